This design comes from an exercise in tuning for small area, a short achievable clock period and few clock cycles on the open sky130 flow, not from production work. Where RTL was checked, it was by simulation tests only, not by an equivalence proof against the original. Order is by start time. A run may have started before the one above it ended, and the first run may already hold edits. Not every run is shown, and edits may drop behaviour that the tests do not exercise. No functional check of the RTL was part of runs 2 to 22, 25, 29, 33 to 35, 43, 44, 55, 56, 59, 60, 62, 67, 69, 71 and 74. The flow treats the clock pin as an ideal source, which a real chip does not have.

`flow/config.mk`:
```
export PLATFORM = sky130hd
export DESIGN_NAME = LBP
export DESIGN_NICKNAME = LBP
export VERILOG_FILES = /design/flow/design.v
export SDC_FILE = /design/flow/constraint.sdc
export NUM_CORES = 4
export LEC_CHECK = 0
export CAP_MARGIN = 20
export CORE_MARGIN = 2
export CORE_UTILIZATION = 40
export SLEW_MARGIN = 20
```
`flow/constraint.sdc`:
```
create_clock -name core_clock -period 4.0 [get_ports {clk}]
set_input_delay 0.8000 -clock core_clock [delete_from_list [all_inputs] [get_ports {clk}]]
set_output_delay 0.8000 -clock core_clock [all_outputs]
set_load 0.01 [all_outputs]
```
`flow/design.v`:
```
`timescale 1ns/10ps
module LBP ( clk, reset, gray_addr, gray_req, gray_ready, gray_data, lbp_addr, lbp_valid, lbp_data, finish);
input   	clk;
input   	reset;
output reg  [13:0] 	gray_addr;
output reg         	gray_req;
input   	gray_ready;
input   [7:0] 	gray_data;
output reg  [13:0] 	lbp_addr;
output reg  	lbp_valid;
output reg  [7:0] 	lbp_data;
output reg  	finish;
reg [7:0] mem[0:8];
reg [2:0] current_state, next_state;
parameter idle = 3'd0, write = 3'd1, read = 3'd2, cal = 3'd3, done = 3'd4;
reg [6:0] row, col;
reg [7:0] result;
reg [3:0] count;
 always @(posedge clk or posedge reset) begin
    if(reset)begin
        current_state <= idle;
    end
    else begin
        current_state <= next_state;
    end
 end
 always @(*) begin
    case (current_state)
        idle:begin
            if(reset)begin
                next_state = idle;
            end
            else begin
                next_state = write;
            end
        end  
        write: begin
            if(row>7'd0 && row<7'd127 && col<7'd126) 
                next_state = read;
            else if(row == 7'd127 && col == 7'd127) 
                next_state = done;
            else
                next_state = write;
        end 
        read: begin
            if( count == 2'd0)
                next_state = cal;
            else
                next_state = read;
        end
        cal: begin
            next_state = write;
        end
        done:
            next_state = idle;
        default:
            next_state = idle;
    endcase
 end
 always @(posedge clk or posedge reset) begin
    if(reset)
    begin
        gray_addr <= 14'd0;
        gray_req <= 1'd0;
        lbp_addr <= 14'd0;
        lbp_data <= 8'd0;
        lbp_valid <= 1'd0;
        finish <= 1'd0;
        row <= 7'd0;
        col <= 7'd0;
        result <= 8'd0;
        count <= 4'd9;
    end
    else
    begin
        case (current_state)
            idle:begin
                gray_addr <= 14'd0;
                gray_req <= 1'd0;
                lbp_addr <= 14'd0;
                lbp_data <= 8'd0;
                lbp_valid <= 1'd0;
                finish <= 1'd0;
                row <= 7'd0;
                col <= 7'd0;
                result <= 8'd0;
                count <= 4'd9;
            end 
            write:begin
                lbp_valid <= 1'd1;
                lbp_addr <= {row, col};
                lbp_data <= result;
                result <= 8'd0;
                count <= 4'd9;
                if(col==127) begin
                    row <= row + 7'd1;
                    col <= 7'd0;
                end
                else begin
                    col <= col + 7'd1;
                end
            end
            read:begin
                case (count)
                    4'd9: begin
                        gray_req <= 1'd1;
                        gray_addr <= {(row-7'd1), (col-7'd1)};
                        count <= count - 4'd1;
                    end
                    4'd8: begin
                        gray_req <= 1'd1;
                        gray_addr <= {(row-7'd1), (col)};
                        mem[0] <= gray_data;
                        count <= count - 4'd1;
                    end
                    4'd7: begin
                        gray_req <= 1'd1;
                        gray_addr <= {(row-7'd1), (col+7'd1)};
                        mem[1] <= gray_data;
                        count <= count - 4'd1;
                    end
                    4'd6: begin
                        gray_req <= 1'd1;
                        gray_addr <= {(row), (col-7'd1)};
                        mem[2] <= gray_data;
                        count <= count - 4'd1;
                    end
                    4'd5: begin
                        gray_req <= 1'd1;
                        gray_addr <= {(row), (col)};
                        mem[3] <= gray_data;
                        count <= count - 4'd1;
                    end
                    4'd4: begin
                        gray_req <= 1'd1;
                        gray_addr <= {(row), (col+7'd1)};
                        mem[4] <= gray_data;
                        count <= count - 4'd1;
                    end
                    4'd3: begin
                        gray_req <= 1'd1;
                        gray_addr <= {(row+7'd1), (col-7'd1)};
                        mem[5] <= gray_data;
                        count <= count - 4'd1;
                    end
                    4'd2: begin
                        gray_req <= 1'd1;
                        gray_addr <= {(row+7'd1), (col)};
                        mem[6] <= gray_data;
                        count <= count - 4'd1;
                    end
                    4'd1: begin
                        gray_req <= 1'd1;
                        gray_addr <= {(row+7'd1), (col+7'd1)};
                        mem[7] <= gray_data;
                        count <= count - 4'd1;
                    end
                    4'd0: begin
                        gray_req <= 1'd0;
                        mem[8] <= gray_data;
                    end
                    default: begin
                        gray_addr <= 14'd0;
                        gray_req <= 1'd0;
                    end
                endcase
            end
            cal: begin
                result[7] <= !(mem[8] < mem[4]);
                result[6] <= !(mem[7] < mem[4]);
                result[5] <= !(mem[6] < mem[4]);
                result[4] <= !(mem[5] < mem[4]);
                result[3] <= !(mem[3] < mem[4]);
                result[2] <= !(mem[2] < mem[4]);
                result[1] <= !(mem[1] < mem[4]);
                result[0] <= !(mem[0] < mem[4]);
            end
            done: begin
                finish <= 1'd1;
            end
        endcase
    end
 end
endmodule
```
`flow/run.sh`:
```
#!/bin/bash
# synth_recipe.tcl (not shown) runs the flow's synth.tcl, then flattens the netlist and writes it again
# the make line also repeats each setting of config.mk as NAME=value (left out here)
make -C /OpenROAD-flow-scripts/flow DESIGN_CONFIG=/design/flow/config.mk WORK_HOME=/design/flow/orfs CLKGATE_MAP_FILE= SYNTH_SCRIPT=/design/flow/synth_recipe.tcl finish
```
==> impl_metrics.json, run 1 <==
{
  "synth_compound_area_frac": 0.181,
  "avgSynthCellArea_um2": 12.2,
  "multiInputGateArea_um2": 2880,
  "drt-pass1-iter-count": 4,
  "drt-initial-drc-count": 349,
  "vias": 4795,
  "cp_slowest_cell": "dfrtp_1",
  "fill_cells": 1523,
  "wl_per_cell_um": 18.4,
  "cp.required_ns": 4.35,
  "r2r_start": "current_state[0]$_DFF_PP0_",
  "end_kind": "flop",
  "synth_flop_cell": "edfxtp_1",
  "dp_hpwl_um": 10600,
  "die_y_um": 136,
  "rrSetupSlack_ns": 1.56,
  "track_usage": 0.183,
  "cts-hold-fix-buffers": 0,
  "min-delay-start": "lbp_valid$_DFFE_PP0P_",
  "routabilityCongestion": 0.844,
  "whs_ns": 0.476,
  "overflow": 0,
  "cts_made_buffers": 17,
  "reg2reg_depth": 7,
  "clock_path_buffers": 2,
  "postRouteAntennaNets": 0,
  "cts_root_buf": "clkbuf_16",
  "dpl_cell_area_um2": 7610,
  "htreeDepth": 4,
  "hold_path_depth": 2,
  "setup_viol": 0,
  "fin_skew_ns": 0.00800,
  "synth_top_family_by_area": "compound AO/OA/AOI/OAI gates",
  "grt_pass1_wl_um": 25700,
  "hold_viol": 0,
  "wl_um": 15600,
  "drc": 0,
  "synth_warnings": 2,
  "max_freq_mhz": 409,
  "worst-path-buf-inv": 2,
  "rows": 48,
  "netlist_area_um2": 6940,
  "hp-class": "flop to flop",
  "cp_common_cell": "buf_4",
  "startpoint_type": "flop",
  "relSlewSlack": 0.341,
  "die-area_um2": 18400,
  "layout-drive-gt1-share": 0.0767,
  "start_util": 0.406,
  "path_cells": "nor3b_4, buf_4, nor2_2, buf_4, nand3_1, o21ai_0, a41o_1",
  "grt_start_max_net_pins": 69,
  "nets": 689,
  "rsz0062_at_grt": "false",
  "numPortBuffers": 48,
  "maxCapViolations": 0,
  "post_cts_buffers": 0,
  "area_growth_pct": 17.9,
  "synth_xor_area_frac": 0.00252,
  "yosysSeqAreaShare": 0.557,
  "final_common_cell": "edfxtp_1",
  "core_area_um2": 17100,
  "synth.net_count": 645,
  "antenna_cells": 0,
  "via_per_inst": 5.63,
  "fin_area_um2": 8190,
  "final.period_utilization": 0.611,
  "tns_ns": 0,
  "clk_latency_ns": 0.42,
  "synth_edf_count": 72,
  "hold_end": "lbp_valid$_DFFE_PP0P_",
  "seqCellArea_um2": 3870,
  "synth_cells": 570,
  "cp_max_fo": 28,
  "status": "complete, no violations",
  "layout_common_cells": "72 x edfxtp_1, 66 x dfrtp_1, 64 x ha_1, 48 x clkdlybuf4s50_1, 44 x o21ai_0",
  "critPathMaxStageDelay_ns": 0.55,
  "die_w_um": 136,
  "numClockSinks": 140,
  "synthSimpleGateAreaFrac": 0.107,
  "grt_pass1_vias": 4820,
  "io_pins": 50,
  "worstPathArrival_ns": 2.79,
  "antenna_found_initial": 0,
  "ys_ff_latch": 140,
  "yosys.area_share.adder": 0.115,
  "clk_pin_slew_ns": 0.06,
  "synthMuxAreaShare": 0.00883,
  "cts_tree": "built",
  "cts_resized": 0,
  "worst_pin_slew_ns": 0.984,
  "yosysUniqueCellTypes": 64,
  "timing_worst_setup_path_type": "flop to flop",
  "crit_family": "simple AND/OR/NAND/NOR gates",
  "async_reset_ff_frac": 0.486,
  "r2r_end": "result[2]$_DFFE_PP0P_",
  "fin_crit_ns": 2.44,
  "finalMaxSlewViolations": 0
}
## metrics by stage
step	util	instances	setup WS [ns]
floorplan	-	570	0.672
global placement	0.445	820	1.44
detailed placement	0.445	820	1.37
CTS	0.478	851	1.55
global route	0.478	851	1.35
finish	0.478	851	1.56
## tightest hold or removal path, cell delays in order, from the launching register on
cell and delay [ns]:
dfrtp_1 0.34, nand2_1 0.05, nand2_1 0.05
## routing by layer
metal | global-route usage | vias up | wire (um)
li1 | - | 2292 | -
met1 | 0.260 | 2394 | 7510
met2 | 0.281 | 97 | 7390
met3 | 0.0434 | 12 | 544
met4 | 0.0538 | 0 | 172
met5 | 0 | - | 0
## logic make-up (layout without fill, tap and decap cells)
group | Yosys count | count (layout)
buffers and inverters | 46 | 102
flip-flops | 140 | 140
AND/OR/NAND/NOR | 137 | 137
adder cells (fa/ha/maj) | 64 | 64
AO/OA/AOI/OAI | 175 | 175
XOR/XNOR | 2 | 2
multiplexers | 6 | 6
## area by class of cell
cell class                 instances  share of cell area
clock buffer                      25              0.0633
clock inverter                     6             0.00703
inverter                          18             0.00825
multi-input combinational        384               0.352
sequential                       140               0.472
tap                              225              0.0344
timing repair buffer              53              0.0633
## synthesized netlist by cell type (3+ instances only)
library cell	count	area [um2]
and3_1	11	68.8
nand3b_1	3	22.5
clkbuf_1	11	41.3
a32o_1	9	90.1
edfxtp_1	72	2160
nor2_1	13	48.8
mux2i_1	5	50.1
and2_1	8	50.1
nand3_1	26	130
nor3_1	11	55.1
o21ai_0	44	220
nand2_1	32	120
a21o_1	16	120
a41o_1	8	80.1
nand2b_1	12	75.1
o211ai_1	4	30.0
or3_1	3	18.8
buf_2	13	65.1
o21a_1	3	22.5
inv_1	18	67.6
a221o_1	6	60.1
o31ai_1	4	30.0
o21ai_1	4	20.0
ha_1	64	801
a21oi_1	24	120
a31oi_1	9	56.3
dfrtp_1	66	1650
o2111ai_1	4	35.0
a22o_1	22	193
## worst max-delay path by stage
stage          depth (start not counted)                        from               endpoint
3_3_place_gp                           4                       reset    mem[0][4]$_DFFE_PP_
3_5_place_dp                           4                       reset    mem[0][5]$_DFFE_PP_
5_1_grt                                7  current_state[0]$_DFF_PP0_  result[2]$_DFFE_PP0P_
6_report                               7  current_state[0]$_DFF_PP0_  result[2]$_DFFE_PP0P_
2_1_floorplan                          4                       reset    mem[7][0]$_DFFE_PP_
4_1_cts                                7  current_state[0]$_DFF_PP0_  result[2]$_DFFE_PP0P_
## state kept, by name, summed over array words and instances (netlist names)
name,count
gray_addr,14
lbp_valid,1
lbp_addr,14
finish,1
current_state,3
result,8
row,7
lbp_data,8
col,7
count,4
mem,72
gray_req,1
Testbench counts, summed over its fixed seeds: cycles 3,438,414.
Power of run 1 is not shown: the default activity estimate is doubtful for this run.
==> inputs of run 2 (changes only) <==
==> flow/design.v (replaced) <==
`timescale 1ns/10ps
module LBP ( clk, reset, gray_addr, gray_req, gray_ready, gray_data, lbp_addr, lbp_valid, lbp_data, finish);
input   	clk;
input   	reset;
output  [13:0] 	gray_addr;
output reg         	gray_req;
input   	gray_ready;
input   [7:0] 	gray_data;
output reg  [13:0] 	lbp_addr;
output reg  	lbp_valid;
output reg  [7:0] 	lbp_data;
output reg  	finish;
parameter K = 4;               
localparam H = K + 2;          
localparam L = 2*H + 2;        
reg [6:0] r, x;                
reg [2:0] j;                   
reg [7:0] sr [0:L-1];
assign gray_addr = {r, x};
wire colend = (j == H-1);
wire [6:0] rdown = r - 7'd1;
wire [6:0] nb = (rdown > 7'd126 - K) ? 7'd126 - K : rdown;
always @(posedge clk or posedge reset) begin
    if (reset) begin
        r <= 7'd1;
        x <= 7'd127;
        j <= H-1;
        gray_req <= 1'b0;
        lbp_valid <= 1'b0;
        finish <= 1'b0;
    end else begin
        gray_req <= 1'b1;
        if (colend) begin
            j <= 3'd0;
            x <= x + 7'd1;
            r <= (&x) ? nb : r - (H-1);
        end else begin
            j <= j + 3'd1;
            r <= r + 7'd1;
        end
        lbp_valid <= (j >= 3'd2) | (r[6:1] == 6'd0);
        finish <= finish | (lbp_valid & (lbp_addr == {7'd126, 7'd126}));
    end
end
wire [7:0] c  = sr[H];
wire [7:0] code;
assign code[0] = sr[2*H+1] >= c;
assign code[1] = sr[H+1]   >= c;
assign code[2] = sr[1]     >= c;
assign code[3] = sr[2*H]   >= c;
assign code[4] = sr[0]     >= c;
assign code[5] = sr[2*H-1] >= c;
assign code[6] = sr[H-1]   >= c;
assign code[7] = gray_data >= c;
wire zero = (r[6:1] == 6'd0) | (x[6:1] == 6'd0);
integer i;
always @(posedge clk) begin
    sr[0] <= gray_data;
    for (i = 1; i < L; i = i + 1)
        sr[i] <= sr[i-1];
    lbp_addr <= {r - 7'd1, x - 7'd1};
    lbp_data <= zero ? 8'd0 : code;
end
endmodule
==> impl_metrics.json, run 2 <==
{
  "drt-initial-drc-count": 100,
  "synthDominantCellAreaShare": 0.497,
  "track_usage": 0.136,
  "start_util": 0.409,
  "placed_cells": 636,
  "htreeDepth": 4,
  "hp-class": "flop to flop",
  "clock_path_buffers": 2,
  "grtUsageMet1": 0.172,
  "rrSetupSlack_ns": 2.02,
  "async_reset_ff_frac": 0.130,
  "synthMuxAreaShare": 0.00371,
  "synth_xor_area_frac": 0.0371,
  "setup_viol": 0,
  "reg2reg_depth": 7,
  "cp_max_fo": 13,
  "buffer_area_frac": 0.0717,
  "startpoint_type": "flop",
  "path_cells": "clkdlybuf4s50_1",
  "numClockSinks": 154,
  "synth_common_cells": "134 x dfxtp_1, 68 x ha_1, 29 x inv_1",
  "seq_share": 0.477,
  "synth.net_count": 498,
  "grt_use_met3": 0.0356,
  "vias": 3162,
  "layout-drive-gt1-share": 0.112,
  "numPortBuffers": 48,
  "antenna_found_initial": 0,
  "maxCapViolations": 0,
  "n_tap_cell": 176,
  "inv_count": 30,
  "worstPathArrival_ns": 1.71,
  "area_growth_pct": 24.2,
  "n_all_buffers": 48,
  "hold_path_depth": 0,
  "worst-path-buf-inv": 1,
  "max_freq_mhz": 398,
  "status": "complete, no violations",
  "multi_input_area_share": 0.304,
  "overflow": 0,
  "avgSynthCellArea_um2": 12.9,
  "core_area_um2": 13200,
  "clkbuf_count": 20,
  "nMultiInputCombCells": 228,
  "antenna_cells": 0,
  "utilization": 0.508,
  "timing_worst_setup_path_type": "flop to output port",
  "yosysUniqueCellTypes": 48,
  "cts_root_buf": "clkbuf_16",
  "cts_tree": "built",
  "yosys.area_share.adder": 0.162,
  "worst_pin_slew_ns": 0.874,
  "synth_flop_cell": "dfxtp_1",
  "crit_family": "flip-flops",
  "critPathMaxStageDelay_ns": 0.67,
  "gr-usage-met2": 0.213,
  "routabilityCongestion": 0.814,
  "synth_edf_count": 0,
  "multiInputGateArea_um2": 2040,
  "clk_latency_ns": 0.41,
  "drt-pass1-iter-count": 4,
  "dominant_cells": "registers",
  "cp_slowest_cell": "dfrtp_1",
  "fill_cells": 1170,
  "io_pins": 50,
  "rows": 42,
  "synth_compound_area_frac": 0.104,
  "synth_most_common_cell": "dfxtp_1",
  "yosys-top-cells-area": "dfxtp_1 50%, ha_1 16%, dfstp_2 4.9%, dfrtp_1 4.6%, a211oi_1 2.4%",
  "final_common_cell": "dfxtp_1",
  "biggestRegsByFlops": "sr x112, lbp_addr x14, lbp_data x8"
}
-- run 2: cell types whose count changed after synthesis, sizes merged, moves of 16 or more --
cell	delta
o21ai	-36
dfrtp	-56
a21oi	-22
a211oi	+16
dfxtp	+134
nand2	-22
edfxtp	-72
a22o	-22
nand3	-21
-- run 2: final timing paths --
check / startpoint / end
worst max-delay path: r[2]$_DFF_PP0_ / gray_addr[9]
worst min-delay path: sr[9][7]$_DFF_P_ / sr[10][7]$_DFF_P_
worst max register to register: r[0]$_DFF_PP1_ / r[1]$_DFF_PP0_
worst min register to register: sr[9][7]$_DFF_P_ / sr[10][7]$_DFF_P_
max in group asynchronous: reset / r[6]$_DFF_PP0_
min in group asynchronous: reset / lbp_valid$_DFF_PP0_
-- run 2: logic make-up (layout without fill, tap and decap cells) --
group                    count (synthesis)  in the layout
other                                    1              1
XOR/XNOR                                22             22
buffers and inverters                   37            110
AND/OR/NAND/NOR                         58             58
flip-flops                             154            154
adder cells (fa/ha/maj)                 70             70
multiplexers                             2              2
AO/OA/AOI/OAI                           75             75
-- run 2: routing by layer --
metal | vias to the layer above | wire (um)
met5 | - | 0
met4 | 0 | 135
met3 | 13 | 281
met2 | 49 | 4160
met1 | 1501 | 4320
li1 | 1599 | -
-- run 2: through the flow --
step	hold WS [ns]	setup slack (ns)
detailed placement	0.312	1.46
CTS	0.324	1.46
global placement	0.310	1.46
floorplan	0.310	2.12
global route	0.326	1.41
finish	0.318	1.49
Power of run 2 is not shown: the default activity estimate is doubtful for this run.
==> inputs of run 3 (changes only) <==
--- a/flow/design.v
+++ b/flow/design.v
@@ -12,8 +12,8 @@
 output reg  	finish;
-parameter K = 4;               
+parameter K = 6;               
 localparam H = K + 2;          
-localparam L = 2*H + 2;        
+localparam JW = $clog2(H);
 reg [6:0] r, x;                
-reg [2:0] j;                   
-reg [7:0] sr [0:L-1];
+reg [JW-1:0] j;                  
+reg [7:0] sr [0:H];            
 assign gray_addr = {r, x};
@@ -33,3 +33,3 @@
         if (colend) begin
-            j <= 3'd0;
+            j <= 0;
             x <= x + 7'd1;
@@ -37,6 +37,6 @@
         end else begin
-            j <= j + 3'd1;
+            j <= j + 1;
             r <= r + 7'd1;
         end
-        lbp_valid <= (j >= 3'd2) | (r[6:1] == 6'd0);
+        lbp_valid <= (j >= 2) | (r[6:1] == 6'd0);
         finish <= finish | (lbp_valid & (lbp_addr == {7'd126, 7'd126}));
@@ -45,11 +45,19 @@
 wire [7:0] c  = sr[H];
+wire [7:0] dr = gray_data;
+wire [7:0] rt = sr[0];
+wire [7:0] ur = sr[1];
+wire [7:0] dn = sr[H-1];
+reg [H:0]   d0;    
+reg [H-1:0] d3;    
+reg [H-2:0] d5;    
+reg         d1;    
 wire [7:0] code;
-assign code[0] = sr[2*H+1] >= c;
-assign code[1] = sr[H+1]   >= c;
-assign code[2] = sr[1]     >= c;
-assign code[3] = sr[2*H]   >= c;
-assign code[4] = sr[0]     >= c;
-assign code[5] = sr[2*H-1] >= c;
-assign code[6] = sr[H-1]   >= c;
-assign code[7] = gray_data >= c;
+assign code[0] = d0[H];
+assign code[1] = d1;
+assign code[2] = ur >= c;
+assign code[3] = d3[H-1];
+assign code[4] = rt >= c;
+assign code[5] = d5[H-2];
+assign code[6] = dn >= c;
+assign code[7] = dr >= c;
 wire zero = (r[6:1] == 6'd0) | (x[6:1] == 6'd0);
@@ -58,4 +66,8 @@
     sr[0] <= gray_data;
-    for (i = 1; i < L; i = i + 1)
+    for (i = 1; i <= H; i = i + 1)
         sr[i] <= sr[i-1];
+    d0 <= {d0[H-1:0], c >= dr};
+    d3 <= {d3[H-2:0], c >= rt};
+    d5 <= {d5[H-3:0], c >= ur};
+    d1 <= c >= dn;
     lbp_addr <= {r - 7'd1, x - 7'd1};
==> impl_metrics.json, run 3 <==
{
  "dr.max_layer_used": "met4",
  "min-delay-start": "sr[4][6]$_DFF_P_",
  "clk_latency_ns": 0.40,
  "drt-met1-wl_um": 3510,
  "hold_viol": 0,
  "core_area_um2": 11300,
  "synth_common_cells": "119 x dfxtp_1, 40 x ha_1, 40 x inv_1",
  "layout_common_cells": "119 x dfxtp_1, 48 x clkdlybuf4s50_1, 40 x inv_1, 40 x ha_1",
  "postRouteAntennaNets": 0,
  "grt_start_max_net_pins": 21,
  "synth_flop_cell": "dfxtp_1",
  "fin_skew_ns": 0.00626,
  "cts_tree": "built",
  "finalMaxSlewViolations": 0,
  "die_y_um": 111,
  "cts_made_buffers": 17,
  "synth.net_count": 435,
  "worst-path-buf-inv": 1,
  "cp_slowest_cell": "dfrtp_1",
  "setup_viol": 0,
  "crit_family": "flip-flops",
  "utilization": 0.515,
  "grt_pass1_vias": 2628,
  "area_growth_pct": 26.7,
  "nets": 494,
  "final_cell_count_no_fill": 599,
  "dp_hpwl_um": 5300,
  "startpoint": "r[2]$_DFF_PP0_",
  "numClockSinks": 139,
  "largest_register": "sr",
  "antenna_cells": 0,
  "fin_crit_ns": 2.44,
  "yosysUniqueCellTypes": 51,
  "cts-hold-fix-buffers": 0,
  "maxCapViolations": 0,
  "rrSetupSlack_ns": 1.85,
  "synth_edf_count": 0,
  "worst_pin_slew_ns": 0.776,
  "worstPathArrival_ns": 1.64,
  "numPortBuffers": 48,
  "htreeDepth": 4,
  "hp-class": "flop to flop",
  "yosys-top-cells-area": "dfxtp_1 52%, ha_1 11%, dfstp_2 6.3%, dfrtp_1 4.9%, inv_1 3.3%",
  "clock_path_buffers": 2,
  "wl_met3_um": 367,
  "final.period_utilization": 0.611,
  "cp_max_fo": 13,
  "yosysSeqAreaShare": 0.633,
  "multiInputGateArea_um2": 1490,
  "wl_um": 7480,
  "hold_path_depth": 0,
  "netlist_area_um2": 4580,
  "overflow": 0,
  "drc": 0,
  "crit_path_end": "gray_addr[9]",
  "relSlewSlack": 0.482,
  "die-area_um2": 12300,
  "final_common_cell": "dfxtp_1",
  "drt-initial-drc-count": 93,
  "async_reset_ff_frac": 0.144,
  "io_pins": 50,
  "status": "complete, no violations",
  "timing_worst_setup_path_type": "flop to output port",
  "routabilityCongestion": 0.799,
  "track_usage": 0.128,
  "synthDominantCellAreaShare": 0.521,
  "vias": 2780,
  "cts_resized": 0,
  "ys_ff_latch": 139,
  "cp.required_ns": 3.20,
  "synth_warnings": 2
}
-- run 3: changes by cell type after synthesis, sizes merged, moves of 8 or more --
| cell | change |
|---|---|
| ha | -28 |
| dfxtp | -15 |
| a211oi | -13 |
| a21oi | +13 |
| a21o | -12 |
| inv | +10 |
| nor2 | +9 |
| nand4 | +8 |
| o211a | -8 |
-- run 3: metal layers --
metal  global-route usage  up-vias
met2                0.207       62
met3               0.0481       13
li1                     -     1412
met1                0.149     1293
met4               0.0625        0
met5                    0        -
-- run 3: cells by family after synthesis --
kind of cell | count (synthesis) | share of synthesized area
buffers and inverters | 48 | 0.0426
other | 1 | 0.000819
AO/OA/AOI/OAI | 52 | 0.0746
flip-flops | 139 | 0.633
adder cells (fa/ha/maj) | 40 | 0.109
XOR/XNOR | 20 | 0.0383
AND/OR/NAND/NOR | 84 | 0.101
-- run 3: cell type report --
class | instances | area share
clock buffer | 19 | 0.0764
clock inverter | 13 | 0.0287
inverter | 40 | 0.0259
multi-input combinational | 197 | 0.256
sequential | 139 | 0.499
tap | 143 | 0.0308
timing repair buffer | 48 | 0.0828
-- run 3: stage by stage --
stage | worst slack, ns | hold WS (ns) | cell area [um2]
2_1_floorplan | 2.04 | 0.310 | 4580
4_1_cts | 1.54 | 0.323 | 5800
3_5_place_dp | 1.43 | 0.312 | 5190
3_3_place_gp | 1.46 | 0.310 | 5190
6_report | 1.56 | 0.324 | 5800
5_1_grt | 1.48 | 0.327 | 5800
Power of run 3 is not shown: the default activity estimate is doubtful for this run.
==> inputs of run 4 (changes only) <==
--- a/flow/config.mk
+++ b/flow/config.mk
@@ -10,2 +10,3 @@
 export CORE_UTILIZATION = 40
+export SETUP_SLACK_MARGIN = 2.4
 export SLEW_MARGIN = 20
==> impl_metrics.json, run 4 <==
{
  "dominant_cells": "registers",
  "final_common_cell": "dfxtp_1",
  "setup_viol": 0,
  "yosysSeqAreaShare": 0.633,
  "cts_tree": "built",
  "rrSetupSlack_ns": 2.09,
  "startpoint_type": "flop",
  "critPathMaxStageDelay_ns": 0.54,
  "start_util": 0.406,
  "netlist_area_um2": 4580,
  "core_area_um2": 11300,
  "wl_um": 8980,
  "largest_reg_flops": 72,
  "grt_start_max_net_pins": 21,
  "rows": 39,
  "dpl_cell_area_um2": 5250,
  "dr.max_layer_used": "met4",
  "grt_pass1_vias": 2989,
  "htreeDepth": 4,
  "cts_made_buffers": 17,
  "r2r_start": "r[0]$_DFF_PP1_",
  "reg2reg_depth": 8,
  "area_growth_pct": 41.9,
  "hold_viol": 0,
  "clock_area_frac": 0.0881,
  "ys_ff_latch": 139,
  "n_tap_cell": 143,
  "inv_count": 40,
  "antenna_found_initial": 0,
  "synth_top_cell_by_area": "dfxtp_1",
  "utilization": 0.576,
  "dr_wl_met2_um": 4520,
  "avgSynthCellArea_um2": 11.9,
  "n_all_buffers": 93,
  "track_usage": 0.143,
  "multi_input_area_share": 0.272,
  "whs_ns": 0.323,
  "seq_share": 0.452,
  "fill_cells": 907,
  "max_freq_mhz": 511,
  "placed_cells": 567,
  "final.period_utilization": 0.489,
  "largest_register": "sr",
  "cp_max_fo": 2,
  "synth.net_count": 435,
  "hp-class": "flop to flop",
  "end_kind": "output port",
  "antenna_cells": 0,
  "final_cell_count_no_fill": 645,
  "clkbuf_count": 21,
  "biggestRegsByFlops": "sr x72, lbp_addr x14, d0 x9",
  "wl_per_cell_um": 13.9,
  "fin_crit_ns": 1.96,
  "multiInputGateArea_um2": 1770,
  "top_usage_layer": "met2",
  "synth_flop_cell": "dfxtp_1",
  "routabilityCongestion": 0.782,
  "postRouteAntennaNets": 0,
  "die-area_um2": 12300,
  "layout_common_cells": "98 x dfxtp_1, 44 x buf_6, 31 x inv_1, 30 x buf_4, 27 x ha_1",
  "drt-met1-wl_um": 3880,
  "layout-drive-gt1-share": 0.416,
  "cp.required_ns": 3.20,
  "timing_worst_setup_path_type": "flop to output port",
  "buffer_area_frac": 0.134,
  "grt_use_met3": 0.0470,
  "status": "complete, no violations",
  "gr-usage-met2": 0.238,
  "path_cells": "buf_4, buf_6",
  "die_y_um": 111,
  "nets": 540
}
run 4: cell types whose count changed in the layout (fill, tap and decap cells not counted), moves of 6 or more:
cell,delta
dfrtp_1,-6
dfxtp_1,-21
ha_4,+11
clkdlybuf4s50_1,-47
dfrtp_2,+6
buf_2,+9
inv_1,-9
dfxtp_2,+20
buf_6,+44
ha_1,-13
buf_4,+30
run 4: what timing repair did:
item	4_1_cts	5_1_grt
gates cloned	1	0
resized for setup	261	38
pin swaps	24	31
hold buffers	0	0
setup buffers	25	20
setup endpoints to repair	64	66
run 4: worst max-delay path by stage:
stage	start	to	slack, ns	cells past startpoint
after floorplan	r[0]$_DFF_PP1_	r[2]$_DFF_PP0_	2.12	7
after global placement	gray_data[1]	d0[0]$_DFF_P_	1.42	8
after detailed placement	gray_data[1]	d0[0]$_DFF_P_	1.42	8
after CTS	r[0]$_DFF_PP1_	gray_addr[7]	2.09	1
after global routing	r[1]$_DFF_PP0_	r[2]$_DFF_PP0_	2.02	8
final	r[0]$_DFF_PP1_	gray_addr[7]	2.04	2
run 4: logic make-up after synthesis:
logic type,Yosys count,share of synthesized area
flops,139,0.633
simple gates,84,0.101
compound gates,52,0.0746
buf+inv,48,0.0426
fa+ha+maj,40,0.109
xor+xnor,20,0.0383
other cells,1,0.000819
run 4: critical path: cells and delay by family, from the launching register on:
kind	cells	cell delay (ns)
buf+inv	2	0.21
flops	1	0.54
Power of run 4 is not shown: the default activity estimate is doubtful for this run.
==> inputs of run 5 (changes only) <==
==> flow/design.v (replaced) <==
`timescale 1ns/10ps
module LBP ( clk, reset, gray_addr, gray_req, gray_ready, gray_data, lbp_addr, lbp_valid, lbp_data, finish);
input   	clk;
input   	reset;
output  [13:0] 	gray_addr;
output reg         	gray_req;
input   	gray_ready;
input   [7:0] 	gray_data;
output reg  [13:0] 	lbp_addr;
output reg  	lbp_valid;
output reg  [7:0] 	lbp_data;
output reg  	finish;
parameter K = 6;               
localparam H = K + 2;          
localparam JW = $clog2(H);
reg [6:0] r, x;                
reg [JW-1:0] j;                
reg [7:0] sr [0:H];            
assign gray_addr = {r, x};
wire colend = (j == 0);
always @(posedge clk or posedge reset) begin
    if (reset) begin
        r <= 7'd1;
        x <= 7'd0;
        j <= 0;
        gray_req <= 1'b0;
        lbp_valid <= 1'b0;
        finish <= 1'b0;
    end else begin
        gray_req <= 1'b1;
        if (colend) begin
            j <= H-1;
            x <= x - 7'd1;
            r <= (x == 7'd0) ? r - 7'd1 : r - (H-1);
        end else begin
            j <= j - 1;
            r <= r + 7'd1;
        end
        lbp_valid <= (j <= H-3) | (r[6:1] == 6'd0);
        finish <= finish | (lbp_valid & (lbp_addr == {7'd126, 7'd1}));
    end
end
function [1:0] cmp2;
    input [7:0] a, b;
    reg [7:0] g, l;
    reg [3:0] g1, l1;
    reg [1:0] g2, l2;
    integer k;
    begin
        g = a & ~b;
        l = ~a & b;
        for (k = 0; k < 4; k = k + 1) begin
            g1[k] = g[2*k+1] | (~l[2*k+1] & g[2*k]);
            l1[k] = l[2*k+1] | (~g[2*k+1] & l[2*k]);
        end
        for (k = 0; k < 2; k = k + 1) begin
            g2[k] = g1[2*k+1] | (~l1[2*k+1] & g1[2*k]);
            l2[k] = l1[2*k+1] | (~g1[2*k+1] & l1[2*k]);
        end
        cmp2[1] = ~(l2[1] | (~g2[1] & l2[0]));
        cmp2[0] = ~(g2[1] | (~l2[1] & g2[0]));
    end
endfunction
wire [7:0] c  = sr[H];
wire [1:0] rdl = cmp2(gray_data, c);
wire [1:0] rlt = cmp2(sr[0], c);
wire [1:0] rul = cmp2(sr[1], c);
wire [1:0] rdn = cmp2(sr[H-1], c);
reg [H:0]   d2;    
reg [H-1:0] d4;    
reg [H-2:0] d7;    
reg         d1;    
wire [7:0] code = {d7[H-2], rdn[1], rdl[1], d4[H-1], rlt[1], d2[H], d1, rul[1]};
wire zero = (r[6:1] == 6'd0) | (x[6:1] == 6'h3f);
integer i;
always @(posedge clk) begin
    sr[0] <= gray_data;
    for (i = 1; i <= H; i = i + 1)
        sr[i] <= sr[i-1];
    d2 <= {d2[H-1:0], rdl[0]};
    d4 <= {d4[H-2:0], rlt[0]};
    d7 <= {d7[H-3:0], rul[0]};
    d1 <= rdn[0];
    lbp_addr <= {r - 7'd1, x + 7'd1};
    lbp_data <= zero ? 8'd0 : code;
end
endmodule
==> impl_metrics.json, run 5 <==
{
  "hold_viol": 0,
  "rsz0062_at_grt": "true",
  "placed_cells": 570,
  "avgSynthCellArea_um2": 11.6,
  "cts_tree": "built",
  "worstPathArrival_ns": 1.06,
  "dpl_cell_area_um2": 5200,
  "synth_warnings": 2,
  "fin_area_um2": 6380,
  "numClockSinks": 139,
  "synth_most_common_cell": "dfxtp_1",
  "clk_pin_slew_ns": 0.06,
  "grt_use_met3": 0.0453,
  "gr-usage-met2": 0.274,
  "area_growth_pct": 41.1,
  "start_util": 0.413,
  "netlist_area_um2": 4520,
  "crit_family": "flip-flops",
  "critPathMaxStageDelay_ns": 0.55,
  "maxCapViolations": 0,
  "die_w_um": 110,
  "cts_made_buffers": 17,
  "layout_common_cells": "96 x dfxtp_1, 42 x buf_6, 30 x buf_4, 24 x inv_1, 21 x nor2_1",
  "via_per_inst": 4.76,
  "finalWorstSetupSlack_ns": 2.14,
  "grtUsageMet1": 0.178,
  "die-area_um2": 12200,
  "final.period_utilization": 0.464,
  "numPortBuffers": 48,
  "wl_per_cell_um": 13.6,
  "clk_latency_ns": 0.41,
  "ys_ff_latch": 139,
  "drt-initial-drc-count": 84,
  "tns_ns": 0,
  "synth_flop_cell": "dfxtp_1",
  "setup_viol": 0,
  "cts_resized": 269,
  "layout-drive-gt1-share": 0.443,
  "overflow": 0,
  "end_kind": "output port",
  "grt_pass1_vias": 3084,
  "drc": 0,
  "htreeDepth": 4,
  "pre_cts_slack_ns": 1.52,
  "cts_root_buf": "clkbuf_16",
  "utilization": 0.583,
  "dp_hpwl_um": 5300,
  "startpoint_type": "flop",
  "routabilityCongestion": 0.768,
  "top_usage_layer": "met2",
  "largest_register": "sr",
  "status": "complete, no violations",
  "fin_skew_ns": 0.00853,
  "rows": 38,
  "cts-hold-fix-buffers": 0,
  "core_area_um2": 10900,
  "max_freq_mhz": 538,
  "async_reset_ff_frac": 0.144,
  "antenna_found_initial": 0,
  "postRouteAntennaNets": 0,
  "clock_path_buffers": 2,
  "fin_crit_ns": 1.86,
  "track_usage": 0.157,
  "vias": 3063,
  "synth_cells": 391,
  "yosys-top-cells-area": "dfxtp_1 53%, dfrtp_1 11%, maj3_1 3.1%, inv_1 2.7%, maj3_2 2.5%",
  "die_y_um": 110,
  "grt_pass1_wl_um": 14200,
  "nets": 509,
  "synth_common_cells": "119 x dfxtp_1, 32 x inv_1, 22 x nand2_1, 22 x nor2_1, 19 x dfrtp_1",
  "cp.required_ns": 3.20
}
## run 5: changes by cell type after synthesis, sizes merged, moves of 7 or more
cell,delta
clkbuf,+7
a21oi,-8
dfrtp,+10
nor2b,+9
inv,-7
dfstp,-10
maj3,+24
nand2b,+7
nand2,+9
ha,-32
nand4,-9
## run 5: layer usage
metal	wire [um]	up-vias	share of wire
met1	3810	1452	0.44
li1	-	1522	-
met2	4390	80	0.50
met5	0	-	0
met3	426	9	0.049
met4	117	0	0.013
## run 5: kinds of logic after synthesis
kind of cell    count (synthesis)  synth area share
other cells                     1          0.000830
flops                         139             0.638
xor+xnor                       21            0.0407
simple gates                   97             0.113
mux                             1           0.00221
buf+inv                        43            0.0357
fa+ha+maj                      32            0.0781
compound gates                 57            0.0911
## run 5: final timing paths
kind	startpoint	endpoint	cells past startpoint
worst max-delay path	r[0]$_DFF_PP1_	gray_addr[7]	1
min in group asynchronous	reset	x[3]$_DFFE_PP0P_	2
worst max register to register	sr[8][4]$_DFF_P_	lbp_data[5]$_SDFF_PP0_	6
worst min register to register	sr[5][2]$_DFF_P_	sr[6][2]$_DFF_P_	0
max in group asynchronous	reset	r[0]$_DFF_PP1_	2
worst min-delay path	sr[5][2]$_DFF_P_	sr[6][2]$_DFF_P_	0
## run 5: area by class of cell
class	count	area [um2]
clock inverters	15	165
clock buffers	17	425
repair buffers	89	818
well taps	140	175
multi-input cells	209	1720
inverters	34	138
fillers	897	4560
flip-flops and latches	139	2940
Power of run 5 is not shown: the default activity estimate is doubtful for this run.
==> inputs of run 6 (changes only) <==
--- a/flow/config.mk
+++ b/flow/config.mk
@@ -10,2 +10,4 @@
 export CORE_UTILIZATION = 40
+export CTS_CLUSTER_DIAMETER = 100
+export CTS_CLUSTER_SIZE = 40
 export SETUP_SLACK_MARGIN = 2.4
==> impl_metrics.json, run 6 <==
{
  "status": "complete, no violations",
  "largest_register": "sr",
  "io_pins": 50,
  "worst-path-buf-inv": 1,
  "cts_resized": 269,
  "cts_root_buf": "clkbuf_16",
  "wl_um": 8740,
  "grt_use_met3": 0.0453,
  "rrSetupSlack_ns": 2.30,
  "grt_pass1_vias": 3084,
  "largest_reg_flops": 72,
  "ys_ff_latch": 139,
  "setup_viol": 0,
  "synth_edf_count": 0,
  "synth.net_count": 410,
  "post_cts_buffers": 30,
  "grtUsageMet1": 0.178,
  "cts_made_buffers": 17,
  "r2r_start": "sr[8][4]$_DFF_P_",
  "hold_path_depth": 0,
  "hold_viol": 0,
  "synth_cells": 391,
  "die_y_um": 110,
  "htreeDepth": 4,
  "cp_slowest_cell": "dfstp_2",
  "grt_start_max_net_pins": 21,
  "end_kind": "output port",
  "biggestRegsByFlops": "sr x72, lbp_addr x14, d2 x9",
  "postRouteAntennaNets": 0,
  "nets": 509,
  "r2r_end": "lbp_data[5]$_SDFF_PP0_",
  "antenna_found_initial": 0,
  "cp_max_fo": 2,
  "cp.required_ns": 3.20,
  "rsz0062_at_grt": "true",
  "numClockSinks": 139,
  "hold_end": "sr[6][2]$_DFF_P_",
  "drt-pass1-iter-count": 4,
  "clk_pin_slew_ns": 0.06,
  "synth_warnings": 2,
  "path_depth": 1,
  "maxCapViolations": 0,
  "yosysUniqueCellTypes": 52,
  "area_growth_pct": 41.1,
  "core_area_um2": 10900,
  "start_util": 0.413,
  "synth_top_cell_by_area": "dfxtp_1",
  "wl_met3_um": 426,
  "drt-met1-wl_um": 3810,
  "drc": 0,
  "path_cells": "buf_6",
  "die_w_um": 110,
  "cts-hold-fix-buffers": 0,
  "yosysSeqAreaShare": 0.638,
  "layout_common_cells": "96 x dfxtp_1, 42 x buf_6, 30 x buf_4, 24 x inv_1, 21 x nor2_1",
  "synth_flop_cell": "dfxtp_1",
  "routabilityCongestion": 0.768,
  "dp_hpwl_um": 5300,
  "clk_latency_ns": 0.41,
  "die-area_um2": 12200,
  "grt_pass1_wl_um": 14200,
  "rows": 38,
  "critPathMaxStageDelay_ns": 0.55,
  "async_reset_ff_frac": 0.144,
  "numPortBuffers": 48,
  "synthDominantCellAreaShare": 0.527,
  "worstPathArrival_ns": 1.06,
  "avgSynthCellArea_um2": 11.6,
  "finalMaxSlewViolations": 0,
  "layout-drive-gt1-share": 0.443,
  "fin_skew_ns": 0.00853
}
-- run 6: cell families after synthesis --
group	count (synthesis)	synth area share
multiplexers	1	0.00221
XOR/XNOR	21	0.0407
adder cells (fa/ha/maj)	32	0.0781
flip-flops	139	0.638
buffers and inverters	43	0.0357
other	1	0.000830
AO/OA/AOI/OAI	57	0.0911
AND/OR/NAND/NOR	97	0.113
-- run 6: area by class of cell --
class                   count  area [um2]
clock inverters            15         165
flip-flops and latches    139        2940
inverters                  34         138
repair buffers             89         818
well taps                 140         175
fillers                   897        4560
clock buffers              17         425
multi-input cells         209        1720
-- run 6: per-stage QoR --
stage | cell area (um2) | hold slack (ns) | utilization | setup WS, ns | cells
after floorplan | 4590 | 0.310 | - | 2.16 | 391
after global placement | 5200 | 0.310 | 0.475 | 1.54 | 570
after detailed placement | 5200 | 0.312 | 0.475 | 1.52 | 570
after CTS | 6160 | 0.322 | 0.563 | 2.12 | 632
after global routing | 6380 | 0.328 | 0.583 | 2.10 | 643
final | 6380 | 0.322 | 0.583 | 2.14 | 643
-- run 6: worst max-delay path by stage --
stage                        endpoint  slack (ns)
3_5_place_dp   lbp_data[5]$_SDFF_PP0_        1.52
6_report                 gray_addr[7]        2.14
2_1_floorplan  lbp_data[5]$_SDFF_PP0_        2.16
3_3_place_gp   lbp_data[5]$_SDFF_PP0_        1.54
4_1_cts                  gray_addr[7]        2.12
5_1_grt                  gray_addr[7]        2.10
Power of run 6 is not shown: the default activity estimate is doubtful for this run.
==> inputs of run 7 (changes only) <==
--- a/flow/config.mk
+++ b/flow/config.mk
@@ -10,5 +10,3 @@
 export CORE_UTILIZATION = 40
-export CTS_CLUSTER_DIAMETER = 100
-export CTS_CLUSTER_SIZE = 40
-export SETUP_SLACK_MARGIN = 2.4
+export SETUP_SLACK_MARGIN = 2.1
 export SLEW_MARGIN = 20
==> impl_metrics.json, run 7 <==
{
  "grt_pass1_wl_um": 13300,
  "final_common_cell": "dfxtp_1",
  "dr_wl_met2_um": 3770,
  "die-area_um2": 12200,
  "utilization": 0.541,
  "gr-usage-met2": 0.244,
  "postRouteAntennaNets": 0,
  "fin_area_um2": 5910,
  "drt-met1-wl_um": 3560,
  "rows": 38,
  "cts_made_buffers": 17,
  "dr.max_layer_used": "met4",
  "clock_path_buffers": 2,
  "cp_max_fo": 2,
  "finalMaxSlewViolations": 0,
  "synth_cells": 391,
  "yosysSeqAreaShare": 0.638,
  "rsz0062_at_grt": "true",
  "fin_crit_ns": 1.87,
  "finalWorstSetupSlack_ns": 2.13,
  "startpoint_type": "flop",
  "yosysUniqueCellTypes": 52,
  "synthSimpleGateAreaFrac": 0.113,
  "relSlewSlack": 0.456,
  "r2r_end": "lbp_data[6]$_SDFF_PP0_",
  "synth_warnings": 2,
  "dp_hpwl_um": 5310,
  "startpoint": "x[0]$_DFFE_PP0P_",
  "antenna_found_initial": 0,
  "antenna_cells": 0,
  "drt-initial-drc-count": 130,
  "die_y_um": 110,
  "synthMuxAreaShare": 0.00221,
  "synth_top_family_by_area": "simple AND/OR/NAND/NOR gates",
  "cp.required_ns": 3.20,
  "vias": 2958,
  "async_reset_ff_frac": 0.144,
  "layout_common_cells": "119 x dfxtp_1, 31 x inv_1, 27 x dlygate4sd2_1, 22 x nor2_1, 22 x nand2_1",
  "track_usage": 0.147,
  "placed_cells": 570,
  "yosys.area_share.adder": 0.0781,
  "status": "complete, no violations",
  "setup_viol": 0,
  "pre_cts_slack_ns": 1.50,
  "crit_family": "flip-flops",
  "cts-hold-fix-buffers": 0,
  "yosys-top-cells-area": "dfxtp_1 53%, dfrtp_1 11%, maj3_1 3.1%, inv_1 2.7%, maj3_2 2.5%",
  "fin_skew_ns": 0.00646,
  "whs_ns": 0.320,
  "final.period_utilization": 0.467,
  "synth_common_cells": "119 x dfxtp_1, 32 x inv_1, 22 x nand2_1, 22 x nor2_1, 19 x dfrtp_1",
  "worst_pin_slew_ns": 0.814,
  "cts_root_buf": "clkbuf_16",
  "synth_most_common_cell": "dfxtp_1",
  "reg2reg_depth": 5,
  "path_depth": 1,
  "synth_flop_cell": "dfxtp_1",
  "worst-path-buf-inv": 1,
  "grt_pass1_vias": 2962,
  "wl_um": 7900,
  "start_util": 0.413,
  "largest_reg_flops": 72,
  "clk_latency_ns": 0.41,
  "end_kind": "output port",
  "tns_ns": 0,
  "hold_viol": 0,
  "cp_slowest_cell": "dfrtp_1",
  "worstPathArrival_ns": 1.07,
  "grtUsageMet1": 0.172,
  "routabilityCongestion": 0.752,
  "synthDominantCellAreaShare": 0.527
}
run 7: cell types whose count changed in the layout (fill, tap and decap cells not counted), moves of 7 or more:
cell	delta
inv_1	+7
buf_4	-11
maj3_2	-7
maj3_1	+7
buf_2	-8
dfxtp_2	-20
dfxtp_1	+23
dlygate4sd2_1	+22
clkdlybuf4s15_1	+10
buf_6	-41
run 7: worst min-delay path by stage:
stage / start / end / slack [ns] / depth (start not counted)
global placement: sr[4][6]$_DFF_P_ / sr[5][6]$_DFF_P_ / 0.31 / 0
finish: sr[3][7]$_DFF_P_ / sr[4][7]$_DFF_P_ / 0.32 / 0
CTS: sr[3][7]$_DFF_P_ / sr[4][7]$_DFF_P_ / 0.32 / 0
global route: sr[2][6]$_DFF_P_ / sr[3][6]$_DFF_P_ / 0.33 / 0
floorplan: d2[0]$_DFF_P_ / d2[1]$_DFF_P_ / 0.31 / 0
detailed placement: sr[2][3]$_DFF_P_ / sr[3][3]$_DFF_P_ / 0.31 / 0
run 7: timing repair:
item	4_1_cts	5_1_grt
pin swaps	2	2
endpoints found under the hold margin	0	0
resized for setup	73	16
buffers inserted	19	0
setup endpoints to repair	49	21
run 7: area by class of cell:
type / instances / area (um2) / area share
Clock buffer: 18 / 450 / 0.0762
Multi-Input combinational cell: 209 / 1530 / 0.259
Inverter: 34 / 128 / 0.0216
Clock inverter: 14 / 160 / 0.0271
Tap cell: 140 / 175 / 0.0296
Sequential cell: 139 / 2900 / 0.490
Timing Repair Buffer: 67 / 573 / 0.0969
Power of run 7 is not shown: the default activity estimate is doubtful for this run.
==> inputs of run 8 (changes only) <==
--- a/flow/config.mk
+++ b/flow/config.mk
@@ -10,3 +10,3 @@
 export CORE_UTILIZATION = 40
-export SETUP_SLACK_MARGIN = 2.1
+export SETUP_SLACK_MARGIN = 1.8
 export SLEW_MARGIN = 20
==> impl_metrics.json, run 8 <==
{
  "status": "complete, no violations",
  "reg2reg_depth": 6,
  "synthSimpleGateAreaFrac": 0.113,
  "max_freq_mhz": 462,
  "clkbuf_count": 18,
  "maxCapViolations": 0,
  "layout_common_cells": "119 x dfxtp_1, 43 x clkdlybuf4s50_1, 32 x inv_1, 22 x nor2_1, 22 x nand2_1",
  "track_usage": 0.144,
  "layout-drive-gt1-share": 0.175,
  "die-area_um2": 12200,
  "numPortBuffers": 48,
  "cp_max_fo": 7,
  "final_common_cell": "dfxtp_1",
  "seq_share": 0.490,
  "avgSynthCellArea_um2": 11.6,
  "clock_path_buffers": 2,
  "cts_root_buf": "clkbuf_16",
  "antenna_found_initial": 0,
  "drt-pass1-iter-count": 4,
  "synth_top_family_by_area": "simple AND/OR/NAND/NOR gates",
  "grt_pass1_wl_um": 13000,
  "synth_common_cells": "119 x dfxtp_1, 32 x inv_1, 22 x nand2_1, 22 x nor2_1, 19 x dfrtp_1",
  "inv_count": 34,
  "fill_cells": 955,
  "tns_ns": 0,
  "hold_path_depth": 0,
  "synth_edf_count": 0,
  "synth_top_cell_by_area": "dfxtp_1",
  "critPathMaxStageDelay_ns": 0.55,
  "area_growth_pct": 30.8,
  "nets": 486,
  "yosysSeqAreaShare": 0.638,
  "synth_warnings": 2,
  "synth_compound_area_frac": 0.0911,
  "multi_input_area_share": 0.252,
  "path_depth": 1,
  "rsz0062_at_grt": "true",
  "grt_start_max_net_pins": 21,
  "fin_skew_ns": 0.00911,
  "crit_path_end": "gray_addr[9]",
  "startpoint": "r[2]$_DFF_PP0_",
  "final_cell_count_no_fill": 620,
  "hold_viol": 0,
  "worstPathArrival_ns": 1.37,
  "n_tap_cell": 140,
  "drc": 0,
  "worst_pin_slew_ns": 0.819,
  "grt_pass1_vias": 2913,
  "r2r_start": "x[2]$_DFFE_PP0P_",
  "timing_worst_setup_path_type": "flop to output port",
  "end_kind": "output port",
  "cts_made_buffers": 17,
  "r2r_end": "r[2]$_DFF_PP0_",
  "clk_latency_ns": 0.41,
  "synth.net_count": 410,
  "final.period_utilization": 0.542,
  "routabilityCongestion": 0.752,
  "clock_area_frac": 0.103,
  "netlist_area_um2": 4520,
  "cp_slowest_cell": "clkdlybuf4s50_1",
  "antenna_cells": 0,
  "wl_per_cell_um": 12.6,
  "n_all_buffers": 66,
  "vias": 2922,
  "finalMaxSlewViolations": 0,
  "hold_end": "sr[4][7]$_DFF_P_",
  "nMultiInputCombCells": 209,
  "core_area_um2": 10900,
  "largest_reg_flops": 72,
  "finalWorstSetupSlack_ns": 1.83,
  "multiInputGateArea_um2": 1490
}
run 8: changes by cell type in the layout (fill, tap and decap cells not counted), moves of 2 or more:
cell / before / now
clkdlybuf4s50_1: 5 / 43
dlygate4sd2_1: 27 / 4
clkdlybuf4s15_1: 10 / 0
clkbuf_2: 4 / 0
nor4_2: 0 / 2
nor4_4: 2 / 0
o21ai_0: 6 / 8
o21ai_1: 2 / 0
run 8: cell families (layout without fill, tap and decap cells):
logic type / count (synthesis) / after routing
buf+inv: 43 / 132
fa+ha+maj: 32 / 32
mux: 1 / 1
compound gates: 57 / 57
xor+xnor: 21 / 21
simple gates: 97 / 97
other cells: 1 / 1
flops: 139 / 139
run 8: routing by layer:
| metal | GRT usage | vias up | part of all wire |
|---|---|---|---|
| met2 | 0.239 | 73 | 0.48 |
| met1 | 0.167 | 1371 | 0.45 |
| met5 | 0 | - | 0 |
| met4 | 0.0571 | 0 | 0.0099 |
| li1 | - | 1470 | - |
| met3 | 0.0553 | 8 | 0.058 |
run 8: what timing repair did:
| item | 4_1_cts | 5_1_grt |
|---|---|---|
| gates resized for setup | 15 | 3 |
| pin swaps | 0 | 0 |
| setup endpoints to repair | 15 | 8 |
| endpoints found under the hold margin | 0 | 0 |
| buffers inserted | 13 | 5 |
run 8: stage by stage:
stage	utilization	instance area [um2]
final	0.541	5910
after global routing	0.541	5910
after CTS	0.536	5860
after detailed placement	0.470	5140
after global placement	0.470	5140
after floorplan	-	4520
Power of run 8 is not shown: the default activity estimate is doubtful for this run.
==> inputs of run 9 (changes only) <==
--- a/flow/config.mk
+++ b/flow/config.mk
@@ -10,3 +10,3 @@
 export CORE_UTILIZATION = 40
-export SETUP_SLACK_MARGIN = 1.8
+export SETUP_SLACK_MARGIN = 2.7
 export SLEW_MARGIN = 20
==> impl_metrics.json, run 9 <==
{
  "clk_latency_ns": 0.41,
  "cp_slowest_cell": "dfstp_2",
  "largest_reg_flops": 72,
  "synth_edf_count": 0,
  "antenna_cells": 0,
  "area_growth_pct": 47.1,
  "utilization": 0.608,
  "maxCapViolations": 0,
  "cts_tree": "built",
  "ys_ff_latch": 139,
  "overflow": 0,
  "setup_viol": 0,
  "drt-pass1-iter-count": 4,
  "startpoint_type": "flop",
  "async_reset_ff_frac": 0.144,
  "dp_hpwl_um": 5410,
  "wl_um": 8940,
  "final_cell_count_no_fill": 653,
  "cts_made_buffers": 17,
  "fin_area_um2": 6650,
  "pre_cts_slack_ns": 1.52,
  "die-area_um2": 12200,
  "drt-met1-wl_um": 3880,
  "whs_ns": 0.318,
  "path_cells": "buf_6",
  "numPortBuffers": 48,
  "final.period_utilization": 0.466,
  "io_pins": 50,
  "end_kind": "output port",
  "synth_cells": 391,
  "yosys.area_share.adder": 0.0781,
  "dr_wl_met2_um": 4460,
  "cts-hold-fix-buffers": 0,
  "grt_start_max_net_pins": 21,
  "hold_viol": 0,
  "wl_met3_um": 469,
  "synth_warnings": 2,
  "synth_xor_area_frac": 0.0407,
  "clock_path_buffers": 2,
  "synthDominantCellAreaShare": 0.527,
  "tns_ns": 0,
  "netlist_area_um2": 4520,
  "synthSimpleGateAreaFrac": 0.113,
  "routabilityCongestion": 0.762,
  "top_usage_layer": "met2",
  "via_per_inst": 4.78,
  "largest_register": "sr",
  "post_cts_buffers": 40,
  "grt_use_met3": 0.0470,
  "nets": 519,
  "gr-usage-met2": 0.272,
  "wl_per_cell_um": 13.7,
  "synth_top_cell_by_area": "dfxtp_1",
  "worst-path-buf-inv": 1,
  "timing_worst_setup_path_type": "flop to output port",
  "finalWorstSetupSlack_ns": 2.14,
  "start_util": 0.413,
  "hp-class": "flop to flop",
  "status": "complete, no violations",
  "cts_resized": 282,
  "finalMaxSlewViolations": 0,
  "grtUsageMet1": 0.177,
  "layout_common_cells": "91 x dfxtp_1, 53 x buf_6, 30 x buf_4, 26 x dfxtp_2, 23 x inv_1",
  "yosysUniqueCellTypes": 52,
  "worstPathArrival_ns": 1.06,
  "dpl_cell_area_um2": 5260,
  "htreeDepth": 4,
  "drt-initial-drc-count": 82,
  "final_common_cell": "dfxtp_1",
  "vias": 3121,
  "crit_family": "flip-flops"
}
[run 9: cell count changes in the layout (fill, tap and decap cells not counted), moves of 7 or more]
cell             previous run  this run
buf_6                       0        53
clkdlybuf4s50_1            43         1
dfxtp_1                   119        91
dfxtp_2                     0        26
buf_4                      18        30
inv_1                      32        23
maj3_1                     14         6
maj3_2                     10        18
buf_2                       0         7
[run 9: logic make-up (layout without fill, tap and decap cells)]
logic type,Yosys count,in the layout
AO/OA/AOI/OAI,57,57
adder cells (fa/ha/maj),32,32
other,1,1
XOR/XNOR,21,21
multiplexers,1,1
buffers and inverters,43,165
flip-flops,139,139
AND/OR/NAND/NOR,97,97
[run 9: final cells by class]
| cell class | count | area, um2 |
|---|---|---|
| fillers | 847 | 4280 |
| flip-flops and latches | 139 | 2940 |
| multi-input cells | 209 | 1850 |
| repair buffers | 99 | 952 |
| clock buffers | 18 | 439 |
| well taps | 140 | 175 |
| clock inverters | 14 | 158 |
| inverters | 34 | 140 |
[run 9: path summary, 6_finish.rpt]
kind	start	endpoint	slack, ns	cells past startpoint
worst max-delay path	r[0]$_DFF_PP1_	gray_addr[7]	2.14	1
max in group asynchronous	reset	r[0]$_DFF_PP1_	2.89	2
worst min-delay path	sr[4][3]$_DFF_P_	sr[5][3]$_DFF_P_	0.32	0
worst max register to register	r[2]$_DFF_PP0_	lbp_data[0]$_SDFF_PP0_	2.29	6
worst min register to register	sr[4][3]$_DFF_P_	sr[5][3]$_DFF_P_	0.32	0
min in group asynchronous	reset	r[6]$_DFF_PP0_	0.79	2
Power of run 9 is not shown: the default activity estimate is doubtful for this run.
==> inputs of run 10 (changes only) <==
--- a/flow/config.mk
+++ b/flow/config.mk
@@ -10,3 +10,4 @@
 export CORE_UTILIZATION = 40
-export SETUP_SLACK_MARGIN = 2.7
+export CTS_BUF_LIST = sky130_fd_sc_hd__clkbuf_8
+export SETUP_SLACK_MARGIN = 2.1
 export SLEW_MARGIN = 20
==> impl_metrics.json, run 10 <==
{
  "clk_pin_slew_ns": 0.08,
  "end_kind": "output port",
  "synthDominantCellAreaShare": 0.527,
  "synth_cells": 391,
  "grt_pass1_vias": 2950,
  "fin_skew_ns": 0.00991,
  "worstPathArrival_ns": 1.08,
  "cp.required_ns": 3.20,
  "max_freq_mhz": 533,
  "final_cell_count_no_fill": 619,
  "hold_path_depth": 0,
  "grt_start_max_net_pins": 21,
  "min-delay-start": "sr[3][7]$_DFF_P_",
  "post_cts_buffers": 17,
  "synth.net_count": 410,
  "numClockSinks": 139,
  "path_cells": "buf_6",
  "cts-hold-fix-buffers": 0,
  "cts_root_buf": "clkbuf_8",
  "area_growth_pct": 25.2,
  "via_per_inst": 4.72,
  "numPortBuffers": 48,
  "drt-initial-drc-count": 138,
  "die_y_um": 110,
  "nets": 485,
  "r2r_start": "x[0]$_DFFE_PP0P_",
  "finalMaxSlewViolations": 0,
  "drc": 0,
  "dp_hpwl_um": 5310,
  "htreeDepth": 4,
  "ys_ff_latch": 139,
  "largest_reg_flops": 72,
  "start_util": 0.413,
  "worst_pin_slew_ns": 0.805,
  "rows": 38,
  "die_w_um": 110,
  "fin_area_um2": 5660,
  "synth_flop_cell": "dfxtp_1",
  "startpoint_type": "flop",
  "yosys-top-cells-area": "dfxtp_1 53%, dfrtp_1 11%, maj3_1 3.1%, inv_1 2.7%, maj3_2 2.5%",
  "synth_common_cells": "119 x dfxtp_1, 32 x inv_1, 22 x nand2_1, 22 x nor2_1, 19 x dfrtp_1",
  "vias": 2921,
  "status": "complete, no violations",
  "routabilityCongestion": 0.752,
  "rsz0062_at_grt": "true",
  "clock_path_buffers": 2,
  "dpl_cell_area_um2": 5140,
  "antenna_found_initial": 0,
  "worst-path-buf-inv": 1,
  "wl_per_cell_um": 12.6,
  "layout-drive-gt1-share": 0.219,
  "grt_pass1_wl_um": 13100,
  "fin_crit_ns": 1.88,
  "hold_viol": 0,
  "die-area_um2": 12200,
  "startpoint": "r[0]$_DFF_PP1_",
  "synth_most_common_cell": "dfxtp_1",
  "tns_ns": 0,
  "hold_end": "sr[4][7]$_DFF_P_",
  "wl_um": 7790,
  "avgSynthCellArea_um2": 11.6,
  "setup_viol": 0,
  "critPathMaxStageDelay_ns": 0.56,
  "cp_slowest_cell": "dfstp_2",
  "whs_ns": 0.325,
  "reg2reg_depth": 8,
  "biggestRegsByFlops": "sr x72, lbp_addr x14, d2 x9",
  "timing_worst_setup_path_type": "flop to output port",
  "rrSetupSlack_ns": 2.22,
  "synth_top_cell_by_area": "dfxtp_1",
  "yosysUniqueCellTypes": 52
}
## run 10: cell counts after synthesis
No cell type changed its count.
## run 10: how the worst max path moves through the flow
stage                              to  slack [ns]  cells past startpoint
4_1_cts                  gray_addr[9]        2.05                      1
2_1_floorplan  lbp_data[5]$_SDFF_PP0_        2.11                      5
3_3_place_gp   lbp_data[5]$_SDFF_PP0_        1.55                      6
6_report                 gray_addr[7]        2.12                      1
5_1_grt                  gray_addr[7]        2.07                      1
3_5_place_dp   lbp_data[5]$_SDFF_PP0_        1.50                      6
## run 10: area by class of cell
class,instances,area (um2)
clock buffer,17,234
clock inverter,15,190
fill,976,5280
inverter,34,128
multi-input combinational,209,1530
sequential,139,2900
tap,140,175
timing repair buffer,65,505
## run 10: cell families after synthesis
| logic type | Yosys count | share of synthesized area |
|---|---|---|
| xor gates and xnor gates | 21 | 0.0407 |
| other | 1 | 0.000830 |
| adders and majority gates | 32 | 0.0781 |
| and+or+nand+nor | 97 | 0.113 |
| AOI/OAI and AO/OA | 57 | 0.0911 |
| buffers and inverters | 43 | 0.0357 |
| DFF | 139 | 0.638 |
| muxes | 1 | 0.00221 |
## run 10: routing by layer
layer | global-route usage | part of all wire | vias to the layer above
met2 | 0.240 | 0.47 | 68
met3 | 0.0447 | 0.054 | 13
met1 | 0.168 | 0.46 | 1372
met4 | 0.0732 | 0.018 | 0
li1 | - | - | 1468
met5 | 0 | 0 | -
Power of run 10 is not shown: the default activity estimate is doubtful for this run.
==> inputs of run 11 (changes only) <==
--- a/flow/config.mk
+++ b/flow/config.mk
@@ -10,3 +10,3 @@
 export CORE_UTILIZATION = 40
-export CTS_BUF_LIST = sky130_fd_sc_hd__clkbuf_8
+export CTS_BUF_LIST = sky130_fd_sc_hd__clkbuf_4 sky130_fd_sc_hd__clkbuf_8
 export SETUP_SLACK_MARGIN = 2.1
==> impl_metrics.json, run 11 <==
{
  "status": "complete, no violations",
  "synth_flop_cell": "dfxtp_1",
  "timing_worst_setup_path_type": "flop to output port",
  "die_y_um": 110,
  "startpoint_type": "flop",
  "track_usage": 0.145,
  "hold_end": "sr[4][7]$_DFF_P_",
  "relSlewSlack": 0.462,
  "layout_common_cells": "119 x dfxtp_1, 31 x inv_1, 22 x nor2_1, 22 x nand2_1, 19 x dlygate4sd2_1",
  "r2r_end": "r[2]$_DFF_PP0_",
  "synth_edf_count": 0,
  "path_cells": "buf_6",
  "end_kind": "output port",
  "fin_skew_ns": 0.00991,
  "cp_slowest_cell": "dfstp_2",
  "synth_most_common_cell": "dfxtp_1",
  "rows": 38,
  "core_area_um2": 10900,
  "largest_register": "sr",
  "antenna_found_initial": 0,
  "rrSetupSlack_ns": 2.22,
  "nets": 485,
  "io_pins": 50,
  "drt-initial-drc-count": 138,
  "utilization": 0.518,
  "synth.net_count": 410,
  "final_cell_count_no_fill": 619,
  "max_freq_mhz": 533,
  "startpoint": "r[0]$_DFF_PP1_",
  "cp_max_fo": 2,
  "synth_common_cells": "119 x dfxtp_1, 32 x inv_1, 22 x nand2_1, 22 x nor2_1, 19 x dfrtp_1",
  "grt_start_max_net_pins": 21,
  "critPathMaxStageDelay_ns": 0.56,
  "drt-pass1-iter-count": 4,
  "path_depth": 1,
  "maxCapViolations": 0,
  "htreeDepth": 4,
  "dp_hpwl_um": 5310,
  "die-area_um2": 12200,
  "layout-drive-gt1-share": 0.219,
  "antenna_cells": 0,
  "cts_tree": "built",
  "tns_ns": 0,
  "postRouteAntennaNets": 0,
  "yosysSeqAreaShare": 0.638,
  "crit_path_end": "gray_addr[7]",
  "setup_viol": 0,
  "die_w_um": 110,
  "hold_path_depth": 0,
  "worstPathArrival_ns": 1.08,
  "finalMaxSlewViolations": 0,
  "synthDominantCellAreaShare": 0.527,
  "wl_um": 7790,
  "cp.required_ns": 3.20,
  "clock_path_buffers": 2,
  "hold_viol": 0,
  "clk_latency_ns": 0.43,
  "fin_area_um2": 5660,
  "clk_pin_slew_ns": 0.08,
  "dpl_cell_area_um2": 5140,
  "start_util": 0.413,
  "grt_pass1_vias": 2950,
  "min-delay-start": "sr[3][7]$_DFF_P_",
  "routabilityCongestion": 0.752,
  "cts_made_buffers": 17,
  "ys_ff_latch": 139,
  "netlist_area_um2": 4520,
  "crit_family": "flip-flops",
  "drc": 0,
  "fin_crit_ns": 1.88,
  "cts_root_buf": "clkbuf_8"
}
run 11: through the flow:
stage | worst slack [ns] | hold slack [ns]
floorplan | 2.11 | 0.310
global placement | 1.55 | 0.310
detailed placement | 1.50 | 0.312
CTS | 2.05 | 0.325
global route | 2.07 | 0.331
finish | 2.12 | 0.325
run 11: cell type report:
cell class / count / area (um2) / share of cell area
Timing Repair Buffer: 65 / 505 / 0.0893
Sequential cell: 139 / 2900 / 0.512
Clock inverter: 15 / 190 / 0.0336
Tap cell: 140 / 175 / 0.0309
Multi-Input combinational cell: 209 / 1530 / 0.270
Clock buffer: 17 / 234 / 0.0413
Inverter: 34 / 128 / 0.0225
run 11: cell families after synthesis:
kind of cell             share of synthesized area
AO/OA/AOI/OAI                               0.0911
adder cells (fa/ha/maj)                     0.0781
AND/OR/NAND/NOR                              0.113
other                                     0.000830
XOR/XNOR                                    0.0407
buffers and inverters                       0.0357
flip-flops                                   0.638
multiplexers                               0.00221
run 11: per-layer routing:
metal	wire length, um	global-route usage	vias up	part of all wire
li1	-	-	1468	-
met1	3560	0.168	1372	0.46
met2	3680	0.240	68	0.47
met3	420	0.0447	13	0.054
met4	137	0.0732	0	0.018
met5	0	0	-	0
run 11: timing repair:
item | in CTS | in global routing
setup buffers | 17 | 0
resized for setup | 88 | 26
endpoints found under the setup margin | 49 | 27
pin swaps | 2 | 0
hold buffers | 0 | 0
Power of run 11 is not shown: the default activity estimate is doubtful for this run.
==> inputs of run 12 (changes only) <==
==> flow/flow/run.sh (new file) <==
#!/bin/bash
# Standard layout, with the port buffers given as buf_2 and the clock tree
# built without dummy loads. make's output goes to make.log here.
set -euo pipefail
export BUFFER_PORTS_ARGS="-buffer_cell sky130_fd_sc_hd__buf_2"
export CTS_ARGS="-sink_clustering_enable -repair_clock_nets -dont_use_dummy_load -buf_list sky130_fd_sc_hd__clkbuf_8"
bash standard.sh > make.log 2>&1
==> flow/standard.sh (new file) <==
#!/bin/bash
# synth_recipe.tcl (not shown) runs the flow's synth.tcl, then flattens the netlist and writes it again
# the make line also repeats each setting of config.mk as NAME=value (left out here)
make -C /OpenROAD-flow-scripts/flow DESIGN_CONFIG=/design/flow/config.mk WORK_HOME=/design/flow/orfs CLKGATE_MAP_FILE= SYNTH_SCRIPT=/design/flow/synth_recipe.tcl "${@:-finish}"
--- a/flow/config.mk
+++ b/flow/config.mk
@@ -10,3 +10,3 @@
 export CORE_UTILIZATION = 40
-export CTS_BUF_LIST = sky130_fd_sc_hd__clkbuf_4 sky130_fd_sc_hd__clkbuf_8
+export CTS_BUF_LIST = sky130_fd_sc_hd__clkbuf_8
 export SETUP_SLACK_MARGIN = 2.1
removed: flow/run.sh
==> impl_metrics.json, run 12 <==
{
  "max_freq_mhz": 535,
  "synth_cells": 391,
  "fin_skew_ns": 0.0241,
  "end_kind": "output port",
  "tns_ns": 0,
  "synth_common_cells": "119 x dfxtp_1, 32 x inv_1, 22 x nand2_1, 22 x nor2_1, 19 x dfrtp_1",
  "yosysUniqueCellTypes": 52,
  "synth_most_common_cell": "dfxtp_1",
  "cts_made_buffers": 17,
  "drt-pass1-iter-count": 4,
  "htreeDepth": 4,
  "dp_hpwl_um": 5380,
  "start_util": 0.413,
  "final.period_utilization": 0.467,
  "largest_reg_flops": 72,
  "placed_cells": 570,
  "rsz0062_at_grt": "true",
  "rows": 38,
  "worstPathArrival_ns": 1.07,
  "numClockSinks": 139,
  "synth_warnings": 2,
  "netlist_area_um2": 4520,
  "setup_viol": 0,
  "die-area_um2": 12200,
  "final_common_cell": "dfxtp_1",
  "synth_edf_count": 0,
  "synth_top_cell_by_area": "dfxtp_1",
  "vias": 2861,
  "avgSynthCellArea_um2": 11.6,
  "fin_crit_ns": 1.87,
  "cp_slowest_cell": "dfrtp_2",
  "yosysSeqAreaShare": 0.638,
  "hold_path_depth": 0,
  "die_w_um": 110,
  "layout_common_cells": "119 x dfxtp_1, 47 x buf_2, 32 x inv_1, 22 x nor2_1, 22 x nand2_1",
  "cts_tree": "built",
  "path_depth": 1,
  "antenna_cells": 0,
  "status": "complete, no violations",
  "nets": 476,
  "startpoint_type": "flop",
  "async_reset_ff_frac": 0.144,
  "io_pins": 50,
  "fill_cells": 1026,
  "synth.net_count": 410,
  "routabilityCongestion": 0.794,
  "r2r_start": "r[4]$_DFF_PP0_",
  "antenna_found_initial": 0,
  "hp-class": "flop to flop",
  "overflow": 0,
  "yosys-top-cells-area": "dfxtp_1 53%, dfrtp_1 11%, maj3_1 3.1%, inv_1 2.7%, maj3_2 2.5%",
  "path_cells": "buf_2",
  "cp.required_ns": 3.20,
  "min-delay-start": "sr[3][2]$_DFF_P_",
  "rrSetupSlack_ns": 2.19,
  "finalMaxSlewViolations": 0,
  "die_y_um": 110,
  "area_growth_pct": 16.3,
  "hold_end": "sr[4][2]$_DFF_P_",
  "reg2reg_depth": 5,
  "maxCapViolations": 0,
  "wl_per_cell_um": 12.6,
  "timing_worst_setup_path_type": "flop to output port",
  "final_cell_count_no_fill": 595,
  "drt-initial-drc-count": 83,
  "ys_ff_latch": 139,
  "grt_start_max_net_pins": 21,
  "critPathMaxStageDelay_ns": 0.48,
  "clock_path_buffers": 2,
  "core_area_um2": 10900,
  "wl_um": 7520
}
## run 12: cell counts after synthesis
Identical to the previous run, type by type.
## run 12: per-stage QoR
step                       util  hold slack, ns  setup slack (ns)  area (um2)
after global routing      0.481           0.314              2.03        5260
after CTS                 0.474           0.312              2.06        5180
final                     0.481           0.309              2.13        5260
after global placement    0.448           0.310              1.86        4900
after floorplan               -           0.310              2.11        4520
after detailed placement  0.448           0.312              1.85        4900
## run 12: area by class of cell
class / count / area (um2) / area share
well taps: 140 / 175 / 0.0333
repair buffers: 56 / 307 / 0.0583
clock buffers: 17 / 234 / 0.0445
multi-input cells: 209 / 1520 / 0.288
flip-flops and latches: 139 / 2900 / 0.551
inverters: 34 / 128 / 0.0243
## run 12: repair_timing
action,CTS,global route
gates resized for setup,10,10
setup endpoints to repair,15,14
buffers inserted,1,7
## run 12: cell families (layout without fill, tap and decap cells)
kind of cell    count (synthesis)  count (layout)  share of synthesized area
flops                         139             139                      0.638
mux                             1               1                    0.00221
xor+xnor                       21              21                     0.0407
compound gates                 57              57                     0.0911
other cells                     1               1                   0.000830
buf+inv                        43             107                     0.0357
fa+ha+maj                      32              32                     0.0781
simple gates                   97              97                      0.113
## run 12: per-layer routing
| layer | vias up | share of wire | track usage |
|---|---|---|---|
| li1 | 1440 | - | - |
| met2 | 68 | 0.47 | 0.220 |
| met3 | 11 | 0.056 | 0.0535 |
| met1 | 1342 | 0.46 | 0.158 |
| met4 | 0 | 0.017 | 0.0616 |
| met5 | - | 0 | 0 |
Power of run 12 is not shown: the default activity estimate is doubtful for this run.
==> inputs of run 13 (changes only) <==
--- a/flow/flow/run.sh
+++ b/flow/flow/run.sh
@@ -6,2 +6,2 @@
 export CTS_ARGS="-sink_clustering_enable -repair_clock_nets -dont_use_dummy_load -buf_list sky130_fd_sc_hd__clkbuf_8"
-bash standard.sh > make.log 2>&1
+bash standard.sh MATCH_CELL_FOOTPRINT=0 finish > make.log 2>&1
==> impl_metrics.json, run 13 <==
{
  "status": "complete, no violations",
  "synth_edf_count": 0,
  "dp_hpwl_um": 5380,
  "area_growth_pct": 16.3,
  "crit_family": "flip-flops",
  "drt-met1-wl_um": 3430,
  "end_kind": "output port",
  "dr_wl_met2_um": 3540,
  "reg2reg_depth": 5,
  "rsz0062_at_grt": "true",
  "maxCapViolations": 0,
  "timing_worst_setup_path_type": "flop to output port",
  "setup_viol": 0,
  "core_area_um2": 10900,
  "worst-path-buf-inv": 1,
  "fin_skew_ns": 0.0241,
  "yosys-top-cells-area": "dfxtp_1 53%, dfrtp_1 11%, maj3_1 3.1%, inv_1 2.7%, maj3_2 2.5%",
  "cp_max_fo": 9,
  "final.period_utilization": 0.467,
  "critPathMaxStageDelay_ns": 0.48,
  "final_common_cell": "dfxtp_1",
  "cp_slowest_cell": "dfrtp_2",
  "routabilityCongestion": 0.794,
  "path_cells": "buf_2",
  "layout_common_cells": "119 x dfxtp_1, 47 x buf_2, 32 x inv_1, 22 x nor2_1, 22 x nand2_1",
  "fin_crit_ns": 1.87,
  "cts_root_buf": "clkbuf_8",
  "nets": 476,
  "wl_met3_um": 421,
  "hp-class": "flop to flop",
  "tns_ns": 0,
  "r2r_end": "lbp_data[6]$_SDFF_PP0_",
  "hold_path_depth": 0,
  "drt-initial-drc-count": 83,
  "drc": 0,
  "crit_path_end": "gray_addr[2]",
  "synth_flop_cell": "dfxtp_1",
  "synth_cells": 391,
  "rows": 38,
  "yosysSeqAreaShare": 0.638,
  "worstPathArrival_ns": 1.07,
  "cts-hold-fix-buffers": 0,
  "die-area_um2": 12200,
  "grt_pass1_vias": 2715,
  "final_cell_count_no_fill": 595,
  "hold_viol": 0,
  "path_depth": 1,
  "ys_ff_latch": 139,
  "min-delay-start": "sr[3][2]$_DFF_P_",
  "clk_latency_ns": 0.43,
  "start_util": 0.413,
  "overflow": 0,
  "r2r_start": "r[4]$_DFF_PP0_",
  "largest_reg_flops": 72,
  "dr.max_layer_used": "met4",
  "max_freq_mhz": 535,
  "netlist_area_um2": 4520,
  "yosysUniqueCellTypes": 52,
  "layout-drive-gt1-share": 0.242,
  "finalMaxSlewViolations": 0,
  "die_w_um": 110,
  "largest_register": "sr",
  "grt_start_max_net_pins": 21,
  "synth.net_count": 410,
  "postRouteAntennaNets": 0,
  "drt-pass1-iter-count": 4,
  "synth_top_cell_by_area": "dfxtp_1",
  "die_y_um": 110,
  "antenna_cells": 0,
  "synthDominantCellAreaShare": 0.527,
  "clk_pin_slew_ns": 0.07
}
## run 13: cell counts after synthesis
No cell type changed its count.
## run 13: timing repair
action / in CTS / in global routing
buffers inserted: 1 / 7
gates cloned: 0 / 0
resized for setup: 10 / 10
setup endpoints to repair: 15 / 14
## run 13: routing by layer
metal	global-route usage	vias to the layer above
met1	0.158	1342
met3	0.0535	11
met5	0	-
li1	-	1440
met4	0.0616	0
met2	0.220	68
## run 13: kinds of logic after synthesis
logic type | Yosys count | synth area share
AOI/OAI and AO/OA | 57 | 0.0911
xor gates and xnor gates | 21 | 0.0407
adders and majority gates | 32 | 0.0781
buffers and inverters | 43 | 0.0357
DFF | 139 | 0.638
muxes | 1 | 0.00221
other | 1 | 0.000830
and+or+nand+nor | 97 | 0.113
## run 13: cell type report
type | instances | area [um2]
fillers | 1026 | 5680
flip-flops and latches | 139 | 2900
multi-input cells | 209 | 1520
repair buffers | 56 | 307
clock buffers | 17 | 234
well taps | 140 | 175
inverters | 34 | 128
## run 13: through the flow
stage / hold WS (ns) / instance area [um2] / setup slack [ns]
final: 0.309 / 5260 / 2.13
after global routing: 0.314 / 5260 / 2.03
after CTS: 0.312 / 5180 / 2.06
after detailed placement: 0.312 / 4900 / 1.85
after global placement: 0.310 / 4900 / 1.86
after floorplan: 0.310 / 4520 / 2.11
Power of run 13 is not shown: the default activity estimate is doubtful for this run.
==> inputs of run 14 (changes only) <==
==> flow/flow/run.sh (replaced) <==
#!/bin/bash
# Standard layout, with the port buffers given as one buffer cell and the
# clock tree built without dummy loads. make's output goes to make.log here.
set -euo pipefail
export BUFFER_PORTS_ARGS="-buffer_cell sky130_fd_sc_hd__buf_2"
export CTS_ARGS="-sink_clustering_enable -repair_clock_nets -dont_use_dummy_load -buf_list sky130_fd_sc_hd__clkbuf_8"
bash standard.sh > make.log 2>&1
--- a/flow/config.mk
+++ b/flow/config.mk
@@ -10,4 +10,3 @@
 export CORE_UTILIZATION = 40
-export CTS_BUF_LIST = sky130_fd_sc_hd__clkbuf_8
-export SETUP_SLACK_MARGIN = 2.1
+export SETUP_SLACK_MARGIN = 2.5
 export SLEW_MARGIN = 20
==> impl_metrics.json, run 14 <==
{
  "drt-initial-drc-count": 117,
  "fin_crit_ns": 1.87,
  "synth_cells": 391,
  "finalMaxSlewViolations": 0,
  "synth_flop_cell": "dfxtp_1",
  "placed_cells": 570,
  "grt_pass1_vias": 2937,
  "dpl_cell_area_um2": 4990,
  "grt_pass1_wl_um": 13300,
  "dr.max_layer_used": "met4",
  "end_kind": "output port",
  "cp.required_ns": 3.20,
  "status": "complete, no violations",
  "drt-pass1-iter-count": 4,
  "cp_slowest_cell": "dfstp_2",
  "cp_max_fo": 2,
  "rsz0062_at_grt": "true",
  "die_y_um": 110,
  "grtUsageMet1": 0.166,
  "postRouteAntennaNets": 0,
  "utilization": 0.554,
  "whs_ns": 0.322,
  "layout_common_cells": "96 x dfxtp_1, 45 x buf_6, 30 x buf_4, 24 x inv_1",
  "yosys-top-cells-area": "dfxtp_1 53%, dfrtp_1 11%, maj3_1 3.1%, inv_1 2.7%, maj3_2 2.5%",
  "track_usage": 0.147,
  "worst_pin_slew_ns": 0.791,
  "cts_root_buf": "clkbuf_8",
  "grt_use_met3": 0.0506,
  "setup_viol": 0,
  "cts_tree": "built",
  "synth_edf_count": 0,
  "cts-hold-fix-buffers": 0,
  "clk_latency_ns": 0.42,
  "die-area_um2": 12200,
  "core_area_um2": 10900,
  "relSlewSlack": 0.472,
  "dp_hpwl_um": 5440,
  "clk_pin_slew_ns": 0.06,
  "worstPathArrival_ns": 1.07,
  "nets": 510,
  "area_growth_pct": 34.0,
  "synth_most_common_cell": "dfxtp_1",
  "yosysSeqAreaShare": 0.638,
  "biggestRegsByFlops": "sr x72, lbp_addr x14, d2 x9",
  "start_util": 0.413,
  "die_w_um": 110,
  "antenna_found_initial": 0,
  "clock_path_buffers": 2,
  "layout-drive-gt1-share": 0.446,
  "dr_wl_met2_um": 4240,
  "io_pins": 50,
  "tns_ns": 0,
  "hold_viol": 0,
  "crit_family": "flip-flops",
  "overflow": 0,
  "synth_warnings": 2,
  "critPathMaxStageDelay_ns": 0.56,
  "max_freq_mhz": 534,
  "worst-path-buf-inv": 1,
  "yosysUniqueCellTypes": 52,
  "antenna_cells": 0,
  "timing_worst_setup_path_type": "flop to output port",
  "startpoint_type": "flop",
  "vias": 3069,
  "final_cell_count_no_fill": 629,
  "hp-class": "flop to flop",
  "grt_start_max_net_pins": 21,
  "numClockSinks": 139,
  "gr-usage-met2": 0.248,
  "async_reset_ff_frac": 0.144,
  "htreeDepth": 4
}
-- run 14: cells by family after synthesis --
family,count (synthesis),share of synthesized area
other,1,0.000830
adder cells (fa/ha/maj),32,0.0781
AO/OA/AOI/OAI,57,0.0911
multiplexers,1,0.00221
flip-flops,139,0.638
AND/OR/NAND/NOR,97,0.113
XOR/XNOR,21,0.0407
buffers and inverters,43,0.0357
-- run 14: area by class of cell --
class,instances,area (um2)
clock buffer,17,234
fill,919,4880
timing repair buffer,90,807
inverter,34,133
sequential,139,2930
multi-input combinational,209,1770
tap,140,175
-- run 14: path summary, 6_finish.rpt --
check | from | slack [ns] | depth (start not counted) | to
worst max-delay path | r[0]$_DFF_PP1_ | 2.13 | 1 | gray_addr[7]
worst min-delay path | sr[4][6]$_DFF_P_ | 0.32 | 0 | sr[5][6]$_DFF_P_
worst max register to register | sr[8][4]$_DFF_P_ | 2.31 | 5 | lbp_data[6]$_SDFF_PP0_
worst min register to register | sr[4][6]$_DFF_P_ | 0.32 | 0 | sr[5][6]$_DFF_P_
max in group asynchronous | reset | 2.90 | 2 | x[4]$_DFFE_PP0P_
min in group asynchronous | reset | 0.54 | 2 | r[4]$_DFF_PP0_
-- run 14: repair_timing --
| item | CTS | global route |
|---|---|---|
| pin swaps | 31 | 21 |
| buffers inserted | 23 | 19 |
| gates resized for setup | 104 | 33 |
| gates cloned | 0 | 0 |
| setup endpoints to repair | 61 | 61 |
Power of run 14 is not shown: the default activity estimate is doubtful for this run.
==> inputs of run 15 (changes only) <==
--- a/flow/config.mk
+++ b/flow/config.mk
@@ -10,3 +10,3 @@
 export CORE_UTILIZATION = 40
-export SETUP_SLACK_MARGIN = 2.5
+export SETUP_SLACK_MARGIN = 2.3
 export SLEW_MARGIN = 20
==> impl_metrics.json, run 15 <==
{
  "status": "complete, no violations",
  "dpl_cell_area_um2": 4920,
  "die-area_um2": 12200,
  "largest_register": "sr",
  "hp-class": "flop to flop",
  "yosys-top-cells-area": "dfxtp_1 53%, dfrtp_1 11%, maj3_1 3.1%, inv_1 2.7%, maj3_2 2.5%",
  "wl_um": 8140,
  "cts-hold-fix-buffers": 0,
  "max_freq_mhz": 537,
  "wl_per_cell_um": 13.2,
  "synth.net_count": 410,
  "path_depth": 1,
  "yosysSeqAreaShare": 0.638,
  "min-delay-start": "d4[4]$_DFF_P_",
  "finalWorstSetupSlack_ns": 2.14,
  "track_usage": 0.141,
  "maxCapViolations": 0,
  "worst-path-buf-inv": 1,
  "via_per_inst": 4.85,
  "synth_common_cells": "119 x dfxtp_1, 32 x inv_1, 22 x nand2_1, 22 x nor2_1, 19 x dfrtp_1",
  "synthMuxAreaShare": 0.00221,
  "pre_cts_slack_ns": 1.81,
  "antenna_cells": 0,
  "multiInputGateArea_um2": 1670,
  "cts_tree": "built",
  "synth_compound_area_frac": 0.0911,
  "htreeDepth": 4,
  "n_all_buffers": 78,
  "critPathMaxStageDelay_ns": 0.56,
  "largest_reg_flops": 72,
  "synthSimpleGateAreaFrac": 0.113,
  "drt-pass1-iter-count": 4,
  "avgSynthCellArea_um2": 11.6,
  "synth_xor_area_frac": 0.0407,
  "yosys.area_share.adder": 0.0781,
  "worst_pin_slew_ns": 0.798,
  "worstPathArrival_ns": 1.06,
  "synth_flop_cell": "dfxtp_1",
  "numClockSinks": 139,
  "cp_slowest_cell": "dfstp_2",
  "crit_family": "flip-flops",
  "drc": 0,
  "multi_input_area_share": 0.290,
  "fill_cells": 980,
  "cp_max_fo": 2,
  "cts_made_buffers": 17,
  "die_w_um": 110,
  "clkbuf_count": 17,
  "final.period_utilization": 0.466,
  "postRouteAntennaNets": 0,
  "netlist_area_um2": 4520,
  "die_y_um": 110,
  "grt_start_max_net_pins": 21,
  "r2r_end": "lbp_data[6]$_SDFF_PP0_",
  "end_kind": "output port",
  "core_area_um2": 10900,
  "cts_root_buf": "clkbuf_8",
  "overflow": 0,
  "fin_skew_ns": 0.0260,
  "synth_most_common_cell": "dfxtp_1",
  "layout_common_cells": "98 x dfxtp_1, 27 x inv_1, 27 x buf_4, 26 x buf_6, 25 x buf_2",
  "synth_top_family_by_area": "simple AND/OR/NAND/NOR gates",
  "fin_area_um2": 5760,
  "async_reset_ff_frac": 0.144,
  "clk_latency_ns": 0.42,
  "grt_pass1_vias": 2799,
  "seq_cells": 139,
  "clk_pin_slew_ns": 0.07,
  "seq_share": 0.509,
  "synth_cells": 391,
  "startpoint_type": "flop"
}
[run 15: metal layers]
metal / share of wire / track usage / vias to the layer above
met1: 0.45 / 0.164 / 1407
met4: 0.027 / 0.0652 / 0
met5: 0 / 0 / -
met3: 0.047 / 0.0476 / 21
met2: 0.48 / 0.236 / 83
li1: - / - / 1481
[run 15: what timing repair did]
action	in CTS	in global routing
resized for setup	45	56
pin swaps	3	19
setup endpoints to repair	37	51
gates cloned	0	0
buffers inserted	23	7
endpoints found under the hold margin	0	0
[run 15: stage by stage]
step	instances	utilization	hold slack, ns
CTS	610	0.503	0.306
global placement	570	0.450	0.310
floorplan	391	-	0.310
detailed placement	570	0.450	0.312
finish	617	0.526	0.307
global route	617	0.526	0.302
[run 15: worst min-delay path by stage]
| stage | endpoint | slack, ns | cells after the start |
|---|---|---|---|
| floorplan | d2[1]$_DFF_P_ | 0.31 | 0 |
| global placement | sr[5][0]$_DFF_P_ | 0.31 | 0 |
| detailed placement | d2[4]$_DFF_P_ | 0.31 | 0 |
| CTS | sr[5][3]$_DFF_P_ | 0.31 | 0 |
| global route | d2[2]$_DFF_P_ | 0.30 | 0 |
| finish | d4[5]$_DFF_P_ | 0.31 | 0 |
[run 15: cells by family (layout without fill, tap and decap cells)]
family | after synthesis | in the layout
AOI/OAI and AO/OA | 57 | 57
xor gates and xnor gates | 21 | 21
adders and majority gates | 32 | 32
buffers and inverters | 43 | 129
DFF | 139 | 139
muxes | 1 | 1
other | 1 | 1
and+or+nand+nor | 97 | 97
Power of run 15 is not shown: the default activity estimate is doubtful for this run.
==> inputs of run 16 (changes only) <==
==> flow/flow/run.sh (replaced) <==
#!/bin/bash
# Standard layout, with the port buffers given as one buffer cell and the
# clock tree built without dummy loads. make's output goes to make.log here.
set -euo pipefail
export BUFFER_PORTS_ARGS="-buffer_cell sky130_fd_sc_hd__buf_2"
export CTS_ARGS="-sink_clustering_enable -repair_clock_nets -dont_use_dummy_load -buf_list sky130_fd_sc_hd__clkbuf_8 -sink_clustering_size 30 -sink_clustering_max_diameter 200"
bash standard.sh > make.log 2>&1
--- a/flow/config.mk
+++ b/flow/config.mk
@@ -10,3 +10,3 @@
 export CORE_UTILIZATION = 40
-export SETUP_SLACK_MARGIN = 2.3
+export SETUP_SLACK_MARGIN = 2.1
 export SLEW_MARGIN = 20
==> impl_metrics.json, run 16 <==
{
  "io_pins": 50,
  "worst_pin_slew_ns": 0.800,
  "status": "complete, no violations",
  "grt_pass1_vias": 2715,
  "postRouteAntennaNets": 0,
  "netlist_area_um2": 4520,
  "maxCapViolations": 0,
  "crit_family": "flip-flops",
  "synth_top_family_by_area": "simple AND/OR/NAND/NOR gates",
  "yosysUniqueCellTypes": 52,
  "dp_hpwl_um": 5380,
  "cp.required_ns": 3.20,
  "synth_flop_cell": "dfxtp_1",
  "yosys-top-cells-area": "dfxtp_1 53%, dfrtp_1 11%, maj3_1 3.1%, inv_1 2.7%, maj3_2 2.5%",
  "critPathMaxStageDelay_ns": 0.48,
  "synthDominantCellAreaShare": 0.527,
  "die_w_um": 110,
  "hold_end": "sr[4][2]$_DFF_P_",
  "fin_skew_ns": 0.0241,
  "fin_area_um2": 5260,
  "dr.max_layer_used": "met4",
  "avgSynthCellArea_um2": 11.6,
  "synth.net_count": 410,
  "track_usage": 0.135,
  "synth_common_cells": "119 x dfxtp_1, 32 x inv_1, 22 x nand2_1, 22 x nor2_1, 19 x dfrtp_1",
  "drt-met1-wl_um": 3430,
  "cts_made_buffers": 17,
  "grt_use_met3": 0.0535,
  "ys_ff_latch": 139,
  "synthSimpleGateAreaFrac": 0.113,
  "wl_um": 7520,
  "placed_cells": 570,
  "htreeDepth": 4,
  "synth_warnings": 2,
  "clock_path_buffers": 2,
  "final_common_cell": "dfxtp_1",
  "utilization": 0.481,
  "hold_viol": 0,
  "yosys.area_share.adder": 0.0781,
  "rsz0062_at_grt": "true",
  "synthMuxAreaShare": 0.00221,
  "grt_pass1_wl_um": 12200,
  "vias": 2861,
  "min-delay-start": "sr[3][2]$_DFF_P_",
  "antenna_found_initial": 0,
  "cp_slowest_cell": "dfrtp_2",
  "core_area_um2": 10900,
  "final.period_utilization": 0.467,
  "numClockSinks": 139,
  "synth_cells": 391,
  "largest_reg_flops": 72,
  "via_per_inst": 4.81,
  "rrSetupSlack_ns": 2.19,
  "worst-path-buf-inv": 1,
  "rows": 38,
  "dr_wl_met2_um": 3540,
  "grtUsageMet1": 0.158,
  "cts_root_buf": "clkbuf_8",
  "drt-initial-drc-count": 83,
  "final_cell_count_no_fill": 595,
  "synth_most_common_cell": "dfxtp_1",
  "overflow": 0,
  "synth_top_cell_by_area": "dfxtp_1",
  "path_cells": "buf_2",
  "async_reset_ff_frac": 0.144,
  "timing_worst_setup_path_type": "flop to output port",
  "biggestRegsByFlops": "sr x72, lbp_addr x14, d2 x9",
  "layout_common_cells": "119 x dfxtp_1, 47 x buf_2, 32 x inv_1, 22 x nor2_1, 22 x nand2_1",
  "whs_ns": 0.309,
  "tns_ns": 0,
  "synth_edf_count": 0
}
-- run 16: cell counts after synthesis --
No cell type changed its count.
-- run 16: worst max path at each step --
stage	start	to	slack, ns	depth (start not counted)
floorplan	gray_data[4]	lbp_data[5]$_SDFF_PP0_	2.11	5
global placement	x[3]$_DFFE_PP0P_	lbp_data[6]$_SDFF_PP0_	1.86	5
detailed placement	x[3]$_DFFE_PP0P_	lbp_data[6]$_SDFF_PP0_	1.85	5
CTS	x[1]$_DFFE_PP0P_	gray_addr[1]	2.06	1
global route	j[0]$_DFF_PP0_	x[5]$_DFFE_PP0P_	2.03	6
finish	x[2]$_DFFE_PP0P_	gray_addr[2]	2.13	1
-- run 16: final cells by class --
| cell class | instances | area, um2 | share of cell area |
|---|---|---|---|
| Clock buffer | 17 | 234 | 0.0445 |
| Multi-Input combinational cell | 209 | 1520 | 0.288 |
| Sequential cell | 139 | 2900 | 0.551 |
| Timing Repair Buffer | 56 | 307 | 0.0583 |
| Tap cell | 140 | 175 | 0.0333 |
| Inverter | 34 | 128 | 0.0243 |
-- run 16: what timing repair did --
action | CTS | global route
resized for setup | 10 | 10
hold buffers | 0 | 0
setup endpoints to repair | 15 | 14
setup buffers | 1 | 7
-- run 16: cells by family after synthesis --
family,count (synthesis)
adder cells (fa/ha/maj),32
XOR/XNOR,21
multiplexers,1
flip-flops,139
other,1
AND/OR/NAND/NOR,97
buffers and inverters,43
AO/OA/AOI/OAI,57
Power of run 16 is not shown: the default activity estimate is doubtful for this run.
==> inputs of run 17 (changes only) <==
--- a/flow/design.v
+++ b/flow/design.v
@@ -22,3 +22,3 @@
     if (reset) begin
-        r <= 7'd1;
+        r <= 7'd0;
         x <= 7'd0;
@@ -33,3 +33,3 @@
             x <= x - 7'd1;
-            r <= (x == 7'd0) ? r - 7'd1 : r - (H-1);
+            r <= (x == 7'd0) ? r - {6'd0, gray_req} : r - (H-1);
         end else begin
==> flow/flow/run.sh (replaced) <==
#!/bin/bash
# Standard layout, with the port buffers given as one buffer cell and the
# clock tree built without dummy loads. make's output goes to make.log here.
set -euo pipefail
export BUFFER_PORTS_ARGS="-buffer_cell sky130_fd_sc_hd__buf_2"
export CTS_ARGS="-sink_clustering_enable -repair_clock_nets -dont_use_dummy_load -buf_list sky130_fd_sc_hd__clkbuf_8"
bash standard.sh > make.log 2>&1
==> impl_metrics.json, run 17 <==
{
  "dp_hpwl_um": 4960,
  "worst-path-buf-inv": 2,
  "status": "complete, no violations",
  "startpoint": "x[0]$_DFFE_PP0N_",
  "reg2reg_depth": 13,
  "finalWorstSetupSlack_ns": 1.66,
  "layout-drive-gt1-share": 0.341,
  "final_common_cell": "dfxtp_1",
  "crit_path_end": "r[6]$_DFF_PP0_",
  "largest_reg_flops": 72,
  "dr_wl_met2_um": 3500,
  "clk_pin_slew_ns": 0.08,
  "finalMaxSlewViolations": 0,
  "yosys-top-cells-area": "dfxtp_1 53%, dfrtp_1 11%, maj3_2 5.0%, xnor2_1 2.7%, maj3_1 2.7%",
  "cp_slowest_cell": "dfrtp_2",
  "min-delay-start": "sr[4][7]$_DFF_P_",
  "crit_family": "simple AND/OR/NAND/NOR gates",
  "rsz0062_at_grt": "true",
  "critPathMaxStageDelay_ns": 0.43,
  "hold_viol": 0,
  "hold_end": "sr[5][7]$_DFF_P_",
  "grtUsageMet1": 0.164,
  "cp.required_ns": 4.30,
  "cp_max_fo": 4,
  "htreeDepth": 4,
  "wl_um": 7560,
  "rows": 38,
  "layout_common_cells": "115 x dfxtp_1, 47 x buf_2, 25 x buf_4, 20 x maj3_2, 17 x clkbuf_8",
  "synth_flop_cell": "dfxtp_1",
  "path_cells": "inv_4, ha_4, nor4b_4, and3_4, nand2b_1, ha_2, inv_2, ha_4, a21oi_2, o21ai_2, and4_1, a21oi_2, xnor2_1",
  "drt-met1-wl_um": 3490,
  "gr-usage-met2": 0.213,
  "final.period_utilization": 0.586,
  "grt_pass1_vias": 2811,
  "clock_path_buffers": 2,
  "synth.net_count": 392,
  "wl_met3_um": 408,
  "end_kind": "flop",
  "vias": 2853,
  "cts-hold-fix-buffers": 0,
  "yosysSeqAreaShare": 0.644,
  "synthDominantCellAreaShare": 0.532,
  "yosysUniqueCellTypes": 44,
  "relSlewSlack": 0.485,
  "clk_latency_ns": 0.41,
  "die-area_um2": 12100,
  "synth_warnings": 2,
  "synth_edf_count": 0,
  "via_per_inst": 4.78,
  "antenna_cells": 0,
  "numPortBuffers": 48,
  "drc": 0,
  "start_util": 0.411,
  "cts_root_buf": "clkbuf_8",
  "overflow": 0,
  "synth_common_cells": "119 x dfxtp_1, 20 x dfrtp_1, 20 x maj3_2",
  "r2r_start": "x[0]$_DFFE_PP0N_",
  "track_usage": 0.137,
  "async_reset_ff_frac": 0.144,
  "largest_register": "sr",
  "ys_ff_latch": 139,
  "worstPathArrival_ns": 2.64,
  "nets": 479,
  "fin_skew_ns": 0.0178,
  "cts_made_buffers": 17,
  "maxCapViolations": 0,
  "worst_pin_slew_ns": 0.772,
  "netlist_area_um2": 4480,
  "r2r_end": "r[6]$_DFF_PP0_",
  "path_depth": 13,
  "synth_cells": 372
}
## run 17: stage by stage
step	instance area (um2)	hold WS, ns	instances	util
finish	5480	0.307	597	0.503
global route	5480	0.313	597	0.503
CTS	5350	0.306	587	0.491
detailed placement	4920	0.312	553	0.452
global placement	4920	0.310	553	0.452
floorplan	4530	0.310	372	-
## run 17: what timing repair did
item / CTS / global route
resized for setup: 23 / 16
endpoints found under the setup margin: 17 / 18
setup buffers: 17 / 10
pin swaps: 9 / 11
## run 17: kinds of logic (layout without fill, tap and decap cells)
family,Yosys count,after routing,synth area share
adder cells (fa/ha/maj),41,41,0.102
XOR/XNOR,23,23,0.0450
AND/OR/NAND/NOR,88,88,0.111
buffers and inverters,31,116,0.0260
flip-flops,139,139,0.644
AO/OA/AOI/OAI,48,48,0.0690
other,1,1,0.000837
multiplexers,1,1,0.00224
## run 17: worst register-to-register path: stages, from the launching register on
cell      delay [ns]
dfrtp_2         0.43
inv_4           0.07
ha_4            0.11
nor4b_4         0.27
and3_4          0.27
nand2b_1        0.06
ha_2            0.18
inv_2           0.07
ha_4            0.15
a21oi_2         0.06
o21ai_2         0.16
and4_1          0.23
a21oi_2         0.04
xnor2_1         0.12
## run 17: layout make-up
cell class / instances / area (um2)
Clock buffer: 17 / 234
Timing Repair Buffer: 76 / 468
Fill cell: 959 / 5410
Tap cell: 140 / 175
Multi-Input combinational cell: 202 / 1610
Inverter: 23 / 88.8
Sequential cell: 139 / 2910
Power of run 17 is not shown: the default activity estimate is doubtful for this run.
==> inputs of run 18 (changes only) <==
--- a/flow/config.mk
+++ b/flow/config.mk
@@ -10,3 +10,3 @@
 export CORE_UTILIZATION = 40
-export SETUP_SLACK_MARGIN = 2.1
+export SETUP_SLACK_MARGIN = 2.3
 export SLEW_MARGIN = 20
==> impl_metrics.json, run 18 <==
{
  "status": "complete, no violations",
  "grt_pass1_wl_um": 12500,
  "finalWorstSetupSlack_ns": 1.77,
  "vias": 2890,
  "routabilityCongestion": 0.813,
  "cts_tree": "built",
  "crit_path_end": "r[6]$_DFF_PP0_",
  "avgSynthCellArea_um2": 12.0,
  "synth.net_count": 392,
  "synth_edf_count": 0,
  "cts_root_buf": "clkbuf_8",
  "htreeDepth": 4,
  "reg2reg_depth": 10,
  "fin_skew_ns": 0.0289,
  "grt_use_met3": 0.0451,
  "final_common_cell": "dfxtp_1",
  "placed_cells": 552,
  "r2r_end": "r[6]$_DFF_PP0_",
  "final.period_utilization": 0.558,
  "io_pins": 50,
  "setup_viol": 0,
  "wl_um": 7820,
  "pre_cts_slack_ns": 1.17,
  "startpoint_type": "flop",
  "netlist_area_um2": 4480,
  "worst_pin_slew_ns": 0.801,
  "top_usage_layer": "met2",
  "overflow": 0,
  "synth_compound_area_frac": 0.0690,
  "antenna_cells": 0,
  "layout_common_cells": "94 x dfxtp_1, 40 x buf_4, 27 x buf_2, 26 x buf_6",
  "cts-hold-fix-buffers": 0,
  "critPathMaxStageDelay_ns": 0.42,
  "synth_most_common_cell": "dfxtp_1",
  "cts_made_buffers": 17,
  "drc": 0,
  "largest_reg_flops": 72,
  "biggestRegsByFlops": "sr x72, lbp_addr x14, d2 x9",
  "numPortBuffers": 48,
  "max_freq_mhz": 448,
  "yosys.area_share.adder": 0.102,
  "finalMaxSlewViolations": 0,
  "worstPathArrival_ns": 2.54,
  "final_cell_count_no_fill": 614,
  "yosys-top-cells-area": "dfxtp_1 53%, dfrtp_1 11%, maj3_2 5.0%, xnor2_1 2.7%, maj3_1 2.7%",
  "fin_crit_ns": 2.23,
  "tns_ns": 0,
  "synth_cells": 372,
  "whs_ns": 0.313,
  "end_kind": "flop",
  "numClockSinks": 139,
  "cp_max_fo": 4,
  "rrSetupSlack_ns": 1.77,
  "drt-pass1-iter-count": 4,
  "path_cells": "inv_2, ha_4, nor4b_4, and3_4, xnor2_1, ha_4, or3_4, a21oi_4, a21oi_2, xnor2_1",
  "clock_path_buffers": 2,
  "rows": 38,
  "largest_register": "sr",
  "synth_warnings": 2,
  "cp_slowest_cell": "dfrtp_2",
  "utilization": 0.533,
  "core_area_um2": 10900,
  "synthDominantCellAreaShare": 0.532,
  "rsz0062_at_grt": "true",
  "post_cts_buffers": 28,
  "synthSimpleGateAreaFrac": 0.111,
  "fin_area_um2": 5800,
  "hold_path_depth": 0,
  "maxCapViolations": 0,
  "track_usage": 0.139,
  "postRouteAntennaNets": 0
}
==> run 18: cell count changes in the layout (fill, tap and decap cells not counted), moves of 2 or more <==
cell | before | now
nand2b_1 | 10 | 8
buf_4 | 25 | 40
nand2b_4 | 1 | 3
dfxtp_2 | 3 | 21
buf_6 | 4 | 26
buf_2 | 47 | 27
dfxtp_1 | 115 | 94
nor2b_4 | 2 | 4
dfxtp_4 | 1 | 4
nor2b_1 | 14 | 12
inv_1 | 11 | 13
inv_2 | 6 | 3
==> run 18: cell type report <==
cell class	count	area, um2
fillers	931	5090
flip-flops and latches	139	2940
multi-input cells	202	1630
repair buffers	93	728
clock buffers	17	234
well taps	140	175
inverters	23	91.3
==> run 18: worst register-to-register path, cell delays in order (launching register included) <==
cell and delay (ns):
dfrtp_2 0.42, inv_2 0.08, ha_4 0.11, nor4b_4 0.21, and3_4 0.26, xnor2_1 0.11, ha_4 0.19, or3_4 0.35
a21oi_4 0.19, a21oi_2 0.08, xnor2_1 0.13
==> run 18: kinds of logic after synthesis <==
logic type,after synthesis
buffers and inverters,31
adder cells (fa/ha/maj),41
multiplexers,1
XOR/XNOR,23
AO/OA/AOI/OAI,48
AND/OR/NAND/NOR,88
flip-flops,139
other,1
==> run 18: layer usage <==
metal / part of all wire / wire, um
met1: 0.45 / 3510
met2: 0.47 / 3690
met3: 0.055 / 432
met4: 0.024 / 187
met5: 0 / 0
Power of run 18 is not shown: the default activity estimate is doubtful for this run.
==> inputs of run 19 (changes only) <==
--- a/flow/design.v
+++ b/flow/design.v
@@ -20,2 +20,5 @@
 wire colend = (j == 0);
+wire [6:0] r_inc = r + 7'd1;
+wire [6:0] r_col = r - (H-1);
+wire [6:0] r_dec = r - 7'd1;
 always @(posedge clk or posedge reset) begin
@@ -33,7 +36,6 @@
             x <= x - 7'd1;
-            r <= (x == 7'd0) ? r - {6'd0, gray_req} : r - (H-1);
         end else begin
             j <= j - 1;
-            r <= r + 7'd1;
         end
+        r <= !colend ? r_inc : (x != 7'd0) ? r_col : gray_req ? r_dec : r;
         lbp_valid <= (j <= H-3) | (r[6:1] == 6'd0);
--- a/flow/config.mk
+++ b/flow/config.mk
@@ -10,3 +10,3 @@
 export CORE_UTILIZATION = 40
-export SETUP_SLACK_MARGIN = 2.3
+export SETUP_SLACK_MARGIN = 2.1
 export SLEW_MARGIN = 20
==> impl_metrics.json, run 19 <==
{
  "drt-initial-drc-count": 129,
  "clk_latency_ns": 0.43,
  "largest_register": "sr",
  "tns_ns": 0,
  "dr.max_layer_used": "met4",
  "timing_worst_setup_path_type": "flop to output port",
  "htreeDepth": 4,
  "biggestRegsByFlops": "sr x72, lbp_addr x14, d2 x9",
  "drc": 0,
  "grt_pass1_wl_um": 13400,
  "fin_crit_ns": 1.93,
  "maxCapViolations": 0,
  "cts_root_buf": "clkbuf_8",
  "drt-pass1-iter-count": 4,
  "layout_common_cells": "115 x dfxtp_1, 47 x buf_2, 21 x inv_1, 17 x clkbuf_8, 17 x buf_4",
  "status": "complete, no violations",
  "grt_pass1_vias": 2950,
  "min-delay-start": "d4[5]$_DFF_P_",
  "grtUsageMet1": 0.159,
  "pre_cts_slack_ns": 1.80,
  "clock_path_buffers": 2,
  "nets": 487,
  "finalMaxSlewViolations": 0,
  "synth_flop_cell": "dfxtp_1",
  "netlist_area_um2": 4620,
  "synthMuxAreaShare": 0,
  "worst_pin_slew_ns": 0.805,
  "wl_per_cell_um": 13.5,
  "rows": 39,
  "startpoint_type": "flop",
  "cts_tree": "built",
  "grt_use_met3": 0.0495,
  "yosysUniqueCellTypes": 56,
  "worstPathArrival_ns": 1.13,
  "start_util": 0.408,
  "final_common_cell": "dfxtp_1",
  "setup_viol": 0,
  "synth_cells": 392,
  "synth_warnings": 2,
  "core_area_um2": 11300,
  "layout-drive-gt1-share": 0.283,
  "fin_skew_ns": 0.0241,
  "die_w_um": 111,
  "r2r_start": "j[0]$_DFF_PP0_",
  "overflow": 0,
  "track_usage": 0.137,
  "clk_pin_slew_ns": 0.08,
  "cts_made_buffers": 17,
  "grt_start_max_net_pins": 21,
  "whs_ns": 0.302,
  "cp_slowest_cell": "dfrtp_2",
  "yosys.area_share.adder": 0.0808,
  "wl_met3_um": 369,
  "cp.required_ns": 3.20,
  "synth_top_cell_by_area": "dfxtp_1",
  "cp_max_fo": 4,
  "startpoint": "x[0]$_DFFE_PP0P_",
  "synth_compound_area_frac": 0.111,
  "hp-class": "flop to flop",
  "critPathMaxStageDelay_ns": 0.43,
  "ys_ff_latch": 139,
  "max_freq_mhz": 518,
  "vias": 3027,
  "dr_wl_met2_um": 4090,
  "area_growth_pct": 18.2,
  "worst-path-buf-inv": 2,
  "die-area_um2": 12400,
  "largest_reg_flops": 72,
  "gr-usage-met2": 0.230,
  "routabilityCongestion": 0.813,
  "rsz0062_at_grt": "true"
}
[run 19: cell count changes after synthesis, sizes merged, moves of 4 or more]
| cell | previous run | this run |
|---|---|---|
| o211a | 5 | 1 |
| inv | 18 | 24 |
| nand2b | 11 | 17 |
| a21o | 1 | 6 |
| maj3 | 32 | 26 |
| a21oi | 17 | 9 |
| and2 | 5 | 1 |
| o21a | 0 | 6 |
| a211oi | 0 | 4 |
[run 19: area by class of cell]
cell class | count | area, um2
inverter | 26 | 104
timing repair buffer | 66 | 385
clock buffer | 17 | 234
fill | 1064 | 5860
sequential | 139 | 2900
tap | 143 | 179
multi-input combinational | 218 | 1650
[run 19: final timing paths]
path	end	slack (ns)	cells after the start
worst max-delay path	gray_addr[0]	2.07	2
worst min-delay path	d4[6]$_DFF_P_	0.30	0
worst max register to register	x[6]$_DFFE_PP0P_	2.18	7
worst min register to register	d4[6]$_DFF_P_	0.30	0
max in group asynchronous	r[4]$_DFFE_PP0P_	2.90	2
min in group asynchronous	r[6]$_DFFE_PP0P_	0.53	2
[run 19: repair_timing]
item                       4_1_cts  5_1_grt
pin swaps                        0        4
resized for setup               12       21
hold endpoints to repair         0        0
setup endpoints to repair       14       22
buffers inserted                 1       17
hold buffers                     0        0
[run 19: through the flow]
stage / instances / utilization / area [um2]
floorplan: 392 / - / 4620
global placement: 574 / 0.442 / 5000
detailed placement: 574 / 0.442 / 5000
CTS: 592 / 0.465 / 5270
global route: 609 / 0.482 / 5460
finish: 609 / 0.482 / 5460
Power of run 19 is not shown: the default activity estimate is doubtful for this run.
==> inputs of run 20 (changes only) <==
--- a/flow/config.mk
+++ b/flow/config.mk
@@ -10,3 +10,3 @@
 export CORE_UTILIZATION = 40
-export SETUP_SLACK_MARGIN = 2.1
+export SETUP_SLACK_MARGIN = 2.3
 export SLEW_MARGIN = 20
==> impl_metrics.json, run 20 <==
{
  "die-area_um2": 12400,
  "avgSynthCellArea_um2": 11.8,
  "cts_made_buffers": 17,
  "dpl_cell_area_um2": 5050,
  "netlist_area_um2": 4620,
  "synth_cells": 392,
  "wl_per_cell_um": 13.6,
  "r2r_end": "r[5]$_DFFE_PP0P_",
  "path_cells": "inv_2, ha_4, or4b_4, nor3_4, nor4_1, a31oi_1, xnor2_1",
  "critPathMaxStageDelay_ns": 0.51,
  "drt-initial-drc-count": 164,
  "max_freq_mhz": 541,
  "io_pins": 50,
  "final_common_cell": "dfxtp_1",
  "async_reset_ff_frac": 0.144,
  "overflow": 0,
  "cp_max_fo": 3,
  "biggestRegsByFlops": "sr x72, lbp_addr x14, d2 x9",
  "layout-drive-gt1-share": 0.380,
  "crit_family": "simple AND/OR/NAND/NOR gates",
  "synth_edf_count": 0,
  "grt_pass1_wl_um": 14300,
  "synth_flop_cell": "dfxtp_1",
  "final_cell_count_no_fill": 625,
  "largest_reg_flops": 72,
  "track_usage": 0.147,
  "setup_viol": 0,
  "wl_um": 8520,
  "grt_start_max_net_pins": 21,
  "numPortBuffers": 48,
  "cp_slowest_cell": "or4b_4",
  "dp_hpwl_um": 5670,
  "clk_latency_ns": 0.43,
  "maxCapViolations": 0,
  "drt-pass1-iter-count": 4,
  "antenna_cells": 0,
  "fin_area_um2": 5890,
  "whs_ns": 0.316,
  "finalMaxSlewViolations": 0,
  "drc": 0,
  "core_area_um2": 11300,
  "grt_pass1_vias": 3086,
  "relSlewSlack": 0.472,
  "cts_root_buf": "clkbuf_8",
  "postRouteAntennaNets": 0,
  "gr-usage-met2": 0.232,
  "min-delay-start": "sr[6][2]$_DFF_P_",
  "synth_most_common_cell": "dfxtp_1",
  "worst_pin_slew_ns": 0.791,
  "area_growth_pct": 27.5,
  "fin_skew_ns": 0.0203,
  "cts_tree": "built",
  "clock_path_buffers": 2,
  "die_w_um": 111,
  "rrSetupSlack_ns": 2.15,
  "via_per_inst": 4.93,
  "ys_ff_latch": 139,
  "start_util": 0.408,
  "status": "complete, no violations",
  "largest_register": "sr",
  "reg2reg_depth": 7,
  "yosysSeqAreaShare": 0.624,
  "final.period_utilization": 0.462,
  "nets": 503,
  "synth.net_count": 411,
  "placed_cells": 574,
  "top_usage_layer": "met2",
  "synth_top_cell_by_area": "dfxtp_1",
  "r2r_start": "x[1]$_DFFE_PP0P_",
  "htreeDepth": 4,
  "timing_worst_setup_path_type": "flop to flop"
}
[run 20: logic make-up after synthesis]
kind of cell,Yosys count,share of synthesized area
xor+xnor,20,0.0379
compound gates,68,0.111
other cells,1,0.000812
buf+inv,35,0.0290
simple gates,95,0.116
fa+ha+maj,34,0.0808
flops,139,0.624
[run 20: layer usage]
layer	up-vias	share of wire
li1	1528	-
met1	1462	0.45
met3	12	0.048
met2	77	0.48
met4	0	0.017
met5	-	0
[run 20: layout make-up]
cell class / instances / area [um2]
fillers: 1000 / 5440
multi-input cells: 218 / 1730
inverters: 26 / 105
well taps: 143 / 179
flip-flops and latches: 139 / 2940
repair buffers: 82 / 697
clock buffers: 17 / 234
[run 20: repair_timing]
action | in CTS | in global routing
endpoints found under the setup margin | 43 | 53
buffers inserted | 25 | 9
gates resized for setup | 51 | 42
pin swaps | 10 | 10
hold buffers | 0 | 0
[run 20: worst max path at each step]
| stage | startpoint | endpoint | cells after the start |
|---|---|---|---|
| after floorplan | gray_data[4] | lbp_data[5]$_SDFF_PP0_ | 5 |
| after global placement | gray_data[4] | lbp_data[5]$_SDFF_PP0_ | 6 |
| after detailed placement | gray_data[4] | lbp_data[5]$_SDFF_PP0_ | 6 |
| after CTS | r[1]$_DFFE_PP0P_ | gray_addr[8] | 1 |
| after global routing | x[1]$_DFFE_PP0P_ | r[5]$_DFFE_PP0P_ | 7 |
| final | x[1]$_DFFE_PP0P_ | r[5]$_DFFE_PP0P_ | 7 |
Power of run 20 is not shown: the default activity estimate is doubtful for this run.
==> inputs of run 21 (changes only) <==
--- a/flow/design.v
+++ b/flow/design.v
@@ -18,10 +18,10 @@
 reg [7:0] sr [0:H];            
-assign gray_addr = {r, x};
+reg [13:0] ga;                 
+assign gray_addr = ga;
 wire colend = (j == 0);
-wire [6:0] r_inc = r + 7'd1;
-wire [6:0] r_col = r - (H-1);
-wire [6:0] r_dec = r - 7'd1;
+wire [6:0] r_n = !colend ? r + 7'd1 : (x == 7'd0) ? r - 7'd1 : r - (H-1);
+wire [6:0] x_n = colend ? x - 7'd1 : x;
 always @(posedge clk or posedge reset) begin
     if (reset) begin
-        r <= 7'd0;
+        r <= 7'd1;
         x <= 7'd0;
@@ -33,9 +33,5 @@
         gray_req <= 1'b1;
-        if (colend) begin
-            j <= H-1;
-            x <= x - 7'd1;
-        end else begin
-            j <= j - 1;
-        end
-        r <= !colend ? r_inc : (x != 7'd0) ? r_col : gray_req ? r_dec : r;
+        j <= colend ? H-1 : j - 1;
+        x <= x_n;
+        r <= r_n;
         lbp_valid <= (j <= H-3) | (r[6:1] == 6'd0);
@@ -78,2 +74,3 @@
 always @(posedge clk) begin
+    ga <= {r_n, x_n};
     sr[0] <= gray_data;
==> impl_metrics.json, run 21 <==
{
  "dp_hpwl_um": 5410,
  "cp_slowest_cell": "or4_4",
  "cts_tree": "built",
  "cts-hold-fix-buffers": 0,
  "utilization": 0.497,
  "antenna_found_initial": 0,
  "reg2reg_depth": 4,
  "final.period_utilization": 0.438,
  "wl_um": 8090,
  "synth.net_count": 417,
  "synthDominantCellAreaShare": 0.552,
  "async_reset_ff_frac": 0.131,
  "rows": 40,
  "clk_pin_slew_ns": 0.07,
  "layout_common_cells": "109 x dfxtp_1, 45 x buf_2, 23 x maj3_2, 21 x dfxtp_2, 21 x buf_4",
  "finalMaxSlewViolations": 0,
  "synth_warnings": 2,
  "wl_per_cell_um": 13.0,
  "end_kind": "flop",
  "fin_area_um2": 5920,
  "synth_top_cell_by_area": "dfxtp_1",
  "yosysUniqueCellTypes": 57,
  "track_usage": 0.131,
  "setup_viol": 0,
  "nets": 498,
  "clock_path_buffers": 2,
  "final_common_cell": "dfxtp_1",
  "synth_flop_cell": "dfxtp_1",
  "core_area_um2": 11900,
  "synth_cells": 398,
  "netlist_area_um2": 4830,
  "finalWorstSetupSlack_ns": 2.25,
  "vias": 3034,
  "worstPathArrival_ns": 2.04,
  "area_growth_pct": 22.7,
  "hold_end": "sr[3][5]$_DFF_P_",
  "synth_most_common_cell": "dfxtp_1",
  "pre_cts_slack_ns": 1.90,
  "io_pins": 50,
  "startpoint_type": "flop",
  "whs_ns": 0.317,
  "synth_edf_count": 0,
  "max_freq_mhz": 571,
  "final_cell_count_no_fill": 624,
  "fin_skew_ns": 0.0248,
  "hold_viol": 0,
  "rrSetupSlack_ns": 2.25,
  "dpl_cell_area_um2": 5250,
  "path_cells": "or3_4, or4_4, o21a_4, and2_1",
  "cp_max_fo": 6,
  "hold_path_depth": 0,
  "synth_common_cells": "133 x dfxtp_1, 23 x inv_1, 19 x dfrtp_1",
  "status": "complete, no violations",
  "clk_latency_ns": 0.42,
  "cp.required_ns": 4.29,
  "timing_worst_setup_path_type": "flop to flop",
  "relSlewSlack": 0.465,
  "largest_register": "sr",
  "die_y_um": 114,
  "cts_made_buffers": 17,
  "start_util": 0.405,
  "grt_pass1_wl_um": 13100,
  "numClockSinks": 153,
  "routabilityCongestion": 0.787,
  "placed_cells": 583,
  "numPortBuffers": 48,
  "startpoint": "r[3]$_DFF_PP0_",
  "largest_reg_flops": 72,
  "maxCapViolations": 0,
  "avgSynthCellArea_um2": 12.1,
  "grt_pass1_vias": 2811
}
[run 21: cell types whose count changed after synthesis, moves of 6 or more]
cell      delta
a21oi_1      +8
and2_1       +6
dfxtp_1     +14
maj3_2       +7
nand2b_1     -9
[run 21: routing by layer]
metal / part of all wire / vias up / wire length (um) / global-route usage
met5: 0 / - / 0 / 0
met4: 0.0096 / 0 / 78 / 0.0537
met3: 0.053 / 8 / 426 / 0.0436
met2: 0.48 / 88 / 3840 / 0.210
met1: 0.46 / 1430 / 3740 / 0.164
li1: - / 1508 / - / -
[run 21: area by class of cell]
cell class	count	area [um2]	area share
flip-flops and latches	153	3210	0.543
multi-input cells	211	1740	0.294
repair buffers	72	459	0.0776
clock buffers	17	234	0.0395
well taps	147	184	0.0311
inverters	24	90.1	0.0152
[run 21: what timing repair did]
item                       4_1_cts  5_1_grt
hold endpoints to repair         0        0
setup endpoints to repair       34       49
pin swaps                       21       12
buffers inserted                10       14
gates resized for setup         33       53
[run 21: logic make-up after synthesis]
family,share of synthesized area
AND/OR/NAND/NOR,0.112
flip-flops,0.656
AO/OA/AOI/OAI,0.0830
other,0.000777
adder cells (fa/ha/maj),0.0853
buffers and inverters,0.0267
XOR/XNOR,0.0363
[run 21: worst max-delay path, delay by kind of cell (launching register included)]
family           cells  cell delay (ns)
AND/OR/NAND/NOR      3             1.03
flip-flops           1             0.43
AO/OA/AOI/OAI        1             0.17
Power of run 21 is not shown: the default activity estimate is doubtful for this run.
==> inputs of run 22 (changes only) <==
--- a/flow/config.mk
+++ b/flow/config.mk
@@ -10,3 +10,3 @@
 export CORE_UTILIZATION = 40
-export SETUP_SLACK_MARGIN = 2.3
+export SETUP_SLACK_MARGIN = 2.1
 export SLEW_MARGIN = 20
==> impl_metrics.json, run 22 <==
{
  "worstPathArrival_ns": 2.15,
  "overflow": 0,
  "cp.required_ns": 4.30,
  "synth.net_count": 417,
  "max_freq_mhz": 540,
  "synth_common_cells": "133 x dfxtp_1, 23 x inv_1, 19 x dfrtp_1",
  "clk_latency_ns": 0.43,
  "nMultiInputCombCells": 211,
  "numPortBuffers": 48,
  "grt_pass1_vias": 2695,
  "rsz0062_at_grt": "true",
  "synth_warnings": 2,
  "via_per_inst": 4.80,
  "yosys-top-cells-area": "dfxtp_1 55%, dfrtp_1 9.9%, maj3_2 4.0%, maj3_1 2.5%, ha_1 2.1%",
  "yosysSeqAreaShare": 0.656,
  "pre_cts_slack_ns": 1.93,
  "maxCapViolations": 0,
  "largest_register": "sr",
  "cts_tree": "built",
  "multi_input_area_share": 0.288,
  "final_common_cell": "dfxtp_1",
  "whs_ns": 0.323,
  "synth_edf_count": 0,
  "dominant_cells": "registers",
  "vias": 2884,
  "placed_cells": 583,
  "htreeDepth": 4,
  "cp_slowest_cell": "dfrtp_2",
  "grtUsageMet1": 0.153,
  "n_tap_cell": 147,
  "tns_ns": 0,
  "final.period_utilization": 0.463,
  "clk_pin_slew_ns": 0.06,
  "async_reset_ff_frac": 0.131,
  "setup_viol": 0,
  "path_cells": "or3_1, or4_4, o21a_2, and2_1",
  "gr-usage-met2": 0.198,
  "clkbuf_count": 17,
  "seq_cells": 153,
  "worst_pin_slew_ns": 0.818,
  "finalWorstSetupSlack_ns": 2.15,
  "grt_pass1_wl_um": 12500,
  "timing_worst_setup_path_type": "flop to flop",
  "postRouteAntennaNets": 0,
  "seqCellArea_um2": 3170,
  "synthDominantCellAreaShare": 0.552,
  "relSlewSlack": 0.454,
  "drt-met1-wl_um": 3600,
  "utilization": 0.463,
  "cp_max_fo": 10,
  "io_pins": 50,
  "grt_start_max_net_pins": 21,
  "fin_area_um2": 5520,
  "drt-initial-drc-count": 132,
  "dr_wl_met2_um": 3430,
  "die-area_um2": 13000,
  "drt-pass1-iter-count": 4,
  "nets": 475,
  "n_all_buffers": 49,
  "fin_skew_ns": 0.0239,
  "routabilityCongestion": 0.797,
  "rows": 40,
  "multiInputGateArea_um2": 1590,
  "fill_cells": 1103,
  "end_kind": "flop",
  "clock_path_buffers": 2,
  "track_usage": 0.128,
  "final_cell_count_no_fill": 601,
  "status": "complete, no violations",
  "start_util": 0.405,
  "core_area_um2": 11900
}
==> run 22: cell counts after synthesis <==
Identical to the previous run, type by type.
==> run 22: repair_timing <==
item,4_1_cts,5_1_grt
endpoints found under the setup margin,17,16
pin swaps,0,1
resized for setup,9,11
buffers inserted,0,1
hold endpoints to repair,0,0
hold buffers,0,0
==> run 22: logic make-up (layout without fill, tap and decap cells) <==
logic type	Yosys count	count (layout)	share of synthesized area
simple gates	94	94	0.112
xor+xnor	20	20	0.0363
fa+ha+maj	37	37	0.0853
flops	153	153	0.656
other cells	1	1	0.000777
compound gates	59	59	0.0830
buf+inv	34	90	0.0267
==> run 22: path summary, 6_finish.rpt <==
path | slack, ns | cells after the start | from | endpoint
worst max-delay path | 2.15 | 4 | r[3]$_DFF_PP0_ | lbp_data[1]$_SDFF_PP0_
worst min-delay path | 0.32 | 0 | d7[5]$_DFF_P_ | d7[6]$_DFF_P_
worst max register to register | 2.15 | 4 | r[3]$_DFF_PP0_ | lbp_data[1]$_SDFF_PP0_
worst min register to register | 0.32 | 0 | d7[5]$_DFF_P_ | d7[6]$_DFF_P_
max in group asynchronous | 2.90 | 2 | reset | r[3]$_DFF_PP0_
min in group asynchronous | 0.53 | 2 | reset | finish$_DFF_PP0_
==> run 22: worst register-to-register path, cell delays in order (launching register included) <==
cell	delay [ns]
dfrtp_2	0.48
or3_1	0.45
or4_4	0.46
o21a_2	0.19
and2_1	0.17
Power of run 22 is not shown: the default activity estimate is doubtful for this run.
==> inputs of run 23 (changes only) <==
--- a/flow/design.v
+++ b/flow/design.v
@@ -14,3 +14,3 @@
 localparam H = K + 2;          
-localparam JW = $clog2(H);
+localparam JW = 3;                
 reg [6:0] r, x;                
@@ -18,7 +18,4 @@
 reg [7:0] sr [0:H];            
-reg [13:0] ga;                 
-assign gray_addr = ga;
+assign gray_addr = {r, x};
 wire colend = (j == 0);
-wire [6:0] r_n = !colend ? r + 7'd1 : (x == 7'd0) ? r - 7'd1 : r - (H-1);
-wire [6:0] x_n = colend ? x - 7'd1 : x;
 always @(posedge clk or posedge reset) begin
@@ -33,5 +30,10 @@
         gray_req <= 1'b1;
-        j <= colend ? H-1 : j - 1;
-        x <= x_n;
-        r <= r_n;
+        if (colend) begin
+            j <= H-1;
+            x <= x - 7'd1;
+            r <= (x == 7'd0) ? r - 7'd1 : r - (H-1);
+        end else begin
+            j <= j - 1;
+            r <= r + 7'd1;
+        end
         lbp_valid <= (j <= H-3) | (r[6:1] == 6'd0);
@@ -74,3 +76,2 @@
 always @(posedge clk) begin
-    ga <= {r_n, x_n};
     sr[0] <= gray_data;
==> flow/flow/run.sh (replaced) <==
#!/bin/bash
# Standard layout, with the port buffers given as buf_2 and the clock tree
# built without dummy loads. make's output goes to make.log here.
set -euo pipefail
export BUFFER_PORTS_ARGS="-buffer_cell sky130_fd_sc_hd__buf_2"
export CTS_ARGS="-sink_clustering_enable -repair_clock_nets -dont_use_dummy_load -buf_list sky130_fd_sc_hd__clkbuf_8"
bash standard.sh > make.log 2>&1
--- a/flow/config.mk
+++ b/flow/config.mk
@@ -10,2 +10,3 @@
 export CORE_UTILIZATION = 40
+export CTS_BUF_LIST = sky130_fd_sc_hd__clkbuf_8
 export SETUP_SLACK_MARGIN = 2.1
==> impl_metrics.json, run 23 <==
{
  "status": "complete, no violations",
  "final.period_utilization": 0.467,
  "die_y_um": 110,
  "cts_tree": "built",
  "synth_cells": 391,
  "maxCapViolations": 0,
  "rsz0062_at_grt": "true",
  "timing_worst_setup_path_type": "flop to output port",
  "synthSimpleGateAreaFrac": 0.113,
  "async_reset_ff_frac": 0.144,
  "synth_warnings": 2,
  "whs_ns": 0.309,
  "io_pins": 50,
  "synth_edf_count": 0,
  "antenna_cells": 0,
  "die_w_um": 110,
  "numClockSinks": 139,
  "htreeDepth": 4,
  "cts_root_buf": "clkbuf_8",
  "crit_family": "flip-flops",
  "synth_top_cell_by_area": "dfxtp_1",
  "placed_cells": 570,
  "end_kind": "output port",
  "clk_pin_slew_ns": 0.07,
  "cts_resized": 10,
  "utilization": 0.481,
  "dpl_cell_area_um2": 4900,
  "tns_ns": 0,
  "synth_compound_area_frac": 0.0911,
  "routabilityCongestion": 0.794,
  "yosys.area_share.adder": 0.0781,
  "overflow": 0,
  "drc": 0,
  "synth.net_count": 410,
  "max_freq_mhz": 535,
  "synth_flop_cell": "dfxtp_1",
  "largest_register": "sr",
  "yosysSeqAreaShare": 0.638,
  "drt-pass1-iter-count": 4,
  "grt_pass1_vias": 2715,
  "grt_pass1_wl_um": 12200,
  "biggestRegsByFlops": "sr x72, lbp_addr x14, d2 x9",
  "fin_skew_ns": 0.0241,
  "avgSynthCellArea_um2": 11.6,
  "track_usage": 0.135,
  "largest_reg_flops": 72,
  "rows": 38,
  "grt_start_max_net_pins": 21,
  "cp_slowest_cell": "dfrtp_2",
  "final_cell_count_no_fill": 595,
  "hold_viol": 0,
  "synthMuxAreaShare": 0.00221,
  "cts_made_buffers": 17,
  "core_area_um2": 10900,
  "numPortBuffers": 48,
  "via_per_inst": 4.81,
  "critPathMaxStageDelay_ns": 0.48,
  "layout-drive-gt1-share": 0.242,
  "netlist_area_um2": 4520,
  "synth_xor_area_frac": 0.0407,
  "fin_area_um2": 5260,
  "worstPathArrival_ns": 1.07,
  "antenna_found_initial": 0,
  "yosysUniqueCellTypes": 52,
  "final_common_cell": "dfxtp_1",
  "clock_path_buffers": 2,
  "cp.required_ns": 3.20,
  "start_util": 0.413,
  "wl_um": 7520,
  "die-area_um2": 12200,
  "drt-initial-drc-count": 83
}
## run 23: cell count changes in the layout (fill, tap and decap cells not counted), moves of 4 or more
cell,previous run,this run
nand2_1,18,22
maj3_1,10,14
buf_4,1,8
inv_1,22,32
maj3_2,19,10
a211oi_1,2,6
dfrtp_2,1,11
a21oi_1,16,8
dfrtp_1,18,8
nor2_1,11,22
dfxtp_1,129,119
## run 23: worst paths after layout
path / start / cells after the start / endpoint / slack, ns
worst max-delay path: x[2]$_DFFE_PP0P_ / 1 / gray_addr[2] / 2.13
worst min-delay path: sr[3][2]$_DFF_P_ / 0 / sr[4][2]$_DFF_P_ / 0.31
worst max register to register: r[4]$_DFF_PP0_ / 5 / lbp_data[6]$_SDFF_PP0_ / 2.19
worst min register to register: sr[3][2]$_DFF_P_ / 0 / sr[4][2]$_DFF_P_ / 0.31
max in group asynchronous: reset / 2 / x[6]$_DFFE_PP0P_ / 2.90
min in group asynchronous: reset / 2 / x[2]$_DFFE_PP0P_ / 0.54
## run 23: per-layer routing
metal / up-vias / share of wire / global-route usage / wire length [um]
li1: 1440 / - / - / -
met1: 1342 / 0.46 / 0.158 / 3430
met3: 11 / 0.056 / 0.0535 / 421
met5: - / 0 / 0 / 0
met2: 68 / 0.47 / 0.220 / 3540
met4: 0 / 0.017 / 0.0616 / 131
## run 23: cell type report
class	instances	area, um2
fillers	1026	5680
repair buffers	56	307
clock buffers	17	234
multi-input cells	209	1520
inverters	34	128
well taps	140	175
flip-flops and latches	139	2900
Testbench counts for the RTL of run 23, summed over its fixed seeds: cycles 387,126.
Power of run 23 is not shown: the default activity estimate is doubtful for this run.
==> inputs of run 24 (changes only) <==
--- a/flow/flow/run.sh
+++ b/flow/flow/run.sh
@@ -1,4 +1,4 @@
 #!/bin/bash
-# Standard layout, with the port buffers given as buf_2 and the clock tree
-# built without dummy loads. make's output goes to make.log here.
+# Standard layout, with the port buffers given as one buffer cell and the
+# clock tree built without dummy loads. make's output goes to make.log here.
 set -euo pipefail
--- a/flow/config.mk
+++ b/flow/config.mk
@@ -7,2 +7,3 @@
 export LEC_CHECK = 0
+export ABC_CLOCK_PERIOD_IN_PS = 1500
 export CAP_MARGIN = 20
@@ -10,3 +11,2 @@
 export CORE_UTILIZATION = 40
-export CTS_BUF_LIST = sky130_fd_sc_hd__clkbuf_8
 export SETUP_SLACK_MARGIN = 2.1
==> impl_metrics.json, run 24 <==
{
  "status": "complete, no violations",
  "worst-path-buf-inv": 1,
  "clkbuf_count": 17,
  "dp_hpwl_um": 5380,
  "wl_per_cell_um": 12.6,
  "cp_slowest_cell": "dfrtp_2",
  "vias": 2861,
  "setup_viol": 0,
  "synthSimpleGateAreaFrac": 0.113,
  "n_all_buffers": 56,
  "largest_register": "sr",
  "placed_cells": 570,
  "drt-initial-drc-count": 83,
  "nets": 476,
  "synthMuxAreaShare": 0.00221,
  "synth_xor_area_frac": 0.0407,
  "antenna_cells": 0,
  "relSlewSlack": 0.466,
  "synth_compound_area_frac": 0.0911,
  "fin_area_um2": 5260,
  "grt_start_max_net_pins": 21,
  "io_pins": 50,
  "multi_input_area_share": 0.288,
  "cts-hold-fix-buffers": 0,
  "worst_pin_slew_ns": 0.800,
  "startpoint_type": "flop",
  "multiInputGateArea_um2": 1520,
  "layout_common_cells": "119 x dfxtp_1, 47 x buf_2, 32 x inv_1, 22 x nor2_1, 22 x nand2_1",
  "track_usage": 0.135,
  "synth_edf_count": 0,
  "synthDominantCellAreaShare": 0.527,
  "tns_ns": 0,
  "rsz0062_at_grt": "true",
  "netlist_area_um2": 4520,
  "r2r_end": "lbp_data[6]$_SDFF_PP0_",
  "dpl_cell_area_um2": 4900,
  "finalMaxSlewViolations": 0,
  "cts_tree": "built",
  "synth.net_count": 410,
  "yosys.area_share.adder": 0.0781,
  "cp_max_fo": 9,
  "numPortBuffers": 48,
  "seqCellArea_um2": 2900,
  "final.period_utilization": 0.467,
  "rows": 38,
  "fill_cells": 1026,
  "synth_top_family_by_area": "simple AND/OR/NAND/NOR gates",
  "path_depth": 1,
  "yosysUniqueCellTypes": 52,
  "clk_latency_ns": 0.43,
  "async_reset_ff_frac": 0.144,
  "reg2reg_depth": 5,
  "final_cell_count_no_fill": 595,
  "fin_crit_ns": 1.87,
  "worstPathArrival_ns": 1.07,
  "fin_skew_ns": 0.0241,
  "end_kind": "output port",
  "startpoint": "x[2]$_DFFE_PP0P_",
  "max_freq_mhz": 535,
  "critPathMaxStageDelay_ns": 0.48,
  "cts_made_buffers": 17,
  "seq_cells": 139,
  "yosysSeqAreaShare": 0.638,
  "postRouteAntennaNets": 0,
  "dominant_cells": "registers",
  "buffer_area_frac": 0.0583,
  "ys_ff_latch": 139,
  "hold_viol": 0,
  "cp.required_ns": 3.20,
  "synth_most_common_cell": "dfxtp_1",
  "seq_share": 0.551
}
[run 24: metrics by stage]
| step | util | setup WS [ns] | hold WS [ns] |
|---|---|---|---|
| 2_1_floorplan | - | 2.11 | 0.310 |
| 3_3_place_gp | 0.448 | 1.86 | 0.310 |
| 3_5_place_dp | 0.448 | 1.85 | 0.312 |
| 4_1_cts | 0.474 | 2.06 | 0.312 |
| 5_1_grt | 0.481 | 2.03 | 0.314 |
| 6_report | 0.481 | 2.13 | 0.309 |
[run 24: layer usage]
layer | GRT usage | vias up | share of wire | routed length, um
li1 | - | 1440 | - | -
met1 | 0.158 | 1342 | 0.46 | 3430
met2 | 0.220 | 68 | 0.47 | 3540
met3 | 0.0535 | 11 | 0.056 | 421
met4 | 0.0616 | 0 | 0.017 | 131
met5 | 0 | - | 0 | 0
[run 24: worst min-delay path by stage]
stage | slack (ns) | end | from
floorplan | 0.31 | d2[1]$_DFF_P_ | d2[0]$_DFF_P_
detailed placement | 0.31 | d2[4]$_DFF_P_ | d2[3]$_DFF_P_
finish | 0.31 | sr[4][2]$_DFF_P_ | sr[3][2]$_DFF_P_
CTS | 0.31 | d2[2]$_DFF_P_ | d2[1]$_DFF_P_
global route | 0.31 | sr[4][2]$_DFF_P_ | sr[3][2]$_DFF_P_
global placement | 0.31 | sr[5][5]$_DFF_P_ | sr[4][5]$_DFF_P_
[run 24: repair_timing]
item	CTS	global route
gates resized for setup	10	10
setup buffers	1	7
endpoints found under the setup margin	15	14
Power of run 24 is not shown: the default activity estimate is doubtful for this run.
==> inputs of run 25 (changes only) <==
--- a/flow/design.v
+++ b/flow/design.v
@@ -18,4 +18,7 @@
 reg [7:0] sr [0:H];            
-assign gray_addr = {r, x};
+reg [13:0] ga;                 
+assign gray_addr = ga;
 wire colend = (j == 0);
+wire [6:0] r_n = !colend ? r + 7'd1 : (x == 7'd0) ? r - 7'd1 : r - (H-1);
+wire [6:0] x_n = colend ? x - 7'd1 : x;
 always @(posedge clk or posedge reset) begin
@@ -30,10 +33,5 @@
         gray_req <= 1'b1;
-        if (colend) begin
-            j <= H-1;
-            x <= x - 7'd1;
-            r <= (x == 7'd0) ? r - 7'd1 : r - (H-1);
-        end else begin
-            j <= j - 1;
-            r <= r + 7'd1;
-        end
+        j <= colend ? H-1 : j - 1;
+        x <= x_n;
+        r <= r_n;
         lbp_valid <= (j <= H-3) | (r[6:1] == 6'd0);
@@ -76,2 +74,3 @@
 always @(posedge clk) begin
+    ga <= {r_n, x_n};
     sr[0] <= gray_data;
--- a/flow/config.mk
+++ b/flow/config.mk
@@ -11,3 +11,3 @@
 export CORE_UTILIZATION = 40
-export SETUP_SLACK_MARGIN = 2.1
+export SETUP_SLACK_MARGIN = 2.3
 export SLEW_MARGIN = 20
==> impl_metrics.json, run 25 <==
{
  "status": "complete, no violations",
  "netlist_area_um2": 4830,
  "synth_xor_area_frac": 0.0363,
  "worstPathArrival_ns": 2.04,
  "dp_hpwl_um": 5410,
  "setup_viol": 0,
  "nets": 498,
  "drt-initial-drc-count": 99,
  "placed_cells": 583,
  "die-area_um2": 13000,
  "biggestRegsByFlops": "sr x72, ga x14, lbp_addr x14",
  "r2r_start": "r[3]$_DFF_PP0_",
  "yosysSeqAreaShare": 0.656,
  "worst-path-buf-inv": 0,
  "rows": 40,
  "synth_common_cells": "133 x dfxtp_1, 23 x inv_1, 19 x dfrtp_1",
  "cts_made_buffers": 17,
  "core_area_um2": 11900,
  "ys_ff_latch": 153,
  "antenna_cells": 0,
  "routabilityCongestion": 0.787,
  "synth_most_common_cell": "dfxtp_1",
  "final_cell_count_no_fill": 624,
  "wl_per_cell_um": 13.0,
  "synth_warnings": 2,
  "avgSynthCellArea_um2": 12.1,
  "synth_flop_cell": "dfxtp_1",
  "rrSetupSlack_ns": 2.25,
  "synth_edf_count": 0,
  "final_common_cell": "dfxtp_1",
  "path_cells": "or3_4, or4_4, o21a_4, and2_1",
  "numPortBuffers": 48,
  "area_growth_pct": 22.7,
  "async_reset_ff_frac": 0.131,
  "hp-class": "flop to flop",
  "crit_path_end": "lbp_data[2]$_SDFF_PP0_",
  "clk_pin_slew_ns": 0.07,
  "cts_tree": "built",
  "die_y_um": 114,
  "synth_top_family_by_area": "simple AND/OR/NAND/NOR gates",
  "worst_pin_slew_ns": 0.801,
  "reg2reg_depth": 4,
  "clock_path_buffers": 2,
  "track_usage": 0.131,
  "cts_root_buf": "clkbuf_8",
  "largest_reg_flops": 72,
  "htreeDepth": 4,
  "overflow": 0,
  "maxCapViolations": 0,
  "synth_compound_area_frac": 0.0830,
  "start_util": 0.405,
  "drt-pass1-iter-count": 4,
  "wl_um": 8090,
  "cp_max_fo": 6,
  "synth_top_cell_by_area": "dfxtp_1",
  "drc": 0,
  "largest_register": "sr",
  "timing_worst_setup_path_type": "flop to flop",
  "yosysUniqueCellTypes": 57,
  "cp_slowest_cell": "or4_4",
  "grt_pass1_wl_um": 13100,
  "yosys-top-cells-area": "dfxtp_1 55%, dfrtp_1 9.9%, maj3_2 4.0%, maj3_1 2.5%, ha_1 2.1%",
  "synthMuxAreaShare": 0,
  "yosys.area_share.adder": 0.0853,
  "numClockSinks": 153,
  "die_w_um": 114,
  "synthDominantCellAreaShare": 0.552,
  "grt_start_max_net_pins": 21,
  "postRouteAntennaNets": 0,
  "hold_viol": 0,
  "crit_family": "simple AND/OR/NAND/NOR gates"
}
-- run 25: worst min-delay path by stage --
stage                       end  slack (ns)  cells past startpoint
2_1_floorplan     d2[1]$_DFF_P_        0.31                      0
3_3_place_gp   sr[4][0]$_DFF_P_        0.31                      0
3_5_place_dp      d7[2]$_DFF_P_        0.31                      0
4_1_cts           d7[6]$_DFF_P_        0.32                      0
5_1_grt           d7[6]$_DFF_P_        0.32                      0
6_report       sr[3][5]$_DFF_P_        0.32                      0
-- run 25: timing repair --
item | in CTS | in global routing
setup endpoints to repair | 34 | 49
buffers inserted | 10 | 14
resized for setup | 33 | 53
pin swaps | 21 | 12
hold buffers | 0 | 0
-- run 25: final cells by class --
class                   instances  area [um2]
inverters                      24        90.1
repair buffers                 72         459
multi-input cells             211        1740
fillers                      1063        5990
clock buffers                  17         234
well taps                     147         184
flip-flops and latches        153        3210
-- run 25: metrics by stage --
step / cell area [um2] / setup WS [ns] / hold slack, ns / utilization
floorplan: 4870 / 2.17 / 0.310 / -
global placement: 5250 / 1.96 / 0.310 / 0.441
detailed placement: 5250 / 1.90 / 0.312 / 0.441
CTS: 5670 / 2.21 / 0.323 / 0.476
global route: 5920 / 2.21 / 0.324 / 0.497
finish: 5920 / 2.25 / 0.317 / 0.497
-- run 25: metal layers --
metal  GRT usage  routed length [um]  up-vias
met4      0.0537                  78        0
met2       0.210                3840       88
li1            -                   -     1508
met5           0                   0        -
met3      0.0436                 426        8
met1       0.164                3740     1430
Power of run 25 is not shown: the default activity estimate is doubtful for this run.
==> inputs of run 26 (changes only) <==
--- a/flow/design.v
+++ b/flow/design.v
@@ -18,7 +18,4 @@
 reg [7:0] sr [0:H];            
-reg [13:0] ga;                 
-assign gray_addr = ga;
+assign gray_addr = {r, x};
 wire colend = (j == 0);
-wire [6:0] r_n = !colend ? r + 7'd1 : (x == 7'd0) ? r - 7'd1 : r - (H-1);
-wire [6:0] x_n = colend ? x - 7'd1 : x;
 always @(posedge clk or posedge reset) begin
@@ -33,5 +30,10 @@
         gray_req <= 1'b1;
-        j <= colend ? H-1 : j - 1;
-        x <= x_n;
-        r <= r_n;
+        if (colend) begin
+            j <= H-1;
+            x <= x - 7'd1;
+            r <= (x == 7'd0) ? r - 7'd1 : r - (H-1);
+        end else begin
+            j <= j - 1;
+            r <= r + 7'd1;
+        end
         lbp_valid <= (j <= H-3) | (r[6:1] == 6'd0);
@@ -74,3 +76,2 @@
 always @(posedge clk) begin
-    ga <= {r_n, x_n};
     sr[0] <= gray_data;
--- a/flow/config.mk
+++ b/flow/config.mk
@@ -7,7 +7,6 @@
 export LEC_CHECK = 0
-export ABC_CLOCK_PERIOD_IN_PS = 1500
 export CAP_MARGIN = 20
 export CORE_MARGIN = 2
-export CORE_UTILIZATION = 40
-export SETUP_SLACK_MARGIN = 2.3
+export CORE_UTILIZATION = 60
+export SETUP_SLACK_MARGIN = 2.1
 export SLEW_MARGIN = 20
==> impl_metrics.json, run 26 <==
{
  "status": "complete, no violations",
  "layout_common_cells": "119 x dfxtp_1, 47 x buf_2, 32 x inv_1, 22 x nor2_1, 22 x nand2_1",
  "utilization": 0.710,
  "cp_max_fo": 8,
  "postRouteAntennaNets": 0,
  "die_w_um": 90.8,
  "n_tap_cell": 99,
  "reg2reg_depth": 7,
  "worst-path-buf-inv": 1,
  "post_cts_buffers": 1,
  "final_cell_count_no_fill": 552,
  "rows": 31,
  "fin_area_um2": 5170,
  "rrSetupSlack_ns": 2.18,
  "hold_viol": 0,
  "yosysUniqueCellTypes": 52,
  "numPortBuffers": 48,
  "core_area_um2": 7290,
  "path_cells": "buf_2",
  "critPathMaxStageDelay_ns": 0.47,
  "synthDominantCellAreaShare": 0.527,
  "nets": 474,
  "synth_common_cells": "119 x dfxtp_1, 32 x inv_1, 22 x nand2_1, 22 x nor2_1, 19 x dfrtp_1",
  "hold_path_depth": 0,
  "avgSynthCellArea_um2": 11.6,
  "clk_pin_slew_ns": 0.07,
  "numClockSinks": 139,
  "finalMaxSlewViolations": 0,
  "n_all_buffers": 54,
  "max_freq_mhz": 541,
  "dp_hpwl_um": 5220,
  "clock_area_frac": 0.0452,
  "start_util": 0.620,
  "via_per_inst": 5.24,
  "hp-class": "flop to flop",
  "wl_per_cell_um": 13.7,
  "biggestRegsByFlops": "sr x72, lbp_addr x14, d2 x9",
  "wl_um": 7580,
  "dpl_cell_area_um2": 4850,
  "synth_cells": 391,
  "maxCapViolations": 0,
  "clock_path_buffers": 2,
  "drc": 0,
  "synth_most_common_cell": "dfxtp_1",
  "pre_cts_slack_ns": 1.89,
  "track_usage": 0.197,
  "final.period_utilization": 0.462,
  "cts_tree": "built",
  "routabilityCongestion": 0.779,
  "min-delay-start": "sr[4][2]$_DFF_P_",
  "area_growth_pct": 14.5,
  "largest_register": "sr",
  "worst_pin_slew_ns": 0.804,
  "fin_crit_ns": 1.85,
  "antenna_cells": 0,
  "synth_warnings": 2,
  "layout-drive-gt1-share": 0.236,
  "relSlewSlack": 0.463,
  "final_common_cell": "dfxtp_1",
  "cts_root_buf": "clkbuf_8",
  "cp_slowest_cell": "dfrtp_2",
  "grt_start_max_net_pins": 21,
  "end_kind": "output port",
  "io_pins": 50,
  "startpoint": "x[3]$_DFFE_PP0P_",
  "hold_end": "sr[5][2]$_DFF_P_",
  "fin_skew_ns": 0.0210,
  "largest_reg_flops": 72,
  "nMultiInputCombCells": 209,
  "finalWorstSetupSlack_ns": 2.15,
  "whs_ns": 0.317
}
## run 26: cell types whose count changed in the layout (fill, tap and decap cells not counted), moves of 4 or more
cell and delta:
a21oi_1 -6, inv_1 +14, nand2_1 +5, a211oi_1 +4
dfxtp_1 +10, dfxtp_2 -21, inv_2 -5, buf_6 -4
maj3_1 +8, maj3_2 -13, nor2b_4 -4, buf_4 -15
nor2_1 +11
## run 26: per-layer routing
layer  track usage  routed length [um]  vias up
met2         0.336                3690       78
met5             0                   0        -
li1              -                   -     1437
met3        0.0584                 376       19
met4        0.0871                 153        0
met1         0.229                3360     1356
## run 26: worst max-delay path by stage
| stage | end | cells after the start | slack [ns] |
|---|---|---|---|
| detailed placement | lbp_data[5]$_SDFF_PP0_ | 6 | 1.89 |
| global route | r[2]$_DFF_PP0_ | 7 | 2.00 |
| global placement | lbp_data[6]$_SDFF_PP0_ | 5 | 1.92 |
| finish | gray_addr[3] | 1 | 2.15 |
| CTS | gray_addr[12] | 1 | 2.09 |
| floorplan | lbp_data[5]$_SDFF_PP0_ | 5 | 2.11 |
## run 26: kinds of logic after synthesis
kind of cell / share of synthesized area
flip-flops: 0.638
AND/OR/NAND/NOR: 0.113
AO/OA/AOI/OAI: 0.0911
buffers and inverters: 0.0357
adder cells (fa/ha/maj): 0.0781
XOR/XNOR: 0.0407
other: 0.000830
multiplexers: 0.00221
Testbench counts for the RTL of run 26, summed over its fixed seeds: cycles 387,126.
Power of run 26 is not shown: the default activity estimate is doubtful for this run.
==> inputs of run 27 (changes only) <==
--- a/flow/config.mk
+++ b/flow/config.mk
@@ -9,3 +9,3 @@
 export CORE_MARGIN = 2
-export CORE_UTILIZATION = 60
+export CORE_UTILIZATION = 75
 export SETUP_SLACK_MARGIN = 2.1
==> impl_metrics.json, run 27 <==
{
  "synth_common_cells": "119 x dfxtp_1, 32 x inv_1, 22 x nand2_1, 22 x nor2_1, 19 x dfrtp_1",
  "postRouteAntennaNets": 0,
  "r2r_end": "lbp_data[6]$_SDFF_PP0_",
  "pre_cts_slack_ns": 1.85,
  "final_common_cell": "dfxtp_1",
  "yosys-top-cells-area": "dfxtp_1 53%, dfrtp_1 11%, maj3_1 3.1%, inv_1 2.7%, maj3_2 2.5%",
  "area_growth_pct": 14.9,
  "max_freq_mhz": 518,
  "fin_area_um2": 5200,
  "clk_pin_slew_ns": 0.08,
  "finalMaxSlewViolations": 0,
  "clk_latency_ns": 0.43,
  "gr-usage-met2": 0.475,
  "overflow": 0,
  "ys_ff_latch": 139,
  "synth_top_cell_by_area": "dfxtp_1",
  "via_per_inst": 5.74,
  "grt_pass1_wl_um": 13100,
  "biggestRegsByFlops": "sr x72, lbp_addr x14, d2 x9",
  "cp.required_ns": 3.20,
  "largest_reg_flops": 72,
  "hold_viol": 0,
  "synth_most_common_cell": "dfxtp_1",
  "end_kind": "output port",
  "yosysUniqueCellTypes": 52,
  "grt_use_met3": 0.0835,
  "async_reset_ff_frac": 0.144,
  "r2r_start": "r[4]$_DFF_PP0_",
  "synth_cells": 391,
  "vias": 3058,
  "utilization": 0.883,
  "seqCellArea_um2": 2900,
  "track_usage": 0.273,
  "largest_register": "sr",
  "reg2reg_depth": 5,
  "numClockSinks": 139,
  "final_cell_count_no_fill": 533,
  "cts_root_buf": "clkbuf_8",
  "relSlewSlack": 0.469,
  "min-delay-start": "sr[6][5]$_DFF_P_",
  "wl_per_cell_um": 16.8,
  "clock_path_buffers": 2,
  "drt-initial-drc-count": 132,
  "synth_edf_count": 0,
  "critPathMaxStageDelay_ns": 0.52,
  "cp_max_fo": 5,
  "netlist_area_um2": 4520,
  "placed_cells": 505,
  "rsz0062_at_grt": "true",
  "synth_flop_cell": "dfxtp_1",
  "setup_viol": 0,
  "cts_tree": "built",
  "die_y_um": 81.6,
  "path_cells": "buf_2",
  "grtUsageMet1": 0.305,
  "hp-class": "flop to flop",
  "crit_family": "flip-flops",
  "drt-pass1-iter-count": 4,
  "start_util": 0.768,
  "antenna_found_initial": 0,
  "synth_warnings": 2,
  "die_w_um": 81.6,
  "status": "complete, no violations",
  "tns_ns": 0,
  "fill_cells": 286,
  "final.period_utilization": 0.483,
  "io_pins": 50,
  "dp_hpwl_um": 5640,
  "rrSetupSlack_ns": 2.14,
  "top_usage_layer": "met2",
  "fin_crit_ns": 1.93
}
==> run 27: cell counts after synthesis <==
Identical to the previous run, type by type.
==> run 27: per-layer routing <==
layer | wire [um] | share of wire
met5 | 0 | 0
met2 | 4800 | 0.54
met1 | 3420 | 0.38
met4 | 168 | 0.019
met3 | 584 | 0.065
==> run 27: area by class of cell <==
type | instances | share of cell area
multi-input combinational | 209 | 0.292
clock buffer | 17 | 0.0450
inverter | 34 | 0.0246
tap | 75 | 0.0181
sequential | 139 | 0.558
timing repair buffer | 59 | 0.0621
==> run 27: kinds of logic after synthesis <==
family,after synthesis,share of synthesized area
compound gates,57,0.0911
xor+xnor,21,0.0407
mux,1,0.00221
fa+ha+maj,32,0.0781
other cells,1,0.000830
simple gates,97,0.113
buf+inv,43,0.0357
flops,139,0.638
==> run 27: worst max-delay path by stage <==
stage | from | end | slack [ns]
3_3_place_gp | gray_data[4] | lbp_data[5]$_SDFF_PP0_ | 1.93
2_1_floorplan | gray_data[4] | lbp_data[5]$_SDFF_PP0_ | 2.11
3_5_place_dp | gray_data[4] | lbp_data[5]$_SDFF_PP0_ | 1.85
6_report | x[6]$_DFFE_PP0P_ | gray_addr[6] | 2.07
5_1_grt | x[6]$_DFFE_PP0P_ | gray_addr[6] | 2.06
4_1_cts | r[5]$_DFF_PP0_ | gray_addr[12] | 2.10
==> run 27: what timing repair did <==
action / in CTS / in global routing
buffers inserted: 4 / 7
setup endpoints to repair: 15 / 17
gates resized for setup: 8 / 13
hold buffers: 0 / 0
Power of run 27 is not shown: the default activity estimate is doubtful for this run.
==> inputs of run 28 (changes only) <==
==> flow/flow/run.sh (replaced) <==
#!/bin/bash
# Standard layout, with the port buffers given as one buffer cell and the
# clock tree built without dummy loads. make's output goes to make.log here.
set -euo pipefail
export BUFFER_PORTS_ARGS="-buffer_cell sky130_fd_sc_hd__buf_2"
export CTS_ARGS="-sink_clustering_enable -repair_clock_nets -dont_use_dummy_load -buf_list sky130_fd_sc_hd__clkbuf_8 -root_buf sky130_fd_sc_hd__clkbuf_16"
bash standard.sh > make.log 2>&1
--- a/flow/config.mk
+++ b/flow/config.mk
@@ -9,3 +9,3 @@
 export CORE_MARGIN = 2
-export CORE_UTILIZATION = 75
+export CORE_UTILIZATION = 60
 export SETUP_SLACK_MARGIN = 2.1
==> impl_metrics.json, run 28 <==
{
  "status": "complete, no violations",
  "nets": 469,
  "synth_most_common_cell": "dfxtp_1",
  "cp.required_ns": 3.20,
  "ys_ff_latch": 139,
  "n_all_buffers": 49,
  "fill_cells": 570,
  "overflow": 0,
  "clk_pin_slew_ns": 0.06,
  "post_cts_buffers": 1,
  "clock_path_buffers": 2,
  "core_area_um2": 7290,
  "worst_pin_slew_ns": 0.775,
  "synth.net_count": 410,
  "antenna_found_initial": 0,
  "setup_viol": 0,
  "cts_made_buffers": 17,
  "relSlewSlack": 0.483,
  "gr-usage-met2": 0.336,
  "die_w_um": 90.8,
  "area_growth_pct": 13.8,
  "layout-drive-gt1-share": 0.212,
  "track_usage": 0.196,
  "buffer_area_frac": 0.0482,
  "clock_area_frac": 0.0477,
  "multi_input_area_share": 0.294,
  "cts-hold-fix-buffers": 0,
  "netlist_area_um2": 4520,
  "routabilityCongestion": 0.779,
  "worst-path-buf-inv": 1,
  "synth_flop_cell": "dfxtp_1",
  "hold_end": "sr[5][2]$_DFF_P_",
  "path_cells": "buf_2",
  "die_y_um": 90.8,
  "nMultiInputCombCells": 209,
  "layout_common_cells": "119 x dfxtp_1, 48 x buf_2, 32 x inv_1, 22 x nor2_1, 22 x nand2_1",
  "rows": 31,
  "yosysSeqAreaShare": 0.638,
  "drc": 0,
  "dpl_cell_area_um2": 4850,
  "startpoint_type": "flop",
  "min-delay-start": "sr[4][2]$_DFF_P_",
  "n_tap_cell": 99,
  "seq_cells": 139,
  "synth_cells": 391,
  "avgSynthCellArea_um2": 11.6,
  "fin_area_um2": 5140,
  "tns_ns": 0,
  "grtUsageMet1": 0.229,
  "grt_pass1_wl_um": 12600,
  "finalMaxSlewViolations": 0,
  "hold_viol": 0,
  "yosysUniqueCellTypes": 52,
  "htreeDepth": 4,
  "wl_um": 7380,
  "multiInputGateArea_um2": 1510,
  "reg2reg_depth": 5,
  "vias": 2844,
  "io_pins": 50,
  "biggestRegsByFlops": "sr x72, lbp_addr x14, d2 x9",
  "final.period_utilization": 0.459,
  "largest_reg_flops": 72,
  "max_freq_mhz": 545,
  "grt_use_met3": 0.0559,
  "clk_latency_ns": 0.34,
  "maxCapViolations": 0,
  "grt_start_max_net_pins": 21,
  "cts_root_buf": "clkbuf_16",
  "via_per_inst": 5.20,
  "cp_slowest_cell": "dfrtp_1",
  "async_reset_ff_frac": 0.144
}
==> run 28: worst max-delay path by stage <==
stage | end | slack, ns
2_1_floorplan | lbp_data[5]$_SDFF_PP0_ | 2.11
5_1_grt | lbp_data[6]$_SDFF_PP0_ | 2.08
4_1_cts | lbp_data[6]$_SDFF_PP0_ | 2.10
3_5_place_dp | lbp_data[5]$_SDFF_PP0_ | 1.89
3_3_place_gp | lbp_data[6]$_SDFF_PP0_ | 1.92
6_report | gray_addr[12] | 2.17
==> run 28: metal layers <==
metal	vias to the layer above	part of all wire
li1	1426	-
met3	10	0.049
met2	77	0.50
met4	0	0.013
met5	-	0
met1	1331	0.44
==> run 28: per-stage QoR <==
| step | cells | utilization | hold WS (ns) |
|---|---|---|---|
| 2_1_floorplan | 391 | - | 0.310 |
| 3_3_place_gp | 529 | 0.665 | 0.310 |
| 3_5_place_dp | 529 | 0.665 | 0.312 |
| 4_1_cts | 547 | 0.702 | 0.315 |
| 5_1_grt | 547 | 0.705 | 0.318 |
| 6_report | 547 | 0.705 | 0.318 |
==> run 28: logic make-up (layout without fill, tap and decap cells) <==
| group | Yosys count | in the layout | synth area share |
|---|---|---|---|
| xor+xnor | 21 | 21 | 0.0407 |
| simple gates | 97 | 97 | 0.113 |
| mux | 1 | 1 | 0.00221 |
| other cells | 1 | 1 | 0.000830 |
| buf+inv | 43 | 100 | 0.0357 |
| fa+ha+maj | 32 | 32 | 0.0781 |
| compound gates | 57 | 57 | 0.0911 |
| flops | 139 | 139 | 0.638 |
Power of run 28 is not shown: the default activity estimate is doubtful for this run.
==> inputs of run 29 (changes only) <==
--- a/flow/design.v
+++ b/flow/design.v
@@ -18,4 +18,7 @@
 reg [7:0] sr [0:H];            
-assign gray_addr = {r, x};
+reg [13:0] ga;                 
+assign gray_addr = ga;
 wire colend = (j == 0);
+wire [6:0] r_n = !colend ? r + 7'd1 : (x == 7'd0) ? r - 7'd1 : r - (H-1);
+wire [6:0] x_n = colend ? x - 7'd1 : x;
 always @(posedge clk or posedge reset) begin
@@ -30,10 +33,5 @@
         gray_req <= 1'b1;
-        if (colend) begin
-            j <= H-1;
-            x <= x - 7'd1;
-            r <= (x == 7'd0) ? r - 7'd1 : r - (H-1);
-        end else begin
-            j <= j - 1;
-            r <= r + 7'd1;
-        end
+        j <= colend ? H-1 : j - 1;
+        x <= x_n;
+        r <= r_n;
         lbp_valid <= (j <= H-3) | (r[6:1] == 6'd0);
@@ -76,2 +74,3 @@
 always @(posedge clk) begin
+    ga <= {r_n, x_n};
     sr[0] <= gray_data;
--- a/flow/config.mk
+++ b/flow/config.mk
@@ -10,3 +10,3 @@
 export CORE_UTILIZATION = 60
-export SETUP_SLACK_MARGIN = 2.1
+export SETUP_SLACK_MARGIN = 2.25
 export SLEW_MARGIN = 20
==> impl_metrics.json, run 29 <==
{
  "hold_viol": 0,
  "timing_worst_setup_path_type": "flop to flop",
  "end_kind": "flop",
  "dp_hpwl_um": 5150,
  "async_reset_ff_frac": 0.131,
  "finalMaxSlewViolations": 0,
  "overflow": 0,
  "fin_crit_ns": 1.73,
  "maxCapViolations": 0,
  "status": "complete, no violations",
  "die_w_um": 93.7,
  "grtUsageMet1": 0.229,
  "yosys.area_share.adder": 0.0853,
  "placed_cells": 538,
  "synth_top_family_by_area": "simple AND/OR/NAND/NOR gates",
  "path_cells": "or3_4, or4_4, o21a_4, o211a_1",
  "die_y_um": 93.7,
  "cts-hold-fix-buffers": 0,
  "dpl_cell_area_um2": 5170,
  "crit_family": "simple AND/OR/NAND/NOR gates",
  "cp_slowest_cell": "or4_4",
  "nets": 497,
  "synth_xor_area_frac": 0.0363,
  "finalWorstSetupSlack_ns": 2.27,
  "wl_per_cell_um": 14.0,
  "synth_common_cells": "133 x dfxtp_1, 23 x inv_1, 19 x dfrtp_1",
  "routabilityCongestion": 0.805,
  "pre_cts_slack_ns": 1.93,
  "antenna_cells": 0,
  "grt_pass1_vias": 2858,
  "layout-drive-gt1-share": 0.334,
  "relSlewSlack": 0.490,
  "numPortBuffers": 48,
  "clock_path_buffers": 2,
  "synth_warnings": 2,
  "final.period_utilization": 0.433,
  "critPathMaxStageDelay_ns": 0.46,
  "fin_area_um2": 5770,
  "tns_ns": 0,
  "worstPathArrival_ns": 1.97,
  "cts_resized": 33,
  "synth.net_count": 417,
  "startpoint_type": "flop",
  "via_per_inst": 5.25,
  "antenna_found_initial": 0,
  "worst-path-buf-inv": 0,
  "fin_skew_ns": 0.0335,
  "yosys-top-cells-area": "dfxtp_1 55%, dfrtp_1 9.9%, maj3_2 4.0%, maj3_1 2.5%, ha_1 2.1%",
  "netlist_area_um2": 4830,
  "setup_viol": 0,
  "rows": 32,
  "grt_use_met3": 0.0690,
  "grt_start_max_net_pins": 21,
  "io_pins": 50,
  "core_area_um2": 7770,
  "max_freq_mhz": 578,
  "drt-initial-drc-count": 111,
  "htreeDepth": 4,
  "start_util": 0.621,
  "cts_tree": "built",
  "post_cts_buffers": 5,
  "synth_edf_count": 0,
  "wl_um": 8080,
  "ys_ff_latch": 153,
  "postRouteAntennaNets": 0,
  "yosysSeqAreaShare": 0.656,
  "vias": 3036,
  "whs_ns": 0.305,
  "yosysUniqueCellTypes": 57,
  "die-area_um2": 8780,
  "cp.required_ns": 4.24
}
run 29: cell count changes after synthesis, moves of 3 or more:
cell,before,now
nor2_1,22,11
a32oi_1,3,0
a211oi_1,6,2
nand4_1,2,5
maj3_2,10,17
o2111ai_1,0,3
nand2_1,22,18
nor3_1,3,6
a21oi_1,8,17
inv_1,32,23
dfxtp_1,119,133
run 29: path summary, 6_finish.rpt:
check,start,to,slack (ns),cells past startpoint
min reg2reg,d7[2]$_DFF_P_,d7[3]$_DFF_P_,0.31,0
max,r[5]$_DFF_PP0_,lbp_data[0]$_SDFF_PP0_,2.27,4
min in group asynchronous,reset,x[5]$_DFF_PP0_,0.56,2
min,d7[2]$_DFF_P_,d7[3]$_DFF_P_,0.31,0
max in group asynchronous,reset,x[1]$_DFF_PP0_,2.88,2
max reg2reg,r[5]$_DFF_PP0_,lbp_data[0]$_SDFF_PP0_,2.27,4
run 29: routing by layer:
layer  vias to the layer above  wire, um
met5                         -         0
li1                       1503         -
met2                        74      4010
met4                         0        91
met1                      1448      3610
met3                        11       369
run 29: area by class of cell:
type | count | area (um2)
tap | 102 | 128
fill | 536 | 2000
sequential | 153 | 3190
clock buffer | 17 | 245
timing repair buffer | 71 | 420
multi-input combinational | 211 | 1690
inverter | 24 | 92.6
run 29: worst register-to-register path, delay by kind of cell (launching register included):
kind | cells | cell delay, ns
flops | 1 | 0.45
simple gates | 2 | 0.85
compound gates | 2 | 0.32
Power of run 29 is not shown: the default activity estimate is doubtful for this run.
==> inputs of run 30 (changes only) <==
--- a/flow/design.v
+++ b/flow/design.v
@@ -18,7 +18,4 @@
 reg [7:0] sr [0:H];            
-reg [13:0] ga;                 
-assign gray_addr = ga;
+assign gray_addr = {r, x};
 wire colend = (j == 0);
-wire [6:0] r_n = !colend ? r + 7'd1 : (x == 7'd0) ? r - 7'd1 : r - (H-1);
-wire [6:0] x_n = colend ? x - 7'd1 : x;
 always @(posedge clk or posedge reset) begin
@@ -33,5 +30,10 @@
         gray_req <= 1'b1;
-        j <= colend ? H-1 : j - 1;
-        x <= x_n;
-        r <= r_n;
+        if (colend) begin
+            j <= H-1;
+            x <= x - 7'd1;
+            r <= (x == 7'd0) ? r - 7'd1 : r - (H-1);
+        end else begin
+            j <= j - 1;
+            r <= r + 7'd1;
+        end
         lbp_valid <= (j <= H-3) | (r[6:1] == 6'd0);
@@ -74,3 +76,2 @@
 always @(posedge clk) begin
-    ga <= {r_n, x_n};
     sr[0] <= gray_data;
--- a/flow/config.mk
+++ b/flow/config.mk
@@ -10,3 +10,3 @@
 export CORE_UTILIZATION = 60
-export SETUP_SLACK_MARGIN = 2.25
+export SETUP_SLACK_MARGIN = 2.0
 export SLEW_MARGIN = 20
==> impl_metrics.json, run 30 <==
{
  "synth_cells": 391,
  "drt-initial-drc-count": 105,
  "cp_slowest_cell": "dfrtp_1",
  "seq_cells": 139,
  "finalMaxSlewViolations": 0,
  "buffer_area_frac": 0.0469,
  "io_pins": 50,
  "synthDominantCellAreaShare": 0.527,
  "yosys-top-cells-area": "dfxtp_1 53%, dfrtp_1 11%, maj3_1 3.1%, inv_1 2.7%, maj3_2 2.5%",
  "hold_end": "sr[5][2]$_DFF_P_",
  "grt_pass1_vias": 2770,
  "status": "complete, no violations",
  "numClockSinks": 139,
  "antenna_cells": 0,
  "area_growth_pct": 13.3,
  "worstPathArrival_ns": 1.11,
  "numPortBuffers": 48,
  "cp.required_ns": 3.20,
  "yosysSeqAreaShare": 0.638,
  "synth_common_cells": "119 x dfxtp_1, 32 x inv_1, 22 x nand2_1, 22 x nor2_1, 19 x dfrtp_1",
  "fin_crit_ns": 1.91,
  "relSlewSlack": 0.463,
  "layout_common_cells": "119 x dfxtp_1, 48 x buf_2, 32 x inv_1, 22 x nor2_1, 22 x nand2_1",
  "multi_input_area_share": 0.293,
  "grt_start_max_net_pins": 21,
  "cts_made_buffers": 17,
  "synth_flop_cell": "dfxtp_1",
  "crit_family": "flip-flops",
  "reg2reg_depth": 5,
  "cts_root_buf": "clkbuf_16",
  "path_cells": "buf_2",
  "biggestRegsByFlops": "sr x72, lbp_addr x14, d2 x9",
  "rrSetupSlack_ns": 2.21,
  "min-delay-start": "sr[4][2]$_DFF_P_",
  "tns_ns": 0,
  "die_y_um": 90.8,
  "nMultiInputCombCells": 209,
  "synth.net_count": 410,
  "pre_cts_slack_ns": 1.89,
  "async_reset_ff_frac": 0.144,
  "crit_path_end": "gray_addr[9]",
  "yosysUniqueCellTypes": 52,
  "synth_warnings": 2,
  "clkbuf_count": 17,
  "critPathMaxStageDelay_ns": 0.57,
  "core_area_um2": 7290,
  "maxCapViolations": 0,
  "seqCellArea_um2": 2880,
  "htreeDepth": 4,
  "cts_tree": "built",
  "worst_pin_slew_ns": 0.804,
  "dominant_cells": "registers",
  "clock_area_frac": 0.0479,
  "final_common_cell": "dfxtp_1",
  "largest_reg_flops": 72,
  "grt_pass1_wl_um": 12600,
  "timing_worst_setup_path_type": "flop to output port",
  "synth_edf_count": 0,
  "fill_cells": 573,
  "drt-pass1-iter-count": 4,
  "clock_path_buffers": 2,
  "overflow": 0,
  "antenna_found_initial": 0,
  "dp_hpwl_um": 5220,
  "r2r_start": "r[4]$_DFF_PP0_",
  "postRouteAntennaNets": 0,
  "setup_viol": 0,
  "max_freq_mhz": 523,
  "clk_pin_slew_ns": 0.06,
  "die-area_um2": 8240,
  "die_w_um": 90.8
}
==> run 30: cell types whose count changed after synthesis, moves of 3 or more <==
cell | previous run | this run
dfxtp_1 | 133 | 119
a21oi_1 | 17 | 8
nand4_1 | 5 | 2
nand2_1 | 18 | 22
nor2_1 | 11 | 22
a32oi_1 | 0 | 3
nor3_1 | 6 | 3
o2111ai_1 | 3 | 0
maj3_2 | 17 | 10
inv_1 | 23 | 32
a211oi_1 | 2 | 6
==> run 30: cells by family (layout without fill, tap and decap cells) <==
kind of cell | count (synthesis) | after routing | share of synthesized area
other | 1 | 1 | 0.000830
DFF | 139 | 139 | 0.638
and+or+nand+nor | 97 | 97 | 0.113
muxes | 1 | 1 | 0.00221
AOI/OAI and AO/OA | 57 | 57 | 0.0911
xor gates and xnor gates | 21 | 21 | 0.0407
adders and majority gates | 32 | 32 | 0.0781
buffers and inverters | 43 | 99 | 0.0357
==> run 30: repair_timing <==
item                       CTS  global route
setup endpoints to repair    8             2
resized for setup            2             2
pin swaps                    0             0
setup buffers                0             0
==> run 30: per-layer routing <==
metal	wire (um)	track usage	vias up
met5	0	0	-
met4	127	0.0833	0
met3	354	0.0559	13
met2	3620	0.333	72
met1	3290	0.229	1347
li1	-	-	1424
==> run 30: stage by stage <==
step | hold slack (ns) | instances | instance area (um2)
final | 0.317 | 546 | 5120
after global routing | 0.318 | 546 | 5120
after CTS | 0.315 | 546 | 5110
after detailed placement | 0.312 | 529 | 4850
after global placement | 0.310 | 529 | 4850
after floorplan | 0.310 | 391 | 4520
Testbench counts for the RTL of run 30, summed over its fixed seeds: cycles 387,126.
Power of run 30 is not shown: the default activity estimate is doubtful for this run.
==> inputs of run 31 (changes only) <==
--- a/flow/config.mk
+++ b/flow/config.mk
@@ -10,3 +10,3 @@
 export CORE_UTILIZATION = 60
-export SETUP_SLACK_MARGIN = 2.0
+export SETUP_SLACK_MARGIN = 2.2
 export SLEW_MARGIN = 20
==> impl_metrics.json, run 31 <==
{
  "fin_crit_ns": 1.79,
  "io_pins": 50,
  "n_tap_cell": 99,
  "wl_um": 7850,
  "reg2reg_depth": 6,
  "relSlewSlack": 0.462,
  "crit_path_end": "gray_addr[7]",
  "inv_count": 34,
  "worst_pin_slew_ns": 0.807,
  "finalMaxSlewViolations": 0,
  "synth_common_cells": "119 x dfxtp_1, 32 x inv_1, 22 x nand2_1, 22 x nor2_1, 19 x dfrtp_1",
  "cts_made_buffers": 17,
  "synthMuxAreaShare": 0.00221,
  "clock_path_buffers": 2,
  "clk_pin_slew_ns": 0.07,
  "core_area_um2": 7290,
  "clock_area_frac": 0.0459,
  "layout_common_cells": "117 x dfxtp_1, 46 x buf_2, 30 x inv_1, 22 x nor2_1, 22 x nand2_1",
  "synth_most_common_cell": "dfxtp_1",
  "synthDominantCellAreaShare": 0.527,
  "cp_max_fo": 2,
  "max_freq_mhz": 560,
  "n_all_buffers": 68,
  "path_depth": 1,
  "largest_reg_flops": 72,
  "buffer_area_frac": 0.0754,
  "seqCellArea_um2": 2900,
  "avgSynthCellArea_um2": 11.6,
  "synth.net_count": 410,
  "cts_tree": "built",
  "postRouteAntennaNets": 0,
  "overflow": 0,
  "async_reset_ff_frac": 0.144,
  "nMultiInputCombCells": 209,
  "drt-initial-drc-count": 150,
  "htreeDepth": 4,
  "status": "complete, no violations",
  "maxCapViolations": 0,
  "fin_skew_ns": 0.0277,
  "synthSimpleGateAreaFrac": 0.113,
  "seq_cells": 139,
  "numClockSinks": 139,
  "synth_top_cell_by_area": "dfxtp_1",
  "rows": 31,
  "r2r_end": "x[5]$_DFFE_PP0P_",
  "final.period_utilization": 0.446,
  "grt_start_max_net_pins": 21,
  "drc": 0,
  "largest_register": "sr",
  "hp-class": "flop to flop",
  "multi_input_area_share": 0.288,
  "multiInputGateArea_um2": 1540,
  "cp_slowest_cell": "dfstp_2",
  "rrSetupSlack_ns": 2.26,
  "die_w_um": 90.8,
  "yosys-top-cells-area": "dfxtp_1 53%, dfrtp_1 11%, maj3_1 3.1%, inv_1 2.7%, maj3_2 2.5%",
  "worstPathArrival_ns": 0.99,
  "drt-pass1-iter-count": 4,
  "numPortBuffers": 48,
  "rsz0062_at_grt": "true",
  "final_common_cell": "dfxtp_1",
  "start_util": 0.620,
  "crit_family": "flip-flops",
  "worst-path-buf-inv": 1,
  "r2r_start": "j[0]$_DFF_PP0_",
  "synth_edf_count": 0,
  "clk_latency_ns": 0.36,
  "synth_xor_area_frac": 0.0407,
  "layout-drive-gt1-share": 0.281,
  "grt_pass1_wl_um": 12700,
  "startpoint_type": "flop"
}
==> run 31: timing repair <==
action,CTS,global route
setup buffers,9,11
endpoints found under the setup margin,22,22
resized for setup,19,10
hold buffers,0,0
cloned,0,0
==> run 31: how the worst min path moves through the flow <==
stage	endpoint	cells after the start	slack, ns	from
after floorplan	d2[1]$_DFF_P_	0	0.31	d2[0]$_DFF_P_
after global placement	sr[3][7]$_DFF_P_	0	0.31	sr[2][7]$_DFF_P_
after detailed placement	sr[5][5]$_DFF_P_	0	0.31	sr[4][5]$_DFF_P_
after CTS	sr[4][7]$_DFF_P_	0	0.30	sr[3][7]$_DFF_P_
after global routing	sr[4][7]$_DFF_P_	0	0.31	sr[3][7]$_DFF_P_
final	sr[4][7]$_DFF_P_	0	0.31	sr[3][7]$_DFF_P_
==> run 31: cell families after synthesis <==
logic type / after synthesis
buf+inv: 43
other cells: 1
xor+xnor: 21
simple gates: 97
flops: 139
mux: 1
compound gates: 57
fa+ha+maj: 32
==> run 31: metrics by stage <==
step,utilization,setup WS [ns],instance area (um2)
2_1_floorplan,-,2.16,4530
3_3_place_gp,0.667,1.92,4860
3_5_place_dp,0.667,1.91,4860
4_1_cts,0.718,2.16,5230
5_1_grt,0.733,2.17,5340
6_report,0.733,2.21,5340
==> run 31: layer usage <==
layer  vias to the layer above  GRT usage  share of wire
met3                        14     0.0718          0.049
met4                         0     0.0972          0.019
li1                       1459          -              -
met1                      1377      0.237           0.44
met2                        90      0.328           0.50
met5                         -          0              0
Power of run 31 is not shown: the default activity estimate is doubtful for this run.
==> inputs of run 32 (changes only) <==
--- a/flow/config.mk
+++ b/flow/config.mk
@@ -7,2 +7,3 @@
 export LEC_CHECK = 0
+export ABC_AREA = 1
 export CAP_MARGIN = 20
@@ -10,3 +11,3 @@
 export CORE_UTILIZATION = 60
-export SETUP_SLACK_MARGIN = 2.2
+export SETUP_SLACK_MARGIN = 2.1
 export SLEW_MARGIN = 20
==> impl_metrics.json, run 32 <==
{
  "grt_pass1_wl_um": 13000,
  "wl_um": 7590,
  "reg2reg_depth": 6,
  "utilization": 0.692,
  "hold_viol": 0,
  "finalWorstSetupSlack_ns": 2.17,
  "finalMaxSlewViolations": 0,
  "cts_tree": "built",
  "max_freq_mhz": 545,
  "largest_reg_flops": 72,
  "synth_xor_area_frac": 0.0275,
  "vias": 3247,
  "synth_common_cells": "146 x nand2_1, 119 x dfxtp_1, 84 x inv_1",
  "cp_slowest_cell": "dfstp_2",
  "end_kind": "output port",
  "antenna_found_initial": 0,
  "seqCellArea_um2": 2890,
  "dpl_cell_area_um2": 5070,
  "r2r_end": "r[6]$_DFF_PP0_",
  "crit_family": "flip-flops",
  "yosys.area_share.adder": 0.0212,
  "startpoint_type": "flop",
  "clk_latency_ns": 0.36,
  "final_common_cell": "nand2_1",
  "synthMuxAreaShare": 0,
  "synth_edf_count": 0,
  "track_usage": 0.195,
  "setup_viol": 0,
  "drt-pass1-iter-count": 4,
  "cts_made_buffers": 17,
  "routabilityCongestion": 0.830,
  "synth_compound_area_frac": 0.0270,
  "tns_ns": 0,
  "cts-hold-fix-buffers": 0,
  "final.period_utilization": 0.459,
  "yosysUniqueCellTypes": 30,
  "numPortBuffers": 48,
  "rows": 32,
  "pre_cts_slack_ns": 2.42,
  "yosysSeqAreaShare": 0.610,
  "biggestRegsByFlops": "sr x72, lbp_addr x14, d2 x9",
  "synth.net_count": 557,
  "synth_cells": 538,
  "nets": 620,
  "ys_ff_latch": 139,
  "path_cells": "buf_2",
  "async_reset_ff_frac": 0.144,
  "fin_skew_ns": 0.0295,
  "synth_top_cell_by_area": "dfxtp_1",
  "crit_path_end": "gray_addr[7]",
  "via_per_inst": 4.63,
  "synth_warnings": 2,
  "relSlewSlack": 0.460,
  "rsz0062_at_grt": "false",
  "startpoint": "r[0]$_DFF_PP1_",
  "critPathMaxStageDelay_ns": 0.56,
  "fin_crit_ns": 1.83,
  "die_y_um": 92.8,
  "io_pins": 50,
  "timing_worst_setup_path_type": "flop to output port",
  "rrSetupSlack_ns": 2.48,
  "drt-initial-drc-count": 105,
  "core_area_um2": 7690,
  "htreeDepth": 4,
  "synth_top_family_by_area": "simple AND/OR/NAND/NOR gates",
  "multiInputGateArea_um2": 1450,
  "final_cell_count_no_fill": 701,
  "clk_pin_slew_ns": 0.09,
  "status": "complete, no violations",
  "cp_max_fo": 5,
  "area_growth_pct": 12.5
}
==> run 32: cell types whose count changed in the layout (fill, tap and decap cells not counted), moves of 11 or more <==
cell     change
buf_4       -20
dfrtp_1     +11
dfrtp_2     -11
inv_1       +54
inv_2       +13
maj3_1      -14
nand2_1    +124
nand3_1     +11
nor2_1      +38
xnor2_1     -11
==> run 32: layout make-up <==
class                      count  share of cell area
timing repair buffer          48              0.0452
inverter                      99              0.0699
clock buffer                  17              0.0461
tap                          102              0.0240
multi-input combinational    296               0.272
sequential                   139               0.543
==> run 32: metal layers <==
metal  vias to the layer above  part of all wire  global-route usage
met5                         -                 0                   0
met4                         0             0.012              0.0662
met3                         9             0.042              0.0594
met2                        70              0.48               0.333
met1                      1462              0.46               0.235
li1                       1706                 -                   -
==> run 32: worst min-delay path by stage <==
stage                     startpoint                to  slack (ns)  cells past startpoint
global placement    sr[6][0]$_DFF_P_  sr[7][0]$_DFF_P_        0.31                      0
floorplan              d2[0]$_DFF_P_     d2[1]$_DFF_P_        0.31                      0
CTS                    d4[6]$_DFF_P_     d4[7]$_DFF_P_        0.30                      0
global route           d4[6]$_DFF_P_     d4[7]$_DFF_P_        0.30                      0
detailed placement     d4[6]$_DFF_P_     d4[7]$_DFF_P_        0.31                      0
finish                 d4[6]$_DFF_P_     d4[7]$_DFF_P_        0.31                      0
Power of run 32 is not shown: the default activity estimate is doubtful for this run.
==> inputs of run 33 (changes only) <==
--- a/flow/design.v
+++ b/flow/design.v
@@ -42,28 +42,7 @@
 end
-function [1:0] cmp2;
-    input [7:0] a, b;
-    reg [7:0] g, l;
-    reg [3:0] g1, l1;
-    reg [1:0] g2, l2;
-    integer k;
-    begin
-        g = a & ~b;
-        l = ~a & b;
-        for (k = 0; k < 4; k = k + 1) begin
-            g1[k] = g[2*k+1] | (~l[2*k+1] & g[2*k]);
-            l1[k] = l[2*k+1] | (~g[2*k+1] & l[2*k]);
-        end
-        for (k = 0; k < 2; k = k + 1) begin
-            g2[k] = g1[2*k+1] | (~l1[2*k+1] & g1[2*k]);
-            l2[k] = l1[2*k+1] | (~g1[2*k+1] & l1[2*k]);
-        end
-        cmp2[1] = ~(l2[1] | (~g2[1] & l2[0]));
-        cmp2[0] = ~(g2[1] | (~l2[1] & g2[0]));
-    end
-endfunction
 wire [7:0] c  = sr[H];
-wire [1:0] rdl = cmp2(gray_data, c);
-wire [1:0] rlt = cmp2(sr[0], c);
-wire [1:0] rul = cmp2(sr[1], c);
-wire [1:0] rdn = cmp2(sr[H-1], c);
+wire [1:0] rdl = {gray_data >= c, c >= gray_data};
+wire [1:0] rlt = {sr[0] >= c, c >= sr[0]};
+wire [1:0] rul = {sr[1] >= c, c >= sr[1]};
+wire [1:0] rdn = {sr[H-1] >= c, c >= sr[H-1]};
 reg [H:0]   d2;    
--- a/flow/config.mk
+++ b/flow/config.mk
@@ -7,3 +7,2 @@
 export LEC_CHECK = 0
-export ABC_AREA = 1
 export CAP_MARGIN = 20
@@ -11,3 +10,3 @@
 export CORE_UTILIZATION = 60
-export SETUP_SLACK_MARGIN = 2.1
+export SETUP_SLACK_MARGIN = 2.2
 export SLEW_MARGIN = 20
==> impl_metrics.json, run 33 <==
{
  "status": "complete, no violations",
  "drc": 0,
  "max_freq_mhz": 565,
  "synth_common_cells": "119 x dfxtp_1, 40 x ha_1, 22 x inv_1",
  "grt_pass1_vias": 2494,
  "wl_um": 7080,
  "synth_most_common_cell": "dfxtp_1",
  "hold_viol": 0,
  "synth_top_cell_by_area": "dfxtp_1",
  "clock_path_buffers": 2,
  "clk_latency_ns": 0.35,
  "rrSetupSlack_ns": 2.27,
  "via_per_inst": 5.13,
  "layout_common_cells": "119 x dfxtp_1, 47 x buf_2, 38 x ha_1, 27 x buf_4, 21 x inv_1",
  "crit_path_end": "gray_addr[7]",
  "nets": 488,
  "fin_crit_ns": 1.77,
  "rows": 31,
  "dr_wl_met2_um": 3490,
  "reg2reg_depth": 7,
  "ys_ff_latch": 139,
  "synth.net_count": 402,
  "cp_max_fo": 2,
  "async_reset_ff_frac": 0.144,
  "final_cell_count_no_fill": 534,
  "postRouteAntennaNets": 0,
  "overflow": 0,
  "timing_worst_setup_path_type": "flop to output port",
  "hold_path_depth": 0,
  "fin_skew_ns": 0.0232,
  "final_common_cell": "dfxtp_1",
  "maxCapViolations": 0,
  "hp-class": "flop to flop",
  "numClockSinks": 139,
  "synth_cells": 351,
  "die-area_um2": 8170,
  "numPortBuffers": 48,
  "antenna_cells": 0,
  "cts_made_buffers": 17,
  "core_area_um2": 7250,
  "antenna_found_initial": 0,
  "critPathMaxStageDelay_ns": 0.55,
  "worst_pin_slew_ns": 0.805,
  "htreeDepth": 4,
  "synth_flop_cell": "dfxtp_1",
  "yosys-top-cells-area": "dfxtp_1 53%, ha_1 11%, dfrtp_1 11%, xnor2_1 2.2%, xor2_1 2.0%",
  "cts_resized": 9,
  "netlist_area_um2": 4480,
  "die_w_um": 90.4,
  "biggestRegsByFlops": "sr x72, lbp_addr x14, d2 x9",
  "vias": 2739,
  "hold_end": "d7[3]$_DFF_P_",
  "dr.max_layer_used": "met4",
  "drt-pass1-iter-count": 6,
  "cp.required_ns": 3.20,
  "r2r_end": "r[2]$_DFF_PP0_",
  "yosysUniqueCellTypes": 49,
  "dp_hpwl_um": 4920,
  "drt-met1-wl_um": 3190,
  "worst-path-buf-inv": 1,
  "post_cts_buffers": 3,
  "fill_cells": 531,
  "cp_slowest_cell": "dfstp_2",
  "utilization": 0.728,
  "avgSynthCellArea_um2": 12.8,
  "clk_pin_slew_ns": 0.07,
  "drt-initial-drc-count": 87,
  "wl_per_cell_um": 13.3,
  "multiInputGateArea_um2": 1480,
  "synth_edf_count": 0,
  "finalMaxSlewViolations": 0
}
run 33: cell count changes in the layout (fill, tap and decap cells not counted), sizes merged, moves of 5 or more:
cell / change
and3: +6
a21o: +8
nand4: +5
inv: -77
buf: +27
xnor2: +10
nand3: -12
ha: +32
nand2: -142
nor2: -60
run 33: final cells by class:
| class | count | area share |
|---|---|---|
| multi-input combinational | 182 | 0.281 |
| clock buffer | 17 | 0.0464 |
| inverter | 22 | 0.0156 |
| timing repair buffer | 75 | 0.0851 |
| tap | 99 | 0.0235 |
| sequential | 139 | 0.549 |
run 33: logic make-up after synthesis:
| group | after synthesis | synth area share |
|---|---|---|
| DFF | 139 | 0.644 |
| and+or+nand+nor | 67 | 0.0945 |
| AOI/OAI and AO/OA | 52 | 0.0755 |
| adders and majority gates | 40 | 0.112 |
| buffers and inverters | 30 | 0.0296 |
| xor gates and xnor gates | 21 | 0.0411 |
| other | 1 | 0.000838 |
| muxes | 1 | 0.00224 |
run 33: metal layers:
metal	up-vias	GRT usage
met3	7	0.0568
met2	69	0.311
met5	-	0
met1	1296	0.218
met4	0	0.0577
li1	1367	-
run 33: stage by stage:
| step | hold WS [ns] | area (um2) |
|---|---|---|
| global placement | 0.310 | 4810 |
| detailed placement | 0.312 | 4810 |
| CTS | 0.314 | 5090 |
| global route | 0.315 | 5280 |
| finish | 0.316 | 5280 |
| floorplan | 0.310 | 4490 |
Power of run 33 is not shown: the default activity estimate is doubtful for this run.
==> inputs of run 34 (changes only) <==
--- a/flow/config.mk
+++ b/flow/config.mk
@@ -10,3 +10,3 @@
 export CORE_UTILIZATION = 60
-export SETUP_SLACK_MARGIN = 2.2
+export SETUP_SLACK_MARGIN = 2.1
 export SLEW_MARGIN = 20
==> impl_metrics.json, run 34 <==
{
  "status": "complete, no violations",
  "antenna_found_initial": 0,
  "cts-hold-fix-buffers": 0,
  "final_common_cell": "dfxtp_1",
  "setup_viol": 0,
  "path_cells": "buf_2",
  "fill_cells": 525,
  "largest_reg_flops": 72,
  "synth_top_cell_by_area": "dfxtp_1",
  "antenna_cells": 0,
  "timing_worst_setup_path_type": "flop to output port",
  "largest_register": "sr",
  "synth_cells": 351,
  "crit_family": "flip-flops",
  "fin_crit_ns": 1.83,
  "fin_skew_ns": 0.0316,
  "synth_top_family_by_area": "adder cells",
  "synthSimpleGateAreaFrac": 0.0945,
  "yosys-top-cells-area": "dfxtp_1 53%, ha_1 11%, dfrtp_1 11%, xnor2_1 2.2%, xor2_1 2.0%",
  "final.period_utilization": 0.457,
  "synth.net_count": 402,
  "core_area_um2": 7250,
  "layout_common_cells": "119 x dfxtp_1, 48 x buf_2, 40 x ha_1, 21 x inv_1, 17 x a21oi_1",
  "numClockSinks": 139,
  "htreeDepth": 4,
  "yosysSeqAreaShare": 0.644,
  "fin_area_um2": 5050,
  "yosys.area_share.adder": 0.112,
  "synth_xor_area_frac": 0.0411,
  "io_pins": 50,
  "end_kind": "output port",
  "layout-drive-gt1-share": 0.210,
  "numPortBuffers": 48,
  "hold_viol": 0,
  "final_cell_count_no_fill": 508,
  "synth_compound_area_frac": 0.0755,
  "drt-pass1-iter-count": 4,
  "rows": 31,
  "placed_cells": 490,
  "vias": 2597,
  "synthDominantCellAreaShare": 0.532,
  "cts_tree": "built",
  "pre_cts_slack_ns": 1.91,
  "hp-class": "flop to flop",
  "max_freq_mhz": 547,
  "async_reset_ff_frac": 0.144,
  "ys_ff_latch": 139,
  "grt_pass1_wl_um": 11600,
  "startpoint_type": "flop",
  "biggestRegsByFlops": "sr x72, lbp_addr x14, d2 x9",
  "dp_hpwl_um": 5040,
  "wl_um": 6830,
  "grt_pass1_vias": 2539,
  "avgSynthCellArea_um2": 12.8,
  "synth_common_cells": "119 x dfxtp_1, 40 x ha_1, 22 x inv_1",
  "cp_slowest_cell": "dfrtp_1",
  "drc": 0,
  "netlist_area_um2": 4480,
  "critPathMaxStageDelay_ns": 0.51,
  "rsz0062_at_grt": "true",
  "cts_made_buffers": 17,
  "tns_ns": 0,
  "relSlewSlack": 0.472,
  "cp_max_fo": 9,
  "clk_latency_ns": 0.36,
  "wl_per_cell_um": 13.5,
  "via_per_inst": 5.11,
  "finalWorstSetupSlack_ns": 2.17,
  "drt-initial-drc-count": 51,
  "worstPathArrival_ns": 1.03,
  "worst-path-buf-inv": 1
}
## run 34: cell families (layout without fill, tap and decap cells)
family,Yosys count,in the layout
flops,139,139
simple gates,67,67
compound gates,52,52
fa+ha+maj,40,40
buf+inv,30,88
xor+xnor,21,21
other cells,1,1
mux,1,1
## run 34: layer usage
metal  vias up  wire (um)  global-route usage
li1       1314          -                   -
met1      1206       2980               0.213
met2        67       3410               0.311
met3        10        340              0.0534
met4         0        106               0.108
met5         -          0                   0
## run 34: path summary, 6_finish.rpt
kind,start,to,slack (ns),depth (start not counted)
setup / recovery,r[5]$_DFF_PP0_,gray_addr[12],2.17,1
hold / removal,d7[2]$_DFF_P_,d7[3]$_DFF_P_,0.31,0
setup reg to reg,x[0]$_DFFE_PP0P_,r[5]$_DFF_PP0_,2.25,7
hold reg to reg,d7[2]$_DFF_P_,d7[3]$_DFF_P_,0.31,0
max in group asynchronous,reset,r[4]$_DFF_PP0_,2.84,2
min in group asynchronous,reset,x[5]$_DFFE_PP0P_,0.58,2
## run 34: cell type report
type	count	area, um2	share of cell area
Sequential cell	139	2890	0.572
Timing Repair Buffer	49	248	0.0491
Tap cell	99	124	0.0245
Multi-Input combinational cell	182	1460	0.289
Inverter	22	82.6	0.0164
Clock buffer	17	245	0.0486
## run 34: timing repair
action,4_1_cts,5_1_grt
cloned,0,0
pin swaps,0,0
endpoints found under the setup margin,5,4
resized for setup,4,2
buffers inserted,1,0
endpoints found under the hold margin,0,0
Power of run 34 is not shown: the default activity estimate is doubtful for this run.
==> inputs of run 35 (changes only) <==
--- a/flow/config.mk
+++ b/flow/config.mk
@@ -10,3 +10,4 @@
 export CORE_UTILIZATION = 60
-export SETUP_SLACK_MARGIN = 2.1
+export SETUP_SLACK_MARGIN = 2.3
 export SLEW_MARGIN = 20
+export TNS_END_PERCENT = 0
==> impl_metrics.json, run 35 <==
{
  "status": "complete, no violations",
  "avgSynthCellArea_um2": 12.8,
  "synth_top_cell_by_area": "dfxtp_1",
  "timing_worst_setup_path_type": "flop to output port",
  "synthMuxAreaShare": 0.00224,
  "synth_common_cells": "119 x dfxtp_1, 40 x ha_1, 22 x inv_1",
  "core_area_um2": 7250,
  "die-area_um2": 8170,
  "cts_made_buffers": 17,
  "synth_compound_area_frac": 0.0755,
  "cts_tree": "built",
  "crit_family": "flip-flops",
  "die_y_um": 90.4,
  "setup_viol": 0,
  "antenna_cells": 0,
  "final_common_cell": "dfxtp_1",
  "top_usage_layer": "met2",
  "wl_per_cell_um": 13.7,
  "yosys.area_share.adder": 0.112,
  "final.period_utilization": 0.451,
  "r2r_end": "r[3]$_DFF_PP0_",
  "cp.required_ns": 3.20,
  "hp-class": "flop to flop",
  "gr-usage-met2": 0.316,
  "antenna_found_initial": 0,
  "wl_met3_um": 341,
  "hold_end": "d7[4]$_DFF_P_",
  "cp_slowest_cell": "dfstp_2",
  "worst_pin_slew_ns": 0.793,
  "placed_cells": 490,
  "grt_pass1_vias": 2615,
  "area_growth_pct": 16.8,
  "track_usage": 0.191,
  "yosysSeqAreaShare": 0.644,
  "tns_ns": 0,
  "worst-path-buf-inv": 1,
  "synth_top_family_by_area": "adder cells",
  "synthDominantCellAreaShare": 0.532,
  "htreeDepth": 4,
  "dr.max_layer_used": "met4",
  "dr_wl_met2_um": 3640,
  "drt-pass1-iter-count": 4,
  "fin_crit_ns": 1.80,
  "max_freq_mhz": 555,
  "rrSetupSlack_ns": 2.22,
  "start_util": 0.617,
  "rsz0062_at_grt": "true",
  "synth_flop_cell": "dfxtp_1",
  "synth_most_common_cell": "dfxtp_1",
  "clk_pin_slew_ns": 0.07,
  "via_per_inst": 5.05,
  "grt_start_max_net_pins": 21,
  "synth_warnings": 2,
  "rows": 31,
  "final_cell_count_no_fill": 525,
  "numClockSinks": 139,
  "drc": 0,
  "critPathMaxStageDelay_ns": 0.55,
  "grtUsageMet1": 0.224,
  "synth.net_count": 402,
  "yosys-top-cells-area": "dfxtp_1 53%, ha_1 11%, dfrtp_1 11%, xnor2_1 2.2%, xor2_1 2.0%",
  "largest_register": "sr",
  "fin_skew_ns": 0.0240,
  "wl_um": 7190,
  "synth_edf_count": 0,
  "largest_reg_flops": 72,
  "min-delay-start": "d7[3]$_DFF_P_",
  "cts_root_buf": "clkbuf_16",
  "nets": 479,
  "vias": 2650,
  "relSlewSlack": 0.471
}
## run 35: cell count changes in the layout (fill, tap and decap cells not counted), moves of 2 or more
cell	change
ha_4	+2
dfrtp_1	-6
buf_4	+17
dfrtp_2	+6
ha_1	-3
## run 35: through the flow
stage          hold WS [ns]  setup slack (ns)  utilization  instance area [um2]
2_1_floorplan         0.310              2.28            -                 4510
3_3_place_gp          0.310              2.05        0.664                 4820
3_5_place_dp          0.312              2.05        0.664                 4820
4_1_cts               0.312              2.18        0.708                 5140
5_1_grt               0.321              2.13        0.721                 5230
6_report              0.312              2.20        0.721                 5230
## run 35: timing repair
action | CTS | global route
setup endpoints to repair | 19 | 28
pin swaps | 0 | 1
hold buffers | 0 | 0
cloned | 0 | 0
resized for setup | 10 | 7
buffers inserted | 7 | 11
## run 35: how the worst max path moves through the flow
stage / endpoint / cells after the start / slack, ns
after floorplan: d2[0]$_DFF_P_ / 6 / 2.28
after global placement: d2[0]$_DFF_P_ / 7 / 2.05
after detailed placement: d2[0]$_DFF_P_ / 7 / 2.05
after CTS: gray_addr[5] / 1 / 2.18
after global routing: r[3]$_DFF_PP0_ / 8 / 2.13
final: gray_addr[7] / 1 / 2.20
## run 35: area by class of cell
type	instances	area [um2]
well taps	99	124
clock buffers	17	245
multi-input cells	182	1490
inverters	22	85.1
fillers	526	2030
repair buffers	66	382
flip-flops and latches	139	2900
Power of run 35 is not shown: the default activity estimate is doubtful for this run.
==> inputs of run 36 (changes only) <==
--- a/flow/design.v
+++ b/flow/design.v
@@ -20,5 +20,8 @@
 wire colend = (j == 0);
+wire [6:0] r_down = r + 7'd1;
+wire [6:0] r_top = r - (H-1);
+wire [6:0] r_strip = {r[6:1], 1'b0};
 always @(posedge clk or posedge reset) begin
     if (reset) begin
-        r <= 7'd1;
+        r <= 7'd0;
         x <= 7'd0;
@@ -33,6 +36,6 @@
             x <= x - 7'd1;
-            r <= (x == 7'd0) ? r - 7'd1 : r - (H-1);
+            r <= (x == 7'd0) ? r_strip : r_top;
         end else begin
             j <= j - 1;
-            r <= r + 7'd1;
+            r <= r_down;
         end
--- a/flow/config.mk
+++ b/flow/config.mk
@@ -10,4 +10,3 @@
 export CORE_UTILIZATION = 60
-export SETUP_SLACK_MARGIN = 2.3
+export SETUP_SLACK_MARGIN = 2.1
 export SLEW_MARGIN = 20
-export TNS_END_PERCENT = 0
==> impl_metrics.json, run 36 <==
{
  "layout-drive-gt1-share": 0.209,
  "worst_pin_slew_ns": 0.790,
  "top_usage_layer": "met2",
  "utilization": 0.693,
  "dr_wl_met2_um": 3130,
  "pre_cts_slack_ns": 1.97,
  "startpoint": "r[1]$_DFFE_PP0P_",
  "start_util": 0.614,
  "ys_ff_latch": 139,
  "synth_edf_count": 0,
  "htreeDepth": 4,
  "rrSetupSlack_ns": 2.24,
  "synth_most_common_cell": "dfxtp_1",
  "wl_per_cell_um": 13.0,
  "path_depth": 1,
  "netlist_area_um2": 4400,
  "rows": 31,
  "numClockSinks": 139,
  "routabilityCongestion": 0.790,
  "fin_crit_ns": 1.82,
  "path_cells": "buf_2",
  "timing_worst_setup_path_type": "flop to output port",
  "final_common_cell": "dfxtp_1",
  "status": "complete, no violations",
  "largest_reg_flops": 72,
  "critPathMaxStageDelay_ns": 0.49,
  "dr.max_layer_used": "met4",
  "clk_latency_ns": 0.36,
  "synth_top_family_by_area": "adder cells",
  "numPortBuffers": 48,
  "fin_area_um2": 4980,
  "synth.net_count": 391,
  "drt-met1-wl_um": 2940,
  "reg2reg_depth": 5,
  "placed_cells": 480,
  "die_y_um": 89.7,
  "synth_xor_area_frac": 0.0418,
  "final.period_utilization": 0.456,
  "dp_hpwl_um": 4610,
  "wl_um": 6450,
  "max_freq_mhz": 549,
  "final_cell_count_no_fill": 497,
  "largest_register": "sr",
  "area_growth_pct": 13.0,
  "clk_pin_slew_ns": 0.07,
  "antenna_cells": 0,
  "avgSynthCellArea_um2": 12.9,
  "synth_top_cell_by_area": "dfxtp_1",
  "drt-initial-drc-count": 70,
  "cp_slowest_cell": "dfrtp_1",
  "cts_tree": "built",
  "finalMaxSlewViolations": 0,
  "die_w_um": 89.7,
  "track_usage": 0.177,
  "synth_warnings": 2,
  "crit_family": "flip-flops",
  "synth_common_cells": "119 x dfxtp_1, 40 x ha_1, 20 x dfrtp_1",
  "overflow": 0,
  "clock_path_buffers": 2,
  "gr-usage-met2": 0.288,
  "crit_path_end": "gray_addr[8]",
  "synthMuxAreaShare": 0.00227,
  "nets": 451,
  "fill_cells": 545,
  "postRouteAntennaNets": 0,
  "grt_pass1_wl_um": 10400,
  "async_reset_ff_frac": 0.144,
  "worstPathArrival_ns": 1.02,
  "vias": 2485,
  "end_kind": "output port",
  "r2r_end": "r[4]$_DFFE_PP0P_"
}
==> run 36: final cells by class <==
cell class / instances / area, um2 / area share
Multi-Input combinational cell: 175 / 1410 / 0.283
Sequential cell: 139 / 2890 / 0.581
Clock buffer: 17 / 245 / 0.0493
Timing Repair Buffer: 48 / 240 / 0.0483
Tap cell: 99 / 124 / 0.0249
Inverter: 19 / 71.3 / 0.0143
==> run 36: kinds of logic (layout without fill, tap and decap cells) <==
group | count (synthesis) | count (layout)
buffers and inverters | 26 | 84
adders and majority gates | 40 | 40
other | 1 | 1
and+or+nand+nor | 70 | 70
AOI/OAI and AO/OA | 42 | 42
DFF | 139 | 139
xor gates and xnor gates | 21 | 21
muxes | 1 | 1
==> run 36: timing repair <==
item	4_1_cts	5_1_grt
resized for setup	5	2
setup endpoints to repair	7	2
cloned	0	0
==> run 36: worst min-delay path by stage <==
stage,to,slack [ns],depth (start not counted),startpoint
after floorplan,d2[1]$_DFF_P_,0.31,0,d2[0]$_DFF_P_
after global routing,d4[6]$_DFF_P_,0.32,0,d4[5]$_DFF_P_
after global placement,d2[7]$_DFF_P_,0.31,0,d2[6]$_DFF_P_
after detailed placement,sr[4][0]$_DFF_P_,0.31,0,sr[3][0]$_DFF_P_
after CTS,d4[6]$_DFF_P_,0.32,0,d4[5]$_DFF_P_
final,sr[4][7]$_DFF_P_,0.31,0,sr[3][7]$_DFF_P_
Testbench counts for the RTL of run 36, summed over its fixed seeds: cycles 387,126.
Power of run 36 is not shown: the default activity estimate is doubtful for this run.
==> inputs of run 37 (changes only) <==
--- a/flow/config.mk
+++ b/flow/config.mk
@@ -10,3 +10,3 @@
 export CORE_UTILIZATION = 60
-export SETUP_SLACK_MARGIN = 2.1
+export SETUP_SLACK_MARGIN = 2.2
 export SLEW_MARGIN = 20
==> impl_metrics.json, run 37 <==
{
  "cts_tree": "built",
  "overflow": 0,
  "worst_pin_slew_ns": 0.798,
  "crit_path_end": "gray_addr[13]",
  "finalMaxSlewViolations": 0,
  "rsz0062_at_grt": "true",
  "clk_latency_ns": 0.35,
  "grt_start_max_net_pins": 21,
  "numClockSinks": 139,
  "postRouteAntennaNets": 0,
  "critPathMaxStageDelay_ns": 0.45,
  "worstPathArrival_ns": 0.96,
  "path_cells": "buf_2",
  "synth_flop_cell": "dfxtp_1",
  "hold_end": "d4[6]$_DFF_P_",
  "r2r_end": "x[5]$_DFFE_PP0P_",
  "tns_ns": 0,
  "startpoint_type": "flop",
  "die_y_um": 89.7,
  "maxCapViolations": 0,
  "cp_max_fo": 4,
  "cts_made_buffers": 17,
  "htreeDepth": 4,
  "antenna_found_initial": 0,
  "hold_viol": 0,
  "cp.required_ns": 3.20,
  "clk_pin_slew_ns": 0.07,
  "final.period_utilization": 0.440,
  "crit_family": "flip-flops",
  "max_freq_mhz": 568,
  "finalWorstSetupSlack_ns": 2.24,
  "fill_cells": 528,
  "yosysUniqueCellTypes": 38,
  "min-delay-start": "d4[5]$_DFF_P_",
  "track_usage": 0.183,
  "core_area_um2": 7180,
  "area_growth_pct": 15.6,
  "ys_ff_latch": 139,
  "yosysSeqAreaShare": 0.655,
  "synthDominantCellAreaShare": 0.541,
  "drt-initial-drc-count": 50,
  "final_common_cell": "dfxtp_1",
  "relSlewSlack": 0.467,
  "cts_root_buf": "clkbuf_16",
  "setup_viol": 0,
  "grt_pass1_vias": 2437,
  "reg2reg_depth": 6,
  "synth.net_count": 391,
  "synth_cells": 340,
  "largest_register": "sr",
  "grt_pass1_wl_um": 10800,
  "io_pins": 50,
  "placed_cells": 480,
  "clock_path_buffers": 2,
  "via_per_inst": 4.99,
  "cts-hold-fix-buffers": 0,
  "avgSynthCellArea_um2": 12.9,
  "antenna_cells": 0,
  "synth_top_cell_by_area": "dfxtp_1",
  "yosys-top-cells-area": "dfxtp_1 54%, dfrtp_1 11%, ha_1 11%, xor2_1 2.6%, a21oi_1 2.0%",
  "die-area_um2": 8040,
  "hold_path_depth": 0,
  "async_reset_ff_frac": 0.144,
  "path_depth": 1,
  "netlist_area_um2": 4400,
  "layout_common_cells": "119 x dfxtp_1, 48 x buf_2, 39 x ha_1, 19 x inv_1, 18 x a21oi_1",
  "pre_cts_slack_ns": 2.02,
  "wl_per_cell_um": 12.8,
  "largest_reg_flops": 72,
  "wl_um": 6510,
  "status": "complete, no violations"
}
run 37: cell counts after synthesis:
Identical to the previous run, type by type.
run 37: final cells by class:
cell class	count	area [um2]	share of cell area
inverters	19	71.3	0.0140
repair buffers	61	338	0.0664
well taps	99	124	0.0243
multi-input cells	175	1410	0.278
clock buffers	17	245	0.0482
flip-flops and latches	139	2900	0.569
run 37: worst reg2reg max path, cell delays in order, from the launching register on:
cell and delay (ns):
dfrtp_1 0.41, inv_1 0.10, ha_1 0.19, nand2b_1 0.25, nor4_4 0.26, nor3b_1 0.27, xor2_1 0.16
run 37: timing repair:
item	4_1_cts	5_1_grt
setup endpoints to repair	14	12
buffers inserted	3	10
resized for setup	12	2
run 37: cell families after synthesis:
family          Yosys count  share of synthesized area
fa+ha+maj                40                      0.114
simple gates             70                     0.0938
xor+xnor                 21                     0.0418
buf+inv                  26                     0.0276
other cells               1                   0.000852
flops                   139                      0.655
compound gates           42                     0.0654
mux                       1                    0.00227
run 37: stage by stage:
step,hold slack [ns],area (um2),util
2_1_floorplan,0.310,4420,-
3_3_place_gp,0.310,4730,0.659
3_5_place_dp,0.312,4730,0.659
4_1_cts,0.322,5010,0.699
5_1_grt,0.326,5090,0.710
6_report,0.317,5090,0.710
run 37: layer usage:
metal / track usage / routed length [um] / up-vias
li1: - / - / 1296
met4: 0.0678 / 20 / 0
met2: 0.299 / 3320 / 59
met5: 0 / 0 / -
met1: 0.215 / 2870 / 1188
met3: 0.0777 / 301 / 2
Power of run 37 is not shown: the default activity estimate is doubtful for this run.
==> inputs of run 38 (changes only) <==
--- a/flow/config.mk
+++ b/flow/config.mk
@@ -10,3 +10,3 @@
 export CORE_UTILIZATION = 60
-export SETUP_SLACK_MARGIN = 2.2
+export SETUP_SLACK_MARGIN = 2.4
 export SLEW_MARGIN = 20
==> impl_metrics.json, run 38 <==
{
  "area_growth_pct": 24.7,
  "setup_viol": 0,
  "via_per_inst": 5.04,
  "biggestRegsByFlops": "sr x72, lbp_addr x14, d2 x9",
  "nets": 474,
  "dp_hpwl_um": 4530,
  "start_util": 0.614,
  "yosysUniqueCellTypes": 38,
  "rows": 31,
  "largest_register": "sr",
  "final_common_cell": "dfxtp_1",
  "grt_pass1_wl_um": 10600,
  "wl_um": 7130,
  "cts_tree": "built",
  "cts_made_buffers": 17,
  "cts-hold-fix-buffers": 0,
  "fin_area_um2": 5490,
  "htreeDepth": 4,
  "status": "complete, no violations",
  "hold_viol": 0,
  "ys_ff_latch": 139,
  "drt-met1-wl_um": 3070,
  "avgSynthCellArea_um2": 12.9,
  "postRouteAntennaNets": 0,
  "top_usage_layer": "met2",
  "layout_common_cells": "100 x dfxtp_1, 36 x ha_1, 35 x buf_6, 20 x buf_4, 19 x dfxtp_2",
  "synth_most_common_cell": "dfxtp_1",
  "io_pins": 50,
  "overflow": 0,
  "fin_skew_ns": 0.0355,
  "timing_worst_setup_path_type": "flop to output port",
  "die_y_um": 89.7,
  "cp_max_fo": 2,
  "cp.required_ns": 3.20,
  "yosys-top-cells-area": "dfxtp_1 54%, dfrtp_1 11%, ha_1 11%, xor2_1 2.6%, a21oi_1 2.0%",
  "worst_pin_slew_ns": 0.786,
  "finalMaxSlewViolations": 0,
  "startpoint_type": "flop",
  "clk_pin_slew_ns": 0.08,
  "cp_slowest_cell": "dfrtp_2",
  "synth_cells": 340,
  "critPathMaxStageDelay_ns": 0.43,
  "path_cells": "buf_6",
  "final.period_utilization": 0.430,
  "core_area_um2": 7180,
  "synthDominantCellAreaShare": 0.541,
  "grt_start_max_net_pins": 21,
  "antenna_found_initial": 0,
  "fin_crit_ns": 1.72,
  "routabilityCongestion": 0.763,
  "grt_pass1_vias": 2356,
  "largest_reg_flops": 72,
  "worst-path-buf-inv": 1,
  "dpl_cell_area_um2": 4730,
  "synth_top_cell_by_area": "dfxtp_1",
  "end_kind": "output port",
  "synth_edf_count": 0,
  "grt_use_met3": 0.0731,
  "max_freq_mhz": 581,
  "synth_flop_cell": "dfxtp_1",
  "netlist_area_um2": 4400,
  "layout-drive-gt1-share": 0.359,
  "numClockSinks": 139,
  "die_w_um": 89.7,
  "worstPathArrival_ns": 0.92,
  "async_reset_ff_frac": 0.144,
  "grtUsageMet1": 0.218,
  "gr-usage-met2": 0.290,
  "clock_path_buffers": 2,
  "relSlewSlack": 0.475,
  "clk_latency_ns": 0.37
}
run 38: repair_timing:
item,4_1_cts,5_1_grt
buffers inserted,18,5
setup endpoints to repair,46,55
pin swaps,6,9
resized for setup,45,44
run 38: logic make-up after synthesis:
| family | synth area share |
|---|---|
| DFF | 0.655 |
| and+or+nand+nor | 0.0938 |
| AOI/OAI and AO/OA | 0.0654 |
| adders and majority gates | 0.114 |
| buffers and inverters | 0.0276 |
| xor gates and xnor gates | 0.0418 |
| other | 0.000852 |
| muxes | 0.00227 |
run 38: area by class of cell:
class	instances	area, um2
multi-input combinational	175	1500
fill	458	1680
inverter	19	73.8
clock buffer	17	245
sequential	139	2920
timing repair buffer	71	624
tap	99	124
run 38: final timing paths:
kind	from	endpoint	slack [ns]	depth (start not counted)
min reg2reg	d7[5]$_DFF_P_	d7[6]$_DFF_P_	0.31	0
max in group asynchronous	reset	r[0]$_DFF_PP0_	2.85	2
min	d7[5]$_DFF_P_	d7[6]$_DFF_P_	0.31	0
max reg2reg	r[3]$_DFFE_PP0P_	lbp_data[1]$_SDFF_PP0_	2.32	5
max	r[3]$_DFFE_PP0P_	gray_addr[10]	2.28	1
min in group asynchronous	reset	r[5]$_DFFE_PP0P_	0.57	2
run 38: metrics by stage:
step	instances	util	hold WS [ns]	worst slack [ns]
floorplan	340	-	0.310	2.21
detailed placement	480	0.659	0.312	2.02
global route	520	0.765	0.311	2.25
CTS	515	0.734	0.315	2.29
global placement	480	0.659	0.310	2.03
finish	520	0.765	0.307	2.28
Power of run 38 is not shown: the default activity estimate is doubtful for this run.
==> inputs of run 39 (changes only) <==
--- a/flow/config.mk
+++ b/flow/config.mk
@@ -10,3 +10,3 @@
 export CORE_UTILIZATION = 60
-export SETUP_SLACK_MARGIN = 2.4
+export SETUP_SLACK_MARGIN = 2.3
 export SLEW_MARGIN = 20
==> impl_metrics.json, run 39 <==
{
  "worstPathArrival_ns": 0.89,
  "worst-path-buf-inv": 1,
  "vias": 2585,
  "cts_tree": "built",
  "htreeDepth": 4,
  "die_w_um": 89.7,
  "cp.required_ns": 3.20,
  "grt_pass1_wl_um": 11100,
  "hp-class": "flop to flop",
  "synth_cells": 340,
  "cts-hold-fix-buffers": 0,
  "rows": 31,
  "numPortBuffers": 48,
  "largest_register": "sr",
  "synth_top_family_by_area": "adder cells",
  "nets": 473,
  "dr.max_layer_used": "met4",
  "overflow": 0,
  "synth_top_cell_by_area": "dfxtp_1",
  "yosysUniqueCellTypes": 38,
  "path_cells": "buf_6",
  "crit_path_end": "gray_addr[0]",
  "r2r_end": "lbp_data[1]$_SDFF_PP0_",
  "synth_flop_cell": "dfxtp_1",
  "antenna_found_initial": 0,
  "critPathMaxStageDelay_ns": 0.42,
  "drt-initial-drc-count": 75,
  "fin_area_um2": 5280,
  "yosysSeqAreaShare": 0.655,
  "biggestRegsByFlops": "sr x72, lbp_addr x14, d2 x9",
  "grt_start_max_net_pins": 21,
  "numClockSinks": 139,
  "grt_pass1_vias": 2478,
  "synth.net_count": 391,
  "maxCapViolations": 0,
  "r2r_start": "r[5]$_DFFE_PP0P_",
  "startpoint": "x[0]$_DFFE_PP0P_",
  "cts_root_buf": "clkbuf_16",
  "max_freq_mhz": 591,
  "rsz0062_at_grt": "true",
  "die-area_um2": 8040,
  "hold_end": "sr[6][1]$_DFF_P_",
  "drt-pass1-iter-count": 4,
  "synth_xor_area_frac": 0.0418,
  "synth_compound_area_frac": 0.0654,
  "netlist_area_um2": 4400,
  "avgSynthCellArea_um2": 12.9,
  "area_growth_pct": 19.9,
  "multiInputGateArea_um2": 1450,
  "wl_per_cell_um": 13.4,
  "synth_most_common_cell": "dfxtp_1",
  "status": "complete, no violations",
  "cp_max_fo": 3,
  "wl_um": 6930,
  "setup_viol": 0,
  "placed_cells": 480,
  "crit_family": "flip-flops",
  "postRouteAntennaNets": 0,
  "layout-drive-gt1-share": 0.290,
  "synth_edf_count": 0,
  "clock_path_buffers": 2,
  "drt-met1-wl_um": 3050,
  "dr_wl_met2_um": 3360,
  "dpl_cell_area_um2": 4730,
  "worst_pin_slew_ns": 0.807,
  "track_usage": 0.192,
  "synth_warnings": 2,
  "core_area_um2": 7180,
  "synthDominantCellAreaShare": 0.541,
  "cts_made_buffers": 17,
  "largest_reg_flops": 72
}
-- run 39: routing by layer --
layer | vias up | GRT usage
met4 | 0 | 0.0923
met1 | 1200 | 0.220
met3 | 12 | 0.0841
met5 | - | 0
met2 | 60 | 0.308
li1 | 1313 | -
-- run 39: through the flow --
| stage | util | setup slack [ns] | hold slack [ns] |
|---|---|---|---|
| after floorplan | - | 2.21 | 0.310 |
| after global placement | 0.659 | 2.02 | 0.310 |
| after detailed placement | 0.659 | 2.02 | 0.312 |
| after CTS | 0.718 | 2.29 | 0.319 |
| after global routing | 0.736 | 2.27 | 0.328 |
| final | 0.736 | 2.31 | 0.313 |
-- run 39: kinds of logic (layout without fill, tap and decap cells) --
logic type / count (synthesis) / in the layout
flip-flops: 139 / 139
adder cells (fa/ha/maj): 40 / 40
AND/OR/NAND/NOR: 70 / 70
AO/OA/AOI/OAI: 42 / 42
multiplexers: 1 / 1
buffers and inverters: 26 / 106
XOR/XNOR: 21 / 21
other: 1 / 1
-- run 39: repair_timing --
item | in CTS | in global routing
setup buffers | 16 | 6
endpoints found under the setup margin | 21 | 25
resized for setup | 21 | 18
pin swaps | 0 | 1
-- run 39: area by class of cell --
cell class / instances / share of cell area
Clock buffer: 17 / 0.0464
Inverter: 19 / 0.0135
Multi-Input combinational cell: 175 / 0.275
Sequential cell: 139 / 0.549
Tap cell: 99 / 0.0235
Timing Repair Buffer: 70 / 0.0922
Power of run 39 is not shown: the default activity estimate is doubtful for this run.
==> inputs of run 40 (changes only) <==
--- a/flow/design.v
+++ b/flow/design.v
@@ -18,2 +18,5 @@
 reg [7:0] sr [0:H];            
+reg xnz;                       
+reg xe;                        
+reg rz;                        
 assign gray_addr = {r, x};
@@ -28,2 +31,5 @@
         j <= 0;
+        xnz <= 1'b0;
+        xe <= 1'b0;
+        rz <= 1'b1;
         gray_req <= 1'b0;
@@ -36,3 +42,6 @@
             x <= x - 7'd1;
-            r <= (x == 7'd0) ? r_strip : r_top;
+            xnz <= (x != 7'd1);
+            xe <= (x == 7'd127) | !xnz;
+            r <= xnz ? r_top : r_strip;
+            rz <= xnz ? (r == H-1) | (r == H) : rz;
         end else begin
@@ -40,4 +49,5 @@
             r <= r_down;
+            rz <= (r == 7'd0);
         end
-        lbp_valid <= (j <= H-3) | (r[6:1] == 6'd0);
+        lbp_valid <= (j <= H-3) | rz;
         finish <= finish | (lbp_valid & (lbp_addr == {7'd126, 7'd1}));
@@ -46,6 +56,27 @@
 wire [7:0] c  = sr[H];
-wire [1:0] rdl = {gray_data >= c, c >= gray_data};
-wire [1:0] rlt = {sr[0] >= c, c >= sr[0]};
-wire [1:0] rul = {sr[1] >= c, c >= sr[1]};
-wire [1:0] rdn = {sr[H-1] >= c, c >= sr[H-1]};
+function [1:0] cmp2;
+    input [7:0] a, b;
+    reg [7:0] g, e;
+    reg [3:0] g1, e1;
+    reg [1:0] g2, e2;
+    integer k;
+    begin
+        g = a & ~b;
+        e = ~(a ^ b);
+        for (k = 0; k < 4; k = k + 1) begin
+            g1[k] = g[2*k+1] | (e[2*k+1] & g[2*k]);
+            e1[k] = e[2*k+1] & e[2*k];
+        end
+        for (k = 0; k < 2; k = k + 1) begin
+            g2[k] = g1[2*k+1] | (e1[2*k+1] & g1[2*k]);
+            e2[k] = e1[2*k+1] & e1[2*k];
+        end
+        cmp2[1] = g2[1] | (e2[1] & g2[0]) | (e2[1] & e2[0]);
+        cmp2[0] = ~(g2[1] | (e2[1] & g2[0]));
+    end
+endfunction
+wire [1:0] rdl = cmp2(gray_data, c);
+wire [1:0] rlt = cmp2(sr[0], c);
+wire [1:0] rul = cmp2(sr[1], c);
+wire [1:0] rdn = cmp2(sr[H-1], c);
 reg [H:0]   d2;    
@@ -55,3 +86,3 @@
 wire [7:0] code = {d7[H-2], rdn[1], rdl[1], d4[H-1], rlt[1], d2[H], d1, rul[1]};
-wire zero = (r[6:1] == 6'd0) | (x[6:1] == 6'h3f);
+wire zero = rz | xe;
 integer i;
==> flow/flow/run.sh (replaced) <==
#!/bin/bash
# Standard layout, with the port buffers given as one buffer cell and the
# clock tree built by flow/clock_tree.tcl in place of TritonCTS's.
# make's output goes to make.log here; ORFS's per-step logs stay in orfs/logs.
set -euo pipefail
export BUFFER_PORTS_ARGS="-buffer_cell sky130_fd_sc_hd__buf_2"
export PRE_CTS_TCL="$PWD/flow/clock_tree.tcl"
export FLOW_TREE_NB=4
export FLOW_TREE_CELL=sky130_fd_sc_hd__clkbuf_16
bash standard.sh > make.log 2>&1
==> flow/flow/clock_tree.tcl (new file) <==
# Run by ORFS's cts.tcl before clock_tree_synthesis (PRE_CTS_TCL).
# Builds a one-level clock tree: the clock port drives FLOW_TREE_NB clock
# buffers, each driving the flip-flops of one group. The groups are made by
# sorting the flip-flops by x into FLOW_TREE_NB/2 columns and splitting each
# column by y into two halves, so every group has about the same size and
# every flip-flop sees the same buffer delay. Each buffer is put at the centre
# of its group; cts.tcl legalizes the placement afterwards. TritonCTS is then
# told to skip these nets, so it adds nothing.
proc my_tree {nb cell} {
  set block [ord::get_db_block]
  set net [$block findNet clk]
  set sinks {}
  foreach it [$net getITerms] {
    set inst [$it getInst]
    if {[[$inst getMaster] isSequential]} {
      set bb [$inst getBBox]
      lappend sinks [list [$inst getName]/[[$it getMTerm] getName] \
        [expr {([$bb xMin] + [$bb xMax]) / 2}] [expr {([$bb yMin] + [$bb yMax]) / 2}]]
    }
  }
  set n [llength $sinks]
  set ncol [expr {$nb / 2}]
  set sx [lsort -integer -index 1 $sinks]
  set groups {}
  for {set c 0} {$c < $ncol} {incr c} {
    set col [lsort -integer -index 2 \
      [lrange $sx [expr {$c * $n / $ncol}] [expr {($c + 1) * $n / $ncol - 1}]]]
    set m [llength $col]
    lappend groups [lrange $col 0 [expr {$m / 2 - 1}]]
    lappend groups [lrange $col [expr {$m / 2}] end]
  }
  set dbu [$block getDbUnitsPerMicron]
  set i 0
  foreach g $groups {
    set pins {}
    set xs 0
    set ys 0
    foreach s $g {
      lappend pins [get_pins [lindex $s 0]]
      set xs [expr {$xs + [lindex $s 1]}]
      set ys [expr {$ys + [lindex $s 2]}]
    }
    set k [llength $g]
    set x [expr {double($xs) / $k / $dbu}]
    set y [expr {double($ys) / $k / $dbu}]
    insert_buffer -buffer_cell $cell -net clk -load_pins $pins -location [list $x $y] \
      -buffer_name clktree_$i -net_name clktree_net_$i
    puts "clock tree: group $i has $k flip-flops, buffer at ($x, $y)"
    incr i
  }
  set skip [list clk]
  foreach inst [$block getInsts] {
    if {[string match clktree_* [$inst getName]]} {
      set onet [[$inst findITerm X] getNet]
      $onet setSigType CLOCK
      lappend skip [$onet getName]
      set_dont_touch [get_cells [$inst getName]]
    }
  }
  set_cts_config -skip_nets $skip
}
my_tree $::env(FLOW_TREE_NB) $::env(FLOW_TREE_CELL)
==> impl_metrics.json, run 40 <==
{
  "yosysUniqueCellTypes": 38,
  "antenna_cells": 0,
  "finalMaxSlewViolations": 0,
  "area_growth_pct": 11.4,
  "relSlewSlack": 0.415,
  "die-area_um2": 8110,
  "startpoint_type": "input port",
  "via_per_inst": 5.02,
  "tns_ns": 0,
  "yosys.area_share.adder": 0.113,
  "pre_cts_slack_ns": 2.05,
  "end_kind": "flop",
  "nets": 455,
  "overflow": 0,
  "drt-initial-drc-count": 69,
  "grt_pass1_wl_um": 10900,
  "utilization": 0.686,
  "wl_um": 6370,
  "path_depth": 6,
  "cp_max_fo": 2,
  "synth_xor_area_frac": 0.0414,
  "whs_ns": 0.325,
  "synthDominantCellAreaShare": 0.536,
  "fin_skew_ns": 0.0150,
  "max_freq_mhz": 594,
  "dp_hpwl_um": 4740,
  "rows": 31,
  "cp_slowest_cell": "a211oi_2",
  "antenna_found_initial": 0,
  "synth_warnings": 2,
  "rsz0062_at_grt": "true",
  "layout_common_cells": "119 x dfxtp_1, 47 x buf_2, 38 x ha_1",
  "final_common_cell": "dfxtp_1",
  "yosysSeqAreaShare": 0.666,
  "drc": 0,
  "io_pins": 50,
  "clk_pin_slew_ns": 0.12,
  "hp-class": "flop to flop",
  "yosys-top-cells-area": "dfxtp_1 54%, dfrtp_1 12%, ha_1 11%, xor2_1 2.2%, xnor2_1 2.0%",
  "synth_edf_count": 0,
  "routabilityCongestion": 0.719,
  "synth_common_cells": "119 x dfxtp_1, 40 x ha_1, 22 x dfrtp_1",
  "synthMuxAreaShare": 0,
  "ys_ff_latch": 142,
  "dpl_cell_area_um2": 4780,
  "track_usage": 0.157,
  "hold_viol": 0,
  "finalWorstSetupSlack_ns": 2.32,
  "cts_resized": 5,
  "drt-pass1-iter-count": 4,
  "cts-hold-fix-buffers": 0,
  "reg2reg_depth": 6,
  "numPortBuffers": 48,
  "start_util": 0.616,
  "netlist_area_um2": 4440,
  "worstPathArrival_ns": 1.76,
  "placed_cells": 494,
  "worst_pin_slew_ns": 0.877,
  "post_cts_buffers": 0,
  "synth.net_count": 405,
  "async_reset_ff_frac": 0.162,
  "synth_top_family_by_area": "adder cells",
  "final_cell_count_no_fill": 501,
  "grt_pass1_vias": 2451,
  "timing_worst_setup_path_type": "input port to flop",
  "fin_crit_ns": 1.68,
  "final.period_utilization": 0.421,
  "status": "complete, no violations",
  "biggestRegsByFlops": "sr x72, lbp_addr x14, d2 x9",
  "core_area_um2": 7210,
  "synthSimpleGateAreaFrac": 0.0896
}
==> run 40: cell types whose count changed after synthesis, moves of 3 or more <==
cell	previous run	this run
nand2_1	15	18
a21oi_1	18	14
o31a_2	4	0
nand3_1	8	11
nor2b_1	5	2
o21ai_0	6	13
a211oi_1	0	6
nor3_1	3	8
o22ai_1	5	1
a21o_1	0	3
o21a_1	0	3
nor2_1	10	18
o211ai_1	4	1
nand4_1	9	4
==> run 40: worst paths after layout <==
check / endpoint / slack, ns / from
setup / recovery: lbp_data[5]$_SDFF_PP0_ / 2.32 / gray_data[1]
hold / removal: d2[6]$_DFF_P_ / 0.32 / d2[5]$_DFF_P_
setup reg to reg: lbp_data[0]$_SDFF_PP0_ / 2.38 / sr[8][1]$_DFF_P_
hold reg to reg: d2[6]$_DFF_P_ / 0.32 / d2[5]$_DFF_P_
max in group asynchronous: x[3]$_DFFE_PP0P_ / 2.62 / reset
min in group asynchronous: r[5]$_DFFE_PP0P_ / 0.78 / reset
==> run 40: layer usage <==
metal / routed length [um] / GRT usage / share of wire / vias up
met4: 64 / 0.0141 / 0.010 / 0
met2: 3200 / 0.291 / 0.50 / 51
met5: 0 / 0 / 0 / -
met1: 2870 / 0.206 / 0.45 / 1172
met3: 243 / 0.0159 / 0.038 / 4
li1: - / - / - / 1290
==> run 40: area by class of cell, without the clock buffers <==
cell class / count / area, um2
multi-input combinational: 187 / 1420
sequential: 142 / 2970
fill: 565 / 2260
tap: 99 / 124
timing repair buffer: 51 / 269
inverter: 18 / 67.6
Testbench counts for the RTL of run 40, summed over its fixed seeds: cycles 387,126.
Power of run 40 is not shown: the default activity estimate is doubtful for this run.
==> inputs of run 41 (changes only) <==
--- a/flow/config.mk
+++ b/flow/config.mk
@@ -10,3 +10,3 @@
 export CORE_UTILIZATION = 60
-export SETUP_SLACK_MARGIN = 2.3
+export SETUP_SLACK_MARGIN = 2.45
 export SLEW_MARGIN = 20
==> impl_metrics.json, run 41 <==
{
  "yosysSeqAreaShare": 0.666,
  "relSlewSlack": 0.578,
  "synth_top_cell_by_area": "dfxtp_1",
  "area_growth_pct": 19.1,
  "n_tap_cell": 99,
  "start_util": 0.616,
  "drc": 0,
  "track_usage": 0.159,
  "nets": 480,
  "nMultiInputCombCells": 187,
  "cts_resized": 10,
  "multiInputGateArea_um2": 1480,
  "hold_viol": 0,
  "setup_viol": 0,
  "hp-class": "flop to flop",
  "largest_reg_flops": 72,
  "worstPathArrival_ns": 0.89,
  "synth_flop_cell": "dfxtp_1",
  "dr_wl_met2_um": 3370,
  "critPathMaxStageDelay_ns": 0.53,
  "synth.net_count": 405,
  "die_y_um": 90.1,
  "grt_use_met3": 0.0159,
  "synth_cells": 354,
  "rows": 31,
  "reg2reg_depth": 6,
  "dominant_cells": "registers",
  "avgSynthCellArea_um2": 12.6,
  "synth_edf_count": 0,
  "crit_family": "flip-flops",
  "core_area_um2": 7210,
  "layout_common_cells": "118 x dfxtp_1, 35 x ha_1, 34 x buf_2, 28 x buf_4",
  "r2r_start": "j[0]$_DFF_PP0_",
  "crit_path_end": "gray_addr[10]",
  "synth_warnings": 2,
  "status": "complete, no violations",
  "wl_um": 6710,
  "yosysUniqueCellTypes": 38,
  "seqCellArea_um2": 2980,
  "numPortBuffers": 48,
  "grt_start_max_net_pins": 37,
  "cts-hold-fix-buffers": 0,
  "tns_ns": 0,
  "final_common_cell": "dfxtp_1",
  "seq_share": 0.563,
  "die-area_um2": 8110,
  "final.period_utilization": 0.422,
  "cp_max_fo": 11,
  "dr.max_layer_used": "met4",
  "path_depth": 1,
  "fin_crit_ns": 1.69,
  "fin_area_um2": 5290,
  "seq_cells": 142,
  "wl_met3_um": 211,
  "routabilityCongestion": 0.719,
  "finalMaxSlewViolations": 0,
  "clk_latency_ns": 0.18,
  "r2r_end": "r[5]$_DFFE_PP0P_",
  "inv_count": 18,
  "dpl_cell_area_um2": 4780,
  "drt-pass1-iter-count": 4,
  "postRouteAntennaNets": 0,
  "yosys-top-cells-area": "dfxtp_1 54%, dfrtp_1 12%, ha_1 11%, xor2_1 2.2%, xnor2_1 2.0%",
  "biggestRegsByFlops": "sr x72, lbp_addr x14, d2 x9",
  "whs_ns": 0.328,
  "startpoint": "r[3]$_DFFE_PP0P_",
  "antenna_cells": 0,
  "cp_slowest_cell": "dfrtp_2",
  "end_kind": "output port",
  "overflow": 0,
  "grt_pass1_wl_um": 11000
}
[run 41: cells by family (layout without fill, tap and decap cells)]
| logic type | after synthesis | after routing | synth area share |
|---|---|---|---|
| buffers and inverters | 25 | 98 | 0.0256 |
| XOR/XNOR | 21 | 21 | 0.0414 |
| AND/OR/NAND/NOR | 79 | 79 | 0.0895 |
| flip-flops | 142 | 142 | 0.666 |
| other | 1 | 1 | 0.000844 |
| adder cells (fa/ha/maj) | 40 | 40 | 0.113 |
| AO/OA/AOI/OAI | 46 | 46 | 0.0639 |
[run 41: worst reg2reg max path, cell delays in order, from the launching register on]
cell and delay, ns:
dfrtp_1 0.44, inv_2 0.10, ha_4 0.15, nor2b_4 0.20
nand3_2 0.13, o32ai_4 0.29, xor2_1 0.18
[run 41: worst min path at each step]
stage,endpoint,depth (start not counted),slack (ns),from
after floorplan,d2[1]$_DFF_P_,0,0.31,d2[0]$_DFF_P_
after global placement,d2[3]$_DFF_P_,0,0.31,d2[2]$_DFF_P_
after detailed placement,d4[4]$_DFF_P_,0,0.31,d4[3]$_DFF_P_
after CTS,d4[4]$_DFF_P_,0,0.31,d4[3]$_DFF_P_
after global routing,sr[7][1]$_DFF_P_,0,0.33,sr[6][1]$_DFF_P_
final,d2[6]$_DFF_P_,0,0.33,d2[5]$_DFF_P_
[run 41: through the flow]
stage	setup slack [ns]	std cells	util
after floorplan	2.30	354	-
after global placement	2.10	494	0.662
after detailed placement	2.05	494	0.662
after CTS	2.11	500	0.684
after global routing	2.25	526	0.733
final	2.31	526	0.733
Power of run 41 is not shown: the default activity estimate is doubtful for this run.
==> inputs of run 42 (changes only) <==
--- a/flow/flow/clock_tree.tcl
+++ b/flow/flow/clock_tree.tcl
@@ -56,3 +56,2 @@
       lappend skip [$onet getName]
-      set_dont_touch [get_cells [$inst getName]]
     }
@@ -60,2 +59,8 @@
   set_cts_config -skip_nets $skip
+  # connect the new buffers' supply pins with the platform's rules (pdn.tcl)
+  add_global_connection -net {VDD} -inst_pattern {clktree_.*} -pin_pattern {VPWR} -power
+  add_global_connection -net {VDD} -inst_pattern {clktree_.*} -pin_pattern {VPB}
+  add_global_connection -net {VSS} -inst_pattern {clktree_.*} -pin_pattern {VGND} -ground
+  add_global_connection -net {VSS} -inst_pattern {clktree_.*} -pin_pattern {VNB}
+  global_connect
 }
--- a/flow/config.mk
+++ b/flow/config.mk
@@ -10,3 +10,3 @@
 export CORE_UTILIZATION = 60
-export SETUP_SLACK_MARGIN = 2.45
+export SETUP_SLACK_MARGIN = 2.3
 export SLEW_MARGIN = 20
==> impl_metrics.json, run 42 <==
{
  "fin_crit_ns": 1.68,
  "post_cts_buffers": 0,
  "hold_viol": 0,
  "synth_most_common_cell": "dfxtp_1",
  "max_freq_mhz": 594,
  "synth_top_cell_by_area": "dfxtp_1",
  "wl_um": 6370,
  "seq_share": 0.600,
  "synth_common_cells": "119 x dfxtp_1, 40 x ha_1, 22 x dfrtp_1",
  "synth_flop_cell": "dfxtp_1",
  "yosysSeqAreaShare": 0.666,
  "setup_viol": 0,
  "tns_ns": 0,
  "antenna_cells": 0,
  "grt_pass1_vias": 2451,
  "finalMaxSlewViolations": 0,
  "io_pins": 50,
  "placed_cells": 494,
  "end_kind": "flop",
  "multi_input_area_share": 0.287,
  "ys_ff_latch": 142,
  "synth_cells": 354,
  "core_area_um2": 7210,
  "status": "complete, no violations",
  "synthMuxAreaShare": 0,
  "cts_resized": 5,
  "vias": 2517,
  "layout_common_cells": "119 x dfxtp_1, 47 x buf_2, 38 x ha_1",
  "yosys-top-cells-area": "dfxtp_1 54%, dfrtp_1 12%, ha_1 11%, xor2_1 2.2%, xnor2_1 2.0%",
  "synth.net_count": 405,
  "drt-pass1-iter-count": 4,
  "drc": 0,
  "relSlewSlack": 0.415,
  "inv_count": 18,
  "clk_pin_slew_ns": 0.12,
  "rsz0062_at_grt": "true",
  "multiInputGateArea_um2": 1420,
  "final.period_utilization": 0.421,
  "dp_hpwl_um": 4740,
  "worst_pin_slew_ns": 0.877,
  "die_y_um": 90.1,
  "nets": 455,
  "n_tap_cell": 99,
  "fill_cells": 565,
  "dominant_cells": "registers",
  "layout-drive-gt1-share": 0.192,
  "synthSimpleGateAreaFrac": 0.0896,
  "synth_warnings": 2,
  "async_reset_ff_frac": 0.162,
  "track_usage": 0.157,
  "fin_skew_ns": 0.0150,
  "fin_area_um2": 4950,
  "cp.required_ns": 4.08,
  "final_cell_count_no_fill": 501,
  "pre_cts_slack_ns": 2.05,
  "seq_cells": 142,
  "cp_max_fo": 2,
  "utilization": 0.686,
  "seqCellArea_um2": 2970,
  "clk_latency_ns": 0.18,
  "drt-initial-drc-count": 69,
  "die_w_um": 90.1,
  "synth_xor_area_frac": 0.0414,
  "largest_register": "sr",
  "worstPathArrival_ns": 1.76,
  "postRouteAntennaNets": 0,
  "start_util": 0.616,
  "cts-hold-fix-buffers": 0,
  "synth_top_family_by_area": "adder cells",
  "numPortBuffers": 48,
  "routabilityCongestion": 0.719
}
## run 42: cell counts after synthesis
No cell type changed its count.
## run 42: worst paths after layout
check | depth (start not counted) | from | endpoint | slack, ns
max | 6 | gray_data[1] | lbp_data[5]$_SDFF_PP0_ | 2.32
min | 0 | d2[5]$_DFF_P_ | d2[6]$_DFF_P_ | 0.32
max reg2reg | 6 | sr[8][1]$_DFF_P_ | lbp_data[0]$_SDFF_PP0_ | 2.38
min reg2reg | 0 | d2[5]$_DFF_P_ | d2[6]$_DFF_P_ | 0.32
max in group asynchronous | 2 | reset | x[3]$_DFFE_PP0P_ | 2.62
min in group asynchronous | 2 | reset | r[5]$_DFFE_PP0P_ | 0.78
## run 42: worst reg2reg max path: cells and delay by family, from the launching register on
kind	cells	cell delay (ns)
compound gates	4	0.71
buf+inv	1	0.19
flops	1	0.32
fa+ha+maj	1	0.29
## run 42: kinds of logic (layout without fill, tap and decap cells)
group | count (synthesis) | count (layout)
flops | 142 | 142
simple gates | 79 | 79
compound gates | 46 | 46
fa+ha+maj | 40 | 40
buf+inv | 25 | 73
xor+xnor | 21 | 21
other cells | 1 | 1
## run 42: layer usage
metal | vias to the layer above | GRT usage | share of wire
met2 | 51 | 0.291 | 0.50
li1 | 1290 | - | -
met3 | 4 | 0.0159 | 0.038
met5 | - | 0 | 0
met1 | 1172 | 0.206 | 0.45
met4 | 0 | 0.0141 | 0.010
Power of run 42 is not shown: the default activity estimate is doubtful for this run.
==> inputs of run 43 (changes only) <==
--- a/flow/design.v
+++ b/flow/design.v
@@ -10,3 +10,3 @@
 output reg  	lbp_valid;
-output reg  [7:0] 	lbp_data;
+output  [7:0] 	lbp_data;
 output reg  	finish;
@@ -21,3 +21,7 @@
 reg rz;                        
-assign gray_addr = {r, x};
+reg [13:0] ga;                 
+reg [7:0] code_q;              
+reg zero_q;                    
+assign lbp_data = zero_q ? 8'd0 : code_q;
+assign gray_addr = ga;
 wire colend = (j == 0);
@@ -26,2 +30,4 @@
 wire [6:0] r_strip = {r[6:1], 1'b0};
+wire [6:0] r_n = !colend ? r_down : xnz ? r_top : r_strip;
+wire [6:0] x_n = colend ? x - 7'd1 : x;
 always @(posedge clk or posedge reset) begin
@@ -39,8 +45,8 @@
         gray_req <= 1'b1;
+        r <= r_n;
+        x <= x_n;
         if (colend) begin
             j <= H-1;
-            x <= x - 7'd1;
             xnz <= (x != 7'd1);
             xe <= (x == 7'd127) | !xnz;
-            r <= xnz ? r_top : r_strip;
             rz <= xnz ? (r == H-1) | (r == H) : rz;
@@ -48,3 +54,2 @@
             j <= j - 1;
-            r <= r_down;
             rz <= (r == 7'd0);
@@ -89,2 +94,3 @@
 always @(posedge clk) begin
+    ga <= {r_n, x_n};
     sr[0] <= gray_data;
@@ -97,3 +103,4 @@
     lbp_addr <= {r - 7'd1, x + 7'd1};
-    lbp_data <= zero ? 8'd0 : code;
+    code_q <= code;
+    zero_q <= zero;
 end
--- a/flow/config.mk
+++ b/flow/config.mk
@@ -10,3 +10,3 @@
 export CORE_UTILIZATION = 60
-export SETUP_SLACK_MARGIN = 2.3
+export SETUP_SLACK_MARGIN = 2.4
 export SLEW_MARGIN = 20
==> impl_metrics.json, run 43 <==
{
  "maxCapViolations": 0,
  "worst_pin_slew_ns": 0.520,
  "yosysUniqueCellTypes": 39,
  "synthDominantCellAreaShare": 0.566,
  "die_w_um": 92.8,
  "startpoint_type": "flop",
  "final_common_cell": "dfxtp_1",
  "hp-class": "flop to flop",
  "synth_common_cells": "134 x dfxtp_1, 40 x ha_1, 22 x a21oi_1, 22 x dfrtp_1, 20 x nand2_1",
  "drt-pass1-iter-count": 4,
  "hold_path_depth": 0,
  "routabilityCongestion": 0.812,
  "die_y_um": 92.8,
  "tns_ns": 0,
  "track_usage": 0.154,
  "yosys.area_share.adder": 0.106,
  "max_freq_mhz": 598,
  "antenna_cells": 0,
  "fin_crit_ns": 1.67,
  "layout_common_cells": "133 x dfxtp_1, 46 x buf_2, 35 x ha_1, 22 x dfrtp_1, 19 x nand2_1",
  "wl_per_cell_um": 13.0,
  "grt_pass1_vias": 2523,
  "io_pins": 50,
  "synth_flop_cell": "dfxtp_1",
  "biggestRegsByFlops": "sr x72, ga x14, lbp_addr x14",
  "start_util": 0.616,
  "clk_pin_slew_ns": 0.12,
  "area_growth_pct": 14.2,
  "grt_start_max_net_pins": 41,
  "synth_top_cell_by_area": "dfxtp_1",
  "synth_compound_area_frac": 0.0658,
  "synthSimpleGateAreaFrac": 0.0753,
  "layout-drive-gt1-share": 0.229,
  "ys_ff_latch": 157,
  "via_per_inst": 4.92,
  "hold_viol": 0,
  "vias": 2563,
  "final.period_utilization": 0.418,
  "largest_register": "sr",
  "min-delay-start": "sr[5][3]$_DFF_P_",
  "timing_worst_setup_path_type": "flop to output port",
  "finalMaxSlewViolations": 0,
  "core_area_um2": 7690,
  "grt_use_met3": 0.00814,
  "synth_cells": 365,
  "reg2reg_depth": 6,
  "numPortBuffers": 48,
  "end_kind": "output port",
  "synth_warnings": 2,
  "antenna_found_initial": 0,
  "drc": 0,
  "async_reset_ff_frac": 0.146,
  "dp_hpwl_um": 4890,
  "postRouteAntennaNets": 0,
  "rsz0062_at_grt": "true",
  "seqCellArea_um2": 3260,
  "rrSetupSlack_ns": 2.38,
  "r2r_start": "j[0]$_DFF_PP0_",
  "whs_ns": 0.338,
  "synth.net_count": 416,
  "die-area_um2": 8620,
  "wl_um": 6760,
  "status": "complete, no violations",
  "hold_end": "sr[6][3]$_DFF_P_",
  "grtUsageMet1": 0.197,
  "clk_latency_ns": 0.18,
  "netlist_area_um2": 4740,
  "top_usage_layer": "met2",
  "cp_max_fo": 8,
  "fill_cells": 593,
  "grt_pass1_wl_um": 10900
}
-- run 43: final cells by class, without the clock buffers --
cell class / instances / area share
Sequential cell: 157 / 0.603
Inverter: 19 / 0.0139
Timing Repair Buffer: 57 / 0.0592
Tap cell: 102 / 0.0236
Multi-Input combinational cell: 182 / 0.282
-- run 43: worst max path at each step --
stage,endpoint
finish,lbp_data[0]
global route,lbp_data[2]
CTS,code_q[5]$_DFF_P_
detailed placement,code_q[5]$_DFF_P_
global placement,code_q[5]$_DFF_P_
floorplan,code_q[5]$_DFF_P_
-- run 43: through the flow --
stage          cells  setup slack [ns]  instance area [um2]
5_1_grt          521              2.28                 5410
2_1_floorplan    365              2.36                 4770
3_3_place_gp     508              2.15                 5090
6_report         521              2.33                 5410
4_1_cts          517              2.17                 5290
3_5_place_dp     508              2.13                 5090
-- run 43: critical path, stage by stage, from the launching register on --
cell,delay [ns]
dfxtp_4,0.42
nor2b_1,0.13
buf_2,0.14
-- run 43: what timing repair did --
| item | 4_1_cts | 5_1_grt |
|---|---|---|
| endpoints found under the setup margin | 34 | 20 |
| hold buffers | 0 | 0 |
| pin swaps | 7 | 5 |
| gates resized for setup | 18 | 20 |
| hold endpoints to repair | 0 | 0 |
| cloned | 0 | 0 |
| buffers inserted | 5 | 4 |
-- run 43: layer usage --
metal / routed length (um) / part of all wire / up-vias
met1: 3020 / 0.45 / 1190
met3: 206 / 0.030 / 6
met2: 3440 / 0.51 / 45
li1: - / - / 1322
met5: 0 / 0 / -
met4: 93 / 0.014 / 0
Power of run 43 is not shown: the default activity estimate is doubtful for this run.
==> inputs of run 44 (changes only) <==
--- a/flow/design.v
+++ b/flow/design.v
@@ -22,7 +22,8 @@
 reg [13:0] ga;                 
-reg [7:0] code_q;              
-reg zero_q;                    
-assign lbp_data = zero_q ? 8'd0 : code_q;
+reg ncz;                       
+reg [7:0] lq;                  
+reg zq;                        
+assign lbp_data = {lq[7:6], lq[5] & !zq, lq[4:0]};
 assign gray_addr = ga;
-wire colend = (j == 0);
+wire colend = !ncz;
 wire [6:0] r_down = r + 7'd1;
@@ -31,3 +32,4 @@
 wire [6:0] r_n = !colend ? r_down : xnz ? r_top : r_strip;
-wire [6:0] x_n = colend ? x - 7'd1 : x;
+wire [6:0] x_dec = x - 7'd1;
+wire [6:0] x_n = colend ? x_dec : x;
 always @(posedge clk or posedge reset) begin
@@ -37,2 +39,3 @@
         j <= 0;
+        ncz <= 1'b0;
         xnz <= 1'b0;
@@ -47,2 +50,3 @@
         x <= x_n;
+        ncz <= colend | (j != 1);
         if (colend) begin
@@ -103,4 +107,4 @@
     lbp_addr <= {r - 7'd1, x + 7'd1};
-    code_q <= code;
-    zero_q <= zero;
+    lq <= {zero ? 2'b0 : code[7:6], code[5], zero ? 5'b0 : code[4:0]};
+    zq <= zero;
 end
--- a/flow/config.mk
+++ b/flow/config.mk
@@ -9,3 +9,3 @@
 export CORE_MARGIN = 2
-export CORE_UTILIZATION = 60
+export CORE_UTILIZATION = 85
 export SETUP_SLACK_MARGIN = 2.4
==> impl_metrics.json, run 44 <==
{
  "die_w_um": 79.9,
  "die_y_um": 79.9,
  "synth_cells": 384,
  "error_line": "[ERROR DPL-0033] detailed placement checks failed during check placement.",
  "synth_top_cell_by_area": "dfxtp_1",
  "synth.net_count": 435,
  "async_reset_ff_frac": 0.152,
  "start_util": 0.883,
  "synth_warnings": 2,
  "routabilityCongestion": 0.861,
  "netlist_area_um2": 4890,
  "cts-hold-fix-buffers": 0,
  "io_pins": 50,
  "synth_edf_count": 0,
  "dp_hpwl_um": 7520,
  "yosysSeqAreaShare": 0.671,
  "post_cts_buffers": 1,
  "yosys-top-cells-area": "dfxtp_1 55%, dfrtp_1 12%, ha_1 10%, xnor2_1 2.1%, xor2_1 1.8%",
  "synthDominantCellAreaShare": 0.548,
  "numPortBuffers": 48,
  "synth_common_cells": "134 x dfxtp_1, 40 x ha_1, 23 x dfrtp_1",
  "synth_flop_cell": "dfxtp_1",
  "cts_resized": 47,
  "rows": 27,
  "avgSynthCellArea_um2": 12.7,
  "ys_ff_latch": 158,
  "stop_stage": "clock tree synthesis (4_1_cts)",
  "synth_most_common_cell": "dfxtp_1",
  "status": "did not finish",
  "yosysUniqueCellTypes": 45
}
## run 44: worst max path at each step
stage	start	to	slack [ns]	cells after the start
after floorplan	gray_data[0]	lq[5]$_DFF_P_	2.43	5
after global placement	gray_data[5]	lq[5]$_DFF_P_	2.22	5
after detailed placement	gray_data[7]	lq[5]$_DFF_P_	2.00	5
## run 44: cells by family after synthesis
logic type	after synthesis	synth area share
flops	158	0.671
simple gates	77	0.0836
compound gates	52	0.0637
fa+ha+maj	40	0.102
buf+inv	32	0.0353
xor+xnor	22	0.0394
mux	2	0.00409
other cells	1	0.000766
## run 44: through the flow
step	worst slack [ns]	util	instance area (um2)	hold slack [ns]	instances
2_1_floorplan	2.43	-	4890	0.310	384
3_3_place_gp	2.22	0.924	5120	0.311	490
3_5_place_dp	2.00	0.924	5120	0.312	490
==> inputs of run 45 (changes only) <==
--- a/flow/design.v
+++ b/flow/design.v
@@ -21,3 +21,2 @@
 reg rz;                        
-reg [13:0] ga;                 
 reg ncz;                       
@@ -26,3 +25,3 @@
 assign lbp_data = {lq[7:6], lq[5] & !zq, lq[4:0]};
-assign gray_addr = ga;
+assign gray_addr = {r, x};
 wire colend = !ncz;
@@ -98,3 +97,2 @@
 always @(posedge clk) begin
-    ga <= {r_n, x_n};
     sr[0] <= gray_data;
--- a/flow/config.mk
+++ b/flow/config.mk
@@ -9,4 +9,4 @@
 export CORE_MARGIN = 2
-export CORE_UTILIZATION = 85
-export SETUP_SLACK_MARGIN = 2.4
+export CORE_UTILIZATION = 60
+export SETUP_SLACK_MARGIN = 2.5
 export SLEW_MARGIN = 20
==> impl_metrics.json, run 45 <==
{
  "grt_pass1_vias": 2569,
  "cp_slowest_cell": "dfrtp_2",
  "multi_input_area_share": 0.293,
  "rsz0062_at_grt": "true",
  "drc": 0,
  "layout_common_cells": "117 x dfxtp_1, 33 x ha_1, 32 x buf_2, 28 x buf_4, 17 x nor2_1",
  "synth.net_count": 421,
  "vias": 2696,
  "die-area_um2": 8400,
  "finalMaxSlewViolations": 0,
  "cp.required_ns": 3.20,
  "clk_latency_ns": 0.18,
  "synth_most_common_cell": "dfxtp_1",
  "synth_common_cells": "120 x dfxtp_1, 40 x ha_1, 23 x dfrtp_1",
  "multiInputGateArea_um2": 1610,
  "routabilityCongestion": 0.751,
  "drt-initial-drc-count": 48,
  "cp_max_fo": 5,
  "ys_ff_latch": 144,
  "antenna_found_initial": 0,
  "synth_cells": 370,
  "synth_compound_area_frac": 0.0687,
  "clk_pin_slew_ns": 0.12,
  "largest_reg_flops": 72,
  "die_y_um": 91.7,
  "postRouteAntennaNets": 0,
  "yosys.area_share.adder": 0.109,
  "rows": 31,
  "via_per_inst": 5.03,
  "biggestRegsByFlops": "sr x72, lbp_addr x14, d2 x9",
  "nets": 490,
  "min-delay-start": "sr[6][3]$_DFF_P_",
  "async_reset_ff_frac": 0.167,
  "start_util": 0.629,
  "crit_family": "flip-flops",
  "synthSimpleGateAreaFrac": 0.0860,
  "worstPathArrival_ns": 0.78,
  "final_common_cell": "dfxtp_1",
  "io_pins": 50,
  "r2r_start": "x[3]$_DFFE_PP0N_",
  "largest_register": "sr",
  "dp_hpwl_um": 4630,
  "n_tap_cell": 99,
  "status": "complete, no violations",
  "inv_count": 18,
  "layout-drive-gt1-share": 0.300,
  "synthDominantCellAreaShare": 0.521,
  "track_usage": 0.156,
  "netlist_area_um2": 4610,
  "yosys-top-cells-area": "dfxtp_1 52%, dfrtp_1 12%, ha_1 11%, xnor2_1 2.5%, o21ai_0 1.7%",
  "synth_top_cell_by_area": "dfxtp_1",
  "avgSynthCellArea_um2": 12.5,
  "reg2reg_depth": 4,
  "worst-path-buf-inv": 1,
  "drt-pass1-iter-count": 4,
  "maxCapViolations": 0,
  "die_w_um": 91.7,
  "seq_cells": 144,
  "synth_warnings": 2,
  "synth_xor_area_frac": 0.0418,
  "path_cells": "buf_6",
  "wl_um": 6880,
  "hold_path_depth": 0,
  "seqCellArea_um2": 3030,
  "area_growth_pct": 19.2,
  "worst_pin_slew_ns": 0.547,
  "critPathMaxStageDelay_ns": 0.47,
  "end_kind": "output port",
  "startpoint_type": "flop",
  "seq_share": 0.551,
  "wl_per_cell_um": 12.8
}
## run 45: final timing paths
path                                      endpoint  slack, ns
min in group asynchronous       gray_req$_DFF_PP0_       0.64
worst min-delay path              sr[7][3]$_DFF_P_       0.33
worst max register to register     xnz$_DFFE_PP0N_       2.50
worst max-delay path                  gray_addr[4]       2.42
worst min register to register    sr[7][3]$_DFF_P_       0.33
max in group asynchronous         r[2]$_DFFE_PP0P_       3.00
## run 45: through the flow
stage	setup WS [ns]	util	cell area (um2)	instances	hold slack (ns)
3_3_place_gp	2.28	0.669	4900	503	0.310
4_1_cts	2.33	0.698	5110	508	0.312
5_1_grt	2.38	0.749	5490	536	0.337
6_report	2.42	0.749	5490	536	0.327
3_5_place_dp	2.23	0.669	4900	503	0.312
2_1_floorplan	2.47	-	4650	370	0.310
## run 45: what timing repair did
item	4_1_cts	5_1_grt
hold buffers	0	0
setup buffers	1	28
setup endpoints to repair	30	34
resized for setup	21	46
pin swaps	12	5
## run 45: routing by layer
layer | part of all wire | track usage
met5 | 0 | 0
met1 | 0.44 | 0.204
met3 | 0.035 | 0.0107
met4 | 0.016 | 0.0227
met2 | 0.51 | 0.292
## run 45: cell families after synthesis
family                   after synthesis
multiplexers                           2
other                                  1
buffers and inverters                 32
AO/OA/AOI/OAI                         53
AND/OR/NAND/NOR                       76
adder cells (fa/ha/maj)               40
XOR/XNOR                              22
flip-flops                           144
Testbench counts for the RTL of run 45, summed over its fixed seeds: cycles 387,126.
Power of run 45 is not shown: the default activity estimate is doubtful for this run.
==> inputs of run 46 (changes only) <==
--- a/flow/config.mk
+++ b/flow/config.mk
@@ -10,3 +10,3 @@
 export CORE_UTILIZATION = 60
-export SETUP_SLACK_MARGIN = 2.5
+export SETUP_SLACK_MARGIN = 2.4
 export SLEW_MARGIN = 20
==> impl_metrics.json, run 46 <==
{
  "netlist_area_um2": 4610,
  "startpoint_type": "flop",
  "finalMaxSlewViolations": 0,
  "hold_viol": 0,
  "setup_viol": 0,
  "layout-drive-gt1-share": 0.247,
  "post_cts_buffers": 0,
  "overflow": 0,
  "path_depth": 1,
  "die_y_um": 91.7,
  "routabilityCongestion": 0.747,
  "worstPathArrival_ns": 0.80,
  "die-area_um2": 8400,
  "synthDominantCellAreaShare": 0.521,
  "fin_crit_ns": 1.60,
  "antenna_found_initial": 0,
  "largest_reg_flops": 72,
  "rrSetupSlack_ns": 2.47,
  "via_per_inst": 4.98,
  "timing_worst_setup_path_type": "flop to output port",
  "r2r_start": "ncz$_DFF_PP0_",
  "maxCapViolations": 0,
  "yosys-top-cells-area": "dfxtp_1 52%, dfrtp_1 12%, ha_1 11%, xnor2_1 2.5%, o21ai_0 1.7%",
  "utilization": 0.725,
  "vias": 2654,
  "die_w_um": 91.7,
  "drc": 0,
  "hp-class": "flop to flop",
  "relSlewSlack": 0.565,
  "dpl_cell_area_um2": 4870,
  "final_cell_count_no_fill": 533,
  "crit_family": "flip-flops",
  "synth_cells": 370,
  "cts_resized": 16,
  "start_util": 0.629,
  "drt-pass1-iter-count": 4,
  "r2r_end": "x[4]$_DFFE_PP0N_",
  "synth_most_common_cell": "dfxtp_1",
  "layout_common_cells": "120 x dfxtp_1, 40 x buf_2, 35 x ha_1, 26 x buf_4",
  "postRouteAntennaNets": 0,
  "async_reset_ff_frac": 0.167,
  "dp_hpwl_um": 4680,
  "synth.net_count": 421,
  "cp_max_fo": 6,
  "synth_common_cells": "120 x dfxtp_1, 40 x ha_1, 23 x dfrtp_1",
  "end_kind": "output port",
  "clk_pin_slew_ns": 0.12,
  "pre_cts_slack_ns": 2.22,
  "finalWorstSetupSlack_ns": 2.40,
  "tns_ns": 0,
  "worst_pin_slew_ns": 0.653,
  "status": "complete, no violations",
  "track_usage": 0.158,
  "whs_ns": 0.330,
  "crit_path_end": "gray_addr[12]",
  "numPortBuffers": 48,
  "wl_um": 6770,
  "critPathMaxStageDelay_ns": 0.48,
  "path_cells": "buf_6",
  "reg2reg_depth": 3,
  "fin_skew_ns": 0.00976,
  "yosysUniqueCellTypes": 40,
  "fin_area_um2": 5320,
  "startpoint": "r[5]$_DFFE_PP0P_",
  "avgSynthCellArea_um2": 12.5,
  "placed_cells": 503,
  "yosysSeqAreaShare": 0.652,
  "area_growth_pct": 15.3,
  "synth_edf_count": 0,
  "grt_pass1_wl_um": 11100,
  "clk_latency_ns": 0.18
}
run 46: cell counts after synthesis:
No cell type changed its count.
run 46: worst min path at each step:
stage,startpoint,endpoint,slack [ns],cells after the start
after detailed placement,d2[4]$_DFF_P_,d2[5]$_DFF_P_,0.31,0
final,sr[4][7]$_DFF_P_,sr[5][7]$_DFF_P_,0.33,0
after global routing,d7[1]$_DFF_P_,d7[2]$_DFF_P_,0.34,0
after CTS,d2[4]$_DFF_P_,d2[5]$_DFF_P_,0.31,0
after floorplan,d2[0]$_DFF_P_,d2[1]$_DFF_P_,0.31,0
after global placement,sr[4][1]$_DFF_P_,sr[5][1]$_DFF_P_,0.31,0
run 46: metal layers:
layer / GRT usage / vias up / share of wire
met5: 0 / - / 0
li1: - / 1363 / -
met1: 0.197 / 1224 / 0.44
met3: 0.0148 / 9 / 0.040
met4: 0.0177 / 0 / 0.015
met2: 0.303 / 58 / 0.50
run 46: cells by family (layout without fill, tap and decap cells):
family | after synthesis | after routing | share of synthesized area
flip-flops | 144 | 144 | 0.652
AND/OR/NAND/NOR | 76 | 76 | 0.0860
AO/OA/AOI/OAI | 53 | 53 | 0.0687
adder cells (fa/ha/maj) | 40 | 40 | 0.109
buffers and inverters | 32 | 96 | 0.0380
XOR/XNOR | 22 | 22 | 0.0418
multiplexers | 2 | 2 | 0.00434
other | 1 | 1 | 0.000814
run 46: area by class of cell, without the clock buffers:
type	count	area, um2
well taps	99	124
fillers	528	2010
repair buffers	74	485
multi-input cells	194	1520
inverters	18	71.3
flip-flops and latches	144	3020
Power of run 46 is not shown: the default activity estimate is doubtful for this run.
==> inputs of run 47 (changes only) <==
--- a/flow/config.mk
+++ b/flow/config.mk
@@ -10,3 +10,3 @@
 export CORE_UTILIZATION = 60
-export SETUP_SLACK_MARGIN = 2.4
+export SETUP_SLACK_MARGIN = 2.0
 export SLEW_MARGIN = 20
==> impl_metrics.json, run 47 <==
{
  "status": "complete, no violations",
  "synthSimpleGateAreaFrac": 0.0860,
  "avgSynthCellArea_um2": 12.5,
  "io_pins": 50,
  "final.period_utilization": 0.434,
  "numPortBuffers": 48,
  "synth_common_cells": "120 x dfxtp_1, 40 x ha_1, 23 x dfrtp_1",
  "final_common_cell": "dfxtp_1",
  "yosysSeqAreaShare": 0.652,
  "vias": 2526,
  "area_growth_pct": 7.74,
  "die-area_um2": 8400,
  "via_per_inst": 4.98,
  "dpl_cell_area_um2": 4870,
  "synthMuxAreaShare": 0.00434,
  "cp_max_fo": 8,
  "ys_ff_latch": 144,
  "max_freq_mhz": 577,
  "hold_viol": 0,
  "antenna_found_initial": 0,
  "path_cells": "buf_2",
  "start_util": 0.629,
  "synth.net_count": 421,
  "cts_resized": 0,
  "layout_common_cells": "120 x dfxtp_1, 48 x buf_2, 40 x ha_1, 23 x dfrtp_1, 19 x nor2_1",
  "maxCapViolations": 0,
  "synth_flop_cell": "dfxtp_1",
  "synth_edf_count": 0,
  "finalMaxSlewViolations": 0,
  "die_w_um": 91.7,
  "layout-drive-gt1-share": 0.137,
  "largest_reg_flops": 72,
  "grt_pass1_vias": 2417,
  "die_y_um": 91.7,
  "critPathMaxStageDelay_ns": 0.56,
  "yosysUniqueCellTypes": 40,
  "synth_cells": 370,
  "setup_viol": 0,
  "nets": 461,
  "finalWorstSetupSlack_ns": 2.27,
  "yosys-top-cells-area": "dfxtp_1 52%, dfrtp_1 12%, ha_1 11%, xnor2_1 2.5%, o21ai_0 1.7%",
  "biggestRegsByFlops": "sr x72, lbp_addr x14, d2 x9",
  "synth_warnings": 2,
  "drt-initial-drc-count": 51,
  "crit_family": "flip-flops",
  "cts-hold-fix-buffers": 0,
  "cp_slowest_cell": "dfrtp_1",
  "drc": 0,
  "clk_pin_slew_ns": 0.12,
  "largest_register": "sr",
  "timing_worst_setup_path_type": "flop to output port",
  "pre_cts_slack_ns": 2.22,
  "wl_per_cell_um": 12.3,
  "end_kind": "output port",
  "drt-pass1-iter-count": 4,
  "startpoint_type": "flop",
  "post_cts_buffers": 0,
  "synth_most_common_cell": "dfxtp_1",
  "fin_skew_ns": 0.00888,
  "rsz0062_at_grt": "false",
  "worst_pin_slew_ns": 0.924,
  "postRouteAntennaNets": 0,
  "hp-class": "flop to flop",
  "worstPathArrival_ns": 0.93,
  "grt_pass1_wl_um": 10800,
  "synth_xor_area_frac": 0.0418,
  "synth_top_cell_by_area": "dfxtp_1",
  "synthDominantCellAreaShare": 0.521,
  "synth_top_family_by_area": "adder cells",
  "rows": 31,
  "antenna_cells": 0
}
run 47: cell types whose count changed in the layout (fill, tap and decap cells not counted), moves of 8 or more:
cell     before  now
buf_4        26    0
buf_2        40   48
buf_6         8    0
dfrtp_1      11   23
dfrtp_2      12    0
run 47: layer usage:
layer / share of wire / up-vias / global-route usage
met5: 0 / - / 0
met4: 0.014 / 0 / 0.0177
met3: 0.041 / 7 / 0.0148
li1: - / 1310 / -
met2: 0.48 / 47 / 0.290
met1: 0.47 / 1162 / 0.194
run 47: metrics by stage:
step	hold WS, ns	utilization	instances
3_5_place_dp	0.312	0.664	503
4_1_cts	0.312	0.677	507
5_1_grt	0.341	0.677	507
6_report	0.330	0.677	507
3_3_place_gp	0.310	0.664	503
2_1_floorplan	0.310	-	370
run 47: final timing paths:
check	startpoint	to	slack [ns]	depth (start not counted)
hold / removal	sr[4][7]$_DFF_P_	sr[5][7]$_DFF_P_	0.33	0
max in group asynchronous	reset	x[1]$_DFFE_PP0N_	2.63	2
min in group asynchronous	reset	r[4]$_DFFE_PP0P_	0.80	2
setup / recovery	x[0]$_DFFE_PP0N_	gray_addr[0]	2.27	1
hold reg to reg	sr[4][7]$_DFF_P_	sr[5][7]$_DFF_P_	0.33	0
setup reg to reg	sr[8][5]$_DFF_P_	d1$_DFF_P_	2.47	6
run 47: cell type report, without the clock buffers:
cell class / instances / area [um2]
multi-input combinational: 194 / 1430
timing repair buffer: 48 / 240
inverter: 18 / 67.6
tap: 99 / 124
sequential: 144 / 3000
fill: 568 / 2360
Power of run 47 is not shown: the default activity estimate is doubtful for this run.
==> inputs of run 48 (changes only) <==
--- a/flow/config.mk
+++ b/flow/config.mk
@@ -10,3 +10,3 @@
 export CORE_UTILIZATION = 60
-export SETUP_SLACK_MARGIN = 2.0
+export SETUP_SLACK_MARGIN = 2.2
 export SLEW_MARGIN = 20
==> impl_metrics.json, run 48 <==
{
  "status": "complete, no violations",
  "biggestRegsByFlops": "sr x72, lbp_addr x14, d2 x9",
  "io_pins": 50,
  "drt-pass1-iter-count": 4,
  "r2r_start": "sr[8][5]$_DFF_P_",
  "seqCellArea_um2": 3010,
  "gr-usage-met2": 0.290,
  "cp_max_fo": 9,
  "drt-initial-drc-count": 60,
  "yosysUniqueCellTypes": 40,
  "top_usage_layer": "met2",
  "grt_pass1_vias": 2417,
  "setup_viol": 0,
  "track_usage": 0.153,
  "cp.required_ns": 3.20,
  "wl_um": 6260,
  "dp_hpwl_um": 4680,
  "grtUsageMet1": 0.194,
  "r2r_end": "d1$_DFF_P_",
  "fin_skew_ns": 0.00895,
  "start_util": 0.629,
  "worst_pin_slew_ns": 0.925,
  "nets": 461,
  "postRouteAntennaNets": 0,
  "rows": 31,
  "netlist_area_um2": 4610,
  "path_cells": "buf_2",
  "worst-path-buf-inv": 1,
  "routabilityCongestion": 0.747,
  "grt_use_met3": 0.0148,
  "synth_cells": 370,
  "vias": 2524,
  "synthDominantCellAreaShare": 0.521,
  "utilization": 0.678,
  "synth_warnings": 2,
  "startpoint_type": "flop",
  "avgSynthCellArea_um2": 12.5,
  "wl_per_cell_um": 12.3,
  "final_cell_count_no_fill": 507,
  "tns_ns": 0,
  "via_per_inst": 4.98,
  "timing_worst_setup_path_type": "flop to output port",
  "critPathMaxStageDelay_ns": 0.53,
  "fill_cells": 566,
  "fin_crit_ns": 1.70,
  "hold_path_depth": 0,
  "synth_edf_count": 0,
  "cp_slowest_cell": "dfrtp_1",
  "dpl_cell_area_um2": 4870,
  "largest_reg_flops": 72,
  "pre_cts_slack_ns": 2.22,
  "core_area_um2": 7330,
  "ys_ff_latch": 144,
  "die_y_um": 91.7,
  "numPortBuffers": 48,
  "maxCapViolations": 0,
  "worstPathArrival_ns": 0.90,
  "drc": 0,
  "final.period_utilization": 0.424,
  "final_common_cell": "dfxtp_1",
  "antenna_cells": 0,
  "async_reset_ff_frac": 0.167,
  "synth_top_cell_by_area": "dfxtp_1",
  "finalMaxSlewViolations": 0,
  "finalWorstSetupSlack_ns": 2.30,
  "min-delay-start": "sr[4][7]$_DFF_P_",
  "synth.net_count": 421,
  "whs_ns": 0.330,
  "clk_latency_ns": 0.18,
  "largest_register": "sr",
  "crit_family": "flip-flops"
}
## run 48: cell count changes in the layout (fill, tap and decap cells not counted)
cell and change:
dfrtp_1 -3, dfrtp_2 +3
## run 48: cells by family after synthesis
logic type / after synthesis / share of synthesized area
AOI/OAI and AO/OA: 53 / 0.0687
xor gates and xnor gates: 22 / 0.0418
adders and majority gates: 40 / 0.109
buffers and inverters: 32 / 0.0380
DFF: 144 / 0.652
muxes: 2 / 0.00434
other: 1 / 0.000814
and+or+nand+nor: 76 / 0.0860
## run 48: area by class of cell, without the clock buffers
type / instances / area share
tap: 99 / 0.0249
multi-input combinational: 194 / 0.288
sequential: 144 / 0.605
timing repair buffer: 48 / 0.0483
inverter: 18 / 0.0136
## run 48: how the worst max path moves through the flow
stage	from	cells after the start	to
2_1_floorplan	gray_data[0]	5	lq[5]$_DFF_P_
3_3_place_gp	gray_data[0]	6	lq[5]$_DFF_P_
3_5_place_dp	gray_data[5]	5	lq[5]$_DFF_P_
4_1_cts	gray_data[5]	5	lq[5]$_DFF_P_
5_1_grt	r[2]$_DFFE_PP0P_	1	gray_addr[9]
6_report	r[2]$_DFFE_PP0P_	1	gray_addr[9]
## run 48: metal layers
metal / share of wire / wire length (um) / up-vias
li1: - / - / 1310
met1: 0.47 / 2930 / 1155
met2: 0.48 / 2980 / 52
met3: 0.043 / 272 / 7
met4: 0.014 / 85 / 0
met5: 0 / 0 / -
Power of run 48 is not shown: the default activity estimate is doubtful for this run.
==> inputs of run 49 (changes only) <==
--- a/flow/design.v
+++ b/flow/design.v
@@ -10,3 +10,3 @@
 output reg  	lbp_valid;
-output  [7:0] 	lbp_data;
+output reg  [7:0] 	lbp_data;
 output reg  	finish;
@@ -21,8 +21,4 @@
 reg rz;                        
-reg ncz;                       
-reg [7:0] lq;                  
-reg zq;                        
-assign lbp_data = {lq[7:6], lq[5] & !zq, lq[4:0]};
 assign gray_addr = {r, x};
-wire colend = !ncz;
+wire colend = (j == 0);
 wire [6:0] r_down = r + 7'd1;
@@ -30,5 +26,2 @@
 wire [6:0] r_strip = {r[6:1], 1'b0};
-wire [6:0] r_n = !colend ? r_down : xnz ? r_top : r_strip;
-wire [6:0] x_dec = x - 7'd1;
-wire [6:0] x_n = colend ? x_dec : x;
 always @(posedge clk or posedge reset) begin
@@ -38,3 +31,2 @@
         j <= 0;
-        ncz <= 1'b0;
         xnz <= 1'b0;
@@ -47,9 +39,8 @@
         gray_req <= 1'b1;
-        r <= r_n;
-        x <= x_n;
-        ncz <= colend | (j != 1);
         if (colend) begin
             j <= H-1;
+            x <= x - 7'd1;
             xnz <= (x != 7'd1);
             xe <= (x == 7'd127) | !xnz;
+            r <= xnz ? r_top : r_strip;
             rz <= xnz ? (r == H-1) | (r == H) : rz;
@@ -57,2 +48,3 @@
             j <= j - 1;
+            r <= r_down;
             rz <= (r == 7'd0);
@@ -105,4 +97,3 @@
     lbp_addr <= {r - 7'd1, x + 7'd1};
-    lq <= {zero ? 2'b0 : code[7:6], code[5], zero ? 5'b0 : code[4:0]};
-    zq <= zero;
+    lbp_data <= zero ? 8'd0 : code;
 end
--- a/flow/config.mk
+++ b/flow/config.mk
@@ -7,6 +7,6 @@
 export LEC_CHECK = 0
-export CAP_MARGIN = 20
+export CAP_MARGIN = 0
 export CORE_MARGIN = 2
 export CORE_UTILIZATION = 60
-export SETUP_SLACK_MARGIN = 2.2
-export SLEW_MARGIN = 20
+export SETUP_SLACK_MARGIN = 2.3
+export SLEW_MARGIN = 0
==> impl_metrics.json, run 49 <==
{
  "fill_cells": 565,
  "fin_skew_ns": 0.0150,
  "critPathMaxStageDelay_ns": 0.22,
  "worst-path-buf-inv": 1,
  "largest_reg_flops": 72,
  "synth_warnings": 2,
  "fin_area_um2": 4950,
  "grt_start_max_net_pins": 37,
  "yosys-top-cells-area": "dfxtp_1 54%, dfrtp_1 12%, ha_1 11%, xor2_1 2.2%, xnor2_1 2.0%",
  "die_y_um": 90.1,
  "netlist_area_um2": 4440,
  "timing_worst_setup_path_type": "input port to flop",
  "rows": 31,
  "fin_crit_ns": 1.68,
  "drc": 0,
  "synth_flop_cell": "dfxtp_1",
  "yosysUniqueCellTypes": 38,
  "io_pins": 50,
  "gr-usage-met2": 0.291,
  "finalWorstSetupSlack_ns": 2.32,
  "grt_pass1_wl_um": 10900,
  "seq_share": 0.600,
  "dr.max_layer_used": "met4",
  "inv_count": 18,
  "overflow": 0,
  "tns_ns": 0,
  "synth_edf_count": 0,
  "track_usage": 0.157,
  "final_cell_count_no_fill": 501,
  "async_reset_ff_frac": 0.162,
  "start_util": 0.616,
  "synth_top_cell_by_area": "dfxtp_1",
  "path_cells": "buf_6, ha_4, a21o_1, a211oi_2, a211oi_1, o21a_1",
  "via_per_inst": 5.02,
  "clk_pin_slew_ns": 0.12,
  "avgSynthCellArea_um2": 12.6,
  "seq_cells": 142,
  "core_area_um2": 7210,
  "wl_per_cell_um": 12.7,
  "biggestRegsByFlops": "sr x72, lbp_addr x14, d2 x9",
  "nMultiInputCombCells": 187,
  "drt-pass1-iter-count": 4,
  "max_freq_mhz": 594,
  "cts_resized": 5,
  "layout_common_cells": "119 x dfxtp_1, 47 x buf_2, 38 x ha_1",
  "cts-hold-fix-buffers": 0,
  "wl_um": 6370,
  "largest_register": "sr",
  "synthDominantCellAreaShare": 0.536,
  "placed_cells": 494,
  "relSlewSlack": 0.415,
  "antenna_cells": 0,
  "cp_slowest_cell": "a211oi_2",
  "dp_hpwl_um": 4740,
  "whs_ns": 0.325,
  "maxCapViolations": 0,
  "clk_latency_ns": 0.18,
  "multi_input_area_share": 0.287,
  "synth.net_count": 405,
  "drt-initial-drc-count": 69,
  "postRouteAntennaNets": 0,
  "numPortBuffers": 48,
  "status": "complete, no violations",
  "cp.required_ns": 4.08,
  "dominant_cells": "registers",
  "dr_wl_met2_um": 3200,
  "dpl_cell_area_um2": 4780,
  "layout-drive-gt1-share": 0.192,
  "drt-met1-wl_um": 2870,
  "finalMaxSlewViolations": 0,
  "final_common_cell": "dfxtp_1"
}
[run 49: cell count changes in the layout (fill, tap and decap cells not counted), moves of 3 or more]
cell | previous run | this run
xnor2_1 | 13 | 10
a211oi_2 | 0 | 3
dfrtp_2 | 3 | 8
dfrtp_1 | 20 | 14
buf_4 | 0 | 3
a21o_1 | 6 | 3
o21ai_0 | 16 | 12
[run 49: path summary, 6_finish.rpt]
kind / start / endpoint / slack (ns) / cells after the start
worst max-delay path: gray_data[1] / lbp_data[5]$_SDFF_PP0_ / 2.32 / 6
worst min-delay path: d2[5]$_DFF_P_ / d2[6]$_DFF_P_ / 0.32 / 0
worst max register to register: sr[8][1]$_DFF_P_ / lbp_data[0]$_SDFF_PP0_ / 2.38 / 6
worst min register to register: d2[5]$_DFF_P_ / d2[6]$_DFF_P_ / 0.32 / 0
max in group asynchronous: reset / x[3]$_DFFE_PP0P_ / 2.62 / 2
min in group asynchronous: reset / r[5]$_DFFE_PP0P_ / 0.78 / 2
[run 49: cell families (layout without fill, tap and decap cells)]
| group | after synthesis | in the layout | share of synthesized area |
|---|---|---|---|
| AOI/OAI and AO/OA | 46 | 46 | 0.0639 |
| xor gates and xnor gates | 21 | 21 | 0.0414 |
| adders and majority gates | 40 | 40 | 0.113 |
| buffers and inverters | 25 | 73 | 0.0256 |
| DFF | 142 | 142 | 0.666 |
| other | 1 | 1 | 0.000844 |
| and+or+nand+nor | 79 | 79 | 0.0895 |
Testbench counts for the RTL of run 49, summed over its fixed seeds: cycles 387,126.
Power of run 49 is not shown: the default activity estimate is doubtful for this run.
==> inputs of run 50 (changes only) <==
--- a/flow/config.mk
+++ b/flow/config.mk
@@ -7,6 +7,7 @@
 export LEC_CHECK = 0
-export CAP_MARGIN = 0
+export CAP_MARGIN = 20
 export CORE_MARGIN = 2
 export CORE_UTILIZATION = 60
+export GPL_ROUTABILITY_DRIVEN = 0
 export SETUP_SLACK_MARGIN = 2.3
-export SLEW_MARGIN = 0
+export SLEW_MARGIN = 20
==> impl_metrics.json, run 50 <==
{
  "rows": 31,
  "numPortBuffers": 48,
  "grt_pass1_vias": 2451,
  "placed_cells": 494,
  "yosysUniqueCellTypes": 38,
  "avgSynthCellArea_um2": 12.6,
  "synth_common_cells": "119 x dfxtp_1, 40 x ha_1, 22 x dfrtp_1",
  "final_common_cell": "dfxtp_1",
  "synth_flop_cell": "dfxtp_1",
  "cp.required_ns": 4.08,
  "min-delay-start": "d2[5]$_DFF_P_",
  "crit_path_end": "lbp_data[5]$_SDFF_PP0_",
  "overflow": 0,
  "status": "complete, no violations",
  "ys_ff_latch": 142,
  "layout-drive-gt1-share": 0.192,
  "synth_most_common_cell": "dfxtp_1",
  "die-area_um2": 8110,
  "cp_max_fo": 2,
  "die_y_um": 90.1,
  "tns_ns": 0,
  "post_cts_buffers": 0,
  "clk_pin_slew_ns": 0.12,
  "end_kind": "flop",
  "largest_reg_flops": 72,
  "drc": 0,
  "antenna_found_initial": 0,
  "fin_skew_ns": 0.0150,
  "synth_edf_count": 0,
  "die_w_um": 90.1,
  "synth_top_cell_by_area": "dfxtp_1",
  "reg2reg_depth": 6,
  "synthDominantCellAreaShare": 0.536,
  "setup_viol": 0,
  "io_pins": 50,
  "rsz0062_at_grt": "true",
  "postRouteAntennaNets": 0,
  "largest_register": "sr",
  "cts-hold-fix-buffers": 0,
  "vias": 2517,
  "startpoint_type": "input port",
  "grt_start_max_net_pins": 37,
  "synth_cells": 354,
  "drt-initial-drc-count": 69,
  "hp-class": "flop to flop",
  "worstPathArrival_ns": 1.76,
  "synth.net_count": 405,
  "r2r_end": "lbp_data[0]$_SDFF_PP0_",
  "yosysSeqAreaShare": 0.666,
  "antenna_cells": 0,
  "start_util": 0.616,
  "dp_hpwl_um": 4740,
  "yosys-top-cells-area": "dfxtp_1 54%, dfrtp_1 12%, ha_1 11%, xor2_1 2.2%, xnor2_1 2.0%",
  "via_per_inst": 5.02,
  "grt_pass1_wl_um": 10900,
  "startpoint": "gray_data[1]",
  "worst_pin_slew_ns": 0.877,
  "biggestRegsByFlops": "sr x72, lbp_addr x14, d2 x9",
  "r2r_start": "sr[8][1]$_DFF_P_",
  "drt-pass1-iter-count": 4,
  "fill_cells": 565,
  "maxCapViolations": 0,
  "wl_per_cell_um": 12.7,
  "nets": 455,
  "finalMaxSlewViolations": 0,
  "final_cell_count_no_fill": 501,
  "area_growth_pct": 11.4,
  "relSlewSlack": 0.415,
  "cts_resized": 5,
  "wl_um": 6370,
  "hold_end": "d2[6]$_DFF_P_",
  "fin_crit_ns": 1.68,
  "rrSetupSlack_ns": 2.38,
  "hold_viol": 0,
  "timing_worst_setup_path_type": "input port to flop",
  "async_reset_ff_frac": 0.162,
  "max_freq_mhz": 594,
  "clk_latency_ns": 0.18,
  "final.period_utilization": 0.421,
  "layout_common_cells": "119 x dfxtp_1, 47 x buf_2, 38 x ha_1",
  "core_area_um2": 7210,
  "netlist_area_um2": 4440,
  "synth_warnings": 2,
  "hold_path_depth": 0,
  "track_usage": 0.157
}
## run 50: cell counts in the layout (fill, tap and decap cells not counted)
No cell type changed its count.
## run 50: kinds of logic after synthesis
group                    share of synthesized area
AO/OA/AOI/OAI                               0.0639
XOR/XNOR                                    0.0414
adder cells (fa/ha/maj)                      0.113
buffers and inverters                       0.0256
flip-flops                                   0.666
other                                     0.000844
AND/OR/NAND/NOR                             0.0895
## run 50: metrics by stage
step / instance area (um2) / setup WS [ns] / hold slack, ns / utilization
after floorplan: 4460 / 2.30 / 0.310 / -
after global placement: 4780 / 2.10 / 0.309 / 0.662
after detailed placement: 4780 / 2.05 / 0.312 / 0.662
after CTS: 4900 / 2.11 / 0.312 / 0.679
after global routing: 4950 / 2.24 / 0.335 / 0.686
final: 4950 / 2.32 / 0.325 / 0.686
## run 50: area by class of cell, without the clock buffers
cell class	instances	area, um2	share of cell area
timing repair buffer	51	269	0.0543
inverter	18	67.6	0.0136
multi-input combinational	187	1420	0.287
tap	99	124	0.0250
sequential	142	2970	0.600
## run 50: worst max-delay path, stage by stage
cell and delay (ns):
buf_6 0.10, ha_4 0.20, a21o_1 0.16, a211oi_2 0.22
a211oi_1 0.11, o21a_1 0.17
## run 50: layer usage
metal  part of all wire  vias to the layer above  track usage
li1                   -                     1290            -
met1               0.45                     1172        0.206
met2               0.50                       51        0.291
met3              0.038                        4       0.0159
met4              0.010                        0       0.0141
met5                  0                        -            0
Power of run 50 is not shown: the default activity estimate is doubtful for this run.
==> inputs of run 51 (changes only) <==
--- a/flow/design.v
+++ b/flow/design.v
@@ -10,3 +10,3 @@
 output reg  	lbp_valid;
-output reg  [7:0] 	lbp_data;
+output  [7:0] 	lbp_data;
 output reg  	finish;
@@ -21,4 +21,8 @@
 reg rz;                        
+reg ncz;                       
+reg [7:0] lq;                  
+reg zq;                        
+assign lbp_data = {lq[7:6], lq[5] & !zq, lq[4:0]};
 assign gray_addr = {r, x};
-wire colend = (j == 0);
+wire colend = !ncz;
 wire [6:0] r_down = r + 7'd1;
@@ -26,2 +30,5 @@
 wire [6:0] r_strip = {r[6:1], 1'b0};
+wire [6:0] r_n = !colend ? r_down : xnz ? r_top : r_strip;
+wire [6:0] x_dec = x - 7'd1;
+wire [6:0] x_n = colend ? x_dec : x;
 always @(posedge clk or posedge reset) begin
@@ -31,2 +38,3 @@
         j <= 0;
+        ncz <= 1'b0;
         xnz <= 1'b0;
@@ -39,8 +47,9 @@
         gray_req <= 1'b1;
+        r <= r_n;
+        x <= x_n;
+        ncz <= colend | (j != 1);
         if (colend) begin
             j <= H-1;
-            x <= x - 7'd1;
             xnz <= (x != 7'd1);
             xe <= (x == 7'd127) | !xnz;
-            r <= xnz ? r_top : r_strip;
             rz <= xnz ? (r == H-1) | (r == H) : rz;
@@ -48,3 +57,2 @@
             j <= j - 1;
-            r <= r_down;
             rz <= (r == 7'd0);
@@ -97,3 +105,4 @@
     lbp_addr <= {r - 7'd1, x + 7'd1};
-    lbp_data <= zero ? 8'd0 : code;
+    lq <= {zero ? 2'b0 : code[7:6], code[5], zero ? 5'b0 : code[4:0]};
+    zq <= zero;
 end
--- a/flow/config.mk
+++ b/flow/config.mk
@@ -10,3 +10,2 @@
 export CORE_UTILIZATION = 60
-export GPL_ROUTABILITY_DRIVEN = 0
 export SETUP_SLACK_MARGIN = 2.3
==> impl_metrics.json, run 51 <==
{
  "cp.required_ns": 3.20,
  "layout-drive-gt1-share": 0.174,
  "cts_resized": 11,
  "fin_crit_ns": 1.65,
  "cp_slowest_cell": "dfrtp_1",
  "gr-usage-met2": 0.303,
  "antenna_found_initial": 0,
  "tns_ns": 0,
  "numPortBuffers": 48,
  "dpl_cell_area_um2": 4870,
  "crit_family": "flip-flops",
  "yosys-top-cells-area": "dfxtp_1 52%, dfrtp_1 12%, ha_1 11%, xnor2_1 2.5%, o21ai_0 1.7%",
  "start_util": 0.629,
  "die-area_um2": 8400,
  "top_usage_layer": "met2",
  "grt_start_max_net_pins": 37,
  "cp_max_fo": 6,
  "final.period_utilization": 0.414,
  "grt_pass1_vias": 2458,
  "clk_latency_ns": 0.18,
  "hold_viol": 0,
  "synth_top_family_by_area": "adder cells",
  "dp_hpwl_um": 4680,
  "vias": 2538,
  "yosysUniqueCellTypes": 40,
  "synth_most_common_cell": "dfxtp_1",
  "overflow": 0,
  "biggestRegsByFlops": "sr x72, lbp_addr x14, d2 x9",
  "hp-class": "flop to flop",
  "synth_xor_area_frac": 0.0418,
  "post_cts_buffers": 0,
  "die_y_um": 91.7,
  "setup_viol": 0,
  "wl_um": 6410,
  "synthMuxAreaShare": 0.00434,
  "drt-initial-drc-count": 54,
  "end_kind": "output port",
  "placed_cells": 503,
  "clk_pin_slew_ns": 0.12,
  "synth_common_cells": "120 x dfxtp_1, 40 x ha_1, 23 x dfrtp_1",
  "largest_reg_flops": 72,
  "synth_cells": 370,
  "synth_top_cell_by_area": "dfxtp_1",
  "synth_flop_cell": "dfxtp_1",
  "worst-path-buf-inv": 1,
  "relSlewSlack": 0.380,
  "grtUsageMet1": 0.197,
  "synth_edf_count": 0,
  "die_w_um": 91.7,
  "whs_ns": 0.330,
  "max_freq_mhz": 604,
  "drc": 0,
  "ys_ff_latch": 144,
  "cts-hold-fix-buffers": 0,
  "via_per_inst": 5.01,
  "avgSynthCellArea_um2": 12.5,
  "largest_register": "sr",
  "rows": 31,
  "status": "complete, no violations",
  "drt-pass1-iter-count": 4,
  "synth_warnings": 2,
  "postRouteAntennaNets": 0,
  "startpoint_type": "flop",
  "yosysSeqAreaShare": 0.652,
  "grt_pass1_wl_um": 11100,
  "track_usage": 0.157,
  "fin_area_um2": 5050,
  "timing_worst_setup_path_type": "flop to output port",
  "antenna_cells": 0,
  "finalMaxSlewViolations": 0,
  "rsz0062_at_grt": "false"
}
run 51: cell type report, without the clock buffers:
cell class / count / area [um2]
inverter: 18 / 67.6
sequential: 144 / 3010
fill: 561 / 2280
tap: 99 / 124
timing repair buffer: 48 / 246
multi-input combinational: 194 / 1500
run 51: cells by family (layout without fill, tap and decap cells):
group,after synthesis,in the layout
other,1,1
muxes,2,2
AOI/OAI and AO/OA,53,53
adders and majority gates,40,40
and+or+nand+nor,76,76
DFF,144,144
xor gates and xnor gates,22,22
buffers and inverters,32,70
run 51: metrics by stage:
step / utilization / setup slack [ns]
3_5_place_dp: 0.664 / 2.22
2_1_floorplan: - / 2.41
3_3_place_gp: 0.664 / 2.23
4_1_cts: 0.687 / 2.31
5_1_grt: 0.688 / 2.30
6_report: 0.688 / 2.35
run 51: worst paths after layout:
kind / cells after the start / to / from / slack (ns)
max in group asynchronous: 2 / x[2]$_DFFE_PP0N_ / reset / 2.56
max: 1 / gray_addr[1] / x[1]$_DFFE_PP0N_ / 2.35
max reg2reg: 6 / d1$_DFF_P_ / sr[8][5]$_DFF_P_ / 2.44
min: 0 / sr[5][7]$_DFF_P_ / sr[4][7]$_DFF_P_ / 0.33
min reg2reg: 0 / sr[5][7]$_DFF_P_ / sr[4][7]$_DFF_P_ / 0.33
min in group asynchronous: 2 / r[4]$_DFFE_PP0P_ / reset / 0.80
run 51: per-layer routing:
layer  up-vias  wire (um)
met5         -          0
met2        50       3140
met1      1169       2920
met4         0         78
met3         6        267
li1       1313          -
Testbench counts for the RTL of run 51, summed over its fixed seeds: cycles 387,126.
Power of run 51 is not shown: the default activity estimate is doubtful for this run.
==> inputs of run 52 (changes only) <==
--- a/flow/config.mk
+++ b/flow/config.mk
@@ -10,2 +10,3 @@
 export CORE_UTILIZATION = 60
+export PLACE_DENSITY = 0.8
 export SETUP_SLACK_MARGIN = 2.3
==> impl_metrics.json, run 52 <==
{
  "cp_max_fo": 8,
  "status": "complete, no violations",
  "crit_family": "flip-flops",
  "numPortBuffers": 48,
  "seqCellArea_um2": 3010,
  "die_y_um": 91.7,
  "multiInputGateArea_um2": 1480,
  "area_growth_pct": 9.26,
  "drt-initial-drc-count": 68,
  "fill_cells": 542,
  "grt_pass1_vias": 2569,
  "grt_start_max_net_pins": 37,
  "cts-hold-fix-buffers": 0,
  "max_freq_mhz": 605,
  "final_common_cell": "dfxtp_1",
  "yosysUniqueCellTypes": 40,
  "synth_edf_count": 0,
  "post_cts_buffers": 0,
  "ys_ff_latch": 144,
  "synthDominantCellAreaShare": 0.521,
  "relSlewSlack": 0.370,
  "synth.net_count": 421,
  "setup_viol": 0,
  "hold_path_depth": 0,
  "synth_warnings": 2,
  "synth_cells": 370,
  "cp_slowest_cell": "dfrtp_1",
  "layout_common_cells": "120 x dfxtp_1, 46 x buf_2, 37 x ha_1, 19 x nor2_1",
  "start_util": 0.629,
  "antenna_found_initial": 0,
  "timing_worst_setup_path_type": "flop to output port",
  "rrSetupSlack_ns": 2.49,
  "end_kind": "output port",
  "nets": 461,
  "synth_top_cell_by_area": "dfxtp_1",
  "via_per_inst": 5.07,
  "worst_pin_slew_ns": 0.944,
  "synth_flop_cell": "dfxtp_1",
  "grt_pass1_wl_um": 11300,
  "track_usage": 0.160,
  "core_area_um2": 7330,
  "wl_um": 6510,
  "drc": 0,
  "antenna_cells": 0,
  "vias": 2571,
  "clk_latency_ns": 0.18,
  "tns_ns": 0,
  "fin_skew_ns": 0.00589,
  "path_cells": "buf_2",
  "path_depth": 1,
  "overflow": 0,
  "r2r_end": "d1$_DFF_P_",
  "worst-path-buf-inv": 1,
  "dp_hpwl_um": 4950,
  "critPathMaxStageDelay_ns": 0.50,
  "clk_pin_slew_ns": 0.12,
  "netlist_area_um2": 4610,
  "startpoint_type": "flop",
  "yosys-top-cells-area": "dfxtp_1 52%, dfrtp_1 12%, ha_1 11%, xnor2_1 2.5%, o21ai_0 1.7%",
  "largest_register": "sr",
  "worstPathArrival_ns": 0.85,
  "reg2reg_depth": 6,
  "drt-pass1-iter-count": 4,
  "min-delay-start": "sr[5][5]$_DFF_P_",
  "io_pins": 50,
  "rsz0062_at_grt": "false",
  "hold_end": "sr[6][5]$_DFF_P_",
  "yosysSeqAreaShare": 0.652,
  "placed_cells": 503,
  "final.period_utilization": 0.413,
  "postRouteAntennaNets": 0
}
## run 52: cell counts after synthesis
No cell type changed its count.
## run 52: metal layers
| metal | GRT usage | up-vias | share of wire |
|---|---|---|---|
| met5 | 0 | - | 0 |
| met4 | 0.0114 | 0 | 0.0077 |
| met3 | 0.0123 | 4 | 0.039 |
| met2 | 0.311 | 46 | 0.51 |
| met1 | 0.202 | 1209 | 0.45 |
| li1 | - | 1312 | - |
## run 52: repair_timing
item	CTS	global route
resized for setup	10	6
cloned	0	0
setup endpoints to repair	2	6
hold endpoints to repair	0	0
pin swaps	5	0
## run 52: stage by stage
stage / instance area (um2) / setup WS [ns] / hold slack, ns / utilization
floorplan: 4610 / 2.41 / 0.310 / -
global placement: 4870 / 2.23 / 0.311 / 0.664
detailed placement: 4870 / 2.19 / 0.312 / 0.664
CTS: 5030 / 2.28 / 0.312 / 0.686
global route: 5040 / 2.31 / 0.340 / 0.687
finish: 5040 / 2.35 / 0.338 / 0.687
## run 52: layout make-up, without the clock buffers
class / instances / area share
Inverter: 18 / 0.0134
Timing Repair Buffer: 48 / 0.0502
Multi-Input combinational cell: 194 / 0.294
Tap cell: 99 / 0.0246
Sequential cell: 144 / 0.598
## run 52: cells by family after synthesis
group	count (synthesis)	share of synthesized area
buf+inv	32	0.0380
simple gates	76	0.0860
xor+xnor	22	0.0418
compound gates	53	0.0687
fa+ha+maj	40	0.109
flops	144	0.652
mux	2	0.00434
other cells	1	0.000814
Power of run 52 is not shown: the default activity estimate is doubtful for this run.
==> inputs of run 53 (changes only) <==
--- a/flow/design.v
+++ b/flow/design.v
@@ -10,3 +10,3 @@
 output reg  	lbp_valid;
-output  [7:0] 	lbp_data;
+output reg  [7:0] 	lbp_data;
 output reg  	finish;
@@ -21,8 +21,4 @@
 reg rz;                        
-reg ncz;                       
-reg [7:0] lq;                  
-reg zq;                        
-assign lbp_data = {lq[7:6], lq[5] & !zq, lq[4:0]};
 assign gray_addr = {r, x};
-wire colend = !ncz;
+wire colend = (j == 0);
 wire [6:0] r_down = r + 7'd1;
@@ -30,5 +26,2 @@
 wire [6:0] r_strip = {r[6:1], 1'b0};
-wire [6:0] r_n = !colend ? r_down : xnz ? r_top : r_strip;
-wire [6:0] x_dec = x - 7'd1;
-wire [6:0] x_n = colend ? x_dec : x;
 always @(posedge clk or posedge reset) begin
@@ -38,3 +31,2 @@
         j <= 0;
-        ncz <= 1'b0;
         xnz <= 1'b0;
@@ -47,9 +39,8 @@
         gray_req <= 1'b1;
-        r <= r_n;
-        x <= x_n;
-        ncz <= colend | (j != 1);
         if (colend) begin
             j <= H-1;
+            x <= x - 7'd1;
             xnz <= (x != 7'd1);
             xe <= (x == 7'd127) | !xnz;
+            r <= xnz ? r_top : r_strip;
             rz <= xnz ? (r == H-1) | (r == H) : rz;
@@ -57,2 +48,3 @@
             j <= j - 1;
+            r <= r_down;
             rz <= (r == 7'd0);
@@ -105,4 +97,3 @@
     lbp_addr <= {r - 7'd1, x + 7'd1};
-    lq <= {zero ? 2'b0 : code[7:6], code[5], zero ? 5'b0 : code[4:0]};
-    zq <= zero;
+    lbp_data <= zero ? 8'd0 : code;
 end
--- a/flow/config.mk
+++ b/flow/config.mk
@@ -11,3 +11,3 @@
 export PLACE_DENSITY = 0.8
-export SETUP_SLACK_MARGIN = 2.3
+export SETUP_SLACK_MARGIN = 2.35
 export SLEW_MARGIN = 20
==> impl_metrics.json, run 53 <==
{
  "numPortBuffers": 48,
  "vias": 2554,
  "area_growth_pct": 13.3,
  "synth_top_family_by_area": "adder cells",
  "core_area_um2": 7210,
  "critPathMaxStageDelay_ns": 0.22,
  "start_util": 0.616,
  "drt-pass1-iter-count": 4,
  "antenna_cells": 0,
  "die_w_um": 90.1,
  "finalMaxSlewViolations": 0,
  "r2r_end": "x[4]$_DFFE_PP0P_",
  "drt-met1-wl_um": 2860,
  "relSlewSlack": 0.421,
  "cp.required_ns": 4.08,
  "synthMuxAreaShare": 0,
  "tns_ns": 0,
  "avgSynthCellArea_um2": 12.6,
  "gr-usage-met2": 0.278,
  "cp_max_fo": 2,
  "path_depth": 6,
  "dp_hpwl_um": 4490,
  "drt-initial-drc-count": 67,
  "maxCapViolations": 0,
  "startpoint_type": "input port",
  "fin_skew_ns": 0.0105,
  "worstPathArrival_ns": 1.75,
  "startpoint": "gray_data[1]",
  "timing_worst_setup_path_type": "input port to flop",
  "cp_slowest_cell": "a211oi_2",
  "ys_ff_latch": 142,
  "hold_end": "d2[1]$_DFF_P_",
  "crit_family": "compound AO/OA/AOI/OAI gates",
  "synth_flop_cell": "dfxtp_1",
  "seqCellArea_um2": 2970,
  "drc": 0,
  "yosys.area_share.adder": 0.113,
  "synth_compound_area_frac": 0.0639,
  "postRouteAntennaNets": 0,
  "grt_pass1_vias": 2352,
  "status": "complete, no violations",
  "r2r_start": "j[0]$_DFF_PP0_",
  "min-delay-start": "d2[0]$_DFF_P_",
  "final_common_cell": "dfxtp_1",
  "dr.max_layer_used": "met4",
  "synth_edf_count": 0,
  "synth_common_cells": "119 x dfxtp_1, 40 x ha_1, 22 x dfrtp_1",
  "synth_warnings": 2,
  "synth_xor_area_frac": 0.0414,
  "dr_wl_met2_um": 3120,
  "end_kind": "flop",
  "synth.net_count": 405,
  "yosysUniqueCellTypes": 38,
  "grt_use_met3": 0.0142,
  "top_usage_layer": "met2",
  "io_pins": 50,
  "wl_um": 6360,
  "overflow": 0,
  "wl_per_cell_um": 12.5,
  "routabilityCongestion": 0.729,
  "yosysSeqAreaShare": 0.666,
  "grt_pass1_wl_um": 10500,
  "hold_viol": 0,
  "hp-class": "flop to flop",
  "wl_met3_um": 261,
  "hold_path_depth": 0,
  "synth_cells": 354,
  "setup_viol": 0,
  "final.period_utilization": 0.416,
  "layout_common_cells": "119 x dfxtp_1, 47 x buf_2, 38 x ha_1, 18 x nand2_1, 18 x nor2_1",
  "fin_crit_ns": 1.66
}
run 53: cell count changes after synthesis, sizes merged, moves of 3 or more:
cell and change:
xnor2 -3, a211oi +3, a21o -3, o21ai -5
nand3 +3, buf -7
run 53: repair_timing:
item                       in CTS  in global routing
buffers inserted                1                 11
gates resized for setup         6                 18
pin swaps                       0                  2
setup endpoints to repair      11                 24
gates cloned                    0                  0
run 53: area by class of cell, without the clock buffers:
| type | instances | area share |
|---|---|---|
| inverter | 18 | 0.0134 |
| multi-input combinational | 187 | 0.285 |
| sequential | 142 | 0.590 |
| tap | 99 | 0.0246 |
| timing repair buffer | 60 | 0.0668 |
run 53: cells by family (layout without fill, tap and decap cells):
kind of cell    Yosys count  after routing
compound gates           46             46
xor+xnor                 21             21
fa+ha+maj                40             40
buf+inv                  25             82
flops                   142            142
other cells               1              1
simple gates             79             79
run 53: metrics by stage:
| step | hold slack [ns] | cell area, um2 | util | setup slack, ns | std cells |
|---|---|---|---|---|---|
| 6_report | 0.335 | 5040 | 0.698 | 2.34 | 510 |
| 5_1_grt | 0.344 | 5040 | 0.698 | 2.27 | 510 |
| 4_1_cts | 0.312 | 4910 | 0.681 | 2.13 | 499 |
| 3_5_place_dp | 0.312 | 4780 | 0.662 | 2.08 | 494 |
| 3_3_place_gp | 0.310 | 4780 | 0.662 | 2.12 | 494 |
| 2_1_floorplan | 0.310 | 4460 | - | 2.30 | 354 |
Testbench counts for the RTL of run 53, summed over its fixed seeds: cycles 387,126.
Power of run 53 is not shown: the default activity estimate is doubtful for this run.
==> inputs of run 54 (changes only) <==
--- a/flow/config.mk
+++ b/flow/config.mk
@@ -11,3 +11,3 @@
 export PLACE_DENSITY = 0.8
-export SETUP_SLACK_MARGIN = 2.35
+export SETUP_SLACK_MARGIN = 2.3
 export SLEW_MARGIN = 20
==> impl_metrics.json, run 54 <==
{
  "synth_cells": 354,
  "r2r_start": "j[1]$_DFF_PP0_",
  "die_w_um": 90.1,
  "cp.required_ns": 4.08,
  "async_reset_ff_frac": 0.162,
  "grt_pass1_wl_um": 10500,
  "nets": 456,
  "drt-pass1-iter-count": 4,
  "synth.net_count": 405,
  "dp_hpwl_um": 4490,
  "worst_pin_slew_ns": 0.873,
  "biggestRegsByFlops": "sr x72, lbp_addr x14, d2 x9",
  "max_freq_mhz": 601,
  "path_cells": "buf_6, ha_4, a21o_1, a211oi_2, a211oi_1, o21a_1",
  "fin_crit_ns": 1.66,
  "synth_most_common_cell": "dfxtp_1",
  "clk_latency_ns": 0.18,
  "grt_start_max_net_pins": 37,
  "netlist_area_um2": 4440,
  "crit_path_end": "lbp_data[5]$_SDFF_PP0_",
  "postRouteAntennaNets": 0,
  "hp-class": "flop to flop",
  "worst-path-buf-inv": 1,
  "end_kind": "flop",
  "relSlewSlack": 0.417,
  "startpoint": "gray_data[1]",
  "io_pins": 50,
  "hold_end": "d2[1]$_DFF_P_",
  "hold_viol": 0,
  "r2r_end": "r[6]$_DFFE_PP0P_",
  "synth_warnings": 2,
  "timing_worst_setup_path_type": "input port to flop",
  "die_y_um": 90.1,
  "core_area_um2": 7210,
  "fill_cells": 526,
  "track_usage": 0.151,
  "rows": 31,
  "rrSetupSlack_ns": 2.42,
  "path_depth": 6,
  "vias": 2534,
  "ys_ff_latch": 142,
  "avgSynthCellArea_um2": 12.6,
  "antenna_found_initial": 0,
  "synthDominantCellAreaShare": 0.536,
  "layout_common_cells": "119 x dfxtp_1, 47 x buf_2, 38 x ha_1, 18 x nand2_1, 18 x nor2_1",
  "maxCapViolations": 0,
  "area_growth_pct": 11.5,
  "status": "complete, no violations",
  "hold_path_depth": 0,
  "reg2reg_depth": 6,
  "cp_slowest_cell": "a211oi_2",
  "via_per_inst": 5.05,
  "largest_register": "sr",
  "final_common_cell": "dfxtp_1",
  "largest_reg_flops": 72,
  "finalMaxSlewViolations": 0,
  "setup_viol": 0,
  "cp_max_fo": 2,
  "drt-initial-drc-count": 76,
  "startpoint_type": "input port",
  "start_util": 0.616,
  "overflow": 0,
  "critPathMaxStageDelay_ns": 0.22,
  "yosysSeqAreaShare": 0.666,
  "utilization": 0.687,
  "yosysUniqueCellTypes": 38,
  "layout-drive-gt1-share": 0.191,
  "cts-hold-fix-buffers": 0,
  "yosys-top-cells-area": "dfxtp_1 54%, dfrtp_1 12%, ha_1 11%, xor2_1 2.2%, xnor2_1 2.0%",
  "clk_pin_slew_ns": 0.12,
  "grt_pass1_vias": 2355
}
[run 54: stage by stage]
stage	std cells	setup WS [ns]	hold WS [ns]	instance area [um2]
4_1_cts	499	2.13	0.312	4910
3_5_place_dp	494	2.08	0.312	4780
3_3_place_gp	494	2.12	0.310	4780
2_1_floorplan	354	2.30	0.310	4460
5_1_grt	502	2.27	0.344	4960
6_report	502	2.34	0.336	4960
[run 54: worst register-to-register path: stages (launching register included)]
cell,delay (ns)
dfrtp_1,0.40
inv_1,0.11
ha_2,0.22
nor2b_4,0.25
nand4b_1,0.15
o22ai_1,0.22
xor2_1,0.17
[run 54: timing repair]
| action | in CTS | in global routing |
|---|---|---|
| resized for setup | 4 | 12 |
| endpoints found under the setup margin | 10 | 17 |
| setup buffers | 1 | 3 |
[run 54: cell type report, without the clock buffers]
class                           count  area, um2  share of cell area
Multi-Input combinational cell    187       1420               0.287
Sequential cell                   142       2970               0.599
Tap cell                           99        124              0.0250
Timing Repair Buffer               52        277              0.0558
Inverter                           18       67.6              0.0136
[run 54: kinds of logic (layout without fill, tap and decap cells)]
family	Yosys count	after routing	synth area share
compound gates	46	46	0.0639
flops	142	142	0.666
other cells	1	1	0.000844
buf+inv	25	74	0.0256
simple gates	79	79	0.0895
fa+ha+maj	40	40	0.113
xor+xnor	21	21	0.0414
[run 54: layer usage]
metal	up-vias	global-route usage	routed length (um)
li1	1291	-	-
met1	1181	0.201	2880
met2	55	0.278	3030
met3	7	0.0142	254
met4	0	0.0167	80
met5	-	0	0
Power of run 54 is not shown: the default activity estimate is doubtful for this run.
==> inputs of run 55 (changes only) <==
--- a/flow/design.v
+++ b/flow/design.v
@@ -18,5 +18,2 @@
 reg [7:0] sr [0:H];            
-reg xnz;                       
-reg xe;                        
-reg rz;                        
 assign gray_addr = {r, x};
@@ -31,5 +28,2 @@
         j <= 0;
-        xnz <= 1'b0;
-        xe <= 1'b0;
-        rz <= 1'b1;
         gray_req <= 1'b0;
@@ -42,6 +36,3 @@
             x <= x - 7'd1;
-            xnz <= (x != 7'd1);
-            xe <= (x == 7'd127) | !xnz;
-            r <= xnz ? r_top : r_strip;
-            rz <= xnz ? (r == H-1) | (r == H) : rz;
+            r <= (x == 7'd0) ? r_strip : r_top;
         end else begin
@@ -49,5 +40,4 @@
             r <= r_down;
-            rz <= (r == 7'd0);
         end
-        lbp_valid <= (j <= H-3) | rz;
+        lbp_valid <= (j <= H-3) | (r[6:1] == 6'd0);
         finish <= finish | (lbp_valid & (lbp_addr == {7'd126, 7'd1}));
@@ -86,3 +76,3 @@
 wire [7:0] code = {d7[H-2], rdn[1], rdl[1], d4[H-1], rlt[1], d2[H], d1, rul[1]};
-wire zero = rz | xe;
+wire zero = (r[6:1] == 6'd0) | (x[6:1] == 6'h3f);
 integer i;
==> impl_metrics.json, run 55 <==
{
  "status": "complete, no violations",
  "wl_met3_um": 237,
  "relSlewSlack": 0.496,
  "drt-pass1-iter-count": 4,
  "area_growth_pct": 12.8,
  "wl_um": 6930,
  "yosysUniqueCellTypes": 40,
  "rsz0062_at_grt": "true",
  "end_kind": "output port",
  "multi_input_area_share": 0.309,
  "inv_count": 18,
  "crit_family": "flip-flops",
  "numPortBuffers": 48,
  "cts_resized": 17,
  "multiInputGateArea_um2": 1540,
  "drt-initial-drc-count": 79,
  "cp_slowest_cell": "dfrtp_2",
  "grt_start_max_net_pins": 36,
  "fill_cells": 510,
  "overflow": 0,
  "via_per_inst": 5.15,
  "startpoint_type": "flop",
  "path_cells": "buf_2",
  "grt_pass1_wl_um": 11800,
  "synth_top_cell_by_area": "dfxtp_1",
  "finalMaxSlewViolations": 0,
  "critPathMaxStageDelay_ns": 0.52,
  "synth_common_cells": "119 x dfxtp_1, 40 x ha_1, 25 x a21oi_1",
  "synthDominantCellAreaShare": 0.539,
  "nets": 451,
  "cp_max_fo": 9,
  "io_pins": 50,
  "r2r_start": "j[0]$_DFF_PP0_",
  "largest_reg_flops": 72,
  "seqCellArea_um2": 2890,
  "largest_register": "sr",
  "synth_warnings": 2,
  "maxCapViolations": 0,
  "postRouteAntennaNets": 0,
  "netlist_area_um2": 4420,
  "top_usage_layer": "met2",
  "worst-path-buf-inv": 1,
  "cp.required_ns": 3.20,
  "layout-drive-gt1-share": 0.211,
  "hold_viol": 0,
  "nMultiInputCombCells": 187,
  "gr-usage-met2": 0.320,
  "max_freq_mhz": 593,
  "antenna_found_initial": 0,
  "dr_wl_met2_um": 3570,
  "final.period_utilization": 0.421,
  "antenna_cells": 0,
  "yosys-top-cells-area": "dfxtp_1 54%, dfrtp_1 11%, ha_1 11%, a21oi_1 2.8%, xor2_1 2.4%",
  "synth_flop_cell": "dfxtp_1",
  "start_util": 0.616,
  "clk_pin_slew_ns": 0.12,
  "hp-class": "flop to flop",
  "seq_share": 0.580,
  "synth_cells": 349,
  "fin_skew_ns": 0.0150,
  "async_reset_ff_frac": 0.144,
  "dr.max_layer_used": "met4",
  "worst_pin_slew_ns": 0.756,
  "die_w_um": 89.8,
  "fin_crit_ns": 1.69,
  "post_cts_buffers": 1,
  "grt_pass1_vias": 2518,
  "tns_ns": 0,
  "drt-met1-wl_um": 3010,
  "dominant_cells": "registers",
  "synth.net_count": 400
}
## run 55: cell types whose count changed after synthesis, sizes merged, moves of 3 or more
cell,previous run,this run
o21a,3,7
nor2,18,9
nand4,4,0
o21ai,13,18
a21oi,14,25
a21o,3,0
and4,0,3
a211oi,6,0
## run 55: through the flow
step / cell area [um2] / worst slack (ns) / cells / hold slack (ns) / util
2_1_floorplan: 4420 / 2.31 / 349 / 0.310 / -
5_1_grt: 4980 / 2.21 / 497 / 0.338 / 0.695
3_5_place_dp: 4740 / 1.98 / 490 / 0.312 / 0.660
6_report: 4980 / 2.31 / 497 / 0.326 / 0.695
3_3_place_gp: 4740 / 2.07 / 490 / 0.310 / 0.660
4_1_cts: 4950 / 2.25 / 495 / 0.312 / 0.690
## run 55: path summary, 6_finish.rpt
path | to | slack (ns) | depth (start not counted)
hold reg to reg | d4[3]$_DFF_P_ | 0.33 | 0
max in group asynchronous | r[2]$_DFFE_PP0P_ | 2.74 | 2
min in group asynchronous | j[0]$_DFF_PP0_ | 0.72 | 2
setup reg to reg | x[5]$_DFFE_PP0P_ | 2.40 | 6
setup / recovery | gray_addr[10] | 2.31 | 1
hold / removal | d4[3]$_DFF_P_ | 0.33 | 0
## run 55: cell families after synthesis
family                   after synthesis  synth area share
AO/OA/AOI/OAI                         58            0.0838
XOR/XNOR                              21            0.0416
adder cells (fa/ha/maj)               40             0.113
buffers and inverters                 24            0.0255
flip-flops                           139             0.653
multiplexers                           1           0.00227
other                                  1          0.000849
AND/OR/NAND/NOR                       65            0.0802
Power of run 55 is not shown: the default activity estimate is doubtful for this run.
==> inputs of run 56 (changes only) <==
--- a/flow/design.v
+++ b/flow/design.v
@@ -10,3 +10,3 @@
 output reg  	lbp_valid;
-output reg  [7:0] 	lbp_data;
+output  [7:0] 	lbp_data;
 output reg  	finish;
@@ -18,2 +18,8 @@
 reg [7:0] sr [0:H];            
+reg xnz;                       
+reg xe;                        
+reg rz;                        
+reg [7:0] lq;                  
+reg zq;                        
+assign lbp_data = {lq[7:6], lq[5] & !zq, lq[4:0]};
 assign gray_addr = {r, x};
@@ -28,2 +34,5 @@
         j <= 0;
+        xnz <= 1'b0;
+        xe <= 1'b0;
+        rz <= 1'b1;
         gray_req <= 1'b0;
@@ -36,3 +45,6 @@
             x <= x - 7'd1;
-            r <= (x == 7'd0) ? r_strip : r_top;
+            xnz <= (x != 7'd1);
+            xe <= (x == 7'd127) | !xnz;
+            r <= xnz ? r_top : r_strip;
+            rz <= xnz ? (r == H-1) | (r == H) : rz;
         end else begin
@@ -40,4 +52,5 @@
             r <= r_down;
+            rz <= (r == 7'd0);
         end
-        lbp_valid <= (j <= H-3) | (r[6:1] == 6'd0);
+        lbp_valid <= (j <= H-3) | rz;
         finish <= finish | (lbp_valid & (lbp_addr == {7'd126, 7'd1}));
@@ -76,3 +89,3 @@
 wire [7:0] code = {d7[H-2], rdn[1], rdl[1], d4[H-1], rlt[1], d2[H], d1, rul[1]};
-wire zero = (r[6:1] == 6'd0) | (x[6:1] == 6'h3f);
+wire zero = rz | xe;
 integer i;
@@ -87,3 +100,4 @@
     lbp_addr <= {r - 7'd1, x + 7'd1};
-    lbp_data <= zero ? 8'd0 : code;
+    lq <= {zero ? 2'b0 : code[7:6], code[5], zero ? 5'b0 : code[4:0]};
+    zq <= zero;
 end
==> impl_metrics.json, run 56 <==
{
  "status": "complete, no violations",
  "timing_worst_setup_path_type": "flop to output port",
  "antenna_cells": 0,
  "synth_flop_cell": "dfxtp_1",
  "die_y_um": 91.4,
  "wl_per_cell_um": 12.8,
  "drc": 0,
  "synth_compound_area_frac": 0.0715,
  "dr_wl_met2_um": 3270,
  "end_kind": "output port",
  "largest_register": "sr",
  "reg2reg_depth": 6,
  "fill_cells": 535,
  "die_w_um": 91.4,
  "finalWorstSetupSlack_ns": 2.34,
  "relSlewSlack": 0.408,
  "biggestRegsByFlops": "sr x72, lbp_addr x14, d2 x9",
  "via_per_inst": 5.12,
  "critPathMaxStageDelay_ns": 0.51,
  "ys_ff_latch": 143,
  "tns_ns": 0,
  "startpoint_type": "flop",
  "yosys-top-cells-area": "dfxtp_1 52%, dfrtp_1 12%, ha_1 11%, xnor2_1 2.1%, o21ai_0 2.0%",
  "routabilityCongestion": 0.813,
  "worst-path-buf-inv": 1,
  "synth_most_common_cell": "dfxtp_1",
  "fin_skew_ns": 0.0135,
  "rows": 31,
  "grt_start_max_net_pins": 37,
  "fin_crit_ns": 1.66,
  "grt_use_met3": 0.0141,
  "worstPathArrival_ns": 0.86,
  "crit_family": "flip-flops",
  "maxCapViolations": 0,
  "start_util": 0.625,
  "drt-pass1-iter-count": 4,
  "setup_viol": 0,
  "dr.max_layer_used": "met4",
  "max_freq_mhz": 603,
  "synth_cells": 369,
  "layout_common_cells": "120 x dfxtp_1, 47 x buf_2, 36 x ha_1, 20 x inv_1, 18 x nand2_1",
  "cp.required_ns": 3.20,
  "synth_xor_area_frac": 0.0401,
  "io_pins": 50,
  "hp-class": "flop to flop",
  "core_area_um2": 7330,
  "cp_max_fo": 10,
  "synth_common_cells": "120 x dfxtp_1, 40 x ha_1, 22 x dfrtp_1",
  "placed_cells": 503,
  "top_usage_layer": "met2",
  "path_cells": "buf_2",
  "clk_latency_ns": 0.18,
  "area_growth_pct": 11.0,
  "cp_slowest_cell": "dfrtp_2",
  "finalMaxSlewViolations": 0,
  "die-area_um2": 8350,
  "clk_pin_slew_ns": 0.12,
  "largest_reg_flops": 72,
  "final_cell_count_no_fill": 510,
  "synthDominantCellAreaShare": 0.524,
  "grt_pass1_vias": 2590,
  "drt-met1-wl_um": 2920,
  "rsz0062_at_grt": "true",
  "postRouteAntennaNets": 0,
  "synth_top_family_by_area": "adder cells",
  "dp_hpwl_um": 4750,
  "synth_warnings": 2,
  "pre_cts_slack_ns": 2.09,
  "synth.net_count": 420,
  "drt-initial-drc-count": 89,
  "nets": 464
}
## run 56: changes by cell type after synthesis, moves of 4 or more
cell | before | now
buf_4 | 1 | 7
a21o_1 | 0 | 6
a21oi_1 | 25 | 15
nand4_1 | 0 | 4
nor2_1 | 8 | 17
o21a_1 | 7 | 2
## run 56: final cells by class, without the clock buffers
type	count	area, um2	area share
Inverter	20	75.1	0.0148
Multi-Input combinational cell	193	1530	0.301
Sequential cell	143	2990	0.588
Tap cell	99	124	0.0244
Timing Repair Buffer	51	269	0.0529
## run 56: repair_timing
item | 4_1_cts | 5_1_grt
setup endpoints to repair | 4 | 13
buffers inserted | 0 | 3
gates resized for setup | 15 | 9
endpoints found under the hold margin | 0 | 0
pin swaps | 7 | 0
## run 56: through the flow
stage          area [um2]  hold WS (ns)
2_1_floorplan        4580         0.310
3_3_place_gp         4860         0.311
3_5_place_dp         4860         0.312
4_1_cts              5050         0.312
5_1_grt              5080         0.340
6_report             5080         0.330
## run 56: worst paths after layout
path | start | end | slack [ns]
min in group asynchronous | reset | x[4]$_DFFE_PP0P_ | 0.79
worst min-delay path | sr[6][3]$_DFF_P_ | sr[7][3]$_DFF_P_ | 0.33
max in group asynchronous | reset | r[4]$_DFFE_PP0P_ | 2.60
worst min register to register | sr[6][3]$_DFF_P_ | sr[7][3]$_DFF_P_ | 0.33
worst max-delay path | r[3]$_DFFE_PP0P_ | gray_addr[10] | 2.34
worst max register to register | sr[8][5]$_DFF_P_ | d1$_DFF_P_ | 2.46
Power of run 56 is not shown: the default activity estimate is doubtful for this run.
==> inputs of run 57 (changes only) <==
--- a/flow/design.v
+++ b/flow/design.v
@@ -10,3 +10,3 @@
 output reg  	lbp_valid;
-output  [7:0] 	lbp_data;
+output reg  [7:0] 	lbp_data;
 output reg  	finish;
@@ -21,5 +21,2 @@
 reg rz;                        
-reg [7:0] lq;                  
-reg zq;                        
-assign lbp_data = {lq[7:6], lq[5] & !zq, lq[4:0]};
 assign gray_addr = {r, x};
@@ -100,4 +97,3 @@
     lbp_addr <= {r - 7'd1, x + 7'd1};
-    lq <= {zero ? 2'b0 : code[7:6], code[5], zero ? 5'b0 : code[4:0]};
-    zq <= zero;
+    lbp_data <= zero ? 8'd0 : code;
 end
--- a/flow/config.mk
+++ b/flow/config.mk
@@ -9,4 +9,4 @@
 export CORE_MARGIN = 2
-export CORE_UTILIZATION = 60
-export PLACE_DENSITY = 0.8
+export CORE_UTILIZATION = 50
+export PLACE_DENSITY = 0.9
 export SETUP_SLACK_MARGIN = 2.3
==> impl_metrics.json, run 57 <==
{
  "seqCellArea_um2": 2970,
  "synth_warnings": 2,
  "overflow": 0,
  "yosys-top-cells-area": "dfxtp_1 54%, dfrtp_1 12%, ha_1 11%, xor2_1 2.2%, xnor2_1 2.0%",
  "placed_cells": 503,
  "pre_cts_slack_ns": 2.08,
  "avgSynthCellArea_um2": 12.6,
  "seq_cells": 142,
  "synth_edf_count": 0,
  "layout_common_cells": "119 x dfxtp_1, 47 x buf_2, 38 x ha_1, 18 x nand2_1, 18 x nor2_1",
  "die-area_um2": 9660,
  "routabilityCongestion": 0.806,
  "rsz0062_at_grt": "true",
  "area_growth_pct": 11.7,
  "synth_flop_cell": "dfxtp_1",
  "start_util": 0.512,
  "critPathMaxStageDelay_ns": 0.22,
  "finalMaxSlewViolations": 0,
  "grt_start_max_net_pins": 37,
  "hold_viol": 0,
  "status": "complete, no violations",
  "dpl_cell_area_um2": 4790,
  "fin_crit_ns": 1.69,
  "ys_ff_latch": 142,
  "netlist_area_um2": 4440,
  "via_per_inst": 5.02,
  "path_cells": "buf_6, ha_4, a21o_1, a211oi_2, a211oi_1, o21a_1",
  "vias": 2566,
  "postRouteAntennaNets": 0,
  "final_cell_count_no_fill": 511,
  "die_w_um": 98.3,
  "max_freq_mhz": 591,
  "largest_register": "sr",
  "cp.required_ns": 4.08,
  "utilization": 0.572,
  "cts-hold-fix-buffers": 0,
  "dominant_cells": "registers",
  "multi_input_area_share": 0.285,
  "yosysUniqueCellTypes": 38,
  "wl_um": 6620,
  "nets": 456,
  "tns_ns": 0,
  "dp_hpwl_um": 5020,
  "synth_cells": 354,
  "antenna_cells": 0,
  "crit_family": "compound AO/OA/AOI/OAI gates",
  "multiInputGateArea_um2": 1420,
  "end_kind": "flop",
  "cp_max_fo": 2,
  "hp-class": "flop to flop",
  "inv_count": 18,
  "timing_worst_setup_path_type": "input port to flop",
  "wl_met3_um": 319,
  "rows": 34,
  "wl_per_cell_um": 12.9,
  "whs_ns": 0.335,
  "finalWorstSetupSlack_ns": 2.31,
  "io_pins": 50,
  "grt_pass1_vias": 2475,
  "async_reset_ff_frac": 0.162,
  "startpoint_type": "input port",
  "fin_skew_ns": 0.00808,
  "cp_slowest_cell": "a211oi_2",
  "antenna_found_initial": 0,
  "synth.net_count": 405,
  "nMultiInputCombCells": 187,
  "final.period_utilization": 0.423,
  "setup_viol": 0,
  "seq_share": 0.598,
  "dr_wl_met2_um": 3290,
  "maxCapViolations": 0
}
==> run 57: cell count changes after synthesis, sizes merged, moves of 3 or more <==
| cell | previous run | this run |
|---|---|---|
| buf | 12 | 7 |
| a21o | 6 | 3 |
| a211oi | 3 | 6 |
| o21ai | 18 | 13 |
| nand3 | 8 | 12 |
| nor3 | 5 | 8 |
==> run 57: path summary, 6_finish.rpt <==
path / from / endpoint / slack (ns) / cells past startpoint
min in group asynchronous: reset / x[5]$_DFFE_PP0P_ / 0.79 / 2
worst max register to register: sr[8][1]$_DFF_P_ / lbp_data[0]$_SDFF_PP0_ / 2.38 / 6
worst min-delay path: sr[5][4]$_DFF_P_ / sr[6][4]$_DFF_P_ / 0.34 / 0
max in group asynchronous: reset / r[2]$_DFFE_PP0P_ / 2.61 / 2
worst min register to register: sr[5][4]$_DFF_P_ / sr[6][4]$_DFF_P_ / 0.34 / 0
worst max-delay path: gray_data[1] / lbp_data[5]$_SDFF_PP0_ / 2.31 / 6
==> run 57: what timing repair did <==
action                                 4_1_cts  5_1_grt
setup endpoints to repair                    9       16
pin swaps                                    2        0
gates cloned                                 0        0
endpoints found under the hold margin        0        0
buffers inserted                             1        3
gates resized for setup                      3       12
==> run 57: kinds of logic after synthesis <==
kind of cell    share of synthesized area
flops                               0.666
simple gates                       0.0895
compound gates                     0.0639
fa+ha+maj                           0.113
buf+inv                            0.0256
xor+xnor                           0.0414
other cells                      0.000844
Testbench counts for the RTL of run 57, summed over its fixed seeds: cycles 387,126.
Power of run 57 is not shown: the default activity estimate is doubtful for this run.
==> inputs of run 58 (changes only) <==
--- a/flow/config.mk
+++ b/flow/config.mk
@@ -9,5 +9,6 @@
 export CORE_MARGIN = 2
-export CORE_UTILIZATION = 50
-export PLACE_DENSITY = 0.9
+export CORE_UTILIZATION = 60
+export PLACE_DENSITY = 0.8
 export SETUP_SLACK_MARGIN = 2.3
 export SLEW_MARGIN = 20
+export TNS_END_PERCENT = 0
==> impl_metrics.json, run 58 <==
{
  "avgSynthCellArea_um2": 12.6,
  "synth.net_count": 405,
  "dpl_cell_area_um2": 4780,
  "maxCapViolations": 0,
  "relSlewSlack": 0.418,
  "track_usage": 0.150,
  "path_depth": 1,
  "yosysSeqAreaShare": 0.666,
  "status": "complete, no violations",
  "dp_hpwl_um": 4490,
  "synth_warnings": 2,
  "synthSimpleGateAreaFrac": 0.0896,
  "final.period_utilization": 0.432,
  "layout_common_cells": "119 x dfxtp_1, 48 x buf_2, 39 x ha_1, 21 x dfrtp_1",
  "yosysUniqueCellTypes": 38,
  "yosys-top-cells-area": "dfxtp_1 54%, dfrtp_1 12%, ha_1 11%, xor2_1 2.2%, xnor2_1 2.0%",
  "startpoint_type": "flop",
  "drc": 0,
  "pre_cts_slack_ns": 2.08,
  "synth_compound_area_frac": 0.0639,
  "cp.required_ns": 3.20,
  "antenna_found_initial": 0,
  "biggestRegsByFlops": "sr x72, lbp_addr x14, d2 x9",
  "die_w_um": 90.1,
  "hold_path_depth": 0,
  "synth_flop_cell": "dfxtp_1",
  "die-area_um2": 8110,
  "rows": 31,
  "synth_xor_area_frac": 0.0414,
  "synth_top_family_by_area": "adder cells",
  "rsz0062_at_grt": "true",
  "clk_pin_slew_ns": 0.12,
  "grt_start_max_net_pins": 37,
  "post_cts_buffers": 0,
  "r2r_start": "j[0]$_DFF_PP0_",
  "setup_viol": 0,
  "yosys.area_share.adder": 0.113,
  "reg2reg_depth": 6,
  "routabilityCongestion": 0.729,
  "cp_max_fo": 10,
  "hold_end": "d2[1]$_DFF_P_",
  "start_util": 0.616,
  "timing_worst_setup_path_type": "flop to output port",
  "end_kind": "output port",
  "seqCellArea_um2": 2960,
  "largest_reg_flops": 72,
  "multiInputGateArea_um2": 1410,
  "area_growth_pct": 10.3,
  "max_freq_mhz": 579,
  "critPathMaxStageDelay_ns": 0.55,
  "netlist_area_um2": 4440,
  "tns_ns": 0,
  "postRouteAntennaNets": 0,
  "cts-hold-fix-buffers": 0,
  "synth_edf_count": 0,
  "nets": 452,
  "numPortBuffers": 48,
  "vias": 2497,
  "overflow": 0,
  "synth_top_cell_by_area": "dfxtp_1",
  "fill_cells": 532,
  "die_y_um": 90.1,
  "finalMaxSlewViolations": 0,
  "min-delay-start": "d2[0]$_DFF_P_",
  "path_cells": "buf_2",
  "utilization": 0.679,
  "synthDominantCellAreaShare": 0.536,
  "grt_pass1_vias": 2344,
  "io_pins": 50,
  "antenna_cells": 0,
  "final_common_cell": "dfxtp_1"
}
-- run 58: per-layer routing --
metal / up-vias / share of wire / track usage
met2: 50 / 0.49 / 0.275
li1: 1279 / - / -
met1: 1162 / 0.46 / 0.201
met5: - / 0 / 0
met4: 0 / 0.013 / 0.0167
met3: 6 / 0.044 / 0.0142
-- run 58: worst max path at each step --
| stage | start | end |
|---|---|---|
| CTS | gray_data[1] | lbp_data[5]$_SDFF_PP0_ |
| global placement | gray_data[1] | lbp_data[5]$_SDFF_PP0_ |
| global route | j[0]$_DFF_PP0_ | r[5]$_DFFE_PP0P_ |
| finish | r[2]$_DFFE_PP0P_ | gray_addr[9] |
| floorplan | gray_data[1] | lbp_data[5]$_SDFF_PP0_ |
| detailed placement | j[0]$_DFF_PP0_ | r[6]$_DFFE_PP0P_ |
-- run 58: final cells by class, without the clock buffers --
cell class / instances / area share
flip-flops and latches: 142 / 0.604
multi-input cells: 187 / 0.287
repair buffers: 48 / 0.0490
well taps: 99 / 0.0253
inverters: 18 / 0.0138
-- run 58: kinds of logic (layout without fill, tap and decap cells) --
family | after synthesis | after routing
and+or+nand+nor | 79 | 79
DFF | 142 | 142
buffers and inverters | 25 | 70
other | 1 | 1
adders and majority gates | 40 | 40
AOI/OAI and AO/OA | 46 | 46
xor gates and xnor gates | 21 | 21
Power of run 58 is not shown: the default activity estimate is doubtful for this run.
==> inputs of run 59 (changes only) <==
--- a/flow/design.v
+++ b/flow/design.v
@@ -10,3 +10,3 @@
 output reg  	lbp_valid;
-output reg  [7:0] 	lbp_data;
+output  [7:0] 	lbp_data;
 output reg  	finish;
@@ -21,2 +21,5 @@
 reg rz;                        
+reg [7:0] lq;                  
+reg zq;                        
+assign lbp_data = {lq[7:6], lq[5] & !zq, lq[4:0]};
 assign gray_addr = {r, x};
@@ -97,3 +100,4 @@
     lbp_addr <= {r - 7'd1, x + 7'd1};
-    lbp_data <= zero ? 8'd0 : code;
+    lq <= {zero ? 2'b0 : code[7:6], code[5], zero ? 5'b0 : code[4:0]};
+    zq <= zero;
 end
--- a/flow/config.mk
+++ b/flow/config.mk
@@ -11,4 +11,3 @@
 export PLACE_DENSITY = 0.8
-export SETUP_SLACK_MARGIN = 2.3
+export SETUP_SLACK_MARGIN = 2.35
 export SLEW_MARGIN = 20
-export TNS_END_PERCENT = 0
==> impl_metrics.json, run 59 <==
{
  "whs_ns": 0.327,
  "track_usage": 0.158,
  "hp-class": "flop to flop",
  "wl_um": 6870,
  "dp_hpwl_um": 4750,
  "placed_cells": 503,
  "relSlewSlack": 0.418,
  "fin_crit_ns": 1.66,
  "end_kind": "output port",
  "drc": 0,
  "seqCellArea_um2": 2990,
  "netlist_area_um2": 4580,
  "rsz0062_at_grt": "true",
  "ys_ff_latch": 143,
  "antenna_found_initial": 0,
  "final.period_utilization": 0.415,
  "synth_warnings": 2,
  "synthDominantCellAreaShare": 0.524,
  "worst_pin_slew_ns": 0.872,
  "max_freq_mhz": 603,
  "maxCapViolations": 0,
  "grt_start_max_net_pins": 37,
  "setup_viol": 0,
  "routabilityCongestion": 0.813,
  "postRouteAntennaNets": 0,
  "numPortBuffers": 48,
  "antenna_cells": 0,
  "fill_cells": 515,
  "synth_edf_count": 0,
  "reg2reg_depth": 6,
  "crit_family": "flip-flops",
  "worst-path-buf-inv": 1,
  "overflow": 0,
  "drt-initial-drc-count": 106,
  "fin_area_um2": 5210,
  "async_reset_ff_frac": 0.161,
  "status": "complete, no violations",
  "critPathMaxStageDelay_ns": 0.51,
  "finalMaxSlewViolations": 0,
  "yosysUniqueCellTypes": 47,
  "synth_cells": 369,
  "dpl_cell_area_um2": 4860,
  "path_depth": 1,
  "largest_reg_flops": 72,
  "synth_top_cell_by_area": "dfxtp_1",
  "grt_pass1_vias": 2588,
  "timing_worst_setup_path_type": "flop to output port",
  "cp_slowest_cell": "dfrtp_2",
  "clk_latency_ns": 0.18,
  "biggestRegsByFlops": "sr x72, lbp_addr x14, d2 x9",
  "synth_common_cells": "120 x dfxtp_1, 40 x ha_1, 22 x dfrtp_1",
  "yosysSeqAreaShare": 0.650,
  "layout-drive-gt1-share": 0.247,
  "vias": 2696,
  "finalWorstSetupSlack_ns": 2.34,
  "drt-pass1-iter-count": 4,
  "wl_per_cell_um": 13.1,
  "rows": 31,
  "grt_pass1_wl_um": 11100,
  "die_w_um": 91.4,
  "largest_register": "sr",
  "synth.net_count": 420,
  "multiInputGateArea_um2": 1540,
  "nets": 478,
  "path_cells": "buf_2",
  "fin_skew_ns": 0.0161,
  "utilization": 0.710,
  "die-area_um2": 8350,
  "area_growth_pct": 13.7,
  "io_pins": 50,
  "final_common_cell": "dfxtp_1"
}
run 59: path summary, 6_finish.rpt:
| path | from | to | slack (ns) |
|---|---|---|---|
| worst min register to register | sr[6][3]$_DFF_P_ | sr[7][3]$_DFF_P_ | 0.33 |
| min in group asynchronous | reset | x[4]$_DFFE_PP0P_ | 0.78 |
| worst min-delay path | sr[6][3]$_DFF_P_ | sr[7][3]$_DFF_P_ | 0.33 |
| worst max-delay path | r[3]$_DFFE_PP0P_ | gray_addr[10] | 2.34 |
| worst max register to register | j[0]$_DFF_PP0_ | x[4]$_DFFE_PP0P_ | 2.44 |
| max in group asynchronous | reset | r[4]$_DFFE_PP0P_ | 2.61 |
run 59: cell type report, without the clock buffers:
class	count	area share
inverter	20	0.0144
multi-input combinational	193	0.296
sequential	143	0.575
tap	99	0.0238
timing repair buffer	65	0.0718
run 59: per-layer routing:
layer,vias to the layer above,share of wire,track usage
li1,1351,-,-
met1,1282,0.45,0.209
met2,56,0.50,0.289
met3,7,0.042,0.0141
met4,0,0.014,0.0189
met5,-,0,0
run 59: cell families after synthesis:
kind of cell,Yosys count,synth area share
flip-flops,143,0.650
other,1,0.000818
buffers and inverters,33,0.0355
AO/OA/AOI/OAI,55,0.0715
adder cells (fa/ha/maj),40,0.109
XOR/XNOR,21,0.0401
AND/OR/NAND/NOR,76,0.0926
run 59: timing repair:
item,CTS,global route
cloned,0,0
buffers inserted,0,17
pin swaps,8,0
gates resized for setup,17,15
endpoints found under the hold margin,0,0
endpoints found under the setup margin,6,14
Power of run 59 is not shown: the default activity estimate is doubtful for this run.
==> inputs of run 60 (changes only) <==
--- a/flow/config.mk
+++ b/flow/config.mk
@@ -11,3 +11,3 @@
 export PLACE_DENSITY = 0.8
-export SETUP_SLACK_MARGIN = 2.35
+export SETUP_SLACK_MARGIN = 2.4
 export SLEW_MARGIN = 20
==> impl_metrics.json, run 60 <==
{
  "finalMaxSlewViolations": 0,
  "hp-class": "flop to flop",
  "rsz0062_at_grt": "true",
  "cp.required_ns": 3.20,
  "die-area_um2": 8350,
  "routabilityCongestion": 0.813,
  "synth_top_family_by_area": "adder cells",
  "yosys.area_share.adder": 0.109,
  "final_common_cell": "dfxtp_1",
  "worstPathArrival_ns": 0.86,
  "timing_worst_setup_path_type": "flop to output port",
  "synth_xor_area_frac": 0.0401,
  "nets": 489,
  "whs_ns": 0.326,
  "fin_crit_ns": 1.66,
  "wl_per_cell_um": 13.7,
  "fin_skew_ns": 0.0160,
  "placed_cells": 503,
  "core_area_um2": 7330,
  "io_pins": 50,
  "yosysSeqAreaShare": 0.650,
  "synth_edf_count": 0,
  "track_usage": 0.160,
  "max_freq_mhz": 601,
  "cts-hold-fix-buffers": 0,
  "antenna_found_initial": 0,
  "avgSynthCellArea_um2": 12.4,
  "clk_latency_ns": 0.18,
  "largest_register": "sr",
  "ys_ff_latch": 143,
  "hold_viol": 0,
  "via_per_inst": 5.10,
  "vias": 2728,
  "drt-initial-drc-count": 123,
  "clk_pin_slew_ns": 0.12,
  "synth_compound_area_frac": 0.0715,
  "critPathMaxStageDelay_ns": 0.51,
  "grt_pass1_wl_um": 11300,
  "final.period_utilization": 0.416,
  "worst_pin_slew_ns": 0.518,
  "setup_viol": 0,
  "cp_slowest_cell": "dfrtp_2",
  "finalWorstSetupSlack_ns": 2.34,
  "postRouteAntennaNets": 0,
  "layout-drive-gt1-share": 0.282,
  "synth.net_count": 420,
  "die_w_um": 91.4,
  "wl_um": 7320,
  "start_util": 0.625,
  "fin_area_um2": 5360,
  "numPortBuffers": 48,
  "netlist_area_um2": 4580,
  "synthMuxAreaShare": 0,
  "synth_warnings": 2,
  "biggestRegsByFlops": "sr x72, lbp_addr x14, d2 x9",
  "synthDominantCellAreaShare": 0.524,
  "overflow": 0,
  "cp_max_fo": 10,
  "synth_flop_cell": "dfxtp_1",
  "yosysUniqueCellTypes": 47,
  "worst-path-buf-inv": 1,
  "async_reset_ff_frac": 0.161,
  "status": "complete, no violations",
  "antenna_cells": 0,
  "grt_start_max_net_pins": 37,
  "end_kind": "output port",
  "yosys-top-cells-area": "dfxtp_1 52%, dfrtp_1 12%, ha_1 11%, xnor2_1 2.1%, o21ai_0 2.0%",
  "dpl_cell_area_um2": 4860,
  "layout_common_cells": "120 x dfxtp_1, 43 x buf_2, 33 x ha_1, 28 x buf_4, 19 x inv_1",
  "drt-pass1-iter-count": 4,
  "relSlewSlack": 0.654
}
[run 60: cell counts after synthesis]
Identical to the previous run, type by type.
[run 60: path summary, 6_finish.rpt]
check	startpoint	to	slack, ns	depth (start not counted)
worst max-delay path	r[3]$_DFFE_PP0P_	gray_addr[10]	2.34	1
worst min-delay path	sr[6][3]$_DFF_P_	sr[7][3]$_DFF_P_	0.33	0
worst max register to register	x[2]$_DFFE_PP0P_	x[6]$_DFFE_PP0P_	2.43	5
worst min register to register	sr[6][3]$_DFF_P_	sr[7][3]$_DFF_P_	0.33	0
max in group asynchronous	reset	r[4]$_DFFE_PP0P_	3.03	2
min in group asynchronous	reset	gray_req$_DFF_PP0_	0.63	2
[run 60: routing by layer]
metal,GRT usage,routed length (um)
met5,0,0
met4,0.0189,70
met3,0.0141,285
met2,0.297,3760
met1,0.209,3200
[run 60: layout make-up, without the clock buffers]
type	instances	area (um2)
multi-input cells	193	1590
flip-flops and latches	143	2990
inverters	20	78.8
well taps	99	124
fillers	485	1970
repair buffers	76	482
[run 60: logic make-up after synthesis]
kind of cell	Yosys count
flip-flops	143
AND/OR/NAND/NOR	76
AO/OA/AOI/OAI	55
adder cells (fa/ha/maj)	40
buffers and inverters	33
XOR/XNOR	21
other	1
[run 60: what timing repair did]
action / CTS / global route
resized for setup: 22 / 22
endpoints found under the setup margin: 30 / 21
setup buffers: 0 / 28
pin swaps: 11 / 0
Power of run 60 is not shown: the default activity estimate is doubtful for this run.
==> inputs of run 61 (changes only) <==
--- a/flow/design.v
+++ b/flow/design.v
@@ -10,3 +10,3 @@
 output reg  	lbp_valid;
-output  [7:0] 	lbp_data;
+output reg  [7:0] 	lbp_data;
 output reg  	finish;
@@ -21,5 +21,2 @@
 reg rz;                        
-reg [7:0] lq;                  
-reg zq;                        
-assign lbp_data = {lq[7:6], lq[5] & !zq, lq[4:0]};
 assign gray_addr = {r, x};
@@ -100,4 +97,3 @@
     lbp_addr <= {r - 7'd1, x + 7'd1};
-    lq <= {zero ? 2'b0 : code[7:6], code[5], zero ? 5'b0 : code[4:0]};
-    zq <= zero;
+    lbp_data <= zero ? 8'd0 : code;
 end
==> flow/flow/run.sh (replaced) <==
#!/bin/bash
# Standard layout (standard.sh), with three changes made through
# ORFS's own hooks and variables:
# - the port buffers are buf_2 cells;
# - flow/clock_tree.tcl builds the clock tree (four clkbuf_16, driven by the
#   clock port, each driving a quarter of the flip-flops) in place of TritonCTS;
# - flow/split_outputs.tcl, after CTS, buffers the address logic off the
#   registers that drive the gray_addr ports.
# make's output goes to make.log here; ORFS's per-step logs stay in orfs/logs.
set -euo pipefail
export BUFFER_PORTS_ARGS="-buffer_cell sky130_fd_sc_hd__buf_2"
export PRE_CTS_TCL="$PWD/flow/clock_tree.tcl"
export POST_CTS_TCL="$PWD/flow/split_outputs.tcl"
export FLOW_TREE_NB=4
export FLOW_TREE_CELL=sky130_fd_sc_hd__clkbuf_16
bash standard.sh > make.log 2>&1
==> flow/flow/split_outputs.tcl (new file) <==
# Run by ORFS's cts.tcl at its end (POST_CTS_TCL).
# The registers that drive the gray_addr ports also feed the address logic.
# Give each of them a buffer for that logic, next to the register, so the
# register itself drives only its port buffer and this one buffer.
proc my_split_outputs {pattern cell} {
  set block [ord::get_db_block]
  set n 0
  foreach bt [$block getBTerms] {
    if {[$bt getIoType] ne "OUTPUT" || ![string match $pattern [$bt getName]]} { continue }
    set pbuf ""
    foreach it [[$bt getNet] getITerms] {
      if {[$it isOutputSignal]} { set pbuf [$it getInst] }
    }
    if {$pbuf eq ""} { continue }
    set ain ""
    foreach it [$pbuf getITerms] {
      if {[$it isInputSignal]} { set ain $it }
    }
    set net [$ain getNet]
    set drv ""
    set loads {}
    foreach it [$net getITerms] {
      if {[$it isOutputSignal]} {
        set drv [$it getInst]
      } elseif {[$it isInputSignal] && $it ne $ain} {
        lappend loads [get_pins [[$it getInst] getName]/[[$it getMTerm] getName]]
      }
    }
    if {$drv eq "" || ![[$drv getMaster] isSequential] || [llength $loads] == 0} { continue }
    set dbu [$block getDbUnitsPerMicron]
    set loc [$drv getLocation]
    insert_buffer -buffer_cell $cell -net [$net getName] -load_pins $loads \
      -location [list [expr {double([lindex $loc 0]) / $dbu}] [expr {double([lindex $loc 1]) / $dbu}]] \
      -buffer_name outsplit_$n
    incr n
  }
  puts "split loads off $n output registers"
  add_global_connection -net {VDD} -inst_pattern {outsplit_.*} -pin_pattern {VPWR} -power
  add_global_connection -net {VDD} -inst_pattern {outsplit_.*} -pin_pattern {VPB}
  add_global_connection -net {VSS} -inst_pattern {outsplit_.*} -pin_pattern {VGND} -ground
  add_global_connection -net {VSS} -inst_pattern {outsplit_.*} -pin_pattern {VNB}
  global_connect
  detailed_placement
  check_placement
}
my_split_outputs {gray_addr*} sky130_fd_sc_hd__buf_1
--- a/flow/config.mk
+++ b/flow/config.mk
@@ -11,3 +11,3 @@
 export PLACE_DENSITY = 0.8
-export SETUP_SLACK_MARGIN = 2.4
+export SETUP_SLACK_MARGIN = 2.35
 export SLEW_MARGIN = 20
==> impl_metrics.json, run 61 <==
{
  "startpoint_type": "input port",
  "final_cell_count_no_fill": 516,
  "nMultiInputCombCells": 187,
  "max_freq_mhz": 601,
  "fill_cells": 514,
  "ys_ff_latch": 142,
  "timing_worst_setup_path_type": "input port to flop",
  "yosys-top-cells-area": "dfxtp_1 54%, dfrtp_1 12%, ha_1 11%, xor2_1 2.2%, xnor2_1 2.0%",
  "synth_flop_cell": "dfxtp_1",
  "rows": 31,
  "r2r_start": "r[4]$_DFFE_PP0P_",
  "worst-path-buf-inv": 1,
  "track_usage": 0.159,
  "core_area_um2": 7210,
  "layout-drive-gt1-share": 0.177,
  "cp_slowest_cell": "a211oi_2",
  "overflow": 0,
  "clk_pin_slew_ns": 0.12,
  "cp_max_fo": 2,
  "routabilityCongestion": 0.729,
  "hold_viol": 0,
  "crit_path_end": "lbp_data[5]$_SDFF_PP0_",
  "critPathMaxStageDelay_ns": 0.22,
  "synth_common_cells": "119 x dfxtp_1, 40 x ha_1, 22 x dfrtp_1",
  "whs_ns": 0.335,
  "grt_start_max_net_pins": 37,
  "multi_input_area_share": 0.287,
  "biggestRegsByFlops": "sr x72, lbp_addr x14, d2 x9",
  "drt-initial-drc-count": 74,
  "seq_share": 0.589,
  "pre_cts_slack_ns": 2.08,
  "postRouteAntennaNets": 0,
  "path_depth": 6,
  "status": "complete, no violations",
  "fin_skew_ns": 0.0115,
  "placed_cells": 494,
  "die_y_um": 90.1,
  "rrSetupSlack_ns": 2.45,
  "antenna_cells": 0,
  "yosysUniqueCellTypes": 38,
  "n_tap_cell": 99,
  "utilization": 0.696,
  "synthDominantCellAreaShare": 0.536,
  "yosysSeqAreaShare": 0.666,
  "largest_register": "sr",
  "dp_hpwl_um": 4490,
  "layout_common_cells": "119 x dfxtp_1, 47 x buf_2, 38 x ha_1, 22 x dfrtp_1",
  "synth.net_count": 405,
  "fin_area_um2": 5020,
  "worstPathArrival_ns": 1.75,
  "finalMaxSlewViolations": 0,
  "avgSynthCellArea_um2": 12.6,
  "wl_um": 6490,
  "async_reset_ff_frac": 0.162,
  "synth_top_cell_by_area": "dfxtp_1",
  "worst_pin_slew_ns": 0.871,
  "maxCapViolations": 0,
  "seq_cells": 142,
  "via_per_inst": 5.05,
  "setup_viol": 0,
  "tns_ns": 0,
  "die-area_um2": 8110,
  "final.period_utilization": 0.416,
  "clk_latency_ns": 0.18,
  "largest_reg_flops": 72,
  "multiInputGateArea_um2": 1440,
  "relSlewSlack": 0.419,
  "drt-pass1-iter-count": 4,
  "startpoint": "gray_data[1]",
  "dominant_cells": "registers",
  "final_common_cell": "dfxtp_1"
}
[run 61: changes by cell type in the layout (fill, tap and decap cells not counted), sizes merged, moves of 2 or more]
cell / delta
buf: -10
or3: -2
a211oi: +3
and3: -2
nor3: +3
a21o: -3
nand3: +4
o21ai: -5
a41oi: -2
[run 61: cell families (layout without fill, tap and decap cells)]
| logic type | after synthesis | in the layout | synth area share |
|---|---|---|---|
| and+or+nand+nor | 79 | 79 | 0.0895 |
| buffers and inverters | 25 | 88 | 0.0256 |
| xor gates and xnor gates | 21 | 21 | 0.0414 |
| adders and majority gates | 40 | 40 | 0.113 |
| other | 1 | 1 | 0.000844 |
| AOI/OAI and AO/OA | 46 | 46 | 0.0639 |
| DFF | 142 | 142 | 0.666 |
[run 61: how the worst min path moves through the flow]
stage / startpoint / to / slack, ns
3_3_place_gp: d7[4]$_DFF_P_ / d7[5]$_DFF_P_ / 0.31
3_5_place_dp: d7[5]$_DFF_P_ / d7[6]$_DFF_P_ / 0.31
5_1_grt: sr[3][1]$_DFF_P_ / sr[4][1]$_DFF_P_ / 0.34
6_report: d2[0]$_DFF_P_ / d2[1]$_DFF_P_ / 0.33
2_1_floorplan: d2[0]$_DFF_P_ / d2[1]$_DFF_P_ / 0.31
[run 61: routing by layer]
metal	global-route usage	share of wire	vias up
met5	0	0	-
met4	0.0205	0.012	0
met3	0.0142	0.046	6
met2	0.281	0.48	55
met1	0.221	0.46	1225
li1	-	-	1322
Testbench counts for the RTL of run 61, summed over its fixed seeds: cycles 387,126.
Power of run 61 is not shown: the default activity estimate is doubtful for this run.
==> inputs of run 62 (changes only) <==
--- a/flow/design.v
+++ b/flow/design.v
@@ -10,3 +10,3 @@
 output reg  	lbp_valid;
-output reg  [7:0] 	lbp_data;
+output  [7:0] 	lbp_data;
 output reg  	finish;
@@ -21,2 +21,5 @@
 reg rz;                        
+reg [7:0] lq;                  
+reg zq;                        
+assign lbp_data = {lq[7:6], lq[5] & !zq, lq[4:0]};
 assign gray_addr = {r, x};
@@ -97,3 +100,4 @@
     lbp_addr <= {r - 7'd1, x + 7'd1};
-    lbp_data <= zero ? 8'd0 : code;
+    lq <= {zero ? 2'b0 : code[7:6], code[5], zero ? 5'b0 : code[4:0]};
+    zq <= zero;
 end
==> impl_metrics.json, run 62 <==
{
  "synth_flop_cell": "dfxtp_1",
  "max_freq_mhz": 620,
  "hold_path_depth": 0,
  "synth_xor_area_frac": 0.0401,
  "dpl_cell_area_um2": 4860,
  "antenna_found_initial": 0,
  "setup_viol": 0,
  "r2r_end": "x[4]$_DFFE_PP0P_",
  "avgSynthCellArea_um2": 12.4,
  "placed_cells": 503,
  "clk_pin_slew_ns": 0.12,
  "final_cell_count_no_fill": 524,
  "relSlewSlack": 0.397,
  "rows": 31,
  "pre_cts_slack_ns": 2.09,
  "maxCapViolations": 0,
  "synth_top_cell_by_area": "dfxtp_1",
  "r2r_start": "j[0]$_DFF_PP0_",
  "grtUsageMet1": 0.221,
  "min-delay-start": "sr[6][3]$_DFF_P_",
  "antenna_cells": 0,
  "cp_max_fo": 7,
  "postRouteAntennaNets": 0,
  "top_usage_layer": "met2",
  "timing_worst_setup_path_type": "flop to flop",
  "yosys-top-cells-area": "dfxtp_1 52%, dfrtp_1 12%, ha_1 11%, xnor2_1 2.1%, o21ai_0 2.0%",
  "nets": 478,
  "biggestRegsByFlops": "sr x72, lbp_addr x14, d2 x9",
  "synth.net_count": 420,
  "critPathMaxStageDelay_ns": 0.43,
  "layout_common_cells": "120 x dfxtp_1, 47 x buf_2, 36 x ha_1, 22 x dfrtp_1, 20 x inv_1",
  "largest_reg_flops": 72,
  "routabilityCongestion": 0.813,
  "track_usage": 0.167,
  "final_common_cell": "dfxtp_1",
  "utilization": 0.700,
  "final.period_utilization": 0.403,
  "end_kind": "flop",
  "worst_pin_slew_ns": 0.903,
  "die-area_um2": 8350,
  "vias": 2684,
  "startpoint_type": "flop",
  "hp-class": "flop to flop",
  "hold_end": "sr[7][3]$_DFF_P_",
  "overflow": 0,
  "gr-usage-met2": 0.306,
  "synthSimpleGateAreaFrac": 0.0926,
  "drc": 0,
  "async_reset_ff_frac": 0.161,
  "grt_start_max_net_pins": 37,
  "grt_use_met3": 0.0141,
  "wl_per_cell_um": 13.2,
  "synth_warnings": 2,
  "hold_viol": 0,
  "fin_crit_ns": 1.61,
  "ys_ff_latch": 143,
  "synth_compound_area_frac": 0.0715,
  "yosysSeqAreaShare": 0.650,
  "start_util": 0.625,
  "rsz0062_at_grt": "true",
  "largest_register": "sr",
  "area_growth_pct": 12.1,
  "synth_top_family_by_area": "adder cells",
  "rrSetupSlack_ns": 2.39,
  "fin_skew_ns": 0.0141,
  "path_cells": "inv_1, ha_1, nor2b_4, nand2_1, nor3_1, xor2_1",
  "synthDominantCellAreaShare": 0.524,
  "status": "complete, no violations",
  "core_area_um2": 7330,
  "die_y_um": 91.4,
  "finalWorstSetupSlack_ns": 2.39
}
run 62: cell count changes after synthesis, sizes merged, moves of 3 or more:
cell	delta
a211oi	-3
a21o	+3
buf	+5
nand3	-4
nor3	-3
o21ai	+5
run 62: worst max-delay path by stage:
stage / startpoint / end / cells after the start
floorplan: gray_data[0] / lq[5]$_DFF_P_ / 5
global placement: j[0]$_DFF_PP0_ / x[4]$_DFFE_PP0P_ / 6
detailed placement: j[0]$_DFF_PP0_ / x[4]$_DFFE_PP0P_ / 6
global route: j[0]$_DFF_PP0_ / r[6]$_DFFE_PP0P_ / 6
finish: j[0]$_DFF_PP0_ / x[4]$_DFFE_PP0P_ / 6
run 62: cell type report, without the clock buffers:
type	instances	area, um2
multi-input cells	193	1530
inverters	20	75.1
fillers	530	2200
repair buffers	65	323
well taps	99	124
flip-flops and latches	143	2980
run 62: cell families (layout without fill, tap and decap cells):
logic type / after synthesis / after routing
xor gates and xnor gates: 21 / 21
and+or+nand+nor: 76 / 76
other: 1 / 1
AOI/OAI and AO/OA: 55 / 55
adders and majority gates: 40 / 40
DFF: 143 / 143
buffers and inverters: 33 / 89
run 62: routing by layer:
layer,vias up,share of wire
met2,49,0.50
met5,-,0
met3,7,0.033
met4,0,0.012
li1,1355,-
met1,1273,0.46
run 62: worst max-delay path: cells and delay by family, from the launching register on:
family / cells / cell delay (ns)
simple gates: 3 / 0.61
fa+ha+maj: 1 / 0.22
flops: 1 / 0.43
buf+inv: 1 / 0.09
xor+xnor: 1 / 0.19
Power of run 62 is not shown: the default activity estimate is doubtful for this run.
==> inputs of run 63 (changes only) <==
--- a/flow/design.v
+++ b/flow/design.v
@@ -21,2 +21,3 @@
 reg rz;                        
+reg ncz;                       
 reg [7:0] lq;                  
@@ -25,3 +26,3 @@
 assign gray_addr = {r, x};
-wire colend = (j == 0);
+wire colend = !ncz;
 wire [6:0] r_down = r + 7'd1;
@@ -29,2 +30,5 @@
 wire [6:0] r_strip = {r[6:1], 1'b0};
+wire [6:0] r_n = !colend ? r_down : xnz ? r_top : r_strip;
+wire [6:0] x_dec = x - 7'd1;
+wire [6:0] x_n = colend ? x_dec : x;
 always @(posedge clk or posedge reset) begin
@@ -34,2 +38,3 @@
         j <= 0;
+        ncz <= 1'b0;
         xnz <= 1'b0;
@@ -42,8 +47,9 @@
         gray_req <= 1'b1;
+        r <= r_n;
+        x <= x_n;
+        ncz <= colend | (j != 1);
         if (colend) begin
             j <= H-1;
-            x <= x - 7'd1;
             xnz <= (x != 7'd1);
             xe <= (x == 7'd127) | !xnz;
-            r <= xnz ? r_top : r_strip;
             rz <= xnz ? (r == H-1) | (r == H) : rz;
@@ -51,3 +57,2 @@
             j <= j - 1;
-            r <= r_down;
             rz <= (r == 7'd0);
==> impl_metrics.json, run 63 <==
{
  "largest_reg_flops": 72,
  "cp_max_fo": 1,
  "yosysSeqAreaShare": 0.652,
  "whs_ns": 0.336,
  "max_freq_mhz": 629,
  "placed_cells": 503,
  "hp-class": "flop to flop",
  "synthDominantCellAreaShare": 0.521,
  "maxCapViolations": 0,
  "synth_cells": 370,
  "die_w_um": 91.7,
  "nets": 475,
  "routabilityCongestion": 0.775,
  "synth_common_cells": "120 x dfxtp_1, 40 x ha_1, 23 x dfrtp_1",
  "synth_most_common_cell": "dfxtp_1",
  "drt-initial-drc-count": 68,
  "die-area_um2": 8400,
  "antenna_found_initial": 0,
  "postRouteAntennaNets": 0,
  "final.period_utilization": 0.398,
  "overflow": 0,
  "finalMaxSlewViolations": 0,
  "drc": 0,
  "final_common_cell": "dfxtp_1",
  "worstPathArrival_ns": 0.79,
  "core_area_um2": 7330,
  "relSlewSlack": 0.563,
  "utilization": 0.695,
  "synth_top_cell_by_area": "dfxtp_1",
  "track_usage": 0.168,
  "wl_per_cell_um": 13.1,
  "fin_skew_ns": 0.00778,
  "finalWorstSetupSlack_ns": 2.41,
  "dpl_cell_area_um2": 4870,
  "numPortBuffers": 48,
  "synth_warnings": 2,
  "vias": 2647,
  "startpoint_type": "flop",
  "end_kind": "output port",
  "hold_path_depth": 0,
  "grt_pass1_vias": 2643,
  "hold_viol": 0,
  "dp_hpwl_um": 4950,
  "status": "complete, no violations",
  "fin_area_um2": 5090,
  "reg2reg_depth": 5,
  "synth_edf_count": 0,
  "yosysUniqueCellTypes": 40,
  "clk_latency_ns": 0.18,
  "fin_crit_ns": 1.59,
  "drt-pass1-iter-count": 4,
  "timing_worst_setup_path_type": "flop to output port",
  "pre_cts_slack_ns": 2.19,
  "rows": 31,
  "wl_um": 6830,
  "antenna_cells": 0,
  "die_y_um": 91.7,
  "grt_pass1_wl_um": 11800,
  "io_pins": 50,
  "biggestRegsByFlops": "sr x72, lbp_addr x14, d2 x9",
  "via_per_inst": 5.08,
  "setup_viol": 0,
  "avgSynthCellArea_um2": 12.5,
  "clk_pin_slew_ns": 0.12,
  "netlist_area_um2": 4610,
  "cp.required_ns": 3.20,
  "rsz0062_at_grt": "false",
  "ys_ff_latch": 144,
  "final_cell_count_no_fill": 521,
  "area_growth_pct": 10.5,
  "largest_register": "sr",
  "worst_pin_slew_ns": 0.656,
  "synth.net_count": 421,
  "async_reset_ff_frac": 0.167,
  "layout-drive-gt1-share": 0.159,
  "grt_start_max_net_pins": 37,
  "synth_flop_cell": "dfxtp_1",
  "layout_common_cells": "120 x dfxtp_1, 46 x buf_2, 37 x ha_1, 23 x dfrtp_1, 19 x nor2_1",
  "tns_ns": 0,
  "fill_cells": 538,
  "start_util": 0.629,
  "yosys-top-cells-area": "dfxtp_1 52%, dfrtp_1 12%, ha_1 11%, xnor2_1 2.5%, o21ai_0 1.7%"
}
[run 63: cell count changes in the layout (fill, tap and decap cells not counted), moves of 3 or more]
| cell | change |
|---|---|
| o21ai_1 | +3 |
| nor2_1 | +3 |
| inv_1 | -3 |
| buf_4 | -3 |
| nor3_1 | +3 |
[run 63: cell type report, without the clock buffers]
cell class                      instances  area [um2]  area share
Inverter                               18        71.3      0.0140
Multi-Input combinational cell        194        1490       0.292
Sequential cell                       144        3000       0.590
Tap cell                               99         124      0.0243
Timing Repair Buffer                   62         309      0.0607
[run 63: worst paths after layout]
kind	slack (ns)	end	startpoint
max reg2reg	2.50	xe$_DFFE_PP0N_	x[2]$_DFFE_PP0N_
min reg2reg	0.34	sr[7][0]$_DFF_P_	sr[6][0]$_DFF_P_
min in group asynchronous	0.66	xnz$_DFFE_PP0N_	reset
min	0.34	sr[7][0]$_DFF_P_	sr[6][0]$_DFF_P_
max	2.41	lbp_data[5]	lq[5]$_DFF_P_
max in group asynchronous	3.00	rz$_DFFE_PP1P_	reset
[run 63: critical path, cell delays in order, from the launching register on]
cell,delay (ns)
dfxtp_1,0.33
nor2b_1,0.14
buf_2,0.14
[run 63: cells by family after synthesis]
logic type / share of synthesized area
simple gates: 0.0860
compound gates: 0.0687
xor+xnor: 0.0418
other cells: 0.000814
fa+ha+maj: 0.109
mux: 0.00434
flops: 0.652
buf+inv: 0.0380
[run 63: per-layer routing]
layer	track usage	part of all wire
met1	0.221	0.46
met4	0.0114	0.0073
met5	0	0
met3	0.0123	0.042
met2	0.315	0.49
Testbench counts for the RTL of run 63, summed over its fixed seeds: cycles 387,126.
Power of run 63 is not shown: the default activity estimate is doubtful for this run.
==> inputs of run 64 (changes only) <==
--- a/flow/config.mk
+++ b/flow/config.mk
@@ -11,3 +11,3 @@
 export PLACE_DENSITY = 0.8
-export SETUP_SLACK_MARGIN = 2.35
+export SETUP_SLACK_MARGIN = 2.3
 export SLEW_MARGIN = 20
==> impl_metrics.json, run 64 <==
{
  "grt_pass1_vias": 2643,
  "largest_register": "sr",
  "worst_pin_slew_ns": 0.941,
  "drt-initial-drc-count": 69,
  "fin_skew_ns": 0.00756,
  "synth_warnings": 2,
  "synthDominantCellAreaShare": 0.521,
  "async_reset_ff_frac": 0.167,
  "fin_crit_ns": 1.59,
  "worst-path-buf-inv": 1,
  "synth_top_cell_by_area": "dfxtp_1",
  "nets": 475,
  "path_depth": 2,
  "grt_pass1_wl_um": 11800,
  "status": "complete, no violations",
  "maxCapViolations": 0,
  "path_cells": "nor2b_1, buf_2",
  "clk_pin_slew_ns": 0.12,
  "postRouteAntennaNets": 0,
  "yosys-top-cells-area": "dfxtp_1 52%, dfrtp_1 12%, ha_1 11%, xnor2_1 2.5%, o21ai_0 1.7%",
  "synth_most_common_cell": "dfxtp_1",
  "grt_start_max_net_pins": 37,
  "pre_cts_slack_ns": 2.19,
  "layout_common_cells": "120 x dfxtp_1, 46 x buf_2, 37 x ha_1, 23 x dfrtp_1, 19 x nor2_1",
  "cp_slowest_cell": "dfxtp_1",
  "synth_edf_count": 0,
  "drc": 0,
  "timing_worst_setup_path_type": "flop to output port",
  "cp.required_ns": 3.20,
  "track_usage": 0.168,
  "setup_viol": 0,
  "io_pins": 50,
  "max_freq_mhz": 629,
  "tns_ns": 0,
  "wl_um": 6820,
  "die_w_um": 91.7,
  "finalMaxSlewViolations": 0,
  "layout-drive-gt1-share": 0.149,
  "dp_hpwl_um": 4950,
  "hold_viol": 0,
  "ys_ff_latch": 144,
  "routabilityCongestion": 0.775,
  "final_common_cell": "dfxtp_1",
  "rows": 31,
  "synth_flop_cell": "dfxtp_1",
  "antenna_found_initial": 0,
  "die_y_um": 91.7,
  "reg2reg_depth": 4,
  "numPortBuffers": 48,
  "yosysUniqueCellTypes": 40,
  "netlist_area_um2": 4610,
  "biggestRegsByFlops": "sr x72, lbp_addr x14, d2 x9",
  "wl_per_cell_um": 13.1,
  "avgSynthCellArea_um2": 12.5,
  "synth.net_count": 421,
  "fin_area_um2": 5080,
  "whs_ns": 0.337,
  "worstPathArrival_ns": 0.79,
  "critPathMaxStageDelay_ns": 0.33,
  "overflow": 0,
  "vias": 2649,
  "antenna_cells": 0,
  "end_kind": "output port",
  "die-area_um2": 8400,
  "yosysSeqAreaShare": 0.652,
  "clk_latency_ns": 0.18,
  "relSlewSlack": 0.372,
  "hp-class": "flop to flop",
  "hold_path_depth": 0,
  "final.period_utilization": 0.398,
  "core_area_um2": 7330
}
[run 64: area by class of cell, without the clock buffers]
cell class              instances  area share
flip-flops and latches        144       0.591
multi-input cells             194       0.291
repair buffers                 62      0.0603
well taps                      99      0.0244
inverters                      18      0.0133
[run 64: path summary, 6_finish.rpt]
path                                   from               end  slack (ns)
max                           lq[5]$_DFF_P_       lbp_data[5]        2.41
min                        sr[6][0]$_DFF_P_  sr[7][0]$_DFF_P_        0.34
max reg2reg                x[2]$_DFFE_PP0N_   xnz$_DFFE_PP0N_        2.42
min reg2reg                sr[6][0]$_DFF_P_  sr[7][0]$_DFF_P_        0.34
max in group asynchronous             reset  r[6]$_DFFE_PP0P_        2.61
min in group asynchronous             reset   xnz$_DFFE_PP0N_        0.82
[run 64: cell families after synthesis]
group,after synthesis,share of synthesized area
AO/OA/AOI/OAI,53,0.0687
buffers and inverters,32,0.0380
XOR/XNOR,22,0.0418
adder cells (fa/ha/maj),40,0.109
other,1,0.000814
flip-flops,144,0.652
AND/OR/NAND/NOR,76,0.0860
multiplexers,2,0.00434
[run 64: metal layers]
metal  vias to the layer above  part of all wire  global-route usage
li1                       1342                 -                   -
met1                      1249              0.46               0.221
met2                        53              0.49               0.315
met3                         5             0.038              0.0123
met4                         0            0.0073              0.0114
met5                         -                 0                   0
[run 64: stage by stage]
| step | std cells | util |
|---|---|---|
| 6_report | 521 | 0.693 |
| 5_1_grt | 521 | 0.693 |
| 3_5_place_dp | 503 | 0.664 |
| 3_3_place_gp | 503 | 0.664 |
| 2_1_floorplan | 370 | - |
Power of run 64 is not shown: the default activity estimate is doubtful for this run.
==> inputs of run 65 (changes only) <==
--- a/flow/config.mk
+++ b/flow/config.mk
@@ -11,3 +11,3 @@
 export PLACE_DENSITY = 0.8
-export SETUP_SLACK_MARGIN = 2.3
+export SETUP_SLACK_MARGIN = 2.4
 export SLEW_MARGIN = 20
==> impl_metrics.json, run 65 <==
{
  "status": "complete, no violations",
  "synthMuxAreaShare": 0.00434,
  "cp.required_ns": 3.20,
  "yosys.area_share.adder": 0.109,
  "finalWorstSetupSlack_ns": 2.43,
  "cp_slowest_cell": "dfxtp_1",
  "track_usage": 0.169,
  "rsz0062_at_grt": "true",
  "relSlewSlack": 0.559,
  "synth_most_common_cell": "dfxtp_1",
  "worst_pin_slew_ns": 0.661,
  "die_y_um": 91.7,
  "pre_cts_slack_ns": 2.19,
  "drt-initial-drc-count": 63,
  "layout-drive-gt1-share": 0.175,
  "fin_area_um2": 5130,
  "area_growth_pct": 11.3,
  "cp_max_fo": 1,
  "wl_um": 6880,
  "via_per_inst": 5.10,
  "grt_use_met3": 0.0123,
  "path_cells": "nor2b_2, buf_2",
  "ys_ff_latch": 144,
  "dp_hpwl_um": 4950,
  "drc": 0,
  "largest_reg_flops": 72,
  "grt_pass1_wl_um": 11900,
  "biggestRegsByFlops": "sr x72, lbp_addr x14, d2 x9",
  "synth_warnings": 2,
  "finalMaxSlewViolations": 0,
  "clk_latency_ns": 0.18,
  "antenna_cells": 0,
  "synth_cells": 370,
  "setup_viol": 0,
  "yosysUniqueCellTypes": 40,
  "core_area_um2": 7330,
  "synthDominantCellAreaShare": 0.521,
  "synth_edf_count": 0,
  "final.period_utilization": 0.393,
  "async_reset_ff_frac": 0.167,
  "fin_skew_ns": 0.00781,
  "timing_worst_setup_path_type": "flop to output port",
  "gr-usage-met2": 0.319,
  "avgSynthCellArea_um2": 12.5,
  "end_kind": "output port",
  "largest_register": "sr",
  "vias": 2657,
  "io_pins": 50,
  "hp-class": "flop to flop",
  "die_w_um": 91.7,
  "placed_cells": 503,
  "worstPathArrival_ns": 0.77,
  "grt_start_max_net_pins": 37,
  "netlist_area_um2": 4610,
  "maxCapViolations": 0,
  "grtUsageMet1": 0.221,
  "rows": 31,
  "top_usage_layer": "met2",
  "synthSimpleGateAreaFrac": 0.0860,
  "whs_ns": 0.339,
  "fin_crit_ns": 1.57,
  "grt_pass1_vias": 2666,
  "postRouteAntennaNets": 0,
  "yosys-top-cells-area": "dfxtp_1 52%, dfrtp_1 12%, ha_1 11%, xnor2_1 2.5%, o21ai_0 1.7%",
  "dpl_cell_area_um2": 4870,
  "wl_per_cell_um": 13.2,
  "synth_top_cell_by_area": "dfxtp_1",
  "final_common_cell": "dfxtp_1",
  "startpoint_type": "flop",
  "synth_top_family_by_area": "adder cells",
  "layout_common_cells": "120 x dfxtp_1, 46 x buf_2, 35 x ha_1, 23 x dfrtp_1"
}
## run 65: per-layer routing
layer | vias to the layer above | share of wire | wire (um)
met5 | - | 0 | 0
met4 | 0 | 0.0073 | 50
met3 | 5 | 0.042 | 287
met2 | 55 | 0.50 | 3430
met1 | 1254 | 0.45 | 3120
li1 | 1343 | - | -
## run 65: final timing paths
path | depth (start not counted) | from | end | slack (ns)
max | 2 | lq[5]$_DFF_P_ | lbp_data[5] | 2.43
min in group asynchronous | 2 | reset | r[4]$_DFFE_PP0P_ | 0.66
max in group asynchronous | 2 | reset | rz$_DFFE_PP1P_ | 3.00
max reg2reg | 6 | sr[8][5]$_DFF_P_ | d1$_DFF_P_ | 2.52
min reg2reg | 0 | sr[6][0]$_DFF_P_ | sr[7][0]$_DFF_P_ | 0.34
min | 0 | sr[6][0]$_DFF_P_ | sr[7][0]$_DFF_P_ | 0.34
## run 65: layout make-up, without the clock buffers
type                       count  area, um2
fill                         528       2200
inverter                      18       71.3
multi-input combinational    194       1520
sequential                   144       3000
tap                           99        124
timing repair buffer          62        310
## run 65: logic make-up (layout without fill, tap and decap cells)
logic type                 count (synthesis)  in the layout
muxes                                      2              2
xor gates and xnor gates                  22             22
DFF                                      144            144
adders and majority gates                 40             40
buffers and inverters                     32             84
and+or+nand+nor                           76             76
other                                      1              1
AOI/OAI and AO/OA                         53             53
Power of run 65 is not shown: the default activity estimate is doubtful for this run.
==> inputs of run 66 (changes only) <==
--- a/flow/config.mk
+++ b/flow/config.mk
@@ -11,3 +11,3 @@
 export PLACE_DENSITY = 0.8
-export SETUP_SLACK_MARGIN = 2.4
+export SETUP_SLACK_MARGIN = 2.5
 export SLEW_MARGIN = 20
==> impl_metrics.json, run 66 <==
{
  "status": "complete, no violations",
  "start_util": 0.629,
  "dr.max_layer_used": "met4",
  "dp_hpwl_um": 4840,
  "rsz0062_at_grt": "true",
  "synth_edf_count": 0,
  "multiInputGateArea_um2": 1570,
  "cp.required_ns": 3.20,
  "netlist_area_um2": 4610,
  "worst_pin_slew_ns": 0.524,
  "synth_cells": 370,
  "whs_ns": 0.336,
  "biggestRegsByFlops": "sr x72, lbp_addr x14, d2 x9",
  "seqCellArea_um2": 3010,
  "worstPathArrival_ns": 0.77,
  "overflow": 0,
  "cp_slowest_cell": "dfxtp_1",
  "maxCapViolations": 0,
  "largest_register": "sr",
  "yosysUniqueCellTypes": 40,
  "max_freq_mhz": 635,
  "synth_flop_cell": "dfxtp_1",
  "async_reset_ff_frac": 0.167,
  "layout_common_cells": "116 x dfxtp_1, 45 x buf_2, 33 x ha_1, 19 x dfrtp_1, 18 x nor2_1",
  "clk_latency_ns": 0.18,
  "grt_start_max_net_pins": 37,
  "cp_max_fo": 1,
  "startpoint_type": "flop",
  "placed_cells": 503,
  "synth_most_common_cell": "dfxtp_1",
  "synthDominantCellAreaShare": 0.521,
  "wl_met3_um": 272,
  "layout-drive-gt1-share": 0.236,
  "setup_viol": 0,
  "die_w_um": 91.7,
  "synth_common_cells": "120 x dfxtp_1, 40 x ha_1, 23 x dfrtp_1",
  "hp-class": "flop to flop",
  "io_pins": 50,
  "drt-initial-drc-count": 49,
  "synth_warnings": 2,
  "core_area_um2": 7330,
  "grtUsageMet1": 0.211,
  "hold_viol": 0,
  "fin_skew_ns": 0.00870,
  "fin_area_um2": 5260,
  "dr_wl_met2_um": 3290,
  "yosys-top-cells-area": "dfxtp_1 52%, dfrtp_1 12%, ha_1 11%, xnor2_1 2.5%, o21ai_0 1.7%",
  "grt_use_met3": 0.0148,
  "pre_cts_slack_ns": 2.26,
  "wl_um": 6840,
  "finalWorstSetupSlack_ns": 2.43,
  "fill_cells": 518,
  "path_cells": "nor2b_4, buf_6",
  "antenna_cells": 0,
  "final_common_cell": "dfxtp_1",
  "clk_pin_slew_ns": 0.12,
  "end_kind": "output port",
  "die_y_um": 91.7,
  "yosysSeqAreaShare": 0.652,
  "nets": 481,
  "critPathMaxStageDelay_ns": 0.34,
  "largest_reg_flops": 72,
  "grt_pass1_vias": 2580,
  "numPortBuffers": 48,
  "finalMaxSlewViolations": 0,
  "track_usage": 0.158,
  "via_per_inst": 5.04,
  "rows": 31,
  "relSlewSlack": 0.650,
  "die-area_um2": 8400,
  "synth_top_cell_by_area": "dfxtp_1"
}
[run 66: cell types whose count changed in the layout (fill, tap and decap cells not counted), sizes merged]
| cell | previous run | this run |
|---|---|---|
| buf | 58 | 61 |
| clkbuf | 8 | 11 |
[run 66: critical path: cells and delay by family, from the launching register on]
kind	cells	cell delay (ns)
buffers and inverters	1	0.11
flip-flops	1	0.34
AND/OR/NAND/NOR	1	0.15
[run 66: layout make-up, without the clock buffers]
cell class,count,share of cell area
inverters,18,0.0136
well taps,99,0.0236
flip-flops and latches,144,0.574
repair buffers,68,0.0710
multi-input cells,194,0.299
[run 66: worst paths after layout]
kind                            cells after the start  slack [ns]             start          endpoint
min in group asynchronous                           2        0.65             reset  r[4]$_DFFE_PP0P_
worst min register to register                      0        0.34  sr[6][5]$_DFF_P_  sr[7][5]$_DFF_P_
worst min-delay path                                0        0.34  sr[6][5]$_DFF_P_  sr[7][5]$_DFF_P_
max in group asynchronous                           2        3.02             reset    rz$_DFFE_PP1P_
worst max-delay path                                2        2.43     lq[5]$_DFF_P_       lbp_data[5]
worst max register to register                      5        2.53  x[3]$_DFFE_PP0N_   xnz$_DFFE_PP0N_
[run 66: cells by family after synthesis]
logic type | Yosys count | synth area share
flops | 144 | 0.652
simple gates | 76 | 0.0860
compound gates | 53 | 0.0687
fa+ha+maj | 40 | 0.109
buf+inv | 32 | 0.0380
xor+xnor | 22 | 0.0418
mux | 2 | 0.00434
other cells | 1 | 0.000814
Power of run 66 is not shown: the default activity estimate is doubtful for this run.
==> inputs of run 67 (changes only) <==
--- a/flow/design.v
+++ b/flow/design.v
@@ -24,2 +24,3 @@
 reg zq;                        
+reg lastq;                     
 assign lbp_data = {lq[7:6], lq[5] & !zq, lq[4:0]};
@@ -45,2 +46,3 @@
         finish <= 1'b0;
+        lastq <= 1'b0;
     end else begin
@@ -60,3 +62,4 @@
         lbp_valid <= (j <= H-3) | rz;
-        finish <= finish | (lbp_valid & (lbp_addr == {7'd126, 7'd1}));
+        lastq <= colend & !xnz & (&r);
+        finish <= finish | lastq;
     end
--- a/flow/config.mk
+++ b/flow/config.mk
@@ -11,3 +11,3 @@
 export PLACE_DENSITY = 0.8
-export SETUP_SLACK_MARGIN = 2.5
+export SETUP_SLACK_MARGIN = 2.4
 export SLEW_MARGIN = 20
==> impl_metrics.json, run 67 <==
{
  "wl_per_cell_um": 13.3,
  "yosys-top-cells-area": "dfxtp_1 53%, dfrtp_1 13%, ha_1 11%, xnor2_1 2.9%, a21oi_1 1.8%",
  "finalMaxSlewViolations": 0,
  "fill_cells": 526,
  "core_area_um2": 7330,
  "drt-pass1-iter-count": 4,
  "worstPathArrival_ns": 1.69,
  "yosysSeqAreaShare": 0.663,
  "layout_common_cells": "120 x dfxtp_1, 49 x buf_2, 35 x ha_1, 23 x dfrtp_1, 19 x inv_1",
  "final.period_utilization": 0.403,
  "rsz0062_at_grt": "true",
  "final_common_cell": "dfxtp_1",
  "yosysUniqueCellTypes": 44,
  "synth_warnings": 2,
  "area_growth_pct": 12.4,
  "reg2reg_depth": 6,
  "fin_skew_ns": 0.0126,
  "drt-met1-wl_um": 3090,
  "grt_pass1_vias": 2495,
  "synth_top_cell_by_area": "dfxtp_1",
  "maxCapViolations": 0,
  "synth_most_common_cell": "dfxtp_1",
  "dr_wl_met2_um": 3530,
  "vias": 2636,
  "track_usage": 0.159,
  "synth_flop_cell": "dfxtp_1",
  "biggestRegsByFlops": "sr x72, lbp_addr x14, d2 x9",
  "grt_use_met3": 0.0149,
  "antenna_cells": 0,
  "ys_ff_latch": 145,
  "largest_reg_flops": 72,
  "rrSetupSlack_ns": 2.39,
  "end_kind": "flop",
  "synth.net_count": 416,
  "startpoint": "r[0]$_DFF_PP0_",
  "top_usage_layer": "met2",
  "synthDominantCellAreaShare": 0.525,
  "via_per_inst": 5.06,
  "drc": 0,
  "die_w_um": 91.3,
  "io_pins": 50,
  "numPortBuffers": 48,
  "timing_worst_setup_path_type": "flop to flop",
  "drt-initial-drc-count": 105,
  "die-area_um2": 8330,
  "hold_path_depth": 0,
  "synth_edf_count": 0,
  "wl_met3_um": 277,
  "grt_pass1_wl_um": 11200,
  "tns_ns": 0,
  "avgSynthCellArea_um2": 12.5,
  "max_freq_mhz": 620,
  "clk_latency_ns": 0.18,
  "die_y_um": 91.3,
  "cp_max_fo": 5,
  "status": "complete, no violations",
  "min-delay-start": "sr[5][5]$_DFF_P_",
  "grtUsageMet1": 0.213,
  "nets": 474,
  "layout-drive-gt1-share": 0.197,
  "crit_path_end": "r[6]$_DFFE_PP0N_",
  "postRouteAntennaNets": 0,
  "gr-usage-met2": 0.291,
  "synth_cells": 366,
  "synth_common_cells": "120 x dfxtp_1, 39 x ha_1, 24 x dfrtp_1",
  "multiInputGateArea_um2": 1480,
  "cp.required_ns": 4.07,
  "largest_register": "sr",
  "dr.max_layer_used": "met4",
  "hold_viol": 0,
  "overflow": 0
}
[run 67: cell count changes after synthesis, moves of 2 or more]
cell      change
xor2_1        -3
clkbuf_1      +4
xnor2_1       +2
buf_2         -2
nor4b_1       -2
inv_1         +2
nor3b_1       +2
o21ai_1       -2
a32oi_1       +3
nand3_1       -4
buf_4         -3
[run 67: area by class of cell, without the clock buffers]
type                            count  area share
Tap cell                           99      0.0241
Sequential cell                   145       0.590
Multi-Input combinational cell    188       0.289
Timing Repair Buffer               65      0.0621
Inverter                           20      0.0153
[run 67: metrics by stage]
stage | cells | utilization | instance area [um2] | hold WS, ns | setup slack [ns]
3_3_place_gp | 500 | 0.662 | 4850 | 0.311 | 2.24
3_5_place_dp | 500 | 0.662 | 4850 | 0.312 | 2.20
2_1_floorplan | 366 | - | 4570 | 0.310 | 2.43
6_report | 521 | 0.701 | 5140 | 0.329 | 2.39
5_1_grt | 521 | 0.701 | 5140 | 0.339 | 2.26
[run 67: critical path, cell delays in order (launching register included)]
cell and delay [ns]:
dfrtp_1 0.37, buf_1 0.22, ha_1 0.23, nand2_1 0.12, nor3_1 0.29, a32oi_1 0.13
xnor2_1 0.15
[run 67: cells by family (layout without fill, tap and decap cells)]
kind of cell | Yosys count | in the layout | synth area share
mux | 2 | 2 | 0.00438
simple gates | 72 | 72 | 0.0794
buf+inv | 33 | 89 | 0.0345
fa+ha+maj | 39 | 39 | 0.107
xor+xnor | 22 | 22 | 0.0438
compound gates | 52 | 52 | 0.0679
flops | 145 | 145 | 0.663
other cells | 1 | 1 | 0.000820
Power of run 67 is not shown: the default activity estimate is doubtful for this run.
==> inputs of run 68 (changes only) <==
--- a/flow/design.v
+++ b/flow/design.v
@@ -24,3 +24,2 @@
 reg zq;                        
-reg lastq;                     
 assign lbp_data = {lq[7:6], lq[5] & !zq, lq[4:0]};
@@ -46,3 +45,2 @@
         finish <= 1'b0;
-        lastq <= 1'b0;
     end else begin
@@ -62,4 +60,3 @@
         lbp_valid <= (j <= H-3) | rz;
-        lastq <= colend & !xnz & (&r);
-        finish <= finish | lastq;
+        finish <= finish | (lbp_valid & (lbp_addr == {7'd126, 7'd1}));
     end
==> flow/flow/run.sh (replaced) <==
#!/bin/bash
# Standard layout (standard.sh), with three changes made through
# ORFS's own hooks and variables:
# - the port buffers are buf_2 cells;
# - before CTS (flow/pre_cts.tcl), flow/clock_tree.tcl builds the clock tree
#   (four clkbuf_16, driven by the clock port, each driving a quarter of the
#   flip-flops) in place of TritonCTS, and flow/split_outputs.tcl buffers the
#   address logic off the registers that drive the gray_addr ports.
# make's output goes to make.log here; ORFS's per-step logs stay in orfs/logs.
set -euo pipefail
export BUFFER_PORTS_ARGS="-buffer_cell sky130_fd_sc_hd__buf_2"
export PRE_CTS_TCL="$PWD/flow/pre_cts.tcl"
export FLOW_TREE_NB=4
export FLOW_TREE_CELL=sky130_fd_sc_hd__clkbuf_16
export FLOW_SPLIT_CELL=sky130_fd_sc_hd__buf_2
bash standard.sh > make.log 2>&1
==> flow/flow/pre_cts.tcl (new file) <==
# Run by ORFS's cts.tcl before clock_tree_synthesis (PRE_CTS_TCL).
source [file join [file dirname [info script]] clock_tree.tcl]
source [file join [file dirname [info script]] split_outputs.tcl]
--- a/flow/flow/split_outputs.tcl
+++ b/flow/flow/split_outputs.tcl
@@ -1,2 +1,2 @@
-# Run by ORFS's cts.tcl at its end (POST_CTS_TCL).
+# Run by flow/pre_cts.tcl, before clock_tree_synthesis.
 # The registers that drive the gray_addr ports also feed the address logic.
@@ -45,2 +45,2 @@
 }
-my_split_outputs {gray_addr*} sky130_fd_sc_hd__buf_1
+my_split_outputs {gray_addr*} $::env(FLOW_SPLIT_CELL)
==> impl_metrics.json, run 68 <==
{
  "timing_worst_setup_path_type": "flop to output port",
  "r2r_start": "x[2]$_DFFE_PP0N_",
  "grt_pass1_vias": 2674,
  "via_per_inst": 5.09,
  "ys_ff_latch": 144,
  "clk_latency_ns": 0.18,
  "post_cts_buffers": 0,
  "maxCapViolations": 0,
  "crit_family": "flip-flops",
  "min-delay-start": "d7[1]$_DFF_P_",
  "antenna_cells": 0,
  "rrSetupSlack_ns": 2.50,
  "start_util": 0.629,
  "cp_slowest_cell": "dfxtp_1",
  "final.period_utilization": 0.392,
  "biggestRegsByFlops": "sr x72, lbp_addr x14, d2 x9",
  "largest_reg_flops": 72,
  "startpoint": "lq[5]$_DFF_P_",
  "die_y_um": 91.7,
  "clk_pin_slew_ns": 0.12,
  "tns_ns": 0,
  "hold_viol": 0,
  "io_pins": 50,
  "synth_edf_count": 0,
  "layout-drive-gt1-share": 0.197,
  "die_w_um": 91.7,
  "dp_hpwl_um": 4950,
  "track_usage": 0.170,
  "drt-pass1-iter-count": 4,
  "die-area_um2": 8400,
  "r2r_end": "xnz$_DFFE_PP0N_",
  "grt_start_max_net_pins": 37,
  "synth_common_cells": "120 x dfxtp_1, 40 x ha_1, 23 x dfrtp_1",
  "placed_cells": 503,
  "reg2reg_depth": 4,
  "yosysSeqAreaShare": 0.652,
  "async_reset_ff_frac": 0.167,
  "startpoint_type": "flop",
  "max_freq_mhz": 638,
  "grt_pass1_wl_um": 12000,
  "synth_cells": 370,
  "overflow": 0,
  "yosysUniqueCellTypes": 40,
  "layout_common_cells": "120 x dfxtp_1, 60 x buf_2, 35 x ha_1, 23 x dfrtp_1",
  "finalMaxSlewViolations": 0,
  "antenna_found_initial": 0,
  "largest_register": "sr",
  "cp_max_fo": 1,
  "drt-initial-drc-count": 57,
  "rsz0062_at_grt": "true",
  "synth_warnings": 2,
  "worst-path-buf-inv": 1,
  "end_kind": "output port",
  "status": "complete, no violations",
  "routabilityCongestion": 0.775,
  "worstPathArrival_ns": 0.77,
  "synth_flop_cell": "dfxtp_1",
  "critPathMaxStageDelay_ns": 0.33,
  "fin_crit_ns": 1.57,
  "final_common_cell": "dfxtp_1",
  "cp.required_ns": 3.20,
  "path_cells": "nor2b_2, buf_2",
  "worst_pin_slew_ns": 0.657,
  "synthDominantCellAreaShare": 0.521,
  "wl_per_cell_um": 13.3,
  "hold_end": "d7[2]$_DFF_P_",
  "numPortBuffers": 48,
  "postRouteAntennaNets": 0,
  "area_growth_pct": 11.4,
  "final_cell_count_no_fill": 521,
  "drc": 0
}
-- run 68: cell families (layout without fill, tap and decap cells) --
logic type               count (synthesis)  count (layout)  synth area share
buffers and inverters                   32              84            0.0380
AND/OR/NAND/NOR                         76              76            0.0860
other                                    1               1          0.000814
AO/OA/AOI/OAI                           53              53            0.0687
XOR/XNOR                                22              22            0.0418
flip-flops                             144             144             0.652
multiplexers                             2               2           0.00434
adder cells (fa/ha/maj)                 40              40             0.109
-- run 68: how the worst max path moves through the flow --
stage	end	slack [ns]	cells past startpoint
after floorplan	lq[5]$_DFF_P_	2.41	5
final	lbp_data[5]	2.43	2
after global placement	lq[5]$_DFF_P_	2.23	6
after CTS	lq[5]$_DFF_P_	2.28	6
after global routing	lbp_data[5]	2.39	2
after detailed placement	lq[5]$_DFF_P_	2.19	6
-- run 68: layout make-up, without the clock buffers --
type                       instances  area (um2)
multi-input combinational        194        1510
sequential                       144        3000
fill                             529        2190
tap                               99         124
timing repair buffer              62         323
inverter                          18        71.3
-- run 68: through the flow --
step	utilization	cell area, um2	worst slack [ns]
after floorplan	-	4610	2.41
after detailed placement	0.664	4870	2.19
after CTS	0.700	5130	2.28
final	0.701	5140	2.43
after global routing	0.701	5140	2.39
after global placement	0.664	4870	2.23
-- run 68: routing by layer --
layer / share of wire / global-route usage
met5: 0 / 0
met1: 0.45 / 0.220
met4: 0.0072 / 0.0114
met3: 0.040 / 0.0123
met2: 0.50 / 0.323
Testbench counts for the RTL of run 68, summed over its fixed seeds: cycles 387,126.
Power of run 68 is not shown: the default activity estimate is doubtful for this run.
==> inputs of run 69 (changes only) <==
--- a/flow/design.v
+++ b/flow/design.v
@@ -24,2 +24,3 @@
 reg zq;                        
+reg lastq;                     
 assign lbp_data = {lq[7:6], lq[5] & !zq, lq[4:0]};
@@ -45,2 +46,3 @@
         finish <= 1'b0;
+        lastq <= 1'b0;
     end else begin
@@ -60,3 +62,4 @@
         lbp_valid <= (j <= H-3) | rz;
-        finish <= finish | (lbp_valid & (lbp_addr == {7'd126, 7'd1}));
+        lastq <= colend & !xnz & (&r);
+        finish <= finish | lastq;
     end
==> impl_metrics.json, run 69 <==
{
  "critPathMaxStageDelay_ns": 0.32,
  "max_freq_mhz": 640,
  "status": "complete, no violations",
  "min-delay-start": "sr[5][5]$_DFF_P_",
  "rrSetupSlack_ns": 2.44,
  "vias": 2661,
  "io_pins": 50,
  "via_per_inst": 5.10,
  "timing_worst_setup_path_type": "flop to output port",
  "rsz0062_at_grt": "true",
  "yosysSeqAreaShare": 0.663,
  "rows": 31,
  "hold_path_depth": 0,
  "placed_cells": 500,
  "ys_ff_latch": 145,
  "die_y_um": 91.3,
  "synth_cells": 366,
  "synth_common_cells": "120 x dfxtp_1, 39 x ha_1, 24 x dfrtp_1",
  "fin_area_um2": 5160,
  "cp_max_fo": 1,
  "synth_most_common_cell": "dfxtp_1",
  "hold_viol": 0,
  "synth_warnings": 2,
  "final_common_cell": "dfxtp_1",
  "core_area_um2": 7330,
  "grt_start_max_net_pins": 38,
  "fin_skew_ns": 0.00932,
  "numPortBuffers": 48,
  "routabilityCongestion": 0.832,
  "pre_cts_slack_ns": 2.20,
  "synth_top_cell_by_area": "dfxtp_1",
  "drt-initial-drc-count": 121,
  "largest_reg_flops": 72,
  "cp.required_ns": 3.20,
  "dpl_cell_area_um2": 4850,
  "async_reset_ff_frac": 0.172,
  "yosys-top-cells-area": "dfxtp_1 53%, dfrtp_1 13%, ha_1 11%, xnor2_1 2.9%, a21oi_1 1.8%",
  "postRouteAntennaNets": 0,
  "nets": 475,
  "final_cell_count_no_fill": 522,
  "wl_um": 6860,
  "hold_end": "sr[6][5]$_DFF_P_",
  "cp_slowest_cell": "dfxtp_1",
  "start_util": 0.624,
  "die-area_um2": 8330,
  "startpoint_type": "flop",
  "dp_hpwl_um": 4640,
  "synth_flop_cell": "dfxtp_1",
  "worstPathArrival_ns": 0.76,
  "worst_pin_slew_ns": 0.526,
  "drc": 0,
  "biggestRegsByFlops": "sr x72, lbp_addr x14, d2 x9",
  "largest_register": "sr",
  "antenna_cells": 0,
  "setup_viol": 0,
  "clk_pin_slew_ns": 0.12,
  "overflow": 0,
  "maxCapViolations": 0,
  "drt-pass1-iter-count": 4,
  "reg2reg_depth": 4,
  "die_w_um": 91.3,
  "end_kind": "output port",
  "antenna_found_initial": 0,
  "hp-class": "flop to flop",
  "synth.net_count": 416,
  "clk_latency_ns": 0.18,
  "synth_edf_count": 0,
  "r2r_start": "ncz$_DFF_PP0_",
  "netlist_area_um2": 4570,
  "avgSynthCellArea_um2": 12.5,
  "synthDominantCellAreaShare": 0.525,
  "relSlewSlack": 0.648,
  "grt_pass1_wl_um": 11200,
  "area_growth_pct": 12.9,
  "path_cells": "nor2b_1, buf_2",
  "track_usage": 0.159,
  "crit_path_end": "lbp_data[5]",
  "fin_crit_ns": 1.56,
  "finalWorstSetupSlack_ns": 2.44,
  "cts-hold-fix-buffers": 0,
  "r2r_end": "x[6]$_DFFE_PP0N_",
  "whs_ns": 0.333,
  "wl_per_cell_um": 13.1,
  "grt_pass1_vias": 2502,
  "layout_common_cells": "120 x dfxtp_1, 60 x buf_2, 35 x ha_1, 23 x dfrtp_1, 19 x inv_1",
  "yosysUniqueCellTypes": 44,
  "layout-drive-gt1-share": 0.222,
  "final.period_utilization": 0.391,
  "utilization": 0.704,
  "finalMaxSlewViolations": 0,
  "tns_ns": 0,
  "startpoint": "lq[5]$_DFF_P_"
}
run 69: routing by layer:
| metal | GRT usage | part of all wire | up-vias |
|---|---|---|---|
| met4 | 0.0114 | 0.0061 | 0 |
| met1 | 0.214 | 0.45 | 1272 |
| met2 | 0.293 | 0.51 | 62 |
| met5 | 0 | 0 | - |
| met3 | 0.0133 | 0.041 | 4 |
| li1 | - | - | 1323 |
run 69: cell type report, without the clock buffers:
type                    instances  area (um2)
fillers                       517        2170
inverters                      20        78.8
multi-input cells             188        1480
flip-flops and latches        145        3030
well taps                      99         124
repair buffers                 66         345
run 69: logic make-up after synthesis:
family                     share of synthesized area
AOI/OAI and AO/OA                             0.0679
xor gates and xnor gates                      0.0438
adders and majority gates                      0.107
buffers and inverters                         0.0345
DFF                                            0.663
muxes                                        0.00438
other                                       0.000820
and+or+nand+nor                               0.0794
run 69: worst max-delay path, delay by kind of cell (launching register included):
family	cells	cell delay, ns
buf+inv	1	0.14
flops	1	0.32
simple gates	1	0.12
run 69: repair_timing:
action                     4_1_cts  5_1_grt
pin swaps                       10        1
resized for setup               18        5
setup buffers                    1        3
setup endpoints to repair       29        7
Power of run 69 is not shown: the default activity estimate is doubtful for this run.
==> inputs of run 70 (changes only) <==
--- a/flow/design.v
+++ b/flow/design.v
@@ -24,3 +24,2 @@
 reg zq;                        
-reg lastq;                     
 assign lbp_data = {lq[7:6], lq[5] & !zq, lq[4:0]};
@@ -46,3 +45,2 @@
         finish <= 1'b0;
-        lastq <= 1'b0;
     end else begin
@@ -62,4 +60,3 @@
         lbp_valid <= (j <= H-3) | rz;
-        lastq <= colend & !xnz & (&r);
-        finish <= finish | lastq;
+        finish <= finish | (lbp_valid & (lbp_addr == {7'd126, 7'd1}));
     end
--- a/flow/config.mk
+++ b/flow/config.mk
@@ -11,3 +11,3 @@
 export PLACE_DENSITY = 0.8
-export SETUP_SLACK_MARGIN = 2.4
+export SETUP_SLACK_MARGIN = 2.45
 export SLEW_MARGIN = 20
==> impl_metrics.json, run 70 <==
{
  "drc": 0,
  "track_usage": 0.168,
  "n_tap_cell": 99,
  "wl_per_cell_um": 13.5,
  "drt-initial-drc-count": 89,
  "final.period_utilization": 0.386,
  "cp.required_ns": 3.20,
  "fin_crit_ns": 1.54,
  "status": "complete, no violations",
  "startpoint_type": "flop",
  "hold_viol": 0,
  "io_pins": 50,
  "biggestRegsByFlops": "sr x72, lbp_addr x14, d2 x9",
  "finalWorstSetupSlack_ns": 2.46,
  "relSlewSlack": 0.635,
  "synth_flop_cell": "dfxtp_1",
  "synth_top_cell_by_area": "dfxtp_1",
  "overflow": 0,
  "grt_start_max_net_pins": 37,
  "antenna_cells": 0,
  "rsz0062_at_grt": "true",
  "end_kind": "output port",
  "largest_register": "sr",
  "die_w_um": 91.7,
  "yosysSeqAreaShare": 0.652,
  "dr_wl_met2_um": 3510,
  "cp_max_fo": 1,
  "grt_pass1_wl_um": 11900,
  "numPortBuffers": 48,
  "fill_cells": 500,
  "dpl_cell_area_um2": 4870,
  "cts-hold-fix-buffers": 0,
  "avgSynthCellArea_um2": 12.5,
  "fin_area_um2": 5260,
  "tns_ns": 0,
  "final_common_cell": "dfxtp_1",
  "multiInputGateArea_um2": 1570,
  "grt_pass1_vias": 2672,
  "dp_hpwl_um": 4840,
  "worst_pin_slew_ns": 0.547,
  "dominant_cells": "registers",
  "postRouteAntennaNets": 0,
  "seq_share": 0.572,
  "layout_common_cells": "119 x dfxtp_1, 55 x buf_2, 33 x ha_1, 22 x dfrtp_1, 18 x nor2_1",
  "maxCapViolations": 0,
  "synth_common_cells": "120 x dfxtp_1, 40 x ha_1, 23 x dfrtp_1",
  "wl_um": 7090,
  "hold_end": "sr[7][2]$_DFF_P_",
  "synth_most_common_cell": "dfxtp_1",
  "startpoint": "lq[5]$_DFF_P_",
  "seqCellArea_um2": 3010,
  "setup_viol": 0,
  "reg2reg_depth": 6,
  "clk_pin_slew_ns": 0.12,
  "ys_ff_latch": 144,
  "netlist_area_um2": 4610,
  "synth_warnings": 2,
  "clk_latency_ns": 0.18,
  "core_area_um2": 7330,
  "async_reset_ff_frac": 0.167,
  "via_per_inst": 5.09,
  "start_util": 0.629,
  "synth.net_count": 421,
  "nMultiInputCombCells": 194,
  "dr.max_layer_used": "met4",
  "finalMaxSlewViolations": 0,
  "hold_path_depth": 0,
  "yosys-top-cells-area": "dfxtp_1 52%, dfrtp_1 12%, ha_1 11%, xnor2_1 2.5%, o21ai_0 1.7%",
  "yosysUniqueCellTypes": 40,
  "final_cell_count_no_fill": 526,
  "fin_skew_ns": 0.00520
}
run 70: critical path: stages (launching register included):
cell,delay [ns]
dfxtp_2,0.34
nor2b_4,0.13
buf_6,0.10
run 70: routing by layer:
layer / vias to the layer above / GRT usage
li1: 1343 / -
met5: - / 0
met2: 65 / 0.318
met4: 0 / 0.0126
met3: 3 / 0.0164
met1: 1265 / 0.217
run 70: kinds of logic (layout without fill, tap and decap cells):
group	count (synthesis)	count (layout)	synth area share
other	1	1	0.000814
flip-flops	144	144	0.652
buffers and inverters	32	89	0.0380
adder cells (fa/ha/maj)	40	40	0.109
AO/OA/AOI/OAI	53	53	0.0687
multiplexers	2	2	0.00434
XOR/XNOR	22	22	0.0418
AND/OR/NAND/NOR	76	76	0.0860
run 70: how the worst max path moves through the flow:
| stage | to | slack, ns |
|---|---|---|
| 3_5_place_dp | lq[5]$_DFF_P_ | 2.23 |
| 4_1_cts | lq[5]$_DFF_P_ | 2.30 |
| 2_1_floorplan | lq[5]$_DFF_P_ | 2.46 |
| 3_3_place_gp | lq[5]$_DFF_P_ | 2.27 |
| 5_1_grt | gray_addr[7] | 2.42 |
| 6_report | lbp_data[5] | 2.46 |
run 70: what timing repair did:
action / in CTS / in global routing
setup endpoints to repair: 26 / 26
pin swaps: 13 / 1
setup buffers: 0 / 5
resized for setup: 25 / 10
Testbench counts for the RTL of run 70, summed over its fixed seeds: cycles 387,126.
Power of run 70 is not shown: the default activity estimate is doubtful for this run.
==> inputs of run 71 (changes only) <==
--- a/flow/design.v
+++ b/flow/design.v
@@ -24,2 +24,3 @@
 reg zq;                        
+reg lastq;                     
 assign lbp_data = {lq[7:6], lq[5] & !zq, lq[4:0]};
@@ -45,2 +46,3 @@
         finish <= 1'b0;
+        lastq <= 1'b0;
     end else begin
@@ -60,3 +62,4 @@
         lbp_valid <= (j <= H-3) | rz;
-        finish <= finish | (lbp_valid & (lbp_addr == {7'd126, 7'd1}));
+        lastq <= colend & !xnz & (&r);
+        finish <= finish | lastq;
     end
==> impl_metrics.json, run 71 <==
{
  "status": "complete, no violations",
  "critPathMaxStageDelay_ns": 0.34,
  "synth_cells": 366,
  "yosysUniqueCellTypes": 44,
  "path_cells": "nor2b_4, buf_6",
  "maxCapViolations": 0,
  "cp.required_ns": 3.20,
  "synth_edf_count": 0,
  "yosys.area_share.adder": 0.107,
  "netlist_area_um2": 4570,
  "timing_worst_setup_path_type": "flop to output port",
  "synth_common_cells": "120 x dfxtp_1, 39 x ha_1, 24 x dfrtp_1",
  "largest_register": "sr",
  "worstPathArrival_ns": 0.76,
  "dp_hpwl_um": 4640,
  "yosys-top-cells-area": "dfxtp_1 53%, dfrtp_1 13%, ha_1 11%, xnor2_1 2.9%, a21oi_1 1.8%",
  "fin_crit_ns": 1.56,
  "grt_pass1_vias": 2656,
  "synth_compound_area_frac": 0.0679,
  "rows": 31,
  "track_usage": 0.170,
  "synthDominantCellAreaShare": 0.525,
  "rsz0062_at_grt": "true",
  "drt-met1-wl_um": 3170,
  "crit_path_end": "lbp_data[5]",
  "max_freq_mhz": 642,
  "area_growth_pct": 14.3,
  "startpoint_type": "flop",
  "synth_top_cell_by_area": "dfxtp_1",
  "reg2reg_depth": 4,
  "min-delay-start": "sr[6][3]$_DFF_P_",
  "avgSynthCellArea_um2": 12.5,
  "synth_top_family_by_area": "adder cells",
  "synth_most_common_cell": "dfxtp_1",
  "via_per_inst": 5.06,
  "antenna_found_initial": 0,
  "layout_common_cells": "119 x dfxtp_1, 60 x buf_2, 33 x ha_1, 23 x dfrtp_1, 18 x nand2_1",
  "ys_ff_latch": 145,
  "finalMaxSlewViolations": 0,
  "die_w_um": 91.3,
  "worst-path-buf-inv": 1,
  "die-area_um2": 8330,
  "startpoint": "lq[5]$_DFF_P_",
  "biggestRegsByFlops": "sr x72, lbp_addr x14, d2 x9",
  "path_depth": 2,
  "async_reset_ff_frac": 0.172,
  "cts-hold-fix-buffers": 0,
  "synth.net_count": 416,
  "synthMuxAreaShare": 0.00438,
  "dr_wl_met2_um": 3500,
  "start_util": 0.624,
  "layout-drive-gt1-share": 0.245,
  "end_kind": "output port",
  "core_area_um2": 7330,
  "numPortBuffers": 48,
  "crit_family": "flip-flops",
  "postRouteAntennaNets": 0,
  "drt-pass1-iter-count": 4,
  "drc": 0,
  "setup_viol": 0,
  "grt_start_max_net_pins": 38,
  "routabilityCongestion": 0.839,
  "final.period_utilization": 0.389,
  "clk_latency_ns": 0.18,
  "wl_um": 7060,
  "hp-class": "flop to flop",
  "largest_reg_flops": 72,
  "fill_cells": 487,
  "yosysSeqAreaShare": 0.663,
  "r2r_start": "ncz$_DFF_PP0_",
  "drt-initial-drc-count": 96
}
-- run 71: per-stage QoR --
step	setup WS, ns	std cells	utilization	hold slack [ns]	area, um2
2_1_floorplan	2.46	366	-	0.310	4570
3_3_place_gp	2.27	500	0.662	0.311	4850
3_5_place_dp	2.26	500	0.662	0.312	4850
4_1_cts	2.31	518	0.700	0.312	5130
5_1_grt	2.39	524	0.713	0.342	5230
6_report	2.44	524	0.713	0.337	5230
-- run 71: how the worst min path moves through the flow --
stage / end / slack (ns) / depth (start not counted)
floorplan: d2[1]$_DFF_P_ / 0.31 / 0
global placement: sr[7][5]$_DFF_P_ / 0.31 / 0
detailed placement: d7[1]$_DFF_P_ / 0.31 / 0
CTS: d7[1]$_DFF_P_ / 0.31 / 0
global route: sr[7][7]$_DFF_P_ / 0.34 / 0
finish: sr[7][3]$_DFF_P_ / 0.34 / 0
-- run 71: layer usage --
| metal | up-vias | track usage |
|---|---|---|
| li1 | 1332 | - |
| met1 | 1243 | 0.226 |
| met2 | 66 | 0.310 |
| met3 | 9 | 0.0141 |
| met4 | 0 | 0.0265 |
| met5 | - | 0 |
-- run 71: cell type report, without the clock buffers --
cell class,instances,share of cell area
Inverter,20,0.0151
Multi-Input combinational cell,188,0.292
Sequential cell,145,0.580
Tap cell,99,0.0237
Timing Repair Buffer,68,0.0697
-- run 71: what timing repair did --
item,CTS,global route
gates resized for setup,16,17
endpoints found under the setup margin,32,22
pin swaps,8,2
buffers inserted,0,6
Power of run 71 is not shown: the default activity estimate is doubtful for this run.
==> inputs of run 72 (changes only) <==
--- a/flow/design.v
+++ b/flow/design.v
@@ -24,3 +24,2 @@
 reg zq;                        
-reg lastq;                     
 assign lbp_data = {lq[7:6], lq[5] & !zq, lq[4:0]};
@@ -46,3 +45,2 @@
         finish <= 1'b0;
-        lastq <= 1'b0;
     end else begin
@@ -62,4 +60,3 @@
         lbp_valid <= (j <= H-3) | rz;
-        lastq <= colend & !xnz & (&r);
-        finish <= finish | lastq;
+        finish <= finish | (lbp_valid & (lbp_addr == {7'd126, 7'd1}));
     end
--- a/flow/config.mk
+++ b/flow/config.mk
@@ -11,3 +11,3 @@
 export PLACE_DENSITY = 0.8
-export SETUP_SLACK_MARGIN = 2.45
+export SETUP_SLACK_MARGIN = 2.35
 export SLEW_MARGIN = 20
==> impl_metrics.json, run 72 <==
{
  "status": "complete, no violations",
  "worst_pin_slew_ns": 0.656,
  "cts-hold-fix-buffers": 0,
  "startpoint": "lq[5]$_DFF_P_",
  "synth_common_cells": "120 x dfxtp_1, 40 x ha_1, 23 x dfrtp_1",
  "whs_ns": 0.338,
  "drt-met1-wl_um": 3120,
  "max_freq_mhz": 629,
  "fin_crit_ns": 1.59,
  "nets": 475,
  "maxCapViolations": 0,
  "largest_reg_flops": 72,
  "die_y_um": 91.7,
  "tns_ns": 0,
  "numPortBuffers": 48,
  "async_reset_ff_frac": 0.167,
  "relSlewSlack": 0.562,
  "start_util": 0.629,
  "postRouteAntennaNets": 0,
  "layout_common_cells": "120 x dfxtp_1, 60 x buf_2, 37 x ha_1, 23 x dfrtp_1, 19 x nor2_1",
  "synth_top_cell_by_area": "dfxtp_1",
  "top_usage_layer": "met2",
  "fin_skew_ns": 0.00634,
  "rsz0062_at_grt": "false",
  "final.period_utilization": 0.398,
  "wl_met3_um": 265,
  "utilization": 0.696,
  "setup_viol": 0,
  "critPathMaxStageDelay_ns": 0.33,
  "overflow": 0,
  "dr.max_layer_used": "met4",
  "final_cell_count_no_fill": 521,
  "final_common_cell": "dfxtp_1",
  "dpl_cell_area_um2": 4870,
  "synth_edf_count": 0,
  "grtUsageMet1": 0.220,
  "timing_worst_setup_path_type": "flop to output port",
  "clk_pin_slew_ns": 0.12,
  "vias": 2650,
  "synthDominantCellAreaShare": 0.521,
  "yosys-top-cells-area": "dfxtp_1 52%, dfrtp_1 12%, ha_1 11%, xnor2_1 2.5%, o21ai_0 1.7%",
  "die_w_um": 91.7,
  "dp_hpwl_um": 4950,
  "routabilityCongestion": 0.775,
  "core_area_um2": 7330,
  "synth_most_common_cell": "dfxtp_1",
  "r2r_start": "sr[8][5]$_DFF_P_",
  "grt_start_max_net_pins": 37,
  "cp.required_ns": 3.20,
  "cp_slowest_cell": "dfxtp_1",
  "path_cells": "nor2b_1, buf_2",
  "antenna_cells": 0,
  "synth.net_count": 421,
  "drt-initial-drc-count": 53,
  "r2r_end": "d1$_DFF_P_",
  "track_usage": 0.168,
  "io_pins": 50,
  "area_growth_pct": 10.7,
  "drc": 0,
  "wl_um": 6840,
  "end_kind": "output port",
  "pre_cts_slack_ns": 2.19,
  "antenna_found_initial": 0,
  "via_per_inst": 5.09,
  "cp_max_fo": 1,
  "placed_cells": 503,
  "synth_flop_cell": "dfxtp_1",
  "rows": 31,
  "drt-pass1-iter-count": 4,
  "grt_pass1_vias": 2651,
  "grt_pass1_wl_um": 11900
}
[run 72: cell types whose count changed in the layout (fill, tap and decap cells not counted), sizes merged, moves of 3 or more]
cell,before,now
a32oi,3,0
buf,67,62
nand3,5,9
xnor2,16,13
xor2,6,9
[run 72: cell type report, without the clock buffers]
type                            instances  area [um2]
Fill cell                             539        2230
Inverter                               18        71.3
Multi-Input combinational cell        194        1480
Sequential cell                       144        3000
Tap cell                               99         124
Timing Repair Buffer                   62         323
[run 72: worst min path at each step]
stage                     slack (ns)                to              from  cells past startpoint
after floorplan                 0.31     d2[1]$_DFF_P_     d2[0]$_DFF_P_                      0
after global placement          0.31  sr[3][2]$_DFF_P_  sr[2][2]$_DFF_P_                      0
after detailed placement        0.31     d4[4]$_DFF_P_     d4[3]$_DFF_P_                      0
after CTS                       0.31     d4[4]$_DFF_P_     d4[3]$_DFF_P_                      0
after global routing            0.34     d7[2]$_DFF_P_     d7[1]$_DFF_P_                      0
final                           0.34  sr[7][0]$_DFF_P_  sr[6][0]$_DFF_P_                      0
[run 72: logic make-up (layout without fill, tap and decap cells)]
logic type,Yosys count,count (layout),share of synthesized area
buf+inv,32,84,0.0380
xor+xnor,22,22,0.0418
other cells,1,1,0.000814
mux,2,2,0.00434
compound gates,53,53,0.0687
fa+ha+maj,40,40,0.109
flops,144,144,0.652
simple gates,76,76,0.0860
[run 72: repair_timing]
action	in CTS	in global routing
setup buffers	0	0
resized for setup	12	0
endpoints found under the setup margin	25	0
Testbench counts for the RTL of run 72, summed over its fixed seeds: cycles 387,126.
Power of run 72 is not shown: the default activity estimate is doubtful for this run.
==> inputs of run 73 (changes only) <==
--- a/flow/flow/run.sh
+++ b/flow/flow/run.sh
@@ -14,3 +14,3 @@
 export FLOW_TREE_CELL=sky130_fd_sc_hd__clkbuf_16
-export FLOW_SPLIT_CELL=sky130_fd_sc_hd__buf_2
+export FLOW_SPLIT_CELL=sky130_fd_sc_hd__buf_1
 bash standard.sh > make.log 2>&1
--- a/flow/config.mk
+++ b/flow/config.mk
@@ -11,3 +11,3 @@
 export PLACE_DENSITY = 0.8
-export SETUP_SLACK_MARGIN = 2.35
+export SETUP_SLACK_MARGIN = 2.4
 export SLEW_MARGIN = 20
==> impl_metrics.json, run 73 <==
{
  "synth_warnings": 2,
  "crit_path_end": "lbp_data[5]",
  "r2r_end": "d1$_DFF_P_",
  "dominant_cells": "registers",
  "async_reset_ff_frac": 0.167,
  "finalWorstSetupSlack_ns": 2.43,
  "seq_share": 0.586,
  "die_w_um": 91.7,
  "tns_ns": 0,
  "max_freq_mhz": 637,
  "fin_area_um2": 5130,
  "startpoint_type": "flop",
  "cp.required_ns": 3.20,
  "cts-hold-fix-buffers": 0,
  "io_pins": 50,
  "clk_latency_ns": 0.18,
  "placed_cells": 503,
  "hp-class": "flop to flop",
  "rrSetupSlack_ns": 2.52,
  "post_cts_buffers": 0,
  "relSlewSlack": 0.559,
  "status": "complete, no violations",
  "yosys-top-cells-area": "dfxtp_1 52%, dfrtp_1 12%, ha_1 11%, xnor2_1 2.5%, o21ai_0 1.7%",
  "grt_pass1_wl_um": 11900,
  "grt_start_max_net_pins": 37,
  "rsz0062_at_grt": "true",
  "seqCellArea_um2": 3000,
  "largest_reg_flops": 72,
  "rows": 31,
  "end_kind": "output port",
  "worstPathArrival_ns": 0.77,
  "synth.net_count": 421,
  "core_area_um2": 7330,
  "maxCapViolations": 0,
  "worst_pin_slew_ns": 0.661,
  "layout_common_cells": "120 x dfxtp_1, 46 x buf_2, 35 x ha_1, 23 x dfrtp_1",
  "via_per_inst": 5.10,
  "drt-initial-drc-count": 63,
  "nMultiInputCombCells": 194,
  "fill_cells": 528,
  "routabilityCongestion": 0.775,
  "crit_family": "flip-flops",
  "pre_cts_slack_ns": 2.19,
  "synth_cells": 370,
  "utilization": 0.700,
  "wl_um": 6880,
  "path_cells": "nor2b_2, buf_2",
  "final_cell_count_no_fill": 521,
  "yosysUniqueCellTypes": 40,
  "start_util": 0.629,
  "final_common_cell": "dfxtp_1",
  "track_usage": 0.169,
  "worst-path-buf-inv": 1,
  "clk_pin_slew_ns": 0.12,
  "dpl_cell_area_um2": 4870,
  "dp_hpwl_um": 4950,
  "nets": 475,
  "n_tap_cell": 99,
  "layout-drive-gt1-share": 0.175,
  "synth_common_cells": "120 x dfxtp_1, 40 x ha_1, 23 x dfrtp_1",
  "inv_count": 18,
  "drt-pass1-iter-count": 4,
  "netlist_area_um2": 4610,
  "avgSynthCellArea_um2": 12.5,
  "synth_flop_cell": "dfxtp_1",
  "biggestRegsByFlops": "sr x72, lbp_addr x14, d2 x9",
  "hold_viol": 0,
  "path_depth": 2,
  "startpoint": "lq[5]$_DFF_P_",
  "critPathMaxStageDelay_ns": 0.33,
  "largest_register": "sr"
}
-- run 73: kinds of logic after synthesis --
| kind of cell | Yosys count | share of synthesized area |
|---|---|---|
| DFF | 144 | 0.652 |
| xor gates and xnor gates | 22 | 0.0418 |
| and+or+nand+nor | 76 | 0.0860 |
| other | 1 | 0.000814 |
| muxes | 2 | 0.00434 |
| buffers and inverters | 32 | 0.0380 |
| AOI/OAI and AO/OA | 53 | 0.0687 |
| adders and majority gates | 40 | 0.109 |
-- run 73: what timing repair did --
item | in CTS | in global routing
pin swaps | 8 | 1
endpoints found under the setup margin | 25 | 12
resized for setup | 16 | 7
-- run 73: worst min-delay path by stage --
| stage | slack [ns] | to | startpoint | cells after the start |
|---|---|---|---|---|
| floorplan | 0.31 | d2[1]$_DFF_P_ | d2[0]$_DFF_P_ | 0 |
| global placement | 0.31 | sr[3][2]$_DFF_P_ | sr[2][2]$_DFF_P_ | 0 |
| detailed placement | 0.31 | d4[4]$_DFF_P_ | d4[3]$_DFF_P_ | 0 |
| CTS | 0.31 | d4[4]$_DFF_P_ | d4[3]$_DFF_P_ | 0 |
| global route | 0.34 | d7[2]$_DFF_P_ | d7[1]$_DFF_P_ | 0 |
| finish | 0.34 | sr[7][0]$_DFF_P_ | sr[6][0]$_DFF_P_ | 0 |
-- run 73: metal layers --
layer	GRT usage	part of all wire	vias up	wire length, um
met5	0	0	-	0
met4	0.0114	0.0073	0	50
met3	0.0123	0.042	5	287
met2	0.319	0.50	55	3430
met1	0.221	0.45	1254	3120
li1	-	-	1343	-
Power of run 73 is not shown: the default activity estimate is doubtful for this run.
==> inputs of run 74 (changes only) <==
--- a/flow/design.v
+++ b/flow/design.v
@@ -85,6 +85,27 @@
 endfunction
+function [1:0] cmp2s;
+    input [7:0] a, b;
+    reg [7:0] g, l;
+    reg [3:0] g1, l1;
+    reg [1:0] g2, l2;
+    integer k;
+    begin
+        g = a & ~b;
+        l = ~a & b;
+        for (k = 0; k < 4; k = k + 1) begin
+            g1[k] = g[2*k+1] | (~l[2*k+1] & g[2*k]);
+            l1[k] = l[2*k+1] | (~g[2*k+1] & l[2*k]);
+        end
+        for (k = 0; k < 2; k = k + 1) begin
+            g2[k] = g1[2*k+1] | (~l1[2*k+1] & g1[2*k]);
+            l2[k] = l1[2*k+1] | (~g1[2*k+1] & l1[2*k]);
+        end
+        cmp2s[1] = ~(l2[1] | (~g2[1] & l2[0]));
+        cmp2s[0] = ~(g2[1] | (~l2[1] & g2[0]));
+    end
+endfunction
 wire [1:0] rdl = cmp2(gray_data, c);
-wire [1:0] rlt = cmp2(sr[0], c);
-wire [1:0] rul = cmp2(sr[1], c);
-wire [1:0] rdn = cmp2(sr[H-1], c);
+wire [1:0] rlt = cmp2s(sr[0], c);
+wire [1:0] rul = cmp2s(sr[1], c);
+wire [1:0] rdn = cmp2s(sr[H-1], c);
 reg [H:0]   d2;    
==> impl_metrics.json, run 74 <==
{
  "yosys-top-cells-area": "dfxtp_1 53%, dfrtp_1 13%, ha_1 4.4%, xnor2_1 2.5%, maj3_1 2.2%",
  "drt-initial-drc-count": 111,
  "hold_path_depth": 0,
  "dp_hpwl_um": 4780,
  "finalWorstSetupSlack_ns": 2.26,
  "worst_pin_slew_ns": 0.586,
  "wl_um": 7240,
  "async_reset_ff_frac": 0.167,
  "hp-class": "flop to flop",
  "synth_warnings": 2,
  "synthDominantCellAreaShare": 0.525,
  "largest_register": "sr",
  "core_area_um2": 7330,
  "rows": 31,
  "worstPathArrival_ns": 1.86,
  "final_cell_count_no_fill": 534,
  "area_growth_pct": 14.2,
  "cp.required_ns": 4.12,
  "grt_start_max_net_pins": 37,
  "via_per_inst": 5.26,
  "startpoint_type": "flop",
  "postRouteAntennaNets": 0,
  "min-delay-start": "sr[6][6]$_DFF_P_",
  "yosysSeqAreaShare": 0.657,
  "synth_most_common_cell": "dfxtp_1",
  "hold_viol": 0,
  "largest_reg_flops": 72,
  "ys_ff_latch": 144,
  "r2r_start": "r[1]$_DFFE_PP0P_",
  "clk_pin_slew_ns": 0.12,
  "rrSetupSlack_ns": 2.26,
  "die_w_um": 91.3,
  "placed_cells": 509,
  "die-area_um2": 8340,
  "biggestRegsByFlops": "sr x72, lbp_addr x14, d2 x9",
  "dpl_cell_area_um2": 4900,
  "cp_slowest_cell": "dfrtp_1",
  "track_usage": 0.167,
  "netlist_area_um2": 4580,
  "drt-pass1-iter-count": 4,
  "numPortBuffers": 48,
  "critPathMaxStageDelay_ns": 0.43,
  "avgSynthCellArea_um2": 12.1,
  "hold_end": "sr[7][6]$_DFF_P_",
  "utilization": 0.713,
  "reg2reg_depth": 8,
  "whs_ns": 0.323,
  "nets": 464,
  "worst-path-buf-inv": 2,
  "tns_ns": 0,
  "startpoint": "r[1]$_DFFE_PP0P_",
  "die_y_um": 91.3,
  "rsz0062_at_grt": "true",
  "cts-hold-fix-buffers": 0,
  "pre_cts_slack_ns": 2.08,
  "max_freq_mhz": 574,
  "grt_pass1_wl_um": 11600,
  "status": "complete, no violations",
  "drc": 0,
  "clk_latency_ns": 0.18,
  "yosysUniqueCellTypes": 50,
  "synth_flop_cell": "dfxtp_1",
  "layout-drive-gt1-share": 0.246,
  "path_cells": "buf_6, inv_1, ha_1, o21ai_0, o32a_1, nor4_2, mux2i_1, o21ai_1",
  "io_pins": 50,
  "antenna_cells": 0,
  "fin_area_um2": 5230,
  "r2r_end": "rz$_DFFE_PP1P_",
  "synth.net_count": 404,
  "final_common_cell": "dfxtp_1",
  "grt_pass1_vias": 2559
}
[run 74: cell families (layout without fill, tap and decap cells)]
family          after synthesis  after routing  share of synthesized area
flops                       144            144                      0.657
simple gates                 88             88                     0.0990
compound gates               50             50                     0.0766
buf+inv                      36             94                     0.0355
fa+ha+maj                    32             32                     0.0804
xor+xnor                     22             22                     0.0421
mux                           4              4                    0.00902
other cells                   1              1                   0.000820
[run 74: layout make-up, without the clock buffers]
class,count,area (um2),share of cell area
inverter,21,90.1,0.0172
sequential,144,3020,0.578
multi-input combinational,197,1510,0.290
timing repair buffer,69,379,0.0725
tap,99,124,0.0237
[run 74: how the worst max path moves through the flow]
| stage | depth (start not counted) | slack (ns) | end |
|---|---|---|---|
| floorplan | 6 | 2.29 | lq[5]$_DFF_P_ |
| global placement | 7 | 2.09 | lq[5]$_DFF_P_ |
| detailed placement | 7 | 2.08 | lq[5]$_DFF_P_ |
| CTS | 7 | 2.13 | lq[5]$_DFF_P_ |
| global route | 8 | 2.19 | rz$_DFFE_PP1P_ |
| finish | 8 | 2.26 | rz$_DFFE_PP1P_ |
[run 74: what timing repair did]
action | in CTS | in global routing
buffers inserted | 2 | 5
setup endpoints to repair | 28 | 14
gates resized for setup | 8 | 34
pin swaps | 10 | 11
cloned | 0 | 0
[run 74: per-layer routing]
layer  part of all wire  GRT usage
met5                  0          0
met4              0.013     0.0202
met3              0.039     0.0124
met2               0.49      0.301
met1               0.46      0.226
Power of run 74 is not shown: the default activity estimate is doubtful for this run.
==> inputs of run 75 (changes only) <==
--- a/flow/design.v
+++ b/flow/design.v
@@ -85,27 +85,6 @@
 endfunction
-function [1:0] cmp2s;
-    input [7:0] a, b;
-    reg [7:0] g, l;
-    reg [3:0] g1, l1;
-    reg [1:0] g2, l2;
-    integer k;
-    begin
-        g = a & ~b;
-        l = ~a & b;
-        for (k = 0; k < 4; k = k + 1) begin
-            g1[k] = g[2*k+1] | (~l[2*k+1] & g[2*k]);
-            l1[k] = l[2*k+1] | (~g[2*k+1] & l[2*k]);
-        end
-        for (k = 0; k < 2; k = k + 1) begin
-            g2[k] = g1[2*k+1] | (~l1[2*k+1] & g1[2*k]);
-            l2[k] = l1[2*k+1] | (~g1[2*k+1] & l1[2*k]);
-        end
-        cmp2s[1] = ~(l2[1] | (~g2[1] & l2[0]));
-        cmp2s[0] = ~(g2[1] | (~l2[1] & g2[0]));
-    end
-endfunction
 wire [1:0] rdl = cmp2(gray_data, c);
-wire [1:0] rlt = cmp2s(sr[0], c);
-wire [1:0] rul = cmp2s(sr[1], c);
-wire [1:0] rdn = cmp2s(sr[H-1], c);
+wire [1:0] rlt = cmp2(sr[0], c);
+wire [1:0] rul = cmp2(sr[1], c);
+wire [1:0] rdn = cmp2(sr[H-1], c);
 reg [H:0]   d2;    
--- a/flow/config.mk
+++ b/flow/config.mk
@@ -9,3 +9,3 @@
 export CORE_MARGIN = 2
-export CORE_UTILIZATION = 60
+export CORE_UTILIZATION = 70
 export PLACE_DENSITY = 0.8
==> impl_metrics.json, run 75 <==
{
  "final.period_utilization": 0.389,
  "rrSetupSlack_ns": 2.48,
  "cp_max_fo": 1,
  "drc": 0,
  "gr-usage-met2": 0.358,
  "vias": 2613,
  "synth_top_cell_by_area": "dfxtp_1",
  "relSlewSlack": 0.551,
  "numPortBuffers": 48,
  "routabilityCongestion": 0.773,
  "top_usage_layer": "met2",
  "synth_most_common_cell": "dfxtp_1",
  "synth_edf_count": 0,
  "final_cell_count_no_fill": 499,
  "synth_top_family_by_area": "adder cells",
  "max_freq_mhz": 642,
  "cts-hold-fix-buffers": 0,
  "die_w_um": 85.1,
  "synth_compound_area_frac": 0.0687,
  "post_cts_buffers": 0,
  "netlist_area_um2": 4610,
  "rsz0062_at_grt": "false",
  "synth_warnings": 2,
  "via_per_inst": 5.24,
  "track_usage": 0.195,
  "drt-pass1-iter-count": 4,
  "grt_pass1_wl_um": 11700,
  "status": "complete, no violations",
  "nets": 475,
  "critPathMaxStageDelay_ns": 0.31,
  "dp_hpwl_um": 4800,
  "start_util": 0.726,
  "multiInputGateArea_um2": 1540,
  "finalWorstSetupSlack_ns": 2.44,
  "yosys-top-cells-area": "dfxtp_1 52%, dfrtp_1 12%, ha_1 11%, xnor2_1 2.5%, o21ai_0 1.7%",
  "fin_crit_ns": 1.56,
  "cts_resized": 18,
  "largest_reg_flops": 72,
  "r2r_start": "r[1]$_DFFE_PP0P_",
  "clk_pin_slew_ns": 0.12,
  "utilization": 0.806,
  "whs_ns": 0.338,
  "postRouteAntennaNets": 0,
  "reg2reg_depth": 6,
  "end_kind": "output port",
  "synth_common_cells": "120 x dfxtp_1, 40 x ha_1, 23 x dfrtp_1",
  "hold_path_depth": 0,
  "timing_worst_setup_path_type": "flop to output port",
  "finalMaxSlewViolations": 0,
  "maxCapViolations": 0,
  "core_area_um2": 6350,
  "setup_viol": 0,
  "hold_viol": 0,
  "area_growth_pct": 11.0,
  "synth_flop_cell": "dfxtp_1",
  "worstPathArrival_ns": 0.76,
  "worst_pin_slew_ns": 0.674,
  "rows": 29,
  "clk_latency_ns": 0.18,
  "synthDominantCellAreaShare": 0.521,
  "layout-drive-gt1-share": 0.180,
  "die-area_um2": 7250,
  "grtUsageMet1": 0.261,
  "layout_common_cells": "120 x dfxtp_1, 47 x buf_2, 34 x ha_1, 23 x dfrtp_1, 18 x nor2_1",
  "synth.net_count": 421,
  "io_pins": 50,
  "wl_per_cell_um": 14.2,
  "yosys.area_share.adder": 0.109,
  "startpoint_type": "flop",
  "pre_cts_slack_ns": 2.22,
  "avgSynthCellArea_um2": 12.5
}
==> run 75: changes by cell type in the layout (fill, tap and decap cells not counted), sizes merged, moves of 3 or more <==
cell    previous run  this run
o21ai             10        18
buf               64        59
ha                16        40
a211oi             0         3
a41oi              3         0
nand2b            13         2
a21oi              9        16
maj3              16         0
==> run 75: final cells by class, without the clock buffers <==
| class | instances | area share |
|---|---|---|
| inverter | 18 | 0.0139 |
| multi-input combinational | 194 | 0.302 |
| sequential | 144 | 0.587 |
| tap | 77 | 0.0188 |
| timing repair buffer | 62 | 0.0592 |
==> run 75: worst max path at each step <==
stage | slack (ns) | cells after the start | start | to
after detailed placement | 2.22 | 6 | gray_data[0] | lq[5]$_DFF_P_
after CTS | 2.27 | 6 | gray_data[1] | lq[5]$_DFF_P_
after global placement | 2.24 | 6 | gray_data[0] | lq[5]$_DFF_P_
after floorplan | 2.41 | 5 | gray_data[0] | lq[5]$_DFF_P_
final | 2.44 | 2 | lq[5]$_DFF_P_ | lbp_data[5]
after global routing | 2.41 | 2 | lq[5]$_DFF_P_ | lbp_data[5]
==> run 75: worst max-delay path, delay by kind of cell (launching register included) <==
| kind | cells | cell delay (ns) |
|---|---|---|
| buffers and inverters | 1 | 0.13 |
| flip-flops | 1 | 0.31 |
| AND/OR/NAND/NOR | 1 | 0.14 |
==> run 75: routing by layer <==
layer,vias up,share of wire
met1,1215,0.45
met3,3,0.043
li1,1330,-
met5,-,0
met4,0,0.0075
met2,65,0.50
Testbench counts for the RTL of run 75, summed over its fixed seeds: cycles 387,126.
Power of run 75 is not shown: the default activity estimate is doubtful for this run.
==> inputs of run 76 (changes only) <==
--- a/flow/config.mk
+++ b/flow/config.mk
@@ -9,3 +9,3 @@
 export CORE_MARGIN = 2
-export CORE_UTILIZATION = 70
+export CORE_UTILIZATION = 50
 export PLACE_DENSITY = 0.8
==> impl_metrics.json, run 76 <==
{
  "yosys.area_share.adder": 0.109,
  "nMultiInputCombCells": 194,
  "track_usage": 0.138,
  "biggestRegsByFlops": "sr x72, lbp_addr x14, d2 x9",
  "rows": 35,
  "multi_input_area_share": 0.296,
  "end_kind": "output port",
  "io_pins": 50,
  "antenna_cells": 0,
  "dpl_cell_area_um2": 4880,
  "cts-hold-fix-buffers": 0,
  "wl_um": 6900,
  "synth_common_cells": "120 x dfxtp_1, 40 x ha_1, 23 x dfrtp_1",
  "inv_count": 18,
  "clk_latency_ns": 0.18,
  "setup_viol": 0,
  "finalMaxSlewViolations": 0,
  "cp_slowest_cell": "dfrtp_1",
  "yosysUniqueCellTypes": 40,
  "via_per_inst": 4.97,
  "largest_register": "sr",
  "fin_skew_ns": 0.00574,
  "final.period_utilization": 0.387,
  "path_cells": "buf_2",
  "largest_reg_flops": 72,
  "start_util": 0.506,
  "status": "complete, no violations",
  "dp_hpwl_um": 4860,
  "hold_viol": 0,
  "drc": 0,
  "die_y_um": 100,
  "placed_cells": 515,
  "rsz0062_at_grt": "true",
  "gr-usage-met2": 0.253,
  "die-area_um2": 10000,
  "synth_top_cell_by_area": "dfxtp_1",
  "fin_crit_ns": 1.55,
  "clk_pin_slew_ns": 0.12,
  "n_tap_cell": 111,
  "top_usage_layer": "met2",
  "grt_pass1_vias": 2605,
  "final_common_cell": "dfxtp_1",
  "synth_edf_count": 0,
  "die_w_um": 100,
  "ys_ff_latch": 144,
  "routabilityCongestion": 0.759,
  "final_cell_count_no_fill": 533,
  "synth.net_count": 421,
  "nets": 475,
  "avgSynthCellArea_um2": 12.5,
  "vias": 2651,
  "worstPathArrival_ns": 0.75,
  "yosysSeqAreaShare": 0.652,
  "critPathMaxStageDelay_ns": 0.42,
  "startpoint_type": "flop",
  "overflow": 0,
  "layout-drive-gt1-share": 0.173,
  "maxCapViolations": 0,
  "synthDominantCellAreaShare": 0.521,
  "crit_family": "flip-flops",
  "drt-initial-drc-count": 57,
  "drt-pass1-iter-count": 4,
  "async_reset_ff_frac": 0.167,
  "grt_use_met3": 0.0104,
  "synth_flop_cell": "dfxtp_1",
  "relSlewSlack": 0.551,
  "antenna_found_initial": 0,
  "netlist_area_um2": 4610,
  "synth_most_common_cell": "dfxtp_1",
  "seq_cells": 144,
  "core_area_um2": 9110
}
run 76: cell counts after synthesis:
Identical to the previous run, type by type.
run 76: cells by family (layout without fill, tap and decap cells):
family          after synthesis  count (layout)
other cells                   1               1
flops                       144             144
buf+inv                      32              84
compound gates               53              53
mux                           2               2
simple gates                 76              76
xor+xnor                     22              22
fa+ha+maj                    40              40
run 76: worst paths after layout:
kind | slack [ns] | to | startpoint | depth (start not counted)
worst max-delay path | 2.45 | gray_addr[0] | x[0]$_DFFE_PP0N_ | 1
worst min-delay path | 0.34 | sr[7][1]$_DFF_P_ | sr[6][1]$_DFF_P_ | 0
worst max register to register | 2.47 | xnz$_DFFE_PP0N_ | x[2]$_DFFE_PP0N_ | 4
worst min register to register | 0.34 | sr[7][1]$_DFF_P_ | sr[6][1]$_DFF_P_ | 0
max in group asynchronous | 3.02 | rz$_DFFE_PP1P_ | reset | 2
min in group asynchronous | 0.64 | gray_req$_DFF_PP0_ | reset | 2
run 76: timing repair:
item	in CTS	in global routing
buffers inserted	0	0
endpoints found under the hold margin	0	0
pin swaps	9	0
gates resized for setup	18	4
setup endpoints to repair	25	9
run 76: through the flow:
step	hold slack (ns)	setup slack [ns]	utilization
final	0.336	2.45	0.565
after global routing	0.343	2.30	0.565
after CTS	0.312	2.30	0.565
after detailed placement	0.312	2.24	0.536
after global placement	0.310	2.24	0.536
after floorplan	0.310	2.41	-
run 76: metal layers:
layer,wire length [um],up-vias
met5,0,-
met4,43,0
met3,272,2
met2,3340,61
met1,3240,1246
li1,-,1342
Power of run 76 is not shown: the default activity estimate is doubtful for this run.

-- port drivers added, routing unchanged --
How much do the figures lean on ideal ports? The routed layouts below were timed once more, with nothing changed but the port constraints. Step 1 (the two cells are an assumption about what drives the block):
set clk [get_ports {clk}]
set_driving_cell -lib_cell sky130_fd_sc_hd__clkbuf_16 $clk
set_driving_cell -lib_cell sky130_fd_sc_hd__buf_2 [delete_from_list [all_inputs] $clk]
Step 2 also shifts input and output timing later by t, the mid clock arrival at the registers, as if the neighbouring blocks saw the same clock. a / b / c = no drivers / after step 1 / after step 2; a / b = the first two.
run | shift t [ns] | slack for setup (ns) | latest minus earliest clock arrival (ns) | worst register clock-pin slew, ns
run 1 | 0.460 | 1.558 / 1.558 / 1.362 | 0.009 / 0.008 | 0.06 / 0.06
run 2 | 0.446 | 1.486 / 1.448 / 1.440 | 0.012 / 0.012 | 0.06 / 0.06
run 3 | 0.441 | 1.557 / 1.516 / 1.450 | 0.006 / 0.007 | 0.06 / 0.06
run 4 | 0.448 | 2.043 / 2.008 / 1.963 | 0.006 / 0.006 | 0.06 / 0.06
run 5 | 0.446 | 2.142 / 2.103 / 1.856 | 0.009 / 0.009 | 0.06 / 0.06
run 6 | 0.446 | 2.142 / 2.103 / 1.856 | 0.009 / 0.009 | 0.06 / 0.06
run 7 | 0.442 | 2.131 / 2.094 / 1.777 | 0.007 / 0.007 | 0.06 / 0.06
run 8 | 0.441 | 1.834 / 1.797 / 1.487 | 0.009 / 0.009 | 0.06 / 0.06
run 9 | 0.443 | 2.136 / 2.098 / 1.900 | 0.014 / 0.014 | 0.06 / 0.06
run 10 | 0.455 | 2.124 / 2.092 / 1.685 | 0.010 / 0.010 | 0.08 / 0.08
run 11 | 0.455 | 2.124 / 2.092 / 1.685 | 0.010 / 0.010 | 0.08 / 0.08
run 12 | 0.448 | 2.131 / 2.096 / 1.875 | 0.034 / 0.034 | 0.08 / 0.08
run 13 | 0.448 | 2.131 / 2.096 / 1.875 | 0.034 / 0.034 | 0.08 / 0.08
run 14 | 0.441 | 2.129 / 2.098 / 1.892 | 0.014 / 0.013 | 0.07 / 0.07
run 15 | 0.441 | 2.138 / 2.105 / 1.886 | 0.031 / 0.032 | 0.08 / 0.08
run 16 | 0.448 | 2.131 / 2.096 / 1.875 | 0.034 / 0.034 | 0.08 / 0.08
run 17 | 0.439 | 1.658 / 1.658 / 1.658 | 0.024 / 0.024 | 0.08 / 0.08
run 18 | 0.448 | 1.767 / 1.767 / 1.767 | 0.037 / 0.036 | 0.08 / 0.08
run 19 | 0.444 | 2.070 / 2.036 / 1.817 | 0.031 / 0.031 | 0.08 / 0.08
run 20 | 0.450 | 2.151 / 2.151 / 1.847 | 0.025 / 0.025 | 0.08 / 0.08
run 21 | 0.438 | 2.248 / 2.245 / 1.971 | 0.026 / 0.026 | 0.09 / 0.09
run 22 | 0.451 | 2.147 / 2.147 / 1.944 | 0.034 / 0.034 | 0.09 / 0.09
run 23 | 0.448 | 2.131 / 2.096 / 1.875 | 0.034 / 0.034 | 0.08 / 0.08
run 24 | 0.448 | 2.131 / 2.096 / 1.875 | 0.034 / 0.034 | 0.08 / 0.08
run 25 | 0.438 | 2.248 / 2.245 / 1.971 | 0.026 / 0.026 | 0.09 / 0.09
run 26 | 0.432 | 2.152 / 2.121 / 1.886 | 0.028 / 0.028 | 0.08 / 0.08
run 27 | 0.453 | 2.069 / 2.038 / 1.838 | 0.027 / 0.027 | 0.08 / 0.08
run 28 | 0.370 | 2.165 / 2.132 / 1.885 | 0.027 / 0.028 | 0.08 / 0.08
run 29 | 0.389 | 2.270 / 2.270 / 1.954 | 0.034 / 0.034 | 0.09 / 0.09
run 30 | 0.371 | 2.088 / 2.055 / 1.883 | 0.027 / 0.027 | 0.08 / 0.08
run 31 | 0.384 | 2.214 / 2.178 / 1.873 | 0.033 / 0.033 | 0.08 / 0.08
run 32 | 0.381 | 2.166 / 2.132 / 2.385 | 0.030 / 0.030 | 0.09 / 0.09
run 33 | 0.372 | 2.229 / 2.194 / 2.009 | 0.030 / 0.030 | 0.08 / 0.08
run 34 | 0.378 | 2.172 / 2.138 / 1.902 | 0.032 / 0.031 | 0.08 / 0.08
run 35 | 0.384 | 2.198 / 2.163 / 2.052 | 0.031 / 0.030 | 0.08 / 0.08
run 36 | 0.377 | 2.177 / 2.144 / 1.965 | 0.027 / 0.028 | 0.08 / 0.08
run 37 | 0.375 | 2.238 / 2.207 / 2.021 | 0.028 / 0.028 | 0.08 / 0.08
run 38 | 0.383 | 2.279 / 2.244 / 2.011 | 0.040 / 0.040 | 0.09 / 0.09
run 39 | 0.380 | 2.309 / 2.275 / 2.015 | 0.021 / 0.021 | 0.07 / 0.07
run 40 | 0.248 | 2.316 / 2.259 / 2.110 | 0.016 / 0.016 | 0.12 / 0.12
run 41 | 0.248 | 2.313 / 2.238 / 2.105 | 0.014 / 0.014 | 0.12 / 0.12
run 42 | 0.248 | 2.316 / 2.259 / 2.110 | 0.016 / 0.016 | 0.12 / 0.12
run 43 | 0.255 | 2.329 / 2.252 / 2.198 | 0.011 / 0.011 | 0.12 / 0.12
run 45 | 0.252 | 2.416 / 2.339 / 2.311 | 0.013 / 0.013 | 0.12 / 0.12
run 46 | 0.251 | 2.402 / 2.326 / 2.305 | 0.011 / 0.011 | 0.12 / 0.12
run 47 | 0.249 | 2.265 / 2.190 / 2.239 | 0.010 / 0.009 | 0.12 / 0.12
run 48 | 0.249 | 2.303 / 2.228 / 2.239 | 0.010 / 0.010 | 0.12 / 0.12
run 49 | 0.248 | 2.316 / 2.259 / 2.110 | 0.016 / 0.016 | 0.12 / 0.12
run 50 | 0.248 | 2.316 / 2.259 / 2.110 | 0.016 / 0.016 | 0.12 / 0.12
run 51 | 0.249 | 2.346 / 2.270 / 2.285 | 0.011 / 0.010 | 0.12 / 0.12
run 52 | 0.247 | 2.347 / 2.272 / 2.283 | 0.007 / 0.006 | 0.12 / 0.12
run 53 | 0.249 | 2.336 / 2.279 / 2.129 | 0.013 / 0.014 | 0.12 / 0.12
run 54 | 0.249 | 2.336 / 2.269 / 2.128 | 0.013 / 0.013 | 0.12 / 0.12
run 55 | 0.248 | 2.315 / 2.241 / 2.208 | 0.016 / 0.016 | 0.12 / 0.12
run 56 | 0.249 | 2.343 / 2.267 / 2.280 | 0.014 / 0.014 | 0.12 / 0.12
run 57 | 0.252 | 2.309 / 2.274 / 2.102 | 0.009 / 0.009 | 0.12 / 0.12
run 58 | 0.248 | 2.274 / 2.199 / 2.118 | 0.014 / 0.014 | 0.12 / 0.12
run 59 | 0.249 | 2.340 / 2.265 / 2.266 | 0.018 / 0.017 | 0.12 / 0.12
run 60 | 0.249 | 2.336 / 2.260 / 2.270 | 0.019 / 0.019 | 0.12 / 0.12
run 61 | 0.249 | 2.336 / 2.377 / 2.128 | 0.012 / 0.013 | 0.12 / 0.12
run 62 | 0.248 | 2.388 / 2.381 / 2.268 | 0.015 / 0.015 | 0.12 / 0.12
run 63 | 0.247 | 2.410 / 2.336 / 2.280 | 0.009 / 0.009 | 0.12 / 0.12
run 64 | 0.247 | 2.410 / 2.336 / 2.280 | 0.009 / 0.009 | 0.12 / 0.12
run 65 | 0.247 | 2.430 / 2.356 / 2.292 | 0.008 / 0.008 | 0.12 / 0.12
run 66 | 0.246 | 2.425 / 2.351 / 2.344 | 0.009 / 0.009 | 0.12 / 0.12
run 67 | 0.248 | 2.388 / 2.363 / 2.295 | 0.013 / 0.013 | 0.12 / 0.12
run 68 | 0.247 | 2.432 / 2.358 / 2.293 | 0.009 / 0.009 | 0.12 / 0.12
run 69 | 0.248 | 2.437 / 2.364 / 2.281 | 0.012 / 0.011 | 0.12 / 0.12
run 70 | 0.246 | 2.455 / 2.382 / 2.352 | 0.007 / 0.007 | 0.12 / 0.12
run 71 | 0.247 | 2.443 / 2.368 / 2.316 | 0.008 / 0.009 | 0.12 / 0.12
run 72 | 0.247 | 2.410 / 2.336 / 2.280 | 0.007 / 0.007 | 0.12 / 0.12
run 73 | 0.247 | 2.430 / 2.356 / 2.292 | 0.008 / 0.008 | 0.12 / 0.12
run 74 | 0.249 | 2.259 / 2.241 / 2.123 | 0.018 / 0.019 | 0.13 / 0.13
run 75 | 0.248 | 2.443 / 2.369 / 2.253 | 0.009 / 0.009 | 0.12 / 0.12
run 76 | 0.249 | 2.451 / 2.376 / 2.305 | 0.006 / 0.006 | 0.12 / 0.12
After both steps setup and hold are still met in every run listed.
